Context: an optimization exercise on an open-source flow, tuned for small area, a short achievable clock period and few clock cycles. The choices shown serve that exercise and are no tape-out recipe.
Where RTL was checked, it was by simulation tests only, not by an equivalence proof against the original.
Runs are listed by start time; runs that overlapped did not see each other's results, and the first one shown may already differ from the original design.
Some runs may be left out. An edit can pass the tests and still lose a function that they never use.
The RTL of runs 3 to 8, 10, 13, 17, 18 and 20 was laid out without a check of its function.
Power is estimated from default activity; no workload was simulated.

$ cat design.v
`timescale 1ns/10ps
module  CONV(
            input		  clk,
            input		  reset,
            output		  busy,
            input		  ready,
            output [11:0] iaddr,
            input  [19:0] idata,
            output	 	  cwr,
            output [11:0] caddr_wr,
            output [19:0] cdata_wr,
            output	 	  crd,
            output [11:0] caddr_rd,
            input  [19:0] cdata_rd,
            output [ 2:0] csel
        );
localparam TRUE = 1'b1;
localparam FALSE = 1'b0;
localparam IMG_NO_PADDING_BIT = 6;
localparam IMG_PADDING_BIT = IMG_NO_PADDING_BIT + 1;
reg [IMG_NO_PADDING_BIT-1:0] img_x, img_y;   
reg signed [IMG_PADDING_BIT-1:0] img_padding_x, img_padding_y;  
reg  [11:0] img_addr;
wire [19:0] img_data = idata;
assign iaddr = img_addr;
reg busy_o;
assign busy = busy_o;
reg mem_valid_w;
reg [11:0] mem_addr_w;
reg [19:0] mem_data_w;
assign cwr = mem_valid_w;
assign caddr_wr = mem_addr_w;
assign cdata_wr = mem_data_w;
reg mem_valid_r;
reg [11:0] mem_addr_r;
wire [19:0] mem_data_r;
assign crd = mem_valid_r;
assign caddr_rd = mem_addr_r;
assign mem_data_r = cdata_rd;
reg [ 2:0] mem_sel;
assign csel = mem_sel;
localparam TIMER_MAX = 9;    
localparam TIMER_BIT = $clog2(TIMER_MAX);
reg [TIMER_BIT-1 : 0] timer;
localparam MEM_NONE = 3'b000,    
           MEM_LAYER0 = 3'b001,  
           MEM_LAYER1 = 3'b011;  
reg [39:0] add_a, add_b, add_o;
reg [19:0] mul_a, mul_b;
reg [39:0] mul_o;
wire [19:0] kernel[0:8];
assign kernel[0] = 20'h0A89E;
assign kernel[1] = 20'h092D5;
assign kernel[2] = 20'h06D43;
assign kernel[3] = 20'h01004;
assign kernel[4] = 20'hF8F71;
assign kernel[5] = 20'hF6E54;
assign kernel[6] = 20'hFA6D7;
assign kernel[7] = 20'hFC834;
assign kernel[8] = 20'hFAC19;
wire [19:0] bias = 20'h01310;
reg first_state_flg;
wire next_conv_pixel_flg = (timer==10);
wire next_maxp_pixel_flg = (timer==4);
reg next_conv_pixel_flg_buf;
wire edge_flg = (img_padding_x[6] || img_padding_y[6]);
reg edge_flg_buf;
localparam FSM_STATE_NUM = 4,
           FSM_STATE_BIT = $clog2(FSM_STATE_NUM);
localparam FSM_IDLE     = {{FSM_STATE_BIT-2{1'b0}}, 2'd0},
           FSM_CONV     = {{FSM_STATE_BIT-2{1'b0}}, 2'd1},
           FSM_MAXP     = {{FSM_STATE_BIT-2{1'b0}}, 2'd2};
reg [FSM_STATE_BIT-1 : 0] cur_state, nxt_state;
wire fsm_start_flg = (ready);
wire fsm_conv_finish_flg = (mem_addr_w=={6'd63, 6'd63} && mem_valid_w);
wire fsm_maxp_finish_flg = (mem_addr_w=={12'd1023} && mem_valid_w);
always @(*) begin
    case(cur_state)
        FSM_IDLE     : begin
            if(fsm_start_flg) begin
                first_state_flg = TRUE;
            end
            else begin
                first_state_flg = FALSE;
            end
        end
        FSM_CONV     : begin
            if(fsm_conv_finish_flg) begin
                first_state_flg = TRUE;
            end
            else begin
                first_state_flg = FALSE;
            end
        end
        FSM_MAXP     : begin
            if(fsm_maxp_finish_flg) begin
                first_state_flg = TRUE;
            end
            else begin
                first_state_flg = FALSE;
            end
        end
        default      : begin
            first_state_flg = FALSE;
        end
    endcase
end
always @(posedge clk or posedge reset) begin
    if(reset) begin
        cur_state <= FSM_IDLE;
    end
    else begin
        cur_state <= nxt_state;
    end
end
always @(*) begin
    case(cur_state)
        FSM_IDLE     : begin
            if(fsm_start_flg) begin
                nxt_state = FSM_CONV;
            end
            else begin
                nxt_state = FSM_IDLE;
            end
        end
        FSM_CONV     : begin
            if(fsm_conv_finish_flg) begin
                nxt_state = FSM_MAXP;
            end
            else begin
                nxt_state = FSM_CONV;
            end
        end
        FSM_MAXP     : begin
            if(fsm_maxp_finish_flg) begin
                nxt_state = FSM_IDLE;
            end
            else begin
                nxt_state = FSM_MAXP;
            end
        end
        default      : begin
            nxt_state = FSM_IDLE;
        end
    endcase
end
always @(posedge clk or posedge reset) begin
    if(reset) begin
        busy_o <= FALSE;
    end
    else begin
        case(cur_state)
            FSM_IDLE     : begin
                if(fsm_start_flg) begin
                    busy_o <= TRUE;
                end
            end
            FSM_MAXP     : begin
                if(fsm_maxp_finish_flg) begin
                    busy_o <= FALSE;
                end
            end
            default      : begin
                busy_o <= busy_o;
            end
        endcase
    end
end
always @(posedge clk or posedge reset) begin
    if(reset) begin
        edge_flg_buf <= FALSE;
    end
    else begin
        edge_flg_buf <= edge_flg;
    end
end
always @(*) begin
    case(cur_state)
        FSM_CONV     : begin
            if(fsm_conv_finish_flg) begin
                img_x = 0;
                img_y = 0;
            end
            else begin
                if(next_conv_pixel_flg_buf) begin
                    if(mem_addr_w[5:0]==6'd63) begin
                        img_x = 0;
                        img_y = mem_addr_w[11:6] + 6'd1;
                    end
                    else begin
                        img_x = mem_addr_w[5:0]  + 6'd1;
                        img_y = mem_addr_w[11:6];
                    end
                end
                else begin
                    img_x = mem_addr_w[5:0];
                    img_y = mem_addr_w[11:6];
                end
            end
        end
        FSM_MAXP     : begin
            img_x = img_addr[5:0];
            img_y = img_addr[11:6];
        end
        default      : begin
            img_x = 0;
            img_y = 0;
        end
    endcase
    case(cur_state)
        FSM_MAXP: begin
            img_padding_x = $signed({1'b0,img_x});
            img_padding_y = $signed({1'b0,img_y});
        end
        default: begin
            case(timer)
                0: begin
                    if(first_state_flg) begin
                        img_padding_x = $signed({1'b0,img_x}) - $signed(7'd1);
                        img_padding_y = $signed({1'b0,img_y}) - $signed(7'd1);
                    end
                    else begin
                        img_padding_x = $signed({1'b0,img_x});
                        img_padding_y = $signed({1'b0,img_y}) - $signed(7'd1);
                    end
                end
                1: begin
                    img_padding_x = $signed({1'b0,img_x}) + $signed(7'd1);
                    img_padding_y = $signed({1'b0,img_y}) - $signed(7'd1);
                end
                2: begin
                    img_padding_x = $signed({1'b0,img_x}) - $signed(7'd1);
                    img_padding_y = $signed({1'b0,img_y});
                end
                3: begin
                    img_padding_x = $signed({1'b0,img_x});
                    img_padding_y = $signed({1'b0,img_y});
                end
                4: begin
                    img_padding_x = $signed({1'b0,img_x}) + $signed(7'd1);
                    img_padding_y = $signed({1'b0,img_y});
                end
                5: begin
                    img_padding_x = $signed({1'b0,img_x}) - $signed(7'd1);
                    img_padding_y = $signed({1'b0,img_y}) + $signed(7'd1);
                end
                6: begin
                    img_padding_x = $signed({1'b0,img_x});
                    img_padding_y = $signed({1'b0,img_y}) + $signed(7'd1);
                end
                7: begin
                    img_padding_x = $signed({1'b0,img_x}) + $signed(7'd1);
                    img_padding_y = $signed({1'b0,img_y}) + $signed(7'd1);
                end
                default : begin
                    img_padding_x = $signed({1'b0,img_x}) - $signed(7'd1);
                    img_padding_y = $signed({1'b0,img_y}) - $signed(7'd1);
                end
            endcase
        end
    endcase
end
always @(posedge clk or posedge reset) begin
    if(reset) begin
        img_addr <= 12'd0;
    end
    else begin
        case(cur_state)
            FSM_IDLE     : begin
                img_addr <= {img_padding_y[5:0], img_padding_x[5:0]};
            end
            FSM_CONV : begin
                if(fsm_conv_finish_flg)
                    img_addr <= 12'd0;
                else
                    img_addr <= {img_padding_y[5:0], img_padding_x[5:0]};
            end
            FSM_MAXP : begin
                if(timer[0]==1'b1) begin
                    if(img_x==6'd63) begin
                        img_addr[11:6] <= img_y + 6'd2;
                    end
                    else begin
                        img_addr[11:6] <= img_y;
                    end
                    img_addr[5:0] <= img_x + 6'd1;
                end
            end
            default      : begin
                img_addr <= 12'd0;
            end
        endcase
    end
end
always @(posedge clk or posedge reset) begin
    if(reset) begin
        mem_valid_w <= FALSE;
        mem_addr_w <= 12'd0;
        mem_data_w <= 20'd0;
    end
    else begin
        case(cur_state)
            FSM_CONV     : begin
                if(fsm_conv_finish_flg) begin
                    mem_valid_w <= FALSE;
                    mem_addr_w <= 12'hfff;
                    mem_data_w <= 20'd0;
                end
                else begin
                    if(next_conv_pixel_flg) begin
                        mem_valid_w <= TRUE;
                        mem_addr_w <= mem_addr_w;
                    end
                    else begin
                        mem_valid_w <= FALSE;
                        mem_addr_w <= {img_y, img_x};
                    end
                    if(add_o[39]==1'b0) begin    
                        mem_data_w <= add_o[40-4-1 -: 20] + add_o[15];
                    end
                    else begin
                        mem_data_w <= 20'd0;
                    end
                end
            end
            FSM_MAXP     : begin
                if(next_maxp_pixel_flg)
                    mem_valid_w <= TRUE;
                else
                    mem_valid_w <= FALSE;
                if(next_maxp_pixel_flg)
                    mem_addr_w <= mem_addr_w + 12'd1;
                case(timer)
                    1: begin
                        mem_data_w <= mem_data_r;
                    end
                    2,3,4: begin
                        if(mem_data_w < mem_data_r)
                            mem_data_w <= mem_data_r;
                    end
                    default:
                        mem_data_w <= mem_data_w;
                endcase
            end
            default      : begin
                mem_valid_w <= FALSE;
                mem_addr_w <= 12'd0;
                mem_data_w <= 20'd0;
            end
        endcase
    end
end
always @(posedge clk or posedge reset) begin
    if(reset) begin
        mem_valid_r <= FALSE;
        mem_addr_r <= 12'd0;
    end
    else begin
        case(cur_state)
            FSM_CONV     : begin
                if(fsm_conv_finish_flg)
                    mem_valid_r <= TRUE;
                else
                    mem_valid_r <= FALSE;
                mem_addr_r <= 12'd0;
            end
            FSM_MAXP     : begin
                if(next_maxp_pixel_flg)
                    mem_valid_r <= FALSE;
                else
                    mem_valid_r <= TRUE;
                case(timer)
                    0, 2: begin
                        mem_addr_r <= {img_padding_y[5:0], img_padding_x[5:0]};
                    end
                    1, 3: begin
                        mem_addr_r <= {img_padding_y[5:0]+$signed(7'd1), img_padding_x[5:0]};
                    end
                    default : begin
                        mem_addr_r <= {img_padding_y[5:0], img_padding_x[5:0]};
                    end
                endcase
            end
            default      : begin
                mem_valid_r <= FALSE;
                mem_addr_r <= 12'd0;
            end
        endcase
    end
end
always @(posedge clk or posedge reset) begin
    if(reset) begin
        mem_sel <= MEM_NONE;
    end
    else begin
        case(cur_state)
            FSM_CONV     : begin
                mem_sel <= MEM_LAYER0;
            end
            FSM_MAXP     : begin
                if(next_maxp_pixel_flg) begin
                    mem_sel <= MEM_LAYER1;
                end
                else begin
                    mem_sel <= MEM_LAYER0;
                end
            end
            default      : begin
                mem_sel <= MEM_NONE;
            end
        endcase
    end
end
always @(posedge clk or posedge reset) begin
    if(reset) begin
        timer <= {{TIMER_BIT-1{1'b0}},1'b0};
    end
    else begin
        case(cur_state)
            FSM_CONV     : begin
                if(first_state_flg) begin
                    timer <= {{TIMER_BIT-1{1'b0}},1'b0};
                end
                else if(fsm_conv_finish_flg) begin
                    timer <= {{TIMER_BIT-1{1'b0}},1'd0};
                end
                else begin
                    if(next_conv_pixel_flg_buf)
                        timer <= {{TIMER_BIT-1{1'b0}},1'b0};
                    else
                        timer <= timer + {{TIMER_BIT-1{1'b0}},1'b1};
                end
            end
            FSM_MAXP     : begin
                if(first_state_flg) begin
                    timer <= {{TIMER_BIT-3{1'b0}},3'd0};
                end
                else begin
                    if(next_maxp_pixel_flg)
                        timer <= {{TIMER_BIT-1{1'b0}},1'b0};
                    else
                        timer <= timer + {{TIMER_BIT-1{1'b0}},1'b1};
                end
            end
            default      : begin
                timer <= {{TIMER_BIT-1{1'b0}},1'b0};
            end
        endcase
    end
end
always @(*) begin
    add_o = $signed(add_a) + $signed(add_b);
end
always @(posedge clk or posedge reset) begin
    if(reset) begin
        add_a <= 40'd0;
        add_b <= 40'd0;
    end
    else begin
        case(cur_state)
            FSM_IDLE     : begin
                if(fsm_start_flg) begin
                    add_a <= {4'd0,bias, 16'd0};
                    add_b <= 40'd0;
                end
                else begin
                    add_a <= 40'd0;
                    add_b <= 40'd0;
                end
            end
            FSM_CONV     : begin
                if(next_conv_pixel_flg) begin
                    add_a <= {4'd0,bias, 16'd0};
                    add_b <= 40'd0;
                end
                else begin
                    add_a <= add_o;
                    add_b <= mul_o;
                end
            end
            default      : begin
                add_a <= 40'd0;
                add_b <= 40'd0;
            end
        endcase
    end
end
always @(*) begin
    mul_o = $signed(mul_a) * $signed(mul_b);
end
always @(posedge clk or posedge reset) begin
    if(reset) begin
        mul_a <= 20'd0;
        mul_b <= 20'd0;
    end
    else begin
        case(cur_state)
            FSM_CONV     : begin
                if(edge_flg_buf)
                    mul_a <= 20'd0;
                else
                    mul_a <= img_data;
                if(timer<9)
                    mul_b <= kernel[timer];
                else
                    mul_b <= 20'd0;
            end
            default      : begin
                mul_a <= 20'd0;
                mul_b <= 20'd0;
            end
        endcase
    end
end
always @(posedge clk or posedge reset) begin
    if(reset) begin
        next_conv_pixel_flg_buf <= FALSE;
    end
    else begin
        next_conv_pixel_flg_buf <= next_conv_pixel_flg;
    end
end
endmodule
$ cat run.sh
#!/bin/bash
# synth_recipe.tcl (not shown) runs the flow's synth.tcl, then flattens the netlist and writes it again
# the make line also repeats each setting of config.mk as NAME=value (left out here)
make -C /OpenROAD-flow-scripts/flow DESIGN_CONFIG=/design/flow/config.mk WORK_HOME=/design/flow/orfs CLKGATE_MAP_FILE= SYNTH_SCRIPT=/design/flow/synth_recipe.tcl finish
$ cat config.mk
export PLATFORM = sky130hd
export DESIGN_NAME = CONV
export DESIGN_NICKNAME = CONV
export VERILOG_FILES = /design/flow/design.v
export SDC_FILE = /design/flow/constraint.sdc
export NUM_CORES = 4
export LEC_CHECK = 0
export CAP_MARGIN = 20
export CORE_MARGIN = 2
export CORE_UTILIZATION = 40
export SLEW_MARGIN = 20
$ cat constraint.sdc
create_clock -name core_clock -period 10.0 [get_ports {clk}]
set_input_delay 2.0000 -clock core_clock [delete_from_list [all_inputs] [get_ports {clk}]]
set_output_delay 2.0000 -clock core_clock [all_outputs]
set_load 0.01 [all_outputs]
==> flow_summary.toml, run 1 <==
[outcome]
status = "no timing/DRC/antenna violations"

[setup_path]
arrival_ps = 7910
critPathLaunchType = "register"
cp_max_fo = 20
crit_required_ps = 10320
r2r_cells = 24
worstSetupEndpointType = "register"
worstSetupPathType = "register to register"

[grt]
grt_start_max_net_pins = 111
grt_pass1_wl_mm = 111
grt_pass1_vias = 20735
grt_use_total_pct = 20.0
grt_overflow = 0
antenna_found_initial = 0

[cells_and_area]
multiInputGateArea_um2 = 19500
seqCellArea_um2 = 4650
layout.nets = 3644
drive_gt1_share_pct = 2.92
stdcell_area_um2 = 29100
fillers = 6466
area_growth_pct = 8.84

[clocking]
cts_buffers = 17
htree_levels = 4
hold_buffers = 0
clkSinkCount = 186
clock-root-buffer = "clkbuf_16"
clk_pin_slew_ps = 80
insertion_delay_ps = 480
cts_buffer_depth = 2
cts_setup_buffers = 0
cts_resized = 0
cts_tree = "built"

[timing]
max_slew_margin_pct = 24.1
setup_tns_ps = 0
fmaxAchievable_mhz = 132
skew_ps = 26.5
hold_viol = 0
tightest_slew_ps = 1130
rsz0062_at_grt = "false"
slew_violations = 0
fin_crit_ps = 7590
finalCritPeriodShare_pct = 75.9
setup_viol = 0

[synth]
synth_edf_count = 0
synth_commonest_cells = "inv_1, fa_1, nand2_1, and2_1, ha_1"
netlist_area_um2 = 26800
yosysUniqueCellTypes = 94
ys_ff_latch = 186
synthArstFlopShare_pct = 100
ys_seq_area_share_pct = 17.4
syn_inst = 2998
synthFlopType = "dfrtp_1"
synth_area_leaders = "fa_1, dfrtp_1, ha_1"
synth_top_area_cell = "fa_1"
synth.most_common_cell = "inv_1"
synth_top_cell_area_share_pct = 31.0
synth-warning-count = 1
syn_avg_cell_area_um2 = 8.93

[drt]
avgRoutedWirePerCell_um = 17.3
drc = 0
drt_iter0_drc = 1202
dr.pass1.iters = 5
routed_wl_mm = 67.0
ant_nets = 0
viasPerCell = 5.19
via_count = 20121

[place]
place_hpwl_mm = 53.3
dpl_cell_area_um2 = 28500
gp_congestion = 0.850
io_buffer_count = 103

[floorplan]
die_h_um = 263
initial_core_util_pct = 40.6
die_area_um2 = 69000
rows = 94
die_w_um = 263
ios = 105
core_area_um2 = 66000

[job]
maxCapViolations = 0

[min_path]
holdPathStages = 2
min_path_type = "register to register"
sequential cells by signal (all words and copies together) (netlist names), 2 cells and up:
name / flops
mul_a: 20
mul_b: 17
timer: 4
add_a: 40
mem_data_w: 20
img_addr: 12
mem_addr_w: 12
mem_sel: 2
cur_state: 2
mem_addr_r: 12
add_b: 40
worst max-delay path: stages (launching register included):
cell and delay, ps:
dfrtp_1 770, nand2_1 270, fa_1 610, fa_1 590
inv_1 60, fa_1 750, inv_1 260, fa_1 530
inv_1 50, fa_1 490, fa_1 500, inv_1 50
fa_1 490, inv_1 40, ha_1 320, nand2_1 120
nand2_1 60, a21oi_1 140, nor2b_1 60, a311o_1 310
a21o_1 210, a311o_1 360, a21oi_1 170, xor2_1 160
nor2_1 50
path summary, 6_finish.rpt:
| kind | start | to | slack (ps) |
|---|---|---|---|
| setup reg to reg | mul_b[2]$_DFF_PP0_ | add_b[37]$_DFF_PP0_ | 2410 |
| hold / removal | mem_data_w[4]$_DFFE_PP0P_ | mem_data_w[4]$_DFFE_PP0P_ | 530 |
| setup / recovery | mul_b[2]$_DFF_PP0_ | add_b[37]$_DFF_PP0_ | 2410 |
| hold reg to reg | mem_data_w[4]$_DFFE_PP0P_ | mem_data_w[4]$_DFFE_PP0P_ | 530 |
| max in group asynchronous | reset | mul_b[5]$_DFF_PP0_ | 6680 |
| min in group asynchronous | reset | mem_addr_r[4]$_DFF_PP0_ | 2080 |
cell usage in the layout, fill, tap and decap left out, types with 56 or more instances in the layout:
cell type / count
inv_1: 551
fa_1: 414
nand2_1: 282
and2_1: 225
ha_1: 186
dfrtp_1: 186
nor2_1: 174
a21oi_1: 125
clkdlybuf4s50_1: 103
o21ai_0: 79
xnor2_1: 64
xor2_1: 56
per-stage QoR:
step	setup WS [ps]	hold WS (ps)	std cells	utilization, %
2_1_floorplan	2910	530	2998	-
3_3_place_gp	2490	515	3845	43.2
3_5_place_dp	2400	514	3845	43.2
4_1_cts	2350	535	3877	44.2
5_1_grt	1940	564	3877	44.2
6_report	2410	530	3878	44.2
cell type report:
cell class | count | area share [%]
Antenna cell | 1 | 0.00859
Clock buffer | 17 | 1.46
Clock inverter | 15 | 0.652
Inverter | 553 | 7.15
Multi-Input combinational cell | 2122 | 67.1
Sequential cell | 186 | 16.0
Tap cell | 864 | 3.71
Timing Repair Buffer | 120 | 3.99
routing by layer:
metal | up-vias | wire [um] | track usage, %
li1 | 9516 | - | -
met1 | 10168 | 30900 | 28.1
met5 | - | 0 | 0
met3 | 55 | 2200 | 2.23
met2 | 382 | 33000 | 33.5
met4 | 0 | 932 | 3.81
cells by family after synthesis:
kind of cell               count (synthesis)  share of synthesized area (%)
and+or+nand+nor                          904                           16.9
buffers and inverters                    690                           9.71
other                                      1                         0.0140
DFF                                      186                           17.4
xor gates and xnor gates                 121                           4.03
AOI/OAI and AO/OA                        478                           11.6
muxes                                     17                          0.659
adders and majority gates                601                           39.7
Testbench counts, summed over its fixed seeds: cycles 976,968.
Power of run 1 is not shown: the default activity estimate is doubtful for this run.
--- run 2: outline of the changes from run 1 ---
design.v: 523 -> 2162 lines; modules unchanged: 0
  CONV: edited, 522 -> 2161 lines, shown in part
==> module CONV as of run 2, first 64 of 2161 lines <==
module  CONV(
            input		  clk,
            input		  reset,
            output		  busy,
            input		  ready,
            output [11:0] iaddr,
            input  [19:0] idata,
            output	 	  cwr,
            output [11:0] caddr_wr,
            output [19:0] cdata_wr,
            output	 	  crd,
            output [11:0] caddr_rd,
            input  [19:0] cdata_rd,
            output [ 2:0] csel
        );
reg        busy_r;
reg        wact;       
reg  [6:0] rx;         
reg  [6:0] ry;         
reg  [3:0] rr;         
reg  [3:0] ws;         
reg  [6:0] wq;         
reg  [3:0] wr;         
reg        cwr_r, csel1_r;
reg [11:0] caddr_wr_r, caddr_rd_r;
reg [19:0] cdata_wr_r;
reg [19:0] rb, pm, pa_r;
assign busy     = busy_r;
assign iaddr    = {ry[5:0], rx[5:0]};
assign cwr      = cwr_r;
assign caddr_wr = caddr_wr_r;
assign cdata_wr = cdata_wr_r;
assign crd      = busy_r;
assign caddr_rd = caddr_rd_r;
assign csel     = {1'b0, csel1_r, 1'b1};
wire start = !busy_r && ready;
wire fin   = wact && ws == 4'd8 && wq == 7'd2;
always @(posedge clk) begin
    if (start) begin
        rx <= 7'd64;
        ry <= 7'h77;           
        rr <= 4'd0;
    end else if (rr == 4'd9) begin
        rr <= 4'd0;
        if (rx == 7'd64) begin
            rx <= 7'd0;
            ry <= ry - 7'd1;
        end else begin
            rx <= rx + 7'd1;
            ry <= ry - 7'd9;
        end
    end else begin
        rr <= rr + 4'd1;
        ry <= ry + 7'd1;
    end
end
reg [459:0] sr;
wire pvalid = !rx[6] && !ry[6];
always @(posedge clk)
    sr <= {sr[439:0], pvalid ? idata : 20'd0};
wire w1 = ~sr[451] ^ sr[447];
wire w2 = ~sr[451] & sr[447];
wire w3 = ~sr[452] ^ sr[448] ^ sr[446];
wire w4 = (~sr[452] & sr[448]) | (~sr[452] & sr[446]) | (sr[448] & sr[446]);
==> flow_summary.toml, run 2 <==
[outcome]
status = "no timing/DRC/antenna violations"

[synth]
synth_area_leaders = "fa_1, dfxtp_1, inv_1"
yosysUniqueCellTypes = 72
synthArstFlopShare_pct = 0.592
synthFlopType = "dfxtp_1"
syn_inst = 3508
synth.most_common_cell = "inv_1"
syn_avg_cell_area_um2 = 12.2
netlist_area_um2 = 42600
synth_top_cell_area_share_pct = 44.9
synth_top_area_cell = "fa_1"
synth_edf_count = 20
ys_seq_area_share_pct = 32.3
synth-warning-count = 1
synth_commonest_cells = "inv_1, fa_1, dfxtp_1, ha_1, a21oi_1"
ys_ff_latch = 676

[clocking]
clock-root-buffer = "clkbuf_16"
cts_buffer_depth = 3
hold_buffers = 0
clkSinkCount = 676
cts_buffers = 75
insertion_delay_ps = 660
cts_resized = 0
cts_setup_buffers = 0
clk_pin_slew_ps = 70
cts_tree = "built"
htree_levels = 3

[cells_and_area]
mostFrequentLayoutCells = "inv_1, fa_1, dfxtp_1"
top_register = "sr"
final_common_cell = "inv_1"
area_growth_pct = 12.6
insertedDiodeCount = 0
layout.nets = 4799
largest_reg_flops = 459
drive_gt1_share_pct = 5.10
final_util_pct = 45.5
reg_top3 = "sr: 459 flops, r1: 76 flops"

[drt]
via_count = 23839
drt_iter0_drc = 1907
avgRoutedWirePerCell_um = 24.7
ant_nets = 0
dr.pass1.iters = 5
viasPerCell = 4.66
drc = 0
routed_wl_mm = 126

[place]
place_hpwl_mm = 108
io_buffer_count = 102
gp_congestion = 1.03
post-place-ws_ps = 3860

[setup_path]
crit_required_ps = 10540
worstSetupEndpoint = "r1[43]$_DFF_P_"
cp_max_fo = 6
arrival_ps = 6730
rrSetupSlack_ps = 3810
critPathLaunchType = "register"
worstSetupEndpointType = "register"
worstSetupStartpoint = "sr[48]$_DFF_P_"
reg2reg_to = "r1[43]$_DFF_P_"
r2r_start = "sr[48]$_DFF_P_"
worstSetupPathType = "register to register"
r2r_cells = 14

[timing]
holdWs_ps = 314
fin_crit_ps = 6190
setup_viol = 0
rsz0062_at_grt = "false"
hold_viol = 0
skew_ps = 20.7
setup_tns_ps = 0
setup_slack_ps = 3810
fmaxAchievable_mhz = 162
finalCritPeriodShare_pct = 61.9
max_slew_margin_pct = 34.1
tightest_slew_ps = 988
slew_violations = 0

[floorplan]
die_w_um = 330
rows = 119
core_area_um2 = 106000
die_area_um2 = 109000
ios = 105
die_h_um = 330
initial_core_util_pct = 40.4

[grt]
grt_pass1_vias = 26216
grt_overflow = 0
grt_use_total_pct = 24.2
grt_start_max_net_pins = 37
antenna_found_initial = 4
grt_pass1_wl_mm = 184

[min_path]
holdPathStages = 0
min_path_type = "register to register"

[job]
maxCapViolations = 0
run 2: through the flow:
stage,cell area (um^2),instances
final,48000,5113
after CTS,48000,5113
after global placement,45300,4977
after global routing,48000,5113
after detailed placement,45300,4977
after floorplan,42600,3508
run 2: critical path, cell delays in order (launching register included):
cell and delay, ps:
dfxtp_1 800, inv_1 360, fa_1 620, inv_1 70, fa_1 510, fa_1 600, fa_1 530, fa_1 490
inv_1 50, fa_1 530, inv_1 50, fa_1 440, fa_1 520, inv_1 50, fa_1 430
run 2: metal layers:
| layer | vias to the layer above | routed length (um) | GRT usage [%] |
|---|---|---|---|
| met5 | - | 13 | 0 |
| met4 | 2 | 6080 | 10.8 |
| met2 | 966 | 57300 | 37.9 |
| met1 | 12347 | 53100 | 32.2 |
| met3 | 274 | 9970 | 5.73 |
| li1 | 10250 | - | - |
run 2: how the worst min path moves through the flow:
| stage | startpoint | end | slack (ps) |
|---|---|---|---|
| 6_report | sr[377]$_DFF_P_ | sr[397]$_DFF_P_ | 310 |
| 5_1_grt | sr[93]$_DFF_P_ | sr[113]$_DFF_P_ | 310 |
| 3_3_place_gp | sr[122]$_DFF_P_ | sr[142]$_DFF_P_ | 310 |
| 4_1_cts | sr[167]$_DFF_P_ | sr[187]$_DFF_P_ | 320 |
| 3_5_place_dp | sr[114]$_DFF_P_ | sr[134]$_DFF_P_ | 310 |
| 2_1_floorplan | sr[80]$_DFF_P_ | sr[100]$_DFF_P_ | 310 |
run 2: logic make-up after synthesis:
kind of cell / after synthesis / synth area share (%)
fa+ha+maj: 1094 / 48.9
mux: 23 / 0.605
xor+xnor: 57 / 1.19
flops: 676 / 32.3
compound gates: 229 / 3.56
other cells: 2 / 0.0176
buf+inv: 1227 / 11.0
simple gates: 200 / 2.46
run 2: cell type report:
cell class / count / area [um^2]
clock buffer: 98 / 2140
clock inverter: 38 / 543
fill: 9634 / 57600
inverter: 1184 / 4440
multi-input combinational: 1605 / 24200
sequential: 676 / 13800
tap: 1391 / 1740
timing repair buffer: 121 / 1160
Testbench counts for the RTL of run 2, summed over its fixed seeds: cycles 94,284.
Power of run 2 is not shown: the default activity estimate is doubtful for this run.
--- run 3: outline of the changes from run 2 ---
design.v: 2162 -> 2352 lines; modules unchanged: 0
  CONV: edited, 2161 -> 2351 lines, shown in part
==> module CONV as of run 3, first 64 of 2351 lines <==
module  CONV(
            input		  clk,
            input		  reset,
            output		  busy,
            input		  ready,
            output [11:0] iaddr,
            input  [19:0] idata,
            output	 	  cwr,
            output [11:0] caddr_wr,
            output [19:0] cdata_wr,
            output	 	  crd,
            output [11:0] caddr_rd,
            input  [19:0] cdata_rd,
            output [ 2:0] csel
        );
reg        busy_r;
reg        wact;       
reg  [6:0] rx;         
reg  [6:0] ry;         
reg  [3:0] rr;         
reg  [3:0] ws;         
reg  [6:0] wq;         
reg  [3:0] wr;         
reg        cwr_r, csel1_r;
reg [11:0] caddr_wr_r, caddr_rd_r;
reg [19:0] cdata_wr_r;
reg [19:0] rb, pm, pa_r;
assign busy     = busy_r;
assign iaddr    = {ry[5:0], rx[5:0]};
assign cwr      = cwr_r;
assign caddr_wr = caddr_wr_r;
assign cdata_wr = cdata_wr_r;
assign crd      = busy_r;
assign caddr_rd = caddr_rd_r;
assign csel     = {1'b0, csel1_r, 1'b1};
wire start = !busy_r && ready;
wire fin   = wact && ws == 4'd8 && wq == 7'd2;
always @(posedge clk) begin
    if (start) begin
        rx <= 7'd64;
        ry <= 7'h77;           
        rr <= 4'd0;
    end else if (rr == 4'd9) begin
        rr <= 4'd0;
        if (rx == 7'd64) begin
            rx <= 7'd0;
            ry <= ry - 7'd1;
        end else begin
            rx <= rx + 7'd1;
            ry <= ry - 7'd9;
        end
    end else begin
        rr <= rr + 4'd1;
        ry <= ry + 7'd1;
    end
end
reg [459:0] sr;
wire pvalid = !rx[6] && !ry[6];
always @(posedge clk)
    sr <= {sr[439:0], pvalid ? idata : 20'd0};
wire w1 = sr[447] ^ sr[451];
wire w2 = sr[447] & ~sr[451];
wire w3 = sr[448] ^ sr[446] ^ sr[442];
wire w4 = (sr[448] & sr[446]) | (sr[448] & sr[442]) | (sr[446] & sr[442]);
--- a/config.mk
+++ b/config.mk
@@ -8,4 +8,5 @@
 export CAP_MARGIN = 20
 export CORE_MARGIN = 2
 export CORE_UTILIZATION = 40
+export SETUP_SLACK_MARGIN = 5
 export SLEW_MARGIN = 20
==> flow_summary.toml, run 3 <==
[setup_path]
crit_slowest_cell = "fa_1"
cp_max_fo = 6
max_stage_delay_ps = 600
arrival_ps = 5450
crit_required_ps = 10570
critPathLaunchType = "register"
crit_top_cell = "fa_1"
path_cells = "inv_1 -> fa_1 -> inv_1 -> fa_1 -> inv_1 -> fa_1 -> inv_1 -> fa_1 -> inv_1 -> fa_1 -> fa_1 -> fa_1 -> inv_1"
worstSetupEndpointType = "register"
worstSetupPathType = "register to register"

[cells_and_area]
layout.nets = 5096
area_growth_pct = 12.9
reg_top3 = "sr: 456 flops, r1: 146 flops"
stdcell_area_um2 = 50700
drive_gt1_share_pct = 5.49
final_util_pct = 45.7
final_common_cell = "inv_1"
mostFrequentLayoutCells = "inv_1, fa_1, dfxtp_1"
largest_reg_flops = 456
top_register = "sr"

[synth]
yosysUniqueCellTypes = 65
synth-warning-count = 1
netlist_area_um2 = 44900
synth_edf_count = 20
synth.most_common_cell = "inv_1"
synth_top_area_cell = "fa_1"
syn_avg_cell_area_um2 = 11.9
ys_ff_latch = 743
synth_commonest_cells = "inv_1, fa_1, dfxtp_1, ha_1, nand2_1"
synthArstFlopShare_pct = 0.538
synth_top_cell_area_share_pct = 43.0
syn_inst = 3792
synth_area_leaders = "fa_1, dfxtp_1, inv_1"
synthFlopType = "dfxtp_1"
ys_seq_area_share_pct = 33.6

[drt]
via_count = 26248
viasPerCell = 4.76
ant_nets = 0
routed_wl_mm = 144
drc = 0
avgRoutedWirePerCell_um = 26.1
dr.pass1.iters = 5
drt_iter0_drc = 1965

[min_path]
min_path_type = "register to register"

[floorplan]
core_area_um2 = 111000
die_h_um = 339
initial_core_util_pct = 40.5
rows = 122
ios = 105
die_w_um = 339
die_area_um2 = 115000

[grt]
grt_start_max_net_pins = 36
antenna_found_initial = 13
grt_overflow = 0
grt_use_total_pct = 25.7
grt_pass1_wl_mm = 206
grt_pass1_vias = 28649

[clocking]
cts_buffers = 81
insertion_delay_ps = 700
cts_buffer_depth = 3
clk_pin_slew_ps = 70
hold_buffers = 0
htree_levels = 3
cts_tree = "built"
clkSinkCount = 743
clock-root-buffer = "clkbuf_16"
cts_setup_buffers = 0
cts_resized = 0

[timing]
rsz0062_at_grt = "false"
max_slew_margin_pct = 25.9
finalCritPeriodShare_pct = 48.8
skew_ps = 55.6
tightest_slew_ps = 1110
setup_viol = 0
hold_viol = 0
setup_tns_ps = 0
fin_crit_ps = 4880
slew_violations = 0
fmaxAchievable_mhz = 205

[job]
maxCapViolations = 0

[place]
dpl_cell_area_um2 = 47900
place_hpwl_mm = 120
gp_congestion = 1.04
io_buffer_count = 102

[outcome]
status = "no timing/DRC/antenna violations"
run 3: cell count changes after synthesis, moves of 17 or more:
cell     delta
inv_1     +101
mux2i_1    +17
nand2_1    +37
a21oi_1    +17
o22ai_1    +26
a21o_1     -26
dfxtp_1    +67
run 3: stage by stage:
stage          setup slack, ps  instances  hold slack (ps)
2_1_floorplan             5560       3792              310
3_3_place_gp              5080       5367              310
3_5_place_dp              5040       5367              312
4_1_cts                   5020       5516              318
5_1_grt                   5010       5516              326
6_report                  5120       5518              301
run 3: worst max-delay path, delay by kind of cell, from the launching register on:
family	cells	cell delay [ps]
adders and majority gates	7	3580
DFF	1	590
buffers and inverters	6	600
run 3: kinds of logic after synthesis:
logic type / after synthesis / share of synthesized area, %
simple gates: 297 / 3.40
mux: 38 / 0.902
buf+inv: 1344 / 11.4
flops: 743 / 33.6
other cells: 2 / 0.0167
xor+xnor: 50 / 0.975
fa+ha+maj: 1091 / 46.5
compound gates: 227 / 3.17
run 3: worst paths after layout:
kind	slack, ps	endpoint	start	cells past startpoint
setup / recovery	5120	r1[67]$_DFF_P_	sr[245]$_DFF_P_	13
hold / removal	300	sr[358]$_DFF_P_	sr[338]$_DFF_P_	0
setup reg to reg	5120	r1[67]$_DFF_P_	sr[245]$_DFF_P_	13
hold reg to reg	300	sr[358]$_DFF_P_	sr[338]$_DFF_P_	0
max in group asynchronous	8340	cwr_r$_DFF_PP0_	reset	2
min in group asynchronous	1520	csel1_r$_DFF_PP0_	reset	2
run 3: final cells by class:
class	count	area [um^2]
clock inverters	44	654
flip-flops and latches	743	15100
multi-input cells	1705	24700
fillers	10219	60200
inverters	1284	4820
well taps	1488	1860
repair buffers	147	1360
clock buffers	105	2230
diodes	2	5.00
run 3: layer usage:
layer  GRT usage, %  part of all wire (%)  vias to the layer above
met1           34.8                    42                    13733
met5              0                 0.023                        -
li1               -                     -                    11160
met2           39.4                    44                     1062
met4           11.4                   4.9                        4
met3           6.06                   8.5                      289
Power of run 3 is left out: the tool's default activity adds up to more than one toggle a clock period on the data nets, which glitch-free logic cannot reach.
==> run 4: changes to the inputs <==
--- a/config.mk
+++ b/config.mk
@@ -8,5 +8,4 @@
 export CAP_MARGIN = 20
 export CORE_MARGIN = 2
 export CORE_UTILIZATION = 40
-export SETUP_SLACK_MARGIN = 5
 export SLEW_MARGIN = 20
==> flow_summary.toml, run 4 <==
[cells_and_area]
top_register = "sr"
final_util_pct = 45.7
drive_gt1_share_pct = 5.31
largest_reg_flops = 456
area_growth_pct = 12.9
final_common_cell = "inv_1"
mostFrequentLayoutCells = "inv_1, fa_1, dfxtp_1"
reg_top3 = "sr: 456 flops, r1: 146 flops"
layout.nets = 5096
stdcell_area_um2 = 50700

[drt]
routed_wl_mm = 144
ant_nets = 0
dr.pass1.iters = 5
avgRoutedWirePerCell_um = 26.1
drt_iter0_drc = 1933
via_count = 26245
drc = 0
viasPerCell = 4.76

[floorplan]
core_area_um2 = 111000
ios = 105
rows = 122
die_w_um = 339
initial_core_util_pct = 40.5
die_h_um = 339
die_area_um2 = 115000

[clocking]
clk_pin_slew_ps = 60
cts_buffers = 81
clkSinkCount = 743
hold_buffers = 0
cts_setup_buffers = 0
htree_levels = 3
cts_tree = "built"
insertion_delay_ps = 700
cts_buffer_depth = 3
cts_resized = 0
clock-root-buffer = "clkbuf_16"

[synth]
syn_inst = 3792
synth-warning-count = 1
synthArstFlopShare_pct = 0.538
synth_commonest_cells = "inv_1, fa_1, dfxtp_1, ha_1, nand2_1"
synth_area_leaders = "fa_1, dfxtp_1, inv_1"
ys_ff_latch = 743
yosysUniqueCellTypes = 65
synth_top_cell_area_share_pct = 43.0
netlist_area_um2 = 44900
synth.most_common_cell = "inv_1"
ys_seq_area_share_pct = 33.6
synth_edf_count = 20
synthFlopType = "dfxtp_1"
synth_top_area_cell = "fa_1"
syn_avg_cell_area_um2 = 11.9

[setup_path]
cp_max_fo = 8
worstSetupEndpointType = "register"
critPathLaunchType = "register"
arrival_ps = 5590
crit_required_ps = 10570
worstSetupPathType = "register to register"

[place]
gp_congestion = 1.04
place_hpwl_mm = 120
io_buffer_count = 102
dpl_cell_area_um2 = 47900

[timing]
slew_violations = 0
fin_crit_ps = 5020
finalCritPeriodShare_pct = 50.2
rsz0062_at_grt = "false"
setup_tns_ps = 0
hold_viol = 0
skew_ps = 56.3
tightest_slew_ps = 1090
max_slew_margin_pct = 27.0
fmaxAchievable_mhz = 199
setup_viol = 0

[outcome]
status = "no timing/DRC/antenna violations"

[min_path]
min_path_type = "register to register"

[grt]
grt_start_max_net_pins = 36
grt_overflow = 0
antenna_found_initial = 13
grt_use_total_pct = 25.7
grt_pass1_vias = 28649
grt_pass1_wl_mm = 206

[job]
maxCapViolations = 0
run 4: cell counts after synthesis:
No cell type changed its count.
run 4: layer usage:
metal	GRT usage [%]	vias to the layer above	wire, um
li1	-	11157	-
met1	34.8	13748	60600
met2	39.4	1051	63600
met3	6.06	285	12400
met4	11.4	4	7080
met5	0	-	33
run 4: cell type report:
type                    count  area, um^2
repair buffers            147        1360
flip-flops and latches    743       15100
fillers                 10218       60200
well taps                1488        1860
clock buffers             105        2230
inverters                1284        4820
multi-input cells        1705       24700
diodes                      2        5.00
clock inverters            44         654
run 4: through the flow:
step | instances | hold slack, ps | setup slack [ps]
detailed placement | 5367 | 312 | 5040
CTS | 5516 | 318 | 5020
floorplan | 3792 | 310 | 5560
global placement | 5367 | 310 | 5080
finish | 5518 | 299 | 4980
global route | 5516 | 326 | 4870
run 4: worst max-delay path, cell delays in order, from the launching register on:
cell and delay [ps]:
dfxtp_1 740, inv_1 310, fa_1 590, inv_1 50, fa_1 480, inv_1 60
fa_1 530, inv_1 60, fa_1 420, inv_1 80, fa_1 440, fa_1 520
fa_1 560, inv_1 50
run 4: final timing paths:
check / start / end / slack (ps) / cells after the start
worst max-delay path: sr[255]$_DFF_P_ / r1[67]$_DFF_P_ / 4980 / 13
worst min register to register: sr[338]$_DFF_P_ / sr[358]$_DFF_P_ / 300 / 0
worst max register to register: sr[255]$_DFF_P_ / r1[67]$_DFF_P_ / 4980 / 13
max in group asynchronous: reset / cwr_r$_DFF_PP0_ / 8340 / 2
worst min-delay path: sr[338]$_DFF_P_ / sr[358]$_DFF_P_ / 300 / 0
min in group asynchronous: reset / csel1_r$_DFF_PP0_ / 1510 / 2
run 4: kinds of logic (layout without fill, tap and decap cells):
family | count (synthesis) | after routing | synth area share [%]
muxes | 38 | 38 | 0.902
and+or+nand+nor | 297 | 297 | 3.40
xor gates and xnor gates | 50 | 50 | 0.975
DFF | 743 | 743 | 33.6
adders and majority gates | 1091 | 1091 | 46.5
buffers and inverters | 1344 | 1580 | 11.4
other | 2 | 4 | 0.0167
AOI/OAI and AO/OA | 227 | 227 | 3.17
Power of run 4 is left out for the same reason.
## Run 5: large edit since run 4, in outline
design.v: 2352 -> 2356 lines; modules unchanged: 0
  CONV: edited, 2351 -> 2351 lines, shown in part
  CONV_fa: new, 4 lines
==> module CONV as of run 5, first 66 of 2351 lines <==
module  CONV(
            input		  clk,
            input		  reset,
            output		  busy,
            input		  ready,
            output [11:0] iaddr,
            input  [19:0] idata,
            output	 	  cwr,
            output [11:0] caddr_wr,
            output [19:0] cdata_wr,
            output	 	  crd,
            output [11:0] caddr_rd,
            input  [19:0] cdata_rd,
            output [ 2:0] csel
        );
reg        busy_r;
reg        wact;       
reg  [6:0] rx;         
reg  [6:0] ry;         
reg  [3:0] rr;         
reg  [3:0] ws;         
reg  [6:0] wq;         
reg  [3:0] wr;         
reg        cwr_r, csel1_r;
reg [11:0] caddr_wr_r, caddr_rd_r;
reg [19:0] cdata_wr_r;
reg [19:0] rb, pm, pa_r;
assign busy     = busy_r;
assign iaddr    = {ry[5:0], rx[5:0]};
assign cwr      = cwr_r;
assign caddr_wr = caddr_wr_r;
assign cdata_wr = cdata_wr_r;
assign crd      = busy_r;
assign caddr_rd = caddr_rd_r;
assign csel     = {1'b0, csel1_r, 1'b1};
wire start = !busy_r && ready;
wire fin   = wact && ws == 4'd8 && wq == 7'd2;
always @(posedge clk) begin
    if (start) begin
        rx <= 7'd64;
        ry <= 7'h77;           
        rr <= 4'd0;
    end else if (rr == 4'd9) begin
        rr <= 4'd0;
        if (rx == 7'd64) begin
            rx <= 7'd0;
            ry <= ry - 7'd1;
        end else begin
            rx <= rx + 7'd1;
            ry <= ry - 7'd9;
        end
    end else begin
        rr <= rr + 4'd1;
        ry <= ry + 7'd1;
    end
end
reg [459:0] sr;
wire pvalid = !rx[6] && !ry[6];
always @(posedge clk)
    sr <= {sr[439:0], pvalid ? idata : 20'd0};
wire w1 = sr[447] ^ sr[451];
wire w2 = sr[447] & ~sr[451];
wire w3, w4;
CONV_fa uw3 (sr[448], sr[446], sr[442], w3, w4);
wire w5, w6;
CONV_fa uw5 (sr[440], sr[253], sr[251], w5, w6);
==> module CONV_fa as of run 5 <==
module CONV_fa(input a, input b, input c, output s, output co);
assign s  = a ^ b ^ c;
assign co = (a & b) | (a & c) | (b & c);
endmodule
--- a/config.mk
+++ b/config.mk
@@ -9,3 +9,4 @@
 export CORE_MARGIN = 2
 export CORE_UTILIZATION = 40
 export SLEW_MARGIN = 20
+export SYNTH_HIERARCHICAL = 1
==> flow_summary.toml, run 5 <==
[timing]
holdWs_ps = 300
slew_violations = 0
setup_tns_ps = 0
fin_crit_ps = 4850
max_slew_margin_pct = 23.7
hold_viol = 0
setup_viol = 0
tightest_slew_ps = 1140
fmaxAchievable_mhz = 206
finalCritPeriodShare_pct = 48.5
rsz0062_at_grt = "false"
skew_ps = 38.0

[clocking]
clk_pin_slew_ps = 60
cts_buffers = 80
clkSinkCount = 743
cts_setup_buffers = 0
hold_buffers = 0
cts_buffer_depth = 3
cts_resized = 0
cts_tree = "built"
htree_levels = 3
insertion_delay_ps = 680
clock-root-buffer = "clkbuf_16"

[power]
power.density_nw_per_um2 = 321
vdd_drop_max_mv = 0.326
p_leak_nw = 22.0

[setup_path]
crit_required_ps = 10530
worstSetupPathType = "register to register"
worstSetupEndpointType = "register"
cp_max_fo = 9
critPathLaunchType = "register"
arrival_ps = 5390

[synth]
synth_top_family_by_area = "adder cells"
synthArstFlopShare_pct = 0.538
synth_top_area_cell = "fa_1"
muxShareOfSynthArea_pct = 0.622
ys_seq_area_share_pct = 36.9
synth_top_cell_area_share_pct = 48.3
synth-simple-area-share_pct = 2.68
synth_compound_area_share_pct = 3.43
netlist_area_um2 = 40900
synth_edf_count = 20
syn_inst = 2737
synthAdderAreaFrac_pct = 51.5
synth.most_common_cell = "fa_1"
synth_xor_area_share_pct = 0.986
yosysUniqueCellTypes = 73
synthFlopType = "dfxtp_1"
syn_avg_cell_area_um2 = 14.9
synth_area_leaders = "fa_1, dfxtp_1, ha_1"
ys_ff_latch = 743
synth_commonest_cells = "fa_1, dfxtp_1, inv_1, ha_1, a21oi_1"
synth-warning-count = 7

[grt]
grt_pass1_vias = 24733
grt_use_total_pct = 26.1
grt_start_max_net_pins = 46
grt_overflow = 0
grt_pass1_wl_mm = 186
antenna_found_initial = 5

[floorplan]
die_area_um2 = 105000
core_area_um2 = 102000
die_h_um = 324
initial_core_util_pct = 40.2
die_w_um = 324
rows = 117
ios = 105

[place]
dpl_cell_area_um2 = 43800
io_buffer_count = 102
place_hpwl_mm = 106
gp_congestion = 0.983

[drt]
drt_iter0_drc = 1783
routed_wl_mm = 132
viasPerCell = 4.96
avgRoutedWirePerCell_um = 30.1
dr.pass1.iters = 5
drc = 0
via_count = 21756
ant_nets = 0

[cells_and_area]
drive_gt1_share_pct = 7.27
top_register = "sr"
mostFrequentLayoutCells = "fa_1, dfxtp_1, inv_1"
stdcell_area_um2 = 46600
reg_top3 = "sr: 456 flops, r1: 146 flops"
final_common_cell = "fa_1"
area_growth_pct = 14.1
largest_reg_flops = 456
layout.nets = 4084

[outcome]
status = "no timing/DRC/antenna violations"

[job]
maxCapViolations = 0

[min_path]
min_path_type = "register to register"
[run 5: Yosys stat by module (local to each module, per instance)]
module / area (um^2) / flops+latches / cells inside
CONV: 21100 / 743 / 1752
CONV_fa: 20.0 / 0 / 1
[run 5: metal layers]
layer	part of all wire (%)	track usage, %
met2	46	40.8
met5	0.0068	0
met3	7.4	5.92
met4	4.2	10.3
met1	42	35.4
[run 5: stage by stage]
step / power, mW / utilization, % / setup WS, ps / std cells
CTS: 15.1 / 45.9 / 5130 / 4382
finish: 15.0 / 45.9 / 5150 / 4384
global route: 16.2 / 45.9 / 5020 / 4383
global placement: 11.8 / 43.1 / 5160 / 4236
floorplan: 9.30 / - / 5930 / 2757
detailed placement: 11.9 / 43.1 / 5150 / 4236
[run 5: cell type report]
class | count | area [um^2]
Antenna cell | 2 | 5.00
Clock buffer | 108 | 2230
Clock inverter | 38 | 544
Fill cell | 8987 | 55000
Inverter | 344 | 1290
Multi-Input combinational cell | 1625 | 24300
Sequential cell | 743 | 15100
Tap cell | 1368 | 1710
Timing Repair Buffer | 156 | 1430
[run 5: final timing paths]
check | from | to | slack (ps) | depth (start not counted)
max | sr[255]$_DFF_P_ | r1[83]$_DFF_P_ | 5150 | 8
min | sr[373]$_DFF_P_ | sr[393]$_DFF_P_ | 300 | 0
max reg2reg | sr[255]$_DFF_P_ | r1[83]$_DFF_P_ | 5150 | 8
min reg2reg | sr[373]$_DFF_P_ | sr[393]$_DFF_P_ | 300 | 0
max in group asynchronous | reset | cwr_r$_DFF_PP0_ | 8320 | 2
min in group asynchronous | reset | wact$_DFFE_PP0P_ | 1520 | 2
[run 5: cell families after synthesis]
group | after synthesis
fa+ha+maj | 1091
other cells | 2
compound gates | 220
mux | 25
flops | 743
xor+xnor | 46
simple gates | 221
buf+inv | 389
[run 5: critical path: stages, from the launching register on]
cell     delay, ps
dfxtp_1       1030
fa_1           580
fa_1           480
fa_1           540
fa_1           440
fa_1           570
inv_1           90
fa_1           550
fa_1           420
[run 5: where the power goes]
group | internal (mW) | switching [mW]
Clock | 1.78 | 1.28
Sequential | 3.53 | 0.367
Combinational | 3.30 | 4.70
==> run 6: changes to the inputs <==
==> design.v (replaced) <==
`timescale 1ns/10ps
module  CONV(
            input		  clk,
            input		  reset,
            output		  busy,
            input		  ready,
            output [11:0] iaddr,
            input  [19:0] idata,
            output	 	  cwr,
            output [11:0] caddr_wr,
            output [19:0] cdata_wr,
            output	 	  crd,
            output [11:0] caddr_rd,
            input  [19:0] cdata_rd,
            output [ 2:0] csel
        );
reg        busy_r;
reg        wact;       
reg  [6:0] rx;         
reg  [6:0] ry;         
reg  [3:0] rr;         
reg  [3:0] ws;         
reg  [6:0] wq;         
reg  [3:0] wr;         
reg        cwr_r, csel1_r;
reg [11:0] caddr_wr_r, caddr_rd_r;
reg [19:0] cdata_wr_r;
reg [19:0] rb, pm, pa_r;
assign busy     = busy_r;
assign iaddr    = {ry[5:0], rx[5:0]};
assign cwr      = cwr_r;
assign caddr_wr = caddr_wr_r;
assign cdata_wr = cdata_wr_r;
assign crd      = busy_r;
assign caddr_rd = caddr_rd_r;
assign csel     = {1'b0, csel1_r, 1'b1};
wire start = !busy_r && ready;
wire fin   = wact && ws == 4'd8 && wq == 7'd2;
always @(posedge clk) begin
    if (start) begin
        rx <= 7'd64;
        ry <= 7'h77;           
        rr <= 4'd0;
    end else if (rr == 4'd9) begin
        rr <= 4'd0;
        if (rx == 7'd64) begin
            rx <= 7'd0;
            ry <= ry - 7'd1;
        end else begin
            rx <= rx + 7'd1;
            ry <= ry - 7'd9;
        end
    end else begin
        rr <= rr + 4'd1;
        ry <= ry + 7'd1;
    end
end
reg [459:0] sr;
wire pvalid = !rx[6] && !ry[6];
always @(posedge clk)
    sr <= {sr[439:0], pvalid ? idata : 20'd0};
wire w1, w2;
CONV_fa uw1 (sr[240], sr[220], sr[0], w1, w2);
wire w3, w4;
CONV_fa uw3 (sr[241], sr[221], sr[1], w3, w4);
wire w5, w6;
CONV_fa uw5 (sr[440], sr[41], sr[401], w5, w6);
wire w7, w8;
CONV_fa uw7 (sr[242], sr[240], sr[40], w7, w8);
wire w9, w10;
CONV_fa uw9 (sr[420], sr[222], sr[20], w9, w10);
wire w11, w12;
CONV_fa uw11 (sr[441], sr[42], sr[402], w11, w12);
wire w13, w14;
CONV_fa uw13 (sr[200], sr[2], 1'b1, w13, w14);
wire w15, w16;
CONV_fa uw15 (sr[243], sr[241], sr[41], w15, w16);
wire w17, w18;
CONV_fa uw17 (sr[421], sr[223], sr[21], w17, w18);
wire w19, w20;
CONV_fa uw19 (sr[442], sr[43], sr[403], w19, w20);
wire w21 = ~sr[400];
wire w22, w23;
CONV_fa uw22 (w21, sr[201], sr[3], w22, w23);
wire w24, w25;
CONV_fa uw24 (sr[244], sr[242], sr[240], w24, w25);
wire w26, w27;
CONV_fa uw26 (sr[42], sr[422], sr[224], w26, w27);
wire w28, w29;
CONV_fa uw28 (sr[22], sr[20], sr[202], w28, w29);
wire w30, w31;
CONV_fa uw30 (sr[443], sr[44], sr[220], w30, w31);
wire w32, w33;
CONV_fa uw32 (sr[404], sr[401], sr[200], w32, w33);
wire w34 = ~sr[4];
wire w35, w36;
CONV_fa uw35 (w34, sr[1], 1'b0, w35, w36);
wire w37, w38;
CONV_fa uw37 (sr[440], sr[245], sr[243], w37, w38);
wire w39, w40;
CONV_fa uw39 (sr[241], sr[43], sr[423], w39, w40);
wire w41, w42;
CONV_fa uw41 (sr[225], sr[23], sr[21], w41, w42);
wire w43, w44;
CONV_fa uw43 (sr[203], sr[5], sr[0], w43, w44);
wire w45, w46;
CONV_fa uw45 (sr[444], sr[45], sr[221], w45, w46);
wire w47, w48;
CONV_fa uw47 (sr[405], sr[402], sr[400], w47, w48);
wire w49, w50;
CONV_fa uw49 (sr[441], sr[246], sr[244], w49, w50);
wire w51, w52;
CONV_fa uw51 (sr[242], sr[44], sr[40], w51, w52);
wire w53, w54;
CONV_fa uw53 (sr[424], sr[226], sr[24], w53, w54);
wire w55, w56;
CONV_fa uw55 (sr[22], sr[20], sr[204], w55, w56);
wire w57, w58;
CONV_fa uw57 (sr[200], sr[6], sr[1], w57, w58);
wire w59, w60;
CONV_fa uw59 (sr[445], sr[240], sr[46], w59, w60);
wire w61, w62;
CONV_fa uw61 (sr[222], sr[406], sr[403], w61, w62);
wire w63, w64;
CONV_fa uw63 (sr[401], sr[202], sr[3], w63, w64);
wire w65, w66;
CONV_fa uw65 (sr[442], sr[440], sr[247], w65, w66);
wire w67, w68;
CONV_fa uw67 (sr[245], sr[243], sr[45], w67, w68);
wire w69, w70;
CONV_fa uw69 (sr[41], sr[425], sr[227], w69, w70);
wire w71, w72;
CONV_fa uw71 (sr[25], sr[23], sr[21], w71, w72);
wire w73, w74;
CONV_fa uw73 (sr[205], sr[201], sr[7], w73, w74);
wire w75, w76;
CONV_fa uw75 (sr[446], sr[241], sr[47], w75, w76);
wire w77, w78;
CONV_fa uw77 (sr[223], sr[220], sr[407], w77, w78);
wire w79, w80;
CONV_fa uw79 (sr[404], sr[402], sr[203], w79, w80);
wire w81, w82;
CONV_fa uw81 (sr[443], sr[441], sr[248], w81, w82);
wire w83, w84;
CONV_fa uw83 (sr[246], sr[244], sr[46], w83, w84);
wire w85, w86;
CONV_fa uw85 (sr[42], sr[40], sr[426], w85, w86);
wire w87, w88;
CONV_fa uw87 (sr[228], sr[26], sr[24], w87, w88);
wire w89, w90;
CONV_fa uw89 (sr[22], sr[206], sr[202], w89, w90);
wire w91, w92;
CONV_fa uw91 (sr[447], sr[242], sr[240], w91, w92);
wire w93, w94;
CONV_fa uw93 (sr[48], sr[224], sr[221], w93, w94);
wire w95, w96;
CONV_fa uw95 (sr[408], sr[405], sr[403], w95, w96);
wire w97, w98;
CONV_fa uw97 (sr[400], sr[204], sr[5], w97, w98);
wire w99, w100;
CONV_fa uw99 (sr[8], sr[3], 1'b1, w99, w100);
wire w101, w102;
CONV_fa uw101 (sr[444], sr[442], sr[249], w101, w102);
wire w103, w104;
CONV_fa uw103 (sr[247], sr[245], sr[47], w103, w104);
wire w105, w106;
CONV_fa uw105 (sr[43], sr[41], sr[427], w105, w106);
wire w107, w108;
CONV_fa uw107 (sr[229], sr[27], sr[25], w107, w108);
wire w109, w110;
CONV_fa uw109 (sr[23], sr[207], sr[203], w109, w110);
wire w111, w112;
CONV_fa uw111 (sr[448], sr[243], sr[241], w111, w112);
wire w113, w114;
CONV_fa uw113 (sr[49], sr[225], sr[222], w113, w114);
wire w115, w116;
CONV_fa uw115 (sr[20], sr[409], sr[406], w115, w116);
wire w117, w118;
CONV_fa uw117 (sr[404], sr[401], sr[205], w117, w118);
wire w119 = ~sr[6];
wire w120, w121;
CONV_fa uw120 (sr[9], w119, sr[4], w120, w121);
wire w122, w123;
CONV_fa uw122 (sr[445], sr[443], sr[250], w122, w123);
wire w124, w125;
CONV_fa uw124 (sr[248], sr[246], sr[240], w124, w125);
wire w126, w127;
CONV_fa uw126 (sr[48], sr[44], sr[42], w126, w127);
wire w128, w129;
CONV_fa uw128 (sr[428], sr[230], sr[28], w128, w129);
wire w130, w131;
CONV_fa uw130 (sr[26], sr[24], sr[208], w130, w131);
wire w132, w133;
CONV_fa uw132 (sr[204], sr[10], sr[5], w132, w133);
wire w134, w135;
CONV_fa uw134 (sr[449], sr[244], sr[242], w134, w135);
wire w136, w137;
CONV_fa uw136 (sr[50], sr[40], sr[226], w136, w137);
wire w138, w139;
CONV_fa uw138 (sr[223], sr[21], sr[410], w138, w139);
wire w140, w141;
CONV_fa uw140 (sr[407], sr[405], sr[402], w140, w141);
wire w142, w143;
CONV_fa uw142 (sr[206], sr[7], sr[0], w142, w143);
wire w144, w145;
CONV_fa uw144 (sr[446], sr[444], sr[440], w144, w145);
wire w146, w147;
CONV_fa uw146 (sr[251], sr[249], sr[247], w146, w147);
wire w148, w149;
CONV_fa uw148 (sr[241], sr[49], sr[45], w148, w149);
wire w150, w151;
CONV_fa uw150 (sr[43], sr[429], sr[231], w150, w151);
wire w152, w153;
CONV_fa uw152 (sr[29], sr[27], sr[25], w152, w153);
wire w154, w155;
CONV_fa uw154 (sr[400], sr[209], sr[205], w154, w155);
wire w156, w157;
CONV_fa uw156 (sr[200], sr[11], sr[6], w156, w157);
wire w158, w159;
CONV_fa uw158 (sr[450], sr[245], sr[243], w158, w159);
wire w160, w161;
CONV_fa uw160 (sr[51], sr[41], sr[227], w160, w161);
wire w162, w163;
CONV_fa uw162 (sr[224], sr[22], sr[411], w162, w163);
wire w164, w165;
CONV_fa uw164 (sr[408], sr[406], sr[403], w164, w165);
wire w166, w167;
CONV_fa uw166 (sr[207], sr[8], sr[1], w166, w167);
wire w168, w169;
CONV_fa uw168 (sr[447], sr[445], sr[441], w168, w169);
wire w170, w171;
CONV_fa uw170 (sr[252], sr[250], sr[248], w170, w171);
wire w172, w173;
CONV_fa uw172 (sr[242], sr[240], sr[50], w172, w173);
wire w174, w175;
CONV_fa uw174 (sr[46], sr[44], sr[430], w174, w175);
wire w176, w177;
CONV_fa uw176 (sr[420], sr[232], sr[220], w176, w177);
wire w178, w179;
CONV_fa uw178 (sr[30], sr[28], sr[26], w178, w179);
wire w180, w181;
CONV_fa uw180 (sr[401], sr[210], sr[206], w180, w181);
wire w182, w183;
CONV_fa uw182 (sr[201], sr[12], sr[7], w182, w183);
wire w184, w185;
CONV_fa uw184 (sr[451], sr[246], sr[244], w184, w185);
wire w186, w187;
CONV_fa uw186 (sr[52], sr[42], sr[40], w186, w187);
wire w188, w189;
CONV_fa uw188 (sr[228], sr[225], sr[23], w188, w189);
wire w190, w191;
CONV_fa uw190 (sr[20], sr[412], sr[409], w190, w191);
wire w192, w193;
CONV_fa uw192 (sr[407], sr[404], sr[208], w192, w193);
wire w194, w195;
CONV_fa uw194 (sr[9], sr[2], sr[0], w194, w195);
wire w196, w197;
CONV_fa uw196 (sr[448], sr[446], sr[442], w196, w197);
wire w198, w199;
CONV_fa uw198 (sr[440], sr[253], sr[251], w198, w199);
wire w200, w201;
CONV_fa uw200 (sr[249], sr[243], sr[241], w200, w201);
wire w202, w203;
CONV_fa uw202 (sr[51], sr[47], sr[45], w202, w203);
wire w204, w205;
CONV_fa uw204 (sr[431], sr[421], sr[233], w204, w205);
wire w206, w207;
CONV_fa uw206 (sr[221], sr[31], sr[29], w206, w207);
wire w208, w209;
CONV_fa uw208 (sr[27], sr[402], sr[400], w208, w209);
wire w210, w211;
CONV_fa uw210 (sr[211], sr[207], sr[202], w210, w211);
wire w212, w213;
CONV_fa uw212 (sr[452], sr[247], sr[245], w212, w213);
wire w214, w215;
CONV_fa uw214 (sr[53], sr[43], sr[41], w214, w215);
wire w216, w217;
CONV_fa uw216 (sr[229], sr[226], sr[24], w216, w217);
wire w218, w219;
CONV_fa uw218 (sr[21], sr[413], sr[410], w218, w219);
wire w220, w221;
CONV_fa uw220 (sr[408], sr[405], sr[209], w220, w221);
wire w222, w223;
CONV_fa uw222 (sr[10], sr[3], sr[1], w222, w223);
wire w224, w225;
CONV_fa uw224 (sr[13], sr[8], 1'b1, w224, w225);
wire w226, w227;
CONV_fa uw226 (sr[449], sr[447], sr[443], w226, w227);
wire w228, w229;
CONV_fa uw228 (sr[441], sr[254], sr[252], w228, w229);
wire w230, w231;
CONV_fa uw230 (sr[250], sr[244], sr[242], w230, w231);
wire w232, w233;
CONV_fa uw232 (sr[52], sr[48], sr[46], w232, w233);
wire w234, w235;
CONV_fa uw234 (sr[432], sr[422], sr[234], w234, w235);
wire w236, w237;
CONV_fa uw236 (sr[222], sr[32], sr[30], w236, w237);
wire w238, w239;
CONV_fa uw238 (sr[28], sr[403], sr[401], w238, w239);
wire w240, w241;
CONV_fa uw240 (sr[212], sr[208], sr[203], w240, w241);
wire w242, w243;
CONV_fa uw242 (sr[453], sr[248], sr[246], w242, w243);
wire w244, w245;
CONV_fa uw244 (sr[54], sr[44], sr[42], w244, w245);
wire w246, w247;
CONV_fa uw246 (sr[230], sr[227], sr[25], w246, w247);
wire w248, w249;
CONV_fa uw248 (sr[22], sr[414], sr[411], w248, w249);
wire w250, w251;
CONV_fa uw250 (sr[409], sr[406], sr[210], w250, w251);
wire w252, w253;
CONV_fa uw252 (sr[200], sr[11], sr[4], w252, w253);
wire w254 = ~sr[2];
wire w255, w256;
CONV_fa uw255 (sr[14], sr[9], w254, w255, w256);
wire w257, w258;
CONV_fa uw257 (sr[450], sr[448], sr[444], w257, w258);
wire w259, w260;
CONV_fa uw259 (sr[442], sr[440], sr[255], w259, w260);
wire w261, w262;
CONV_fa uw261 (sr[253], sr[251], sr[245], w261, w262);
wire w263, w264;
CONV_fa uw263 (sr[243], sr[240], sr[53], w263, w264);
wire w265, w266;
CONV_fa uw265 (sr[49], sr[47], sr[40], w265, w266);
wire w267, w268;
CONV_fa uw267 (sr[433], sr[423], sr[235], w267, w268);
wire w269, w270;
CONV_fa uw269 (sr[223], sr[33], sr[31], w269, w270);
wire w271, w272;
CONV_fa uw271 (sr[29], sr[404], sr[402], w271, w272);
wire w273, w274;
CONV_fa uw273 (sr[213], sr[209], sr[204], w273, w274);
wire w275, w276;
CONV_fa uw275 (sr[454], sr[249], sr[247], w275, w276);
wire w277, w278;
CONV_fa uw277 (sr[55], sr[45], sr[43], w277, w278);
wire w279, w280;
CONV_fa uw279 (sr[231], sr[228], sr[220], w279, w280);
wire w281, w282;
CONV_fa uw281 (sr[26], sr[23], sr[20], w281, w282);
wire w283, w284;
CONV_fa uw283 (sr[415], sr[412], sr[410], w283, w284);
wire w285, w286;
CONV_fa uw285 (sr[407], sr[400], sr[211], w285, w286);
wire w287, w288;
CONV_fa uw287 (sr[201], sr[12], sr[5], w287, w288);
wire w289, w290;
CONV_fa uw289 (sr[3], sr[1], 1'b0, w289, w290);
wire w291, w292;
CONV_fa uw291 (sr[451], sr[449], sr[445], w291, w292);
wire w293, w294;
CONV_fa uw293 (sr[443], sr[441], sr[256], w293, w294);
wire w295, w296;
CONV_fa uw295 (sr[254], sr[252], sr[246], w295, w296);
wire w297, w298;
CONV_fa uw297 (sr[244], sr[241], sr[54], w297, w298);
wire w299, w300;
CONV_fa uw299 (sr[50], sr[48], sr[41], w299, w300);
wire w301, w302;
CONV_fa uw301 (sr[434], sr[424], sr[236], w301, w302);
wire w303, w304;
CONV_fa uw303 (sr[224], sr[34], sr[32], w303, w304);
wire w305, w306;
CONV_fa uw305 (sr[30], sr[405], sr[403], w305, w306);
wire w307, w308;
CONV_fa uw307 (sr[214], sr[210], sr[205], w307, w308);
wire w309, w310;
CONV_fa uw309 (sr[455], sr[250], sr[248], w309, w310);
wire w311, w312;
CONV_fa uw311 (sr[56], sr[46], sr[44], w311, w312);
wire w313, w314;
CONV_fa uw313 (sr[232], sr[229], sr[221], w313, w314);
wire w315, w316;
CONV_fa uw315 (sr[27], sr[24], sr[21], w315, w316);
wire w317, w318;
CONV_fa uw317 (sr[416], sr[413], sr[411], w317, w318);
wire w319, w320;
CONV_fa uw319 (sr[408], sr[401], sr[212], w319, w320);
wire w321, w322;
CONV_fa uw321 (sr[202], sr[13], sr[6], w321, w322);
wire w323 = ~sr[4];
wire w324, w325;
CONV_fa uw324 (sr[16], sr[11], w323, w324, w325);
wire w326, w327;
CONV_fa uw326 (sr[452], sr[450], sr[446], w326, w327);
wire w328, w329;
CONV_fa uw328 (sr[444], sr[442], sr[257], w328, w329);
wire w330, w331;
CONV_fa uw330 (sr[255], sr[253], sr[247], w330, w331);
wire w332, w333;
CONV_fa uw332 (sr[245], sr[242], sr[55], w332, w333);
wire w334, w335;
CONV_fa uw334 (sr[51], sr[49], sr[42], w334, w335);
wire w336, w337;
CONV_fa uw336 (sr[435], sr[425], sr[237], w336, w337);
wire w338, w339;
CONV_fa uw338 (sr[225], sr[35], sr[33], w338, w339);
wire w340, w341;
CONV_fa uw340 (sr[31], sr[406], sr[404], w340, w341);
wire w342, w343;
CONV_fa uw342 (sr[215], sr[211], sr[206], w342, w343);
wire w344, w345;
CONV_fa uw344 (sr[456], sr[251], sr[249], w344, w345);
wire w346, w347;
CONV_fa uw346 (sr[57], sr[47], sr[45], w346, w347);
wire w348, w349;
CONV_fa uw348 (sr[233], sr[230], sr[222], w348, w349);
wire w350, w351;
CONV_fa uw350 (sr[28], sr[25], sr[22], w350, w351);
wire w352, w353;
CONV_fa uw352 (sr[417], sr[414], sr[412], w352, w353);
wire w354, w355;
CONV_fa uw354 (sr[409], sr[402], sr[213], w354, w355);
wire w356, w357;
CONV_fa uw356 (sr[203], sr[14], sr[7], w356, w357);
wire w358, w359;
CONV_fa uw358 (sr[5], sr[3], 1'b0, w358, w359);
wire w360, w361;
CONV_fa uw360 (sr[453], sr[451], sr[447], w360, w361);
wire w362, w363;
CONV_fa uw362 (sr[445], sr[443], sr[258], w362, w363);
wire w364, w365;
CONV_fa uw364 (sr[256], sr[254], sr[248], w364, w365);
wire w366, w367;
CONV_fa uw366 (sr[246], sr[243], sr[56], w366, w367);
wire w368, w369;
CONV_fa uw368 (sr[52], sr[50], sr[43], w368, w369);
wire w370, w371;
CONV_fa uw370 (sr[436], sr[426], sr[238], w370, w371);
wire w372, w373;
CONV_fa uw372 (sr[226], sr[36], sr[34], w372, w373);
wire w374, w375;
CONV_fa uw374 (sr[32], sr[407], sr[405], w374, w375);
wire w376, w377;
CONV_fa uw376 (sr[216], sr[212], sr[207], w376, w377);
wire w378, w379;
CONV_fa uw378 (sr[457], sr[252], sr[250], w378, w379);
wire w380, w381;
CONV_fa uw380 (sr[58], sr[48], sr[46], w380, w381);
wire w382, w383;
CONV_fa uw382 (sr[234], sr[231], sr[223], w382, w383);
wire w384, w385;
CONV_fa uw384 (sr[29], sr[26], sr[23], w384, w385);
wire w386, w387;
CONV_fa uw386 (sr[418], sr[415], sr[413], w386, w387);
wire w388, w389;
CONV_fa uw388 (sr[410], sr[403], sr[214], w388, w389);
wire w390, w391;
CONV_fa uw390 (sr[204], sr[15], sr[8], w390, w391);
wire w392 = ~sr[6];
wire w393, w394;
CONV_fa uw393 (sr[18], sr[13], w392, w393, w394);
wire w395, w396;
CONV_fa uw395 (sr[454], sr[452], sr[448], w395, w396);
wire w397, w398;
CONV_fa uw397 (sr[446], sr[444], sr[257], w397, w398);
wire w399, w400;
CONV_fa uw399 (sr[255], sr[249], sr[247], w399, w400);
wire w401, w402;
CONV_fa uw401 (sr[244], sr[59], sr[57], w401, w402);
wire w403, w404;
CONV_fa uw403 (sr[53], sr[51], sr[44], w403, w404);
wire w405, w406;
CONV_fa uw405 (sr[437], sr[427], sr[227], w405, w406);
wire w407, w408;
CONV_fa uw407 (sr[37], sr[35], sr[33], w407, w408);
wire w409, w410;
CONV_fa uw409 (sr[419], sr[408], sr[406], w409, w410);
wire w411, w412;
CONV_fa uw411 (sr[217], sr[213], sr[208], w411, w412);
wire w413, w414;
CONV_fa uw413 (sr[458], sr[259], sr[253], w413, w414);
wire w415, w416;
CONV_fa uw415 (sr[251], sr[49], sr[47], w415, w416);
wire w417, w418;
CONV_fa uw417 (sr[239], sr[235], sr[232], w417, w418);
wire w419, w420;
CONV_fa uw419 (sr[224], sr[30], sr[27], w419, w420);
wire w421, w422;
CONV_fa uw421 (sr[24], sr[416], sr[414], w421, w422);
wire w423, w424;
CONV_fa uw423 (sr[411], sr[404], sr[215], w423, w424);
wire w425, w426;
CONV_fa uw425 (sr[205], sr[19], sr[16], w425, w426);
wire w427, w428;
CONV_fa uw427 (sr[9], sr[7], sr[5], w427, w428);
wire w429, w430;
CONV_fa uw429 (sr[459], sr[455], sr[453], w429, w430);
wire w431, w432;
CONV_fa uw431 (sr[449], sr[447], sr[445], w431, w432);
wire w433, w434;
CONV_fa uw433 (sr[258], sr[256], sr[250], w433, w434);
wire w435, w436;
CONV_fa uw435 (sr[248], sr[245], sr[58], w435, w436);
wire w437, w438;
CONV_fa uw437 (sr[54], sr[52], sr[45], w437, w438);
wire w439, w440;
CONV_fa uw439 (sr[438], sr[428], sr[228], w439, w440);
wire w441, w442;
CONV_fa uw441 (sr[38], sr[36], sr[34], w441, w442);
wire w443, w444;
CONV_fa uw443 (sr[409], sr[407], sr[218], w443, w444);
wire w445, w446;
CONV_fa uw445 (sr[214], sr[209], sr[15], w445, w446);
wire w447, w448;
CONV_fa uw447 (sr[254], sr[252], sr[50], w447, w448);
wire w449, w450;
CONV_fa uw449 (sr[48], sr[236], sr[233], w449, w450);
wire w451, w452;
CONV_fa uw451 (sr[225], sr[31], sr[28], w451, w452);
wire w453, w454;
CONV_fa uw453 (sr[25], sr[417], sr[415], w453, w454);
wire w455, w456;
CONV_fa uw455 (sr[412], sr[405], sr[216], w455, w456);
wire w457, w458;
CONV_fa uw457 (sr[206], sr[17], sr[10], w457, w458);
wire w459, w460;
CONV_fa uw459 (sr[8], sr[6], 1'b0, w459, w460);
wire w461, w462;
CONV_fa uw461 (sr[456], sr[454], sr[450], w461, w462);
wire w463, w464;
CONV_fa uw463 (sr[448], sr[446], sr[257], w463, w464);
wire w465, w466;
CONV_fa uw465 (sr[251], sr[249], sr[246], w465, w466);
wire w467, w468;
CONV_fa uw467 (sr[55], sr[53], sr[46], w467, w468);
wire w469, w470;
CONV_fa uw469 (sr[429], sr[229], sr[37], w469, w470);
wire w471, w472;
CONV_fa uw471 (sr[35], sr[410], sr[408], w471, w472);
wire w473, w474;
CONV_fa uw473 (sr[215], sr[210], sr[16], w473, w474);
wire w475, w476;
CONV_fa uw475 (sr[259], sr[255], sr[253], w475, w476);
wire w477, w478;
CONV_fa uw477 (sr[59], sr[51], sr[49], w477, w478);
wire w479, w480;
CONV_fa uw479 (sr[439], sr[237], sr[234], w479, w480);
wire w481, w482;
CONV_fa uw481 (sr[226], sr[39], sr[32], w481, w482);
wire w483, w484;
CONV_fa uw483 (sr[29], sr[26], sr[418], w483, w484);
wire w485, w486;
CONV_fa uw485 (sr[416], sr[413], sr[406], w485, w486);
wire w487, w488;
CONV_fa uw487 (sr[219], sr[217], sr[207], w487, w488);
wire w489, w490;
CONV_fa uw489 (sr[18], sr[11], sr[9], w489, w490);
wire w491, w492;
CONV_fa uw491 (sr[457], sr[455], sr[451], w491, w492);
wire w493, w494;
CONV_fa uw493 (sr[449], sr[447], sr[258], w493, w494);
wire w495, w496;
CONV_fa uw495 (sr[252], sr[250], sr[247], w495, w496);
wire w497, w498;
CONV_fa uw497 (sr[56], sr[54], sr[47], w497, w498);
wire w499, w500;
CONV_fa uw499 (sr[430], sr[230], sr[38], w499, w500);
wire w501, w502;
CONV_fa uw501 (sr[36], sr[419], sr[411], w501, w502);
wire w503, w504;
CONV_fa uw503 (sr[409], sr[216], sr[211], w503, w504);
wire w505, w506;
CONV_fa uw505 (sr[256], sr[254], sr[52], w505, w506);
wire w507, w508;
CONV_fa uw507 (sr[50], sr[238], sr[235], w507, w508);
wire w509, w510;
CONV_fa uw509 (sr[227], sr[33], sr[30], w509, w510);
wire w511, w512;
CONV_fa uw511 (sr[27], sr[417], sr[414], w511, w512);
wire w513, w514;
CONV_fa uw513 (sr[407], sr[218], sr[208], w513, w514);
wire w515, w516;
CONV_fa uw515 (sr[12], sr[10], sr[8], w515, w516);
wire w517, w518;
CONV_fa uw517 (sr[458], sr[456], sr[452], w517, w518);
wire w519, w520;
CONV_fa uw519 (sr[450], sr[448], sr[253], w519, w520);
wire w521, w522;
CONV_fa uw521 (sr[251], sr[248], sr[57], w521, w522);
wire w523, w524;
CONV_fa uw523 (sr[55], sr[48], sr[431], w523, w524);
wire w525, w526;
CONV_fa uw525 (sr[239], sr[231], sr[37], w525, w526);
wire w527, w528;
CONV_fa uw527 (sr[412], sr[410], sr[219], w527, w528);
wire w529, w530;
CONV_fa uw529 (sr[217], sr[212], sr[18], w529, w530);
wire w531, w532;
CONV_fa uw531 (sr[259], sr[257], sr[255], w531, w532);
wire w533, w534;
CONV_fa uw533 (sr[53], sr[51], sr[236], w533, w534);
wire w535, w536;
CONV_fa uw535 (sr[228], sr[39], sr[34], w535, w536);
wire w537, w538;
CONV_fa uw537 (sr[31], sr[28], sr[418], w537, w538);
wire w539, w540;
CONV_fa uw539 (sr[415], sr[408], sr[209], w539, w540);
wire w541, w542;
CONV_fa uw541 (sr[13], sr[11], sr[9], w541, w542);
wire w543, w544;
CONV_fa uw543 (sr[457], sr[453], sr[451], w543, w544);
wire w545, w546;
CONV_fa uw545 (sr[449], sr[254], sr[252], w545, w546);
wire w547, w548;
CONV_fa uw547 (sr[249], sr[58], sr[56], w547, w548);
wire w549, w550;
CONV_fa uw549 (sr[49], sr[432], sr[232], w549, w550);
wire w551, w552;
CONV_fa uw551 (sr[38], sr[419], sr[413], w551, w552);
wire w553, w554;
CONV_fa uw553 (sr[411], sr[218], sr[213], w553, w554);
wire w555, w556;
CONV_fa uw555 (sr[459], sr[258], sr[256], w555, w556);
wire w557, w558;
CONV_fa uw557 (sr[54], sr[52], sr[237], w557, w558);
wire w559, w560;
CONV_fa uw559 (sr[229], sr[35], sr[32], w559, w560);
wire w561, w562;
CONV_fa uw561 (sr[29], sr[416], sr[409], w561, w562);
wire w563, w564;
CONV_fa uw563 (sr[210], sr[19], sr[14], w563, w564);
wire w565, w566;
CONV_fa uw565 (sr[458], sr[454], sr[452], w565, w566);
wire w567, w568;
CONV_fa uw567 (sr[450], sr[259], sr[255], w567, w568);
wire w569, w570;
CONV_fa uw569 (sr[253], sr[250], sr[57], w569, w570);
wire w571, w572;
CONV_fa uw571 (sr[50], sr[433], sr[233], w571, w572);
wire w573, w574;
CONV_fa uw573 (sr[414], sr[412], sr[214], w573, w574);
wire w575, w576;
CONV_fa uw575 (sr[257], sr[59], sr[55], w575, w576);
wire w577, w578;
CONV_fa uw577 (sr[53], sr[238], sr[230], w577, w578);
wire w579, w580;
CONV_fa uw579 (sr[39], sr[36], sr[33], w579, w580);
wire w581, w582;
CONV_fa uw581 (sr[30], sr[417], sr[410], w581, w582);
wire w583, w584;
CONV_fa uw583 (sr[219], sr[211], sr[15], w583, w584);
wire w585, w586;
CONV_fa uw585 (sr[455], sr[453], sr[451], w585, w586);
wire w587, w588;
CONV_fa uw587 (sr[256], sr[254], sr[251], w587, w588);
wire w589, w590;
CONV_fa uw589 (sr[58], sr[51], sr[434], w589, w590);
wire w591, w592;
CONV_fa uw591 (sr[239], sr[234], sr[415], w591, w592);
wire w593, w594;
CONV_fa uw593 (sr[459], sr[258], sr[56], w593, w594);
wire w595, w596;
CONV_fa uw595 (sr[54], sr[231], sr[37], w595, w596);
wire w597, w598;
CONV_fa uw597 (sr[34], sr[31], sr[418], w597, w598);
wire w599, w600;
CONV_fa uw599 (sr[411], sr[212], sr[16], w599, w600);
wire w601, w602;
CONV_fa uw601 (sr[14], sr[12], 1'b0, w601, w602);
wire w603, w604;
CONV_fa uw603 (sr[456], sr[454], sr[452], w603, w604);
wire w605, w606;
CONV_fa uw605 (sr[259], sr[257], sr[255], w605, w606);
wire w607, w608;
CONV_fa uw607 (sr[252], sr[52], sr[435], w607, w608);
wire w609, w610;
CONV_fa uw609 (sr[235], sr[419], sr[416], w609, w610);
wire w611, w612;
CONV_fa uw611 (sr[59], sr[57], sr[55], w611, w612);
wire w613, w614;
CONV_fa uw613 (sr[232], sr[38], sr[35], w613, w614);
wire w615, w616;
CONV_fa uw615 (sr[32], sr[412], sr[213], w615, w616);
wire w617, w618;
CONV_fa uw617 (sr[17], sr[15], sr[13], w617, w618);
wire w619, w620;
CONV_fa uw619 (sr[457], sr[455], sr[453], w619, w620);
wire w621, w622;
CONV_fa uw621 (sr[258], sr[256], sr[253], w621, w622);
wire w623, w624;
CONV_fa uw623 (sr[53], sr[436], sr[236], w623, w624);
wire w625, w626;
CONV_fa uw625 (sr[39], sr[417], sr[415], w625, w626);
wire w627, w628;
CONV_fa uw627 (sr[58], sr[56], sr[233], w627, w628);
wire w629, w630;
CONV_fa uw629 (sr[36], sr[33], sr[413], w629, w630);
wire w631, w632;
CONV_fa uw631 (sr[214], sr[18], sr[16], w631, w632);
wire w633 = ~sr[217];
wire w634, w635;
CONV_fa uw634 (w633, sr[14], 1'b0, w634, w635);
wire w636, w637;
CONV_fa uw636 (sr[458], sr[456], sr[454], w636, w637);
wire w638, w639;
CONV_fa uw638 (sr[257], sr[254], sr[59], w638, w639);
wire w640, w641;
CONV_fa uw640 (sr[54], sr[437], sr[237], w640, w641);
wire w642, w643;
CONV_fa uw642 (sr[418], sr[416], sr[218], w642, w643);
wire w644, w645;
CONV_fa uw644 (sr[259], sr[57], sr[234], w644, w645);
wire w646, w647;
CONV_fa uw646 (sr[37], sr[34], sr[414], w646, w647);
wire w648, w649;
CONV_fa uw648 (sr[215], sr[17], sr[15], w648, w649);
wire w650, w651;
CONV_fa uw650 (sr[457], sr[455], sr[258], w650, w651);
wire w652, w653;
CONV_fa uw652 (sr[255], sr[55], sr[438], w652, w653);
wire w654, w655;
CONV_fa uw654 (sr[459], sr[58], sr[235], w654, w655);
wire w656, w657;
CONV_fa uw656 (sr[38], sr[35], sr[419], w656, w657);
wire w658, w659;
CONV_fa uw658 (sr[415], sr[219], sr[216], w658, w659);
wire w660 = ~sr[18];
wire w661, w662;
CONV_fa uw661 (sr[238], sr[417], w660, w661, w662);
wire w663, w664;
CONV_fa uw663 (sr[458], sr[456], sr[256], w663, w664);
wire w665, w666;
CONV_fa uw665 (sr[59], sr[56], sr[39], w665, w666);
wire w667, w668;
CONV_fa uw667 (sr[259], sr[439], sr[239], w667, w668);
wire w669, w670;
CONV_fa uw669 (sr[236], sr[36], sr[416], w669, w670);
wire w671, w672;
CONV_fa uw671 (sr[217], sr[17], 1'b0, w671, w672);
wire w673, w674;
CONV_fa uw673 (sr[457], sr[257], sr[57], w673, w674);
wire w675, w676;
CONV_fa uw675 (sr[459], sr[237], sr[37], w675, w676);
wire w677, w678;
CONV_fa uw677 (sr[419], sr[417], sr[218], w677, w678);
wire w679, w680;
CONV_fa uw679 (sr[458], sr[258], sr[58], w679, w680);
wire w681, w682;
CONV_fa uw681 (sr[238], sr[38], sr[418], w681, w682);
wire w683, w684;
CONV_fa uw683 (sr[239], sr[39], sr[419], w683, w684);
wire w685, w686;
CONV_fa uw685 (sr[459], sr[259], sr[59], w685, w686);
wire w687 = ~w1;
wire w688, w689;
CONV_fa uw688 (sr[40], sr[400], w687, w688, w689);
wire w690 = ~w5;
wire w691, w692;
CONV_fa uw691 (w3, w690, w2, w691, w692);
wire w693, w694;
CONV_fa uw693 (w7, w9, w13, w693, w694);
wire w695 = ~w4;
wire w696, w697;
CONV_fa uw696 (w11, w695, w6, w696, w697);
wire w698, w699;
CONV_fa uw698 (w15, w17, w8, w698, w699);
wire w700, w701;
CONV_fa uw700 (sr[0], w19, w12, w700, w701);
wire w702, w703;
CONV_fa uw702 (w10, w14, w22, w702, w703);
wire w704, w705;
CONV_fa uw704 (w24, w26, w28, w704, w705);
wire w706, w707;
CONV_fa uw706 (w30, w32, w20, w706, w707);
wire w708, w709;
CONV_fa uw708 (w16, w18, w23, w708, w709);
wire w710, w711;
CONV_fa uw710 (w37, w39, w41, w710, w711);
wire w712, w713;
CONV_fa uw712 (w43, w25, w27, w712, w713);
wire w714, w715;
CONV_fa uw714 (sr[201], sr[2], w45, w714, w715);
wire w716, w717;
CONV_fa uw716 (w47, w31, w33, w716, w717);
wire w718, w719;
CONV_fa uw718 (w49, w51, w53, w718, w719);
wire w720, w721;
CONV_fa uw720 (w55, w57, w38, w720, w721);
wire w722, w723;
CONV_fa uw722 (w40, w42, w44, w722, w723);
wire w724, w725;
CONV_fa uw724 (w59, w61, w63, w724, w725);
wire w726, w727;
CONV_fa uw726 (sr[2], w65, w67, w726, w727);
wire w728, w729;
CONV_fa uw728 (w69, w71, w73, w728, w729);
wire w730, w731;
CONV_fa uw730 (w50, w52, w54, w730, w731);
wire w732, w733;
CONV_fa uw732 (sr[4], w75, w77, w732, w733);
wire w734, w735;
CONV_fa uw734 (w79, w60, w62, w734, w735);
wire w736 = ~w64;
wire w737, w738;
CONV_fa uw737 (w56, w58, w736, w737, w738);
wire w739, w740;
CONV_fa uw739 (w81, w83, w85, w739, w740);
wire w741, w742;
CONV_fa uw741 (w87, w89, w99, w741, w742);
wire w743, w744;
CONV_fa uw743 (w66, w68, w70, w743, w744);
wire w745, w746;
CONV_fa uw745 (w91, w93, w95, w745, w746);
wire w747, w748;
CONV_fa uw747 (w97, w76, w78, w747, w748);
wire w749 = ~w80;
wire w750, w751;
CONV_fa uw750 (w72, w74, w749, w750, w751);
wire w752, w753;
CONV_fa uw752 (w101, w103, w105, w752, w753);
wire w754, w755;
CONV_fa uw754 (w107, w109, w82, w754, w755);
wire w756, w757;
CONV_fa uw756 (w84, w86, w88, w756, w757);
wire w758, w759;
CONV_fa uw758 (w111, w113, w115, w758, w759);
wire w760, w761;
CONV_fa uw760 (w117, w92, w94, w760, w761);
wire w762 = ~w90;
wire w763, w764;
CONV_fa uw763 (w762, w96, w98, w763, w764);
wire w765, w766;
CONV_fa uw765 (w122, w124, w126, w765, w766);
wire w767, w768;
CONV_fa uw767 (w128, w130, w132, w767, w768);
wire w769, w770;
CONV_fa uw769 (w102, w104, w106, w769, w770);
wire w771, w772;
CONV_fa uw771 (1'b0, w134, w136, w771, w772);
wire w773, w774;
CONV_fa uw773 (w138, w140, w142, w773, w774);
wire w775, w776;
CONV_fa uw775 (w112, w114, w116, w775, w776);
wire w777 = ~w118;
wire w778, w779;
CONV_fa uw778 (w108, w110, w777, w778, w779);
wire w780, w781;
CONV_fa uw780 (w144, w146, w148, w780, w781);
wire w782, w783;
CONV_fa uw782 (w150, w152, w154, w782, w783);
wire w784, w785;
CONV_fa uw784 (w156, w123, w125, w784, w785);
wire w786, w787;
CONV_fa uw786 (w127, w129, w131, w786, w787);
wire w788, w789;
CONV_fa uw788 (1'b0, w158, w160, w788, w789);
wire w790, w791;
CONV_fa uw790 (w162, w164, w166, w790, w791);
wire w792, w793;
CONV_fa uw792 (w135, w137, w139, w792, w793);
wire w794 = ~w133;
wire w795, w796;
CONV_fa uw795 (w794, w141, w143, w795, w796);
wire w797, w798;
CONV_fa uw797 (w168, w170, w172, w797, w798);
wire w799, w800;
CONV_fa uw799 (w174, w176, w178, w799, w800);
wire w801, w802;
CONV_fa uw801 (w180, w182, w145, w801, w802);
wire w803, w804;
CONV_fa uw803 (w147, w149, w151, w803, w804);
wire w805, w806;
CONV_fa uw805 (w153, w155, w157, w805, w806);
wire w807, w808;
CONV_fa uw807 (1'b0, w184, w186, w807, w808);
wire w809, w810;
CONV_fa uw809 (w188, w190, w192, w809, w810);
wire w811, w812;
CONV_fa uw811 (w194, w159, w161, w811, w812);
wire w813, w814;
CONV_fa uw813 (w163, w165, w167, w813, w814);
wire w815, w816;
CONV_fa uw815 (w196, w198, w200, w815, w816);
wire w817, w818;
CONV_fa uw817 (w202, w204, w206, w817, w818);
wire w819, w820;
CONV_fa uw819 (w208, w210, w224, w819, w820);
wire w821, w822;
CONV_fa uw821 (w169, w171, w173, w821, w822);
wire w823, w824;
CONV_fa uw823 (w175, w177, w179, w823, w824);
wire w825, w826;
CONV_fa uw825 (w212, w214, w216, w825, w826);
wire w827, w828;
CONV_fa uw827 (w218, w220, w222, w827, w828);
wire w829, w830;
CONV_fa uw829 (w185, w187, w189, w829, w830);
wire w831, w832;
CONV_fa uw831 (w191, w193, w195, w831, w832);
wire w833, w834;
CONV_fa uw833 (w226, w228, w230, w833, w834);
wire w835, w836;
CONV_fa uw835 (w232, w234, w236, w835, w836);
wire w837, w838;
CONV_fa uw837 (w238, w240, w197, w837, w838);
wire w839, w840;
CONV_fa uw839 (w199, w201, w203, w839, w840);
wire w841, w842;
CONV_fa uw841 (w205, w207, w209, w841, w842);
wire w843, w844;
CONV_fa uw843 (sr[0], w242, w244, w843, w844);
wire w845, w846;
CONV_fa uw845 (w246, w248, w250, w845, w846);
wire w847, w848;
CONV_fa uw847 (w252, w213, w215, w847, w848);
wire w849, w850;
CONV_fa uw849 (w217, w219, w221, w849, w850);
wire w851 = ~w223;
wire w852, w853;
CONV_fa uw852 (w211, w851, w225, w852, w853);
wire w854, w855;
CONV_fa uw854 (sr[15], sr[10], w257, w854, w855);
wire w856, w857;
CONV_fa uw856 (w259, w261, w263, w856, w857);
wire w858, w859;
CONV_fa uw858 (w265, w267, w269, w858, w859);
wire w860, w861;
CONV_fa uw860 (w271, w273, w227, w860, w861);
wire w862, w863;
CONV_fa uw862 (w229, w231, w233, w862, w863);
wire w864, w865;
CONV_fa uw864 (w235, w237, w239, w864, w865);
wire w866, w867;
CONV_fa uw866 (w275, w277, w279, w866, w867);
wire w868, w869;
CONV_fa uw868 (w281, w283, w285, w868, w869);
wire w870, w871;
CONV_fa uw870 (w287, w289, w243, w870, w871);
wire w872, w873;
CONV_fa uw872 (w245, w247, w249, w872, w873);
wire w874 = ~w241;
wire w875, w876;
CONV_fa uw875 (w874, w251, w253, w875, w876);
wire w877, w878;
CONV_fa uw877 (w291, w293, w295, w877, w878);
wire w879, w880;
CONV_fa uw879 (w297, w299, w301, w879, w880);
wire w881, w882;
CONV_fa uw881 (w303, w305, w307, w881, w882);
wire w883, w884;
CONV_fa uw883 (w258, w260, w262, w883, w884);
wire w885, w886;
CONV_fa uw885 (w264, w266, w268, w885, w886);
wire w887, w888;
CONV_fa uw887 (w270, w272, w274, w887, w888);
wire w889, w890;
CONV_fa uw889 (sr[2], w309, w311, w889, w890);
wire w891, w892;
CONV_fa uw891 (w313, w315, w317, w891, w892);
wire w893, w894;
CONV_fa uw893 (w319, w321, w276, w893, w894);
wire w895, w896;
CONV_fa uw895 (w278, w280, w282, w895, w896);
wire w897, w898;
CONV_fa uw897 (w284, w286, w288, w897, w898);
wire w899, w900;
CONV_fa uw899 (sr[17], sr[12], w326, w899, w900);
wire w901, w902;
CONV_fa uw901 (w328, w330, w332, w901, w902);
wire w903, w904;
CONV_fa uw903 (w334, w336, w338, w903, w904);
wire w905, w906;
CONV_fa uw905 (w340, w342, w292, w905, w906);
wire w907, w908;
CONV_fa uw907 (w294, w296, w298, w907, w908);
wire w909, w910;
CONV_fa uw909 (w300, w302, w304, w909, w910);
wire w911, w912;
CONV_fa uw911 (w344, w346, w348, w911, w912);
wire w913, w914;
CONV_fa uw913 (w350, w352, w354, w913, w914);
wire w915, w916;
CONV_fa uw915 (w356, w358, w310, w915, w916);
wire w917, w918;
CONV_fa uw917 (w312, w314, w316, w917, w918);
wire w919, w920;
CONV_fa uw919 (w318, w320, w322, w919, w920);
wire w921, w922;
CONV_fa uw921 (w306, w308, w325, w921, w922);
wire w923, w924;
CONV_fa uw923 (w360, w362, w364, w923, w924);
wire w925, w926;
CONV_fa uw925 (w366, w368, w370, w925, w926);
wire w927, w928;
CONV_fa uw927 (w372, w374, w376, w927, w928);
wire w929, w930;
CONV_fa uw929 (w327, w329, w331, w929, w930);
wire w931, w932;
CONV_fa uw931 (w333, w335, w337, w931, w932);
wire w933, w934;
CONV_fa uw933 (w339, w341, w343, w933, w934);
wire w935, w936;
CONV_fa uw935 (sr[4], w378, w380, w935, w936);
wire w937, w938;
CONV_fa uw937 (w382, w384, w386, w937, w938);
wire w939, w940;
CONV_fa uw939 (w388, w390, w345, w939, w940);
wire w941, w942;
CONV_fa uw941 (w347, w349, w351, w941, w942);
wire w943, w944;
CONV_fa uw943 (w353, w355, w357, w943, w944);
wire w945, w946;
CONV_fa uw945 (sr[14], w395, w397, w945, w946);
wire w947, w948;
CONV_fa uw947 (w399, w401, w403, w947, w948);
wire w949, w950;
CONV_fa uw949 (w405, w407, w409, w949, w950);
wire w951, w952;
CONV_fa uw951 (w411, w361, w363, w951, w952);
wire w953, w954;
CONV_fa uw953 (w365, w367, w369, w953, w954);
wire w955, w956;
CONV_fa uw955 (w371, w373, w375, w955, w956);
wire w957, w958;
CONV_fa uw957 (1'b0, w413, w415, w957, w958);
wire w959, w960;
CONV_fa uw959 (w417, w419, w421, w959, w960);
wire w961, w962;
CONV_fa uw961 (w423, w425, w427, w961, w962);
wire w963, w964;
CONV_fa uw963 (w379, w381, w383, w963, w964);
wire w965, w966;
CONV_fa uw965 (w385, w387, w389, w965, w966);
wire w967 = ~w391;
wire w968, w969;
CONV_fa uw968 (w377, w967, w394, w968, w969);
wire w970, w971;
CONV_fa uw970 (w429, w431, w433, w970, w971);
wire w972, w973;
CONV_fa uw972 (w435, w437, w439, w972, w973);
wire w974, w975;
CONV_fa uw974 (w441, w443, w445, w974, w975);
wire w976, w977;
CONV_fa uw976 (w396, w398, w400, w976, w977);
wire w978, w979;
CONV_fa uw978 (w402, w404, w406, w978, w979);
wire w980, w981;
CONV_fa uw980 (w408, w410, w412, w980, w981);
wire w982, w983;
CONV_fa uw982 (w447, w449, w451, w982, w983);
wire w984, w985;
CONV_fa uw984 (w453, w455, w457, w984, w985);
wire w986, w987;
CONV_fa uw986 (w459, w414, w416, w986, w987);
wire w988, w989;
CONV_fa uw988 (w418, w420, w422, w988, w989);
wire w990, w991;
CONV_fa uw990 (w424, w426, w428, w990, w991);
wire w992, w993;
CONV_fa uw992 (w461, w463, w465, w992, w993);
wire w994, w995;
CONV_fa uw994 (w467, w469, w471, w994, w995);
wire w996, w997;
CONV_fa uw996 (w473, w430, w432, w996, w997);
wire w998, w999;
CONV_fa uw998 (w434, w436, w438, w998, w999);
wire w1000, w1001;
CONV_fa uw1000 (w440, w442, w444, w1000, w1001);
wire w1002, w1003;
CONV_fa uw1002 (sr[7], 1'b0, w475, w1002, w1003);
wire w1004, w1005;
CONV_fa uw1004 (w477, w479, w481, w1004, w1005);
wire w1006, w1007;
CONV_fa uw1006 (w483, w485, w487, w1006, w1007);
wire w1008, w1009;
CONV_fa uw1008 (w489, w448, w450, w1008, w1009);
wire w1010, w1011;
CONV_fa uw1010 (w452, w454, w456, w1010, w1011);
wire w1012 = ~w446;
wire w1013, w1014;
CONV_fa uw1013 (w1012, w458, w460, w1013, w1014);
wire w1015, w1016;
CONV_fa uw1015 (sr[19], sr[17], w491, w1015, w1016);
wire w1017, w1018;
CONV_fa uw1017 (w493, w495, w497, w1017, w1018);
wire w1019, w1020;
CONV_fa uw1019 (w499, w501, w503, w1019, w1020);
wire w1021, w1022;
CONV_fa uw1021 (w462, w464, w466, w1021, w1022);
wire w1023, w1024;
CONV_fa uw1023 (w468, w470, w472, w1023, w1024);
wire w1025, w1026;
CONV_fa uw1025 (w505, w507, w509, w1025, w1026);
wire w1027, w1028;
CONV_fa uw1027 (w511, w513, w515, w1027, w1028);
wire w1029, w1030;
CONV_fa uw1029 (w476, w478, w480, w1029, w1030);
wire w1031, w1032;
CONV_fa uw1031 (w482, w484, w486, w1031, w1032);
wire w1033 = ~w474;
wire w1034, w1035;
CONV_fa uw1034 (w1033, w488, w490, w1034, w1035);
wire w1036, w1037;
CONV_fa uw1036 (w517, w519, w521, w1036, w1037);
wire w1038, w1039;
CONV_fa uw1038 (w523, w525, w527, w1038, w1039);
wire w1040, w1041;
CONV_fa uw1040 (w529, w492, w494, w1040, w1041);
wire w1042, w1043;
CONV_fa uw1042 (w496, w498, w500, w1042, w1043);
wire w1044, w1045;
CONV_fa uw1044 (1'b0, w531, w533, w1044, w1045);
wire w1046, w1047;
CONV_fa uw1046 (w535, w537, w539, w1046, w1047);
wire w1048, w1049;
CONV_fa uw1048 (w541, w506, w508, w1048, w1049);
wire w1050, w1051;
CONV_fa uw1050 (w510, w512, w514, w1050, w1051);
wire w1052 = ~w516;
wire w1053, w1054;
CONV_fa uw1053 (w502, w504, w1052, w1053, w1054);
wire w1055, w1056;
CONV_fa uw1055 (w543, w545, w547, w1055, w1056);
wire w1057, w1058;
CONV_fa uw1057 (w549, w551, w553, w1057, w1058);
wire w1059, w1060;
CONV_fa uw1059 (w518, w520, w522, w1059, w1060);
wire w1061, w1062;
CONV_fa uw1061 (w524, w526, w528, w1061, w1062);
wire w1063, w1064;
CONV_fa uw1063 (sr[12], sr[10], w555, w1063, w1064);
wire w1065, w1066;
CONV_fa uw1065 (w557, w559, w561, w1065, w1066);
wire w1067, w1068;
CONV_fa uw1067 (w563, w532, w534, w1067, w1068);
wire w1069, w1070;
CONV_fa uw1069 (w536, w538, w540, w1069, w1070);
wire w1071, w1072;
CONV_fa uw1071 (w565, w567, w569, w1071, w1072);
wire w1073, w1074;
CONV_fa uw1073 (w571, w573, w544, w1073, w1074);
wire w1075, w1076;
CONV_fa uw1075 (w546, w548, w550, w1075, w1076);
wire w1077, w1078;
CONV_fa uw1077 (sr[13], sr[11], w575, w1077, w1078);
wire w1079, w1080;
CONV_fa uw1079 (w577, w579, w581, w1079, w1080);
wire w1081, w1082;
CONV_fa uw1081 (w583, w556, w558, w1081, w1082);
wire w1083, w1084;
CONV_fa uw1083 (w560, w562, w564, w1083, w1084);
wire w1085, w1086;
CONV_fa uw1085 (sr[413], sr[215], w585, w1085, w1086);
wire w1087, w1088;
CONV_fa uw1087 (w587, w589, w591, w1087, w1088);
wire w1089, w1090;
CONV_fa uw1089 (w566, w568, w570, w1089, w1090);
wire w1091, w1092;
CONV_fa uw1091 (w593, w595, w597, w1091, w1092);
wire w1093, w1094;
CONV_fa uw1093 (w599, w601, w576, w1093, w1094);
wire w1095, w1096;
CONV_fa uw1095 (w578, w580, w582, w1095, w1096);
wire w1097 = ~w584;
wire w1098, w1099;
CONV_fa uw1098 (w572, w574, w1097, w1098, w1099);
wire w1100, w1101;
CONV_fa uw1100 (sr[414], sr[216], w603, w1100, w1101);
wire w1102, w1103;
CONV_fa uw1102 (w605, w607, w609, w1102, w1103);
wire w1104, w1105;
CONV_fa uw1104 (w586, w588, w590, w1104, w1105);
wire w1106, w1107;
CONV_fa uw1106 (w611, w613, w615, w1106, w1107);
wire w1108, w1109;
CONV_fa uw1108 (w617, w594, w596, w1108, w1109);
wire w1110, w1111;
CONV_fa uw1110 (w598, w600, w602, w1110, w1111);
wire w1112, w1113;
CONV_fa uw1112 (w619, w621, w623, w1112, w1113);
wire w1114, w1115;
CONV_fa uw1114 (w625, w604, w606, w1114, w1115);
wire w1116, w1117;
CONV_fa uw1116 (w627, w629, w631, w1116, w1117);
wire w1118, w1119;
CONV_fa uw1118 (w612, w614, w616, w1118, w1119);
wire w1120 = ~w618;
wire w1121, w1122;
CONV_fa uw1121 (w608, w610, w1120, w1121, w1122);
wire w1123, w1124;
CONV_fa uw1123 (sr[19], w636, w638, w1123, w1124);
wire w1125, w1126;
CONV_fa uw1125 (w640, w642, w620, w1125, w1126);
wire w1127, w1128;
CONV_fa uw1127 (w622, w624, w626, w1127, w1128);
wire w1129, w1130;
CONV_fa uw1129 (1'b0, w644, w646, w1129, w1130);
wire w1131, w1132;
CONV_fa uw1131 (w648, w628, w630, w1131, w1132);
wire w1133, w1134;
CONV_fa uw1133 (w650, w652, w637, w1133, w1134);
wire w1135, w1136;
CONV_fa uw1135 (w639, w641, w643, w1135, w1136);
wire w1137, w1138;
CONV_fa uw1137 (sr[16], w654, w656, w1137, w1138);
wire w1139, w1140;
CONV_fa uw1139 (w658, w645, w647, w1139, w1140);
wire w1141, w1142;
CONV_fa uw1141 (sr[418], sr[19], w663, w1141, w1142);
wire w1143, w1144;
CONV_fa uw1143 (w665, w651, w653, w1143, w1144);
wire w1145, w1146;
CONV_fa uw1145 (w667, w669, w671, w1145, w1146);
wire w1147, w1148;
CONV_fa uw1147 (w655, w657, w659, w1147, w1148);
wire w1149, w1150;
CONV_fa uw1149 (w673, w664, w666, w1149, w1150);
wire w1151, w1152;
CONV_fa uw1151 (sr[18], 1'b0, w675, w1151, w1152);
wire w1153, w1154;
CONV_fa uw1153 (w677, w668, w670, w1153, w1154);
wire w1155, w1156;
CONV_fa uw1155 (sr[219], sr[19], w679, w1155, w1156);
wire w1157, w1158;
CONV_fa uw1157 (w681, w676, w678, w1157, w1158);
wire w1159, w1160;
CONV_fa uw1159 (1'b0, w685, w682, w1159, w1160);
wire w1161 = ~w684;
wire w1162, w1163;
CONV_fa uw1162 (1'b0, w1161, w686, w1162, w1163);
wire w1164 = ~w696;
wire w1165, w1166;
CONV_fa uw1165 (w693, w1164, w692, w1165, w1166);
wire w1167 = ~w700;
wire w1168, w1169;
CONV_fa uw1168 (w698, w1167, w694, w1168, w1169);
wire w1170, w1171;
CONV_fa uw1170 (w35, w706, w701, w1170, w1171);
wire w1172, w1173;
CONV_fa uw1172 (w704, w699, w708, w1172, w1173);
wire w1174, w1175;
CONV_fa uw1174 (w29, w710, w712, w1174, w1175);
wire w1176, w1177;
CONV_fa uw1176 (w36, w714, w716, w1176, w1177);
wire w1178 = ~w707;
wire w1179, w1180;
CONV_fa uw1179 (w705, w1178, w709, w1179, w1180);
wire w1181, w1182;
CONV_fa uw1181 (w718, w720, w722, w1181, w1182);
wire w1183, w1184;
CONV_fa uw1183 (w46, w48, w724, w1183, w1184);
wire w1185 = ~w715;
wire w1186, w1187;
CONV_fa uw1186 (w711, w713, w1185, w1186, w1187);
wire w1188, w1189;
CONV_fa uw1188 (w726, w728, w730, w1188, w1189);
wire w1190, w1191;
CONV_fa uw1190 (w719, w721, w723, w1190, w1191);
wire w1192, w1193;
CONV_fa uw1192 (w732, w734, w725, w1192, w1193);
wire w1194, w1195;
CONV_fa uw1194 (w739, w741, w743, w1194, w1195);
wire w1196, w1197;
CONV_fa uw1196 (w727, w729, w731, w1196, w1197);
wire w1198, w1199;
CONV_fa uw1198 (w745, w747, w733, w1198, w1199);
wire w1200 = ~w735;
wire w1201, w1202;
CONV_fa uw1201 (w1200, w750, w738, w1201, w1202);
wire w1203, w1204;
CONV_fa uw1203 (w100, w120, w752, w1203, w1204);
wire w1205, w1206;
CONV_fa uw1205 (w754, w756, w740, w1205, w1206);
wire w1207, w1208;
CONV_fa uw1207 (w758, w760, w746, w1207, w1208);
wire w1209 = ~w748;
wire w1210, w1211;
CONV_fa uw1210 (w742, w744, w1209, w1210, w1211);
wire w1212, w1213;
CONV_fa uw1212 (w121, w765, w767, w1212, w1213);
wire w1214, w1215;
CONV_fa uw1214 (w769, w753, w755, w1214, w1215);
wire w1216, w1217;
CONV_fa uw1216 (w771, w773, w775, w1216, w1217);
wire w1218 = ~w757;
wire w1219, w1220;
CONV_fa uw1219 (w1218, w759, w761, w1219, w1220);
wire w1221, w1222;
CONV_fa uw1221 (w780, w782, w784, w1221, w1222);
wire w1223, w1224;
CONV_fa uw1223 (w786, w766, w768, w1223, w1224);
wire w1225, w1226;
CONV_fa uw1225 (w788, w790, w792, w1225, w1226);
wire w1227, w1228;
CONV_fa uw1227 (w772, w774, w776, w1227, w1228);
wire w1229 = ~w795;
wire w1230, w1231;
CONV_fa uw1230 (w770, w1229, w779, w1230, w1231);
wire w1232, w1233;
CONV_fa uw1232 (w797, w799, w801, w1232, w1233);
wire w1234, w1235;
CONV_fa uw1234 (w803, w805, w781, w1234, w1235);
wire w1236, w1237;
CONV_fa uw1236 (w783, w785, w787, w1236, w1237);
wire w1238, w1239;
CONV_fa uw1238 (w807, w809, w811, w1238, w1239);
wire w1240, w1241;
CONV_fa uw1240 (w813, w789, w791, w1240, w1241);
wire w1242, w1243;
CONV_fa uw1242 (w181, w183, w815, w1242, w1243);
wire w1244, w1245;
CONV_fa uw1244 (w817, w819, w821, w1244, w1245);
wire w1246, w1247;
CONV_fa uw1246 (w823, w798, w800, w1246, w1247);
wire w1248, w1249;
CONV_fa uw1248 (w802, w804, w806, w1248, w1249);
wire w1250, w1251;
CONV_fa uw1250 (w825, w827, w829, w1250, w1251);
wire w1252, w1253;
CONV_fa uw1252 (w831, w808, w810, w1252, w1253);
wire w1254, w1255;
CONV_fa uw1254 (w255, w833, w835, w1254, w1255);
wire w1256, w1257;
CONV_fa uw1256 (w837, w839, w841, w1256, w1257);
wire w1258, w1259;
CONV_fa uw1258 (w816, w818, w820, w1258, w1259);
wire w1260, w1261;
CONV_fa uw1260 (w843, w845, w847, w1260, w1261);
wire w1262, w1263;
CONV_fa uw1262 (w849, w826, w828, w1262, w1263);
wire w1264 = ~w830;
wire w1265, w1266;
CONV_fa uw1265 (w822, w824, w1264, w1265, w1266);
wire w1267, w1268;
CONV_fa uw1267 (w256, w854, w856, w1267, w1268);
wire w1269, w1270;
CONV_fa uw1269 (w858, w860, w862, w1269, w1270);
wire w1271, w1272;
CONV_fa uw1271 (w864, w834, w836, w1271, w1272);
wire w1273, w1274;
CONV_fa uw1273 (w838, w840, w842, w1273, w1274);
wire w1275, w1276;
CONV_fa uw1275 (w866, w868, w870, w1275, w1276);
wire w1277, w1278;
CONV_fa uw1277 (w872, w844, w846, w1277, w1278);
wire w1279, w1280;
CONV_fa uw1279 (w848, w850, w875, w1279, w1280);
wire w1281, w1282;
CONV_fa uw1281 (w324, w877, w879, w1281, w1282);
wire w1283, w1284;
CONV_fa uw1283 (w881, w883, w885, w1283, w1284);
wire w1285, w1286;
CONV_fa uw1285 (w887, w855, w857, w1285, w1286);
wire w1287, w1288;
CONV_fa uw1287 (w859, w861, w863, w1287, w1288);
wire w1289, w1290;
CONV_fa uw1289 (w290, w889, w891, w1289, w1290);
wire w1291, w1292;
CONV_fa uw1291 (w893, w895, w897, w1291, w1292);
wire w1293, w1294;
CONV_fa uw1293 (w867, w869, w871, w1293, w1294);
wire w1295 = ~w865;
wire w1296, w1297;
CONV_fa uw1296 (w1295, w873, w876, w1296, w1297);
wire w1298, w1299;
CONV_fa uw1298 (w899, w901, w903, w1298, w1299);
wire w1300, w1301;
CONV_fa uw1300 (w905, w907, w909, w1300, w1301);
wire w1302, w1303;
CONV_fa uw1302 (w878, w880, w882, w1302, w1303);
wire w1304, w1305;
CONV_fa uw1304 (w884, w886, w888, w1304, w1305);
wire w1306, w1307;
CONV_fa uw1306 (w911, w913, w915, w1306, w1307);
wire w1308, w1309;
CONV_fa uw1308 (w917, w919, w890, w1308, w1309);
wire w1310, w1311;
CONV_fa uw1310 (w892, w894, w896, w1310, w1311);
wire w1312, w1313;
CONV_fa uw1312 (w393, w923, w925, w1312, w1313);
wire w1314, w1315;
CONV_fa uw1314 (w927, w929, w931, w1314, w1315);
wire w1316, w1317;
CONV_fa uw1316 (w933, w900, w902, w1316, w1317);
wire w1318, w1319;
CONV_fa uw1318 (w904, w906, w908, w1318, w1319);
wire w1320, w1321;
CONV_fa uw1320 (w359, w935, w937, w1320, w1321);
wire w1322, w1323;
CONV_fa uw1322 (w939, w941, w943, w1322, w1323);
wire w1324, w1325;
CONV_fa uw1324 (w912, w914, w916, w1324, w1325);
wire w1326 = ~w910;
wire w1327, w1328;
CONV_fa uw1327 (w1326, w918, w920, w1327, w1328);
wire w1329, w1330;
CONV_fa uw1329 (w945, w947, w949, w1329, w1330);
wire w1331, w1332;
CONV_fa uw1331 (w951, w953, w955, w1331, w1332);
wire w1333, w1334;
CONV_fa uw1333 (w924, w926, w928, w1333, w1334);
wire w1335, w1336;
CONV_fa uw1335 (w930, w932, w934, w1335, w1336);
wire w1337, w1338;
CONV_fa uw1337 (w957, w959, w961, w1337, w1338);
wire w1339, w1340;
CONV_fa uw1339 (w963, w965, w936, w1339, w1340);
wire w1341, w1342;
CONV_fa uw1341 (w938, w940, w942, w1341, w1342);
wire w1343, w1344;
CONV_fa uw1343 (w970, w972, w974, w1343, w1344);
wire w1345, w1346;
CONV_fa uw1345 (w976, w978, w980, w1345, w1346);
wire w1347, w1348;
CONV_fa uw1347 (w946, w948, w950, w1347, w1348);
wire w1349, w1350;
CONV_fa uw1349 (w952, w954, w956, w1349, w1350);
wire w1351, w1352;
CONV_fa uw1351 (w982, w984, w986, w1351, w1352);
wire w1353, w1354;
CONV_fa uw1353 (w988, w990, w958, w1353, w1354);
wire w1355, w1356;
CONV_fa uw1355 (w960, w962, w964, w1355, w1356);
wire w1357, w1358;
CONV_fa uw1357 (w992, w994, w996, w1357, w1358);
wire w1359, w1360;
CONV_fa uw1359 (w998, w1000, w971, w1359, w1360);
wire w1361, w1362;
CONV_fa uw1361 (w973, w975, w977, w1361, w1362);
wire w1363, w1364;
CONV_fa uw1363 (w1002, w1004, w1006, w1363, w1364);
wire w1365, w1366;
CONV_fa uw1365 (w1008, w1010, w983, w1365, w1366);
wire w1367, w1368;
CONV_fa uw1367 (w985, w987, w989, w1367, w1368);
wire w1369 = ~w991;
wire w1370, w1371;
CONV_fa uw1370 (w979, w981, w1369, w1370, w1371);
wire w1372, w1373;
CONV_fa uw1372 (w1015, w1017, w1019, w1372, w1373);
wire w1374, w1375;
CONV_fa uw1374 (w1021, w1023, w993, w1374, w1375);
wire w1376, w1377;
CONV_fa uw1376 (w995, w997, w999, w1376, w1377);
wire w1378, w1379;
CONV_fa uw1378 (w1025, w1027, w1029, w1378, w1379);
wire w1380, w1381;
CONV_fa uw1380 (w1031, w1003, w1005, w1380, w1381);
wire w1382, w1383;
CONV_fa uw1382 (w1007, w1009, w1011, w1382, w1383);
wire w1384 = ~w1001;
wire w1385, w1386;
CONV_fa uw1385 (w1384, w1034, w1014, w1385, w1386);
wire w1387, w1388;
CONV_fa uw1387 (w1036, w1038, w1040, w1387, w1388);
wire w1389, w1390;
CONV_fa uw1389 (w1042, w1016, w1018, w1389, w1390);
wire w1391, w1392;
CONV_fa uw1391 (w1020, w1022, w1024, w1391, w1392);
wire w1393, w1394;
CONV_fa uw1393 (w1044, w1046, w1048, w1393, w1394);
wire w1395, w1396;
CONV_fa uw1395 (w1050, w1026, w1028, w1395, w1396);
wire w1397, w1398;
CONV_fa uw1397 (w1030, w1032, w1035, w1397, w1398);
wire w1399, w1400;
CONV_fa uw1399 (w530, w1055, w1057, w1399, w1400);
wire w1401, w1402;
CONV_fa uw1401 (w1059, w1061, w1037, w1401, w1402);
wire w1403, w1404;
CONV_fa uw1403 (w1039, w1041, w1043, w1403, w1404);
wire w1405, w1406;
CONV_fa uw1405 (w542, w1063, w1065, w1405, w1406);
wire w1407, w1408;
CONV_fa uw1407 (w1067, w1069, w1045, w1407, w1408);
wire w1409, w1410;
CONV_fa uw1409 (w1047, w1049, w1051, w1409, w1410);
wire w1411, w1412;
CONV_fa uw1411 (w552, w554, w1071, w1411, w1412);
wire w1413, w1414;
CONV_fa uw1413 (w1073, w1075, w1056, w1413, w1414);
wire w1415, w1416;
CONV_fa uw1415 (w1058, w1060, w1062, w1415, w1416);
wire w1417, w1418;
CONV_fa uw1417 (w1077, w1079, w1081, w1417, w1418);
wire w1419, w1420;
CONV_fa uw1419 (w1083, w1064, w1066, w1419, w1420);
wire w1421, w1422;
CONV_fa uw1421 (w1085, w1087, w1089, w1421, w1422);
wire w1423, w1424;
CONV_fa uw1423 (w1072, w1074, w1076, w1423, w1424);
wire w1425, w1426;
CONV_fa uw1425 (w1091, w1093, w1095, w1425, w1426);
wire w1427, w1428;
CONV_fa uw1427 (w1078, w1080, w1082, w1427, w1428);
wire w1429, w1430;
CONV_fa uw1429 (w592, w1100, w1102, w1429, w1430);
wire w1431, w1432;
CONV_fa uw1431 (w1104, w1086, w1088, w1431, w1432);
wire w1433, w1434;
CONV_fa uw1433 (w1106, w1108, w1110, w1433, w1434);
wire w1435, w1436;
CONV_fa uw1435 (w1092, w1094, w1096, w1435, w1436);
wire w1437, w1438;
CONV_fa uw1437 (w1112, w1114, w1101, w1437, w1438);
wire w1439, w1440;
CONV_fa uw1439 (w634, w1116, w1118, w1439, w1440);
wire w1441, w1442;
CONV_fa uw1441 (w1107, w1109, w1111, w1441, w1442);
wire w1443, w1444;
CONV_fa uw1443 (w1103, w1105, w1121, w1443, w1444);
wire w1445, w1446;
CONV_fa uw1445 (w1123, w1125, w1127, w1445, w1446);
wire w1447, w1448;
CONV_fa uw1447 (w632, w635, w1129, w1447, w1448);
wire w1449, w1450;
CONV_fa uw1449 (w1131, w1117, w1119, w1449, w1450);
wire w1451, w1452;
CONV_fa uw1451 (w1113, w1115, w1122, w1451, w1452);
wire w1453, w1454;
CONV_fa uw1453 (w661, w1133, w1135, w1453, w1454);
wire w1455, w1456;
CONV_fa uw1455 (w1124, w1126, w1128, w1455, w1456);
wire w1457, w1458;
CONV_fa uw1457 (w649, w1137, w1139, w1457, w1458);
wire w1459, w1460;
CONV_fa uw1459 (w662, w1141, w1143, w1459, w1460);
wire w1461, w1462;
CONV_fa uw1461 (w1145, w1147, w1138, w1461, w1462);
wire w1463 = ~w1140;
wire w1464, w1465;
CONV_fa uw1464 (w1134, w1136, w1463, w1464, w1465);
wire w1466, w1467;
CONV_fa uw1466 (w1149, w1142, w1144, w1466, w1467);
wire w1468, w1469;
CONV_fa uw1468 (w672, w1151, w1153, w1468, w1469);
wire w1470, w1471;
CONV_fa uw1470 (w674, w1155, w1150, w1470, w1471);
wire w1472, w1473;
CONV_fa uw1472 (w1157, w1152, w1154, w1472, w1473);
wire w1474, w1475;
CONV_fa uw1474 (w683, w680, w1156, w1474, w1475);
wire w1476 = ~w697;
wire w1477, w1478;
CONV_fa uw1477 (w702, w1476, w1168, w1477, w1478);
wire w1479, w1480;
CONV_fa uw1479 (w703, w1172, w1169, w1479, w1480);
wire w1481 = ~w1174;
wire w1482, w1483;
CONV_fa uw1482 (w1481, w1176, w1171, w1482, w1483);
wire w1484, w1485;
CONV_fa uw1484 (w717, w1183, w1177, w1484, w1485);
wire w1486, w1487;
CONV_fa uw1486 (w1181, w1175, w1186, w1486, w1487);
wire w1488, w1489;
CONV_fa uw1488 (w737, w1188, w1190, w1488, w1489);
wire w1490 = ~w1182;
wire w1491, w1492;
CONV_fa uw1491 (w1192, w1490, w1184, w1491, w1492);
wire w1493, w1494;
CONV_fa uw1493 (w1194, w1196, w1189, w1493, w1494);
wire w1495 = ~w1191;
wire w1496, w1497;
CONV_fa uw1496 (w1198, w1495, w1193, w1496, w1497);
wire w1498, w1499;
CONV_fa uw1498 (w751, w1203, w1205, w1498, w1499);
wire w1500, w1501;
CONV_fa uw1500 (w763, w1207, w1199, w1500, w1501);
wire w1502, w1503;
CONV_fa uw1502 (w1195, w1197, w1210, w1502, w1503);
wire w1504, w1505;
CONV_fa uw1504 (w778, w1212, w1214, w1504, w1505);
wire w1506, w1507;
CONV_fa uw1506 (w764, w1216, w1208, w1506, w1507);
wire w1508, w1509;
CONV_fa uw1508 (w1204, w1206, w1211, w1508, w1509);
wire w1510, w1511;
CONV_fa uw1510 (w1221, w1223, w1213, w1510, w1511);
wire w1512, w1513;
CONV_fa uw1512 (w1225, w1227, w1217, w1512, w1513);
wire w1514 = ~w1220;
wire w1515, w1516;
CONV_fa uw1515 (w1215, w1514, w1230, w1515, w1516);
wire w1517, w1518;
CONV_fa uw1517 (w1232, w1234, w1236, w1517, w1518);
wire w1519, w1520;
CONV_fa uw1519 (w793, w796, w1238, w1519, w1520);
wire w1521, w1522;
CONV_fa uw1521 (w1240, w1226, w1228, w1521, w1522);
wire w1523, w1524;
CONV_fa uw1523 (w1222, w1224, w1231, w1523, w1524);
wire w1525, w1526;
CONV_fa uw1525 (w1242, w1244, w1246, w1525, w1526);
wire w1527, w1528;
CONV_fa uw1527 (w1248, w1233, w1235, w1527, w1528);
wire w1529, w1530;
CONV_fa uw1529 (w812, w814, w1250, w1529, w1530);
wire w1531, w1532;
CONV_fa uw1531 (w1252, w1239, w1241, w1531, w1532);
wire w1533, w1534;
CONV_fa uw1533 (w852, w1254, w1256, w1533, w1534);
wire w1535, w1536;
CONV_fa uw1535 (w1258, w1243, w1245, w1535, w1536);
wire w1537, w1538;
CONV_fa uw1537 (w832, w1260, w1262, w1537, w1538);
wire w1539 = ~w1251;
wire w1540, w1541;
CONV_fa uw1540 (w1247, w1249, w1539, w1540, w1541);
wire w1542, w1543;
CONV_fa uw1542 (w853, w1267, w1269, w1542, w1543);
wire w1544, w1545;
CONV_fa uw1544 (w1271, w1273, w1255, w1544, w1545);
wire w1546, w1547;
CONV_fa uw1546 (w1275, w1277, w1261, w1546, w1547);
wire w1548 = ~w1263;
wire w1549, w1550;
CONV_fa uw1549 (w1257, w1259, w1548, w1549, w1550);
wire w1551, w1552;
CONV_fa uw1551 (w1281, w1283, w1285, w1551, w1552);
wire w1553, w1554;
CONV_fa uw1553 (w1287, w1268, w1270, w1553, w1554);
wire w1555, w1556;
CONV_fa uw1555 (w1289, w1291, w1293, w1555, w1556);
wire w1557 = ~w1276;
wire w1558, w1559;
CONV_fa uw1558 (w1272, w1274, w1557, w1558, w1559);
wire w1560, w1561;
CONV_fa uw1560 (w1278, w1296, w1280, w1560, w1561);
wire w1562, w1563;
CONV_fa uw1562 (w921, w1298, w1300, w1562, w1563);
wire w1564, w1565;
CONV_fa uw1564 (w1302, w1304, w1282, w1564, w1565);
wire w1566, w1567;
CONV_fa uw1566 (w1284, w1286, w1288, w1566, w1567);
wire w1568, w1569;
CONV_fa uw1568 (w898, w1306, w1308, w1568, w1569);
wire w1570, w1571;
CONV_fa uw1570 (w1310, w1290, w1292, w1570, w1571);
wire w1572, w1573;
CONV_fa uw1572 (w922, w1312, w1314, w1572, w1573);
wire w1574, w1575;
CONV_fa uw1574 (w1316, w1318, w1299, w1574, w1575);
wire w1576, w1577;
CONV_fa uw1576 (w1301, w1303, w1305, w1576, w1577);
wire w1578, w1579;
CONV_fa uw1578 (w1320, w1322, w1324, w1578, w1579);
wire w1580, w1581;
CONV_fa uw1580 (w1307, w1309, w1311, w1580, w1581);
wire w1582, w1583;
CONV_fa uw1582 (w968, w1329, w1331, w1582, w1583);
wire w1584, w1585;
CONV_fa uw1584 (w1333, w1335, w1313, w1584, w1585);
wire w1586, w1587;
CONV_fa uw1586 (w1315, w1317, w1319, w1586, w1587);
wire w1588, w1589;
CONV_fa uw1588 (w944, w1337, w1339, w1588, w1589);
wire w1590, w1591;
CONV_fa uw1590 (w1341, w1321, w1323, w1590, w1591);
wire w1592, w1593;
CONV_fa uw1592 (w969, w1343, w1345, w1592, w1593);
wire w1594, w1595;
CONV_fa uw1594 (w1347, w1349, w1330, w1594, w1595);
wire w1596, w1597;
CONV_fa uw1596 (w1332, w1334, w1336, w1596, w1597);
wire w1598, w1599;
CONV_fa uw1598 (w966, w1351, w1353, w1598, w1599);
wire w1600, w1601;
CONV_fa uw1600 (w1355, w1338, w1340, w1600, w1601);
wire w1602, w1603;
CONV_fa uw1602 (w1357, w1359, w1361, w1602, w1603);
wire w1604, w1605;
CONV_fa uw1604 (w1344, w1346, w1348, w1604, w1605);
wire w1606, w1607;
CONV_fa uw1606 (w1013, w1363, w1365, w1606, w1607);
wire w1608, w1609;
CONV_fa uw1608 (w1367, w1352, w1354, w1608, w1609);
wire w1610 = ~w1356;
wire w1611, w1612;
CONV_fa uw1611 (w1350, w1610, w1370, w1611, w1612);
wire w1613, w1614;
CONV_fa uw1613 (w1372, w1374, w1376, w1613, w1614);
wire w1615, w1616;
CONV_fa uw1615 (w1358, w1360, w1362, w1615, w1616);
wire w1617, w1618;
CONV_fa uw1617 (w1378, w1380, w1382, w1617, w1618);
wire w1619, w1620;
CONV_fa uw1619 (w1364, w1366, w1368, w1619, w1620);
wire w1621, w1622;
CONV_fa uw1621 (w1053, w1387, w1389, w1621, w1622);
wire w1623, w1624;
CONV_fa uw1623 (w1391, w1373, w1375, w1623, w1624);
wire w1625, w1626;
CONV_fa uw1625 (w1393, w1395, w1379, w1625, w1626);
wire w1627 = ~w1377;
wire w1628, w1629;
CONV_fa uw1628 (w1627, w1381, w1383, w1628, w1629);
wire w1630, w1631;
CONV_fa uw1630 (w1054, w1399, w1401, w1630, w1631);
wire w1632, w1633;
CONV_fa uw1632 (w1403, w1388, w1390, w1632, w1633);
wire w1634, w1635;
CONV_fa uw1634 (w1405, w1407, w1409, w1634, w1635);
wire w1636 = ~w1392;
wire w1637, w1638;
CONV_fa uw1637 (w1636, w1394, w1396, w1637, w1638);
wire w1639, w1640;
CONV_fa uw1639 (w1411, w1413, w1415, w1639, w1640);
wire w1641, w1642;
CONV_fa uw1641 (w1400, w1402, w1404, w1641, w1642);
wire w1643, w1644;
CONV_fa uw1643 (w1068, w1070, w1417, w1643, w1644);
wire w1645, w1646;
CONV_fa uw1645 (w1419, w1406, w1408, w1645, w1646);
wire w1647, w1648;
CONV_fa uw1647 (w1098, w1421, w1423, w1647, w1648);
wire w1649, w1650;
CONV_fa uw1649 (w1412, w1414, w1416, w1649, w1650);
wire w1651, w1652;
CONV_fa uw1651 (w1084, w1425, w1427, w1651, w1652);
wire w1653, w1654;
CONV_fa uw1653 (w1090, w1099, w1429, w1653, w1654);
wire w1655, w1656;
CONV_fa uw1655 (w1431, w1422, w1424, w1655, w1656);
wire w1657, w1658;
CONV_fa uw1657 (w1433, w1435, w1426, w1657, w1658);
wire w1659, w1660;
CONV_fa uw1659 (w1437, w1430, w1432, w1659, w1660);
wire w1661, w1662;
CONV_fa uw1661 (w1439, w1441, w1434, w1661, w1662);
wire w1663, w1664;
CONV_fa uw1663 (w1447, w1449, w1440, w1663, w1664);
wire w1665 = ~w1442;
wire w1666, w1667;
CONV_fa uw1666 (w1445, w1438, w1665, w1666, w1667);
wire w1668, w1669;
CONV_fa uw1668 (w1453, w1455, w1446, w1668, w1669);
wire w1670, w1671;
CONV_fa uw1670 (w1130, w1132, w1457, w1670, w1671);
wire w1672 = ~w1452;
wire w1673, w1674;
CONV_fa uw1673 (w1448, w1450, w1672, w1673, w1674);
wire w1675, w1676;
CONV_fa uw1675 (w1459, w1454, w1456, w1675, w1676);
wire w1677 = ~w1464;
wire w1678, w1679;
CONV_fa uw1678 (w1461, w1458, w1677, w1678, w1679);
wire w1680, w1681;
CONV_fa uw1680 (w1146, w1148, w1468, w1680, w1681);
wire w1682 = ~w1462;
wire w1683, w1684;
CONV_fa uw1683 (w1466, w1460, w1682, w1683, w1684);
wire w1685 = ~w1472;
wire w1686, w1687;
CONV_fa uw1686 (w1470, w1685, w1467, w1686, w1687);
wire w1688, w1689;
CONV_fa uw1688 (w1159, w1158, w1473, w1688, w1689);
wire w1690 = ~w1475;
wire w1691, w1692;
CONV_fa uw1691 (w1160, w1162, w1690, w1691, w1692);
reg [241:0] r1;
always @(posedge clk) r1 <= {w1692, w1163, w1689, w1691, w1687, w1471, w1474, w1688, w1684, w1681, w1469, w1686, w1679, w1676, w1465, w1683, w1680, w1674, w1671, w1669, w1678, w1675, w1667, w1664, w1673, w1670, w1668, w1662, w1660, w1444, w1451, w1666, w1663, w1658, w1656, w1654, w1443, w1436, w1661, w1659, w1652, w1650, w1648, w1428, w1657, w1655, w1653, w1646, w1644, w1642, w1640, w1420, w1418, w1651, w1649, w1647, w1638, w1635, w1633, w1631, w1410, w1645, w1643, w1641, w1639, w1629, w1626, w1624, w1622, w1398, w1637, w1634, w1632, w1630, w1620, w1618, w1616, w1614, w1386, w1397, w1628, w1625, w1623, w1621, w1612, w1609, w1607, w1605, w1603, w1371, w1385, w1619, w1617, w1615, w1613, w1601, w1599, w1597, w1595, w1593, w1611, w1608, w1606, w1604, w1602, w1591, w1589, w1587, w1585, w1583, w1342, w1600, w1598, w1596, w1594, w1592, w1581, w1579, w1577, w1575, w1573, w1328, w1325, w1590, w1588, w1586, w1584, w1582, w1571, w1569, w1567, w1565, w1563, w1327, w1580, w1578, w1576, w1574, w1572, w1561, w1559, w1556, w1554, w1552, w1297, w1294, w1570, w1568, w1566, w1564, w1562, w1550, w1547, w1545, w1543, w1560, w1558, w1555, w1553, w1551, w1541, w1538, w1536, w1534, w1266, w1279, w1549, w1546, w1544, w1542, w1532, w1530, w1528, w1526, w1265, w1253, w1540, w1537, w1535, w1533, w1524, w1522, w1520, w1518, w1237, w1531, w1529, w1527, w1525, w1516, w1513, w1511, w1523, w1521, w1519, w1517, w1509, w1507, w1505, w1515, w1512, w1510, w1503, w1501, w1499, w1219, w1508, w1506, w1504, w1497, w1494, w1202, w1502, w1500, w1498, w1492, w1489, w1201, w1496, w1493, w1487, w1485, w1187, w1491, w1488, w1483, w1180, w1486, w1484, w1480, w1173, w1179, w1482, w1478, w1170, w1479, w1166, w1477, w1165, w689, w691, w688};
wire w1693 = r1[62] ^ r1[63];
wire w1694 = r1[62] & r1[63];
wire w1695, w1696;
CONV_fa uw1695 (r1[72], r1[73], r1[75], w1695, w1696);
wire w1697 = r1[82] ^ r1[83];
wire w1698 = r1[82] & r1[83];
wire w1699, w1700;
CONV_fa uw1699 (r1[91], r1[92], r1[93], w1699, w1700);
wire w1701, w1702;
CONV_fa uw1701 (r1[98], r1[99], r1[101], w1701, w1702);
wire w1703, w1704;
CONV_fa uw1703 (r1[103], r1[104], r1[105], w1703, w1704);
wire w1705, w1706;
CONV_fa uw1705 (r1[109], r1[110], r1[111], w1705, w1706);
wire w1707, w1708;
CONV_fa uw1707 (r1[114], r1[115], r1[116], w1707, w1708);
wire w1709, w1710;
CONV_fa uw1709 (r1[121], r1[122], r1[123], w1709, w1710);
wire w1711 = r1[117] ^ r1[118];
wire w1712 = r1[117] | r1[118];
wire w1713, w1714;
CONV_fa uw1713 (r1[126], r1[127], r1[128], w1713, w1714);
wire w1715, w1716;
CONV_fa uw1715 (r1[132], r1[133], r1[134], w1715, w1716);
wire w1717 = r1[129] ^ r1[130];
wire w1718 = r1[129] | r1[130];
wire w1719, w1720;
CONV_fa uw1719 (r1[137], r1[138], r1[141], w1719, w1720);
wire w1721, w1722;
CONV_fa uw1721 (r1[142], r1[143], r1[144], w1721, w1722);
wire w1723, w1724;
CONV_fa uw1723 (r1[147], r1[148], r1[152], w1723, w1724);
wire w1725, w1726;
CONV_fa uw1725 (r1[153], r1[154], r1[157], w1725, w1726);
wire w1727, w1728;
CONV_fa uw1727 (r1[158], r1[159], r1[164], w1727, w1728);
wire w1729 = r1[160] ^ r1[161];
wire w1730 = r1[160] | r1[161];
wire w1731, w1732;
CONV_fa uw1731 (r1[168], r1[169], r1[173], w1731, w1732);
wire w1733 = r1[177] ^ r1[178];
wire w1734 = r1[177] & r1[178];
wire w1735 = r1[186] ^ r1[187];
wire w1736 = r1[186] & r1[187];
wire w1737 = r1[33] ^ r1[34];
wire w1738 = r1[33] & ~r1[34];
wire w1739 = r1[40] ^ r1[41];
wire w1740 = r1[40] & ~r1[41];
wire w1741, w1742;
CONV_fa uw1741 (r1[46], r1[49], r1[50], w1741, w1742);
wire w1743, w1744;
CONV_fa uw1743 (r1[53], r1[54], r1[57], w1743, w1744);
wire w1745, w1746;
CONV_fa uw1745 (r1[55], r1[56], r1[59], w1745, w1746);
wire w1747, w1748;
CONV_fa uw1747 (r1[65], r1[67], r1[68], w1747, w1748);
wire w1749, w1750;
CONV_fa uw1749 (r1[64], r1[66], r1[70], w1749, w1750);
wire w1751 = r1[69] ^ r1[71];
wire w1752 = r1[69] & ~r1[71];
wire w1753, w1754;
CONV_fa uw1753 (r1[77], r1[78], r1[79], w1753, w1754);
wire w1755, w1756;
CONV_fa uw1755 (r1[74], r1[76], r1[80], w1755, w1756);
wire w1757, w1758;
CONV_fa uw1757 (r1[81], w1694, w1695, w1757, w1758);
wire w1759, w1760;
CONV_fa uw1759 (r1[85], r1[87], r1[88], w1759, w1760);
wire w1761, w1762;
CONV_fa uw1761 (r1[84], r1[86], r1[89], w1761, w1762);
wire w1763, w1764;
CONV_fa uw1763 (r1[90], w1697, w1696, w1763, w1764);
wire w1765, w1766;
CONV_fa uw1765 (r1[94], r1[95], r1[96], w1765, w1766);
wire w1767, w1768;
CONV_fa uw1767 (r1[97], r1[100], r1[102], w1767, w1768);
wire w1769, w1770;
CONV_fa uw1769 (w1698, w1699, w1701, w1769, w1770);
wire w1771, w1772;
CONV_fa uw1771 (r1[106], r1[107], r1[108], w1771, w1772);
wire w1773, w1774;
CONV_fa uw1773 (w1700, w1702, w1703, w1773, w1774);
wire w1775 = ~w1705;
wire w1776, w1777;
CONV_fa uw1776 (r1[112], r1[113], w1775, w1776, w1777);
wire w1778, w1779;
CONV_fa uw1778 (r1[119], r1[120], r1[124], w1778, w1779);
wire w1780, w1781;
CONV_fa uw1780 (w1711, w1704, w1706, w1780, w1781);
wire w1782 = ~r1[125];
wire w1783, w1784;
CONV_fa uw1783 (w1782, w1707, w1709, w1783, w1784);
wire w1785, w1786;
CONV_fa uw1785 (r1[131], r1[135], r1[136], w1785, w1786);
wire w1787, w1788;
CONV_fa uw1787 (w1717, w1708, w1710, w1787, w1788);
wire w1789 = ~w1712;
wire w1790, w1791;
CONV_fa uw1790 (w1789, w1713, w1715, w1790, w1791);
wire w1792, w1793;
CONV_fa uw1792 (r1[139], r1[140], r1[145], w1792, w1793);
wire w1794, w1795;
CONV_fa uw1794 (w1714, w1716, w1719, w1794, w1795);
wire w1796 = ~w1721;
wire w1797, w1798;
CONV_fa uw1797 (r1[146], w1718, w1796, w1797, w1798);
wire w1799, w1800;
CONV_fa uw1799 (r1[149], r1[150], r1[151], w1799, w1800);
wire w1801, w1802;
CONV_fa uw1801 (w1720, w1722, w1723, w1801, w1802);
wire w1803 = ~w1725;
wire w1804, w1805;
CONV_fa uw1804 (r1[155], r1[156], w1803, w1804, w1805);
wire w1806, w1807;
CONV_fa uw1806 (r1[162], r1[163], r1[166], w1806, w1807);
wire w1808 = ~r1[167];
wire w1809, w1810;
CONV_fa uw1809 (r1[165], w1808, w1729, w1809, w1810);
wire w1811, w1812;
CONV_fa uw1811 (w1724, w1726, w1727, w1811, w1812);
wire w1813, w1814;
CONV_fa uw1813 (r1[170], r1[171], r1[172], w1813, w1814);
wire w1815 = ~r1[174];
wire w1816, w1817;
CONV_fa uw1816 (w1815, r1[175], r1[176], w1816, w1817);
wire w1818 = ~w1730;
wire w1819, w1820;
CONV_fa uw1819 (w1818, w1728, w1731, w1819, w1820);
wire w1821, w1822;
CONV_fa uw1821 (r1[179], r1[180], r1[181], w1821, w1822);
wire w1823 = ~r1[184];
wire w1824, w1825;
CONV_fa uw1824 (r1[182], r1[183], w1823, w1824, w1825);
wire w1826 = ~r1[185];
wire w1827, w1828;
CONV_fa uw1827 (w1826, w1733, w1732, w1827, w1828);
wire w1829, w1830;
CONV_fa uw1829 (r1[188], r1[189], r1[190], w1829, w1830);
wire w1831 = ~r1[193];
wire w1832, w1833;
CONV_fa uw1832 (r1[191], r1[192], w1831, w1832, w1833);
wire w1834 = ~r1[194];
wire w1835, w1836;
CONV_fa uw1835 (w1834, w1734, w1735, w1835, w1836);
wire w1837, w1838;
CONV_fa uw1837 (r1[195], r1[196], r1[199], w1837, w1838);
wire w1839, w1840;
CONV_fa uw1839 (r1[197], r1[198], r1[201], w1839, w1840);
wire w1841 = r1[200] ^ w1736;
wire w1842 = r1[200] & w1736;
wire w1843, w1844;
CONV_fa uw1843 (r1[202], r1[205], r1[206], w1843, w1844);
wire w1845, w1846;
CONV_fa uw1845 (r1[203], r1[204], r1[208], w1845, w1846);
wire w1847, w1848;
CONV_fa uw1847 (r1[210], r1[211], r1[212], w1847, w1848);
wire w1849 = r1[17] ^ r1[18];
wire w1850 = r1[17] & ~r1[18];
wire w1851, w1852;
CONV_fa uw1851 (r1[22], r1[24], r1[25], w1851, w1852);
wire w1853, w1854;
CONV_fa uw1853 (r1[27], r1[29], r1[30], w1853, w1854);
wire w1855 = r1[31] ^ r1[28];
wire w1856 = r1[31] & ~r1[28];
wire w1857, w1858;
CONV_fa uw1857 (r1[35], r1[37], r1[39], w1857, w1858);
wire w1859, w1860;
CONV_fa uw1859 (r1[36], r1[38], w1737, w1859, w1860);
wire w1861, w1862;
CONV_fa uw1861 (r1[42], r1[43], r1[45], w1861, w1862);
wire w1863 = ~w1738;
wire w1864, w1865;
CONV_fa uw1864 (r1[44], w1863, w1739, w1864, w1865);
wire w1866, w1867;
CONV_fa uw1866 (r1[47], r1[48], r1[51], w1866, w1867);
wire w1868, w1869;
CONV_fa uw1868 (r1[52], w1740, w1741, w1868, w1869);
wire w1870 = ~r1[60];
wire w1871, w1872;
CONV_fa uw1871 (r1[58], w1870, r1[61], w1871, w1872);
wire w1873 = ~w1745;
wire w1874, w1875;
CONV_fa uw1874 (w1742, w1743, w1873, w1874, w1875);
wire w1876, w1877;
CONV_fa uw1876 (w1693, w1744, w1747, w1876, w1877);
wire w1878, w1879;
CONV_fa uw1878 (w1751, w1746, w1749, w1878, w1879);
wire w1880, w1881;
CONV_fa uw1880 (w1752, w1748, w1753, w1880, w1881);
wire w1882 = ~w1757;
wire w1883, w1884;
CONV_fa uw1883 (w1750, w1755, w1882, w1883, w1884);
wire w1885 = ~w1756;
wire w1886, w1887;
CONV_fa uw1886 (w1754, w1885, w1759, w1886, w1887);
wire w1888 = ~w1761;
wire w1889, w1890;
CONV_fa uw1889 (w1888, w1758, w1763, w1889, w1890);
wire w1891, w1892;
CONV_fa uw1891 (w1762, w1765, w1767, w1891, w1892);
wire w1893, w1894;
CONV_fa uw1893 (w1760, w1764, w1769, w1893, w1894);
wire w1895, w1896;
CONV_fa uw1895 (w1766, w1768, w1771, w1895, w1896);
wire w1897 = ~w1776;
wire w1898, w1899;
CONV_fa uw1898 (w1770, w1773, w1897, w1898, w1899);
wire w1900, w1901;
CONV_fa uw1900 (w1774, w1780, w1783, w1900, w1901);
wire w1902, w1903;
CONV_fa uw1902 (w1772, w1778, w1777, w1902, w1903);
wire w1904, w1905;
CONV_fa uw1904 (w1781, w1784, w1787, w1904, w1905);
wire w1906 = ~w1790;
wire w1907, w1908;
CONV_fa uw1907 (w1779, w1785, w1906, w1907, w1908);
wire w1909, w1910;
CONV_fa uw1909 (w1788, w1791, w1794, w1909, w1910);
wire w1911, w1912;
CONV_fa uw1911 (w1786, w1792, w1797, w1911, w1912);
wire w1913 = ~w1795;
wire w1914, w1915;
CONV_fa uw1914 (w1793, w1799, w1913, w1914, w1915);
wire w1916 = ~w1801;
wire w1917, w1918;
CONV_fa uw1917 (w1916, w1798, w1804, w1917, w1918);
wire w1919 = ~w1809;
wire w1920, w1921;
CONV_fa uw1920 (w1800, w1806, w1919, w1920, w1921);
wire w1922 = ~w1805;
wire w1923, w1924;
CONV_fa uw1923 (w1802, w1811, w1922, w1923, w1924);
wire w1925, w1926;
CONV_fa uw1925 (w1807, w1813, w1816, w1925, w1926);
wire w1927, w1928;
CONV_fa uw1927 (w1810, w1812, w1819, w1927, w1928);
wire w1929, w1930;
CONV_fa uw1929 (w1814, w1821, w1817, w1929, w1930);
wire w1931, w1932;
CONV_fa uw1931 (w1824, w1820, w1827, w1931, w1932);
wire w1933 = ~w1825;
wire w1934, w1935;
CONV_fa uw1934 (w1822, w1829, w1933, w1934, w1935);
wire w1936, w1937;
CONV_fa uw1936 (w1832, w1835, w1828, w1936, w1937);
wire w1938 = ~w1837;
wire w1939, w1940;
CONV_fa uw1939 (w1830, w1938, w1839, w1939, w1940);
wire w1941, w1942;
CONV_fa uw1941 (w1833, w1841, w1836, w1941, w1942);
wire w1943, w1944;
CONV_fa uw1943 (r1[207], w1838, w1843, w1943, w1944);
wire w1945 = ~w1842;
wire w1946, w1947;
CONV_fa uw1946 (w1840, w1845, w1945, w1946, w1947);
wire w1948 = ~r1[213];
wire w1949, w1950;
CONV_fa uw1949 (r1[209], w1948, r1[214], w1949, w1950);
wire w1951 = ~w1846;
wire w1952, w1953;
CONV_fa uw1952 (w1844, w1951, w1847, w1952, w1953);
wire w1954, w1955;
CONV_fa uw1954 (r1[216], r1[217], r1[218], w1954, w1955);
wire w1956, w1957;
CONV_fa uw1956 (r1[215], r1[219], w1848, w1956, w1957);
wire w1958, w1959;
CONV_fa uw1958 (r1[221], r1[223], r1[224], w1958, w1959);
wire w1960 = r1[220] ^ r1[222];
wire w1961 = r1[220] & r1[222];
wire w1962, w1963;
CONV_fa uw1962 (r1[226], r1[227], r1[228], w1962, w1963);
wire w1964 = r1[225] ^ r1[229];
wire w1965 = r1[225] | r1[229];
wire w1966 = ~r1[230];
wire w1967, w1968;
CONV_fa uw1967 (w1966, r1[231], r1[232], w1967, w1968);
wire w1969 = r1[235] ^ r1[234];
wire w1970 = r1[235] & ~r1[234];
wire w1971 = r1[10] ^ r1[9];
wire w1972 = r1[10] & ~r1[9];
wire w1973 = ~r1[13];
wire w1974, w1975;
CONV_fa uw1974 (w1973, r1[14], r1[15], w1974, w1975);
wire w1976 = ~r1[20];
wire w1977, w1978;
CONV_fa uw1977 (r1[19], w1976, r1[21], w1977, w1978);
wire w1979 = ~w1850;
wire w1980, w1981;
CONV_fa uw1980 (r1[23], r1[26], w1979, w1980, w1981);
wire w1982 = ~w1852;
wire w1983, w1984;
CONV_fa uw1983 (r1[32], w1855, w1982, w1983, w1984);
wire w1985, w1986;
CONV_fa uw1985 (w1856, w1854, w1857, w1985, w1986);
wire w1987 = ~w1860;
wire w1988, w1989;
CONV_fa uw1988 (w1858, w1861, w1987, w1988, w1989);
wire w1990 = ~w1862;
wire w1991, w1992;
CONV_fa uw1991 (w1990, w1866, w1865, w1991, w1992);
wire w1993 = ~w1867;
wire w1994, w1995;
CONV_fa uw1994 (w1993, w1871, w1869, w1994, w1995);
wire w1996 = ~w1878;
wire w1997, w1998;
CONV_fa uw1997 (w1872, w1876, w1996, w1997, w1998);
wire w1999 = ~w1879;
wire w2000, w2001;
CONV_fa uw2000 (w1877, w1999, w1880, w2000, w2001);
wire w2002, w2003;
CONV_fa uw2002 (w1881, w1886, w1889, w2002, w2003);
wire w2004, w2005;
CONV_fa uw2004 (w1887, w1890, w1893, w2004, w2005);
wire w2006 = ~w1894;
wire w2007, w2008;
CONV_fa uw2007 (w1892, w1895, w2006, w2007, w2008);
wire w2009 = ~w1900;
wire w2010, w2011;
CONV_fa uw2010 (w1896, w2009, w1902, w2010, w2011);
wire w2012 = ~w1903;
wire w2013, w2014;
CONV_fa uw2013 (w1901, w1904, w2012, w2013, w2014);
wire w2015 = ~w1908;
wire w2016, w2017;
CONV_fa uw2016 (w1905, w1909, w2015, w2016, w2017);
wire w2018, w2019;
CONV_fa uw2018 (w1912, w1914, w1917, w2018, w2019);
wire w2020, w2021;
CONV_fa uw2020 (w1920, w1915, w1918, w2020, w2021);
wire w2022 = ~w1927;
wire w2023, w2024;
CONV_fa uw2023 (w1925, w1921, w2022, w2023, w2024);
wire w2025 = ~w1928;
wire w2026, w2027;
CONV_fa uw2026 (w1926, w1929, w2025, w2026, w2027);
wire w2028 = ~w1932;
wire w2029, w2030;
CONV_fa uw2029 (w1930, w1934, w2028, w2029, w2030);
wire w2031 = ~w1941;
wire w2032, w2033;
CONV_fa uw2032 (w1939, w1935, w2031, w2032, w2033);
wire w2034 = ~w1943;
wire w2035, w2036;
CONV_fa uw2035 (w2034, w1940, w1946, w2035, w2036);
wire w2037 = ~w1949;
wire w2038, w2039;
CONV_fa uw2038 (w2037, w1944, w1952, w2038, w2039);
wire w2040 = ~w1956;
wire w2041, w2042;
CONV_fa uw2041 (w1954, w1950, w2040, w2041, w2042);
wire w2043 = ~w1960;
wire w2044, w2045;
CONV_fa uw2044 (w2043, w1955, w1958, w2044, w2045);
wire w2046, w2047;
CONV_fa uw2046 (w1961, w1964, w1962, w2046, w2047);
wire w2048 = ~w1965;
wire w2049, w2050;
CONV_fa uw2049 (r1[233], w2048, w1963, w2049, w2050);
wire w2051 = ~w1969;
wire w2052, w2053;
CONV_fa uw2052 (r1[236], r1[237], w2051, w2052, w2053);
wire w2054 = r1[238] ^ r1[239];
wire w2055 = r1[238] | r1[239];
wire w2056 = 1'b0 ^ r1[240];
wire w2057 = 1'b0 | r1[240];
reg [105:0] r2;
always @(posedge clk) r2 <= {w2057, r1[241], w2056, w2055, w1970, w2054, w2053, w1968, w2052, w2050, w1967, w2049, w2047, w1959, w2046, w2045, w1957, w2044, w2042, w1953, w2041, w2039, w1947, w2038, w2036, w1942, w2035, w2033, w1937, w2032, w2030, w1936, w2029, w2027, w1931, w2026, w2024, w1924, w2023, w2021, w1923, w2020, w2019, w1910, w2018, w2017, w1911, w2016, w2014, w1907, w2013, w2011, w1899, w2010, w2008, w1898, w2007, w2005, w1891, w2004, w2003, w1884, w2002, w2001, w1883, w2000, w1998, w1875, w1997, w1995, w1874, w1994, w1992, w1868, w1991, w1989, w1864, w1988, w1986, w1859, w1985, w1984, w1853, w1983, w1981, w1851, w1980, w1978, w1849, w1977, w1975, r1[16], w1974, w1972, r1[12], r1[11], w1971, r1[8], r1[7], r1[6], r1[5], r1[4], r1[3], r1[2], r1[1], r1[0]};
wire w2058 = r2[6] ^ r2[7];
wire w2059 = r2[6] & ~r2[7];
wire w2060 = ~r2[9];
wire w2061, w2062;
CONV_fa uw2061 (w2060, r2[10], r2[11], w2061, w2062);
wire w2063 = ~r2[14];
wire w2064, w2065;
CONV_fa uw2064 (r2[12], r2[13], w2063, w2064, w2065);
wire w2066 = ~r2[17];
wire w2067, w2068;
CONV_fa uw2067 (r2[15], r2[16], w2066, w2067, w2068);
wire w2069 = ~r2[19];
wire w2070, w2071;
CONV_fa uw2070 (r2[18], w2069, r2[20], w2070, w2071);
wire w2072 = ~r2[23];
wire w2073, w2074;
CONV_fa uw2073 (r2[21], r2[22], w2072, w2073, w2074);
wire w2075 = ~r2[25];
wire w2076, w2077;
CONV_fa uw2076 (r2[24], w2075, r2[26], w2076, w2077);
wire w2078 = ~r2[29];
wire w2079, w2080;
CONV_fa uw2079 (r2[27], r2[28], w2078, w2079, w2080);
wire w2081 = ~r2[31];
wire w2082, w2083;
CONV_fa uw2082 (r2[30], w2081, r2[32], w2082, w2083);
wire w2084 = ~r2[33];
wire w2085, w2086;
CONV_fa uw2085 (w2084, r2[34], r2[35], w2085, w2086);
wire w2087, w2088;
CONV_fa uw2087 (r2[36], r2[37], r2[38], w2087, w2088);
wire w2089 = ~r2[41];
wire w2090, w2091;
CONV_fa uw2090 (r2[39], r2[40], w2089, w2090, w2091);
wire w2092 = ~r2[44];
wire w2093, w2094;
CONV_fa uw2093 (r2[42], r2[43], w2092, w2093, w2094);
wire w2095 = ~r2[47];
wire w2096, w2097;
CONV_fa uw2096 (r2[45], r2[46], w2095, w2096, w2097);
wire w2098 = ~r2[49];
wire w2099, w2100;
CONV_fa uw2099 (r2[48], w2098, r2[50], w2099, w2100);
wire w2101 = ~r2[53];
wire w2102, w2103;
CONV_fa uw2102 (r2[51], r2[52], w2101, w2102, w2103);
wire w2104 = ~r2[55];
wire w2105, w2106;
CONV_fa uw2105 (r2[54], w2104, r2[56], w2105, w2106);
wire w2107 = ~r2[59];
wire w2108, w2109;
CONV_fa uw2108 (r2[57], r2[58], w2107, w2108, w2109);
wire w2110 = ~r2[61];
wire w2111, w2112;
CONV_fa uw2111 (r2[60], w2110, r2[62], w2111, w2112);
wire w2113 = ~r2[65];
wire w2114, w2115;
CONV_fa uw2114 (r2[63], r2[64], w2113, w2114, w2115);
wire w2116 = ~r2[68];
wire w2117, w2118;
CONV_fa uw2117 (r2[66], r2[67], w2116, w2117, w2118);
wire w2119 = ~r2[71];
wire w2120, w2121;
CONV_fa uw2120 (r2[69], r2[70], w2119, w2120, w2121);
wire w2122 = ~r2[74];
wire w2123, w2124;
CONV_fa uw2123 (r2[72], r2[73], w2122, w2123, w2124);
wire w2125 = ~r2[77];
wire w2126, w2127;
CONV_fa uw2126 (r2[75], r2[76], w2125, w2126, w2127);
wire w2128 = ~r2[80];
wire w2129, w2130;
CONV_fa uw2129 (r2[78], r2[79], w2128, w2129, w2130);
wire w2131 = ~r2[82];
wire w2132, w2133;
CONV_fa uw2132 (r2[81], w2131, r2[83], w2132, w2133);
wire w2134 = ~r2[85];
wire w2135, w2136;
CONV_fa uw2135 (r2[84], w2134, r2[86], w2135, w2136);
wire w2137 = ~r2[89];
wire w2138, w2139;
CONV_fa uw2138 (r2[87], r2[88], w2137, w2138, w2139);
wire w2140 = ~r2[91];
wire w2141, w2142;
CONV_fa uw2141 (r2[90], w2140, r2[92], w2141, w2142);
wire w2143 = ~r2[95];
wire w2144, w2145;
CONV_fa uw2144 (r2[93], r2[94], w2143, w2144, w2145);
wire w2146 = ~r2[98];
wire w2147, w2148;
CONV_fa uw2147 (r2[96], r2[97], w2146, w2147, w2148);
wire w2149, w2150;
CONV_fa uw2149 (r2[99], r2[100], r2[101], w2149, w2150);
wire w2151 = ~r2[103];
wire w2152, w2153;
CONV_fa uw2152 (r2[102], w2151, r2[104], w2152, w2153);
wire [37:0] suma = {~w2153, w2150, w2148, w2145, ~w2142, ~w2139, w2136, ~w2133, ~w2130, ~w2127, ~w2124, ~w2121, ~w2118, ~w2115, w2112, w2109, ~w2106, ~w2103, w2100, w2097, w2094, w2091, w2088, w2086, w2083, w2080, ~w2077, ~w2074, w2071, w2068, w2065, w2062, w2059, ~w2058, r2[4], r2[3], r2[1], ~r2[0]};
wire [37:0] sumb = {~r2[105], ~w2152, w2149, w2147, w2144, ~w2141, ~w2138, w2135, ~w2132, ~w2129, ~w2126, ~w2123, ~w2120, ~w2117, ~w2114, w2111, w2108, ~w2105, ~w2102, w2099, w2096, w2093, w2090, w2087, w2085, w2082, w2079, ~w2076, ~w2073, w2070, w2067, w2064, w2061, r2[8], r2[5], 1'b0, ~r2[2], 1'b0};
wire [37:0] acc  = suma + sumb;
wire [19:0] relu = acc[37] ? 20'd0 : acc[35:16];
wire       wlow  = wq < 7'd2;
wire [6:0] wq2   = wlow ? wq + 7'd65 : wq;
wire [6:0] pt    = wq2 - 7'd3;
wire [4:0] pi    = pt[5:1];        
wire       ph    = pt[0];          
wire [3:0] psx   = wlow ? ws - 4'd1 : ws;
wire       pact  = wq != 7'd2 && !(ws == 4'd0 && wlow);
wire       l0we  = wq != 7'd0 && ws != 4'd8;
wire [6:0] wx    = wq - 7'd1;
wire [19:0] pmax = (rb > pm) ? rb : pm;
always @(posedge clk or posedge reset) begin
    if (reset) begin
        busy_r  <= 1'b0;
        wact    <= 1'b0;
        cwr_r   <= 1'b0;
        csel1_r <= 1'b0;
    end else begin
        if (start)
            busy_r <= 1'b1;
        else if (fin)
            busy_r <= 1'b0;
        if (start || fin)
            wact <= 1'b0;
        else if (busy_r && rx == 7'd0 && rr == 4'd4)
            wact <= 1'b1;
        if (wact && !fin) begin
            cwr_r   <= wr[3] ? pact : l0we;
            csel1_r <= wr[3];
        end else begin
            cwr_r   <= 1'b0;
            csel1_r <= 1'b0;
        end
    end
end
always @(posedge clk) begin
    if (!wact) begin
        ws <= 4'd0;
        wq <= 7'd0;
        wr <= 4'd0;
    end else if (wr == 4'd9) begin
        wr <= 4'd0;
        if (wq == 7'd64) begin
            wq <= 7'd0;
            ws <= ws + 4'd1;
        end else
            wq <= wq + 7'd1;
    end else
        wr <= wr + 4'd1;
    if (wr[3])
        caddr_wr_r <= {2'b00, psx[2:0], ph, wr[0], pi};
    else
        caddr_wr_r <= {ws[2:0], wr[2:0], wx[5:0]};
    caddr_rd_r <= {psx[2:0], ph, wr[2], wr[0], pi, wr[1]};
    cdata_wr_r <= wr[3] ? (wr[0] ? pmax : pa_r) : relu;
    rb <= cdata_rd;
    if (wr == 4'd2 || wr == 4'd6)
        pm <= rb;
    else
        pm <= pmax;
    if (wr == 4'd5)
        pa_r <= pmax;
end
endmodule
module CONV_fa(input a, input b, input c, output s, output co);
assign s  = a ^ b ^ c;
assign co = (a & b) | (a & c) | (b & c);
endmodule
==> flow_summary.toml, run 6 <==
[min_path]
min_path_type = "register to register"
holdPathStages = 0
min_to = "sr[195]$_DFF_P_"
hp-start = "sr[175]$_DFF_P_"

[synth]
synth-simple-area-share_pct = 2.81
ys_seq_area_share_pct = 42.9
ys_ff_latch = 946
muxShareOfSynthArea_pct = 0.579
synthAdderAreaFrac_pct = 46.9
synth-warning-count = 7
yosysUniqueCellTypes = 74
synthFlopType = "dfxtp_1"
synth_area_leaders = "fa_1, dfxtp_1, ha_1"
synth_compound_area_share_pct = 3.09
synth_edf_count = 20
synth_top_cell_area_share_pct = 44.2
syn_inst = 2880
synth_commonest_cells = "fa_1, dfxtp_1, inv_1, ha_1, a21oi_1"
synth.most_common_cell = "fa_1"
synth_xor_area_share_pct = 0.999
synth_top_family_by_area = "adder cells"
netlist_area_um2 = 44700
synthArstFlopShare_pct = 0.423
synth_top_area_cell = "fa_1"
syn_avg_cell_area_um2 = 15.5

[setup_path]
max_stage_delay_ps = 570
r2r_start = "r2[42]$_DFF_P_"
critPathLaunchType = "register"
worstSetupPathType = "register to output port"
rrSetupSlack_ps = 6480
reg2reg_to = "cdata_wr_r[3]$_DFF_P_"
r2r_cells = 10
arrival_ps = 1690
crit_slowest_cell = "clkdlybuf4s50_1"
cp_max_fo = 5
crit_buf_inv = 1
path_delay_family = "buffers and inverters"
crit_required_ps = 8000
path_cells = "clkdlybuf4s50_1"
worstSetupEndpointType = "output port"

[drt]
route.met3.wl_mm = 14.2
avgRoutedWirePerCell_um = 27.4
dr.pass1.iters = 5
viasPerCell = 4.95
ant_nets = 0
wl_met1_mm = 52.7
drc = 0
routed-wl-met2_mm = 53.9
drt_iter0_drc = 1874
top_layer = "met4"
routed_wl_mm = 127
via_count = 22924

[timing]
hold_viol = 0
fmaxAchievable_mhz = 271
rsz0062_at_grt = "false"
slew_violations = 0
fin_crit_ps = 3690
setup_tns_ps = 0
tightest_slew_ps = 1150
skew_ps = 23.8
max_slew_margin_pct = 23.1
finalCritPeriodShare_pct = 36.9
setup_viol = 0

[cells_and_area]
fillers = 9729
multiInputGateArea_um2 = 24400
mostFrequentLayoutCells = "fa_1, dfxtp_1, inv_1"
top_register = "sr"
seqCellArea_um2 = 19200
largest_reg_flops = 460
final_common_cell = "fa_1"
reg_top3 = "sr: 460 flops, r1: 241 flops, r2: 104 flops"
layout.nets = 4187
area_growth_pct = 14.0
drive_gt1_share_pct = 6.43

[place]
gp_congestion = 1.02
place_hpwl_mm = 96.8
io_buffer_count = 102

[clocking]
cts_buffers = 97
hold_buffers = 0
clk_pin_slew_ps = 60
cts_buffer_depth = 3
insertion_delay_ps = 690
htree_levels = 3
cts_resized = 0
clkSinkCount = 946
cts_tree = "built"
cts_setup_buffers = 0
clock-root-buffer = "clkbuf_16"

[grt]
grt_pass1_vias = 24845
antenna_found_initial = 7
grt_use_total_pct = 22.6
grt_pass1_wl_mm = 181
grt_start_max_net_pins = 43
grt_overflow = 0

[floorplan]
initial_core_util_pct = 40.3
core_area_um2 = 111000
ios = 105
rows = 122
die_area_um2 = 114000
die_h_um = 338
die_w_um = 338

[job]
maxCapViolations = 0

[outcome]
status = "no timing/DRC/antenna violations"
-- run 6: kinds of logic after synthesis --
logic type | Yosys count
mux | 25
buf+inv | 300
flops | 946
xor+xnor | 51
fa+ha+maj | 1082
simple gates | 252
other cells | 2
compound gates | 222
-- run 6: through the flow --
step	hold WS, ps	setup slack (ps)	instance area [um^2]	std cells	utilization [%]
floorplan	310	6890	44800	2900	-
global placement	310	6500	47400	4451	42.8
detailed placement	312	6440	47400	4451	42.8
CTS	318	6260	51000	4631	46.0
global route	324	6250	51000	4631	46.0
finish	318	6310	51000	4633	46.0
-- run 6: layout make-up --
class	instances	share of cell area, %
Clock inverter	39	1.09
Sequential cell	946	37.6
Timing Repair Buffer	113	2.17
Inverter	250	1.84
Antenna cell	2	0.00982
Multi-Input combinational cell	1654	47.8
Clock buffer	141	5.81
Tap cell	1488	3.65
-- run 6: worst max-delay path by stage --
stage	from	end	slack (ps)	depth (start not counted)
3_3_place_gp	r2[9]$_DFF_P_	cdata_wr_r[19]$_DFF_P_	6500	11
6_report	busy_r$_DFFE_PP0N_	busy	6310	1
4_1_cts	busy_r$_DFFE_PP0N_	busy	6260	1
2_1_floorplan	r2[51]$_DFF_P_	cdata_wr_r[7]$_DFF_P_	6890	12
3_5_place_dp	r2[42]$_DFF_P_	cdata_wr_r[3]$_DFF_P_	6440	10
5_1_grt	r2[61]$_DFF_P_	cdata_wr_r[19]$_DFF_P_	6250	11
-- run 6: Yosys stat by module, one instance, submodules excluded --
module	flip-flops and latches	times used	area, um^2	cells
CONV	946	1	24900	1893
CONV_fa	0	987	20.0	1
-- run 6: per-layer routing --
layer  up-vias  track usage [%]
met4         0             10.2
met3       311             8.24
met5         -                0
met1     11998             30.5
met2      1268             32.6
li1       9347                -
Power of run 6 is not shown: default switching activity piles up to over one toggle a cycle in this logic, so the estimate is an artifact.
==> run 7: changes to the inputs <==
--- a/design.v
+++ b/design.v
@@ -1751,473 +1751,477 @@
 wire w1690 = ~w1475;
 wire w1691, w1692;
 CONV_fa uw1691 (w1160, w1162, w1690, w1691, w1692);
-reg [241:0] r1;
-always @(posedge clk) r1 <= {w1692, w1163, w1689, w1691, w1687, w1471, w1474, w1688, w1684, w1681, w1469, w1686, w1679, w1676, w1465, w1683, w1680, w1674, w1671, w1669, w1678, w1675, w1667, w1664, w1673, w1670, w1668, w1662, w1660, w1444, w1451, w1666, w1663, w1658, w1656, w1654, w1443, w1436, w1661, w1659, w1652, w1650, w1648, w1428, w1657, w1655, w1653, w1646, w1644, w1642, w1640, w1420, w1418, w1651, w1649, w1647, w1638, w1635, w1633, w1631, w1410, w1645, w1643, w1641, w1639, w1629, w1626, w1624, w1622, w1398, w1637, w1634, w1632, w1630, w1620, w1618, w1616, w1614, w1386, w1397, w1628, w1625, w1623, w1621, w1612, w1609, w1607, w1605, w1603, w1371, w1385, w1619, w1617, w1615, w1613, w1601, w1599, w1597, w1595, w1593, w1611, w1608, w1606, w1604, w1602, w1591, w1589, w1587, w1585, w1583, w1342, w1600, w1598, w1596, w1594, w1592, w1581, w1579, w1577, w1575, w1573, w1328, w1325, w1590, w1588, w1586, w1584, w1582, w1571, w1569, w1567, w1565, w1563, w1327, w1580, w1578, w1576, w1574, w1572, w1561, w1559, w1556, w1554, w1552, w1297, w1294, w1570, w1568, w1566, w1564, w1562, w1550, w1547, w1545, w1543, w1560, w1558, w1555, w1553, w1551, w1541, w1538, w1536, w1534, w1266, w1279, w1549, w1546, w1544, w1542, w1532, w1530, w1528, w1526, w1265, w1253, w1540, w1537, w1535, w1533, w1524, w1522, w1520, w1518, w1237, w1531, w1529, w1527, w1525, w1516, w1513, w1511, w1523, w1521, w1519, w1517, w1509, w1507, w1505, w1515, w1512, w1510, w1503, w1501, w1499, w1219, w1508, w1506, w1504, w1497, w1494, w1202, w1502, w1500, w1498, w1492, w1489, w1201, w1496, w1493, w1487, w1485, w1187, w1491, w1488, w1483, w1180, w1486, w1484, w1480, w1173, w1179, w1482, w1478, w1170, w1479, w1166, w1477, w1165, w689, w691, w688};
-wire w1693 = r1[62] ^ r1[63];
-wire w1694 = r1[62] & r1[63];
-wire w1695, w1696;
-CONV_fa uw1695 (r1[72], r1[73], r1[75], w1695, w1696);
-wire w1697 = r1[82] ^ r1[83];
-wire w1698 = r1[82] & r1[83];
+wire w1693 = ~w1170;
+wire w1694, w1695;
+CONV_fa uw1694 (w1693, w1479, w1478, w1694, w1695);
+wire w1696, w1697;
+CONV_fa uw1696 (w1179, w1173, w1480, w1696, w1697);
+wire w1698 = ~w1484;
 wire w1699, w1700;
-CONV_fa uw1699 (r1[91], r1[92], r1[93], w1699, w1700);
-wire w1701, w1702;
-CONV_fa uw1701 (r1[98], r1[99], r1[101], w1701, w1702);
-wire w1703, w1704;
-CONV_fa uw1703 (r1[103], r1[104], r1[105], w1703, w1704);
-wire w1705, w1706;
-CONV_fa uw1705 (r1[109], r1[110], r1[111], w1705, w1706);
-wire w1707, w1708;
-CONV_fa uw1707 (r1[114], r1[115], r1[116], w1707, w1708);
+CONV_fa uw1699 (w1180, w1698, w1486, w1699, w1700);
+wire w1701 = ~w1485;
+wire w1702, w1703;
+CONV_fa uw1702 (w1187, w1488, w1701, w1702, w1703);
+wire w1704, w1705;
+CONV_fa uw1704 (w1201, w1493, w1489, w1704, w1705);
+wire w1706, w1707;
+CONV_fa uw1706 (w1202, w1498, w1494, w1706, w1707);
+wire w1708 = ~w1502;
 wire w1709, w1710;
-CONV_fa uw1709 (r1[121], r1[122], r1[123], w1709, w1710);
-wire w1711 = r1[117] ^ r1[118];
-wire w1712 = r1[117] | r1[118];
+CONV_fa uw1709 (w1500, w1708, w1497, w1709, w1710);
+wire w1711, w1712;
+CONV_fa uw1711 (w1219, w1506, w1501, w1711, w1712);
 wire w1713, w1714;
-CONV_fa uw1713 (r1[126], r1[127], r1[128], w1713, w1714);
-wire w1715, w1716;
-CONV_fa uw1715 (r1[132], r1[133], r1[134], w1715, w1716);
-wire w1717 = r1[129] ^ r1[130];
-wire w1718 = r1[129] | r1[130];
+CONV_fa uw1713 (w1504, w1499, w1508, w1713, w1714);
+wire w1715 = ~w1512;
+wire w1716, w1717;
+CONV_fa uw1716 (w1510, w1715, w1505, w1716, w1717);
+wire w1718 = ~w1507;
 wire w1719, w1720;
-CONV_fa uw1719 (r1[137], r1[138], r1[141], w1719, w1720);
+CONV_fa uw1719 (w1718, w1509, w1515, w1719, w1720);
 wire w1721, w1722;
-CONV_fa uw1721 (r1[142], r1[143], r1[144], w1721, w1722);
+CONV_fa uw1721 (w1519, w1521, w1513, w1721, w1722);
 wire w1723, w1724;
-CONV_fa uw1723 (r1[147], r1[148], r1[152], w1723, w1724);
+CONV_fa uw1723 (w1517, w1511, w1523, w1723, w1724);
 wire w1725, w1726;
-CONV_fa uw1725 (r1[153], r1[154], r1[157], w1725, w1726);
+CONV_fa uw1725 (w1237, w1525, w1527, w1725, w1726);
 wire w1727, w1728;
-CONV_fa uw1727 (r1[158], r1[159], r1[164], w1727, w1728);
-wire w1729 = r1[160] ^ r1[161];
-wire w1730 = r1[160] | r1[161];
-wire w1731, w1732;
-CONV_fa uw1731 (r1[168], r1[169], r1[173], w1731, w1732);
-wire w1733 = r1[177] ^ r1[178];
-wire w1734 = r1[177] & r1[178];
-wire w1735 = r1[186] ^ r1[187];
-wire w1736 = r1[186] & r1[187];
-wire w1737 = r1[33] ^ r1[34];
-wire w1738 = r1[33] & ~r1[34];
-wire w1739 = r1[40] ^ r1[41];
-wire w1740 = r1[40] & ~r1[41];
+CONV_fa uw1727 (w1529, w1531, w1520, w1727, w1728);
+wire w1729 = ~w1522;
+wire w1730, w1731;
+CONV_fa uw1730 (w1518, w1729, w1524, w1730, w1731);
+wire w1732, w1733;
+CONV_fa uw1732 (w1265, w1533, w1535, w1732, w1733);
+wire w1734, w1735;
+CONV_fa uw1734 (w1253, w1537, w1530, w1734, w1735);
+wire w1736 = ~w1532;
+wire w1737, w1738;
+CONV_fa uw1737 (w1526, w1528, w1736, w1737, w1738);
+wire w1739, w1740;
+CONV_fa uw1739 (w1266, w1542, w1544, w1739, w1740);
 wire w1741, w1742;
-CONV_fa uw1741 (r1[46], r1[49], r1[50], w1741, w1742);
+CONV_fa uw1741 (w1279, w1546, w1538, w1741, w1742);
 wire w1743, w1744;
-CONV_fa uw1743 (r1[53], r1[54], r1[57], w1743, w1744);
+CONV_fa uw1743 (w1534, w1536, w1549, w1743, w1744);
 wire w1745, w1746;
-CONV_fa uw1745 (r1[55], r1[56], r1[59], w1745, w1746);
-wire w1747, w1748;
-CONV_fa uw1747 (r1[65], r1[67], r1[68], w1747, w1748);
-wire w1749, w1750;
-CONV_fa uw1749 (r1[64], r1[66], r1[70], w1749, w1750);
-wire w1751 = r1[69] ^ r1[71];
-wire w1752 = r1[69] & ~r1[71];
+CONV_fa uw1745 (w1551, w1553, w1543, w1745, w1746);
+wire w1747 = ~w1545;
+wire w1748, w1749;
+CONV_fa uw1748 (w1555, w1747, w1547, w1748, w1749);
+wire w1750 = ~w1560;
+wire w1751, w1752;
+CONV_fa uw1751 (w1558, w1750, w1550, w1751, w1752);
 wire w1753, w1754;
-CONV_fa uw1753 (r1[77], r1[78], r1[79], w1753, w1754);
+CONV_fa uw1753 (w1562, w1564, w1566, w1753, w1754);
 wire w1755, w1756;
-CONV_fa uw1755 (r1[74], r1[76], r1[80], w1755, w1756);
-wire w1757, w1758;
-CONV_fa uw1757 (r1[81], w1694, w1695, w1757, w1758);
-wire w1759, w1760;
-CONV_fa uw1759 (r1[85], r1[87], r1[88], w1759, w1760);
+CONV_fa uw1755 (w1294, w1297, w1568, w1755, w1756);
+wire w1757 = ~w1570;
+wire w1758, w1759;
+CONV_fa uw1758 (w1757, w1552, w1554, w1758, w1759);
+wire w1760 = ~w1559;
 wire w1761, w1762;
-CONV_fa uw1761 (r1[84], r1[86], r1[89], w1761, w1762);
+CONV_fa uw1761 (w1556, w1760, w1561, w1761, w1762);
 wire w1763, w1764;
-CONV_fa uw1763 (r1[90], w1697, w1696, w1763, w1764);
+CONV_fa uw1763 (w1572, w1574, w1576, w1763, w1764);
 wire w1765, w1766;
-CONV_fa uw1765 (r1[94], r1[95], r1[96], w1765, w1766);
+CONV_fa uw1765 (w1563, w1565, w1567, w1765, w1766);
 wire w1767, w1768;
-CONV_fa uw1767 (r1[97], r1[100], r1[102], w1767, w1768);
+CONV_fa uw1767 (w1327, w1578, w1580, w1767, w1768);
 wire w1769, w1770;
-CONV_fa uw1769 (w1698, w1699, w1701, w1769, w1770);
+CONV_fa uw1769 (w1582, w1584, w1586, w1769, w1770);
 wire w1771, w1772;
-CONV_fa uw1771 (r1[106], r1[107], r1[108], w1771, w1772);
+CONV_fa uw1771 (w1573, w1575, w1577, w1771, w1772);
 wire w1773, w1774;
-CONV_fa uw1773 (w1700, w1702, w1703, w1773, w1774);
-wire w1775 = ~w1705;
-wire w1776, w1777;
-CONV_fa uw1776 (r1[112], r1[113], w1775, w1776, w1777);
-wire w1778, w1779;
-CONV_fa uw1778 (r1[119], r1[120], r1[124], w1778, w1779);
-wire w1780, w1781;
-CONV_fa uw1780 (w1711, w1704, w1706, w1780, w1781);
-wire w1782 = ~r1[125];
+CONV_fa uw1773 (w1325, w1328, w1588, w1773, w1774);
+wire w1775, w1776;
+CONV_fa uw1775 (w1590, w1579, w1581, w1775, w1776);
+wire w1777, w1778;
+CONV_fa uw1777 (w1592, w1594, w1596, w1777, w1778);
+wire w1779, w1780;
+CONV_fa uw1779 (w1583, w1585, w1587, w1779, w1780);
+wire w1781, w1782;
+CONV_fa uw1781 (w1342, w1598, w1600, w1781, w1782);
 wire w1783, w1784;
-CONV_fa uw1783 (w1782, w1707, w1709, w1783, w1784);
+CONV_fa uw1783 (w1602, w1604, w1593, w1783, w1784);
 wire w1785, w1786;
-CONV_fa uw1785 (r1[131], r1[135], r1[136], w1785, w1786);
-wire w1787, w1788;
-CONV_fa uw1787 (w1717, w1708, w1710, w1787, w1788);
-wire w1789 = ~w1712;
+CONV_fa uw1785 (w1606, w1608, w1599, w1785, w1786);
+wire w1787 = ~w1601;
+wire w1788, w1789;
+CONV_fa uw1788 (w1595, w1597, w1787, w1788, w1789);
 wire w1790, w1791;
-CONV_fa uw1790 (w1789, w1713, w1715, w1790, w1791);
+CONV_fa uw1790 (w1371, w1613, w1615, w1790, w1791);
 wire w1792, w1793;
-CONV_fa uw1792 (r1[139], r1[140], r1[145], w1792, w1793);
-wire w1794, w1795;
-CONV_fa uw1794 (w1714, w1716, w1719, w1794, w1795);
-wire w1796 = ~w1721;
+CONV_fa uw1792 (w1385, w1617, w1619, w1792, w1793);
+wire w1794 = ~w1607;
+wire w1795, w1796;
+CONV_fa uw1795 (w1603, w1605, w1794, w1795, w1796);
 wire w1797, w1798;
-CONV_fa uw1797 (r1[146], w1718, w1796, w1797, w1798);
+CONV_fa uw1797 (w1621, w1623, w1614, w1797, w1798);
 wire w1799, w1800;
-CONV_fa uw1799 (r1[149], r1[150], r1[151], w1799, w1800);
-wire w1801, w1802;
-CONV_fa uw1801 (w1720, w1722, w1723, w1801, w1802);
-wire w1803 = ~w1725;
+CONV_fa uw1799 (w1397, w1386, w1625, w1799, w1800);
+wire w1801 = ~w1616;
+wire w1802, w1803;
+CONV_fa uw1802 (w1801, w1618, w1620, w1802, w1803);
 wire w1804, w1805;
-CONV_fa uw1804 (r1[155], r1[156], w1803, w1804, w1805);
+CONV_fa uw1804 (w1630, w1632, w1622, w1804, w1805);
 wire w1806, w1807;
-CONV_fa uw1806 (r1[162], r1[163], r1[166], w1806, w1807);
-wire w1808 = ~r1[167];
+CONV_fa uw1806 (w1398, w1634, w1626, w1806, w1807);
+wire w1808 = ~w1624;
 wire w1809, w1810;
-CONV_fa uw1809 (r1[165], w1808, w1729, w1809, w1810);
+CONV_fa uw1809 (w1808, w1637, w1629, w1809, w1810);
 wire w1811, w1812;
-CONV_fa uw1811 (w1724, w1726, w1727, w1811, w1812);
+CONV_fa uw1811 (w1639, w1641, w1631, w1811, w1812);
 wire w1813, w1814;
-CONV_fa uw1813 (r1[170], r1[171], r1[172], w1813, w1814);
-wire w1815 = ~r1[174];
+CONV_fa uw1813 (w1410, w1643, w1645, w1813, w1814);
+wire w1815 = ~w1633;
 wire w1816, w1817;
-CONV_fa uw1816 (w1815, r1[175], r1[176], w1816, w1817);
-wire w1818 = ~w1730;
-wire w1819, w1820;
-CONV_fa uw1819 (w1818, w1728, w1731, w1819, w1820);
-wire w1821, w1822;
-CONV_fa uw1821 (r1[179], r1[180], r1[181], w1821, w1822);
-wire w1823 = ~r1[184];
-wire w1824, w1825;
-CONV_fa uw1824 (r1[182], r1[183], w1823, w1824, w1825);
-wire w1826 = ~r1[185];
+CONV_fa uw1816 (w1815, w1635, w1638, w1816, w1817);
+wire w1818, w1819;
+CONV_fa uw1818 (w1647, w1649, w1640, w1818, w1819);
+wire w1820, w1821;
+CONV_fa uw1820 (w1418, w1420, w1651, w1820, w1821);
+wire w1822 = ~w1642;
+wire w1823, w1824;
+CONV_fa uw1823 (w1822, w1644, w1646, w1823, w1824);
+wire w1825, w1826;
+CONV_fa uw1825 (w1653, w1655, w1648, w1825, w1826);
 wire w1827, w1828;
-CONV_fa uw1827 (w1826, w1733, w1732, w1827, w1828);
+CONV_fa uw1827 (w1428, w1657, w1652, w1827, w1828);
 wire w1829, w1830;
-CONV_fa uw1829 (r1[188], r1[189], r1[190], w1829, w1830);
-wire w1831 = ~r1[193];
-wire w1832, w1833;
-CONV_fa uw1832 (r1[191], r1[192], w1831, w1832, w1833);
-wire w1834 = ~r1[194];
-wire w1835, w1836;
-CONV_fa uw1835 (w1834, w1734, w1735, w1835, w1836);
-wire w1837, w1838;
-CONV_fa uw1837 (r1[195], r1[196], r1[199], w1837, w1838);
+CONV_fa uw1829 (w1443, w1659, w1654, w1829, w1830);
+wire w1831, w1832;
+CONV_fa uw1831 (w1436, w1661, w1658, w1831, w1832);
+wire w1833, w1834;
+CONV_fa uw1833 (w1451, w1444, w1660, w1833, w1834);
+wire w1835 = ~w1666;
+wire w1836, w1837;
+CONV_fa uw1836 (w1663, w1662, w1835, w1836, w1837);
+wire w1838 = ~w1668;
 wire w1839, w1840;
-CONV_fa uw1839 (r1[197], r1[198], r1[201], w1839, w1840);
-wire w1841 = r1[200] ^ w1736;
-wire w1842 = r1[200] & w1736;
-wire w1843, w1844;
-CONV_fa uw1843 (r1[202], r1[205], r1[206], w1843, w1844);
+CONV_fa uw1839 (w1838, w1670, w1664, w1839, w1840);
+wire w1841 = ~w1671;
+wire w1842, w1843;
+CONV_fa uw1842 (w1675, w1669, w1841, w1842, w1843);
+wire w1844 = ~w1680;
 wire w1845, w1846;
-CONV_fa uw1845 (r1[203], r1[204], r1[208], w1845, w1846);
-wire w1847, w1848;
-CONV_fa uw1847 (r1[210], r1[211], r1[212], w1847, w1848);
-wire w1849 = r1[17] ^ r1[18];
-wire w1850 = r1[17] & ~r1[18];
+CONV_fa uw1845 (w1465, w1844, w1676, w1845, w1846);
+wire w1847 = ~w1686;
+wire w1848, w1849;
+CONV_fa uw1848 (w1469, w1681, w1847, w1848, w1849);
+wire w1850 = ~w1688;
 wire w1851, w1852;
-CONV_fa uw1851 (r1[22], r1[24], r1[25], w1851, w1852);
+CONV_fa uw1851 (w1474, w1471, w1850, w1851, w1852);
 wire w1853, w1854;
-CONV_fa uw1853 (r1[27], r1[29], r1[30], w1853, w1854);
-wire w1855 = r1[31] ^ r1[28];
-wire w1856 = r1[31] & ~r1[28];
+CONV_fa uw1853 (1'b0, w1163, w1692, w1853, w1854);
+reg [173:0] r1;
+always @(posedge clk) r1 <= {w1854, w1853, w1852, w1689, w1691, w1849, w1687, w1851, w1846, w1684, w1848, w1843, w1679, w1683, w1845, w1840, w1674, w1678, w1842, w1837, w1834, w1673, w1667, w1839, w1832, w1830, w1836, w1833, w1828, w1826, w1656, w1831, w1829, w1824, w1821, w1819, w1650, w1827, w1825, w1817, w1814, w1812, w1823, w1820, w1818, w1810, w1807, w1805, w1816, w1813, w1811, w1803, w1800, w1798, w1809, w1806, w1804, w1796, w1793, w1791, w1628, w1802, w1799, w1797, w1789, w1786, w1784, w1612, w1609, w1795, w1792, w1790, w1782, w1780, w1778, w1611, w1788, w1785, w1783, w1776, w1774, w1772, w1770, w1591, w1589, w1781, w1779, w1777, w1768, w1766, w1764, w1775, w1773, w1771, w1769, w1762, w1759, w1756, w1754, w1571, w1569, w1767, w1765, w1763, w1752, w1749, w1746, w1761, w1758, w1755, w1753, w1744, w1742, w1740, w1751, w1748, w1745, w1738, w1735, w1733, w1541, w1743, w1741, w1739, w1731, w1728, w1726, w1540, w1737, w1734, w1732, w1724, w1722, w1730, w1727, w1725, w1720, w1717, w1516, w1723, w1721, w1714, w1712, w1719, w1716, w1710, w1707, w1503, w1713, w1711, w1705, w1709, w1706, w1703, w1492, w1496, w1704, w1700, w1487, w1491, w1702, w1697, w1483, w1699, w1695, w1482, w1696, w1694, w1166, w1477, w1165, w689, w691, w688};
+wire w1855 = r1[43] ^ r1[44];
+wire w1856 = r1[43] & ~r1[44];
 wire w1857, w1858;
-CONV_fa uw1857 (r1[35], r1[37], r1[39], w1857, w1858);
-wire w1859, w1860;
-CONV_fa uw1859 (r1[36], r1[38], w1737, w1859, w1860);
+CONV_fa uw1857 (r1[50], r1[52], r1[53], w1857, w1858);
+wire w1859 = r1[57] ^ r1[58];
+wire w1860 = r1[57] & ~r1[58];
 wire w1861, w1862;
-CONV_fa uw1861 (r1[42], r1[43], r1[45], w1861, w1862);
-wire w1863 = ~w1738;
-wire w1864, w1865;
-CONV_fa uw1864 (r1[44], w1863, w1739, w1864, w1865);
-wire w1866, w1867;
-CONV_fa uw1866 (r1[47], r1[48], r1[51], w1866, w1867);
-wire w1868, w1869;
-CONV_fa uw1868 (r1[52], w1740, w1741, w1868, w1869);
-wire w1870 = ~r1[60];
+CONV_fa uw1861 (r1[63], r1[65], r1[67], w1861, w1862);
+wire w1863, w1864;
+CONV_fa uw1863 (r1[70], r1[71], r1[75], w1863, w1864);
+wire w1865, w1866;
+CONV_fa uw1865 (r1[72], r1[73], r1[74], w1865, w1866);
+wire w1867, w1868;
+CONV_fa uw1867 (r1[79], r1[80], r1[83], w1867, w1868);
+wire w1869 = r1[81] ^ r1[82];
+wire w1870 = r1[81] | r1[82];
 wire w1871, w1872;
-CONV_fa uw1871 (r1[58], w1870, r1[61], w1871, w1872);
-wire w1873 = ~w1745;
-wire w1874, w1875;
-CONV_fa uw1874 (w1742, w1743, w1873, w1874, w1875);
-wire w1876, w1877;
-CONV_fa uw1876 (w1693, w1744, w1747, w1876, w1877);
-wire w1878, w1879;
-CONV_fa uw1878 (w1751, w1746, w1749, w1878, w1879);
+CONV_fa uw1871 (r1[86], r1[87], r1[91], w1871, w1872);
+wire w1873, w1874;
+CONV_fa uw1873 (r1[88], r1[89], r1[90], w1873, w1874);
+wire w1875 = r1[92] ^ r1[93];
+wire w1876 = r1[92] & ~r1[93];
+wire w1877, w1878;
+CONV_fa uw1877 (r1[95], r1[97], r1[98], w1877, w1878);
+wire w1879 = ~r1[96];
 wire w1880, w1881;
-CONV_fa uw1880 (w1752, w1748, w1753, w1880, w1881);
-wire w1882 = ~w1757;
-wire w1883, w1884;
-CONV_fa uw1883 (w1750, w1755, w1882, w1883, w1884);
-wire w1885 = ~w1756;
+CONV_fa uw1880 (w1879, r1[99], r1[100], w1880, w1881);
+wire w1882, w1883;
+CONV_fa uw1882 (r1[102], r1[104], r1[106], w1882, w1883);
+wire w1884, w1885;
+CONV_fa uw1884 (r1[103], r1[105], r1[108], w1884, w1885);
 wire w1886, w1887;
-CONV_fa uw1886 (w1754, w1885, w1759, w1886, w1887);
-wire w1888 = ~w1761;
-wire w1889, w1890;
-CONV_fa uw1889 (w1888, w1758, w1763, w1889, w1890);
-wire w1891, w1892;
-CONV_fa uw1891 (w1762, w1765, w1767, w1891, w1892);
-wire w1893, w1894;
-CONV_fa uw1893 (w1760, w1764, w1769, w1893, w1894);
-wire w1895, w1896;
-CONV_fa uw1895 (w1766, w1768, w1771, w1895, w1896);
-wire w1897 = ~w1776;
-wire w1898, w1899;
-CONV_fa uw1898 (w1770, w1773, w1897, w1898, w1899);
-wire w1900, w1901;
-CONV_fa uw1900 (w1774, w1780, w1783, w1900, w1901);
+CONV_fa uw1886 (r1[110], r1[114], r1[116], w1886, w1887);
+wire w1888 = r1[111] ^ r1[112];
+wire w1889 = r1[111] | r1[112];
+wire w1890, w1891;
+CONV_fa uw1890 (r1[118], r1[119], r1[121], w1890, w1891);
+wire w1892 = r1[123] ^ r1[124];
+wire w1893 = r1[123] & ~r1[124];
+wire w1894 = r1[129] ^ r1[130];
+wire w1895 = r1[129] & ~r1[130];
+wire w1896 = r1[135] ^ r1[136];
+wire w1897 = r1[135] & ~r1[136];
+wire w1898 = r1[25] ^ r1[24];
+wire w1899 = r1[25] & ~r1[24];
+wire w1900 = r1[29] ^ r1[30];
+wire w1901 = r1[29] & r1[30];
 wire w1902, w1903;
-CONV_fa uw1902 (w1772, w1778, w1777, w1902, w1903);
+CONV_fa uw1902 (r1[34], r1[35], r1[36], w1902, w1903);
 wire w1904, w1905;
-CONV_fa uw1904 (w1781, w1784, w1787, w1904, w1905);
-wire w1906 = ~w1790;
-wire w1907, w1908;
-CONV_fa uw1907 (w1779, w1785, w1906, w1907, w1908);
-wire w1909, w1910;
-CONV_fa uw1909 (w1788, w1791, w1794, w1909, w1910);
+CONV_fa uw1904 (r1[38], r1[40], r1[42], w1904, w1905);
+wire w1906, w1907;
+CONV_fa uw1906 (r1[45], r1[46], r1[47], w1906, w1907);
+wire w1908 = r1[49] ^ r1[48];
+wire w1909 = r1[49] & ~r1[48];
+wire w1910 = ~r1[54];
 wire w1911, w1912;
-CONV_fa uw1911 (w1786, w1792, w1797, w1911, w1912);
-wire w1913 = ~w1795;
-wire w1914, w1915;
-CONV_fa uw1914 (w1793, w1799, w1913, w1914, w1915);
-wire w1916 = ~w1801;
-wire w1917, w1918;
-CONV_fa uw1917 (w1916, w1798, w1804, w1917, w1918);
-wire w1919 = ~w1809;
+CONV_fa uw1911 (r1[51], w1910, r1[55], w1911, w1912);
+wire w1913, w1914;
+CONV_fa uw1913 (r1[56], w1856, w1857, w1913, w1914);
+wire w1915, w1916;
+CONV_fa uw1915 (r1[59], r1[60], r1[62], w1915, w1916);
+wire w1917 = ~w1858;
+wire w1918, w1919;
+CONV_fa uw1918 (r1[61], w1859, w1917, w1918, w1919);
 wire w1920, w1921;
-CONV_fa uw1920 (w1800, w1806, w1919, w1920, w1921);
-wire w1922 = ~w1805;
-wire w1923, w1924;
-CONV_fa uw1923 (w1802, w1811, w1922, w1923, w1924);
+CONV_fa uw1920 (r1[64], r1[66], r1[68], w1920, w1921);
+wire w1922, w1923;
+CONV_fa uw1922 (r1[69], w1860, w1861, w1922, w1923);
+wire w1924 = ~r1[77];
 wire w1925, w1926;
-CONV_fa uw1925 (w1807, w1813, w1816, w1925, w1926);
-wire w1927, w1928;
-CONV_fa uw1927 (w1810, w1812, w1819, w1927, w1928);
-wire w1929, w1930;
-CONV_fa uw1929 (w1814, w1821, w1817, w1929, w1930);
+CONV_fa uw1925 (r1[76], w1924, r1[78], w1925, w1926);
+wire w1927 = ~w1865;
+wire w1928, w1929;
+CONV_fa uw1928 (w1862, w1863, w1927, w1928, w1929);
+wire w1930 = ~r1[85];
 wire w1931, w1932;
-CONV_fa uw1931 (w1824, w1820, w1827, w1931, w1932);
-wire w1933 = ~w1825;
+CONV_fa uw1931 (r1[84], w1930, w1869, w1931, w1932);
+wire w1933 = ~w1866;
 wire w1934, w1935;
-CONV_fa uw1934 (w1822, w1829, w1933, w1934, w1935);
+CONV_fa uw1934 (w1864, w1933, w1867, w1934, w1935);
 wire w1936, w1937;
-CONV_fa uw1936 (w1832, w1835, w1828, w1936, w1937);
-wire w1938 = ~w1837;
+CONV_fa uw1936 (r1[94], w1870, w1875, w1936, w1937);
+wire w1938 = ~w1873;
 wire w1939, w1940;
-CONV_fa uw1939 (w1830, w1938, w1839, w1939, w1940);
+CONV_fa uw1939 (w1868, w1871, w1938, w1939, w1940);
 wire w1941, w1942;
-CONV_fa uw1941 (w1833, w1841, w1836, w1941, w1942);
-wire w1943, w1944;
-CONV_fa uw1943 (r1[207], w1838, w1843, w1943, w1944);
-wire w1945 = ~w1842;
+CONV_fa uw1941 (w1876, w1872, w1877, w1941, w1942);
+wire w1943 = ~w1880;
+wire w1944, w1945;
+CONV_fa uw1944 (r1[101], w1874, w1943, w1944, w1945);
 wire w1946, w1947;
-CONV_fa uw1946 (w1840, w1845, w1945, w1946, w1947);
-wire w1948 = ~r1[213];
+CONV_fa uw1946 (r1[107], r1[109], w1878, w1946, w1947);
+wire w1948 = ~w1884;
 wire w1949, w1950;
-CONV_fa uw1949 (r1[209], w1948, r1[214], w1949, w1950);
-wire w1951 = ~w1846;
+CONV_fa uw1949 (w1882, w1948, w1881, w1949, w1950);
+wire w1951 = ~w1888;
 wire w1952, w1953;
-CONV_fa uw1952 (w1844, w1951, w1847, w1952, w1953);
-wire w1954, w1955;
-CONV_fa uw1954 (r1[216], r1[217], r1[218], w1954, w1955);
-wire w1956, w1957;
-CONV_fa uw1956 (r1[215], r1[219], w1848, w1956, w1957);
+CONV_fa uw1952 (r1[113], r1[115], w1951, w1952, w1953);
+wire w1954 = ~w1885;
+wire w1955, w1956;
+CONV_fa uw1955 (w1883, w1954, w1886, w1955, w1956);
+wire w1957 = ~r1[122];
 wire w1958, w1959;
-CONV_fa uw1958 (r1[221], r1[223], r1[224], w1958, w1959);
-wire w1960 = r1[220] ^ r1[222];
-wire w1961 = r1[220] & r1[222];
-wire w1962, w1963;
-CONV_fa uw1962 (r1[226], r1[227], r1[228], w1962, w1963);
-wire w1964 = r1[225] ^ r1[229];
-wire w1965 = r1[225] | r1[229];
-wire w1966 = ~r1[230];
-wire w1967, w1968;
-CONV_fa uw1967 (w1966, r1[231], r1[232], w1967, w1968);
-wire w1969 = r1[235] ^ r1[234];
-wire w1970 = r1[235] & ~r1[234];
-wire w1971 = r1[10] ^ r1[9];
-wire w1972 = r1[10] & ~r1[9];
-wire w1973 = ~r1[13];
+CONV_fa uw1958 (r1[117], r1[120], w1957, w1958, w1959);
+wire w1960 = ~w1887;
+wire w1961, w1962;
+CONV_fa uw1961 (w1889, w1960, w1890, w1961, w1962);
+wire w1963, w1964;
+CONV_fa uw1963 (r1[125], r1[127], r1[128], w1963, w1964);
+wire w1965 = ~r1[126];
+wire w1966, w1967;
+CONV_fa uw1966 (w1965, w1892, w1891, w1966, w1967);
+wire w1968, w1969;
+CONV_fa uw1968 (r1[131], r1[133], r1[134], w1968, w1969);
+wire w1970 = ~w1894;
+wire w1971, w1972;
+CONV_fa uw1971 (r1[132], w1893, w1970, w1971, w1972);
+wire w1973 = ~r1[139];
 wire w1974, w1975;
-CONV_fa uw1974 (w1973, r1[14], r1[15], w1974, w1975);
-wire w1976 = ~r1[20];
+CONV_fa uw1974 (r1[137], r1[138], w1973, w1974, w1975);
+wire w1976 = ~w1895;
 wire w1977, w1978;
-CONV_fa uw1977 (r1[19], w1976, r1[21], w1977, w1978);
-wire w1979 = ~w1850;
-wire w1980, w1981;
-CONV_fa uw1980 (r1[23], r1[26], w1979, w1980, w1981);
-wire w1982 = ~w1852;
-wire w1983, w1984;
-CONV_fa uw1983 (r1[32], w1855, w1982, w1983, w1984);
+CONV_fa uw1977 (r1[140], w1976, w1896, w1977, w1978);
+wire w1979, w1980;
+CONV_fa uw1979 (r1[141], r1[143], r1[144], w1979, w1980);
+wire w1981 = ~w1897;
+wire w1982, w1983;
+CONV_fa uw1982 (r1[142], r1[145], w1981, w1982, w1983);
+wire w1984 = ~r1[147];
 wire w1985, w1986;
-CONV_fa uw1985 (w1856, w1854, w1857, w1985, w1986);
-wire w1987 = ~w1860;
-wire w1988, w1989;
-CONV_fa uw1988 (w1858, w1861, w1987, w1988, w1989);
-wire w1990 = ~w1862;
-wire w1991, w1992;
-CONV_fa uw1991 (w1990, w1866, w1865, w1991, w1992);
-wire w1993 = ~w1867;
-wire w1994, w1995;
-CONV_fa uw1994 (w1993, w1871, w1869, w1994, w1995);
-wire w1996 = ~w1878;
-wire w1997, w1998;
-CONV_fa uw1997 (w1872, w1876, w1996, w1997, w1998);
-wire w1999 = ~w1879;
-wire w2000, w2001;
-CONV_fa uw2000 (w1877, w1999, w1880, w2000, w2001);
-wire w2002, w2003;
-CONV_fa uw2002 (w1881, w1886, w1889, w2002, w2003);
-wire w2004, w2005;
-CONV_fa uw2004 (w1887, w1890, w1893, w2004, w2005);
-wire w2006 = ~w1894;
-wire w2007, w2008;
-CONV_fa uw2007 (w1892, w1895, w2006, w2007, w2008);
-wire w2009 = ~w1900;
-wire w2010, w2011;
-CONV_fa uw2010 (w1896, w2009, w1902, w2010, w2011);
-wire w2012 = ~w1903;
-wire w2013, w2014;
-CONV_fa uw2013 (w1901, w1904, w2012, w2013, w2014);
-wire w2015 = ~w1908;
-wire w2016, w2017;
-CONV_fa uw2016 (w1905, w1909, w2015, w2016, w2017);
+CONV_fa uw1985 (r1[146], w1984, r1[148], w1985, w1986);
+wire w1987, w1988;
+CONV_fa uw1987 (r1[150], r1[152], r1[154], w1987, w1988);
+wire w1989 = r1[155] ^ r1[156];
+wire w1990 = r1[155] & ~r1[156];
+wire w1991 = r1[159] ^ r1[160];
+wire w1992 = r1[159] & r1[160];
+wire w1993 = r1[13] ^ r1[14];
+wire w1994 = r1[13] & ~r1[14];
+wire w1995 = ~r1[17];
+wire w1996, w1997;
+CONV_fa uw1996 (w1995, r1[18], r1[19], w1996, w1997);
+wire w1998 = r1[21] ^ r1[22];
+wire w1999 = r1[21] & ~r1[22];
+wire w2000 = ~r1[28];
+wire w2001, w2002;
+CONV_fa uw2001 (r1[26], r1[27], w2000, w2001, w2002);
+wire w2003, w2004;
+CONV_fa uw2003 (r1[32], w1899, w1900, w2003, w2004);
+wire w2005 = ~r1[33];
+wire w2006, w2007;
+CONV_fa uw2006 (w2005, r1[37], w1901, w2006, w2007);
+wire w2008 = ~w1903;
+wire w2009, w2010;
+CONV_fa uw2009 (r1[39], r1[41], w2008, w2009, w2010);
+wire w2011 = ~w1905;
+wire w2012, w2013;
+CONV_fa uw2012 (w1908, w1855, w2011, w2012, w2013);
+wire w2014 = ~w1911;
+wire w2015, w2016;
+CONV_fa uw2015 (w1909, w1907, w2014, w2015, w2016);
+wire w2017 = ~w1912;
 wire w2018, w2019;
-CONV_fa uw2018 (w1912, w1914, w1917, w2018, w2019);
-wire w2020, w2021;
-CONV_fa uw2020 (w1920, w1915, w1918, w2020, w2021);
-wire w2022 = ~w1927;
-wire w2023, w2024;
-CONV_fa uw2023 (w1925, w1921, w2022, w2023, w2024);
-wire w2025 = ~w1928;
+CONV_fa uw2018 (w1915, w2017, w1914, w2018, w2019);
+wire w2020 = ~w1920;
+wire w2021, w2022;
+CONV_fa uw2021 (w1916, w2020, w1922, w2021, w2022);
+wire w2023 = ~w1923;
+wire w2024, w2025;
+CONV_fa uw2024 (w1921, w1925, w2023, w2024, w2025);
 wire w2026, w2027;
-CONV_fa uw2026 (w1926, w1929, w2025, w2026, w2027);
-wire w2028 = ~w1932;
-wire w2029, w2030;
-CONV_fa uw2029 (w1930, w1934, w2028, w2029, w2030);
-wire w2031 = ~w1941;
-wire w2032, w2033;
-CONV_fa uw2032 (w1939, w1935, w2031, w2032, w2033);
-wire w2034 = ~w1943;
+CONV_fa uw2026 (w1931, w1929, w1934, w2026, w2027);
+wire w2028, w2029;
+CONV_fa uw2028 (w1932, w1935, w1939, w2028, w2029);
+wire w2030 = ~w1937;
+wire w2031, w2032;
+CONV_fa uw2031 (w2030, w1941, w1940, w2031, w2032);
+wire w2033, w2034;
+CONV_fa uw2033 (w1942, w1946, w1949, w2033, w2034);
 wire w2035, w2036;
-CONV_fa uw2035 (w2034, w1940, w1946, w2035, w2036);
-wire w2037 = ~w1949;
+CONV_fa uw2035 (w1947, w1950, w1955, w2035, w2036);
+wire w2037 = ~w1953;
 wire w2038, w2039;
-CONV_fa uw2038 (w2037, w1944, w1952, w2038, w2039);
-wire w2040 = ~w1956;
+CONV_fa uw2038 (w1958, w2037, w1956, w2038, w2039);
+wire w2040 = ~w1959;
 wire w2041, w2042;
-CONV_fa uw2041 (w1954, w1950, w2040, w2041, w2042);
-wire w2043 = ~w1960;
+CONV_fa uw2041 (w1963, w2040, w1966, w2041, w2042);
+wire w2043 = ~w1971;
 wire w2044, w2045;
-CONV_fa uw2044 (w2043, w1955, w1958, w2044, w2045);
-wire w2046, w2047;
-CONV_fa uw2046 (w1961, w1964, w1962, w2046, w2047);
-wire w2048 = ~w1965;
-wire w2049, w2050;
-CONV_fa uw2049 (r1[233], w2048, w1963, w2049, w2050);
-wire w2051 = ~w1969;
-wire w2052, w2053;
-CONV_fa uw2052 (r1[236], r1[237], w2051, w2052, w2053);
-wire w2054 = r1[238] ^ r1[239];
-wire w2055 = r1[238] | r1[239];
-wire w2056 = 1'b0 ^ r1[240];
-wire w2057 = 1'b0 | r1[240];
-reg [105:0] r2;
-always @(posedge clk) r2 <= {w2057, r1[241], w2056, w2055, w1970, w2054, w2053, w1968, w2052, w2050, w1967, w2049, w2047, w1959, w2046, w2045, w1957, w2044, w2042, w1953, w2041, w2039, w1947, w2038, w2036, w1942, w2035, w2033, w1937, w2032, w2030, w1936, w2029, w2027, w1931, w2026, w2024, w1924, w2023, w2021, w1923, w2020, w2019, w1910, w2018, w2017, w1911, w2016, w2014, w1907, w2013, w2011, w1899, w2010, w2008, w1898, w2007, w2005, w1891, w2004, w2003, w1884, w2002, w2001, w1883, w2000, w1998, w1875, w1997, w1995, w1874, w1994, w1992, w1868, w1991, w1989, w1864, w1988, w1986, w1859, w1985, w1984, w1853, w1983, w1981, w1851, w1980, w1978, w1849, w1977, w1975, r1[16], w1974, w1972, r1[12], r1[11], w1971, r1[8], r1[7], r1[6], r1[5], r1[4], r1[3], r1[2], r1[1], r1[0]};
-wire w2058 = r2[6] ^ r2[7];
-wire w2059 = r2[6] & ~r2[7];
-wire w2060 = ~r2[9];
-wire w2061, w2062;
-CONV_fa uw2061 (w2060, r2[10], r2[11], w2061, w2062);
-wire w2063 = ~r2[14];
-wire w2064, w2065;
-CONV_fa uw2064 (r2[12], r2[13], w2063, w2064, w2065);
-wire w2066 = ~r2[17];
-wire w2067, w2068;
-CONV_fa uw2067 (r2[15], r2[16], w2066, w2067, w2068);
-wire w2069 = ~r2[19];
-wire w2070, w2071;
-CONV_fa uw2070 (r2[18], w2069, r2[20], w2070, w2071);
-wire w2072 = ~r2[23];
-wire w2073, w2074;
-CONV_fa uw2073 (r2[21], r2[22], w2072, w2073, w2074);
-wire w2075 = ~r2[25];
-wire w2076, w2077;
-CONV_fa uw2076 (r2[24], w2075, r2[26], w2076, w2077);
-wire w2078 = ~r2[29];
-wire w2079, w2080;
-CONV_fa uw2079 (r2[27], r2[28], w2078, w2079, w2080);
-wire w2081 = ~r2[31];
-wire w2082, w2083;
-CONV_fa uw2082 (r2[30], w2081, r2[32], w2082, w2083);
-wire w2084 = ~r2[33];
-wire w2085, w2086;
-CONV_fa uw2085 (w2084, r2[34], r2[35], w2085, w2086);
+CONV_fa uw2044 (w1964, w1968, w2043, w2044, w2045);
+wire w2046 = ~w1969;
+wire w2047, w2048;
+CONV_fa uw2047 (w2046, w1974, w1972, w2047, w2048);
+wire w2049 = ~w1978;
+wire w2050, w2051;
+CONV_fa uw2050 (w1979, w1975, w2049, w2050, w2051);
+wire w2052 = ~r1[149];
+wire w2053, w2054;
+CONV_fa uw2053 (w2052, w1980, w1985, w2053, w2054);
+wire w2055 = ~w1987;
+wire w2056, w2057;
+CONV_fa uw2056 (r1[151], r1[153], w2055, w2056, w2057);
+wire w2058, w2059;
+CONV_fa uw2058 (r1[157], r1[158], w1989, w2058, w2059);
+wire w2060, w2061;
+CONV_fa uw2060 (r1[162], w1990, w1991, w2060, w2061);
+wire w2062 = ~r1[163];
+wire w2063, w2064;
+CONV_fa uw2063 (w2062, r1[164], r1[165], w2063, w2064);
+wire w2065 = r1[166] ^ r1[167];
+wire w2066 = r1[166] & r1[167];
+wire w2067 = r1[169] ^ r1[170];
+wire w2068 = r1[169] | r1[170];
+wire w2069 = r1[7] ^ r1[8];
+wire w2070 = r1[7] & ~r1[8];
+wire w2071 = ~r1[11];
+wire w2072, w2073;
+CONV_fa uw2072 (r1[10], w2071, r1[12], w2072, w2073);
+wire w2074 = ~w1993;
+wire w2075, w2076;
+CONV_fa uw2075 (r1[15], r1[16], w2074, w2075, w2076);
+wire w2077 = ~w1996;
+wire w2078, w2079;
+CONV_fa uw2078 (r1[20], w1994, w2077, w2078, w2079);
+wire w2080 = ~r1[23];
+wire w2081, w2082;
+CONV_fa uw2081 (w2080, w1998, w1997, w2081, w2082);
+wire w2083 = ~w1898;
+wire w2084, w2085;
+CONV_fa uw2084 (w1999, w2083, w2001, w2084, w2085);
+wire w2086 = ~r1[31];
 wire w2087, w2088;
-CONV_fa uw2087 (r2[36], r2[37], r2[38], w2087, w2088);
-wire w2089 = ~r2[41];
-wire w2090, w2091;
-CONV_fa uw2090 (r2[39], r2[40], w2089, w2090, w2091);
-wire w2092 = ~r2[44];
-wire w2093, w2094;
-CONV_fa uw2093 (r2[42], r2[43], w2092, w2093, w2094);
-wire w2095 = ~r2[47];
-wire w2096, w2097;
-CONV_fa uw2096 (r2[45], r2[46], w2095, w2096, w2097);
-wire w2098 = ~r2[49];
-wire w2099, w2100;
-CONV_fa uw2099 (r2[48], w2098, r2[50], w2099, w2100);
-wire w2101 = ~r2[53];
-wire w2102, w2103;
-CONV_fa uw2102 (r2[51], r2[52], w2101, w2102, w2103);
-wire w2104 = ~r2[55];
-wire w2105, w2106;
-CONV_fa uw2105 (r2[54], w2104, r2[56], w2105, w2106);
-wire w2107 = ~r2[59];
-wire w2108, w2109;
-CONV_fa uw2108 (r2[57], r2[58], w2107, w2108, w2109);
-wire w2110 = ~r2[61];
-wire w2111, w2112;
-CONV_fa uw2111 (r2[60], w2110, r2[62], w2111, w2112);
-wire w2113 = ~r2[65];
-wire w2114, w2115;
-CONV_fa uw2114 (r2[63], r2[64], w2113, w2114, w2115);
-wire w2116 = ~r2[68];
-wire w2117, w2118;
-CONV_fa uw2117 (r2[66], r2[67], w2116, w2117, w2118);
-wire w2119 = ~r2[71];
-wire w2120, w2121;
-CONV_fa uw2120 (r2[69], r2[70], w2119, w2120, w2121);
-wire w2122 = ~r2[74];
-wire w2123, w2124;
-CONV_fa uw2123 (r2[72], r2[73], w2122, w2123, w2124);
-wire w2125 = ~r2[77];
-wire w2126, w2127;
-CONV_fa uw2126 (r2[75], r2[76], w2125, w2126, w2127);
-wire w2128 = ~r2[80];
-wire w2129, w2130;
-CONV_fa uw2129 (r2[78], r2[79], w2128, w2129, w2130);
-wire w2131 = ~r2[82];
-wire w2132, w2133;
-CONV_fa uw2132 (r2[81], w2131, r2[83], w2132, w2133);
-wire w2134 = ~r2[85];
-wire w2135, w2136;
-CONV_fa uw2135 (r2[84], w2134, r2[86], w2135, w2136);
-wire w2137 = ~r2[89];
-wire w2138, w2139;
-CONV_fa uw2138 (r2[87], r2[88], w2137, w2138, w2139);
-wire w2140 = ~r2[91];
+CONV_fa uw2087 (w2086, w2002, w2003, w2087, w2088);
+wire w2089, w2090;
+CONV_fa uw2089 (w1902, w2004, w2006, w2089, w2090);
+wire w2091 = ~w2009;
+wire w2092, w2093;
+CONV_fa uw2092 (w1904, w2007, w2091, w2092, w2093);
+wire w2094 = ~w1906;
+wire w2095, w2096;
+CONV_fa uw2095 (w2094, w2010, w2012, w2095, w2096);
+wire w2097 = ~w2013;
+wire w2098, w2099;
+CONV_fa uw2098 (w1913, w2097, w2015, w2098, w2099);
+wire w2100 = ~w1918;
+wire w2101, w2102;
+CONV_fa uw2101 (w2100, w2016, w2018, w2101, w2102);
+wire w2103 = ~w1919;
+wire w2104, w2105;
+CONV_fa uw2104 (w2103, w2019, w2021, w2104, w2105);
+wire w2106 = ~w2024;
+wire w2107, w2108;
+CONV_fa uw2107 (w1928, w2022, w2106, w2107, w2108);
+wire w2109 = ~w2026;
+wire w2110, w2111;
+CONV_fa uw2110 (w1926, w2025, w2109, w2110, w2111);
+wire w2112 = ~w1936;
+wire w2113, w2114;
+CONV_fa uw2113 (w2112, w2027, w2028, w2113, w2114);
+wire w2115 = ~w1944;
+wire w2116, w2117;
+CONV_fa uw2116 (w2115, w2029, w2031, w2116, w2117);
+wire w2118 = ~w1945;
+wire w2119, w2120;
+CONV_fa uw2119 (w2118, w2032, w2033, w2119, w2120);
+wire w2121 = ~w1952;
+wire w2122, w2123;
+CONV_fa uw2122 (w2121, w2034, w2035, w2122, w2123);
+wire w2124 = ~w1961;
+wire w2125, w2126;
+CONV_fa uw2125 (w2124, w2036, w2038, w2125, w2126);
+wire w2127 = ~w2039;
+wire w2128, w2129;
+CONV_fa uw2128 (w1962, w2041, w2127, w2128, w2129);
+wire w2130, w2131;
+CONV_fa uw2130 (w1967, w2042, w2044, w2130, w2131);
+wire w2132 = ~w2047;
+wire w2133, w2134;
+CONV_fa uw2133 (w1977, w2132, w2045, w2133, w2134);
+wire w2135 = ~w1982;
+wire w2136, w2137;
+CONV_fa uw2136 (w2135, w2048, w2050, w2136, w2137);
+wire w2138 = ~w1983;
+wire w2139, w2140;
+CONV_fa uw2139 (w2138, w2053, w2051, w2139, w2140);
 wire w2141, w2142;
-CONV_fa uw2141 (r2[90], w2140, r2[92], w2141, w2142);
-wire w2143 = ~r2[95];
+CONV_fa uw2141 (w1986, w2054, w2056, w2141, w2142);
+wire w2143 = ~w2057;
 wire w2144, w2145;
-CONV_fa uw2144 (r2[93], r2[94], w2143, w2144, w2145);
-wire w2146 = ~r2[98];
+CONV_fa uw2144 (w1988, w2058, w2143, w2144, w2145);
+wire w2146 = ~w2060;
 wire w2147, w2148;
-CONV_fa uw2147 (r2[96], r2[97], w2146, w2147, w2148);
+CONV_fa uw2147 (r1[161], w2059, w2146, w2147, w2148);
 wire w2149, w2150;
-CONV_fa uw2149 (r2[99], r2[100], r2[101], w2149, w2150);
-wire w2151 = ~r2[103];
+CONV_fa uw2149 (w1992, w2063, w2061, w2149, w2150);
+wire w2151 = ~r1[168];
 wire w2152, w2153;
-CONV_fa uw2152 (r2[102], w2151, r2[104], w2152, w2153);
-wire [37:0] suma = {~w2153, w2150, w2148, w2145, ~w2142, ~w2139, w2136, ~w2133, ~w2130, ~w2127, ~w2124, ~w2121, ~w2118, ~w2115, w2112, w2109, ~w2106, ~w2103, w2100, w2097, w2094, w2091, w2088, w2086, w2083, w2080, ~w2077, ~w2074, w2071, w2068, w2065, w2062, w2059, ~w2058, r2[4], r2[3], r2[1], ~r2[0]};
-wire [37:0] sumb = {~r2[105], ~w2152, w2149, w2147, w2144, ~w2141, ~w2138, w2135, ~w2132, ~w2129, ~w2126, ~w2123, ~w2120, ~w2117, ~w2114, w2111, w2108, ~w2105, ~w2102, w2099, w2096, w2093, w2090, w2087, w2085, w2082, w2079, ~w2076, ~w2073, w2070, w2067, w2064, w2061, r2[8], r2[5], 1'b0, ~r2[2], 1'b0};
+CONV_fa uw2152 (w2151, w2065, w2064, w2152, w2153);
+wire w2154, w2155;
+CONV_fa uw2154 (r1[171], w2066, w2067, w2154, w2155);
+wire w2156 = r1[172] ^ w2068;
+wire w2157 = r1[172] | w2068;
+reg [72:0] r2;
+always @(posedge clk) r2 <= {r1[173], w2157, w2156, w2155, w2154, w2153, w2152, w2150, w2149, w2148, w2147, w2145, w2144, w2142, w2141, w2140, w2139, w2137, w2136, w2134, w2133, w2131, w2130, w2129, w2128, w2126, w2125, w2123, w2122, w2120, w2119, w2117, w2116, w2114, w2113, w2111, w2110, w2108, w2107, w2105, w2104, w2102, w2101, w2099, w2098, w2096, w2095, w2093, w2092, w2090, w2089, w2088, w2087, w2085, w2084, w2082, w2081, w2079, w2078, w2076, w2075, w2073, w2072, w2070, r1[9], w2069, r1[6], r1[5], r1[4], r1[3], r1[2], r1[1], r1[0]};
+wire [37:0] suma = {~r2[71], r2[69], r2[67], r2[65], ~r2[63], ~r2[61], r2[59], r2[57], r2[55], ~r2[53], ~r2[51], ~r2[49], r2[47], r2[45], r2[43], r2[41], r2[39], ~r2[37], r2[35], r2[33], r2[31], r2[29], ~r2[27], r2[25], r2[23], r2[21], r2[19], ~r2[17], r2[15], r2[13], r2[11], r2[9], ~r2[7], r2[6], r2[4], r2[3], r2[1], ~r2[0]};
+wire [37:0] sumb = {~r2[72], r2[70], r2[68], r2[66], r2[64], ~r2[62], ~r2[60], r2[58], r2[56], r2[54], ~r2[52], ~r2[50], ~r2[48], r2[46], r2[44], r2[42], r2[40], r2[38], ~r2[36], r2[34], r2[32], r2[30], r2[28], ~r2[26], r2[24], r2[22], r2[20], r2[18], ~r2[16], r2[14], r2[12], r2[10], r2[8], 1'b0, r2[5], 1'b0, ~r2[2], 1'b0};
 wire [37:0] acc  = suma + sumb;
 wire [19:0] relu = acc[37] ? 20'd0 : acc[35:16];
 wire       wlow  = wq < 7'd2;
==> flow_summary.toml, run 7 <==
[outcome]
status = "no timing/DRC/antenna violations"

[min_path]
hp-start = "sr[326]$_DFF_P_"
holdPathStages = 0
min_path_type = "register to register"
min_to = "sr[346]$_DFF_P_"

[grt]
grt_start_max_net_pins = 45
antenna_found_initial = 8
grt_overflow = 0
grt_pass1_wl_mm = 189
grt_use_total_pct = 25.7
grt_pass1_vias = 24891

[timing]
fin_crit_ps = 4060
skew_ps = 53.9
hold_viol = 0
slew_violations = 0
max_slew_margin_pct = 21.5
fmaxAchievable_mhz = 246
setup_viol = 0
rsz0062_at_grt = "false"
tightest_slew_ps = 1180
finalCritPeriodShare_pct = 40.6
setup_tns_ps = 0

[place]
dpl_cell_area_um2 = 45000
place_hpwl_mm = 106
gp_congestion = 0.994
io_buffer_count = 102

[synth]
ys_ff_latch = 846
synthArstFlopShare_pct = 0.473
synthFlopType = "dfxtp_1"
syn_avg_cell_area_um2 = 15.7
synth_top_cell_area_share_pct = 46.8
synth_top_area_cell = "fa_1"
ys_seq_area_share_pct = 40.6
synth_area_leaders = "fa_1, dfxtp_1, ha_1"
synth-warning-count = 7
synth.most_common_cell = "fa_1"
synth_commonest_cells = "fa_1, dfxtp_1, inv_1, ha_1, nor2_1"
netlist_area_um2 = 42300
syn_inst = 2698
yosysUniqueCellTypes = 59
synth_edf_count = 20

[setup_path]
rrSetupSlack_ps = 5940
worstSetupEndpointType = "register"
r2r_start = "sr[448]$_DFF_P_"
crit_required_ps = 10520
cp_max_fo = 6
worstSetupPathType = "register to register"
reg2reg_to = "r1[50]$_DFF_P_"
arrival_ps = 4590
critPathLaunchType = "register"
r2r_cells = 5

[cells_and_area]
multiInputGateArea_um2 = 24000
reg_top3 = "sr: 460 flops, r1: 173 flops, r2: 72 flops"
stdcell_area_um2 = 48000
top_register = "sr"
area_growth_pct = 13.5
fillers = 9112
seqCellArea_um2 = 17200
final_common_cell = "fa_1"
mostFrequentLayoutCells = "fa_1, dfxtp_1, inv_1"
largest_reg_flops = 460
layout.nets = 4003
final_util_pct = 45.7
drive_gt1_share_pct = 6.21

[drt]
routed_wl_mm = 135
viasPerCell = 5.03
avgRoutedWirePerCell_um = 31.0
dr.pass1.iters = 5
via_count = 21841
drt_iter0_drc = 1701
ant_nets = 0
drc = 0

[clocking]
clkSinkCount = 846
cts_setup_buffers = 0
hold_buffers = 0
cts_resized = 0
cts_buffers = 87
cts_buffer_depth = 3
insertion_delay_ps = 690
clock-root-buffer = "clkbuf_16"
htree_levels = 3
cts_tree = "built"
clk_pin_slew_ps = 60

[floorplan]
initial_core_util_pct = 40.3
ios = 105
die_h_um = 329
core_area_um2 = 105000
die_w_um = 329
rows = 119
die_area_um2 = 108000

[job]
maxCapViolations = 0
run 7: cell count changes after synthesis, moves of 5 or more:
cell / previous run / this run
xor2_1: 16 / 21
nand2_1: 67 / 49
a211o_1: 1 / 6
and2_1: 30 / 25
o21ai_0: 62 / 43
a21oi_1: 78 / 60
o21ai_2: 9 / 0
o21a_1: 3 / 8
clkbuf_1: 24 / 19
dfxtp_1: 922 / 822
run 7: stage by stage:
stage / cells / hold slack (ps) / setup slack [ps]
2_1_floorplan: 2719 / 310 / 6730
3_3_place_gp: 4180 / 310 / 5910
6_report: 4341 / 303 / 5940
4_1_cts: 4339 / 311 / 5940
5_1_grt: 4339 / 317 / 5910
3_5_place_dp: 4180 / 312 / 5970
run 7: worst max-delay path, cell delays in order (launching register included):
cell and delay, ps:
dfxtp_1 1080, fa_1 650, fa_1 690, fa_1 500, fa_1 560, fa_1 420
run 7: final cells by class:
cell class / count / share of cell area [%]
Timing Repair Buffer: 116 / 2.35
Sequential cell: 846 / 35.8
Clock inverter: 40 / 1.03
Antenna cell: 2 / 0.0104
Tap cell: 1391 / 3.63
Inverter: 245 / 1.92
Clock buffer: 119 / 5.23
Multi-Input combinational cell: 1582 / 50.1
run 7: worst max path at each step:
| stage | slack (ps) | cells past startpoint | end | startpoint |
|---|---|---|---|---|
| final | 5940 | 5 | r1[50]$_DFF_P_ | sr[448]$_DFF_P_ |
| after global routing | 5910 | 5 | r1[58]$_DFF_P_ | sr[412]$_DFF_P_ |
| after CTS | 5940 | 5 | r1[58]$_DFF_P_ | sr[247]$_DFF_P_ |
| after detailed placement | 5970 | 5 | r1[51]$_DFF_P_ | sr[247]$_DFF_P_ |
| after global placement | 5910 | 5 | r1[22]$_DFF_P_ | sr[243]$_DFF_P_ |
| after floorplan | 6730 | 6 | r1[150]$_DFF_P_ | sr[258]$_DFF_P_ |
run 7: cell families after synthesis:
group / Yosys count / share of synthesized area (%)
multiplexers: 26 / 0.637
AO/OA/AOI/OAI: 186 / 2.80
XOR/XNOR: 56 / 1.16
buffers and inverters: 291 / 2.79
flip-flops: 846 / 40.6
adder cells (fa/ha/maj): 1082 / 49.6
other: 2 / 0.0178
AND/OR/NAND/NOR: 209 / 2.40
run 7: layer usage:
| layer | part of all wire (%) | GRT usage (%) | vias to the layer above |
|---|---|---|---|
| li1 | - | - | 8718 |
| met1 | 42 | 34.2 | 12027 |
| met2 | 47 | 40.8 | 843 |
| met3 | 6.6 | 5.59 | 251 |
| met4 | 4.7 | 10.9 | 2 |
| met5 | 0.015 | 0 | - |
run 7: Yosys stat by module (local to each module, per instance):
module / area, um^2 / times used / cells inside / flops+latches
CONV: 22500 / 1 / 1710 / 846
CONV_fa: 20.0 / 988 / 1 / 0
Power of run 7 is left out for the same reason.
==> run 8: changes to the inputs <==
==> design.v: back to that of run 6 <==
--- a/config.mk
+++ b/config.mk
@@ -7,6 +7,7 @@
 export LEC_CHECK = 0
 export CAP_MARGIN = 20
 export CORE_MARGIN = 2
-export CORE_UTILIZATION = 40
+export CORE_UTILIZATION = 65
+export PLACE_DENSITY = 0.75
 export SLEW_MARGIN = 20
 export SYNTH_HIERARCHICAL = 1
==> flow_summary.toml, run 8 <==
[timing]
fmaxAchievable_mhz = 268
finalCritPeriodShare_pct = 37.3
setup_tns_ps = 0
rsz0062_at_grt = "false"
tightest_slew_ps = 1180
slew_violations = 0
setup_viol = 0
skew_ps = 57.8
max_slew_margin_pct = 21.3
fin_crit_ps = 3730
hold_viol = 0

[setup_path]
crit_buf_inv = 1
arrival_ps = 1730
worstSetupPathType = "register to output port"
r2r_start = "r2[75]$_DFF_P_"
rrSetupSlack_ps = 6320
crit_required_ps = 8000
worstSetupStartpoint = "busy_r$_DFFE_PP0N_"
r2r_cells = 11
path_cells = "clkdlybuf4s50_1"
cp.depth = 1
cp_max_fo = 5
crit_slowest_cell = "clkdlybuf4s50_1"
max_stage_delay_ps = 610
path_delay_family = "buffers and inverters"
critPathLaunchType = "register"
worstSetupEndpointType = "output port"

[grt]
grt_overflow = 0
use_met1_pct = 48.9
grt_use_total_pct = 38.6
grt_start_max_net_pins = 40
grt_pass1_vias = 26891
grtUsageMet3_pct = 15.7
grt_pass1_wl_mm = 187
busiest_layer = "met2"
antenna_found_initial = 6
grt_use_met2_pct = 57.5

[cells_and_area]
mostFrequentLayoutCells = "fa_1, dfxtp_1, inv_1"
layout.nets = 4186
largest_reg_flops = 460
insertedDiodeCount = 0
area_growth_pct = 11.9
final_common_cell = "fa_1"
drive_gt1_share_pct = 6.47
final-instance-count-excl-fill = 4021
final_util_pct = 73.2
top_register = "sr"
reg_top3 = "sr: 460 flops, r1: 241 flops, r2: 104 flops"

[synth]
synth_top_area_cell = "fa_1"
syn_avg_cell_area_um2 = 15.5
netlist_area_um2 = 44700
ys_ff_latch = 946
synth-warning-count = 7
synth_commonest_cells = "fa_1, dfxtp_1, inv_1, ha_1, a21oi_1"
synthArstFlopShare_pct = 0.423
synth_area_leaders = "fa_1, dfxtp_1, ha_1"
synth_edf_count = 20
yosysUniqueCellTypes = 74
ys_seq_area_share_pct = 42.9
synth.most_common_cell = "fa_1"
synthFlopType = "dfxtp_1"
synth_top_cell_area_share_pct = 44.2
syn_inst = 2880

[clocking]
htree_levels = 3
cts_setup_buffers = 0
cts_buffers = 92
insertion_delay_ps = 690
clkSinkCount = 946
hold_buffers = 0
cts_resized = 0
cts_tree = "built"
clk_pin_slew_ps = 60
cts_buffer_depth = 3
clock-root-buffer = "clkbuf_16"

[outcome]
status = "no timing/DRC/antenna violations"

[place]
place_hpwl_mm = 99.6
gp_congestion = 1.04
io_buffer_count = 102
placed_cells = 3848

[drt]
ant_nets = 0
avgRoutedWirePerCell_um = 32.4
drt_iter0_drc = 2344
dr.pass1.iters = 7
via_count = 23925
viasPerCell = 5.95
drc = 0
routed_wl_mm = 130

[floorplan]
die_w_um = 266
initial_core_util_pct = 65.4
ios = 105
rows = 96
die_h_um = 266
core_area_um2 = 68300
die_area_um2 = 70900

[min_path]
hp-start = "r1[241]$_DFF_P_"
min_path_type = "register to register"
holdPathStages = 0

[job]
maxCapViolations = 0
==> run 8: cell types whose count changed in the layout (fill, tap and decap cells not counted), moves of 6 or more <==
cell and change:
dfxtp_1 +107, o21ai_0 +19, a21oi_1 +18, nand2_1 +18, o21ai_2 +8, dfxtp_2 -7
clkinv_2 +6
==> run 8: cells by family after synthesis <==
group                      after synthesis  synth area share (%)
AOI/OAI and AO/OA                      222                  3.09
muxes                                   25                 0.579
xor gates and xnor gates                51                 0.999
DFF                                    946                  42.9
other                                    2                0.0168
adders and majority gates             1082                  46.9
buffers and inverters                  300                  2.77
and+or+nand+nor                        252                  2.81
==> run 8: stage by stage <==
stage | area [um^2] | hold slack (ps) | setup slack, ps
after global placement | 46700 | 309 | 6460
after detailed placement | 46700 | 312 | 6370
after CTS | 50000 | 269 | 6250
after global routing | 50000 | 280 | 6030
after floorplan | 44800 | 310 | 6890
final | 50000 | 288 | 6270
==> run 8: worst paths after layout <==
path | endpoint
max in group asynchronous | cwr_r$_DFF_PP0_
hold / removal | r2[104]$_DFF_P_
hold reg to reg | r2[104]$_DFF_P_
setup reg to reg | cdata_wr_r[3]$_DFF_P_
min in group asynchronous | busy_r$_DFFE_PP0N_
setup / recovery | crd
==> run 8: layout make-up <==
| cell class | count | area [um^2] |
|---|---|---|
| multi-input combinational | 1654 | 24400 |
| sequential | 946 | 19200 |
| fill | 4318 | 18300 |
| clock buffer | 122 | 2620 |
| timing repair buffer | 117 | 1150 |
| tap | 882 | 1100 |
| inverter | 250 | 938 |
| clock inverter | 50 | 648 |
==> run 8: per-layer routing <==
metal  part of all wire, %  routed length (um)  up-vias
li1                      -                   -     9336
met1                    37               47600    12620
met2                    45               58400     1503
met3                    12               16100      460
met4                   6.3                8200        6
met5                 0.038                  49        -
==> run 8: Yosys stat by module, one instance, submodules excluded <==
module	flip-flops and latches	times used	cells inside	area (um^2)
CONV	946	1	1893	24900
CONV_fa	0	987	1	20.0
Power of run 8 is left out for the same reason.
==> run 9: changes to the inputs <==
==> design.v (replaced) <==
`timescale 1ns/10ps
module  CONV(
            input		  clk,
            input		  reset,
            output		  busy,
            input		  ready,
            output [11:0] iaddr,
            input  [19:0] idata,
            output	 	  cwr,
            output [11:0] caddr_wr,
            output [19:0] cdata_wr,
            output	 	  crd,
            output [11:0] caddr_rd,
            input  [19:0] cdata_rd,
            output [ 2:0] csel
        );
reg        busy_r;
reg        wact;       
reg  [6:0] rx;         
reg  [6:0] ry;         
reg  [3:0] rr;         
reg  [3:0] ws;         
reg  [6:0] wq;         
reg  [3:0] wr;         
reg        cwr_r, csel1_r;
reg [11:0] caddr_wr_r, caddr_rd_r;
reg [19:0] cdata_wr_r;
reg [19:0] pm, pa_r;
assign busy     = busy_r;
assign iaddr    = {ry[5:0], rx[5:0]};
assign cwr      = cwr_r;
assign caddr_wr = caddr_wr_r;
assign cdata_wr = cdata_wr_r;
assign crd      = busy_r;
assign caddr_rd = caddr_rd_r;
assign csel     = {1'b0, csel1_r, 1'b1};
wire start = !busy_r && ready;
wire fin   = wact && ws == 4'd8 && wq == 7'd2;
always @(posedge clk) begin
    if (start) begin
        rx <= 7'd64;
        ry <= 7'h77;           
        rr <= 4'd0;
    end else if (rr == 4'd9) begin
        rr <= 4'd0;
        if (rx == 7'd64) begin
            rx <= 7'd0;
            ry <= ry - 7'd1;
        end else begin
            rx <= rx + 7'd1;
            ry <= ry - 7'd9;
        end
    end else begin
        rr <= rr + 4'd1;
        ry <= ry + 7'd1;
    end
end
reg [459:0] sr;
wire pvalid = !rx[6] && !ry[6];
always @(posedge clk)
    sr <= {sr[439:0], pvalid ? idata : 20'd0};
wire w1, w2;
CONV_fa uw1 (sr[240], sr[220], sr[0], w1, w2);
wire w3, w4;
CONV_fa uw3 (sr[440], sr[41], sr[401], w3, w4);
wire w5, w6;
CONV_fa uw5 (sr[241], sr[221], sr[1], w5, w6);
wire w7, w8;
CONV_fa uw7 (sr[242], sr[240], sr[40], w7, w8);
wire w9, w10;
CONV_fa uw9 (sr[441], sr[42], sr[402], w9, w10);
wire w11, w12;
CONV_fa uw11 (sr[420], sr[222], sr[20], w11, w12);
wire w13, w14;
CONV_fa uw13 (sr[200], sr[2], 1'b1, w13, w14);
wire w15, w16;
CONV_fa uw15 (sr[243], sr[241], sr[41], w15, w16);
wire w17, w18;
CONV_fa uw17 (sr[442], sr[43], sr[403], w17, w18);
wire w19, w20;
CONV_fa uw19 (sr[421], sr[223], sr[21], w19, w20);
wire w21 = ~sr[400];
wire w22, w23;
CONV_fa uw22 (w21, sr[201], sr[3], w22, w23);
wire w24, w25;
CONV_fa uw24 (sr[244], sr[242], sr[240], w24, w25);
wire w26, w27;
CONV_fa uw26 (sr[443], sr[44], sr[220], w26, w27);
wire w28, w29;
CONV_fa uw28 (sr[42], sr[422], sr[224], w28, w29);
wire w30, w31;
CONV_fa uw30 (sr[22], sr[20], sr[202], w30, w31);
wire w32, w33;
CONV_fa uw32 (sr[404], sr[401], sr[200], w32, w33);
wire w34 = ~sr[4];
wire w35, w36;
CONV_fa uw35 (w34, sr[1], 1'b0, w35, w36);
wire w37, w38;
CONV_fa uw37 (sr[440], sr[245], sr[243], w37, w38);
wire w39, w40;
CONV_fa uw39 (sr[444], sr[45], sr[221], w39, w40);
wire w41, w42;
CONV_fa uw41 (sr[241], sr[43], sr[423], w41, w42);
wire w43, w44;
CONV_fa uw43 (sr[225], sr[23], sr[21], w43, w44);
wire w45, w46;
CONV_fa uw45 (sr[405], sr[402], sr[400], w45, w46);
wire w47, w48;
CONV_fa uw47 (sr[203], sr[5], sr[0], w47, w48);
wire w49, w50;
CONV_fa uw49 (sr[445], sr[240], sr[46], w49, w50);
wire w51, w52;
CONV_fa uw51 (sr[441], sr[246], sr[244], w51, w52);
wire w53, w54;
CONV_fa uw53 (sr[242], sr[44], sr[40], w53, w54);
wire w55, w56;
CONV_fa uw55 (sr[424], sr[226], sr[24], w55, w56);
wire w57, w58;
CONV_fa uw57 (sr[222], sr[406], sr[403], w57, w58);
wire w59, w60;
CONV_fa uw59 (sr[22], sr[20], sr[204], w59, w60);
wire w61, w62;
CONV_fa uw61 (sr[401], sr[202], sr[3], w61, w62);
wire w63, w64;
CONV_fa uw63 (sr[200], sr[6], sr[1], w63, w64);
wire w65, w66;
CONV_fa uw65 (sr[442], sr[440], sr[247], w65, w66);
wire w67, w68;
CONV_fa uw67 (sr[446], sr[241], sr[47], w67, w68);
wire w69, w70;
CONV_fa uw69 (sr[245], sr[243], sr[45], w69, w70);
wire w71, w72;
CONV_fa uw71 (sr[41], sr[425], sr[227], w71, w72);
wire w73, w74;
CONV_fa uw73 (sr[223], sr[220], sr[407], w73, w74);
wire w75, w76;
CONV_fa uw75 (sr[25], sr[23], sr[21], w75, w76);
wire w77, w78;
CONV_fa uw77 (sr[404], sr[402], sr[203], w77, w78);
wire w79, w80;
CONV_fa uw79 (sr[205], sr[201], sr[7], w79, w80);
wire w81, w82;
CONV_fa uw81 (sr[443], sr[441], sr[248], w81, w82);
wire w83, w84;
CONV_fa uw83 (sr[447], sr[242], sr[240], w83, w84);
wire w85, w86;
CONV_fa uw85 (sr[246], sr[244], sr[46], w85, w86);
wire w87, w88;
CONV_fa uw87 (sr[48], sr[224], sr[221], w87, w88);
wire w89, w90;
CONV_fa uw89 (sr[42], sr[40], sr[426], w89, w90);
wire w91, w92;
CONV_fa uw91 (sr[228], sr[26], sr[24], w91, w92);
wire w93, w94;
CONV_fa uw93 (sr[408], sr[405], sr[403], w93, w94);
wire w95, w96;
CONV_fa uw95 (sr[22], sr[206], sr[202], w95, w96);
wire w97, w98;
CONV_fa uw97 (sr[400], sr[204], sr[5], w97, w98);
wire w99, w100;
CONV_fa uw99 (sr[8], sr[3], 1'b1, w99, w100);
wire w101, w102;
CONV_fa uw101 (sr[444], sr[442], sr[249], w101, w102);
wire w103, w104;
CONV_fa uw103 (sr[448], sr[243], sr[241], w103, w104);
wire w105, w106;
CONV_fa uw105 (sr[247], sr[245], sr[47], w105, w106);
wire w107, w108;
CONV_fa uw107 (sr[49], sr[225], sr[222], w107, w108);
wire w109, w110;
CONV_fa uw109 (sr[43], sr[41], sr[427], w109, w110);
wire w111, w112;
CONV_fa uw111 (sr[229], sr[27], sr[25], w111, w112);
wire w113, w114;
CONV_fa uw113 (sr[20], sr[409], sr[406], w113, w114);
wire w115, w116;
CONV_fa uw115 (sr[23], sr[207], sr[203], w115, w116);
wire w117, w118;
CONV_fa uw117 (sr[404], sr[401], sr[205], w117, w118);
wire w119 = ~sr[6];
wire w120, w121;
CONV_fa uw120 (sr[9], w119, sr[4], w120, w121);
wire w122, w123;
CONV_fa uw122 (sr[445], sr[443], sr[250], w122, w123);
wire w124, w125;
CONV_fa uw124 (sr[449], sr[244], sr[242], w124, w125);
wire w126, w127;
CONV_fa uw126 (sr[248], sr[246], sr[240], w126, w127);
wire w128, w129;
CONV_fa uw128 (sr[48], sr[44], sr[42], w128, w129);
wire w130, w131;
CONV_fa uw130 (sr[50], sr[40], sr[226], w130, w131);
wire w132, w133;
CONV_fa uw132 (sr[428], sr[230], sr[28], w132, w133);
wire w134, w135;
CONV_fa uw134 (sr[223], sr[21], sr[410], w134, w135);
wire w136, w137;
CONV_fa uw136 (sr[26], sr[24], sr[208], w136, w137);
wire w138, w139;
CONV_fa uw138 (sr[407], sr[405], sr[402], w138, w139);
wire w140, w141;
CONV_fa uw140 (sr[206], sr[7], sr[0], w140, w141);
wire w142, w143;
CONV_fa uw142 (sr[204], sr[10], sr[5], w142, w143);
wire w144, w145;
CONV_fa uw144 (sr[446], sr[444], sr[440], w144, w145);
wire w146, w147;
CONV_fa uw146 (sr[450], sr[245], sr[243], w146, w147);
wire w148, w149;
CONV_fa uw148 (sr[251], sr[249], sr[247], w148, w149);
wire w150, w151;
CONV_fa uw150 (sr[241], sr[49], sr[45], w150, w151);
wire w152, w153;
CONV_fa uw152 (sr[51], sr[41], sr[227], w152, w153);
wire w154, w155;
CONV_fa uw154 (sr[43], sr[429], sr[231], w154, w155);
wire w156, w157;
CONV_fa uw156 (sr[224], sr[22], sr[411], w156, w157);
wire w158, w159;
CONV_fa uw158 (sr[29], sr[27], sr[25], w158, w159);
wire w160, w161;
CONV_fa uw160 (sr[408], sr[406], sr[403], w160, w161);
wire w162, w163;
CONV_fa uw162 (sr[400], sr[209], sr[205], w162, w163);
wire w164, w165;
CONV_fa uw164 (sr[207], sr[8], sr[1], w164, w165);
wire w166, w167;
CONV_fa uw166 (sr[200], sr[11], sr[6], w166, w167);
wire w168, w169;
CONV_fa uw168 (sr[447], sr[445], sr[441], w168, w169);
wire w170, w171;
CONV_fa uw170 (sr[451], sr[246], sr[244], w170, w171);
wire w172, w173;
CONV_fa uw172 (sr[252], sr[250], sr[248], w172, w173);
wire w174, w175;
CONV_fa uw174 (sr[242], sr[240], sr[50], w174, w175);
wire w176, w177;
CONV_fa uw176 (sr[52], sr[42], sr[40], w176, w177);
wire w178, w179;
CONV_fa uw178 (sr[46], sr[44], sr[430], w178, w179);
wire w180, w181;
CONV_fa uw180 (sr[420], sr[232], sr[220], w180, w181);
wire w182, w183;
CONV_fa uw182 (sr[228], sr[225], sr[23], w182, w183);
wire w184, w185;
CONV_fa uw184 (sr[30], sr[28], sr[26], w184, w185);
wire w186, w187;
CONV_fa uw186 (sr[20], sr[412], sr[409], w186, w187);
wire w188, w189;
CONV_fa uw188 (sr[407], sr[404], sr[208], w188, w189);
wire w190, w191;
CONV_fa uw190 (sr[401], sr[210], sr[206], w190, w191);
wire w192, w193;
CONV_fa uw192 (sr[201], sr[12], sr[7], w192, w193);
wire w194, w195;
CONV_fa uw194 (sr[9], sr[2], sr[0], w194, w195);
wire w196, w197;
CONV_fa uw196 (sr[448], sr[446], sr[442], w196, w197);
wire w198, w199;
CONV_fa uw198 (sr[452], sr[247], sr[245], w198, w199);
wire w200, w201;
CONV_fa uw200 (sr[440], sr[253], sr[251], w200, w201);
wire w202, w203;
CONV_fa uw202 (sr[249], sr[243], sr[241], w202, w203);
wire w204, w205;
CONV_fa uw204 (sr[53], sr[43], sr[41], w204, w205);
wire w206, w207;
CONV_fa uw206 (sr[51], sr[47], sr[45], w206, w207);
wire w208, w209;
CONV_fa uw208 (sr[431], sr[421], sr[233], w208, w209);
wire w210, w211;
CONV_fa uw210 (sr[229], sr[226], sr[24], w210, w211);
wire w212, w213;
CONV_fa uw212 (sr[221], sr[31], sr[29], w212, w213);
wire w214, w215;
CONV_fa uw214 (sr[21], sr[413], sr[410], w214, w215);
wire w216, w217;
CONV_fa uw216 (sr[27], sr[402], sr[400], w216, w217);
wire w218, w219;
CONV_fa uw218 (sr[408], sr[405], sr[209], w218, w219);
wire w220, w221;
CONV_fa uw220 (sr[211], sr[207], sr[202], w220, w221);
wire w222, w223;
CONV_fa uw222 (sr[10], sr[3], sr[1], w222, w223);
wire w224, w225;
CONV_fa uw224 (sr[13], sr[8], 1'b1, w224, w225);
wire w226, w227;
CONV_fa uw226 (sr[449], sr[447], sr[443], w226, w227);
wire w228, w229;
CONV_fa uw228 (sr[453], sr[248], sr[246], w228, w229);
wire w230, w231;
CONV_fa uw230 (sr[441], sr[254], sr[252], w230, w231);
wire w232, w233;
CONV_fa uw232 (sr[250], sr[244], sr[242], w232, w233);
wire w234, w235;
CONV_fa uw234 (sr[54], sr[44], sr[42], w234, w235);
wire w236, w237;
CONV_fa uw236 (sr[52], sr[48], sr[46], w236, w237);
wire w238, w239;
CONV_fa uw238 (sr[432], sr[422], sr[234], w238, w239);
wire w240, w241;
CONV_fa uw240 (sr[230], sr[227], sr[25], w240, w241);
wire w242, w243;
CONV_fa uw242 (sr[222], sr[32], sr[30], w242, w243);
wire w244, w245;
CONV_fa uw244 (sr[22], sr[414], sr[411], w244, w245);
wire w246, w247;
CONV_fa uw246 (sr[28], sr[403], sr[401], w246, w247);
wire w248, w249;
CONV_fa uw248 (sr[409], sr[406], sr[210], w248, w249);
wire w250, w251;
CONV_fa uw250 (sr[212], sr[208], sr[203], w250, w251);
wire w252, w253;
CONV_fa uw252 (sr[200], sr[11], sr[4], w252, w253);
wire w254 = ~sr[2];
wire w255, w256;
CONV_fa uw255 (sr[14], sr[9], w254, w255, w256);
wire w257, w258;
CONV_fa uw257 (sr[450], sr[448], sr[444], w257, w258);
wire w259, w260;
CONV_fa uw259 (sr[442], sr[440], sr[255], w259, w260);
wire w261, w262;
CONV_fa uw261 (sr[454], sr[249], sr[247], w261, w262);
wire w263, w264;
CONV_fa uw263 (sr[253], sr[251], sr[245], w263, w264);
wire w265, w266;
CONV_fa uw265 (sr[243], sr[240], sr[53], w265, w266);
wire w267, w268;
CONV_fa uw267 (sr[55], sr[45], sr[43], w267, w268);
wire w269, w270;
CONV_fa uw269 (sr[49], sr[47], sr[40], w269, w270);
wire w271, w272;
CONV_fa uw271 (sr[433], sr[423], sr[235], w271, w272);
wire w273, w274;
CONV_fa uw273 (sr[231], sr[228], sr[220], w273, w274);
wire w275, w276;
CONV_fa uw275 (sr[223], sr[33], sr[31], w275, w276);
wire w277, w278;
CONV_fa uw277 (sr[26], sr[23], sr[20], w277, w278);
wire w279, w280;
CONV_fa uw279 (sr[29], sr[404], sr[402], w279, w280);
wire w281, w282;
CONV_fa uw281 (sr[415], sr[412], sr[410], w281, w282);
wire w283, w284;
CONV_fa uw283 (sr[407], sr[400], sr[211], w283, w284);
wire w285, w286;
CONV_fa uw285 (sr[213], sr[209], sr[204], w285, w286);
wire w287, w288;
CONV_fa uw287 (sr[201], sr[12], sr[5], w287, w288);
wire w289, w290;
CONV_fa uw289 (sr[3], sr[1], 1'b0, w289, w290);
wire w291, w292;
CONV_fa uw291 (sr[451], sr[449], sr[445], w291, w292);
wire w293, w294;
CONV_fa uw293 (sr[443], sr[441], sr[256], w293, w294);
wire w295, w296;
CONV_fa uw295 (sr[455], sr[250], sr[248], w295, w296);
wire w297, w298;
CONV_fa uw297 (sr[254], sr[252], sr[246], w297, w298);
wire w299, w300;
CONV_fa uw299 (sr[244], sr[241], sr[54], w299, w300);
wire w301, w302;
CONV_fa uw301 (sr[56], sr[46], sr[44], w301, w302);
wire w303, w304;
CONV_fa uw303 (sr[50], sr[48], sr[41], w303, w304);
wire w305, w306;
CONV_fa uw305 (sr[434], sr[424], sr[236], w305, w306);
wire w307, w308;
CONV_fa uw307 (sr[232], sr[229], sr[221], w307, w308);
wire w309, w310;
CONV_fa uw309 (sr[224], sr[34], sr[32], w309, w310);
wire w311, w312;
CONV_fa uw311 (sr[27], sr[24], sr[21], w311, w312);
wire w313, w314;
CONV_fa uw313 (sr[30], sr[405], sr[403], w313, w314);
wire w315, w316;
CONV_fa uw315 (sr[416], sr[413], sr[411], w315, w316);
wire w317, w318;
CONV_fa uw317 (sr[408], sr[401], sr[212], w317, w318);
wire w319, w320;
CONV_fa uw319 (sr[214], sr[210], sr[205], w319, w320);
wire w321, w322;
CONV_fa uw321 (sr[202], sr[13], sr[6], w321, w322);
wire w323 = ~sr[4];
wire w324, w325;
CONV_fa uw324 (sr[16], sr[11], w323, w324, w325);
wire w326, w327;
CONV_fa uw326 (sr[452], sr[450], sr[446], w326, w327);
wire w328, w329;
CONV_fa uw328 (sr[444], sr[442], sr[257], w328, w329);
wire w330, w331;
CONV_fa uw330 (sr[456], sr[251], sr[249], w330, w331);
wire w332, w333;
CONV_fa uw332 (sr[255], sr[253], sr[247], w332, w333);
wire w334, w335;
CONV_fa uw334 (sr[245], sr[242], sr[55], w334, w335);
wire w336, w337;
CONV_fa uw336 (sr[57], sr[47], sr[45], w336, w337);
wire w338, w339;
CONV_fa uw338 (sr[51], sr[49], sr[42], w338, w339);
wire w340, w341;
CONV_fa uw340 (sr[435], sr[425], sr[237], w340, w341);
wire w342, w343;
CONV_fa uw342 (sr[233], sr[230], sr[222], w342, w343);
wire w344, w345;
CONV_fa uw344 (sr[225], sr[35], sr[33], w344, w345);
wire w346, w347;
CONV_fa uw346 (sr[28], sr[25], sr[22], w346, w347);
wire w348, w349;
CONV_fa uw348 (sr[31], sr[406], sr[404], w348, w349);
wire w350, w351;
CONV_fa uw350 (sr[417], sr[414], sr[412], w350, w351);
wire w352, w353;
CONV_fa uw352 (sr[409], sr[402], sr[213], w352, w353);
wire w354, w355;
CONV_fa uw354 (sr[215], sr[211], sr[206], w354, w355);
wire w356, w357;
CONV_fa uw356 (sr[203], sr[14], sr[7], w356, w357);
wire w358, w359;
CONV_fa uw358 (sr[5], sr[3], 1'b0, w358, w359);
wire w360, w361;
CONV_fa uw360 (sr[453], sr[451], sr[447], w360, w361);
wire w362, w363;
CONV_fa uw362 (sr[445], sr[443], sr[258], w362, w363);
wire w364, w365;
CONV_fa uw364 (sr[457], sr[252], sr[250], w364, w365);
wire w366, w367;
CONV_fa uw366 (sr[256], sr[254], sr[248], w366, w367);
wire w368, w369;
CONV_fa uw368 (sr[246], sr[243], sr[56], w368, w369);
wire w370, w371;
CONV_fa uw370 (sr[58], sr[48], sr[46], w370, w371);
wire w372, w373;
CONV_fa uw372 (sr[52], sr[50], sr[43], w372, w373);
wire w374, w375;
CONV_fa uw374 (sr[436], sr[426], sr[238], w374, w375);
wire w376, w377;
CONV_fa uw376 (sr[234], sr[231], sr[223], w376, w377);
wire w378, w379;
CONV_fa uw378 (sr[226], sr[36], sr[34], w378, w379);
wire w380, w381;
CONV_fa uw380 (sr[29], sr[26], sr[23], w380, w381);
wire w382, w383;
CONV_fa uw382 (sr[32], sr[407], sr[405], w382, w383);
wire w384, w385;
CONV_fa uw384 (sr[418], sr[415], sr[413], w384, w385);
wire w386, w387;
CONV_fa uw386 (sr[410], sr[403], sr[214], w386, w387);
wire w388, w389;
CONV_fa uw388 (sr[216], sr[212], sr[207], w388, w389);
wire w390, w391;
CONV_fa uw390 (sr[204], sr[15], sr[8], w390, w391);
wire w392 = ~sr[6];
wire w393, w394;
CONV_fa uw393 (sr[18], sr[13], w392, w393, w394);
wire w395, w396;
CONV_fa uw395 (sr[454], sr[452], sr[448], w395, w396);
wire w397, w398;
CONV_fa uw397 (sr[458], sr[259], sr[253], w397, w398);
wire w399, w400;
CONV_fa uw399 (sr[446], sr[444], sr[257], w399, w400);
wire w401, w402;
CONV_fa uw401 (sr[255], sr[249], sr[247], w401, w402);
wire w403, w404;
CONV_fa uw403 (sr[244], sr[59], sr[57], w403, w404);
wire w405, w406;
CONV_fa uw405 (sr[251], sr[49], sr[47], w405, w406);
wire w407, w408;
CONV_fa uw407 (sr[53], sr[51], sr[44], w407, w408);
wire w409, w410;
CONV_fa uw409 (sr[437], sr[427], sr[227], w409, w410);
wire w411, w412;
CONV_fa uw411 (sr[239], sr[235], sr[232], w411, w412);
wire w413, w414;
CONV_fa uw413 (sr[224], sr[30], sr[27], w413, w414);
wire w415, w416;
CONV_fa uw415 (sr[37], sr[35], sr[33], w415, w416);
wire w417, w418;
CONV_fa uw417 (sr[24], sr[416], sr[414], w417, w418);
wire w419, w420;
CONV_fa uw419 (sr[419], sr[408], sr[406], w419, w420);
wire w421, w422;
CONV_fa uw421 (sr[411], sr[404], sr[215], w421, w422);
wire w423, w424;
CONV_fa uw423 (sr[217], sr[213], sr[208], w423, w424);
wire w425, w426;
CONV_fa uw425 (sr[205], sr[19], sr[16], w425, w426);
wire w427, w428;
CONV_fa uw427 (sr[9], sr[7], sr[5], w427, w428);
wire w429, w430;
CONV_fa uw429 (sr[459], sr[455], sr[453], w429, w430);
wire w431, w432;
CONV_fa uw431 (sr[449], sr[447], sr[445], w431, w432);
wire w433, w434;
CONV_fa uw433 (sr[258], sr[256], sr[250], w433, w434);
wire w435, w436;
CONV_fa uw435 (sr[248], sr[245], sr[58], w435, w436);
wire w437, w438;
CONV_fa uw437 (sr[254], sr[252], sr[50], w437, w438);
wire w439, w440;
CONV_fa uw439 (sr[54], sr[52], sr[45], w439, w440);
wire w441, w442;
CONV_fa uw441 (sr[48], sr[236], sr[233], w441, w442);
wire w443, w444;
CONV_fa uw443 (sr[438], sr[428], sr[228], w443, w444);
wire w445, w446;
CONV_fa uw445 (sr[225], sr[31], sr[28], w445, w446);
wire w447, w448;
CONV_fa uw447 (sr[38], sr[36], sr[34], w447, w448);
wire w449, w450;
CONV_fa uw449 (sr[25], sr[417], sr[415], w449, w450);
wire w451, w452;
CONV_fa uw451 (sr[412], sr[405], sr[216], w451, w452);
wire w453, w454;
CONV_fa uw453 (sr[409], sr[407], sr[218], w453, w454);
wire w455, w456;
CONV_fa uw455 (sr[214], sr[209], sr[15], w455, w456);
wire w457, w458;
CONV_fa uw457 (sr[206], sr[17], sr[10], w457, w458);
wire w459, w460;
CONV_fa uw459 (sr[8], sr[6], 1'b0, w459, w460);
wire w461, w462;
CONV_fa uw461 (sr[456], sr[454], sr[450], w461, w462);
wire w463, w464;
CONV_fa uw463 (sr[448], sr[446], sr[257], w463, w464);
wire w465, w466;
CONV_fa uw465 (sr[259], sr[255], sr[253], w465, w466);
wire w467, w468;
CONV_fa uw467 (sr[251], sr[249], sr[246], w467, w468);
wire w469, w470;
CONV_fa uw469 (sr[59], sr[51], sr[49], w469, w470);
wire w471, w472;
CONV_fa uw471 (sr[55], sr[53], sr[46], w471, w472);
wire w473, w474;
CONV_fa uw473 (sr[439], sr[237], sr[234], w473, w474);
wire w475, w476;
CONV_fa uw475 (sr[429], sr[229], sr[37], w475, w476);
wire w477, w478;
CONV_fa uw477 (sr[226], sr[39], sr[32], w477, w478);
wire w479, w480;
CONV_fa uw479 (sr[29], sr[26], sr[418], w479, w480);
wire w481, w482;
CONV_fa uw481 (sr[35], sr[410], sr[408], w481, w482);
wire w483, w484;
CONV_fa uw483 (sr[416], sr[413], sr[406], w483, w484);
wire w485, w486;
CONV_fa uw485 (sr[219], sr[217], sr[207], w485, w486);
wire w487, w488;
CONV_fa uw487 (sr[215], sr[210], sr[16], w487, w488);
wire w489, w490;
CONV_fa uw489 (sr[18], sr[11], sr[9], w489, w490);
wire w491, w492;
CONV_fa uw491 (sr[457], sr[455], sr[451], w491, w492);
wire w493, w494;
CONV_fa uw493 (sr[449], sr[447], sr[258], w493, w494);
wire w495, w496;
CONV_fa uw495 (sr[252], sr[250], sr[247], w495, w496);
wire w497, w498;
CONV_fa uw497 (sr[256], sr[254], sr[52], w497, w498);
wire w499, w500;
CONV_fa uw499 (sr[56], sr[54], sr[47], w499, w500);
wire w501, w502;
CONV_fa uw501 (sr[50], sr[238], sr[235], w501, w502);
wire w503, w504;
CONV_fa uw503 (sr[430], sr[230], sr[38], w503, w504);
wire w505, w506;
CONV_fa uw505 (sr[227], sr[33], sr[30], w505, w506);
wire w507, w508;
CONV_fa uw507 (sr[36], sr[419], sr[411], w507, w508);
wire w509, w510;
CONV_fa uw509 (sr[27], sr[417], sr[414], w509, w510);
wire w511, w512;
CONV_fa uw511 (sr[409], sr[216], sr[211], w511, w512);
wire w513, w514;
CONV_fa uw513 (sr[407], sr[218], sr[208], w513, w514);
wire w515, w516;
CONV_fa uw515 (sr[12], sr[10], sr[8], w515, w516);
wire w517, w518;
CONV_fa uw517 (sr[458], sr[456], sr[452], w517, w518);
wire w519, w520;
CONV_fa uw519 (sr[450], sr[448], sr[253], w519, w520);
wire w521, w522;
CONV_fa uw521 (sr[259], sr[257], sr[255], w521, w522);
wire w523, w524;
CONV_fa uw523 (sr[251], sr[248], sr[57], w523, w524);
wire w525, w526;
CONV_fa uw525 (sr[55], sr[48], sr[431], w525, w526);
wire w527, w528;
CONV_fa uw527 (sr[53], sr[51], sr[236], w527, w528);
wire w529, w530;
CONV_fa uw529 (sr[239], sr[231], sr[37], w529, w530);
wire w531, w532;
CONV_fa uw531 (sr[228], sr[39], sr[34], w531, w532);
wire w533, w534;
CONV_fa uw533 (sr[31], sr[28], sr[418], w533, w534);
wire w535, w536;
CONV_fa uw535 (sr[412], sr[410], sr[219], w535, w536);
wire w537, w538;
CONV_fa uw537 (sr[415], sr[408], sr[209], w537, w538);
wire w539, w540;
CONV_fa uw539 (sr[217], sr[212], sr[18], w539, w540);
wire w541, w542;
CONV_fa uw541 (sr[13], sr[11], sr[9], w541, w542);
wire w543, w544;
CONV_fa uw543 (sr[459], sr[258], sr[256], w543, w544);
wire w545, w546;
CONV_fa uw545 (sr[457], sr[453], sr[451], w545, w546);
wire w547, w548;
CONV_fa uw547 (sr[449], sr[254], sr[252], w547, w548);
wire w549, w550;
CONV_fa uw549 (sr[249], sr[58], sr[56], w549, w550);
wire w551, w552;
CONV_fa uw551 (sr[54], sr[52], sr[237], w551, w552);
wire w553, w554;
CONV_fa uw553 (sr[49], sr[432], sr[232], w553, w554);
wire w555, w556;
CONV_fa uw555 (sr[229], sr[35], sr[32], w555, w556);
wire w557, w558;
CONV_fa uw557 (sr[38], sr[419], sr[413], w557, w558);
wire w559, w560;
CONV_fa uw559 (sr[29], sr[416], sr[409], w559, w560);
wire w561, w562;
CONV_fa uw561 (sr[411], sr[218], sr[213], w561, w562);
wire w563, w564;
CONV_fa uw563 (sr[210], sr[19], sr[14], w563, w564);
wire w565, w566;
CONV_fa uw565 (sr[458], sr[454], sr[452], w565, w566);
wire w567, w568;
CONV_fa uw567 (sr[450], sr[259], sr[255], w567, w568);
wire w569, w570;
CONV_fa uw569 (sr[257], sr[59], sr[55], w569, w570);
wire w571, w572;
CONV_fa uw571 (sr[253], sr[250], sr[57], w571, w572);
wire w573, w574;
CONV_fa uw573 (sr[53], sr[238], sr[230], w573, w574);
wire w575, w576;
CONV_fa uw575 (sr[50], sr[433], sr[233], w575, w576);
wire w577, w578;
CONV_fa uw577 (sr[39], sr[36], sr[33], w577, w578);
wire w579, w580;
CONV_fa uw579 (sr[30], sr[417], sr[410], w579, w580);
wire w581, w582;
CONV_fa uw581 (sr[414], sr[412], sr[214], w581, w582);
wire w583, w584;
CONV_fa uw583 (sr[219], sr[211], sr[15], w583, w584);
wire w585, w586;
CONV_fa uw585 (sr[455], sr[453], sr[451], w585, w586);
wire w587, w588;
CONV_fa uw587 (sr[459], sr[258], sr[56], w587, w588);
wire w589, w590;
CONV_fa uw589 (sr[256], sr[254], sr[251], w589, w590);
wire w591, w592;
CONV_fa uw591 (sr[58], sr[51], sr[434], w591, w592);
wire w593, w594;
CONV_fa uw593 (sr[54], sr[231], sr[37], w593, w594);
wire w595, w596;
CONV_fa uw595 (sr[239], sr[234], sr[415], w595, w596);
wire w597, w598;
CONV_fa uw597 (sr[34], sr[31], sr[418], w597, w598);
wire w599, w600;
CONV_fa uw599 (sr[411], sr[212], sr[16], w599, w600);
wire w601, w602;
CONV_fa uw601 (sr[14], sr[12], 1'b0, w601, w602);
wire w603, w604;
CONV_fa uw603 (sr[456], sr[454], sr[452], w603, w604);
wire w605, w606;
CONV_fa uw605 (sr[259], sr[257], sr[255], w605, w606);
wire w607, w608;
CONV_fa uw607 (sr[252], sr[52], sr[435], w607, w608);
wire w609, w610;
CONV_fa uw609 (sr[59], sr[57], sr[55], w609, w610);
wire w611, w612;
CONV_fa uw611 (sr[235], sr[419], sr[416], w611, w612);
wire w613, w614;
CONV_fa uw613 (sr[232], sr[38], sr[35], w613, w614);
wire w615, w616;
CONV_fa uw615 (sr[32], sr[412], sr[213], w615, w616);
wire w617, w618;
CONV_fa uw617 (sr[17], sr[15], sr[13], w617, w618);
wire w619, w620;
CONV_fa uw619 (sr[457], sr[455], sr[453], w619, w620);
wire w621, w622;
CONV_fa uw621 (sr[258], sr[256], sr[253], w621, w622);
wire w623, w624;
CONV_fa uw623 (sr[58], sr[56], sr[233], w623, w624);
wire w625, w626;
CONV_fa uw625 (sr[53], sr[436], sr[236], w625, w626);
wire w627, w628;
CONV_fa uw627 (sr[39], sr[417], sr[415], w627, w628);
wire w629, w630;
CONV_fa uw629 (sr[36], sr[33], sr[413], w629, w630);
wire w631, w632;
CONV_fa uw631 (sr[214], sr[18], sr[16], w631, w632);
wire w633 = ~sr[217];
wire w634, w635;
CONV_fa uw634 (w633, sr[14], 1'b0, w634, w635);
wire w636, w637;
CONV_fa uw636 (sr[458], sr[456], sr[454], w636, w637);
wire w638, w639;
CONV_fa uw638 (sr[257], sr[254], sr[59], w638, w639);
wire w640, w641;
CONV_fa uw640 (sr[259], sr[57], sr[234], w640, w641);
wire w642, w643;
CONV_fa uw642 (sr[54], sr[437], sr[237], w642, w643);
wire w644, w645;
CONV_fa uw644 (sr[37], sr[34], sr[414], w644, w645);
wire w646, w647;
CONV_fa uw646 (sr[418], sr[416], sr[218], w646, w647);
wire w648, w649;
CONV_fa uw648 (sr[215], sr[17], sr[15], w648, w649);
wire w650, w651;
CONV_fa uw650 (sr[457], sr[455], sr[258], w650, w651);
wire w652, w653;
CONV_fa uw652 (sr[459], sr[58], sr[235], w652, w653);
wire w654, w655;
CONV_fa uw654 (sr[255], sr[55], sr[438], w654, w655);
wire w656, w657;
CONV_fa uw656 (sr[38], sr[35], sr[419], w656, w657);
wire w658, w659;
CONV_fa uw658 (sr[415], sr[219], sr[216], w658, w659);
wire w660 = ~sr[18];
wire w661, w662;
CONV_fa uw661 (sr[238], sr[417], w660, w661, w662);
wire w663, w664;
CONV_fa uw663 (sr[458], sr[456], sr[256], w663, w664);
wire w665, w666;
CONV_fa uw665 (sr[259], sr[439], sr[239], w665, w666);
wire w667, w668;
CONV_fa uw667 (sr[59], sr[56], sr[39], w667, w668);
wire w669, w670;
CONV_fa uw669 (sr[236], sr[36], sr[416], w669, w670);
wire w671, w672;
CONV_fa uw671 (sr[217], sr[17], 1'b0, w671, w672);
wire w673, w674;
CONV_fa uw673 (sr[459], sr[237], sr[37], w673, w674);
wire w675, w676;
CONV_fa uw675 (sr[457], sr[257], sr[57], w675, w676);
wire w677, w678;
CONV_fa uw677 (sr[419], sr[417], sr[218], w677, w678);
wire w679, w680;
CONV_fa uw679 (sr[458], sr[258], sr[58], w679, w680);
wire w681, w682;
CONV_fa uw681 (sr[238], sr[38], sr[418], w681, w682);
wire w683, w684;
CONV_fa uw683 (sr[459], sr[259], sr[59], w683, w684);
wire w685, w686;
CONV_fa uw685 (sr[239], sr[39], sr[419], w685, w686);
wire w687 = ~w1;
wire w688, w689;
CONV_fa uw688 (sr[40], sr[400], w687, w688, w689);
wire w690 = ~w3;
wire w691, w692;
CONV_fa uw691 (w690, w5, w2, w691, w692);
wire w693, w694;
CONV_fa uw693 (w7, w11, w13, w693, w694);
wire w695 = ~w6;
wire w696, w697;
CONV_fa uw696 (w9, w4, w695, w696, w697);
wire w698, w699;
CONV_fa uw698 (sr[0], w17, w10, w698, w699);
wire w700, w701;
CONV_fa uw700 (w15, w19, w8, w700, w701);
wire w702, w703;
CONV_fa uw702 (w12, w14, w22, w702, w703);
wire w704, w705;
CONV_fa uw704 (w24, w28, w30, w704, w705);
wire w706, w707;
CONV_fa uw706 (w26, w32, w18, w706, w707);
wire w708, w709;
CONV_fa uw708 (w16, w20, w23, w708, w709);
wire w710, w711;
CONV_fa uw710 (sr[201], sr[2], w39, w710, w711);
wire w712, w713;
CONV_fa uw712 (w37, w41, w43, w712, w713);
wire w714, w715;
CONV_fa uw714 (w45, w27, w33, w714, w715);
wire w716, w717;
CONV_fa uw716 (w47, w25, w29, w716, w717);
wire w718, w719;
CONV_fa uw718 (w49, w57, w61, w718, w719);
wire w720, w721;
CONV_fa uw720 (w51, w53, w55, w720, w721);
wire w722, w723;
CONV_fa uw722 (w59, w63, w38, w722, w723);
wire w724, w725;
CONV_fa uw724 (w42, w44, w48, w724, w725);
wire w726, w727;
CONV_fa uw726 (sr[4], w67, w73, w726, w727);
wire w728, w729;
CONV_fa uw728 (sr[2], w65, w69, w728, w729);
wire w730, w731;
CONV_fa uw730 (w71, w75, w79, w730, w731);
wire w732, w733;
CONV_fa uw732 (w77, w50, w58, w732, w733);
wire w734, w735;
CONV_fa uw734 (w52, w54, w56, w734, w735);
wire w736 = ~w62;
wire w737, w738;
CONV_fa uw737 (w60, w736, w64, w737, w738);
wire w739, w740;
CONV_fa uw739 (w81, w85, w89, w739, w740);
wire w741, w742;
CONV_fa uw741 (w83, w87, w93, w741, w742);
wire w743, w744;
CONV_fa uw743 (w91, w95, w99, w743, w744);
wire w745, w746;
CONV_fa uw745 (w97, w68, w74, w745, w746);
wire w747, w748;
CONV_fa uw747 (w66, w70, w72, w747, w748);
wire w749 = ~w78;
wire w750, w751;
CONV_fa uw750 (w76, w749, w80, w750, w751);
wire w752, w753;
CONV_fa uw752 (w101, w105, w109, w752, w753);
wire w754, w755;
CONV_fa uw754 (w103, w107, w113, w754, w755);
wire w756, w757;
CONV_fa uw756 (w111, w115, w82, w756, w757);
wire w758, w759;
CONV_fa uw758 (w117, w84, w88, w758, w759);
wire w760, w761;
CONV_fa uw760 (w86, w90, w92, w760, w761);
wire w762, w763;
CONV_fa uw762 (w96, w100, w120, w762, w763);
wire w764, w765;
CONV_fa uw764 (1'b0, w124, w130, w764, w765);
wire w766, w767;
CONV_fa uw766 (w122, w126, w128, w766, w767);
wire w768, w769;
CONV_fa uw768 (w132, w136, w142, w768, w769);
wire w770, w771;
CONV_fa uw770 (w134, w138, w140, w770, w771);
wire w772, w773;
CONV_fa uw772 (w102, w106, w110, w772, w773);
wire w774, w775;
CONV_fa uw774 (w104, w108, w114, w774, w775);
wire w776, w777;
CONV_fa uw776 (w112, w116, w121, w776, w777);
wire w778, w779;
CONV_fa uw778 (1'b0, w146, w152, w778, w779);
wire w780, w781;
CONV_fa uw780 (w144, w148, w150, w780, w781);
wire w782, w783;
CONV_fa uw782 (w154, w158, w162, w782, w783);
wire w784, w785;
CONV_fa uw784 (w156, w160, w164, w784, w785);
wire w786, w787;
CONV_fa uw786 (w166, w123, w127, w786, w787);
wire w788, w789;
CONV_fa uw788 (w125, w131, w135, w788, w789);
wire w790, w791;
CONV_fa uw790 (w129, w133, w137, w790, w791);
wire w792 = ~w143;
wire w793, w794;
CONV_fa uw793 (w139, w141, w792, w793, w794);
wire w795, w796;
CONV_fa uw795 (1'b0, w170, w176, w795, w796);
wire w797, w798;
CONV_fa uw797 (w168, w172, w174, w797, w798);
wire w799, w800;
CONV_fa uw799 (w178, w180, w184, w799, w800);
wire w801, w802;
CONV_fa uw801 (w182, w186, w188, w801, w802);
wire w803, w804;
CONV_fa uw803 (w190, w192, w145, w803, w804);
wire w805, w806;
CONV_fa uw805 (w194, w147, w153, w805, w806);
wire w807, w808;
CONV_fa uw807 (w149, w151, w155, w807, w808);
wire w809, w810;
CONV_fa uw809 (w157, w161, w165, w809, w810);
wire w811, w812;
CONV_fa uw811 (w159, w163, w167, w811, w812);
wire w813, w814;
CONV_fa uw813 (w196, w200, w202, w813, w814);
wire w815, w816;
CONV_fa uw815 (w198, w204, w210, w815, w816);
wire w817, w818;
CONV_fa uw817 (w206, w208, w212, w817, w818);
wire w819, w820;
CONV_fa uw819 (w214, w218, w222, w819, w820);
wire w821, w822;
CONV_fa uw821 (w216, w220, w224, w821, w822);
wire w823, w824;
CONV_fa uw823 (w169, w173, w175, w823, w824);
wire w825, w826;
CONV_fa uw825 (w171, w177, w183, w825, w826);
wire w827, w828;
CONV_fa uw827 (w179, w181, w185, w827, w828);
wire w829, w830;
CONV_fa uw829 (w187, w189, w195, w829, w830);
wire w831, w832;
CONV_fa uw831 (sr[0], w228, w234, w831, w832);
wire w833, w834;
CONV_fa uw833 (w226, w230, w232, w833, w834);
wire w835, w836;
CONV_fa uw835 (w236, w238, w242, w835, w836);
wire w837, w838;
CONV_fa uw837 (w240, w244, w248, w837, w838);
wire w839, w840;
CONV_fa uw839 (w246, w250, w197, w839, w840);
wire w841, w842;
CONV_fa uw841 (w252, w199, w205, w841, w842);
wire w843, w844;
CONV_fa uw843 (w201, w203, w207, w843, w844);
wire w845, w846;
CONV_fa uw845 (w209, w213, w217, w845, w846);
wire w847, w848;
CONV_fa uw847 (w211, w215, w219, w847, w848);
wire w849, w850;
CONV_fa uw849 (w221, w225, w255, w849, w850);
wire w851, w852;
CONV_fa uw851 (sr[15], sr[10], w257, w851, w852);
wire w853, w854;
CONV_fa uw853 (w259, w263, w265, w853, w854);
wire w855, w856;
CONV_fa uw855 (w261, w267, w273, w855, w856);
wire w857, w858;
CONV_fa uw857 (w269, w271, w275, w857, w858);
wire w859, w860;
CONV_fa uw859 (w277, w281, w283, w859, w860);
wire w861, w862;
CONV_fa uw861 (w279, w285, w227, w861, w862);
wire w863, w864;
CONV_fa uw863 (w287, w289, w229, w863, w864);
wire w865, w866;
CONV_fa uw865 (w231, w233, w237, w865, w866);
wire w867, w868;
CONV_fa uw867 (w235, w241, w245, w867, w868);
wire w869, w870;
CONV_fa uw869 (w239, w243, w247, w869, w870);
wire w871 = ~w251;
wire w872, w873;
CONV_fa uw872 (w249, w871, w253, w872, w873);
wire w874, w875;
CONV_fa uw874 (sr[2], w295, w301, w874, w875);
wire w876, w877;
CONV_fa uw876 (w291, w293, w297, w876, w877);
wire w878, w879;
CONV_fa uw878 (w299, w303, w305, w878, w879);
wire w880, w881;
CONV_fa uw880 (w307, w311, w315, w880, w881);
wire w882, w883;
CONV_fa uw882 (w309, w313, w319, w882, w883);
wire w884, w885;
CONV_fa uw884 (w317, w321, w262, w884, w885);
wire w886, w887;
CONV_fa uw886 (w258, w260, w264, w886, w887);
wire w888, w889;
CONV_fa uw888 (w266, w270, w272, w888, w889);
wire w890, w891;
CONV_fa uw890 (w268, w274, w278, w890, w891);
wire w892, w893;
CONV_fa uw892 (w276, w280, w286, w892, w893);
wire w894, w895;
CONV_fa uw894 (w282, w284, w288, w894, w895);
wire w896, w897;
CONV_fa uw896 (sr[17], sr[12], w326, w896, w897);
wire w898, w899;
CONV_fa uw898 (w328, w332, w334, w898, w899);
wire w900, w901;
CONV_fa uw900 (w330, w336, w342, w900, w901);
wire w902, w903;
CONV_fa uw902 (w338, w340, w344, w902, w903);
wire w904, w905;
CONV_fa uw904 (w346, w350, w352, w904, w905);
wire w906, w907;
CONV_fa uw906 (w348, w354, w292, w906, w907);
wire w908, w909;
CONV_fa uw908 (w356, w358, w296, w908, w909);
wire w910, w911;
CONV_fa uw910 (w294, w298, w300, w910, w911);
wire w912, w913;
CONV_fa uw912 (w302, w308, w312, w912, w913);
wire w914, w915;
CONV_fa uw914 (w304, w306, w310, w914, w915);
wire w916, w917;
CONV_fa uw916 (w316, w318, w322, w916, w917);
wire w918, w919;
CONV_fa uw918 (w314, w320, w325, w918, w919);
wire w920, w921;
CONV_fa uw920 (sr[4], w364, w370, w920, w921);
wire w922, w923;
CONV_fa uw922 (w360, w362, w366, w922, w923);
wire w924, w925;
CONV_fa uw924 (w368, w372, w374, w924, w925);
wire w926, w927;
CONV_fa uw926 (w376, w380, w384, w926, w927);
wire w928, w929;
CONV_fa uw928 (w378, w382, w388, w928, w929);
wire w930, w931;
CONV_fa uw930 (w386, w390, w331, w930, w931);
wire w932, w933;
CONV_fa uw932 (w327, w329, w333, w932, w933);
wire w934, w935;
CONV_fa uw934 (w335, w339, w341, w934, w935);
wire w936, w937;
CONV_fa uw936 (w337, w343, w347, w936, w937);
wire w938, w939;
CONV_fa uw938 (w345, w349, w355, w938, w939);
wire w940, w941;
CONV_fa uw940 (w351, w353, w357, w940, w941);
wire w942, w943;
CONV_fa uw942 (sr[14], w395, w399, w942, w943);
wire w944, w945;
CONV_fa uw944 (1'b0, w397, w405, w944, w945);
wire w946, w947;
CONV_fa uw946 (w401, w403, w407, w946, w947);
wire w948, w949;
CONV_fa uw948 (w409, w415, w419, w948, w949);
wire w950, w951;
CONV_fa uw950 (w411, w413, w417, w950, w951);
wire w952, w953;
CONV_fa uw952 (w421, w425, w427, w952, w953);
wire w954, w955;
CONV_fa uw954 (w423, w361, w363, w954, w955);
wire w956, w957;
CONV_fa uw956 (w365, w371, w377, w956, w957);
wire w958, w959;
CONV_fa uw958 (w367, w369, w373, w958, w959);
wire w960, w961;
CONV_fa uw960 (w375, w379, w383, w960, w961);
wire w962, w963;
CONV_fa uw962 (w381, w385, w387, w962, w963);
wire w964 = ~w391;
wire w965, w966;
CONV_fa uw965 (w389, w964, w394, w965, w966);
wire w967, w968;
CONV_fa uw967 (w429, w431, w433, w967, w968);
wire w969, w970;
CONV_fa uw969 (w435, w439, w443, w969, w970);
wire w971, w972;
CONV_fa uw971 (w437, w441, w445, w971, w972);
wire w973, w974;
CONV_fa uw973 (w447, w453, w455, w973, w974);
wire w975, w976;
CONV_fa uw975 (w449, w451, w457, w975, w976);
wire w977, w978;
CONV_fa uw977 (w459, w398, w406, w977, w978);
wire w979, w980;
CONV_fa uw979 (w396, w400, w402, w979, w980);
wire w981, w982;
CONV_fa uw981 (w404, w408, w410, w981, w982);
wire w983, w984;
CONV_fa uw983 (w412, w414, w418, w983, w984);
wire w985, w986;
CONV_fa uw985 (w416, w420, w424, w985, w986);
wire w987, w988;
CONV_fa uw987 (w422, w426, w428, w987, w988);
wire w989, w990;
CONV_fa uw989 (sr[7], 1'b0, w465, w989, w990);
wire w991, w992;
CONV_fa uw991 (w461, w463, w467, w991, w992);
wire w993, w994;
CONV_fa uw993 (w469, w473, w477, w993, w994);
wire w995, w996;
CONV_fa uw995 (w471, w475, w481, w995, w996);
wire w997, w998;
CONV_fa uw997 (w479, w483, w485, w997, w998);
wire w999, w1000;
CONV_fa uw999 (w487, w430, w432, w999, w1000);
wire w1001, w1002;
CONV_fa uw1001 (w489, w438, w442, w1001, w1002);
wire w1003, w1004;
CONV_fa uw1003 (w434, w436, w440, w1003, w1004);
wire w1005, w1006;
CONV_fa uw1005 (w444, w448, w454, w1005, w1006);
wire w1007, w1008;
CONV_fa uw1007 (w446, w450, w452, w1007, w1008);
wire w1009 = ~w456;
wire w1010, w1011;
CONV_fa uw1010 (w1009, w458, w460, w1010, w1011);
wire w1012, w1013;
CONV_fa uw1012 (sr[19], sr[17], w491, w1012, w1013);
wire w1014, w1015;
CONV_fa uw1014 (w493, w495, w499, w1014, w1015);
wire w1016, w1017;
CONV_fa uw1016 (w497, w501, w505, w1016, w1017);
wire w1018, w1019;
CONV_fa uw1018 (w503, w507, w511, w1018, w1019);
wire w1020, w1021;
CONV_fa uw1020 (w509, w513, w515, w1020, w1021);
wire w1022, w1023;
CONV_fa uw1022 (w462, w464, w468, w1022, w1023);
wire w1024, w1025;
CONV_fa uw1024 (w466, w470, w474, w1024, w1025);
wire w1026, w1027;
CONV_fa uw1026 (w472, w476, w482, w1026, w1027);
wire w1028, w1029;
CONV_fa uw1028 (w478, w480, w484, w1028, w1029);
wire w1030 = ~w488;
wire w1031, w1032;
CONV_fa uw1031 (w486, w1030, w490, w1031, w1032);
wire w1033, w1034;
CONV_fa uw1033 (1'b0, w521, w527, w1033, w1034);
wire w1035, w1036;
CONV_fa uw1035 (w517, w519, w523, w1035, w1036);
wire w1037, w1038;
CONV_fa uw1037 (w525, w529, w535, w1037, w1038);
wire w1039, w1040;
CONV_fa uw1039 (w531, w533, w537, w1039, w1040);
wire w1041, w1042;
CONV_fa uw1041 (w539, w492, w494, w1041, w1042);
wire w1043, w1044;
CONV_fa uw1043 (w541, w498, w502, w1043, w1044);
wire w1045, w1046;
CONV_fa uw1045 (w496, w500, w504, w1045, w1046);
wire w1047, w1048;
CONV_fa uw1047 (w506, w510, w514, w1047, w1048);
wire w1049 = ~w516;
wire w1050, w1051;
CONV_fa uw1050 (w508, w512, w1049, w1050, w1051);
wire w1052, w1053;
CONV_fa uw1052 (sr[12], sr[10], w543, w1052, w1053);
wire w1054, w1055;
CONV_fa uw1054 (w545, w547, w549, w1054, w1055);
wire w1056, w1057;
CONV_fa uw1056 (w551, w555, w559, w1056, w1057);
wire w1058, w1059;
CONV_fa uw1058 (w553, w557, w561, w1058, w1059);
wire w1060, w1061;
CONV_fa uw1060 (w563, w522, w528, w1060, w1061);
wire w1062, w1063;
CONV_fa uw1062 (w518, w520, w524, w1062, w1063);
wire w1064, w1065;
CONV_fa uw1064 (w526, w530, w536, w1064, w1065);
wire w1066, w1067;
CONV_fa uw1066 (w532, w534, w538, w1066, w1067);
wire w1068, w1069;
CONV_fa uw1068 (sr[13], sr[11], w569, w1068, w1069);
wire w1070, w1071;
CONV_fa uw1070 (w565, w567, w571, w1070, w1071);
wire w1072, w1073;
CONV_fa uw1072 (w573, w577, w579, w1072, w1073);
wire w1074, w1075;
CONV_fa uw1074 (w575, w581, w546, w1074, w1075);
wire w1076, w1077;
CONV_fa uw1076 (w583, w544, w552, w1076, w1077);
wire w1078, w1079;
CONV_fa uw1078 (w548, w550, w554, w1078, w1079);
wire w1080, w1081;
CONV_fa uw1080 (w556, w560, w564, w1080, w1081);
wire w1082, w1083;
CONV_fa uw1082 (sr[413], sr[215], w585, w1082, w1083);
wire w1084, w1085;
CONV_fa uw1084 (w587, w593, w597, w1084, w1085);
wire w1086, w1087;
CONV_fa uw1086 (w589, w591, w595, w1086, w1087);
wire w1088, w1089;
CONV_fa uw1088 (w599, w601, w570, w1088, w1089);
wire w1090, w1091;
CONV_fa uw1090 (w566, w568, w572, w1090, w1091);
wire w1092, w1093;
CONV_fa uw1092 (w574, w578, w580, w1092, w1093);
wire w1094 = ~w584;
wire w1095, w1096;
CONV_fa uw1095 (w576, w582, w1094, w1095, w1096);
wire w1097, w1098;
CONV_fa uw1097 (sr[414], sr[216], w603, w1097, w1098);
wire w1099, w1100;
CONV_fa uw1099 (w605, w607, w611, w1099, w1100);
wire w1101, w1102;
CONV_fa uw1101 (w609, w613, w615, w1101, w1102);
wire w1103, w1104;
CONV_fa uw1103 (w617, w588, w594, w1103, w1104);
wire w1105, w1106;
CONV_fa uw1105 (w586, w590, w592, w1105, w1106);
wire w1107, w1108;
CONV_fa uw1107 (w598, w600, w602, w1107, w1108);
wire w1109, w1110;
CONV_fa uw1109 (w619, w621, w625, w1109, w1110);
wire w1111, w1112;
CONV_fa uw1111 (w623, w629, w631, w1111, w1112);
wire w1113, w1114;
CONV_fa uw1113 (w627, w604, w606, w1113, w1114);
wire w1115, w1116;
CONV_fa uw1115 (w610, w614, w616, w1115, w1116);
wire w1117 = ~w618;
wire w1118, w1119;
CONV_fa uw1118 (w608, w612, w1117, w1118, w1119);
wire w1120, w1121;
CONV_fa uw1120 (sr[19], w636, w638, w1120, w1121);
wire w1122, w1123;
CONV_fa uw1122 (1'b0, w640, w644, w1122, w1123);
wire w1124, w1125;
CONV_fa uw1124 (w642, w646, w620, w1124, w1125);
wire w1126, w1127;
CONV_fa uw1126 (w648, w624, w630, w1126, w1127);
wire w1128, w1129;
CONV_fa uw1128 (w622, w626, w628, w1128, w1129);
wire w1130, w1131;
CONV_fa uw1130 (sr[16], w652, w656, w1130, w1131);
wire w1132, w1133;
CONV_fa uw1132 (w650, w654, w637, w1132, w1133);
wire w1134, w1135;
CONV_fa uw1134 (w658, w641, w645, w1134, w1135);
wire w1136, w1137;
CONV_fa uw1136 (w639, w643, w647, w1136, w1137);
wire w1138, w1139;
CONV_fa uw1138 (sr[418], sr[19], w663, w1138, w1139);
wire w1140, w1141;
CONV_fa uw1140 (w665, w669, w671, w1140, w1141);
wire w1142, w1143;
CONV_fa uw1142 (w667, w651, w655, w1142, w1143);
wire w1144, w1145;
CONV_fa uw1144 (w653, w657, w659, w1144, w1145);
wire w1146, w1147;
CONV_fa uw1146 (sr[18], 1'b0, w673, w1146, w1147);
wire w1148, w1149;
CONV_fa uw1148 (w675, w664, w668, w1148, w1149);
wire w1150, w1151;
CONV_fa uw1150 (w677, w666, w670, w1150, w1151);
wire w1152, w1153;
CONV_fa uw1152 (sr[219], sr[19], w679, w1152, w1153);
wire w1154, w1155;
CONV_fa uw1154 (w681, w674, w678, w1154, w1155);
wire w1156, w1157;
CONV_fa uw1156 (1'b0, w683, w682, w1156, w1157);
wire w1158 = ~w686;
wire w1159, w1160;
CONV_fa uw1159 (1'b0, w684, w1158, w1159, w1160);
wire w1161 = ~w696;
wire w1162, w1163;
CONV_fa uw1162 (w693, w1161, w692, w1162, w1163);
wire w1164, w1165;
CONV_fa uw1164 (w700, w694, w702, w1164, w1165);
wire w1166, w1167;
CONV_fa uw1166 (w35, w706, w699, w1166, w1167);
wire w1168, w1169;
CONV_fa uw1168 (w704, w701, w708, w1168, w1169);
wire w1170, w1171;
CONV_fa uw1170 (w31, w712, w716, w1170, w1171);
wire w1172, w1173;
CONV_fa uw1172 (w36, w710, w714, w1172, w1173);
wire w1174 = ~w707;
wire w1175, w1176;
CONV_fa uw1175 (w705, w1174, w709, w1175, w1176);
wire w1177, w1178;
CONV_fa uw1177 (w40, w46, w718, w1177, w1178);
wire w1179, w1180;
CONV_fa uw1179 (w720, w722, w724, w1179, w1180);
wire w1181 = ~w713;
wire w1182, w1183;
CONV_fa uw1182 (w711, w1181, w715, w1182, w1183);
wire w1184, w1185;
CONV_fa uw1184 (w726, w732, w719, w1184, w1185);
wire w1186, w1187;
CONV_fa uw1186 (w728, w730, w734, w1186, w1187);
wire w1188, w1189;
CONV_fa uw1188 (w721, w723, w725, w1188, w1189);
wire w1190, w1191;
CONV_fa uw1190 (w739, w743, w747, w1190, w1191);
wire w1192, w1193;
CONV_fa uw1192 (w741, w745, w727, w1192, w1193);
wire w1194, w1195;
CONV_fa uw1194 (w729, w731, w735, w1194, w1195);
wire w1196 = ~w733;
wire w1197, w1198;
CONV_fa uw1197 (w1196, w750, w738, w1197, w1198);
wire w1199, w1200;
CONV_fa uw1199 (w94, w98, w754, w1199, w1200);
wire w1201, w1202;
CONV_fa uw1201 (w752, w756, w760, w1201, w1202);
wire w1203, w1204;
CONV_fa uw1203 (w758, w742, w746, w1203, w1204);
wire w1205, w1206;
CONV_fa uw1205 (w740, w744, w748, w1205, w1206);
wire w1207, w1208;
CONV_fa uw1207 (w118, w764, w770, w1207, w1208);
wire w1209, w1210;
CONV_fa uw1209 (w766, w768, w772, w1209, w1210);
wire w1211, w1212;
CONV_fa uw1211 (w774, w755, w759, w1211, w1212);
wire w1213, w1214;
CONV_fa uw1213 (w753, w757, w761, w1213, w1214);
wire w1215, w1216;
CONV_fa uw1215 (w778, w784, w788, w1215, w1216);
wire w1217, w1218;
CONV_fa uw1217 (w780, w782, w786, w1217, w1218);
wire w1219, w1220;
CONV_fa uw1219 (w790, w767, w769, w1219, w1220);
wire w1221, w1222;
CONV_fa uw1221 (w765, w771, w775, w1221, w1222);
wire w1223 = ~w793;
wire w1224, w1225;
CONV_fa uw1224 (w773, w1223, w777, w1224, w1225);
wire w1226, w1227;
CONV_fa uw1226 (w795, w801, w805, w1226, w1227);
wire w1228, w1229;
CONV_fa uw1228 (w797, w799, w803, w1228, w1229);
wire w1230, w1231;
CONV_fa uw1230 (w807, w811, w781, w1230, w1231);
wire w1232, w1233;
CONV_fa uw1232 (w809, w779, w785, w1232, w1233);
wire w1234, w1235;
CONV_fa uw1234 (w783, w787, w791, w1234, w1235);
wire w1236, w1237;
CONV_fa uw1236 (w191, w193, w813, w1236, w1237);
wire w1238, w1239;
CONV_fa uw1238 (w815, w819, w825, w1238, w1239);
wire w1240, w1241;
CONV_fa uw1240 (w817, w821, w823, w1240, w1241);
wire w1242, w1243;
CONV_fa uw1242 (w827, w798, w800, w1242, w1243);
wire w1244, w1245;
CONV_fa uw1244 (w829, w796, w802, w1244, w1245);
wire w1246, w1247;
CONV_fa uw1246 (w804, w808, w812, w1246, w1247);
wire w1248, w1249;
CONV_fa uw1248 (w223, w831, w837, w1248, w1249);
wire w1250, w1251;
CONV_fa uw1250 (w833, w835, w839, w1250, w1251);
wire w1252, w1253;
CONV_fa uw1252 (w841, w847, w816, w1252, w1253);
wire w1254, w1255;
CONV_fa uw1254 (w843, w845, w814, w1254, w1255);
wire w1256, w1257;
CONV_fa uw1256 (w818, w822, w824, w1256, w1257);
wire w1258, w1259;
CONV_fa uw1258 (w820, w826, w830, w1258, w1259);
wire w1260, w1261;
CONV_fa uw1260 (w256, w851, w853, w1260, w1261);
wire w1262, w1263;
CONV_fa uw1262 (w855, w859, w863, w1262, w1263);
wire w1264, w1265;
CONV_fa uw1264 (w857, w861, w865, w1264, w1265);
wire w1266, w1267;
CONV_fa uw1266 (w867, w832, w838, w1266, w1267);
wire w1268, w1269;
CONV_fa uw1268 (w869, w834, w836, w1268, w1269);
wire w1270, w1271;
CONV_fa uw1270 (w840, w844, w846, w1270, w1271);
wire w1272, w1273;
CONV_fa uw1272 (w842, w848, w872, w1272, w1273);
wire w1274, w1275;
CONV_fa uw1274 (w290, w874, w880, w1274, w1275);
wire w1276, w1277;
CONV_fa uw1276 (w324, w876, w878, w1276, w1277);
wire w1278, w1279;
CONV_fa uw1278 (w882, w886, w888, w1278, w1279);
wire w1280, w1281;
CONV_fa uw1280 (w884, w890, w894, w1280, w1281);
wire w1282, w1283;
CONV_fa uw1282 (w892, w852, w854, w1282, w1283);
wire w1284, w1285;
CONV_fa uw1284 (w856, w860, w864, w1284, w1285);
wire w1286, w1287;
CONV_fa uw1286 (w858, w862, w866, w1286, w1287);
wire w1288 = ~w870;
wire w1289, w1290;
CONV_fa uw1289 (w868, w1288, w873, w1289, w1290);
wire w1291, w1292;
CONV_fa uw1291 (w896, w898, w902, w1291, w1292);
wire w1293, w1294;
CONV_fa uw1293 (w900, w904, w908, w1293, w1294);
wire w1295, w1296;
CONV_fa uw1295 (w906, w910, w914, w1295, w1296);
wire w1297, w1298;
CONV_fa uw1297 (w912, w916, w875, w1297, w1298);
wire w1299, w1300;
CONV_fa uw1299 (w877, w879, w883, w1299, w1300);
wire w1301, w1302;
CONV_fa uw1301 (w881, w885, w891, w1301, w1302);
wire w1303, w1304;
CONV_fa uw1303 (w887, w889, w893, w1303, w1304);
wire w1305, w1306;
CONV_fa uw1305 (w359, w920, w926, w1305, w1306);
wire w1307, w1308;
CONV_fa uw1307 (w393, w922, w924, w1307, w1308);
wire w1309, w1310;
CONV_fa uw1309 (w928, w932, w934, w1309, w1310);
wire w1311, w1312;
CONV_fa uw1311 (w930, w936, w940, w1311, w1312);
wire w1313, w1314;
CONV_fa uw1313 (w938, w897, w899, w1313, w1314);
wire w1315, w1316;
CONV_fa uw1315 (w901, w905, w909, w1315, w1316);
wire w1317, w1318;
CONV_fa uw1317 (w903, w907, w911, w1317, w1318);
wire w1319 = ~w915;
wire w1320, w1321;
CONV_fa uw1320 (w913, w1319, w917, w1320, w1321);
wire w1322, w1323;
CONV_fa uw1322 (w942, w946, w948, w1322, w1323);
wire w1324, w1325;
CONV_fa uw1324 (w944, w950, w952, w1324, w1325);
wire w1326, w1327;
CONV_fa uw1326 (w954, w958, w960, w1326, w1327);
wire w1328, w1329;
CONV_fa uw1328 (w956, w962, w921, w1328, w1329);
wire w1330, w1331;
CONV_fa uw1330 (w923, w925, w929, w1330, w1331);
wire w1332, w1333;
CONV_fa uw1332 (w927, w931, w937, w1332, w1333);
wire w1334, w1335;
CONV_fa uw1334 (w933, w935, w939, w1334, w1335);
wire w1336, w1337;
CONV_fa uw1336 (w967, w969, w973, w1336, w1337);
wire w1338, w1339;
CONV_fa uw1338 (w971, w975, w977, w1338, w1339);
wire w1340, w1341;
CONV_fa uw1340 (w979, w981, w985, w1340, w1341);
wire w1342, w1343;
CONV_fa uw1342 (w983, w987, w945, w1342, w1343);
wire w1344, w1345;
CONV_fa uw1344 (w943, w947, w949, w1344, w1345);
wire w1346, w1347;
CONV_fa uw1346 (w951, w953, w957, w1346, w1347);
wire w1348, w1349;
CONV_fa uw1348 (w955, w959, w961, w1348, w1349);
wire w1350, w1351;
CONV_fa uw1350 (w989, w993, w997, w1350, w1351);
wire w1352, w1353;
CONV_fa uw1352 (w991, w995, w999, w1352, w1353);
wire w1354, w1355;
CONV_fa uw1354 (w1001, w1007, w972, w1354, w1355);
wire w1356, w1357;
CONV_fa uw1356 (w1003, w1005, w968, w1356, w1357);
wire w1358, w1359;
CONV_fa uw1358 (w970, w974, w980, w1358, w1359);
wire w1360, w1361;
CONV_fa uw1360 (w976, w978, w984, w1360, w1361);
wire w1362 = ~w988;
wire w1363, w1364;
CONV_fa uw1363 (w982, w986, w1362, w1363, w1364);
wire w1365, w1366;
CONV_fa uw1365 (w1012, w1014, w1018, w1365, w1366);
wire w1367, w1368;
CONV_fa uw1367 (w1016, w1020, w1024, w1367, w1368);
wire w1369, w1370;
CONV_fa uw1369 (w1022, w1026, w992, w1369, w1370);
wire w1371, w1372;
CONV_fa uw1371 (w1028, w990, w994, w1371, w1372);
wire w1373, w1374;
CONV_fa uw1373 (w996, w1000, w1004, w1373, w1374);
wire w1375, w1376;
CONV_fa uw1375 (w998, w1002, w1008, w1375, w1376);
wire w1377 = ~w1006;
wire w1378, w1379;
CONV_fa uw1378 (w1377, w1031, w1011, w1378, w1379);
wire w1380, w1381;
CONV_fa uw1380 (w1033, w1039, w1043, w1380, w1381);
wire w1382, w1383;
CONV_fa uw1382 (w1035, w1037, w1041, w1382, w1383);
wire w1384, w1385;
CONV_fa uw1384 (w1045, w1013, w1015, w1384, w1385);
wire w1386, w1387;
CONV_fa uw1386 (w1047, w1017, w1021, w1386, w1387);
wire w1388, w1389;
CONV_fa uw1388 (w1019, w1023, w1027, w1388, w1389);
wire w1390, w1391;
CONV_fa uw1390 (w1025, w1029, w1032, w1390, w1391);
wire w1392, w1393;
CONV_fa uw1392 (w540, w1054, w1058, w1392, w1393);
wire w1394, w1395;
CONV_fa uw1394 (w542, w1052, w1056, w1394, w1395);
wire w1396, w1397;
CONV_fa uw1396 (w1060, w1066, w1034, w1396, w1397);
wire w1398, w1399;
CONV_fa uw1398 (w1062, w1064, w1036, w1398, w1399);
wire w1400, w1401;
CONV_fa uw1400 (w1038, w1042, w1046, w1400, w1401);
wire w1402, w1403;
CONV_fa uw1402 (w1040, w1044, w1048, w1402, w1403);
wire w1404, w1405;
CONV_fa uw1404 (w558, w562, w1070, w1404, w1405);
wire w1406, w1407;
CONV_fa uw1406 (w1068, w1072, w1076, w1406, w1407);
wire w1408, w1409;
CONV_fa uw1408 (w1074, w1078, w1055, w1408, w1409);
wire w1410, w1411;
CONV_fa uw1410 (w1080, w1053, w1057, w1410, w1411);
wire w1412, w1413;
CONV_fa uw1412 (w1059, w1063, w1065, w1412, w1413);
wire w1414, w1415;
CONV_fa uw1414 (w1082, w1086, w1090, w1414, w1415);
wire w1416, w1417;
CONV_fa uw1416 (w1084, w1088, w1092, w1416, w1417);
wire w1418, w1419;
CONV_fa uw1418 (w1069, w1073, w1077, w1418, w1419);
wire w1420, w1421;
CONV_fa uw1420 (w1071, w1075, w1079, w1420, w1421);
wire w1422, w1423;
CONV_fa uw1422 (w596, w1097, w1099, w1422, w1423);
wire w1424, w1425;
CONV_fa uw1424 (w1101, w1103, w1107, w1424, w1425);
wire w1426, w1427;
CONV_fa uw1426 (w1105, w1083, w1087, w1426, w1427);
wire w1428, w1429;
CONV_fa uw1428 (w1085, w1089, w1093, w1428, w1429);
wire w1430, w1431;
CONV_fa uw1430 (w634, w1111, w1115, w1430, w1431);
wire w1432, w1433;
CONV_fa uw1432 (w1109, w1113, w1098, w1432, w1433);
wire w1434, w1435;
CONV_fa uw1434 (w1102, w1104, w1108, w1434, w1435);
wire w1436, w1437;
CONV_fa uw1436 (w1100, w1106, w1118, w1436, w1437);
wire w1438, w1439;
CONV_fa uw1438 (w632, w635, w1122, w1438, w1439);
wire w1440, w1441;
CONV_fa uw1440 (w1120, w1124, w1128, w1440, w1441);
wire w1442, w1443;
CONV_fa uw1442 (w1126, w1112, w1116, w1442, w1443);
wire w1444, w1445;
CONV_fa uw1444 (w1110, w1114, w1119, w1444, w1445);
wire w1446, w1447;
CONV_fa uw1446 (w649, w1130, w1134, w1446, w1447);
wire w1448, w1449;
CONV_fa uw1448 (w661, w1132, w1136, w1448, w1449);
wire w1450, w1451;
CONV_fa uw1450 (w1121, w1125, w1129, w1450, w1451);
wire w1452, w1453;
CONV_fa uw1452 (w662, w1138, w1142, w1452, w1453);
wire w1454, w1455;
CONV_fa uw1454 (w1140, w1144, w1131, w1454, w1455);
wire w1456 = ~w1135;
wire w1457, w1458;
CONV_fa uw1457 (w1133, w1456, w1137, w1457, w1458);
wire w1459, w1460;
CONV_fa uw1459 (w672, w1146, w1150, w1459, w1460);
wire w1461, w1462;
CONV_fa uw1461 (w1148, w1139, w1143, w1461, w1462);
wire w1463, w1464;
CONV_fa uw1463 (w676, w1152, w1149, w1463, w1464);
wire w1465, w1466;
CONV_fa uw1465 (w1154, w1147, w1151, w1465, w1466);
wire w1467, w1468;
CONV_fa uw1467 (w685, w680, w1153, w1467, w1468);
wire w1469 = ~w1164;
wire w1470, w1471;
CONV_fa uw1470 (w698, w697, w1469, w1470, w1471);
wire w1472, w1473;
CONV_fa uw1472 (w703, w1168, w1165, w1472, w1473);
wire w1474, w1475;
CONV_fa uw1474 (w1170, w1175, w1169, w1474, w1475);
wire w1476, w1477;
CONV_fa uw1476 (w717, w1179, w1171, w1476, w1477);
wire w1478, w1479;
CONV_fa uw1478 (w1177, w1173, w1182, w1478, w1479);
wire w1480, w1481;
CONV_fa uw1480 (w737, w1186, w1188, w1480, w1481);
wire w1482, w1483;
CONV_fa uw1482 (w1184, w1178, w1183, w1482, w1483);
wire w1484, w1485;
CONV_fa uw1484 (w1190, w1194, w1187, w1484, w1485);
wire w1486 = ~w1189;
wire w1487, w1488;
CONV_fa uw1487 (w1192, w1185, w1486, w1487, w1488);
wire w1489, w1490;
CONV_fa uw1489 (w762, w751, w1201, w1489, w1490);
wire w1491, w1492;
CONV_fa uw1491 (w1199, w1203, w1193, w1491, w1492);
wire w1493, w1494;
CONV_fa uw1493 (w1205, w1191, w1195, w1493, w1494);
wire w1495, w1496;
CONV_fa uw1495 (w776, w763, w1209, w1495, w1496);
wire w1497, w1498;
CONV_fa uw1497 (w1207, w1211, w1200, w1497, w1498);
wire w1499, w1500;
CONV_fa uw1499 (w1213, w1202, w1206, w1499, w1500);
wire w1501, w1502;
CONV_fa uw1501 (w1215, w1221, w1208, w1501, w1502);
wire w1503, w1504;
CONV_fa uw1503 (w1217, w1219, w1210, w1503, w1504);
wire w1505 = ~w1212;
wire w1506, w1507;
CONV_fa uw1506 (w1505, w1214, w1224, w1506, w1507);
wire w1508, w1509;
CONV_fa uw1508 (w789, w794, w1226, w1508, w1509);
wire w1510, w1511;
CONV_fa uw1510 (w1228, w1230, w1234, w1510, w1511);
wire w1512, w1513;
CONV_fa uw1512 (w1232, w1216, w1222, w1512, w1513);
wire w1514, w1515;
CONV_fa uw1514 (w1218, w1220, w1225, w1514, w1515);
wire w1516, w1517;
CONV_fa uw1516 (w806, w810, w1238, w1516, w1517);
wire w1518, w1519;
CONV_fa uw1518 (w1236, w1240, w1242, w1518, w1519);
wire w1520, w1521;
CONV_fa uw1520 (w1244, w1227, w1233, w1520, w1521);
wire w1522, w1523;
CONV_fa uw1522 (w1246, w1229, w1231, w1522, w1523);
wire w1524, w1525;
CONV_fa uw1524 (w828, w849, w1250, w1524, w1525);
wire w1526, w1527;
CONV_fa uw1526 (w1248, w1252, w1258, w1526, w1527);
wire w1528, w1529;
CONV_fa uw1528 (w1254, w1256, w1237, w1528, w1529);
wire w1530, w1531;
CONV_fa uw1530 (w1241, w1243, w1247, w1530, w1531);
wire w1532, w1533;
CONV_fa uw1532 (w850, w1260, w1264, w1532, w1533);
wire w1534, w1535;
CONV_fa uw1534 (w1262, w1266, w1249, w1534, w1535);
wire w1536, w1537;
CONV_fa uw1536 (w1268, w1270, w1251, w1536, w1537);
wire w1538, w1539;
CONV_fa uw1538 (w1253, w1259, w1272, w1538, w1539);
wire w1540, w1541;
CONV_fa uw1540 (w1274, w1280, w1284, w1540, w1541);
wire w1542, w1543;
CONV_fa uw1542 (w1276, w1278, w1282, w1542, w1543);
wire w1544, w1545;
CONV_fa uw1544 (w1286, w1261, w1265, w1544, w1545);
wire w1546, w1547;
CONV_fa uw1546 (w1263, w1267, w1289, w1546, w1547);
wire w1548 = ~w1273;
wire w1549, w1550;
CONV_fa uw1549 (w1269, w1271, w1548, w1549, w1550);
wire w1551, w1552;
CONV_fa uw1551 (w895, w1293, w1297, w1551, w1552);
wire w1553, w1554;
CONV_fa uw1553 (w918, w1291, w1295, w1553, w1554);
wire w1555, w1556;
CONV_fa uw1555 (w1299, w1303, w1277, w1555, w1556);
wire w1557, w1558;
CONV_fa uw1557 (w1301, w1275, w1281, w1557, w1558);
wire w1559, w1560;
CONV_fa uw1559 (w1279, w1283, w1287, w1559, w1560);
wire w1561, w1562;
CONV_fa uw1561 (w919, w1307, w1309, w1561, w1562);
wire w1563, w1564;
CONV_fa uw1563 (w1305, w1311, w1315, w1563, w1564);
wire w1565, w1566;
CONV_fa uw1565 (w1313, w1317, w1292, w1565, w1566);
wire w1567, w1568;
CONV_fa uw1567 (w1294, w1298, w1302, w1567, w1568);
wire w1569, w1570;
CONV_fa uw1569 (w1296, w1300, w1304, w1569, w1570);
wire w1571, w1572;
CONV_fa uw1571 (w941, w1324, w1328, w1571, w1572);
wire w1573, w1574;
CONV_fa uw1573 (w965, w1322, w1326, w1573, w1574);
wire w1575, w1576;
CONV_fa uw1575 (w1330, w1334, w1308, w1575, w1576);
wire w1577, w1578;
CONV_fa uw1577 (w1332, w1306, w1312, w1577, w1578);
wire w1579, w1580;
CONV_fa uw1579 (w1310, w1314, w1318, w1579, w1580);
wire w1581, w1582;
CONV_fa uw1581 (w963, w1338, w1342, w1581, w1582);
wire w1583, w1584;
CONV_fa uw1583 (w966, w1336, w1340, w1583, w1584);
wire w1585, w1586;
CONV_fa uw1585 (w1344, w1348, w1323, w1585, w1586);
wire w1587, w1588;
CONV_fa uw1587 (w1346, w1325, w1329, w1587, w1588);
wire w1589, w1590;
CONV_fa uw1589 (w1327, w1331, w1335, w1589, w1590);
wire w1591, w1592;
CONV_fa uw1591 (w1010, w1350, w1354, w1591, w1592);
wire w1593, w1594;
CONV_fa uw1593 (w1352, w1356, w1358, w1593, w1594);
wire w1595, w1596;
CONV_fa uw1595 (w1360, w1339, w1343, w1595, w1596);
wire w1597, w1598;
CONV_fa uw1597 (w1337, w1341, w1345, w1597, w1598);
wire w1599 = ~w1347;
wire w1600, w1601;
CONV_fa uw1600 (w1599, w1349, w1363, w1600, w1601);
wire w1602, w1603;
CONV_fa uw1602 (w1365, w1369, w1373, w1602, w1603);
wire w1604, w1605;
CONV_fa uw1604 (w1367, w1371, w1375, w1604, w1605);
wire w1606, w1607;
CONV_fa uw1606 (w1351, w1355, w1361, w1606, w1607);
wire w1608, w1609;
CONV_fa uw1608 (w1353, w1357, w1359, w1608, w1609);
wire w1610, w1611;
CONV_fa uw1610 (w1050, w1382, w1384, w1610, w1611);
wire w1612, w1613;
CONV_fa uw1612 (w1380, w1386, w1368, w1612, w1613);
wire w1614, w1615;
CONV_fa uw1614 (w1388, w1366, w1370, w1614, w1615);
wire w1616, w1617;
CONV_fa uw1616 (w1372, w1376, w1390, w1616, w1617);
wire w1618, w1619;
CONV_fa uw1618 (w1051, w1392, w1398, w1618, w1619);
wire w1620, w1621;
CONV_fa uw1620 (w1394, w1396, w1402, w1620, w1621);
wire w1622, w1623;
CONV_fa uw1622 (w1400, w1383, w1385, w1622, w1623);
wire w1624, w1625;
CONV_fa uw1624 (w1381, w1387, w1391, w1624, w1625);
wire w1626, w1627;
CONV_fa uw1626 (w1061, w1067, w1406, w1626, w1627);
wire w1628, w1629;
CONV_fa uw1628 (w1404, w1408, w1412, w1628, w1629);
wire w1630, w1631;
CONV_fa uw1630 (w1410, w1395, w1397, w1630, w1631);
wire w1632, w1633;
CONV_fa uw1632 (w1393, w1399, w1401, w1632, w1633);
wire w1634, w1635;
CONV_fa uw1634 (w1081, w1416, w1418, w1634, w1635);
wire w1636, w1637;
CONV_fa uw1636 (w1095, w1414, w1420, w1636, w1637);
wire w1638, w1639;
CONV_fa uw1638 (w1405, w1409, w1413, w1638, w1639);
wire w1640, w1641;
CONV_fa uw1640 (w1091, w1096, w1422, w1640, w1641);
wire w1642, w1643;
CONV_fa uw1642 (w1424, w1428, w1417, w1642, w1643);
wire w1644, w1645;
CONV_fa uw1644 (w1426, w1415, w1421, w1644, w1645);
wire w1646, w1647;
CONV_fa uw1646 (w1430, w1434, w1425, w1646, w1647);
wire w1648, w1649;
CONV_fa uw1648 (w1432, w1423, w1427, w1648, w1649);
wire w1650, w1651;
CONV_fa uw1650 (w1438, w1442, w1431, w1650, w1651);
wire w1652, w1653;
CONV_fa uw1652 (w1440, w1433, w1444, w1652, w1653);
wire w1654, w1655;
CONV_fa uw1654 (w1123, w1127, w1446, w1654, w1655);
wire w1656, w1657;
CONV_fa uw1656 (w1448, w1450, w1441, w1656, w1657);
wire w1658 = ~w1445;
wire w1659, w1660;
CONV_fa uw1659 (w1439, w1443, w1658, w1659, w1660);
wire w1661, w1662;
CONV_fa uw1661 (w1452, w1449, w1451, w1661, w1662);
wire w1663 = ~w1457;
wire w1664, w1665;
CONV_fa uw1664 (w1454, w1447, w1663, w1664, w1665);
wire w1666, w1667;
CONV_fa uw1666 (w1141, w1145, w1459, w1666, w1667);
wire w1668, w1669;
CONV_fa uw1668 (w1461, w1453, w1458, w1668, w1669);
wire w1670 = ~w1463;
wire w1671, w1672;
CONV_fa uw1671 (w1670, w1465, w1460, w1671, w1672);
wire w1673, w1674;
CONV_fa uw1673 (w1156, w1155, w1466, w1673, w1674);
wire w1675 = ~w1468;
wire w1676, w1677;
CONV_fa uw1676 (w1157, w1159, w1675, w1676, w1677);
reg [241:0] r1;
always @(posedge clk) r1 <= {w1677, w1160, w1674, w1676, w1672, w1464, w1467, w1673, w1669, w1667, w1462, w1671, w1665, w1662, w1455, w1668, w1666, w1660, w1657, w1655, w1664, w1661, w1653, w1651, w1659, w1656, w1654, w1649, w1647, w1437, w1435, w1652, w1650, w1645, w1643, w1641, w1436, w1429, w1648, w1646, w1639, w1637, w1635, w1419, w1644, w1642, w1640, w1633, w1631, w1629, w1627, w1411, w1407, w1638, w1636, w1634, w1625, w1623, w1621, w1619, w1403, w1632, w1630, w1628, w1626, w1617, w1615, w1613, w1611, w1389, w1624, w1622, w1620, w1618, w1609, w1607, w1605, w1603, w1379, w1374, w1616, w1614, w1612, w1610, w1601, w1598, w1596, w1594, w1592, w1364, w1378, w1608, w1606, w1604, w1602, w1590, w1588, w1586, w1584, w1582, w1600, w1597, w1595, w1593, w1591, w1580, w1578, w1576, w1574, w1572, w1333, w1589, w1587, w1585, w1583, w1581, w1570, w1568, w1566, w1564, w1562, w1321, w1316, w1579, w1577, w1575, w1573, w1571, w1560, w1558, w1556, w1554, w1552, w1320, w1569, w1567, w1565, w1563, w1561, w1550, w1547, w1545, w1543, w1541, w1290, w1285, w1559, w1557, w1555, w1553, w1551, w1539, w1537, w1535, w1533, w1549, w1546, w1544, w1542, w1540, w1531, w1529, w1527, w1525, w1257, w1255, w1538, w1536, w1534, w1532, w1523, w1521, w1519, w1517, w1245, w1239, w1530, w1528, w1526, w1524, w1515, w1513, w1511, w1509, w1235, w1522, w1520, w1518, w1516, w1507, w1504, w1502, w1514, w1512, w1510, w1508, w1500, w1498, w1496, w1506, w1503, w1501, w1494, w1492, w1490, w1204, w1499, w1497, w1495, w1488, w1485, w1198, w1493, w1491, w1489, w1483, w1481, w1197, w1487, w1484, w1479, w1477, w1180, w1482, w1480, w1475, w1176, w1478, w1476, w1473, w1167, w1172, w1474, w1471, w1166, w1472, w1163, w1470, w1162, w689, w691, w688};
wire w1678 = r1[62] ^ r1[63];
wire w1679 = r1[62] & ~r1[63];
wire w1680, w1681;
CONV_fa uw1680 (r1[72], r1[74], r1[76], w1680, w1681);
wire w1682 = r1[83] ^ r1[82];
wire w1683 = r1[83] & ~r1[82];
wire w1684, w1685;
CONV_fa uw1684 (r1[91], r1[94], r1[96], w1684, w1685);
wire w1686, w1687;
CONV_fa uw1686 (r1[92], r1[93], r1[95], w1686, w1687);
wire w1688, w1689;
CONV_fa uw1688 (r1[103], r1[105], r1[107], w1688, w1689);
wire w1690, w1691;
CONV_fa uw1690 (r1[104], r1[106], r1[108], w1690, w1691);
wire w1692, w1693;
CONV_fa uw1692 (r1[114], r1[117], r1[119], w1692, w1693);
wire w1694, w1695;
CONV_fa uw1694 (r1[115], r1[116], r1[118], w1694, w1695);
wire w1696 = r1[121] ^ r1[120];
wire w1697 = r1[121] & ~r1[120];
wire w1698, w1699;
CONV_fa uw1698 (r1[126], r1[129], r1[131], w1698, w1699);
wire w1700, w1701;
CONV_fa uw1700 (r1[127], r1[128], r1[130], w1700, w1701);
wire w1702 = r1[133] ^ r1[132];
wire w1703 = r1[133] & ~r1[132];
wire w1704, w1705;
CONV_fa uw1704 (r1[137], r1[139], r1[142], w1704, w1705);
wire w1706, w1707;
CONV_fa uw1706 (r1[138], r1[140], r1[141], w1706, w1707);
wire w1708, w1709;
CONV_fa uw1708 (r1[147], r1[150], r1[152], w1708, w1709);
wire w1710, w1711;
CONV_fa uw1710 (r1[148], r1[149], r1[151], w1710, w1711);
wire w1712, w1713;
CONV_fa uw1712 (r1[158], r1[160], r1[162], w1712, w1713);
wire w1714 = r1[159] ^ r1[161];
wire w1715 = r1[159] | r1[161];
wire w1716, w1717;
CONV_fa uw1716 (r1[168], r1[170], r1[172], w1716, w1717);
wire w1718 = r1[178] ^ r1[177];
wire w1719 = r1[178] & ~r1[177];
wire w1720 = r1[187] ^ r1[186];
wire w1721 = r1[187] & ~r1[186];
wire w1722 = r1[33] ^ r1[34];
wire w1723 = r1[33] & ~r1[34];
wire w1724 = r1[41] ^ r1[40];
wire w1725 = r1[41] & ~r1[40];
wire w1726, w1727;
CONV_fa uw1726 (r1[46], r1[48], r1[50], w1726, w1727);
wire w1728, w1729;
CONV_fa uw1728 (r1[53], r1[55], r1[58], w1728, w1729);
wire w1730, w1731;
CONV_fa uw1730 (r1[54], r1[56], r1[57], w1730, w1731);
wire w1732, w1733;
CONV_fa uw1732 (r1[64], r1[65], r1[69], w1732, w1733);
wire w1734, w1735;
CONV_fa uw1734 (r1[66], r1[67], r1[68], w1734, w1735);
wire w1736 = r1[71] ^ r1[70];
wire w1737 = r1[71] & ~r1[70];
wire w1738, w1739;
CONV_fa uw1738 (r1[73], r1[75], r1[79], w1738, w1739);
wire w1740, w1741;
CONV_fa uw1740 (r1[77], r1[78], r1[80], w1740, w1741);
wire w1742, w1743;
CONV_fa uw1742 (r1[81], w1679, w1680, w1742, w1743);
wire w1744, w1745;
CONV_fa uw1744 (r1[84], r1[86], r1[87], w1744, w1745);
wire w1746, w1747;
CONV_fa uw1746 (r1[85], r1[88], r1[90], w1746, w1747);
wire w1748 = ~w1682;
wire w1749, w1750;
CONV_fa uw1749 (r1[89], w1748, w1681, w1749, w1750);
wire w1751, w1752;
CONV_fa uw1751 (r1[97], r1[98], r1[101], w1751, w1752);
wire w1753, w1754;
CONV_fa uw1753 (r1[99], r1[100], r1[102], w1753, w1754);
wire w1755 = ~w1684;
wire w1756, w1757;
CONV_fa uw1756 (w1683, w1755, w1686, w1756, w1757);
wire w1758, w1759;
CONV_fa uw1758 (r1[110], r1[111], r1[113], w1758, w1759);
wire w1760, w1761;
CONV_fa uw1760 (r1[109], r1[112], w1685, w1760, w1761);
wire w1762 = ~w1690;
wire w1763, w1764;
CONV_fa uw1763 (w1687, w1688, w1762, w1763, w1764);
wire w1765 = ~r1[123];
wire w1766, w1767;
CONV_fa uw1766 (r1[122], w1765, r1[124], w1766, w1767);
wire w1768, w1769;
CONV_fa uw1768 (r1[125], w1689, w1694, w1768, w1769);
wire w1770, w1771;
CONV_fa uw1770 (w1696, w1691, w1692, w1770, w1771);
wire w1772 = ~r1[135];
wire w1773, w1774;
CONV_fa uw1773 (r1[134], w1772, r1[136], w1773, w1774);
wire w1775, w1776;
CONV_fa uw1775 (w1697, w1695, w1700, w1775, w1776);
wire w1777, w1778;
CONV_fa uw1777 (w1702, w1693, w1698, w1777, w1778);
wire w1779, w1780;
CONV_fa uw1779 (r1[143], r1[144], r1[146], w1779, w1780);
wire w1781, w1782;
CONV_fa uw1781 (r1[145], w1699, w1704, w1781, w1782);
wire w1783, w1784;
CONV_fa uw1783 (w1703, w1701, w1706, w1783, w1784);
wire w1785, w1786;
CONV_fa uw1785 (r1[154], r1[156], r1[157], w1785, w1786);
wire w1787, w1788;
CONV_fa uw1787 (r1[153], r1[155], w1705, w1787, w1788);
wire w1789 = ~w1710;
wire w1790, w1791;
CONV_fa uw1790 (w1707, w1708, w1789, w1790, w1791);
wire w1792, w1793;
CONV_fa uw1792 (r1[163], r1[165], r1[166], w1792, w1793);
wire w1794, w1795;
CONV_fa uw1794 (r1[164], r1[167], w1714, w1794, w1795);
wire w1796 = ~w1711;
wire w1797, w1798;
CONV_fa uw1797 (w1709, w1796, w1712, w1797, w1798);
wire w1799, w1800;
CONV_fa uw1799 (r1[169], r1[171], r1[174], w1799, w1800);
wire w1801 = ~r1[176];
wire w1802, w1803;
CONV_fa uw1802 (r1[173], r1[175], w1801, w1802, w1803);
wire w1804 = ~w1715;
wire w1805, w1806;
CONV_fa uw1805 (w1804, w1713, w1716, w1805, w1806);
wire w1807, w1808;
CONV_fa uw1807 (r1[179], r1[181], r1[183], w1807, w1808);
wire w1809, w1810;
CONV_fa uw1809 (r1[180], r1[182], r1[184], w1809, w1810);
wire w1811 = ~w1717;
wire w1812, w1813;
CONV_fa uw1812 (r1[185], w1718, w1811, w1812, w1813);
wire w1814, w1815;
CONV_fa uw1814 (r1[188], r1[192], r1[194], w1814, w1815);
wire w1816, w1817;
CONV_fa uw1816 (r1[189], r1[190], r1[191], w1816, w1817);
wire w1818 = ~w1719;
wire w1819, w1820;
CONV_fa uw1819 (r1[193], w1818, w1720, w1819, w1820);
wire w1821, w1822;
CONV_fa uw1821 (r1[195], r1[197], r1[200], w1821, w1822);
wire w1823, w1824;
CONV_fa uw1823 (r1[196], r1[198], r1[199], w1823, w1824);
wire w1825 = r1[201] ^ w1721;
wire w1826 = r1[201] & w1721;
wire w1827, w1828;
CONV_fa uw1827 (r1[202], r1[204], r1[207], w1827, w1828);
wire w1829, w1830;
CONV_fa uw1829 (r1[203], r1[205], r1[206], w1829, w1830);
wire w1831, w1832;
CONV_fa uw1831 (r1[209], r1[211], r1[213], w1831, w1832);
wire w1833 = r1[17] ^ r1[18];
wire w1834 = r1[17] & ~r1[18];
wire w1835, w1836;
CONV_fa uw1835 (r1[22], r1[24], r1[25], w1835, w1836);
wire w1837, w1838;
CONV_fa uw1837 (r1[27], r1[29], r1[30], w1837, w1838);
wire w1839 = r1[31] ^ r1[28];
wire w1840 = r1[31] & ~r1[28];
wire w1841, w1842;
CONV_fa uw1841 (r1[35], r1[37], r1[39], w1841, w1842);
wire w1843, w1844;
CONV_fa uw1843 (r1[36], r1[38], w1722, w1843, w1844);
wire w1845, w1846;
CONV_fa uw1845 (r1[42], r1[43], r1[45], w1845, w1846);
wire w1847 = ~w1723;
wire w1848, w1849;
CONV_fa uw1848 (r1[44], w1847, w1724, w1848, w1849);
wire w1850, w1851;
CONV_fa uw1850 (r1[47], r1[49], r1[51], w1850, w1851);
wire w1852 = ~w1726;
wire w1853, w1854;
CONV_fa uw1853 (r1[52], w1725, w1852, w1853, w1854);
wire w1855 = ~r1[60];
wire w1856, w1857;
CONV_fa uw1856 (r1[59], w1855, r1[61], w1856, w1857);
wire w1858 = ~w1730;
wire w1859, w1860;
CONV_fa uw1859 (w1727, w1728, w1858, w1859, w1860);
wire w1861, w1862;
CONV_fa uw1861 (w1736, w1678, w1729, w1861, w1862);
wire w1863 = ~w1734;
wire w1864, w1865;
CONV_fa uw1864 (w1731, w1732, w1863, w1864, w1865);
wire w1866, w1867;
CONV_fa uw1866 (w1737, w1733, w1740, w1866, w1867);
wire w1868 = ~w1742;
wire w1869, w1870;
CONV_fa uw1869 (w1735, w1738, w1868, w1869, w1870);
wire w1871 = ~w1739;
wire w1872, w1873;
CONV_fa uw1872 (w1871, w1741, w1744, w1872, w1873);
wire w1874 = ~w1746;
wire w1875, w1876;
CONV_fa uw1875 (w1874, w1743, w1749, w1875, w1876);
wire w1877 = ~w1745;
wire w1878, w1879;
CONV_fa uw1878 (w1877, w1747, w1751, w1878, w1879);
wire w1880, w1881;
CONV_fa uw1880 (w1753, w1750, w1756, w1880, w1881);
wire w1882 = ~w1752;
wire w1883, w1884;
CONV_fa uw1883 (w1882, w1754, w1758, w1883, w1884);
wire w1885 = ~w1760;
wire w1886, w1887;
CONV_fa uw1886 (w1885, w1757, w1763, w1886, w1887);
wire w1888, w1889;
CONV_fa uw1888 (w1766, w1761, w1770, w1888, w1889);
wire w1890, w1891;
CONV_fa uw1890 (w1759, w1768, w1764, w1890, w1891);
wire w1892, w1893;
CONV_fa uw1892 (w1767, w1771, w1777, w1892, w1893);
wire w1894, w1895;
CONV_fa uw1894 (w1773, w1769, w1775, w1894, w1895);
wire w1896, w1897;
CONV_fa uw1896 (w1779, w1774, w1776, w1896, w1897);
wire w1898 = ~w1783;
wire w1899, w1900;
CONV_fa uw1899 (w1778, w1781, w1898, w1899, w1900);
wire w1901, w1902;
CONV_fa uw1901 (w1780, w1785, w1784, w1901, w1902);
wire w1903 = ~w1790;
wire w1904, w1905;
CONV_fa uw1904 (w1782, w1787, w1903, w1904, w1905);
wire w1906 = ~w1792;
wire w1907, w1908;
CONV_fa uw1907 (w1786, w1906, w1794, w1907, w1908);
wire w1909 = ~w1788;
wire w1910, w1911;
CONV_fa uw1910 (w1909, w1791, w1797, w1910, w1911);
wire w1912 = ~w1802;
wire w1913, w1914;
CONV_fa uw1913 (w1793, w1799, w1912, w1913, w1914);
wire w1915, w1916;
CONV_fa uw1915 (w1795, w1805, w1798, w1915, w1916);
wire w1917 = ~w1809;
wire w1918, w1919;
CONV_fa uw1918 (w1800, w1807, w1917, w1918, w1919);
wire w1920 = ~w1812;
wire w1921, w1922;
CONV_fa uw1921 (w1803, w1806, w1920, w1921, w1922);
wire w1923 = ~w1808;
wire w1924, w1925;
CONV_fa uw1924 (w1923, w1810, w1814, w1924, w1925);
wire w1926, w1927;
CONV_fa uw1926 (w1816, w1819, w1813, w1926, w1927);
wire w1928 = ~w1817;
wire w1929, w1930;
CONV_fa uw1929 (w1815, w1928, w1821, w1929, w1930);
wire w1931 = ~w1825;
wire w1932, w1933;
CONV_fa uw1932 (w1823, w1931, w1820, w1932, w1933);
wire w1934, w1935;
CONV_fa uw1934 (r1[208], w1822, w1829, w1934, w1935);
wire w1936 = ~w1826;
wire w1937, w1938;
CONV_fa uw1937 (w1824, w1827, w1936, w1937, w1938);
wire w1939, w1940;
CONV_fa uw1939 (r1[210], r1[212], r1[214], w1939, w1940);
wire w1941 = ~w1830;
wire w1942, w1943;
CONV_fa uw1942 (w1828, w1941, w1831, w1942, w1943);
wire w1944, w1945;
CONV_fa uw1944 (r1[215], r1[217], r1[218], w1944, w1945);
wire w1946 = ~w1832;
wire w1947, w1948;
CONV_fa uw1947 (r1[216], r1[219], w1946, w1947, w1948);
wire w1949, w1950;
CONV_fa uw1949 (r1[221], r1[222], r1[224], w1949, w1950);
wire w1951 = r1[220] ^ r1[223];
wire w1952 = r1[220] & r1[223];
wire w1953, w1954;
CONV_fa uw1953 (r1[225], r1[227], r1[229], w1953, w1954);
wire w1955 = r1[226] ^ r1[228];
wire w1956 = r1[226] & r1[228];
wire w1957 = ~r1[231];
wire w1958, w1959;
CONV_fa uw1958 (r1[230], w1957, r1[232], w1958, w1959);
wire w1960 = r1[235] ^ r1[234];
wire w1961 = r1[235] & ~r1[234];
wire w1962 = r1[9] ^ r1[10];
wire w1963 = r1[9] & ~r1[10];
wire w1964, w1965;
CONV_fa uw1964 (r1[13], r1[15], r1[16], w1964, w1965);
wire w1966 = ~r1[21];
wire w1967, w1968;
CONV_fa uw1967 (r1[19], r1[20], w1966, w1967, w1968);
wire w1969 = ~w1834;
wire w1970, w1971;
CONV_fa uw1970 (r1[23], r1[26], w1969, w1970, w1971);
wire w1972 = ~w1836;
wire w1973, w1974;
CONV_fa uw1973 (r1[32], w1839, w1972, w1973, w1974);
wire w1975, w1976;
CONV_fa uw1975 (w1840, w1838, w1841, w1975, w1976);
wire w1977 = ~w1844;
wire w1978, w1979;
CONV_fa uw1978 (w1842, w1845, w1977, w1978, w1979);
wire w1980 = ~w1849;
wire w1981, w1982;
CONV_fa uw1981 (w1846, w1850, w1980, w1981, w1982);
wire w1983, w1984;
CONV_fa uw1983 (w1851, w1856, w1854, w1983, w1984);
wire w1985 = ~w1857;
wire w1986, w1987;
CONV_fa uw1986 (w1985, w1861, w1860, w1986, w1987);
wire w1988 = ~w1862;
wire w1989, w1990;
CONV_fa uw1989 (w1988, w1866, w1865, w1989, w1990);
wire w1991, w1992;
CONV_fa uw1991 (w1867, w1872, w1875, w1991, w1992);
wire w1993, w1994;
CONV_fa uw1993 (w1873, w1876, w1880, w1993, w1994);
wire w1995, w1996;
CONV_fa uw1995 (w1883, w1881, w1886, w1995, w1996);
wire w1997, w1998;
CONV_fa uw1997 (w1884, w1887, w1890, w1997, w1998);
wire w1999 = ~w1894;
wire w2000, w2001;
CONV_fa uw2000 (w1889, w1892, w1999, w2000, w2001);
wire w2002 = ~w1893;
wire w2003, w2004;
CONV_fa uw2003 (w2002, w1895, w1896, w2003, w2004);
wire w2005 = ~w1900;
wire w2006, w2007;
CONV_fa uw2006 (w1897, w1901, w2005, w2006, w2007);
wire w2008, w2009;
CONV_fa uw2008 (w1907, w1902, w1910, w2008, w2009);
wire w2010, w2011;
CONV_fa uw2010 (w1908, w1911, w1915, w2010, w2011);
wire w2012 = ~w1916;
wire w2013, w2014;
CONV_fa uw2013 (w1918, w1914, w2012, w2013, w2014);
wire w2015 = ~w1924;
wire w2016, w2017;
CONV_fa uw2016 (w1919, w2015, w1926, w2016, w2017);
wire w2018 = ~w1932;
wire w2019, w2020;
CONV_fa uw2019 (w1925, w1929, w2018, w2019, w2020);
wire w2021 = ~w1937;
wire w2022, w2023;
CONV_fa uw2022 (w1934, w1930, w2021, w2022, w2023);
wire w2024 = ~w1942;
wire w2025, w2026;
CONV_fa uw2025 (w1939, w1935, w2024, w2025, w2026);
wire w2027 = ~w1940;
wire w2028, w2029;
CONV_fa uw2028 (w2027, w1944, w1943, w2028, w2029);
wire w2030 = ~w1951;
wire w2031, w2032;
CONV_fa uw2031 (w2030, w1945, w1949, w2031, w2032);
wire w2033 = ~w1950;
wire w2034, w2035;
CONV_fa uw2034 (w1952, w1955, w2033, w2034, w2035);
wire w2036 = ~w1954;
wire w2037, w2038;
CONV_fa uw2037 (r1[233], w1956, w2036, w2037, w2038);
wire w2039 = ~r1[236];
wire w2040, w2041;
CONV_fa uw2040 (w2039, r1[237], w1960, w2040, w2041);
wire w2042 = r1[238] ^ r1[239];
wire w2043 = r1[238] | r1[239];
wire w2044 = 1'b0 ^ r1[240];
wire w2045 = 1'b0 | r1[240];
reg [105:0] r2;
always @(posedge clk) r2 <= {w2045, r1[241], w2044, w2043, w1961, w2042, w2041, w1959, w2040, w2038, w1958, w2037, w2035, w1953, w2034, w2032, w1948, w2031, w2029, w1947, w2028, w2026, w1938, w2025, w2023, w1933, w2022, w2020, w1927, w2019, w2017, w1922, w2016, w2014, w1921, w2013, w2011, w1913, w2010, w2009, w1905, w2008, w2007, w1904, w2006, w2004, w1899, w2003, w2001, w1891, w2000, w1998, w1888, w1997, w1996, w1879, w1995, w1994, w1878, w1993, w1992, w1870, w1991, w1990, w1869, w1989, w1987, w1864, w1986, w1984, w1859, w1983, w1982, w1853, w1981, w1979, w1848, w1978, w1976, w1843, w1975, w1974, w1837, w1973, w1971, w1835, w1970, w1968, w1833, w1967, w1965, r1[14], w1964, w1963, r1[12], r1[11], w1962, r1[8], r1[7], r1[6], r1[5], r1[4], r1[3], r1[2], r1[1], r1[0]};
wire w2046 = r2[6] ^ r2[7];
wire w2047 = r2[6] & ~r2[7];
wire w2048 = ~r2[11];
wire w2049, w2050;
CONV_fa uw2049 (r2[9], r2[10], w2048, w2049, w2050);
wire w2051 = ~r2[14];
wire w2052, w2053;
CONV_fa uw2052 (r2[12], r2[13], w2051, w2052, w2053);
wire w2054 = ~r2[17];
wire w2055, w2056;
CONV_fa uw2055 (r2[15], r2[16], w2054, w2055, w2056);
wire w2057 = ~r2[19];
wire w2058, w2059;
CONV_fa uw2058 (r2[18], w2057, r2[20], w2058, w2059);
wire w2060 = ~r2[23];
wire w2061, w2062;
CONV_fa uw2061 (r2[21], r2[22], w2060, w2061, w2062);
wire w2063 = ~r2[25];
wire w2064, w2065;
CONV_fa uw2064 (r2[24], w2063, r2[26], w2064, w2065);
wire w2066 = ~r2[29];
wire w2067, w2068;
CONV_fa uw2067 (r2[27], r2[28], w2066, w2067, w2068);
wire w2069, w2070;
CONV_fa uw2069 (r2[30], r2[31], r2[32], w2069, w2070);
wire w2071 = ~r2[35];
wire w2072, w2073;
CONV_fa uw2072 (r2[33], r2[34], w2071, w2072, w2073);
wire w2074 = ~r2[37];
wire w2075, w2076;
CONV_fa uw2075 (r2[36], w2074, r2[38], w2075, w2076);
wire w2077 = ~r2[40];
wire w2078, w2079;
CONV_fa uw2078 (r2[39], w2077, r2[41], w2078, w2079);
wire w2080 = ~r2[44];
wire w2081, w2082;
CONV_fa uw2081 (r2[42], r2[43], w2080, w2081, w2082);
wire w2083 = ~r2[47];
wire w2084, w2085;
CONV_fa uw2084 (r2[45], r2[46], w2083, w2084, w2085);
wire w2086 = ~r2[50];
wire w2087, w2088;
CONV_fa uw2087 (r2[48], r2[49], w2086, w2087, w2088);
wire w2089 = ~r2[53];
wire w2090, w2091;
CONV_fa uw2090 (r2[51], r2[52], w2089, w2090, w2091);
wire w2092 = ~r2[55];
wire w2093, w2094;
CONV_fa uw2093 (r2[54], w2092, r2[56], w2093, w2094);
wire w2095 = ~r2[58];
wire w2096, w2097;
CONV_fa uw2096 (r2[57], w2095, r2[59], w2096, w2097);
wire w2098 = ~r2[62];
wire w2099, w2100;
CONV_fa uw2099 (r2[60], r2[61], w2098, w2099, w2100);
wire w2101 = ~r2[65];
wire w2102, w2103;
CONV_fa uw2102 (r2[63], r2[64], w2101, w2102, w2103);
wire w2104 = ~r2[68];
wire w2105, w2106;
CONV_fa uw2105 (r2[66], r2[67], w2104, w2105, w2106);
wire w2107 = ~r2[70];
wire w2108, w2109;
CONV_fa uw2108 (r2[69], w2107, r2[71], w2108, w2109);
wire w2110 = ~r2[74];
wire w2111, w2112;
CONV_fa uw2111 (r2[72], r2[73], w2110, w2111, w2112);
wire w2113 = ~r2[76];
wire w2114, w2115;
CONV_fa uw2114 (r2[75], w2113, r2[77], w2114, w2115);
wire w2116 = ~r2[80];
wire w2117, w2118;
CONV_fa uw2117 (r2[78], r2[79], w2116, w2117, w2118);
wire w2119 = ~r2[83];
wire w2120, w2121;
CONV_fa uw2120 (r2[81], r2[82], w2119, w2120, w2121);
wire w2122 = ~r2[85];
wire w2123, w2124;
CONV_fa uw2123 (r2[84], w2122, r2[86], w2123, w2124);
wire w2125 = ~r2[89];
wire w2126, w2127;
CONV_fa uw2126 (r2[87], r2[88], w2125, w2126, w2127);
wire w2128 = ~r2[91];
wire w2129, w2130;
CONV_fa uw2129 (r2[90], w2128, r2[92], w2129, w2130);
wire w2131 = ~r2[95];
wire w2132, w2133;
CONV_fa uw2132 (r2[93], r2[94], w2131, w2132, w2133);
wire w2134 = ~r2[96];
wire w2135, w2136;
CONV_fa uw2135 (w2134, r2[97], r2[98], w2135, w2136);
wire w2137 = ~r2[99];
wire w2138, w2139;
CONV_fa uw2138 (w2137, r2[100], r2[101], w2138, w2139);
wire w2140 = ~r2[103];
wire w2141, w2142;
CONV_fa uw2141 (r2[102], w2140, r2[104], w2141, w2142);
wire [37:0] suma = {~w2142, w2139, ~w2136, w2133, ~w2130, ~w2127, w2124, w2121, w2118, ~w2115, ~w2112, w2109, w2106, w2103, w2100, ~w2097, w2094, w2091, w2088, w2085, w2082, ~w2079, w2076, w2073, w2070, w2068, ~w2065, ~w2062, w2059, w2056, w2053, ~w2050, w2047, ~w2046, ~r2[4], r2[3], r2[1], ~r2[0]};
wire [37:0] sumb = {~r2[105], ~w2141, w2138, ~w2135, w2132, ~w2129, ~w2126, w2123, w2120, w2117, ~w2114, ~w2111, w2108, w2105, w2102, w2099, ~w2096, w2093, w2090, w2087, w2084, w2081, ~w2078, w2075, w2072, w2069, w2067, ~w2064, ~w2061, w2058, w2055, w2052, ~w2049, ~r2[8], r2[5], 1'b0, ~r2[2], 1'b0};
wire [37:0] acc  = suma + sumb;
wire [19:0] relu = acc[37] ? 20'd0 : acc[35:16];
wire       wlow  = wq < 7'd2;
wire [6:0] wq2   = wlow ? wq + 7'd65 : wq;
wire [6:0] pt    = wq2 - 7'd3;
wire [4:0] pi    = pt[5:1];        
wire       ph    = pt[0];          
wire [3:0] psx   = wlow ? ws - 4'd1 : ws;
wire       pact  = wq != 7'd2 && !(ws == 4'd0 && wlow);
wire       l0we  = wq != 7'd0 && ws != 4'd8;
wire [6:0] wx    = wq - 7'd1;
wire [19:0] pmax = (cdata_rd > pm) ? cdata_rd : pm;
always @(posedge clk or posedge reset) begin
    if (reset) begin
        busy_r  <= 1'b0;
        wact    <= 1'b0;
        cwr_r   <= 1'b0;
        csel1_r <= 1'b0;
    end else begin
        if (start)
            busy_r <= 1'b1;
        else if (fin)
            busy_r <= 1'b0;
        if (start || fin)
            wact <= 1'b0;
        else if (busy_r && rx == 7'd0 && rr == 4'd4)
            wact <= 1'b1;
        if (wact && !fin) begin
            cwr_r   <= wr[3] ? pact : l0we;
            csel1_r <= wr[3];
        end else begin
            cwr_r   <= 1'b0;
            csel1_r <= 1'b0;
        end
    end
end
always @(posedge clk) begin
    if (!wact) begin
        ws <= 4'd0;
        wq <= 7'd0;
        wr <= 4'd0;
    end else if (wr == 4'd9) begin
        wr <= 4'd0;
        if (wq == 7'd64) begin
            wq <= 7'd0;
            ws <= ws + 4'd1;
        end else
            wq <= wq + 7'd1;
    end else
        wr <= wr + 4'd1;
    if (wr[3])
        caddr_wr_r <= {2'b00, psx[2:0], ph, wr[0], pi};
    else
        caddr_wr_r <= {ws[2:0], wr[2:0], wx[5:0]};
    caddr_rd_r <= {psx[2:0], ph, wr[2], wr[0], pi, wr[1]};
    cdata_wr_r <= wr[3] ? (wr[0] ? pm : pa_r) : relu;
    if (wr == 4'd1 || wr == 4'd5)
        pm <= cdata_rd;
    else if (wr != 4'd9)
        pm <= pmax;
    if (wr == 4'd4)
        pa_r <= pmax;
end
endmodule
module CONV_fa(input a, input b, input c, output s, output co);
assign s  = a ^ b ^ c;
assign co = (a & b) | (a & c) | (b & c);
endmodule
--- a/config.mk
+++ b/config.mk
@@ -7,7 +7,6 @@
 export LEC_CHECK = 0
 export CAP_MARGIN = 20
 export CORE_MARGIN = 2
-export CORE_UTILIZATION = 65
-export PLACE_DENSITY = 0.75
+export CORE_UTILIZATION = 40
 export SLEW_MARGIN = 20
 export SYNTH_HIERARCHICAL = 1
==> flow_summary.toml, run 9 <==
[outcome]
status = "no timing/DRC/antenna violations"

[drt]
via_count = 22409
dr.pass1.iters = 5
drc = 0
routed_wl_mm = 130
viasPerCell = 4.97
drt_iter0_drc = 1561
avgRoutedWirePerCell_um = 28.7
ant_nets = 0

[grt]
use_met1_pct = 31.7
grt_use_total_pct = 23.8
grt_pass1_vias = 25438
grt_overflow = 0
busiest_layer = "met2"
antenna_found_initial = 9
grtUsageMet3_pct = 4.69
grt_pass1_wl_mm = 184
grt_use_met2_pct = 37.2
grt_start_max_net_pins = 40

[floorplan]
die_h_um = 336
initial_core_util_pct = 40.5
ios = 105
rows = 121
die_area_um2 = 113000
die_w_um = 336
core_area_um2 = 109000

[place]
placed_cells = 4338
place_hpwl_mm = 99.9
gp_congestion = 0.969
io_buffer_count = 102

[cells_and_area]
final-instance-count-excl-fill = 4513
final_common_cell = "fa_1"
fillers = 9450
area_growth_pct = 14.0
drive_gt1_share_pct = 7.19
layout.nets = 4084
top_register = "sr"
largest_reg_flops = 460
reg_top3 = "sr: 460 flops, r1: 241 flops, r2: 104 flops"
multiInputGateArea_um2 = 24200
seqCellArea_um2 = 19000
mostFrequentLayoutCells = "fa_1, dfxtp_1, inv_1"

[timing]
slew_violations = 0
fin_crit_ps = 4490
max_slew_margin_pct = 19.5
rsz0062_at_grt = "false"
tightest_slew_ps = 1210
holdWs_ps = 320
setup_tns_ps = 0
fmaxAchievable_mhz = 223
setup_viol = 0
skew_ps = 30.5
finalCritPeriodShare_pct = 44.9
hold_viol = 0

[synth]
synthAdderAreaFrac_pct = 47.5
netlist_area_um2 = 44200
synthArstFlopShare_pct = 0.432
ys_seq_area_share_pct = 42.9
synth_top_cell_area_share_pct = 44.8
synthFlopType = "dfxtp_1"
synth_area_leaders = "fa_1, dfxtp_1, edfxtp_1"
ys_ff_latch = 926
synth_xor_area_share_pct = 1.01
syn_inst = 2769
synth.most_common_cell = "fa_1"
synth_top_family_by_area = "adder cells"
muxShareOfSynthArea_pct = 1.04
synth_commonest_cells = "fa_1, dfxtp_1, inv_1, ha_1, nand2_1"
synth_edf_count = 40
yosysUniqueCellTypes = 61
synth_top_area_cell = "fa_1"
synth-simple-area-share_pct = 2.41
syn_avg_cell_area_um2 = 15.9
synth_compound_area_share_pct = 2.69
synth-warning-count = 7

[setup_path]
cp_max_fo = 20
worstSetupPathType = "primary input to register"
crit_buf_inv = 1
path_delay_family = "compound AO/OA/AOI/OAI gates"
path_cells = "clkdlybuf4s50_1 -> ha_1 -> nand4_1 -> nor2_1 -> nand2_1 -> o21ai_1 -> a211oi_1 -> a31oi_2 -> a21o_1 -> mux2_2"
max_stage_delay_ps = 770
crit_required_ps = 10430
arrival_ps = 4920
crit_slowest_cell = "a21o_1"
critPathLaunchType = "primary input"
worstSetupEndpointType = "register"

[job]
maxCapViolations = 0

[clocking]
cts_buffers = 95
hold_buffers = 0
clock-root-buffer = "clkbuf_16"
insertion_delay_ps = 690
cts_tree = "built"
cts_setup_buffers = 0
htree_levels = 3
clk_pin_slew_ps = 60
cts_buffer_depth = 3
cts_resized = 0
clkSinkCount = 926

[min_path]
min_path_type = "register to register"
==> run 9: layout make-up <==
type	count	area share, %
Tap cell	1476	3.67
Sequential cell	926	37.7
Antenna cell	3	0.0149
Inverter	223	1.66
Timing Repair Buffer	118	2.27
Clock buffer	121	5.18
Clock inverter	51	1.47
Multi-Input combinational cell	1595	48.1
==> run 9: Yosys stat by module, one instance, submodules excluded <==
module	flip-flops and latches	cells inside	cell area, um^2
CONV	926	1782	24400
CONV_fa	0	1	20.0
==> run 9: worst reg2reg max path, delay by kind of cell, from the launching register on <==
family,cells,cell delay [ps]
XOR/XNOR,1,170
buffers and inverters,1,40
AND/OR/NAND/NOR,1,70
AO/OA/AOI/OAI,7,2270
adder cells (fa/ha/maj),2,770
flip-flops,1,310
==> run 9: final timing paths <==
| path | startpoint | cells past startpoint | slack [ps] | end |
|---|---|---|---|---|
| max reg2reg | r2[9]$_DFF_P_ | 12 | 6210 | cdata_wr_r[15]$_DFF_P_ |
| min | sr[305]$_DFF_P_ | 0 | 320 | sr[325]$_DFF_P_ |
| max in group asynchronous | reset | 2 | 8370 | cwr_r$_DFF_PP0_ |
| min reg2reg | sr[305]$_DFF_P_ | 0 | 320 | sr[325]$_DFF_P_ |
| max | cdata_rd[18] | 10 | 5510 | pm[17]$_DFFE_PP_ |
| min in group asynchronous | reset | 2 | 1490 | csel1_r$_DFF_PP0_ |
==> run 9: cell families (layout without fill, tap and decap cells) <==
family | count (synthesis) | after routing
AOI/OAI and AO/OA | 182 | 182
xor gates and xnor gates | 51 | 51
adders and majority gates | 1082 | 1082
buffers and inverters | 268 | 513
DFF | 926 | 926
muxes | 43 | 43
other | 2 | 25
and+or+nand+nor | 215 | 215
==> run 9: per-stage QoR <==
| step | cell area (um^2) | utilization [%] | setup WS [ps] |
|---|---|---|---|
| global route | 50300 | 46.1 | 5350 |
| detailed placement | 47000 | 43.1 | 4810 |
| floorplan | 44200 | - | 6000 |
| CTS | 50300 | 46.1 | 5550 |
| global placement | 47000 | 43.0 | 4820 |
| finish | 50400 | 46.1 | 5510 |
==> run 9: per-layer routing <==
layer | up-vias | wire (um)
met1 | 12133 | 53800
li1 | 9014 | -
met2 | 963 | 60100
met5 | - | 0
met3 | 299 | 8810
met4 | 0 | 6850
Testbench counts for the RTL of run 9, summed over its fixed seeds: cycles 94,302.
Power of run 9 is left out for the same reason.
==> run 10: changes to the inputs <==
==> design.v: back to that of run 6 <==
--- a/config.mk
+++ b/config.mk
@@ -8,5 +8,7 @@
 export CAP_MARGIN = 20
 export CORE_MARGIN = 2
 export CORE_UTILIZATION = 40
+export CTS_CLUSTER_DIAMETER = 100
+export CTS_CLUSTER_SIZE = 25
 export SLEW_MARGIN = 20
 export SYNTH_HIERARCHICAL = 1
==> flow_summary.toml, run 10 <==
[timing]
tightest_slew_ps = 1220
skew_ps = 37.6
fmaxAchievable_mhz = 271
setup_viol = 0
slew_violations = 0
rsz0062_at_grt = "false"
setup_slack_ps = 6310
max_slew_margin_pct = 18.7
finalCritPeriodShare_pct = 36.9
hold_viol = 0
setup_tns_ps = 0
fin_crit_ps = 3690

[cells_and_area]
final_util_pct = 44.2
largest_reg_flops = 460
mostFrequentLayoutCells = "fa_1, dfxtp_1, inv_1"
drive_gt1_share_pct = 3.43
final_common_cell = "fa_1"
top_register = "sr"
reg_top3 = "sr: 460 flops, r1: 241 flops, r2: 104 flops"
layout.nets = 4140
area_growth_pct = 9.64

[floorplan]
die_h_um = 338
initial_core_util_pct = 40.3
core_area_um2 = 111000
die_area_um2 = 114000
die_w_um = 338
ios = 105
rows = 122

[outcome]
status = "no timing/DRC/antenna violations"

[synth]
synth-warning-count = 7
synthFlopType = "dfxtp_1"
synth_xor_area_share_pct = 0.999
syn_avg_cell_area_um2 = 15.5
muxShareOfSynthArea_pct = 0.579
synth_edf_count = 20
synth_top_cell_area_share_pct = 44.2
synth-simple-area-share_pct = 2.81
ys_ff_latch = 946
synth_commonest_cells = "fa_1, dfxtp_1, inv_1, ha_1, a21oi_1"
synthAdderAreaFrac_pct = 46.9
synth_compound_area_share_pct = 3.09
synth_top_area_cell = "fa_1"
synth.most_common_cell = "fa_1"
synth_area_leaders = "fa_1, dfxtp_1, ha_1"
synthArstFlopShare_pct = 0.423
syn_inst = 2880
synth_top_family_by_area = "adder cells"
netlist_area_um2 = 44700
yosysUniqueCellTypes = 74
ys_seq_area_share_pct = 42.9

[clocking]
cts_setup_buffers = 0
htree_levels = 2
cts_tree = "built"
hold_buffers = 0
cts_resized = 0
clock-root-buffer = "clkbuf_16"
clkSinkCount = 946
clk_pin_slew_ps = 100
cts_buffers = 50
cts_buffer_depth = 3
insertion_delay_ps = 690

[setup_path]
crit_required_ps = 8000
cp_max_fo = 5
worstSetupPathType = "register to output port"
r2r_start = "sr[48]$_DFF_P_"
crit_slowest_cell = "clkdlybuf4s50_1"
worstSetupEndpointType = "output port"
r2r_cells = 4
max_stage_delay_ps = 570
path_cells = "clkdlybuf4s50_1"
crit_buf_inv = 1
arrival_ps = 1690
rrSetupSlack_ps = 6470
path_delay_family = "buffers and inverters"
reg2reg_to = "r1[73]$_DFF_P_"
critPathLaunchType = "register"

[drt]
drc = 0
route.met3.wl_mm = 14.0
routed_wl_mm = 125
drt_iter0_drc = 1937
viasPerCell = 4.95
wl_met1_mm = 52.3
top_layer = "met4"
via_count = 22390
ant_nets = 0
avgRoutedWirePerCell_um = 27.7
routed-wl-met2_mm = 52.8
dr.pass1.iters = 5

[min_path]
min_path_type = "register to register"
holdPathStages = 0
min_to = "sr[195]$_DFF_P_"
hp-start = "sr[175]$_DFF_P_"

[job]
maxCapViolations = 0

[place]
place_hpwl_mm = 96.8
post-place-ws_ps = 6440
gp_congestion = 1.02
io_buffer_count = 102

[grt]
grt_pass1_wl_mm = 179
grt_use_total_pct = 22.3
grt_pass1_vias = 24275
antenna_found_initial = 8
grt_overflow = 0
grt_start_max_net_pins = 43
==> run 10: cell families after synthesis <==
logic type,count (synthesis)
simple gates,252
fa+ha+maj,1082
flops,946
buf+inv,300
other cells,2
xor+xnor,51
compound gates,222
mux,25
==> run 10: per-module statistics from Yosys (local to each module, per instance) <==
module   flip-flops and latches  cells
CONV                        946   1893
CONV_fa                       0      1
==> run 10: layer usage <==
metal | track usage (%) | vias to the layer above
met4 | 9.60 | 0
li1 | - | 9184
met1 | 30.4 | 11723
met5 | 0 | -
met3 | 8.00 | 277
met2 | 32.0 | 1206
==> run 10: how the worst max path moves through the flow <==
stage | start | to | slack, ps | cells after the start
finish | busy_r$_DFFE_PP0N_ | busy | 6310 | 1
global route | busy_r$_DFFE_PP0N_ | crd | 6230 | 1
CTS | busy_r$_DFFE_PP0N_ | busy | 6250 | 1
detailed placement | r2[42]$_DFF_P_ | cdata_wr_r[3]$_DFF_P_ | 6440 | 10
global placement | r2[9]$_DFF_P_ | cdata_wr_r[19]$_DFF_P_ | 6500 | 11
floorplan | r2[51]$_DFF_P_ | cdata_wr_r[7]$_DFF_P_ | 6890 | 12
==> run 10: area by class of cell <==
cell class	instances	area [um^2]
Sequential cell	946	19200
Clock inverter	16	270
Multi-Input combinational cell	1654	24400
Antenna cell	3	7.51
Fill cell	9913	61800
Timing Repair Buffer	113	1100
Inverter	250	938
Tap cell	1488	1860
Clock buffer	57	1290
==> run 10: per-stage QoR <==
step | std cells | hold slack [ps] | cell area (um^2)
2_1_floorplan | 2900 | 310 | 44800
3_3_place_gp | 4451 | 310 | 47400
3_5_place_dp | 4451 | 312 | 47400
4_1_cts | 4524 | 320 | 49000
5_1_grt | 4524 | 329 | 49000
6_report | 4527 | 307 | 49000
Power of run 10 is left out for the same reason.
==> run 11: changes to the inputs <==
==> design.v: back to that of run 9 <==
==> flow/run.sh (new file) <==
#!/bin/bash
# Own layout flow: the standard flow (standard.sh, unchanged synthesis,
# floorplan, power grid and tap cells), with buf_2 cells as the port buffers
# instead of the delay buffer buffer_ports picks by default.
# The full make/ORFS output goes to flow_standard.log in the work folder;
# ORFS also keeps a log per step under orfs/logs.
set -euo pipefail
bash standard.sh \
  "BUFFER_PORTS_ARGS=-buffer_cell sky130_fd_sc_hd__buf_2" \
  finish > flow_standard.log 2>&1
==> standard.sh (new file) <==
#!/bin/bash
# synth_recipe.tcl (not shown) runs the flow's synth.tcl, then flattens the netlist and writes it again
# the make line also repeats each setting of config.mk as NAME=value (left out here)
make -C /OpenROAD-flow-scripts/flow DESIGN_CONFIG=/design/flow/config.mk WORK_HOME=/design/flow/orfs CLKGATE_MAP_FILE= SYNTH_SCRIPT=/design/flow/synth_recipe.tcl "${@:-finish}"
removed: run.sh
==> flow_summary.toml, run 11 <==
[timing]
holdWs_ps = 314
setup_tns_ps = 0
tightest_slew_ps = 1200
hold_viol = 0
setup_slack_ps = 5970
fmaxAchievable_mhz = 248
setup_viol = 0
fin_crit_ps = 4030
slew_violations = 0
skew_ps = 39.2
max_slew_margin_pct = 19.7
rsz0062_at_grt = "false"
finalCritPeriodShare_pct = 40.3

[drt]
ant_nets = 0
via_count = 21510
routed_wl_mm = 119
viasPerCell = 4.89
dr.pass1.iters = 5
drt_iter0_drc = 1818
avgRoutedWirePerCell_um = 27.0
drc = 0

[cells_and_area]
fillers = 9705
mostFrequentLayoutCells = "fa_1, dfxtp_1, inv_1"
stdcell_area_um2 = 47900
final_common_cell = "fa_1"
largest_reg_flops = 460
drive_gt1_share_pct = 7.62
multiInputGateArea_um2 = 24200
reg_top3 = "sr: 460 flops, r1: 241 flops, r2: 104 flops"
top_register = "sr"
area_growth_pct = 8.43
layout.nets = 4036
seqCellArea_um2 = 19000

[synth]
synth_commonest_cells = "fa_1, dfxtp_1, inv_1, ha_1, nand2_1"
synth.most_common_cell = "fa_1"
ys_seq_area_share_pct = 42.9
synthFlopType = "dfxtp_1"
yosysUniqueCellTypes = 61
synthArstFlopShare_pct = 0.432
syn_inst = 2769
netlist_area_um2 = 44200
synth_area_leaders = "fa_1, dfxtp_1, edfxtp_1"
ys_ff_latch = 926
synth_edf_count = 40
synth-warning-count = 7
synth_top_area_cell = "fa_1"
syn_avg_cell_area_um2 = 15.9
synth_top_cell_area_share_pct = 44.8

[floorplan]
ios = 105
die_w_um = 336
die_h_um = 336
initial_core_util_pct = 40.5
rows = 121
die_area_um2 = 113000
core_area_um2 = 109000

[job]
maxCapViolations = 0

[setup_path]
cp_max_fo = 20
worstSetupEndpointType = "register"
crit_required_ps = 10410
r2r_start = "r2[55]$_DFF_P_"
arrival_ps = 4440
r2r_cells = 11
critPathLaunchType = "primary input"
worstSetupStartpoint = "cdata_rd[19]"
worstSetupPathType = "primary input to register"

[grt]
grt_use_total_pct = 21.7
grt_pass1_vias = 23696
antenna_found_initial = 6
grt_pass1_wl_mm = 170
grt_start_max_net_pins = 40
grt_overflow = 0

[clocking]
cts_setup_buffers = 0
clock-root-buffer = "clkbuf_16"
hold_buffers = 0
clk_pin_slew_ps = 90
clkSinkCount = 926
cts_buffers = 46
cts_tree = "built"
htree_levels = 2
cts_resized = 0
cts_buffer_depth = 3
insertion_delay_ps = 660

[min_path]
min_path_type = "register to register"
holdPathStages = 0
hp-start = "sr[193]$_DFF_P_"

[place]
post-place-ws_ps = 5240
gp_congestion = 1.02
io_buffer_count = 102
place_hpwl_mm = 93.0
dpl_cell_area_um2 = 46500

[outcome]
status = "no timing/DRC/antenna violations"
run 11: cell count changes in the layout (fill, tap and decap cells not counted), moves of 13 or more:
cell	previous run	this run
o2bb2ai_1	0	13
clkdlybuf4s50_1	102	0
mux2_2	3	23
nor2_1	62	41
a21oi_1	78	46
buf_2	0	102
edfxtp_1	20	40
dfxtp_1	922	877
inv_1	248	222
run 11: logic make-up (layout without fill, tap and decap cells):
kind of cell | count (synthesis) | count (layout) | share of synthesized area (%)
AO/OA/AOI/OAI | 182 | 182 | 2.69
multiplexers | 43 | 43 | 1.04
XOR/XNOR | 51 | 51 | 1.01
flip-flops | 926 | 926 | 42.9
other | 2 | 23 | 0.0170
adder cells (fa/ha/maj) | 1082 | 1082 | 47.5
AND/OR/NAND/NOR | 215 | 215 | 2.41
buffers and inverters | 268 | 405 | 2.45
run 11: final cells by class:
class                   count  share of cell area (%)
inverters                 223                    1.75
repair buffers            119                    1.33
well taps                1476                    3.86
diodes                      1                 0.00523
multi-input cells        1595                    50.6
clock inverters            11                   0.348
clock buffers              52                    2.54
flip-flops and latches    926                    39.6
run 11: layer usage:
metal,GRT usage (%),wire (um)
met1,29.1,48400
met2,33.9,55000
met3,4.92,9840
met4,9.42,5900
met5,0,0
run 11: Yosys stat by module, one instance, submodules excluded:
module,flops+latches,cells inside,area [um^2]
CONV_fa,0,1,20.0
CONV,926,1782,24400
run 11: final timing paths:
check	endpoint	slack (ps)
hold reg to reg	sr[213]$_DFF_P_	310
hold / removal	sr[213]$_DFF_P_	310
setup / recovery	pm[1]$_DFFE_PP_	5970
max in group asynchronous	wact$_DFFE_PP0P_	8650
min in group asynchronous	cwr_r$_DFF_PP0_	1210
setup reg to reg	cdata_wr_r[15]$_DFF_P_	6240
run 11: worst max-delay path, stage by stage:
cell	delay (ps)
buf_2	120
ha_1	300
nand4_1	160
nor2_1	250
nand2_1	80
o21ai_1	130
a211oi_1	70
a31oi_2	180
a21o_1	720
mux2_2	420
run 11: metrics by stage:
| step | cells | utilization (%) |
|---|---|---|
| 2_1_floorplan | 2789 | - |
| 3_3_place_gp | 4339 | 42.6 |
| 3_5_place_dp | 4339 | 42.6 |
| 4_1_cts | 4402 | 43.9 |
| 5_1_grt | 4402 | 43.9 |
| 6_report | 4403 | 43.9 |
Testbench counts for the RTL of run 11, summed over its fixed seeds: cycles 94,302.
Power of run 11 is left out for the same reason.
==> run 12: changes to the inputs <==
==> flow/run.sh (replaced) <==
#!/bin/bash
# Own layout flow: the standard flow (standard.sh, unchanged synthesis,
# floorplan, power grid and tap cells), with buf_2 cells as the port buffers
# instead of the delay buffer buffer_ports picks by default, and repair_timing
# aiming for 6.6 ns of setup slack.
# The full make/ORFS output goes to flow_standard.log in the work folder;
# ORFS also keeps a log per step under orfs/logs.
set -euo pipefail
bash standard.sh \
  "BUFFER_PORTS_ARGS=-buffer_cell sky130_fd_sc_hd__buf_2" \
  SETUP_SLACK_MARGIN=6.6 \
  finish > flow_standard.log 2>&1
==> flow_summary.toml, run 12 <==
[outcome]
status = "no timing/DRC/antenna violations"

[job]
maxCapViolations = 0

[drt]
avgRoutedWirePerCell_um = 26.9
viasPerCell = 4.93
via_count = 21804
dr.pass1.iters = 7
drt_iter0_drc = 1843
drc = 0
routed_wl_mm = 119
ant_nets = 0

[setup_path]
max_stage_delay_ps = 310
arrival_ps = 3910
path_delay_family = "compound AO/OA/AOI/OAI gates"
cp_max_fo = 6
worstSetupPathType = "primary input to register"
crit_required_ps = 10420
critPathLaunchType = "primary input"
worstSetupEndpointType = "register"
crit_slowest_cell = "a31oi_4"
crit_buf_inv = 1
path_cells = "buf_8 -> ha_4 -> nand4_1 -> nor2_4 -> nand2_2 -> o21ai_2 -> a211oi_2 -> a31oi_4 -> a21o_4 -> mux2_4"

[grt]
grt_start_max_net_pins = 40
grt_use_total_pct = 21.6
grt_pass1_vias = 23872
grt_overflow = 0
antenna_found_initial = 8
grt_pass1_wl_mm = 170

[synth]
synthAdderAreaFrac_pct = 47.5
synth_top_cell_area_share_pct = 44.8
synthFlopType = "dfxtp_1"
synth_edf_count = 40
synthArstFlopShare_pct = 0.432
synth.most_common_cell = "fa_1"
synth_top_family_by_area = "adder cells"
synth_compound_area_share_pct = 2.69
muxShareOfSynthArea_pct = 1.04
syn_inst = 2769
synth-simple-area-share_pct = 2.41
synth_xor_area_share_pct = 1.01
synth-warning-count = 7
ys_ff_latch = 926
ys_seq_area_share_pct = 42.9
syn_avg_cell_area_um2 = 15.9
netlist_area_um2 = 44200
synth_area_leaders = "fa_1, dfxtp_1, edfxtp_1"
synth_commonest_cells = "fa_1, dfxtp_1, inv_1, ha_1, nand2_1"
yosysUniqueCellTypes = 61
synth_top_area_cell = "fa_1"

[cells_and_area]
area_growth_pct = 10.3
layout.nets = 4051
reg_top3 = "sr: 460 flops, r1: 241 flops, r2: 104 flops"
final_common_cell = "fa_1"
largest_reg_flops = 460
final_util_pct = 44.6
top_register = "sr"
mostFrequentLayoutCells = "fa_1, dfxtp_1, inv_1"
drive_gt1_share_pct = 9.99

[floorplan]
die_h_um = 336
ios = 105
core_area_um2 = 109000
rows = 121
die_w_um = 336
initial_core_util_pct = 40.5
die_area_um2 = 113000

[timing]
max_slew_margin_pct = 21.1
rsz0062_at_grt = "true"
setup_viol = 0
setup_tns_ps = 0
setup_slack_ps = 6510
skew_ps = 35.7
fin_crit_ps = 3490
hold_viol = 0
tightest_slew_ps = 1180
finalCritPeriodShare_pct = 34.9
slew_violations = 0
fmaxAchievable_mhz = 286

[clocking]
clk_pin_slew_ps = 100
cts_tree = "built"
cts_buffer_depth = 3
cts_buffers = 46
insertion_delay_ps = 660
clock-root-buffer = "clkbuf_16"
clkSinkCount = 926
htree_levels = 2

[place]
place_hpwl_mm = 91.9
io_buffer_count = 102
post-place-ws_ps = 5120
gp_congestion = 1.01

[min_path]
min_path_type = "register to register"
[run 12: changes by cell type in the layout (fill, tap and decap cells not counted), sizes merged]
cell    previous run  this run
diode              1         3
a21o              21        24
bufinv             1         4
buf              119       130
clkinv             3         7
inv              229       225
[run 12: final cells by class]
| cell class | instances | area, um^2 |
|---|---|---|
| fillers | 9649 | 60400 |
| repair buffers | 131 | 830 |
| inverters | 223 | 837 |
| flip-flops and latches | 926 | 19000 |
| diodes | 3 | 7.51 |
| multi-input cells | 1598 | 24700 |
| clock inverters | 14 | 292 |
| clock buffers | 51 | 1200 |
| well taps | 1476 | 1850 |
[run 12: path summary, 6_finish.rpt]
path	depth (start not counted)	slack [ps]	startpoint	end
max	10	6510	cdata_rd[19]	pm[0]$_DFFE_PP_
min	0	320	sr[93]$_DFF_P_	sr[113]$_DFF_P_
max reg2reg	4	6610	sr[52]$_DFF_P_	r1[148]$_DFF_P_
min reg2reg	0	320	sr[93]$_DFF_P_	sr[113]$_DFF_P_
max in group asynchronous	2	8650	reset	csel1_r$_DFF_PP0_
min in group asynchronous	2	1200	reset	wact$_DFFE_PP0P_
[run 12: worst register-to-register path, cell delays in order (launching register included)]
cell and delay (ps):
dfxtp_1 1040, fa_1 590, fa_1 520, fa_1 550
fa_1 570
[run 12: layer usage]
| layer | vias to the layer above | GRT usage, % | wire length, um |
|---|---|---|---|
| met4 | 2 | 9.88 | 6210 |
| met2 | 959 | 33.7 | 54200 |
| met5 | - | 0 | 9 |
| li1 | 8882 | - | - |
| met1 | 11686 | 29.4 | 50200 |
| met3 | 275 | 4.16 | 8310 |
[run 12: metrics by stage]
| stage | instance area, um^2 | std cells | hold slack (ps) |
|---|---|---|---|
| final | 48700 | 4422 | 317 |
| after global routing | 48700 | 4421 | 324 |
| after CTS | 48400 | 4407 | 312 |
| after detailed placement | 46700 | 4335 | 312 |
| after global placement | 46600 | 4334 | 310 |
| after floorplan | 44400 | 2789 | 310 |
[run 12: per-module statistics from Yosys (local to each module, per instance)]
module	flops+latches	cells inside
CONV	926	1782
CONV_fa	0	1
[run 12: cell families after synthesis]
family,after synthesis
other,2
AND/OR/NAND/NOR,215
buffers and inverters,268
multiplexers,43
AO/OA/AOI/OAI,182
adder cells (fa/ha/maj),1082
flip-flops,926
XOR/XNOR,51
[run 12: timing repair]
item                                    in CTS  in global routing
hold endpoints to repair                     0                  0
buffers inserted                             6                  9
gates resized for setup                     31                 57
endpoints found under the setup margin      54                 62
cloned                                       1                  3
hold buffers                                 0                  0
pin swaps                                    5                 31
Power of run 12 is left out for the same reason.
==> run 13: changes to the inputs <==
--- a/design.v
+++ b/design.v
@@ -25,7 +25,7 @@
 reg        cwr_r, csel1_r;
 reg [11:0] caddr_wr_r, caddr_rd_r;
 reg [19:0] cdata_wr_r;
-reg [19:0] pm, pa_r;
+reg [19:0] rb, pm, pa_r;
 assign busy     = busy_r;
 assign iaddr    = {ry[5:0], rx[5:0]};
 assign cwr      = cwr_r;
@@ -2218,7 +2218,7 @@
 wire       pact  = wq != 7'd2 && !(ws == 4'd0 && wlow);
 wire       l0we  = wq != 7'd0 && ws != 4'd8;
 wire [6:0] wx    = wq - 7'd1;
-wire [19:0] pmax = (cdata_rd > pm) ? cdata_rd : pm;
+wire [19:0] pmax = (rb > pm) ? rb : pm;
 always @(posedge clk or posedge reset) begin
     if (reset) begin
         busy_r  <= 1'b0;
@@ -2262,12 +2262,13 @@
     else
         caddr_wr_r <= {ws[2:0], wr[2:0], wx[5:0]};
     caddr_rd_r <= {psx[2:0], ph, wr[2], wr[0], pi, wr[1]};
-    cdata_wr_r <= wr[3] ? (wr[0] ? pm : pa_r) : relu;
-    if (wr == 4'd1 || wr == 4'd5)
-        pm <= cdata_rd;
-    else if (wr != 4'd9)
+    cdata_wr_r <= wr[3] ? (wr[0] ? pmax : pa_r) : relu;
+    rb <= cdata_rd;
+    if (wr == 4'd2 || wr == 4'd6)
+        pm <= rb;
+    else
         pm <= pmax;
-    if (wr == 4'd4)
+    if (wr == 4'd5)
         pa_r <= pmax;
 end
 endmodule
==> flow/run.sh (replaced) <==
#!/bin/bash
# Own layout flow: the standard flow (standard.sh, unchanged synthesis,
# floorplan, power grid and tap cells), with buf_2 cells as the port buffers
# instead of the delay buffer buffer_ports picks by default, and repair_timing
# aiming for 6.8 ns of setup slack.
# The full make/ORFS output goes to flow_standard.log in the work folder;
# ORFS also keeps a log per step under orfs/logs.
set -euo pipefail
bash standard.sh \
  "BUFFER_PORTS_ARGS=-buffer_cell sky130_fd_sc_hd__buf_2" \
  SETUP_SLACK_MARGIN=6.8 \
  finish > flow_standard.log 2>&1
==> flow_summary.toml, run 13 <==
[outcome]
status = "no timing/DRC/antenna violations"

[setup_path]
r2r_start = "r2[25]$_DFF_P_"
crit_slowest_cell = "fa_1"
worstSetupPathType = "register to register"
arrival_ps = 3790
max_stage_delay_ps = 510
worstSetupEndpointType = "register"
cp_max_fo = 5
critPathLaunchType = "register"
crit_buf_inv = 3
worstSetupStartpoint = "r2[25]$_DFF_P_"
path_delay_family = "compound AO/OA/AOI/OAI gates"
crit_required_ps = 10540
path_cells = "inv_2 -> fa_1 -> inv_2 -> ha_4 -> a21oi_4 -> o211ai_1 -> a311oi_2 -> buf_4 -> a31oi_4 -> o211ai_1 -> o2bb2ai_4 -> mux2_4 -> a21o_1"

[timing]
hold_viol = 0
setup_viol = 0
tightest_slew_ps = 965
skew_ps = 60.0
fin_crit_ps = 3250
finalCritPeriodShare_pct = 32.5
max_slew_margin_pct = 35.6
holdWs_ps = 295
slew_violations = 0
setup_tns_ps = 0
fmaxAchievable_mhz = 308
rsz0062_at_grt = "true"

[synth]
synth_top_cell_area_share_pct = 44.4
yosysUniqueCellTypes = 66
syn_inst = 2856
syn_avg_cell_area_um2 = 15.6
ys_seq_area_share_pct = 43.0
synth_area_leaders = "fa_1, dfxtp_1, ha_1"
synth_edf_count = 20
synthFlopType = "dfxtp_1"
ys_ff_latch = 946
synth-warning-count = 7
synthArstFlopShare_pct = 0.423
netlist_area_um2 = 44500
synth_top_area_cell = "fa_1"
synth.most_common_cell = "fa_1"
synth_commonest_cells = "fa_1, dfxtp_1, inv_1, ha_1, a21oi_1"

[grt]
grt_start_max_net_pins = 46
use_met1_pct = 30.6
busiest_layer = "met2"
grt_overflow = 0
grt_pass1_wl_mm = 176
grt_use_met2_pct = 33.9
antenna_found_initial = 6
grt_use_total_pct = 22.2
grt_pass1_vias = 24263
grtUsageMet3_pct = 6.18

[drt]
drt_iter0_drc = 2140
avgRoutedWirePerCell_um = 27.3
drc = 0
viasPerCell = 4.94
ant_nets = 0
via_count = 22302
routed_wl_mm = 123
dr.pass1.iters = 5

[cells_and_area]
layout.nets = 4137
mostFrequentLayoutCells = "fa_1, dfxtp_1, inv_1"
area_growth_pct = 9.42
top_register = "sr"
largest_reg_flops = 460
drive_gt1_share_pct = 10.7
final_common_cell = "fa_1"
insertedDiodeCount = 0
reg_top3 = "sr: 460 flops, r1: 241 flops, r2: 104 flops"
final-instance-count-excl-fill = 4516

[floorplan]
rows = 122
ios = 105
initial_core_util_pct = 40.3
die_h_um = 338
die_w_um = 338
die_area_um2 = 114000
core_area_um2 = 111000

[min_path]
min_path_type = "register to register"
hp-start = "sr[186]$_DFF_P_"

[clocking]
cts_buffer_depth = 3
insertion_delay_ps = 670
hold_buffers = 0
htree_levels = 2
cts_tree = "built"
clkSinkCount = 946
clock-root-buffer = "clkbuf_16"
cts_buffers = 47
clk_pin_slew_ps = 100

[place]
io_buffer_count = 102
gp_congestion = 1.01
placed_cells = 4433
place_hpwl_mm = 94.4

[job]
maxCapViolations = 0
run 13: changes by cell type after synthesis, sizes merged, moves of 16 or more:
| cell | delta |
|---|---|
| edfxtp | -20 |
| a21oi | +39 |
| mux2 | -21 |
| nor2 | +28 |
| o2bb2ai | -16 |
| inv | +18 |
| dfxtp | +40 |
run 13: timing repair:
| action | in CTS | in global routing |
|---|---|---|
| endpoints found under the setup margin | 169 | 70 |
| buffers inserted | 15 | 0 |
| pin swaps | 10 | 7 |
| hold endpoints to repair | 0 | 0 |
| resized for setup | 95 | 39 |
| gates cloned | 3 | 0 |
run 13: stage by stage:
step	area [um^2]	worst slack [ps]	utilization, %
finish	48700	6750	44.1
global route	48700	6610	44.1
CTS	48600	6750	44.0
detailed placement	46800	6130	42.4
global placement	46800	6170	42.4
floorplan	44600	6920	-
run 13: final timing paths:
check                                        end  slack [ps]  cells after the start
hold reg to reg                  sr[206]$_DFF_P_         300                      0
setup / recovery           cdata_wr_r[5]$_DFF_P_        6750                     13
max in group asynchronous       wact$_DFFE_PP0P_        8640                      2
min in group asynchronous      csel1_r$_DFF_PP0_        1210                      2
hold / removal                   sr[206]$_DFF_P_         300                      0
setup reg to reg           cdata_wr_r[5]$_DFF_P_        6750                     13
run 13: logic make-up (layout without fill, tap and decap cells):
| group | after synthesis | after routing | synth area share [%] |
|---|---|---|---|
| XOR/XNOR | 51 | 51 | 1.00 |
| other | 2 | 22 | 0.0169 |
| AO/OA/AOI/OAI | 216 | 216 | 2.97 |
| buffers and inverters | 287 | 436 | 2.63 |
| adder cells (fa/ha/maj) | 1082 | 1082 | 47.1 |
| multiplexers | 27 | 30 | 0.638 |
| flip-flops | 946 | 946 | 43.0 |
| AND/OR/NAND/NOR | 245 | 245 | 2.67 |
run 13: worst register-to-register path: stages (launching register included):
cell	delay (ps)
dfxtp_2	330
inv_2	30
fa_1	510
inv_2	50
ha_4	230
a21oi_4	130
o211ai_1	160
a311oi_2	260
buf_4	190
a31oi_4	130
o211ai_1	320
o2bb2ai_4	230
mux2_4	390
a21o_1	180
run 13: layer usage:
layer  part of all wire, %  vias up
met3                   9.2      270
li1                      -     9142
met1                    42    11830
met2                    44     1058
met5                 0.016        -
met4                   4.4        2
run 13: layout make-up:
type / instances / area [um^2]
inverters: 241 / 905
flip-flops and latches: 946 / 19300
well taps: 1488 / 1860
fillers: 9832 / 61800
repair buffers: 130 / 731
clock buffers: 55 / 1260
clock inverters: 10 / 153
multi-input cells: 1646 / 24500
run 13: Yosys stat by module (local to each module, per instance):
module   area [um^2]  cells inside
CONV           24800          1869
CONV_fa         20.0             1
Power of run 13 is left out for the same reason.
==> run 14: changes to the inputs <==
--- a/design.v
+++ b/design.v
@@ -2106,107 +2106,107 @@
 wire w2043 = r1[238] | r1[239];
 wire w2044 = 1'b0 ^ r1[240];
 wire w2045 = 1'b0 | r1[240];
-reg [105:0] r2;
-always @(posedge clk) r2 <= {w2045, r1[241], w2044, w2043, w1961, w2042, w2041, w1959, w2040, w2038, w1958, w2037, w2035, w1953, w2034, w2032, w1948, w2031, w2029, w1947, w2028, w2026, w1938, w2025, w2023, w1933, w2022, w2020, w1927, w2019, w2017, w1922, w2016, w2014, w1921, w2013, w2011, w1913, w2010, w2009, w1905, w2008, w2007, w1904, w2006, w2004, w1899, w2003, w2001, w1891, w2000, w1998, w1888, w1997, w1996, w1879, w1995, w1994, w1878, w1993, w1992, w1870, w1991, w1990, w1869, w1989, w1987, w1864, w1986, w1984, w1859, w1983, w1982, w1853, w1981, w1979, w1848, w1978, w1976, w1843, w1975, w1974, w1837, w1973, w1971, w1835, w1970, w1968, w1833, w1967, w1965, r1[14], w1964, w1963, r1[12], r1[11], w1962, r1[8], r1[7], r1[6], r1[5], r1[4], r1[3], r1[2], r1[1], r1[0]};
-wire w2046 = r2[6] ^ r2[7];
-wire w2047 = r2[6] & ~r2[7];
-wire w2048 = ~r2[11];
+wire w2046 = r1[6] ^ r1[7];
+wire w2047 = r1[6] & ~r1[7];
+wire w2048 = ~r1[12];
 wire w2049, w2050;
-CONV_fa uw2049 (r2[9], r2[10], w2048, w2049, w2050);
-wire w2051 = ~r2[14];
+CONV_fa uw2049 (r1[11], w2048, w1962, w2049, w2050);
+wire w2051 = ~r1[14];
 wire w2052, w2053;
-CONV_fa uw2052 (r2[12], r2[13], w2051, w2052, w2053);
-wire w2054 = ~r2[17];
+CONV_fa uw2052 (w2051, w1963, w1964, w2052, w2053);
+wire w2054 = ~w1833;
 wire w2055, w2056;
-CONV_fa uw2055 (r2[15], r2[16], w2054, w2055, w2056);
-wire w2057 = ~r2[19];
+CONV_fa uw2055 (w2054, w1965, w1967, w2055, w2056);
+wire w2057 = ~w1970;
 wire w2058, w2059;
-CONV_fa uw2058 (r2[18], w2057, r2[20], w2058, w2059);
-wire w2060 = ~r2[23];
+CONV_fa uw2058 (w1835, w1968, w2057, w2058, w2059);
+wire w2060 = ~w1837;
 wire w2061, w2062;
-CONV_fa uw2061 (r2[21], r2[22], w2060, w2061, w2062);
-wire w2063 = ~r2[25];
+CONV_fa uw2061 (w2060, w1971, w1973, w2061, w2062);
+wire w2063 = ~w1975;
 wire w2064, w2065;
-CONV_fa uw2064 (r2[24], w2063, r2[26], w2064, w2065);
-wire w2066 = ~r2[29];
+CONV_fa uw2064 (w1843, w2063, w1974, w2064, w2065);
+wire w2066 = ~w1848;
 wire w2067, w2068;
-CONV_fa uw2067 (r2[27], r2[28], w2066, w2067, w2068);
+CONV_fa uw2067 (w2066, w1976, w1978, w2067, w2068);
 wire w2069, w2070;
-CONV_fa uw2069 (r2[30], r2[31], r2[32], w2069, w2070);
-wire w2071 = ~r2[35];
+CONV_fa uw2069 (w1853, w1979, w1981, w2069, w2070);
+wire w2071 = ~w1859;
 wire w2072, w2073;
-CONV_fa uw2072 (r2[33], r2[34], w2071, w2072, w2073);
-wire w2074 = ~r2[37];
+CONV_fa uw2072 (w2071, w1982, w1983, w2072, w2073);
+wire w2074 = ~w1986;
 wire w2075, w2076;
-CONV_fa uw2075 (r2[36], w2074, r2[38], w2075, w2076);
-wire w2077 = ~r2[40];
+CONV_fa uw2075 (w1864, w1984, w2074, w2075, w2076);
+wire w2077 = ~w1989;
 wire w2078, w2079;
-CONV_fa uw2078 (r2[39], w2077, r2[41], w2078, w2079);
-wire w2080 = ~r2[44];
+CONV_fa uw2078 (w1987, w2077, w1869, w2078, w2079);
+wire w2080 = ~w1870;
 wire w2081, w2082;
-CONV_fa uw2081 (r2[42], r2[43], w2080, w2081, w2082);
-wire w2083 = ~r2[47];
+CONV_fa uw2081 (w1990, w2080, w1991, w2081, w2082);
+wire w2083 = ~w1878;
 wire w2084, w2085;
-CONV_fa uw2084 (r2[45], r2[46], w2083, w2084, w2085);
-wire w2086 = ~r2[50];
+CONV_fa uw2084 (w2083, w1992, w1993, w2084, w2085);
+wire w2086 = ~w1879;
 wire w2087, w2088;
-CONV_fa uw2087 (r2[48], r2[49], w2086, w2087, w2088);
-wire w2089 = ~r2[53];
+CONV_fa uw2087 (w2086, w1994, w1995, w2087, w2088);
+wire w2089 = ~w1888;
 wire w2090, w2091;
-CONV_fa uw2090 (r2[51], r2[52], w2089, w2090, w2091);
-wire w2092 = ~r2[55];
+CONV_fa uw2090 (w2089, w1996, w1997, w2090, w2091);
+wire w2092 = ~w2000;
 wire w2093, w2094;
-CONV_fa uw2093 (r2[54], w2092, r2[56], w2093, w2094);
-wire w2095 = ~r2[58];
+CONV_fa uw2093 (w1891, w1998, w2092, w2093, w2094);
+wire w2095 = ~w2003;
 wire w2096, w2097;
-CONV_fa uw2096 (r2[57], w2095, r2[59], w2096, w2097);
-wire w2098 = ~r2[62];
+CONV_fa uw2096 (w1899, w2001, w2095, w2096, w2097);
+wire w2098 = ~w1904;
 wire w2099, w2100;
-CONV_fa uw2099 (r2[60], r2[61], w2098, w2099, w2100);
-wire w2101 = ~r2[65];
+CONV_fa uw2099 (w2098, w2004, w2006, w2099, w2100);
+wire w2101 = ~w1905;
 wire w2102, w2103;
-CONV_fa uw2102 (r2[63], r2[64], w2101, w2102, w2103);
-wire w2104 = ~r2[68];
+CONV_fa uw2102 (w2101, w2008, w2007, w2102, w2103);
+wire w2104 = ~w1913;
 wire w2105, w2106;
-CONV_fa uw2105 (r2[66], r2[67], w2104, w2105, w2106);
-wire w2107 = ~r2[70];
+CONV_fa uw2105 (w2104, w2009, w2010, w2105, w2106);
+wire w2107 = ~w2013;
 wire w2108, w2109;
-CONV_fa uw2108 (r2[69], w2107, r2[71], w2108, w2109);
-wire w2110 = ~r2[74];
+CONV_fa uw2108 (w1921, w2011, w2107, w2108, w2109);
+wire w2110 = ~w1922;
 wire w2111, w2112;
-CONV_fa uw2111 (r2[72], r2[73], w2110, w2111, w2112);
-wire w2113 = ~r2[76];
+CONV_fa uw2111 (w2110, w2016, w2014, w2111, w2112);
+wire w2113 = ~w2019;
 wire w2114, w2115;
-CONV_fa uw2114 (r2[75], w2113, r2[77], w2114, w2115);
-wire w2116 = ~r2[80];
+CONV_fa uw2114 (w1927, w2113, w2017, w2114, w2115);
+wire w2116 = ~w1933;
 wire w2117, w2118;
-CONV_fa uw2117 (r2[78], r2[79], w2116, w2117, w2118);
-wire w2119 = ~r2[83];
+CONV_fa uw2117 (w2116, w2022, w2020, w2117, w2118);
+wire w2119 = ~w1938;
 wire w2120, w2121;
-CONV_fa uw2120 (r2[81], r2[82], w2119, w2120, w2121);
-wire w2122 = ~r2[85];
+CONV_fa uw2120 (w2119, w2025, w2023, w2120, w2121);
+wire w2122 = ~w2028;
 wire w2123, w2124;
-CONV_fa uw2123 (r2[84], w2122, r2[86], w2123, w2124);
-wire w2125 = ~r2[89];
+CONV_fa uw2123 (w1947, w2122, w2026, w2123, w2124);
+wire w2125 = ~w1948;
 wire w2126, w2127;
-CONV_fa uw2126 (r2[87], r2[88], w2125, w2126, w2127);
-wire w2128 = ~r2[91];
+CONV_fa uw2126 (w2031, w2125, w2029, w2126, w2127);
+wire w2128 = ~w2034;
 wire w2129, w2130;
-CONV_fa uw2129 (r2[90], w2128, r2[92], w2129, w2130);
-wire w2131 = ~r2[95];
+CONV_fa uw2129 (w1953, w2032, w2128, w2129, w2130);
+wire w2131 = ~w1958;
 wire w2132, w2133;
-CONV_fa uw2132 (r2[93], r2[94], w2131, w2132, w2133);
-wire w2134 = ~r2[96];
+CONV_fa uw2132 (w2131, w2035, w2037, w2132, w2133);
+wire w2134 = ~w2038;
 wire w2135, w2136;
-CONV_fa uw2135 (w2134, r2[97], r2[98], w2135, w2136);
-wire w2137 = ~r2[99];
+CONV_fa uw2135 (w1959, w2040, w2134, w2135, w2136);
+wire w2137 = ~w2041;
 wire w2138, w2139;
-CONV_fa uw2138 (w2137, r2[100], r2[101], w2138, w2139);
-wire w2140 = ~r2[103];
+CONV_fa uw2138 (w2042, w1961, w2137, w2138, w2139);
+wire w2140 = ~w2044;
 wire w2141, w2142;
-CONV_fa uw2141 (r2[102], w2140, r2[104], w2141, w2142);
-wire [37:0] suma = {~w2142, w2139, ~w2136, w2133, ~w2130, ~w2127, w2124, w2121, w2118, ~w2115, ~w2112, w2109, w2106, w2103, w2100, ~w2097, w2094, w2091, w2088, w2085, w2082, ~w2079, w2076, w2073, w2070, w2068, ~w2065, ~w2062, w2059, w2056, w2053, ~w2050, w2047, ~w2046, ~r2[4], r2[3], r2[1], ~r2[0]};
-wire [37:0] sumb = {~r2[105], ~w2141, w2138, ~w2135, w2132, ~w2129, ~w2126, w2123, w2120, w2117, ~w2114, ~w2111, w2108, w2105, w2102, w2099, ~w2096, w2093, w2090, w2087, w2084, w2081, ~w2078, w2075, w2072, w2069, w2067, ~w2064, ~w2061, w2058, w2055, w2052, ~w2049, ~r2[8], r2[5], 1'b0, ~r2[2], 1'b0};
+CONV_fa uw2141 (r1[241], w2043, w2140, w2141, w2142);
+reg [73:0] r2;
+always @(posedge clk) r2 <= {w2045, w2142, w2141, w2139, w2138, w2136, w2135, w2133, w2132, w2130, w2129, w2127, w2126, w2124, w2123, w2121, w2120, w2118, w2117, w2115, w2114, w2112, w2111, w2109, w2108, w2106, w2105, w2103, w2102, w2100, w2099, w2097, w2096, w2094, w2093, w2091, w2090, w2088, w2087, w2085, w2084, w2082, w2081, w2079, w2078, w2076, w2075, w2073, w2072, w2070, w2069, w2068, w2067, w2065, w2064, w2062, w2061, w2059, w2058, w2056, w2055, w2053, w2052, w2050, w2049, w2047, r1[8], w2046, r1[5], r1[4], r1[3], r1[2], r1[1], r1[0]};
+wire [37:0] suma = {~r2[72], r2[70], ~r2[68], r2[66], ~r2[64], ~r2[62], r2[60], r2[58], r2[56], ~r2[54], ~r2[52], r2[50], r2[48], r2[46], r2[44], ~r2[42], r2[40], r2[38], r2[36], r2[34], r2[32], ~r2[30], r2[28], r2[26], r2[24], r2[22], ~r2[20], ~r2[18], r2[16], r2[14], r2[12], ~r2[10], r2[8], ~r2[6], ~r2[4], r2[3], r2[1], ~r2[0]};
+wire [37:0] sumb = {~r2[73], ~r2[71], r2[69], ~r2[67], r2[65], ~r2[63], ~r2[61], r2[59], r2[57], r2[55], ~r2[53], ~r2[51], r2[49], r2[47], r2[45], r2[43], ~r2[41], r2[39], r2[37], r2[35], r2[33], r2[31], ~r2[29], r2[27], r2[25], r2[23], r2[21], ~r2[19], ~r2[17], r2[15], r2[13], r2[11], ~r2[9], ~r2[7], r2[5], 1'b0, ~r2[2], 1'b0};
 wire [37:0] acc  = suma + sumb;
 wire [19:0] relu = acc[37] ? 20'd0 : acc[35:16];
 wire       wlow  = wq < 7'd2;
==> flow_summary.toml, run 14 <==
[outcome]
status = "no timing/DRC/antenna violations"

[floorplan]
die_w_um = 336
ios = 105
rows = 121
core_area_um2 = 109000
initial_core_util_pct = 40.4
die_area_um2 = 113000
die_h_um = 336

[setup_path]
path_cells = "inv_1 -> fa_1 -> fa_1 -> fa_1 -> fa_1"
cp_max_fo = 6
crit_required_ps = 10540
arrival_ps = 3740
crit_slowest_cell = "dfxtp_1"
crit_top_cell = "fa_1"
critPathLaunchType = "register"
max_stage_delay_ps = 850
crit_buf_inv = 1
worstSetupPathType = "register to register"
worstSetupEndpointType = "register"
path_delay_family = "adder cells"
rrSetupSlack_ps = 6800

[timing]
skew_ps = 40.5
slew_violations = 0
finalCritPeriodShare_pct = 32.0
tightest_slew_ps = 918
rsz0062_at_grt = "true"
setup_viol = 0
fmaxAchievable_mhz = 312
fin_crit_ps = 3200
setup_tns_ps = 0
max_slew_margin_pct = 38.7
hold_viol = 0

[synth]
synth_commonest_cells = "fa_1, dfxtp_1, inv_1, ha_1, nand2_1"
synth.most_common_cell = "fa_1"
synthArstFlopShare_pct = 0.437
synth_top_cell_area_share_pct = 44.7
synth_top_area_cell = "fa_1"
yosysUniqueCellTypes = 64
syn_avg_cell_area_um2 = 15.7
synth_edf_count = 20
ys_ff_latch = 915
syn_inst = 2809
ys_seq_area_share_pct = 41.9
synthFlopType = "dfxtp_1"
synth_area_leaders = "fa_1, dfxtp_1, ha_1"
netlist_area_um2 = 44200
synth-warning-count = 7

[grt]
use_met1_pct = 30.8
grt_overflow = 0
grt_use_met2_pct = 33.6
grt_pass1_vias = 23857
busiest_layer = "met2"
grt_use_total_pct = 22.2
antenna_found_initial = 9
grt_pass1_wl_mm = 174
grtUsageMet3_pct = 5.57
grt_start_max_net_pins = 64

[clocking]
cts_buffer_depth = 3
cts_tree = "built"
cts_buffers = 45
insertion_delay_ps = 680
clk_pin_slew_ps = 90
clkSinkCount = 915
htree_levels = 2
clock-root-buffer = "clkbuf_16"

[drt]
avgRoutedWirePerCell_um = 27.5
ant_nets = 0
dr.pass1.iters = 5
via_count = 22001
drt_iter0_drc = 2033
routed_wl_mm = 122
viasPerCell = 4.96
drc = 0

[place]
place_hpwl_mm = 94.4
gp_congestion = 0.987
io_buffer_count = 102

[cells_and_area]
mostFrequentLayoutCells = "fa_1, dfxtp_1, inv_1"
area_growth_pct = 8.64
largest_reg_flops = 460
seqCellArea_um2 = 18700
drive_gt1_share_pct = 11.6
layout.nets = 4071
reg_top3 = "sr: 460 flops, r1: 241 flops, r2: 73 flops"
fillers = 9826
final_common_cell = "fa_1"
multiInputGateArea_um2 = 24600
top_register = "sr"

[min_path]
min_path_type = "register to register"

[job]
maxCapViolations = 0
## run 14: cell types whose count changed in the layout (fill, tap and decap cells not counted), moves of 6 or more
cell / change
o22ai_1: +17
dfxtp_2: +11
ha_4: -6
inv_1: -16
a21oi_1: -42
nand2_1: +14
mux2_2: +40
ha_1: +9
nand2b_1: +20
buf_4: -9
nor2_1: -28
dfxtp_1: -42
a21o_1: -9
## run 14: per-module statistics from Yosys (local to each module, per instance)
module | cells | times used | cell area (um^2) | flip-flops and latches
CONV_fa | 1 | 987 | 20.0 | 0
CONV | 1822 | 1 | 24500 | 915
## run 14: metrics by stage
step           cells  hold slack, ps  util, %  worst slack (ps)  area (um^2)
5_1_grt         4439             323     43.9              6730        48000
2_1_floorplan   2829             310        -              7170        44300
3_5_place_dp    4362             312     42.4              6470        46400
6_report        4440             312     43.9              6800        48000
4_1_cts         4435             316     43.9              6740        48000
3_3_place_gp    4362             310     42.4              6530        46400
## run 14: final timing paths
path | startpoint | end | cells after the start
min in group asynchronous | reset | wact$_DFFE_PP0P_ | 2
worst max register to register | sr[6]$_SDFF_PN0_ | r1[42]$_DFF_P_ | 5
worst max-delay path | sr[6]$_SDFF_PN0_ | r1[42]$_DFF_P_ | 5
max in group asynchronous | reset | cwr_r$_DFF_PP0_ | 2
worst min-delay path | sr[295]$_DFF_P_ | sr[315]$_DFF_P_ | 0
worst min register to register | sr[295]$_DFF_P_ | sr[315]$_DFF_P_ | 0
## run 14: layout make-up
type	instances	area share (%)
Clock buffer	52	2.44
Antenna cell	1	0.00521
Multi-Input combinational cell	1641	51.3
Tap cell	1476	3.85
Inverter	223	1.74
Timing Repair Buffer	120	1.41
Sequential cell	915	38.9
Clock inverter	12	0.388
## run 14: logic make-up after synthesis
kind of cell               synth area share (%)
adders and majority gates                  47.4
DFF                                        41.9
xor gates and xnor gates                   1.03
muxes                                      1.50
other                                    0.0170
buffers and inverters                      2.60
AOI/OAI and AO/OA                          2.62
and+or+nand+nor                            2.90
## run 14: layer usage
metal,part of all wire (%),up-vias,routed length [um]
met4,4.8,2,5860
met1,42,11742,51900
met5,0.011,-,13
met3,8.6,266,10500
li1,-,8983,-
met2,44,1008,53900
## run 14: timing repair
item,CTS,global route
pin swaps,1,1
buffers inserted,8,4
hold endpoints to repair,0,0
gates cloned,1,0
endpoints found under the setup margin,205,79
hold buffers,0,0
gates resized for setup,83,28
## run 14: worst reg2reg max path, delay by kind of cell (launching register included)
family / cells / cell delay, ps
buffers and inverters: 1 / 360
adder cells (fa/ha/maj): 4 / 1900
flip-flops: 1 / 850
Testbench counts for the RTL of run 14, summed over its fixed seeds: cycles 94,302.
Power of run 14 is left out for the same reason.
==> run 15: changes to the inputs <==
--- a/config.mk
+++ b/config.mk
@@ -7,8 +7,9 @@
 export LEC_CHECK = 0
 export CAP_MARGIN = 20
 export CORE_MARGIN = 2
-export CORE_UTILIZATION = 40
+export CORE_UTILIZATION = 55
 export CTS_CLUSTER_DIAMETER = 100
 export CTS_CLUSTER_SIZE = 25
+export PLACE_DENSITY = 0.68
 export SLEW_MARGIN = 20
 export SYNTH_HIERARCHICAL = 1
==> flow_summary.toml, run 15 <==
[timing]
tightest_slew_ps = 1060
max_slew_margin_pct = 29.1
setup_viol = 0
setup_tns_ps = 0
fmaxAchievable_mhz = 310
hold_viol = 0
rsz0062_at_grt = "true"
finalCritPeriodShare_pct = 32.2
slew_violations = 0
skew_ps = 62.3
setup_slack_ps = 6780
fin_crit_ps = 3220

[place]
post-place-ws_ps = 6570
gp_congestion = 1.05
place_hpwl_mm = 96.1
io_buffer_count = 102

[synth]
syn_avg_cell_area_um2 = 15.7
synth_top_area_cell = "fa_1"
synthFlopType = "dfxtp_1"
ys_seq_area_share_pct = 41.9
yosysUniqueCellTypes = 64
synth_edf_count = 20
synth.most_common_cell = "fa_1"
synth_area_leaders = "fa_1, dfxtp_1, ha_1"
synth_commonest_cells = "fa_1, dfxtp_1, inv_1, ha_1, nand2_1"
ys_ff_latch = 915
synth_top_cell_area_share_pct = 44.7
netlist_area_um2 = 44200
synthArstFlopShare_pct = 0.437
syn_inst = 2809
synth-warning-count = 7

[cells_and_area]
largest_reg_flops = 460
drive_gt1_share_pct = 11.2
area_growth_pct = 7.18
mostFrequentLayoutCells = "fa_1, dfxtp_1, inv_1"
top_register = "sr"
final_common_cell = "fa_1"
reg_top3 = "sr: 460 flops, r1: 241 flops, r2: 73 flops"
layout.nets = 4061

[grt]
grtUsageMet3_pct = 9.33
antenna_found_initial = 5
grt_use_met2_pct = 47.4
grt_pass1_wl_mm = 179
grt_overflow = 0
grt_pass1_vias = 25182
use_met1_pct = 42.8
grt_start_max_net_pins = 64
busiest_layer = "met2"
grt_use_total_pct = 31.5

[setup_path]
worstSetupEndpointType = "register"
arrival_ps = 3730
cp_max_fo = 7
critPathLaunchType = "register"
worstSetupPathType = "register to register"
crit_required_ps = 10510

[min_path]
min_path_type = "register to register"

[clocking]
clkSinkCount = 915
clock-root-buffer = "clkbuf_16"
htree_levels = 2
cts_buffers = 45
insertion_delay_ps = 670
cts_tree = "built"
cts_buffer_depth = 3
clk_pin_slew_ps = 100

[drt]
via_count = 22497
routed_wl_mm = 125
ant_nets = 0
avgRoutedWirePerCell_um = 31.2
dr.pass1.iters = 5
drc = 0
viasPerCell = 5.62
drt_iter0_drc = 1864

[floorplan]
rows = 103
initial_core_util_pct = 55.8
core_area_um2 = 79300
ios = 105
die_w_um = 288
die_area_um2 = 82700
die_h_um = 288

[job]
maxCapViolations = 0

[outcome]
status = "no timing/DRC/antenna violations"
run 15: cell counts after synthesis:
No cell type changed its count.
run 15: cell families (layout without fill, tap and decap cells):
kind of cell,Yosys count,count (layout),share of synthesized area (%)
multiplexers,61,61,1.50
AND/OR/NAND/NOR,247,247,2.90
XOR/XNOR,52,52,1.03
buffers and inverters,274,397,2.60
adder cells (fa/ha/maj),1082,1082,47.4
other,2,25,0.0170
flip-flops,915,915,41.9
AO/OA/AOI/OAI,176,177,2.62
run 15: area by class of cell:
class | count | area, um^2
Fill cell | 6048 | 31900
Sequential cell | 915 | 18700
Timing Repair Buffer | 110 | 578
Clock buffer | 54 | 1170
Clock inverter | 10 | 179
Antenna cell | 3 | 7.51
Inverter | 223 | 837
Tap cell | 1050 | 1310
Multi-Input combinational cell | 1641 | 24600
run 15: final timing paths:
check                                start               end  slack [ps]  cells after the start
min in group asynchronous            reset  wact$_DFFE_PP0P_        1220                      2
min reg2reg                sr[136]$_DFF_P_   sr[156]$_DFF_P_         310                      0
max reg2reg                 sr[25]$_DFF_P_    r1[73]$_DFF_P_        6780                      4
max                         sr[25]$_DFF_P_    r1[73]$_DFF_P_        6780                      4
max in group asynchronous            reset   cwr_r$_DFF_PP0_        8640                      2
min                        sr[136]$_DFF_P_   sr[156]$_DFF_P_         310                      0
run 15: worst max-delay path: stages (launching register included):
cell	delay (ps)
dfxtp_1	890
fa_1	570
fa_1	470
fa_1	680
fa_1	460
run 15: what timing repair did:
action / 4_1_cts / 5_1_grt
gates resized for setup: 65 / 38
gates cloned: 1 / 0
pin swaps: 1 / 0
hold buffers: 0 / 0
setup endpoints to repair: 194 / 88
setup buffers: 2 / 0
run 15: layer usage:
layer	vias to the layer above	share of wire, %
met3	276	9.9
met2	1183	45
li1	8968	-
met5	-	0.010
met4	2	5.2
met1	12068	40
run 15: stage by stage:
step	area, um^2	hold slack, ps	instances	utilization [%]
after floorplan	44300	310	2829	-
after global placement	45800	310	3935	57.8
after detailed placement	45800	312	3936	57.8
after CTS	47300	314	4003	59.7
after global routing	47400	319	4003	59.8
final	47400	306	4006	59.8
run 15: modules after synthesis (local to each module, per instance):
module / flops+latches / times used
CONV: 915 / 1
CONV_fa: 0 / 987
Power of run 15 is left out for the same reason.
==> run 16: changes to the inputs <==
==> flow/run.sh (replaced) <==
#!/bin/bash
# Own layout flow: the standard flow (standard.sh, unchanged synthesis,
# floorplan, power grid and tap cells), with buf_2 cells as the port buffers
# instead of the delay buffer buffer_ports picks by default, and repair_timing
# aiming for 7.0 ns of setup slack.
# The full make/ORFS output goes to flow_standard.log in the work folder;
# ORFS also keeps a log per step under orfs/logs.
set -euo pipefail
bash standard.sh \
  "BUFFER_PORTS_ARGS=-buffer_cell sky130_fd_sc_hd__buf_2" \
  SETUP_SLACK_MARGIN=7.0 \
  finish > flow_standard.log 2>&1
--- a/config.mk
+++ b/config.mk
@@ -5,11 +5,11 @@
 export SDC_FILE = /design/flow/constraint.sdc
 export NUM_CORES = 4
 export LEC_CHECK = 0
+export ABC_AREA = 1
 export CAP_MARGIN = 20
 export CORE_MARGIN = 2
-export CORE_UTILIZATION = 55
+export CORE_UTILIZATION = 40
 export CTS_CLUSTER_DIAMETER = 100
 export CTS_CLUSTER_SIZE = 25
-export PLACE_DENSITY = 0.68
 export SLEW_MARGIN = 20
 export SYNTH_HIERARCHICAL = 1
==> flow_summary.toml, run 16 <==
[grt]
grt_pass1_wl_mm = 187
grt_use_total_pct = 23.1
grt_overflow = 0
grt_start_max_net_pins = 41
grt_pass1_vias = 25932
antenna_found_initial = 5

[synth]
ys_ff_latch = 915
netlist_area_um2 = 45300
synthFlopType = "dfxtp_1"
synth.most_common_cell = "fa_1"
ys_seq_area_share_pct = 40.9
synth_top_cell_area_share_pct = 43.7
synth_area_leaders = "fa_1, dfxtp_1, inv_1"
syn_avg_cell_area_um2 = 13.7
synth_commonest_cells = "fa_1, dfxtp_1, inv_1, nand2_1, nor2_1"
synth-warning-count = 7
syn_inst = 3312
synth_edf_count = 20
yosysUniqueCellTypes = 48
synth_top_area_cell = "fa_1"
synthArstFlopShare_pct = 0.437

[drt]
drt_iter0_drc = 2023
via_count = 24114
routed_wl_mm = 131
dr.pass1.iters = 5
avgRoutedWirePerCell_um = 26.3
drc = 0
ant_nets = 0
viasPerCell = 4.84

[setup_path]
cp_max_fo = 4
max_stage_delay_ps = 430
crit_buf_inv = 1
arrival_ps = 1260
critPathLaunchType = "register"
crit_required_ps = 8000
path_cells = "buf_2"
worstSetupPathType = "register to output port"
worstSetupEndpointType = "output port"
path_delay_family = "flip-flops"
crit_slowest_cell = "dfrtp_1"

[timing]
setup_tns_ps = 0
hold_viol = 0
fin_crit_ps = 3260
finalCritPeriodShare_pct = 32.6
skew_ps = 41.9
fmaxAchievable_mhz = 307
max_slew_margin_pct = 47.2
tightest_slew_ps = 791
rsz0062_at_grt = "true"
slew_violations = 0
setup_viol = 0

[place]
gp_congestion = 0.987
place_hpwl_mm = 102
io_buffer_count = 102

[clocking]
clkSinkCount = 915
clk_pin_slew_ps = 100
cts_buffer_depth = 3
clock-root-buffer = "clkbuf_16"
insertion_delay_ps = 710
hold_buffers = 0
htree_levels = 2
cts_tree = "built"
cts_buffers = 48

[cells_and_area]
largest_reg_flops = 460
area_growth_pct = 9.52
drive_gt1_share_pct = 12.7
final_common_cell = "fa_1"
layout.nets = 4585
top_register = "sr"
reg_top3 = "sr: 460 flops, r1: 241 flops, r2: 73 flops"
mostFrequentLayoutCells = "fa_1, dfxtp_1, inv_1"
fillers = 10286

[floorplan]
core_area_um2 = 112000
die_w_um = 340
initial_core_util_pct = 40.3
die_h_um = 340
ios = 105
rows = 123
die_area_um2 = 116000

[min_path]
min_path_type = "register to register"

[job]
maxCapViolations = 0

[outcome]
status = "no timing/DRC/antenna violations"
==> run 16: cell count changes in the layout (fill, tap and decap cells not counted), sizes merged, moves of 17 or more <==
cell | before | now
mux2 | 41 | 0
nand3 | 23 | 77
nor2 | 42 | 128
a21o | 23 | 2
mux2i | 20 | 0
nand2b | 22 | 0
inv | 228 | 442
and2 | 28 | 2
xnor2 | 35 | 10
nand2 | 75 | 426
o22ai | 17 | 0
==> run 16: layout make-up <==
| cell class | count | area (um^2) | area share [%] |
|---|---|---|---|
| Antenna cell | 1 | 2.50 | 0.00505 |
| Clock buffer | 53 | 1220 | 2.46 |
| Clock inverter | 17 | 289 | 0.583 |
| Inverter | 438 | 1640 | 3.32 |
| Multi-Input combinational cell | 1937 | 24900 | 50.3 |
| Sequential cell | 915 | 18800 | 37.9 |
| Tap cell | 1500 | 1880 | 3.78 |
| Timing Repair Buffer | 120 | 818 | 1.65 |
==> run 16: kinds of logic after synthesis <==
kind of cell	count (synthesis)	synth area share, %
flops	915	40.9
other cells	2	0.0166
compound gates	132	1.58
buf+inv	480	4.19
xor+xnor	23	0.445
fa+ha+maj	1082	46.3
simple gates	678	6.56
==> run 16: per-stage QoR <==
step	setup WS, ps	cells	hold WS [ps]	utilization, %	instance area [um^2]
after floorplan	7170	3332	310	-	45400
after global placement	6590	4901	309	42.3	47600
after detailed placement	6550	4901	312	42.3	47600
after CTS	6680	4979	308	44.0	49500
after global routing	6680	4980	303	44.1	49600
final	6740	4981	307	44.1	49600
==> run 16: layer usage <==
layer	GRT usage [%]	routed length (um)
met3	6.31	12200
met4	10.2	6540
met5	0	27
met2	34.9	57800
met1	31.3	54200
==> run 16: path summary, 6_finish.rpt <==
check / from / endpoint / slack (ps) / cells after the start
worst min-delay path: sr[318]$_DFF_P_ / sr[338]$_DFF_P_ / 310 / 0
worst max register to register: sr[246]$_DFF_P_ / r1[13]$_DFF_P_ / 7000 / 4
worst min register to register: sr[318]$_DFF_P_ / sr[338]$_DFF_P_ / 310 / 0
min in group asynchronous: reset / busy_r$_DFFE_PP0N_ / 1190 / 2
worst max-delay path: busy_r$_DFFE_PP0N_ / busy / 6740 / 1
max in group asynchronous: reset / wact$_DFFE_PP0P_ / 8660 / 2
==> run 16: Yosys stat by module (local to each module, per instance) <==
| module | times used | flip-flops and latches | cell area (um^2) | cells inside |
|---|---|---|---|---|
| CONV_fa | 987 | 0 | 20.0 | 1 |
| CONV | 1 | 915 | 25500 | 2325 |
==> run 16: repair_timing <==
item                       4_1_cts  5_1_grt
setup endpoints to repair      260      109
gates resized for setup        187       41
pin swaps                        4        2
buffers inserted                 8        0
Power of run 16 is not shown: the default activity estimate is doubtful for this run.
==> run 17: changes to the inputs <==
--- a/design.v
+++ b/design.v
@@ -2203,11 +2203,12 @@
 wire w2140 = ~w2044;
 wire w2141, w2142;
 CONV_fa uw2141 (r1[241], w2043, w2140, w2141, w2142);
-reg [73:0] r2;
-always @(posedge clk) r2 <= {w2045, w2142, w2141, w2139, w2138, w2136, w2135, w2133, w2132, w2130, w2129, w2127, w2126, w2124, w2123, w2121, w2120, w2118, w2117, w2115, w2114, w2112, w2111, w2109, w2108, w2106, w2105, w2103, w2102, w2100, w2099, w2097, w2096, w2094, w2093, w2091, w2090, w2088, w2087, w2085, w2084, w2082, w2081, w2079, w2078, w2076, w2075, w2073, w2072, w2070, w2069, w2068, w2067, w2065, w2064, w2062, w2061, w2059, w2058, w2056, w2055, w2053, w2052, w2050, w2049, w2047, r1[8], w2046, r1[5], r1[4], r1[3], r1[2], r1[1], r1[0]};
-wire [37:0] suma = {~r2[72], r2[70], ~r2[68], r2[66], ~r2[64], ~r2[62], r2[60], r2[58], r2[56], ~r2[54], ~r2[52], r2[50], r2[48], r2[46], r2[44], ~r2[42], r2[40], r2[38], r2[36], r2[34], r2[32], ~r2[30], r2[28], r2[26], r2[24], r2[22], ~r2[20], ~r2[18], r2[16], r2[14], r2[12], ~r2[10], r2[8], ~r2[6], ~r2[4], r2[3], r2[1], ~r2[0]};
-wire [37:0] sumb = {~r2[73], ~r2[71], r2[69], ~r2[67], r2[65], ~r2[63], ~r2[61], r2[59], r2[57], r2[55], ~r2[53], ~r2[51], r2[49], r2[47], r2[45], r2[43], ~r2[41], r2[39], r2[37], r2[35], r2[33], r2[31], ~r2[29], r2[27], r2[25], r2[23], r2[21], ~r2[19], ~r2[17], r2[15], r2[13], r2[11], ~r2[9], ~r2[7], r2[5], 1'b0, ~r2[2], 1'b0};
-wire [37:0] acc  = suma + sumb;
+wire [16:0] lowsum = {1'b0, {w2076, w2073, w2070, w2068, ~w2065, ~w2062, w2059, w2056, w2053, ~w2050, w2047, ~w2046, ~r1[4], r1[3], r1[1], ~r1[0]}} + {1'b0, {~w2078, w2075, w2072, w2069, w2067, ~w2064, ~w2061, w2058, w2055, w2052, ~w2049, ~r1[8], r1[5], 1'b0, ~r1[2], 1'b0}};
+reg [44:0] r2;
+always @(posedge clk) r2 <= {w2045, w2142, w2141, w2139, w2138, w2136, w2135, w2133, w2132, w2130, w2129, w2127, w2126, w2124, w2123, w2121, w2120, w2118, w2117, w2115, w2114, w2112, w2111, w2109, w2108, w2106, w2105, w2103, w2102, w2100, w2099, w2097, w2096, w2094, w2093, w2091, w2090, w2088, w2087, w2085, w2084, w2082, w2081, w2079, lowsum[16]};
+wire [37:0] suma = {~r2[43], r2[41], ~r2[39], r2[37], ~r2[35], ~r2[33], r2[31], r2[29], r2[27], ~r2[25], ~r2[23], r2[21], r2[19], r2[17], r2[15], ~r2[13], r2[11], r2[9], r2[7], r2[5], r2[3], ~r2[1], 1'b0, 1'b0, 1'b0, 1'b0, 1'b0, 1'b0, 1'b0, 1'b0, 1'b0, 1'b0, 1'b0, 1'b0, 1'b0, 1'b0, 1'b0, 1'b0};
+wire [37:0] sumb = {~r2[44], ~r2[42], r2[40], ~r2[38], r2[36], ~r2[34], ~r2[32], r2[30], r2[28], r2[26], ~r2[24], ~r2[22], r2[20], r2[18], r2[16], r2[14], ~r2[12], r2[10], r2[8], r2[6], r2[4], r2[2], 1'b0, 1'b0, 1'b0, 1'b0, 1'b0, 1'b0, 1'b0, 1'b0, 1'b0, 1'b0, 1'b0, 1'b0, 1'b0, 1'b0, 1'b0, 1'b0};
+wire [37:0] acc = {suma[37:16] + sumb[37:16] + r2[0], 16'd0};
 wire [19:0] relu = acc[37] ? 20'd0 : acc[35:16];
 wire       wlow  = wq < 7'd2;
 wire [6:0] wq2   = wlow ? wq + 7'd65 : wq;
==> flow/run.sh (replaced) <==
#!/bin/bash
# Own layout flow: the standard flow (standard.sh, unchanged synthesis,
# floorplan, power grid and tap cells), with buf_2 cells as the port buffers
# instead of the delay buffer buffer_ports picks by default, and repair_timing
# aiming for 6.8 ns of setup slack.
# The full make/ORFS output goes to flow_standard.log in the work folder;
# ORFS also keeps a log per step under orfs/logs.
set -euo pipefail
bash standard.sh \
  "BUFFER_PORTS_ARGS=-buffer_cell sky130_fd_sc_hd__buf_2" \
  SETUP_SLACK_MARGIN=6.8 \
  finish > flow_standard.log 2>&1
--- a/config.mk
+++ b/config.mk
@@ -5,7 +5,6 @@
 export SDC_FILE = /design/flow/constraint.sdc
 export NUM_CORES = 4
 export LEC_CHECK = 0
-export ABC_AREA = 1
 export CAP_MARGIN = 20
 export CORE_MARGIN = 2
 export CORE_UTILIZATION = 40
==> flow_summary.toml, run 17 <==
[outcome]
status = "no timing/DRC/antenna violations"

[cells_and_area]
top_register = "sr"
final_util_pct = 44.3
mostFrequentLayoutCells = "fa_1, dfxtp_1, inv_1"
reg_top3 = "sr: 460 flops, r1: 241 flops, r2: 45 flops"
area_growth_pct = 9.93
largest_reg_flops = 460
layout.nets = 4002
drive_gt1_share_pct = 13.6
final_common_cell = "fa_1"

[synth]
synth-warning-count = 7
synth.most_common_cell = "fa_1"
yosysUniqueCellTypes = 67
synth_top_area_cell = "fa_1"
synth_edf_count = 20
synth_area_leaders = "fa_1, dfxtp_1, ha_1"
netlist_area_um2 = 43000
synth_commonest_cells = "fa_1, dfxtp_1, inv_1, ha_1, nor2_1"
synthFlopType = "dfxtp_1"
synthArstFlopShare_pct = 0.451
synth_top_cell_area_share_pct = 46.0
ys_seq_area_share_pct = 41.8
syn_inst = 2719
syn_avg_cell_area_um2 = 15.8
ys_ff_latch = 887

[clocking]
clock-root-buffer = "clkbuf_16"
clk_pin_slew_ps = 100
cts_buffer_depth = 3
clkSinkCount = 887
cts_tree = "built"
cts_buffers = 47
htree_levels = 2
insertion_delay_ps = 700

[timing]
rsz0062_at_grt = "true"
holdWs_ps = 315
setup_tns_ps = 0
slew_violations = 0
finalCritPeriodShare_pct = 33.6
fmaxAchievable_mhz = 298
hold_viol = 0
setup_viol = 0
max_slew_margin_pct = 36.2
tightest_slew_ps = 955
skew_ps = 69.7
fin_crit_ps = 3360
setup_slack_ps = 6640

[setup_path]
cp_max_fo = 2
reg2reg_to = "r2[0]$_DFF_P_"
r2r_start = "r1[53]$_DFF_P_"
worstSetupPathType = "register to register"
worstSetupEndpointType = "register"
crit_slowest_cell = "fa_1"
arrival_ps = 3920
r2r_cells = 8
worstSetupEndpoint = "r2[0]$_DFF_P_"
worstSetupStartpoint = "r1[53]$_DFF_P_"
path_cells = "fa_2 -> fa_2 -> fa_1 -> inv_1 -> fa_1 -> ha_1 -> a211o_1 -> o41a_1"
critPathLaunchType = "register"
max_stage_delay_ps = 510
rrSetupSlack_ps = 6640
crit_required_ps = 10560

[place]
io_buffer_count = 102
gp_congestion = 0.981
place_hpwl_mm = 97.4
post-place-ws_ps = 6500

[drt]
drc = 0
via_count = 21402
dr.pass1.iters = 5
ant_nets = 0
avgRoutedWirePerCell_um = 29.2
drt_iter0_drc = 1793
viasPerCell = 4.97
routed_wl_mm = 126

[floorplan]
initial_core_util_pct = 40.3
die_h_um = 332
core_area_um2 = 107000
ios = 105
die_w_um = 332
die_area_um2 = 110000
rows = 120

[grt]
grt_pass1_vias = 24461
grt_use_total_pct = 23.3
grt_overflow = 0
antenna_found_initial = 3
grt_start_max_net_pins = 40
grt_pass1_wl_mm = 178

[min_path]
min_path_type = "register to register"
hp-start = "sr[297]$_DFF_P_"

[job]
maxCapViolations = 0
run 17: changes by cell type after synthesis, sizes merged, moves of 28 or more:
cell,before,now
nor2,128,79
dfxtp,891,863
nand3,77,7
nand2,426,58
inv,437,222
and2,2,30
run 17: timing repair:
item                       CTS  global route
setup buffers               13             2
hold buffers                 0             0
resized for setup          128            38
setup endpoints to repair  178            70
pin swaps                    6             1
run 17: area by class of cell:
| cell class | count | area (um^2) |
|---|---|---|
| Timing Repair Buffer | 133 | 945 |
| Clock inverter | 17 | 310 |
| Inverter | 223 | 837 |
| Antenna cell | 2 | 5.00 |
| Clock buffer | 54 | 1230 |
| Multi-Input combinational cell | 1584 | 24100 |
| Tap cell | 1403 | 1760 |
| Fill cell | 9425 | 59600 |
| Sequential cell | 887 | 18100 |
run 17: worst max-delay path: cells and delay by family (launching register included):
family          cells  cell delay, ps
flops               1             370
buf+inv             1              50
compound gates      2             720
fa+ha+maj           5            2140
run 17: how the worst min path moves through the flow:
stage	cells past startpoint	end
after floorplan	0	sr[100]$_DFF_P_
after global placement	0	sr[160]$_DFF_P_
after detailed placement	0	sr[94]$_DFF_P_
after CTS	0	sr[369]$_DFF_P_
after global routing	0	sr[350]$_DFF_P_
final	0	sr[317]$_DFF_P_
run 17: metrics by stage:
stage	area, um^2	std cells
floorplan	43100	2739
detailed placement	45300	4215
CTS	47200	4299
global route	47300	4301
global placement	45200	4214
finish	47300	4303
run 17: modules after synthesis, one instance, submodules excluded:
module	cells	cell area, um^2	copies in the design	flops+latches
CONV	1732	23300	1	887
CONV_fa	1	20.0	987	0
run 17: metal layers:
metal / routed length [um] / global-route usage (%) / vias up
met3: 7360 / 4.15 / 222
met5: 0 / 0 / -
li1: - / - / 8660
met4: 5470 / 9.35 / 0
met1: 52100 / 30.6 / 11705
met2: 60800 / 38.4 / 815
run 17: logic make-up (layout without fill, tap and decap cells):
| group | after synthesis | after routing | synth area share (%) |
|---|---|---|---|
| AND/OR/NAND/NOR | 234 | 234 | 2.62 |
| adder cells (fa/ha/maj) | 1083 | 1083 | 48.7 |
| other | 2 | 24 | 0.0174 |
| XOR/XNOR | 49 | 49 | 0.997 |
| flip-flops | 887 | 887 | 41.8 |
| multiplexers | 24 | 24 | 0.634 |
| AO/OA/AOI/OAI | 172 | 172 | 2.63 |
| buffers and inverters | 268 | 427 | 2.60 |
Power of run 17 is not shown: default switching activity piles up to over one toggle a cycle in this logic, so the estimate is an artifact.
==> run 18: changes to the inputs <==
--- a/design.v
+++ b/design.v
@@ -2203,12 +2203,12 @@
 wire w2140 = ~w2044;
 wire w2141, w2142;
 CONV_fa uw2141 (r1[241], w2043, w2140, w2141, w2142);
-wire [16:0] lowsum = {1'b0, {w2076, w2073, w2070, w2068, ~w2065, ~w2062, w2059, w2056, w2053, ~w2050, w2047, ~w2046, ~r1[4], r1[3], r1[1], ~r1[0]}} + {1'b0, {~w2078, w2075, w2072, w2069, w2067, ~w2064, ~w2061, w2058, w2055, w2052, ~w2049, ~r1[8], r1[5], 1'b0, ~r1[2], 1'b0}};
-reg [44:0] r2;
-always @(posedge clk) r2 <= {w2045, w2142, w2141, w2139, w2138, w2136, w2135, w2133, w2132, w2130, w2129, w2127, w2126, w2124, w2123, w2121, w2120, w2118, w2117, w2115, w2114, w2112, w2111, w2109, w2108, w2106, w2105, w2103, w2102, w2100, w2099, w2097, w2096, w2094, w2093, w2091, w2090, w2088, w2087, w2085, w2084, w2082, w2081, w2079, lowsum[16]};
-wire [37:0] suma = {~r2[43], r2[41], ~r2[39], r2[37], ~r2[35], ~r2[33], r2[31], r2[29], r2[27], ~r2[25], ~r2[23], r2[21], r2[19], r2[17], r2[15], ~r2[13], r2[11], r2[9], r2[7], r2[5], r2[3], ~r2[1], 1'b0, 1'b0, 1'b0, 1'b0, 1'b0, 1'b0, 1'b0, 1'b0, 1'b0, 1'b0, 1'b0, 1'b0, 1'b0, 1'b0, 1'b0, 1'b0};
-wire [37:0] sumb = {~r2[44], ~r2[42], r2[40], ~r2[38], r2[36], ~r2[34], ~r2[32], r2[30], r2[28], r2[26], ~r2[24], ~r2[22], r2[20], r2[18], r2[16], r2[14], ~r2[12], r2[10], r2[8], r2[6], r2[4], r2[2], 1'b0, 1'b0, 1'b0, 1'b0, 1'b0, 1'b0, 1'b0, 1'b0, 1'b0, 1'b0, 1'b0, 1'b0, 1'b0, 1'b0, 1'b0, 1'b0};
-wire [37:0] acc = {suma[37:16] + sumb[37:16] + r2[0], 16'd0};
+wire [12:0] lowsum = {1'b0, {~w2065, ~w2062, w2059, w2056, w2053, ~w2050, w2047, ~w2046, ~r1[4], r1[3], r1[1], ~r1[0]}} + {1'b0, {w2067, ~w2064, ~w2061, w2058, w2055, w2052, ~w2049, ~r1[8], r1[5], 1'b0, ~r1[2], 1'b0}};
+reg [52:0] r2;
+always @(posedge clk) r2 <= {w2045, w2142, w2141, w2139, w2138, w2136, w2135, w2133, w2132, w2130, w2129, w2127, w2126, w2124, w2123, w2121, w2120, w2118, w2117, w2115, w2114, w2112, w2111, w2109, w2108, w2106, w2105, w2103, w2102, w2100, w2099, w2097, w2096, w2094, w2093, w2091, w2090, w2088, w2087, w2085, w2084, w2082, w2081, w2079, w2078, w2076, w2075, w2073, w2072, w2070, w2069, w2068, lowsum[12]};
+wire [37:0] suma = {~r2[51], r2[49], ~r2[47], r2[45], ~r2[43], ~r2[41], r2[39], r2[37], r2[35], ~r2[33], ~r2[31], r2[29], r2[27], r2[25], r2[23], ~r2[21], r2[19], r2[17], r2[15], r2[13], r2[11], ~r2[9], r2[7], r2[5], r2[3], r2[1], 1'b0, 1'b0, 1'b0, 1'b0, 1'b0, 1'b0, 1'b0, 1'b0, 1'b0, 1'b0, 1'b0, 1'b0};
+wire [37:0] sumb = {~r2[52], ~r2[50], r2[48], ~r2[46], r2[44], ~r2[42], ~r2[40], r2[38], r2[36], r2[34], ~r2[32], ~r2[30], r2[28], r2[26], r2[24], r2[22], ~r2[20], r2[18], r2[16], r2[14], r2[12], r2[10], ~r2[8], r2[6], r2[4], r2[2], 1'b0, 1'b0, 1'b0, 1'b0, 1'b0, 1'b0, 1'b0, 1'b0, 1'b0, 1'b0, 1'b0, 1'b0};
+wire [37:0] acc = {suma[37:12] + sumb[37:12] + r2[0], 12'd0};
 wire [19:0] relu = acc[37] ? 20'd0 : acc[35:16];
 wire       wlow  = wq < 7'd2;
 wire [6:0] wq2   = wlow ? wq + 7'd65 : wq;
==> flow_summary.toml, run 18 <==
[clocking]
cts_tree = "built"
hold_buffers = 0
cts_buffers = 49
clock-root-buffer = "clkbuf_16"
clkSinkCount = 895
htree_levels = 2
clk_pin_slew_ps = 90
cts_buffer_depth = 3
insertion_delay_ps = 690

[job]
maxCapViolations = 0

[place]
place_hpwl_mm = 93.7
post-place-ws_ps = 6580
gp_congestion = 1.03
io_buffer_count = 102

[grt]
grt_overflow = 0
grt_pass1_vias = 23714
antenna_found_initial = 5
grt_use_total_pct = 22.2
grt_pass1_wl_mm = 172
grt_start_max_net_pins = 50

[cells_and_area]
insertedDiodeCount = 0
drive_gt1_share_pct = 10.9
multiInputGateArea_um2 = 24400
fillers = 9655
reg_top3 = "sr: 460 flops, r1: 241 flops, r2: 53 flops"
largest_reg_flops = 460
final_common_cell = "fa_1"
top_register = "sr"
area_growth_pct = 8.98
mostFrequentLayoutCells = "fa_1, dfxtp_1, inv_1"
seqCellArea_um2 = 18200
layout.nets = 4021

[setup_path]
path_cells = "buf_2"
crit_buf_inv = 1
reg2reg_to = "r1[148]$_DFF_P_"
r2r_cells = 4
path_delay_family = "flip-flops"
crit_slowest_cell = "dfrtp_2"
max_stage_delay_ps = 420
arrival_ps = 1220
critPathLaunchType = "register"
worstSetupPathType = "register to output port"
crit_required_ps = 8000
cp.depth = 1
r2r_start = "sr[30]$_DFF_P_"
cp_max_fo = 3
worstSetupEndpointType = "output port"
rrSetupSlack_ps = 6820

[drt]
dr.pass1.iters = 5
viasPerCell = 5.10
avgRoutedWirePerCell_um = 28.0
drt_iter0_drc = 2013
via_count = 22082
routed_wl_mm = 121
drc = 0
ant_nets = 0

[synth]
ys_seq_area_share_pct = 41.7
synth_area_leaders = "fa_1, dfxtp_1, ha_1"
synth.most_common_cell = "fa_1"
netlist_area_um2 = 43500
synthArstFlopShare_pct = 0.447
synthFlopType = "dfxtp_1"
syn_avg_cell_area_um2 = 15.8
synth_commonest_cells = "fa_1, dfxtp_1, inv_1, ha_1, o21ai_0"
synth_top_area_cell = "fa_1"
synth_top_cell_area_share_pct = 45.4
yosysUniqueCellTypes = 69
synth_edf_count = 20
ys_ff_latch = 895
synth-warning-count = 7
syn_inst = 2762

[min_path]
holdPathStages = 0
min_to = "sr[347]$_DFF_P_"
hp-start = "sr[327]$_DFF_P_"
min_path_type = "register to register"

[timing]
setup_tns_ps = 0
rsz0062_at_grt = "true"
fmaxAchievable_mhz = 310
tightest_slew_ps = 1030
fin_crit_ps = 3220
setup_viol = 0
slew_violations = 0
skew_ps = 48.3
hold_viol = 0
setup_slack_ps = 6780
holdWs_ps = 294
max_slew_margin_pct = 31.3
finalCritPeriodShare_pct = 32.2

[floorplan]
die_w_um = 334
initial_core_util_pct = 40.1
ios = 105
rows = 121
die_h_um = 334
die_area_um2 = 111000
core_area_um2 = 108000

[outcome]
status = "no timing/DRC/antenna violations"
## run 18: Yosys stat by module (local to each module, per instance)
module,cell area (um^2),flip-flops and latches,cells inside,times used
CONV_fa,20.0,0,1,987
CONV,23800,895,1775,1
## run 18: final cells by class
cell class,count,share of cell area [%]
Clock buffer,52,2.61
Clock inverter,20,0.652
Inverter,217,1.72
Multi-Input combinational cell,1615,51.4
Sequential cell,895,38.4
Tap cell,1414,3.73
Timing Repair Buffer,118,1.41
## run 18: routing by layer
layer  vias up  GRT usage (%)  routed length (um)
met5         -              0                   0
met4         0           9.18                5810
met3       247           6.87               12000
met2      1189           32.9               53300
met1     11727           30.3               50200
li1       8919              -                   -
## run 18: metrics by stage
step	cells	util (%)	area, um^2
6_report	4331	43.8	47400
5_1_grt	4331	43.8	47400
4_1_cts	4331	43.7	47400
2_1_floorplan	2782	-	43600
3_3_place_gp	4250	42.1	45600
3_5_place_dp	4250	42.1	45600
## run 18: how the worst max path moves through the flow
stage / startpoint / to / slack (ps)
after floorplan: r1[127]$_DFF_P_ / r2[18]$_DFF_P_ / 7170
final: busy_r$_DFFE_PP0N_ / busy / 6780
after global routing: busy_r$_DFFE_PP0N_ / busy / 6710
after detailed placement: sr[249]$_DFF_P_ / r1[73]$_DFF_P_ / 6580
after CTS: busy_r$_DFFE_PP0N_ / busy / 6710
after global placement: sr[249]$_DFF_P_ / r1[73]$_DFF_P_ / 6570
## run 18: what timing repair did
action,in CTS,in global routing
gates resized for setup,56,33
buffers inserted,8,0
pin swaps,1,1
setup endpoints to repair,118,110
gates cloned,1,0
## run 18: cell families after synthesis
group,after synthesis,share of synthesized area [%]
buffers and inverters,273,2.56
AND/OR/NAND/NOR,208,2.46
adder cells (fa/ha/maj),1082,48.1
XOR/XNOR,51,1.03
flip-flops,895,41.7
other,2,0.0173
multiplexers,22,0.566
AO/OA/AOI/OAI,229,3.54
Power of run 18 is left out for the same reason.
==> run 19: changes to the inputs <==
--- a/design.v
+++ b/design.v
@@ -2203,12 +2203,12 @@
 wire w2140 = ~w2044;
 wire w2141, w2142;
 CONV_fa uw2141 (r1[241], w2043, w2140, w2141, w2142);
-wire [12:0] lowsum = {1'b0, {~w2065, ~w2062, w2059, w2056, w2053, ~w2050, w2047, ~w2046, ~r1[4], r1[3], r1[1], ~r1[0]}} + {1'b0, {w2067, ~w2064, ~w2061, w2058, w2055, w2052, ~w2049, ~r1[8], r1[5], 1'b0, ~r1[2], 1'b0}};
-reg [52:0] r2;
-always @(posedge clk) r2 <= {w2045, w2142, w2141, w2139, w2138, w2136, w2135, w2133, w2132, w2130, w2129, w2127, w2126, w2124, w2123, w2121, w2120, w2118, w2117, w2115, w2114, w2112, w2111, w2109, w2108, w2106, w2105, w2103, w2102, w2100, w2099, w2097, w2096, w2094, w2093, w2091, w2090, w2088, w2087, w2085, w2084, w2082, w2081, w2079, w2078, w2076, w2075, w2073, w2072, w2070, w2069, w2068, lowsum[12]};
-wire [37:0] suma = {~r2[51], r2[49], ~r2[47], r2[45], ~r2[43], ~r2[41], r2[39], r2[37], r2[35], ~r2[33], ~r2[31], r2[29], r2[27], r2[25], r2[23], ~r2[21], r2[19], r2[17], r2[15], r2[13], r2[11], ~r2[9], r2[7], r2[5], r2[3], r2[1], 1'b0, 1'b0, 1'b0, 1'b0, 1'b0, 1'b0, 1'b0, 1'b0, 1'b0, 1'b0, 1'b0, 1'b0};
-wire [37:0] sumb = {~r2[52], ~r2[50], r2[48], ~r2[46], r2[44], ~r2[42], ~r2[40], r2[38], r2[36], r2[34], ~r2[32], ~r2[30], r2[28], r2[26], r2[24], r2[22], ~r2[20], r2[18], r2[16], r2[14], r2[12], r2[10], ~r2[8], r2[6], r2[4], r2[2], 1'b0, 1'b0, 1'b0, 1'b0, 1'b0, 1'b0, 1'b0, 1'b0, 1'b0, 1'b0, 1'b0, 1'b0};
-wire [37:0] acc = {suma[37:12] + sumb[37:12] + r2[0], 12'd0};
+wire [14:0] lowsum = {1'b0, {w2070, w2068, ~w2065, ~w2062, w2059, w2056, w2053, ~w2050, w2047, ~w2046, ~r1[4], r1[3], r1[1], ~r1[0]}} + {1'b0, {w2072, w2069, w2067, ~w2064, ~w2061, w2058, w2055, w2052, ~w2049, ~r1[8], r1[5], 1'b0, ~r1[2], 1'b0}};
+reg [48:0] r2;
+always @(posedge clk) r2 <= {w2045, w2142, w2141, w2139, w2138, w2136, w2135, w2133, w2132, w2130, w2129, w2127, w2126, w2124, w2123, w2121, w2120, w2118, w2117, w2115, w2114, w2112, w2111, w2109, w2108, w2106, w2105, w2103, w2102, w2100, w2099, w2097, w2096, w2094, w2093, w2091, w2090, w2088, w2087, w2085, w2084, w2082, w2081, w2079, w2078, w2076, w2075, w2073, lowsum[14]};
+wire [37:0] suma = {~r2[47], r2[45], ~r2[43], r2[41], ~r2[39], ~r2[37], r2[35], r2[33], r2[31], ~r2[29], ~r2[27], r2[25], r2[23], r2[21], r2[19], ~r2[17], r2[15], r2[13], r2[11], r2[9], r2[7], ~r2[5], r2[3], r2[1], 1'b0, 1'b0, 1'b0, 1'b0, 1'b0, 1'b0, 1'b0, 1'b0, 1'b0, 1'b0, 1'b0, 1'b0, 1'b0, 1'b0};
+wire [37:0] sumb = {~r2[48], ~r2[46], r2[44], ~r2[42], r2[40], ~r2[38], ~r2[36], r2[34], r2[32], r2[30], ~r2[28], ~r2[26], r2[24], r2[22], r2[20], r2[18], ~r2[16], r2[14], r2[12], r2[10], r2[8], r2[6], ~r2[4], r2[2], 1'b0, 1'b0, 1'b0, 1'b0, 1'b0, 1'b0, 1'b0, 1'b0, 1'b0, 1'b0, 1'b0, 1'b0, 1'b0, 1'b0};
+wire [37:0] acc = {suma[37:14] + sumb[37:14] + r2[0], 14'd0};
 wire [19:0] relu = acc[37] ? 20'd0 : acc[35:16];
 wire       wlow  = wq < 7'd2;
 wire [6:0] wq2   = wlow ? wq + 7'd65 : wq;
==> flow_summary.toml, run 19 <==
[outcome]
status = "no timing/DRC/antenna violations"

[timing]
setup_viol = 0
hold_viol = 0
fmaxAchievable_mhz = 309
tightest_slew_ps = 1050
skew_ps = 51.1
max_slew_margin_pct = 30.1
rsz0062_at_grt = "true"
fin_crit_ps = 3240
finalCritPeriodShare_pct = 32.4
slew_violations = 0
setup_tns_ps = 0

[synth]
ys_ff_latch = 891
synth_top_cell_area_share_pct = 46.1
syn_inst = 2715
synth_top_area_cell = "fa_1"
synth_edf_count = 20
synth_commonest_cells = "fa_1, dfxtp_1, inv_1, ha_1, a21oi_1"
syn_avg_cell_area_um2 = 15.8
synth.most_common_cell = "fa_1"
yosysUniqueCellTypes = 58
ys_seq_area_share_pct = 42.0
synthArstFlopShare_pct = 0.449
synth-warning-count = 7
netlist_area_um2 = 42900
synth_area_leaders = "fa_1, dfxtp_1, ha_1"
synthFlopType = "dfxtp_1"

[grt]
grt_use_total_pct = 23.4
grt_pass1_wl_mm = 180
grt_pass1_vias = 24367
antenna_found_initial = 10
grt_start_max_net_pins = 45
grt_overflow = 0

[clocking]
clkSinkCount = 891
htree_levels = 2
clk_pin_slew_ps = 100
insertion_delay_ps = 690
cts_buffers = 45
cts_tree = "built"
cts_buffer_depth = 3
hold_buffers = 0
clock-root-buffer = "clkbuf_16"

[drt]
avgRoutedWirePerCell_um = 29.5
viasPerCell = 5.00
drt_iter0_drc = 1758
routed_wl_mm = 126
dr.pass1.iters = 5
ant_nets = 0
drc = 0
via_count = 21434

[floorplan]
ios = 105
initial_core_util_pct = 40.2
core_area_um2 = 107000
rows = 120
die_h_um = 332
die_w_um = 332
die_area_um2 = 110000

[cells_and_area]
layout.nets = 3990
drive_gt1_share_pct = 10.9
area_growth_pct = 9.07
top_register = "sr"
multiInputGateArea_um2 = 23900
seqCellArea_um2 = 18200
fillers = 9350
reg_top3 = "sr: 460 flops, r1: 241 flops, r2: 49 flops"
final_common_cell = "fa_1"
mostFrequentLayoutCells = "fa_1, dfxtp_1, inv_1"
largest_reg_flops = 460

[setup_path]
path_cells = "buf_2"
worstSetupEndpointType = "output port"
max_stage_delay_ps = 420
worstSetupPathType = "register to output port"
worstSetupStartpoint = "busy_r$_DFFE_PP0N_"
cp_max_fo = 3
crit_required_ps = 8000
crit_buf_inv = 1
arrival_ps = 1240
critPathLaunchType = "register"
path_delay_family = "flip-flops"
crit_slowest_cell = "dfrtp_1"
r2r_start = "sr[204]$_DFF_P_"

[place]
io_buffer_count = 102
place_hpwl_mm = 97.1
gp_congestion = 1.03

[min_path]
hp-start = "sr[287]$_DFF_P_"
min_path_type = "register to register"

[job]
maxCapViolations = 0
-- run 19: cell type report --
cell class	instances	area share [%]
diodes	2	0.0107
clock inverters	11	0.331
inverters	240	1.95
flip-flops and latches	891	38.8
repair buffers	124	1.53
well taps	1403	3.75
clock buffers	53	2.58
multi-input cells	1563	51.0
-- run 19: worst paths after layout --
kind                                          end  slack (ps)  cells past startpoint
worst max-delay path                          crd        6760                      1
worst min-delay path              sr[307]$_DFF_P_         310                      0
worst max register to register    r1[104]$_DFF_P_        6800                      4
worst min register to register    sr[307]$_DFF_P_         310                      0
max in group asynchronous        wact$_DFFE_PP0P_        8650                      2
min in group asynchronous       csel1_r$_DFF_PP0_        1200                      2
-- run 19: routing by layer --
metal	track usage [%]	vias to the layer above	part of all wire, %
li1	-	8611	-
met2	35.9	925	45
met5	0	-	0
met3	5.58	224	7.8
met4	8.14	0	3.9
met1	32.7	11674	43
-- run 19: what timing repair did --
item,in CTS,in global routing
pin swaps,1,4
gates resized for setup,75,47
cloned,0,2
endpoints found under the setup margin,203,103
setup buffers,9,5
-- run 19: logic make-up (layout without fill, tap and decap cells) --
group	Yosys count	after routing	share of synthesized area (%)
fa+ha+maj	1082	1082	48.8
simple gates	196	196	2.16
compound gates	182	182	2.59
flops	891	891	42.0
xor+xnor	54	54	1.10
buf+inv	283	428	2.70
other cells	2	24	0.0175
mux	25	27	0.597
-- run 19: per-stage QoR --
step                      utilization (%)  worst slack, ps  area, um^2  hold WS (ps)  instances
after floorplan                         -             7170       43000           310       2735
after global placement               42.3             6390       45100           309       4205
after detailed placement             42.3             6390       45100           312       4205
after CTS                            43.7             6710       46700           308       4278
after global routing                 43.9             6690       46800           314       4285
final                                43.9             6760       46800           306       4287
-- run 19: modules after synthesis, one instance, submodules excluded --
module	area, um^2	cells	flip-flops and latches	times used
CONV	23200	1728	891	1
CONV_fa	20.0	1	0	987
-- run 19: worst reg2reg max path, cell delays in order (launching register included) --
cell and delay (ps):
dfxtp_1 870, fa_1 650, fa_1 540, fa_1 590, fa_1 420
Testbench counts for the RTL of run 19, summed over its fixed seeds: cycles 94,302.
Power of run 19 is left out for the same reason.
==> run 20: changes to the inputs <==
--- a/design.v
+++ b/design.v
@@ -25,7 +25,7 @@
 reg        cwr_r, csel1_r;
 reg [11:0] caddr_wr_r, caddr_rd_r;
 reg [19:0] cdata_wr_r;
-reg [19:0] rb, pm, pa_r;
+reg [19:0] pm, pa_r;
 assign busy     = busy_r;
 assign iaddr    = {ry[5:0], rx[5:0]};
 assign cwr      = cwr_r;
@@ -2219,7 +2219,7 @@
 wire       pact  = wq != 7'd2 && !(ws == 4'd0 && wlow);
 wire       l0we  = wq != 7'd0 && ws != 4'd8;
 wire [6:0] wx    = wq - 7'd1;
-wire [19:0] pmax = (rb > pm) ? rb : pm;
+wire [19:0] pmax = (cdata_rd > pm) ? cdata_rd : pm;
 always @(posedge clk or posedge reset) begin
     if (reset) begin
         busy_r  <= 1'b0;
@@ -2263,13 +2263,12 @@
     else
         caddr_wr_r <= {ws[2:0], wr[2:0], wx[5:0]};
     caddr_rd_r <= {psx[2:0], ph, wr[2], wr[0], pi, wr[1]};
-    cdata_wr_r <= wr[3] ? (wr[0] ? pmax : pa_r) : relu;
-    rb <= cdata_rd;
-    if (wr == 4'd2 || wr == 4'd6)
-        pm <= rb;
-    else
+    cdata_wr_r <= wr[3] ? (wr[0] ? pm : pa_r) : relu;
+    if (wr == 4'd1 || wr == 4'd5)
+        pm <= cdata_rd;
+    else if (wr != 4'd9)
         pm <= pmax;
-    if (wr == 4'd5)
+    if (wr == 4'd4)
         pa_r <= pmax;
 end
 endmodule
==> flow_summary.toml, run 20 <==
[drt]
dr.pass1.iters = 5
routed_wl_mm = 125
avgRoutedWirePerCell_um = 29.6
drc = 0
ant_nets = 0
drt_iter0_drc = 1813
viasPerCell = 5.05
via_count = 21352

[cells_and_area]
area_growth_pct = 10.7
final_common_cell = "fa_1"
layout.nets = 3945
reg_top3 = "sr: 460 flops, r1: 241 flops, r2: 49 flops"
top_register = "sr"
fillers = 9247
largest_reg_flops = 460
mostFrequentLayoutCells = "fa_1, dfxtp_1, inv_1"
final-instance-count-excl-fill = 4228
drive_gt1_share_pct = 14.2
final_util_pct = 44.8

[floorplan]
rows = 119
core_area_um2 = 106000
initial_core_util_pct = 40.4
die_w_um = 331
ios = 105
die_area_um2 = 110000
die_h_um = 331

[timing]
hold_viol = 0
tightest_slew_ps = 1000
holdWs_ps = 317
fin_crit_ps = 3490
finalCritPeriodShare_pct = 34.9
setup_tns_ps = 0
skew_ps = 46.2
setup_viol = 0
max_slew_margin_pct = 32.7
slew_violations = 0
fmaxAchievable_mhz = 286
rsz0062_at_grt = "true"

[setup_path]
max_stage_delay_ps = 320
worstSetupEndpointType = "register"
arrival_ps = 3910
worstSetupPathType = "primary input to register"
critPathLaunchType = "primary input"
path_cells = "buf_8 -> ha_4 -> a21o_1 -> a21o_1 -> a21oi_2 -> nor2_2 -> a211oi_2 -> a31oi_4 -> a21o_4 -> mux2_4"
crit_slowest_cell = "mux2_4"
crit_top_cell = "a21o_1"
cp_max_fo = 7
crit_required_ps = 10420

[synth]
synth.most_common_cell = "fa_1"
synth_edf_count = 40
ys_seq_area_share_pct = 41.8
yosysUniqueCellTypes = 59
syn_inst = 2652
synth_top_cell_area_share_pct = 46.3
synthArstFlopShare_pct = 0.459
ys_ff_latch = 871
synth_commonest_cells = "fa_1, dfxtp_1, inv_1, ha_1, nand2_1"
synthFlopType = "dfxtp_1"
synth_area_leaders = "fa_1, dfxtp_1, edfxtp_1"
netlist_area_um2 = 42800
synth_top_area_cell = "fa_1"
synth-warning-count = 7
syn_avg_cell_area_um2 = 16.1

[grt]
grt_use_total_pct = 23.7
grt_start_max_net_pins = 31
grt_pass1_wl_mm = 178
grt_overflow = 0
antenna_found_initial = 9
grt_pass1_vias = 24482

[clocking]
insertion_delay_ps = 690
clkSinkCount = 871
clock-root-buffer = "clkbuf_16"
cts_tree = "built"
clk_pin_slew_ps = 100
cts_buffer_depth = 3
cts_buffers = 44
htree_levels = 2
hold_buffers = 0

[place]
io_buffer_count = 102
place_hpwl_mm = 96.4
gp_congestion = 0.982
placed_cells = 4134

[outcome]
status = "no timing/DRC/antenna violations"

[min_path]
min_path_type = "register to register"

[job]
maxCapViolations = 0
## run 20: cells by family (layout without fill, tap and decap cells)
| group | count (synthesis) | in the layout | synth area share [%] |
|---|---|---|---|
| compound gates | 143 | 146 | 2.35 |
| xor+xnor | 50 | 50 | 1.02 |
| fa+ha+maj | 1082 | 1082 | 49.0 |
| buf+inv | 259 | 420 | 2.46 |
| flops | 871 | 871 | 41.8 |
| mux | 42 | 42 | 1.05 |
| other cells | 2 | 23 | 0.0176 |
| simple gates | 203 | 203 | 2.31 |
## run 20: critical path: cells and delay by family
| kind | cells | cell delay [ps] |
|---|---|---|
| AO/OA/AOI/OAI | 6 | 1220 |
| adder cells (fa/ha/maj) | 1 | 200 |
| buffers and inverters | 1 | 100 |
| multiplexers | 1 | 320 |
| AND/OR/NAND/NOR | 1 | 70 |
## run 20: per-stage QoR
step                worst slack (ps)  area [um^2]
finish                          6510        47300
global route                    6480        47300
CTS                             6580        47000
detailed placement              5150        45100
global placement                5150        45100
floorplan                       6150        43000
## run 20: worst paths after layout
| kind | startpoint | end | slack (ps) | cells past startpoint |
|---|---|---|---|---|
| max in group asynchronous | reset | wact$_DFFE_PP0P_ | 8660 | 2 |
| min reg2reg | sr[365]$_DFF_P_ | sr[385]$_DFF_P_ | 320 | 0 |
| max reg2reg | sr[13]$_SDFF_PN0_ | r1[159]$_DFF_P_ | 6780 | 4 |
| max | cdata_rd[13] | pm[5]$_DFFE_PP_ | 6510 | 10 |
| min in group asynchronous | reset | csel1_r$_DFF_PP0_ | 1200 | 2 |
| min | sr[365]$_DFF_P_ | sr[385]$_DFF_P_ | 320 | 0 |
## run 20: final cells by class
| cell class | count | area, um^2 | area share, % |
|---|---|---|---|
| Tap cell | 1391 | 1740 | 3.68 |
| Multi-Input combinational cell | 1545 | 24400 | 51.6 |
| Timing Repair Buffer | 139 | 1010 | 2.13 |
| Sequential cell | 871 | 18000 | 38.1 |
| Inverter | 219 | 822 | 1.74 |
| Clock inverter | 13 | 175 | 0.370 |
| Antenna cell | 1 | 2.50 | 0.00529 |
| Clock buffer | 49 | 1150 | 2.43 |
## run 20: per-layer routing
layer	part of all wire, %	up-vias	wire length [um]	GRT usage (%)
li1	-	8535	-	-
met1	41	11623	51100	31.6
met2	47	945	58600	37.7
met3	7.7	249	9640	4.86
met4	4.7	0	5900	10.0
met5	0	-	0	0
## run 20: per-module statistics from Yosys (local to each module, per instance)
module,flops+latches,cell area [um^2]
CONV_fa,0,20.0
CONV,871,23000
## run 20: timing repair
item | in CTS | in global routing
buffers inserted | 13 | 10
gates cloned | 5 | 3
resized for setup | 154 | 65
pin swaps | 20 | 18
endpoints found under the setup margin | 257 | 112
Power of run 20 is left out for the same reason.
==> run 21: changes to the inputs <==
--- a/design.v
+++ b/design.v
@@ -25,7 +25,7 @@
 reg        cwr_r, csel1_r;
 reg [11:0] caddr_wr_r, caddr_rd_r;
 reg [19:0] cdata_wr_r;
-reg [19:0] pm, pa_r;
+reg [19:0] rb, pm, pa_r;
 assign busy     = busy_r;
 assign iaddr    = {ry[5:0], rx[5:0]};
 assign cwr      = cwr_r;
@@ -2219,7 +2219,7 @@
 wire       pact  = wq != 7'd2 && !(ws == 4'd0 && wlow);
 wire       l0we  = wq != 7'd0 && ws != 4'd8;
 wire [6:0] wx    = wq - 7'd1;
-wire [19:0] pmax = (cdata_rd > pm) ? cdata_rd : pm;
+wire [19:0] pmax = (rb > pm) ? rb : pm;
 always @(posedge clk or posedge reset) begin
     if (reset) begin
         busy_r  <= 1'b0;
@@ -2263,12 +2263,13 @@
     else
         caddr_wr_r <= {ws[2:0], wr[2:0], wx[5:0]};
     caddr_rd_r <= {psx[2:0], ph, wr[2], wr[0], pi, wr[1]};
-    cdata_wr_r <= wr[3] ? (wr[0] ? pm : pa_r) : relu;
-    if (wr == 4'd1 || wr == 4'd5)
-        pm <= cdata_rd;
-    else if (wr != 4'd9)
+    cdata_wr_r <= wr[3] ? (wr[0] ? pmax : pa_r) : relu;
+    rb <= cdata_rd;
+    if (wr == 4'd2 || wr == 4'd6)
+        pm <= rb;
+    else
         pm <= pmax;
-    if (wr == 4'd4)
+    if (wr == 4'd5)
         pa_r <= pmax;
 end
 endmodule
==> flow/run.sh (replaced) <==
#!/bin/bash
# Own layout flow: the standard flow (standard.sh, unchanged synthesis,
# floorplan, power grid and tap cells), with buf_2 cells as the port buffers
# instead of the delay buffer buffer_ports picks by default, and repair_timing
# aiming for 7.0 ns of setup slack.
# The full make/ORFS output goes to flow_standard.log in the work folder;
# ORFS also keeps a log per step under orfs/logs.
set -euo pipefail
bash standard.sh \
  "BUFFER_PORTS_ARGS=-buffer_cell sky130_fd_sc_hd__buf_2" \
  SETUP_SLACK_MARGIN=7.0 \
  finish > flow_standard.log 2>&1
==> flow_summary.toml, run 21 <==
[outcome]
status = "no timing/DRC/antenna violations"

[synth]
synthArstFlopShare_pct = 0.449
synth-warning-count = 7
yosysUniqueCellTypes = 58
syn_avg_cell_area_um2 = 15.8
netlist_area_um2 = 42900
synth_commonest_cells = "fa_1, dfxtp_1, inv_1, ha_1, a21oi_1"
synth_top_cell_area_share_pct = 46.1
synth.most_common_cell = "fa_1"
ys_ff_latch = 891
syn_inst = 2715
synth_area_leaders = "fa_1, dfxtp_1, ha_1"
synth_edf_count = 20
synth_top_area_cell = "fa_1"
ys_seq_area_share_pct = 42.0
synthFlopType = "dfxtp_1"

[timing]
slew_violations = 0
holdWs_ps = 306
setup_tns_ps = 0
rsz0062_at_grt = "true"
fin_crit_ps = 3240
max_slew_margin_pct = 30.3
skew_ps = 48.5
finalCritPeriodShare_pct = 32.4
tightest_slew_ps = 1050
setup_slack_ps = 6760
hold_viol = 0
setup_viol = 0
fmaxAchievable_mhz = 309

[cells_and_area]
fillers = 9292
area_growth_pct = 10.4
drive_gt1_share_pct = 15.2
layout.nets = 3997
seqCellArea_um2 = 18300
top_register = "sr"
final_common_cell = "fa_1"
largest_reg_flops = 460
reg_top3 = "sr: 460 flops, r1: 241 flops, r2: 49 flops"
mostFrequentLayoutCells = "fa_1, dfxtp_1, inv_1"
multiInputGateArea_um2 = 24100

[place]
io_buffer_count = 102
place_hpwl_mm = 97.1
gp_congestion = 1.03
post-place-ws_ps = 6390

[clocking]
insertion_delay_ps = 690
cts_buffer_depth = 3
clkSinkCount = 891
htree_levels = 2
clk_pin_slew_ps = 100
clock-root-buffer = "clkbuf_16"
hold_buffers = 0
cts_buffers = 45
cts_tree = "built"

[setup_path]
path_delay_family = "flip-flops"
arrival_ps = 1240
max_stage_delay_ps = 420
cp_max_fo = 3
crit_required_ps = 8000
crit_slowest_cell = "dfrtp_1"
worstSetupEndpointType = "output port"
critPathLaunchType = "register"
crit_buf_inv = 1
path_cells = "buf_2"
worstSetupPathType = "register to output port"

[grt]
grt_pass1_wl_mm = 181
grt_pass1_vias = 24478
grt_use_total_pct = 23.6
grt_overflow = 0
antenna_found_initial = 11
grt_start_max_net_pins = 45

[floorplan]
initial_core_util_pct = 40.2
die_h_um = 332
die_w_um = 332
die_area_um2 = 110000
core_area_um2 = 107000
rows = 120
ios = 105

[drt]
avgRoutedWirePerCell_um = 29.5
routed_wl_mm = 127
via_count = 21528
ant_nets = 0
drt_iter0_drc = 1589
viasPerCell = 5.01
drc = 0
dr.pass1.iters = 5

[min_path]
min_path_type = "register to register"

[job]
maxCapViolations = 0
-- run 21: cells by family after synthesis --
kind of cell / synth area share [%]
XOR/XNOR: 1.10
flip-flops: 42.0
AND/OR/NAND/NOR: 2.16
multiplexers: 0.597
other: 0.0175
buffers and inverters: 2.70
adder cells (fa/ha/maj): 48.8
AO/OA/AOI/OAI: 2.59
-- run 21: final cells by class --
type,instances,area share [%]
clock inverter,11,0.327
timing repair buffer,131,2.05
inverter,240,1.93
sequential,891,38.7
multi-input combinational,1563,50.7
tap,1403,3.70
clock buffer,53,2.55
antenna,3,0.0158
-- run 21: stage by stage --
stage | util [%] | instance area [um^2] | instances
after floorplan | - | 43000 | 2735
after global placement | 42.3 | 45100 | 4205
after detailed placement | 42.3 | 45100 | 4205
after CTS | 44.2 | 47200 | 4286
after global routing | 44.4 | 47400 | 4292
final | 44.4 | 47400 | 4295
-- run 21: worst paths after layout --
path                            slack [ps]                end               start  depth (start not counted)
worst min register to register         310    sr[307]$_DFF_P_     sr[287]$_DFF_P_                          0
worst min-delay path                   310    sr[307]$_DFF_P_     sr[287]$_DFF_P_                          0
min in group asynchronous             1190  csel1_r$_DFF_PP0_               reset                          2
max in group asynchronous             8660   wact$_DFFE_PP0P_               reset                          2
worst max-delay path                  6760               busy  busy_r$_DFFE_PP0N_                          1
worst max register to register        7030     r1[74]$_DFF_P_     sr[203]$_DFF_P_                          4
-- run 21: timing repair --
item	in CTS	in global routing
gates resized for setup	244	49
buffers inserted	15	6
gates cloned	2	0
pin swaps	7	5
setup endpoints to repair	303	125
-- run 21: Yosys stat by module (local to each module, per instance) --
| module | cells inside | cell area (um^2) | flip-flops and latches | times used |
|---|---|---|---|---|
| CONV | 1728 | 23200 | 891 | 1 |
| CONV_fa | 1 | 20.0 | 0 | 987 |
-- run 21: routing by layer --
metal  global-route usage [%]  vias up  part of all wire, %  routed length [um]
met3                     5.49      209                  7.7                9730
met4                     8.07        0                  3.8                4760
met2                     36.3      991                   45               57500
met5                        0        -                    0                   0
met1                     33.1    11698                   43               54600
li1                         -     8630                    -                   -
Testbench counts for the RTL of run 21, summed over its fixed seeds: cycles 94,302.
Power of run 21 is left out for the same reason.
==> run 22: changes to the inputs <==
==> flow/run.sh (replaced) <==
#!/bin/bash
# Own layout flow: the standard flow (standard.sh, unchanged synthesis,
# floorplan, power grid and tap cells), with buf_2 cells as the port buffers
# instead of the delay buffer buffer_ports picks by default, and repair_timing
# aiming for 6.8 ns of setup slack.
# The full make/ORFS output goes to flow_standard.log in the work folder;
# ORFS also keeps a log per step under orfs/logs.
set -euo pipefail
bash standard.sh \
  "BUFFER_PORTS_ARGS=-buffer_cell sky130_fd_sc_hd__buf_2" \
  SETUP_SLACK_MARGIN=6.8 \
  finish > flow_standard.log 2>&1
--- a/config.mk
+++ b/config.mk
@@ -8,6 +8,7 @@
 export CAP_MARGIN = 20
 export CORE_MARGIN = 2
 export CORE_UTILIZATION = 40
+export CTS_BUF_LIST = sky130_fd_sc_hd__clkbuf_16
 export CTS_CLUSTER_DIAMETER = 100
 export CTS_CLUSTER_SIZE = 25
 export SLEW_MARGIN = 20
==> flow_summary.toml, run 22 <==
[outcome]
status = "no timing/DRC/antenna violations"

[synth]
synth.most_common_cell = "fa_1"
synthFlopType = "dfxtp_1"
syn_inst = 2715
synth_commonest_cells = "fa_1, dfxtp_1, inv_1, ha_1, a21oi_1"
ys_seq_area_share_pct = 42.0
netlist_area_um2 = 42900
synth_top_area_cell = "fa_1"
ys_ff_latch = 891
synth_area_leaders = "fa_1, dfxtp_1, ha_1"
synth_top_cell_area_share_pct = 46.1
syn_avg_cell_area_um2 = 15.8
yosysUniqueCellTypes = 58
synthArstFlopShare_pct = 0.449
synth_edf_count = 20
synth-warning-count = 7

[min_path]
hp-start = "sr[287]$_DFF_P_"
holdPathStages = 0
min_path_type = "register to register"
min_to = "sr[307]$_DFF_P_"

[floorplan]
ios = 105
rows = 120
die_area_um2 = 110000
die_h_um = 332
core_area_um2 = 107000
initial_core_util_pct = 40.2
die_w_um = 332

[timing]
hold_viol = 0
slew_violations = 0
tightest_slew_ps = 1050
fin_crit_ps = 3240
fmaxAchievable_mhz = 309
setup_viol = 0
rsz0062_at_grt = "true"
max_slew_margin_pct = 29.9
finalCritPeriodShare_pct = 32.4
holdWs_ps = 309
skew_ps = 49.5
setup_tns_ps = 0

[drt]
ant_nets = 0
drc = 0
avgRoutedWirePerCell_um = 29.5
via_count = 21520
dr.pass1.iters = 5
drt_iter0_drc = 1715
routed_wl_mm = 126
viasPerCell = 5.02

[grt]
grt_pass1_vias = 24366
grt_overflow = 0
grt_use_total_pct = 23.4
antenna_found_initial = 10
grt_pass1_wl_mm = 180
grt_start_max_net_pins = 45

[job]
maxCapViolations = 0

[setup_path]
crit_buf_inv = 1
rrSetupSlack_ps = 6810
path_cells = "buf_2"
crit_required_ps = 8000
cp_max_fo = 3
arrival_ps = 1240
path_delay_family = "flip-flops"
worstSetupPathType = "register to output port"
crit_slowest_cell = "dfrtp_1"
max_stage_delay_ps = 420
reg2reg_to = "r1[42]$_DFF_P_"
critPathLaunchType = "register"
r2r_start = "sr[6]$_SDFF_PN0_"
worstSetupEndpointType = "output port"
r2r_cells = 5

[clocking]
clock-root-buffer = "clkbuf_16"
clk_pin_slew_ps = 100
cts_buffer_depth = 3
htree_levels = 2
cts_buffers = 45
hold_buffers = 0
clkSinkCount = 891
insertion_delay_ps = 690
cts_tree = "built"

[cells_and_area]
top_register = "sr"
layout.nets = 3990
area_growth_pct = 9.05
final_common_cell = "fa_1"
mostFrequentLayoutCells = "fa_1, dfxtp_1, inv_1"
drive_gt1_share_pct = 11.0
reg_top3 = "sr: 460 flops, r1: 241 flops, r2: 49 flops"
final_util_pct = 43.9
largest_reg_flops = 460

[place]
io_buffer_count = 102
gp_congestion = 1.03
place_hpwl_mm = 97.1
==> run 22: cell counts after synthesis <==
No cell type changed its count.
==> run 22: area by class of cell <==
class	count	area (um^2)
antenna	2	5.00
multi-input combinational	1563	23900
timing repair buffer	124	714
tap	1403	1760
clock buffer	47	1180
inverter	240	915
fill	9348	59900
clock inverter	17	178
sequential	891	18200
==> run 22: metrics by stage <==
step	cells	setup WS [ps]	instance area (um^2)
5_1_grt	4285	6690	46800
3_5_place_dp	4205	6390	45100
4_1_cts	4278	6710	46600
2_1_floorplan	2735	7170	43000
6_report	4287	6760	46800
3_3_place_gp	4205	6390	45100
==> run 22: cells by family after synthesis <==
group | share of synthesized area, %
adders and majority gates | 48.8
DFF | 42.0
buffers and inverters | 2.70
and+or+nand+nor | 2.16
AOI/OAI and AO/OA | 2.59
xor gates and xnor gates | 1.10
muxes | 0.597
other | 0.0175
==> run 22: how the worst max path moves through the flow <==
stage	from	to	slack, ps	cells after the start
after floorplan	r1[127]$_DFF_P_	r2[14]$_DFF_P_	7170	7
after global placement	pm[17]$_DFF_P_	cdata_wr_r[19]$_DFF_P_	6390	11
after detailed placement	pm[17]$_DFF_P_	cdata_wr_r[19]$_DFF_P_	6390	11
after CTS	busy_r$_DFFE_PP0N_	busy	6710	1
after global routing	busy_r$_DFFE_PP0N_	crd	6690	1
final	busy_r$_DFFE_PP0N_	crd	6760	1
==> run 22: layer usage <==
metal / GRT usage [%] / part of all wire (%) / up-vias
met5: 0 / 0 / -
met3: 5.58 / 8.2 / 239
li1: - / - / 8617
met1: 32.7 / 43 / 11673
met4: 8.14 / 3.9 / 0
met2: 35.9 / 45 / 991
==> run 22: modules after synthesis, one instance, submodules excluded <==
module | times used | cell area, um^2 | cells | flip-flops and latches
CONV | 1 | 23200 | 1728 | 891
CONV_fa | 987 | 20.0 | 1 | 0
==> run 22: timing repair <==
item	CTS	global route
gates resized for setup	75	49
gates cloned	0	2
pin swaps	1	4
endpoints found under the setup margin	203	104
setup buffers	9	5
Power of run 22 is left out for the same reason.
==> run 23: changes to the inputs <==
--- a/config.mk
+++ b/config.mk
@@ -8,8 +8,8 @@
 export CAP_MARGIN = 20
 export CORE_MARGIN = 2
 export CORE_UTILIZATION = 40
-export CTS_BUF_LIST = sky130_fd_sc_hd__clkbuf_16
+export CTS_BUF_LIST = sky130_fd_sc_hd__clkbuf_8 sky130_fd_sc_hd__clkbuf_16
 export CTS_CLUSTER_DIAMETER = 100
-export CTS_CLUSTER_SIZE = 25
+export CTS_CLUSTER_SIZE = 20
 export SLEW_MARGIN = 20
 export SYNTH_HIERARCHICAL = 1
==> flow_summary.toml, run 23 <==
[outcome]
status = "no timing/DRC/antenna violations"

[floorplan]
die_h_um = 332
core_area_um2 = 107000
die_area_um2 = 110000
ios = 105
initial_core_util_pct = 40.2
rows = 120
die_w_um = 332

[cells_and_area]
layout.nets = 3999
largest_reg_flops = 460
area_growth_pct = 9.55
final_common_cell = "fa_1"
reg_top3 = "sr: 460 flops, r1: 241 flops, r2: 49 flops"
stdcell_area_um2 = 47100
fillers = 9330
drive_gt1_share_pct = 11.3
mostFrequentLayoutCells = "fa_1, dfxtp_1, inv_1"
top_register = "sr"

[job]
maxCapViolations = 0

[drt]
via_count = 21509
dr.pass1.iters = 5
avgRoutedWirePerCell_um = 29.4
viasPerCell = 5.00
drc = 0
ant_nets = 0
routed_wl_mm = 126
drt_iter0_drc = 1747

[clocking]
clkSinkCount = 891
hold_buffers = 0
clk_pin_slew_ps = 90
cts_buffers = 54
cts_buffer_depth = 3
insertion_delay_ps = 700
htree_levels = 2
cts_tree = "built"
clock-root-buffer = "clkbuf_16"

[place]
place_hpwl_mm = 97.1
gp_congestion = 1.03
io_buffer_count = 102
dpl_cell_area_um2 = 45100

[synth]
synth_commonest_cells = "fa_1, dfxtp_1, inv_1, ha_1, a21oi_1"
ys_ff_latch = 891
synth_edf_count = 20
synth-warning-count = 7
synth_area_leaders = "fa_1, dfxtp_1, ha_1"
synth_top_cell_area_share_pct = 46.1
ys_seq_area_share_pct = 42.0
yosysUniqueCellTypes = 58
synthFlopType = "dfxtp_1"
synth_top_area_cell = "fa_1"
netlist_area_um2 = 42900
syn_avg_cell_area_um2 = 15.8
syn_inst = 2715
synth.most_common_cell = "fa_1"
synthArstFlopShare_pct = 0.449

[setup_path]
worstSetupPathType = "register to output port"
path_cells = "buf_2"
worstSetupEndpointType = "output port"
cp_max_fo = 3
crit_required_ps = 8000
crit_slowest_cell = "dfrtp_1"
arrival_ps = 1250
max_stage_delay_ps = 410
critPathLaunchType = "register"
crit_buf_inv = 1
path_delay_family = "flip-flops"

[timing]
fmaxAchievable_mhz = 308
tightest_slew_ps = 1040
finalCritPeriodShare_pct = 32.5
setup_tns_ps = 0
hold_viol = 0
fin_crit_ps = 3250
rsz0062_at_grt = "true"
max_slew_margin_pct = 30.4
setup_viol = 0
holdWs_ps = 290
skew_ps = 49.2
slew_violations = 0

[grt]
grt_pass1_wl_mm = 179
grt_start_max_net_pins = 45
grt_pass1_vias = 24421
antenna_found_initial = 10
grt_use_total_pct = 23.4
grt_overflow = 0

[min_path]
min_path_type = "register to register"
[run 23: cell counts after synthesis]
No cell type changed its count.
[run 23: cell families after synthesis]
group / Yosys count / share of synthesized area [%]
adders and majority gates: 1082 / 48.8
xor gates and xnor gates: 54 / 1.10
other: 2 / 0.0175
AOI/OAI and AO/OA: 182 / 2.59
buffers and inverters: 283 / 2.70
DFF: 891 / 42.0
and+or+nand+nor: 196 / 2.16
muxes: 25 / 0.597
[run 23: metrics by stage]
| step | utilization [%] | instances | setup WS (ps) |
|---|---|---|---|
| floorplan | - | 2735 | 7170 |
| global placement | 42.3 | 4205 | 6390 |
| detailed placement | 42.3 | 4205 | 6390 |
| CTS | 43.9 | 4292 | 6700 |
| global route | 44.1 | 4298 | 6680 |
| finish | 44.1 | 4301 | 6750 |
[run 23: routing by layer]
metal / up-vias / GRT usage [%] / wire length, um
met5: - / 0 / 13
met2: 992 / 36.0 / 56900
met3: 248 / 5.73 / 10300
met4: 2 / 8.18 / 5050
li1: 8643 / - / -
met1: 11624 / 32.5 / 53900
[run 23: worst paths after layout]
path	end	startpoint	cells past startpoint	slack [ps]
max	busy	busy_r$_DFFE_PP0N_	1	6750
min	sr[307]$_DFF_P_	sr[287]$_DFF_P_	0	290
max reg2reg	r1[31]$_DFF_P_	sr[24]$_DFF_P_	4	6820
min reg2reg	sr[307]$_DFF_P_	sr[287]$_DFF_P_	0	290
max in group asynchronous	busy_r$_DFFE_PP0N_	reset	2	8680
min in group asynchronous	wact$_DFFE_PP0P_	reset	2	1170
[run 23: area by class of cell]
type                    instances  area [um^2]  share of cell area [%]
diodes                          3         7.51                  0.0160
well taps                    1403         1760                    3.73
inverters                     240          915                    1.94
flip-flops and latches        891        18200                    38.7
repair buffers                124          724                    1.54
multi-input cells            1563        23900                    50.8
clock inverters                22          198                   0.420
clock buffers                  55         1370                    2.90
[run 23: modules after synthesis, one instance, submodules excluded]
module / flops+latches / cells / times used / cell area (um^2)
CONV: 891 / 1728 / 1 / 23200
CONV_fa: 0 / 1 / 987 / 20.0
[run 23: timing repair]
item / in CTS / in global routing
resized for setup: 81 / 47
buffers inserted: 10 / 4
gates cloned: 0 / 2
endpoints found under the setup margin: 204 / 85
pin swaps: 1 / 4
Power of run 23 is left out for the same reason.
==> run 24: changes to the inputs <==
==> flow/run.sh (replaced) <==
#!/bin/bash
# Own layout flow: the standard flow (standard.sh, unchanged synthesis,
# floorplan, power grid and tap cells), with buf_2 cells as the port buffers
# instead of the delay buffer buffer_ports picks by default
# The full make/ORFS output goes to flow_standard.log in the work folder;
# ORFS also keeps a log per step under orfs/logs.
set -euo pipefail
bash standard.sh \
  "BUFFER_PORTS_ARGS=-buffer_cell sky130_fd_sc_hd__buf_2" \
  finish > flow_standard.log 2>&1
--- a/config.mk
+++ b/config.mk
@@ -8,8 +8,7 @@
 export CAP_MARGIN = 20
 export CORE_MARGIN = 2
 export CORE_UTILIZATION = 40
-export CTS_BUF_LIST = sky130_fd_sc_hd__clkbuf_8 sky130_fd_sc_hd__clkbuf_16
 export CTS_CLUSTER_DIAMETER = 100
-export CTS_CLUSTER_SIZE = 20
+export CTS_CLUSTER_SIZE = 25
 export SLEW_MARGIN = 20
 export SYNTH_HIERARCHICAL = 1
==> flow_summary.toml, run 24 <==
[synth]
synth_area_leaders = "fa_1, dfxtp_1, ha_1"
synth-warning-count = 7
muxShareOfSynthArea_pct = 0.597
synth_compound_area_share_pct = 2.59
synth_top_area_cell = "fa_1"
yosysUniqueCellTypes = 58
syn_avg_cell_area_um2 = 15.8
synth_xor_area_share_pct = 1.10
synthFlopType = "dfxtp_1"
synth_top_cell_area_share_pct = 46.1
synthAdderAreaFrac_pct = 48.8
synthArstFlopShare_pct = 0.449
synth_top_family_by_area = "adder cells"
ys_ff_latch = 891
synth_edf_count = 20
synth-simple-area-share_pct = 2.16
syn_inst = 2715
netlist_area_um2 = 42900
ys_seq_area_share_pct = 42.0
synth.most_common_cell = "fa_1"
synth_commonest_cells = "fa_1, dfxtp_1, inv_1, ha_1, a21oi_1"

[cells_and_area]
final_util_pct = 43.6
drive_gt1_share_pct = 6.87
top_register = "sr"
area_growth_pct = 8.27
reg_top3 = "sr: 460 flops, r1: 241 flops, r2: 49 flops"
mostFrequentLayoutCells = "fa_1, dfxtp_1, inv_1"
stdcell_area_um2 = 46500
largest_reg_flops = 460
final_common_cell = "fa_1"
fillers = 9356
layout.nets = 3975

[clocking]
cts_tree = "built"
cts_resized = 0
cts_buffers = 45
clkSinkCount = 891
cts_buffer_depth = 3
hold_buffers = 0
clock-root-buffer = "clkbuf_16"
cts_setup_buffers = 0
insertion_delay_ps = 690
htree_levels = 2
clk_pin_slew_ps = 100

[place]
dpl_cell_area_um2 = 45100
gp_congestion = 1.03
place_hpwl_mm = 97.1
io_buffer_count = 102

[outcome]
status = "no timing/DRC/antenna violations"

[floorplan]
die_area_um2 = 110000
die_w_um = 332
initial_core_util_pct = 40.2
ios = 105
core_area_um2 = 107000
die_h_um = 332
rows = 120

[drt]
routed_wl_mm = 125
via_count = 21382
ant_nets = 0
dr.pass1.iters = 5
drc = 0
viasPerCell = 5.01
avgRoutedWirePerCell_um = 29.3
drt_iter0_drc = 1792

[timing]
fin_crit_ps = 3600
setup_tns_ps = 0
rsz0062_at_grt = "false"
setup_viol = 0
skew_ps = 49.8
max_slew_margin_pct = 16.2
holdWs_ps = 311
fmaxAchievable_mhz = 278
hold_viol = 0
finalCritPeriodShare_pct = 36.0
slew_violations = 0
tightest_slew_ps = 1260

[setup_path]
worstSetupEndpointType = "register"
worstSetupStartpoint = "pm[18]$_DFF_P_"
r2r_start = "pm[18]$_DFF_P_"
worstSetupPathType = "register to register"
rrSetupSlack_ps = 6400
reg2reg_to = "cdata_wr_r[19]$_DFF_P_"
cp_max_fo = 12
critPathLaunchType = "register"
crit_required_ps = 10560
arrival_ps = 4160
r2r_cells = 11

[grt]
grt_pass1_wl_mm = 179
grt_pass1_vias = 24350
grt_overflow = 0
grt_use_total_pct = 23.4
antenna_found_initial = 11
grt_start_max_net_pins = 45

[min_path]
hp-start = "sr[287]$_DFF_P_"
min_to = "sr[307]$_DFF_P_"
min_path_type = "register to register"
holdPathStages = 0

[job]
maxCapViolations = 0
-- run 24: per-module statistics from Yosys, one instance, submodules excluded --
module	flops+latches	cells inside	area [um^2]	times used
CONV_fa	0	1	20.0	987
CONV	891	1728	23200	1
-- run 24: routing by layer --
layer	track usage, %	part of all wire [%]	vias to the layer above
li1	-	-	8581
met1	32.7	43	11590
met2	35.7	45	977
met3	5.63	7.9	234
met4	8.36	4.0	0
met5	0	0	-
-- run 24: cell families (layout without fill, tap and decap cells) --
family / Yosys count / count (layout)
flip-flops: 891 / 891
XOR/XNOR: 54 / 54
adder cells (fa/ha/maj): 1082 / 1082
buffers and inverters: 283 / 415
AO/OA/AOI/OAI: 182 / 182
multiplexers: 25 / 25
AND/OR/NAND/NOR: 196 / 196
other: 2 / 24
-- run 24: how the worst max path moves through the flow --
| stage | end | slack, ps | cells after the start |
|---|---|---|---|
| 3_5_place_dp | cdata_wr_r[19]$_DFF_P_ | 6390 | 11 |
| 2_1_floorplan | r2[14]$_DFF_P_ | 7170 | 7 |
| 3_3_place_gp | cdata_wr_r[19]$_DFF_P_ | 6390 | 11 |
| 5_1_grt | cdata_wr_r[19]$_DFF_P_ | 6200 | 11 |
| 6_report | cdata_wr_r[19]$_DFF_P_ | 6400 | 11 |
| 4_1_cts | cdata_wr_r[19]$_DFF_P_ | 6360 | 11 |
-- run 24: metrics by stage --
| step | setup slack [ps] | instances |
|---|---|---|
| floorplan | 7170 | 2735 |
| global placement | 6390 | 4205 |
| detailed placement | 6390 | 4205 |
| CTS | 6360 | 4269 |
| global route | 6200 | 4270 |
| finish | 6400 | 4272 |
-- run 24: cell type report --
class                   instances  area [um^2]  share of cell area (%)
clock buffers                  53         1210                    2.60
multi-input cells            1561        23800                    51.2
diodes                          2         5.00                  0.0108
clock inverters                11          155                   0.334
flip-flops and latches        891        18100                    38.8
well taps                    1403         1760                    3.78
repair buffers                111          586                    1.26
inverters                     240          915                    1.97
-- run 24: critical path, stage by stage, from the launching register on --
cell     delay [ps]
dfxtp_1         340
inv_1            40
ha_1            290
nand4_1         160
nor3_1          360
nand2_1         120
o21a_1          210
a31oi_2         610
buf_4           370
mux2i_1         410
o21ai_0         300
and3_1          250
Power of run 24 is left out for the same reason.
==> run 25: changes to the inputs <==
==> run.sh (new file) <==
#!/bin/bash
# synth_recipe.tcl (not shown) runs the flow's synth.tcl, then flattens the netlist and writes it again
# the make line also repeats each setting of config.mk as NAME=value (left out here)
make -C /OpenROAD-flow-scripts/flow DESIGN_CONFIG=/design/flow/config.mk WORK_HOME=/design/flow/orfs CLKGATE_MAP_FILE= SYNTH_SCRIPT=/design/flow/synth_recipe.tcl finish
removed: flow/run.sh
removed: standard.sh
==> flow_summary.toml, run 25 <==
[outcome]
status = "no timing/DRC/antenna violations"

[setup_path]
cp.depth = 1
max_stage_delay_ps = 570
rrSetupSlack_ps = 6390
critPathLaunchType = "register"
arrival_ps = 1700
crit_slowest_cell = "clkdlybuf4s50_1"
path_delay_family = "buffers and inverters"
r2r_cells = 4
crit_required_ps = 8000
worstSetupEndpointType = "output port"
crit_buf_inv = 1
path_cells = "clkdlybuf4s50_1"
worstSetupPathType = "register to output port"
cp_max_fo = 5

[drt]
viasPerCell = 5.00
ant_nets = 0
via_count = 21409
drt_iter0_drc = 1750
drc = 0
dr.pass1.iters = 5
routed_wl_mm = 127
avgRoutedWirePerCell_um = 29.7

[synth]
synthFlopType = "dfxtp_1"
synth_area_leaders = "fa_1, dfxtp_1, ha_1"
synth_top_area_cell = "fa_1"
ys_seq_area_share_pct = 42.0
syn_avg_cell_area_um2 = 15.8
syn_inst = 2715
synth-warning-count = 7
netlist_area_um2 = 42900
ys_ff_latch = 891
yosysUniqueCellTypes = 58
synthArstFlopShare_pct = 0.449
synth_edf_count = 20
synth_commonest_cells = "fa_1, dfxtp_1, inv_1, ha_1, a21oi_1"
synth.most_common_cell = "fa_1"
synth_top_cell_area_share_pct = 46.1

[floorplan]
core_area_um2 = 107000
ios = 105
initial_core_util_pct = 40.2
rows = 120
die_area_um2 = 110000
die_w_um = 332
die_h_um = 332

[timing]
fmaxAchievable_mhz = 270
hold_viol = 0
max_slew_margin_pct = 20.8
skew_ps = 33.8
setup_tns_ps = 0
fin_crit_ps = 3700
slew_violations = 0
setup_viol = 0
tightest_slew_ps = 1190
finalCritPeriodShare_pct = 37.0
rsz0062_at_grt = "false"

[grt]
grt_pass1_wl_mm = 181
grt_pass1_vias = 24354
antenna_found_initial = 5
grt_overflow = 0
grt_start_max_net_pins = 46
grt_use_total_pct = 23.8

[clocking]
cts_buffers = 47
cts_tree = "built"
clkSinkCount = 891
cts_resized = 0
clock-root-buffer = "clkbuf_16"
cts_buffer_depth = 3
htree_levels = 2
cts_setup_buffers = 0
hold_buffers = 0
clk_pin_slew_ps = 100
insertion_delay_ps = 670

[cells_and_area]
largest_reg_flops = 460
mostFrequentLayoutCells = "fa_1, dfxtp_1, inv_1"
area_growth_pct = 9.80
final_common_cell = "fa_1"
top_register = "sr"
layout.nets = 3982
drive_gt1_share_pct = 3.79
reg_top3 = "sr: 460 flops, r1: 241 flops, r2: 49 flops"

[job]
maxCapViolations = 0

[place]
gp_congestion = 0.982
io_buffer_count = 102
place_hpwl_mm = 98.8

[min_path]
min_path_type = "register to register"
holdPathStages = 0
## run 25: final timing paths
kind,startpoint,endpoint
max,busy_r$_DFFE_PP0N_,crd
min,sr[324]$_DFF_P_,sr[344]$_DFF_P_
max reg2reg,sr[447]$_DFF_P_,r1[59]$_DFF_P_
min reg2reg,sr[324]$_DFF_P_,sr[344]$_DFF_P_
max in group asynchronous,reset,csel1_r$_DFF_PP0_
min in group asynchronous,reset,wact$_DFFE_PP0P_
## run 25: Yosys stat by module, one instance, submodules excluded
module	flops+latches	cells inside
CONV	891	1728
CONV_fa	0	1
## run 25: area by class of cell
cell class / count / area (um^2)
well taps: 1403 / 1760
inverters: 240 / 915
clock buffers: 54 / 1230
flip-flops and latches: 891 / 18100
clock inverters: 17 / 241
repair buffers: 116 / 1130
multi-input cells: 1561 / 23800
fillers: 9385 / 59600
diodes: 4 / 10.0
## run 25: kinds of logic (layout without fill, tap and decap cells)
group           Yosys count  count (layout)  share of synthesized area, %
simple gates            196             196                          2.16
compound gates          182             182                          2.59
flops                   891             891                          42.0
fa+ha+maj              1082            1082                          48.8
other cells               2              26                        0.0175
xor+xnor                 54              54                          1.10
buf+inv                 283             427                          2.70
mux                      25              25                         0.597
## run 25: stage by stage
step	hold slack [ps]	worst slack, ps	utilization [%]	instances	cell area [um^2]
after global placement	310	6470	42.8	4211	45700
after CTS	307	6230	44.2	4282	47100
after detailed placement	312	6510	42.8	4211	45700
after global routing	314	6220	44.2	4282	47100
after floorplan	310	7170	-	2735	43000
final	304	6300	44.2	4286	47200
## run 25: per-layer routing
layer,up-vias,share of wire (%),global-route usage (%)
met4,0,4.2,8.57
met3,234,6.6,4.59
met5,-,0,0
met2,771,46,37.0
li1,8593,-,-
met1,11811,43,33.3
Power of run 25 is left out for the same reason.

## what the ideal ports hide
In the flow no input, the clock included, has a driving cell. The finished layouts below were timed again as built, in two steps. Step 1, drivers: a clkbuf_16 drives clk and a buf_2 each remaining input, both assumed. Step 2, shift: input delay + t, output delay - t, t = (earliest + latest rising clock arrival at the registers) / 2. This alone moves slack from input paths to output paths. Three values: ideal ports, drivers, drivers and shift; two values: the first two.
run	shift t [ns]	slack for setup (ns)	worst setup path after step 2	slew at the worst register clock pin (ns)	cell pins on the clock port's net
run 1	0.522	2.412 / 2.412 / 2.412	register to register	0.10 / 0.10	1
run 2	0.726	3.809 / 3.809 / 3.809	register to register	0.07 / 0.07	1
run 3	0.744	5.118 / 5.118 / 5.118	register to register	0.08 / 0.08	1
run 4	0.744	4.978 / 4.978 / 4.978	register to register	0.08 / 0.08	1
run 5	0.726	5.149 / 5.149 / 5.149	register to register	0.07 / 0.07	1
run 6	0.746	6.313 / 6.244 / 6.480	register to register	0.08 / 0.08	1
run 7	0.739	5.939 / 5.939 / 5.939	register to register	0.07 / 0.07	1
run 8	0.734	6.273 / 6.205 / 6.321	register to register	0.07 / 0.07	1
run 9	0.753	5.511 / 5.564 / 4.811	input to register	0.07 / 0.07	1
run 10	0.740	6.309 / 6.241 / 6.470	register to register	0.10 / 0.10	1
run 11	0.710	5.970 / 6.010 / 5.300	input to register	0.11 / 0.11	1
run 12	0.721	6.508 / 6.528 / 5.807	input to register	0.11 / 0.11	1
run 13	0.709	6.754 / 6.735 / 6.754	register to register	0.10 / 0.10	1
run 14	0.731	6.796 / 6.735 / 6.796	register to register	0.11 / 0.11	1
run 15	0.713	6.778 / 6.766 / 6.778	register to register	0.11 / 0.11	1
run 16	0.761	6.739 / 6.663 / 6.795	input to register	0.11 / 0.11	1
run 17	0.734	6.639 / 6.639 / 6.639	register to register	0.10 / 0.10	1
run 18	0.730	6.777 / 6.707 / 6.816	register to register	0.10 / 0.10	1
run 19	0.732	6.763 / 6.691 / 6.800	register to register	0.11 / 0.11	1
run 20	0.734	6.507 / 6.536 / 5.803	input to register	0.10 / 0.10	1
run 21	0.733	6.763 / 6.690 / 7.015	input to register	0.11 / 0.11	1
run 22	0.732	6.763 / 6.691 / 6.814	register to register	0.11 / 0.11	1
run 23	0.751	6.753 / 6.673 / 6.821	register to register	0.09 / 0.09	1
run 24	0.731	6.397 / 6.397 / 6.397	register to register	0.11 / 0.11	1
run 25	0.717	6.303 / 6.236 / 6.394	register to register	0.11 / 0.11	1
After both steps every run listed still meets setup and hold. For run 20, which loses most, drivers alone change the setup slack by +0.029 ns; drivers and shift together by -0.704 ns.
